This design comes from an exercise in tuning for small area and a short achievable clock period on the open sky130 flow, not from production work. Where RTL was checked, it was by simulation tests only, not by an equivalence proof against the original. Order is by start time. A run may have started before the one above it ended, and the first run may already hold edits. The series may have gaps, and a smaller design here may also do less where the tests do not look. No functional check of the RTL was part of run 1.

<file path="flow/design.v">
`timescale 1ns/1ps
module CSA_3_2 (
    input a,
    input b,
    input cin,
    output cout,
    output sum
); 
assign sum = a^b^cin;
assign cout = (a&&b)||(cin&&(a||b));
endmodule
`timescale 1ns/1ps
module Booth_Encoder (input[16-1:0] weight,
                      input[16-1:0] feature,
                      output reg [16*2*8-1:0] PP);
    integer i;
    wire[16:0] PP_0;
    assign PP_0 = {weight,1'b0}; 
    reg  signed  [2:0]  PPC[0:16/2-1];
    always @(*) begin
        for(i = 0;i<16/2;i = i+1)begin
            case(PP_0[2*i+:3]) 
                3'd0:PPC[i] <= 3'd0;
                3'd1:PPC[i] <= 3'd1;
                3'd2:PPC[i] <= 3'd1;
                3'd3:PPC[i] <= 3'd2;
                3'd4:PPC[i] <= -3'sd2;
                3'd5:PPC[i] <= -3'sd1;
                3'd6:PPC[i] <= -3'sd1;
                3'd7:PPC[i] <= 3'd0;
            endcase
        end
    end
    always @(*) begin
        for(i = 0;i<16/2;i = i+1)begin
            case(PPC[i]) 
                3'd0:PP[i*16*2+:16*2]   <= 16*2'd0; 
                3'd1:PP[i*16*2+:16*2]   <= {{16{feature[16-1]}},feature}<<2*i; 
                3'd2:PP[i*16*2+:16*2]   <= {{16{feature[16-1]}},feature}<<(2*i+1); 
                -3'sd1:PP[i*16*2+:16*2] <= (~{{16{feature[16-1]}},feature}+1)<<2*i; 
                -3'sd2:PP[i*16*2+:16*2] <= (~{{16{feature[16-1]}},feature}+1)<<(2*i+1); 
                default:PP[i*16*2+:16*2] <= 16*2'd0;
            endcase
        end
    end
endmodule
`timescale 1ns/1ps
module Wallace_PPA_16 (input[16*2*8-1:0] PP,   
                       output[16*2-1:0] cout,
                       output[16*2-1:0] sum);
    reg[16*2-1:0] PP_reg[0:7];
    integer j;
    always @(*) begin
        for(j = 0;j<8;j = j+1)
            PP_reg[j] <= PP[j*16*2+:16*2];
    end
    wire[16*2-1:0] cout_1_1,cout_1_2,cout_2_1,cout_2_2,cout_3_1,cout_4_1;
    wire[16*2-1:0] cout_1_1_r,cout_1_2_r,cout_2_1_r,cout_2_2_r,cout_3_1_r,cout_4_1_r;
    wire[16*2-1:0] sum_1_1,sum_1_2,sum_2_1,sum_2_2,sum_3_1,sum_4_1;
    assign cout_1_1_r = cout_1_1 <<1;
    assign cout_1_2_r = cout_1_2 <<1;
    assign cout_2_1_r = cout_2_1 <<1;
    assign cout_2_2_r = cout_2_2 <<1;
    assign cout_3_1_r = cout_3_1 <<1;
    assign cout_4_1_r = cout_4_1 <<1;
    genvar i;
    generate
    for(i = 0;i<16*2;i= i+1)begin
        CSA_3_2  u_1_1 (
        .a   (PP_reg[0][i]),
        .b   (PP_reg[1][i]),
        .cin (PP_reg[2][i]),
        .cout(cout_1_1[i]),
        .sum (sum_1_1[i])
        );
        CSA_3_2  u_1_2 (
        .a   (PP_reg[3][i]),
        .b   (PP_reg[4][i]),
        .cin (PP_reg[5][i]),
        .cout(cout_1_2[i]),
        .sum (sum_1_2[i])
        );
        CSA_3_2  u_2_1 (
        .a   (cout_1_1_r[i]),
        .b   (sum_1_1[i]),
        .cin (sum_1_2[i]),
        .cout(cout_2_1[i]),
        .sum (sum_2_1[i])
        );
        CSA_3_2  u_2_2 (
        .a   (cout_1_2_r[i]),
        .b   (PP_reg[6][i]),
        .cin (PP_reg[7][i]),
        .cout(cout_2_2[i]),
        .sum (sum_2_2[i])
        );
        CSA_3_2  u_3_1 (
        .a   (sum_2_1[i]),
        .b   (cout_2_1_r[i]),
        .cin (sum_2_2[i]),
        .cout(cout_3_1[i]),
        .sum (sum_3_1[i])
        );
        CSA_3_2  u_4_1 (
        .a   (cout_2_2_r[i]),
        .b   (cout_3_1_r[i]),
        .cin (sum_3_1[i]),
        .cout(cout[i]),
        .sum (sum[i])
        );
    end
    endgenerate
endmodule
`timescale 1ns/1ps
module MAC (input[16-1:0] weight,
            input[16-1:0] feature,
            input[16*2-1:0] psum_in,
            output[16*2-1:0] psum_out);
    wire [16*2*8-1:0]                     PP;
    Booth_Encoder  u_Booth_Encoder (
    .weight (weight),
    .feature(feature),
    .PP     (PP)
    );
    wire [16*2-1:0]                   PPA_cout;
    wire [16*2-1:0]                   PPA_cout_r;
    wire [16*2-1:0]                   PPA_sum ;
    assign PPA_cout_r = PPA_cout << 1;
    Wallace_PPA_16  u_Wallace_PPA_16 (
    .PP  (PP),
    .cout(PPA_cout),
    .sum (PPA_sum)
    );
    wire signed[16*2-1:0]                   adder_cout;
    wire signed[16*2-1:0]                   adder_sum ;
    genvar i;
    generate
        for(i = 0;i<16*2;i= i+1)begin
            CSA_3_2  u_CSA (
                .a   (PPA_cout_r[i]),
                .b   (PPA_sum[i]),
                .cin (psum_in[i]),
                .cout(adder_cout[i]),
                .sum (adder_sum[i])
                );          
        end
    endgenerate
    assign psum_out = (adder_cout << 1) + adder_sum;
endmodule
`timescale 1ns/1ps
module PE (
    input clk,
    input rst_n,
    input[16-1:0] w_in,
    input w_valid,
    input[16-1:0] fm_in,
    input[16*2-1:0] psum_in,
    output[16-1:0] w_out,
    output[16-1:0] fm_out,
    output [16*2-1:0] psum_out
);
reg[16-1:0] w_reg;
always @(posedge clk or negedge rst_n) begin
    if(~rst_n)
        w_reg <= 'd0;
    else if(w_valid)
        w_reg <= w_in;
    else
        w_reg <= w_reg;
end
reg[16-1:0] fm_reg;
reg[16*2-1:0] psum_reg;
always @(posedge clk or negedge rst_n) begin
    if(~rst_n)begin
        fm_reg <= 'd0;
        psum_reg <= 'd0;
    end
    else begin
        fm_reg <= fm_in;
        psum_reg <= psum_in;
    end
end
wire[16*2-1:0] psum_out_MAC;
reg[16*2-1:0] psum_out_reg;
MAC  u_MAC (
    .weight  (w_reg  ),
    .feature (fm_reg ),
    .psum_in (psum_reg ),
    .psum_out(psum_out_MAC)
);
always @(posedge clk or negedge rst_n) begin
    if(~rst_n)begin
        psum_out_reg <= 'd0;
    end
    else begin
        psum_out_reg <= psum_out_MAC;
    end
end
assign psum_out = psum_out_reg;
endmodule
`timescale 1ns/1ps
module conv1d#(
    parameter k = 16'd3 
) (
    input clk,
    input rst_n,
    input w_valid,
    input [k*16-1:0] w_in, 
    input [16-1:0] x,
    input [16-1:0] b, 
    output signed[16*2-1:0] y 
);
wire[16-1:0]                    w_out   ;
wire [16-1:0]                   fm_out  ;
wire [16*2-1:0]                   psum_out[0:k-1];
genvar  i;
generate
    for(i=0;i<k;i=i+1) begin :inst_PE
        if(i==0)
            PE  u_PE (
                .clk     (clk     ),
                .rst_n   (rst_n   ),
                .w_in    (w_in[i*16+:16]    ),
                .w_valid (w_valid ),
                .fm_in   (x ),
                .psum_in ({{16{b[16-1]}},b} ),
                .w_out   (),
                .fm_out  (),
                .psum_out(psum_out[i])
            );
        else begin
            PE  u_PE (
                .clk     (clk     ),
                .rst_n   (rst_n   ),
                .w_in    (w_in[i*16+:16]    ),
                .w_valid (w_valid ),
                .fm_in   (x ),
                .psum_in (psum_out[i-1]),
                .w_out   (),
                .fm_out  (),
                .psum_out(psum_out[i])
            );
        end
    end
endgenerate
assign y=psum_out[k-1];
endmodule
</file>
<file path="flow/run.sh">
#!/bin/bash
# synth_recipe.tcl (not shown) runs the flow's synth.tcl, then flattens the netlist and writes it again
# the make line also repeats each setting of config.mk as NAME=value (left out here)
make -C /OpenROAD-flow-scripts/flow DESIGN_CONFIG=/design/flow/config.mk WORK_HOME=/design/flow/orfs CLKGATE_MAP_FILE= SYNTH_SCRIPT=/design/flow/synth_recipe.tcl finish
</file>
<file path="flow/config.mk">
export PLATFORM = sky130hd
export DESIGN_NAME = conv1d
export DESIGN_NICKNAME = conv1d
export VERILOG_FILES = /design/flow/design.v
export SDC_FILE = /design/flow/constraint.sdc
export NUM_CORES = 4
export LEC_CHECK = 0
export CAP_MARGIN = 20
export CORE_MARGIN = 2
export CORE_UTILIZATION = 40
export SLEW_MARGIN = 20
</file>
<file path="flow/constraint.sdc">
create_clock -name core_clock -period 10.0 [get_ports {clk}]
set_input_delay 2.0000 -clock core_clock [delete_from_list [all_inputs] [get_ports {clk}]]
set_output_delay 2.0000 -clock core_clock [all_outputs]
set_load 0.01 [all_outputs]
</file>
==> flow_summary.yaml, run 1 <==
cts:
  clock-sinks: 240
  cts_tree: "built"
  cts_root_buf: "clkbuf_16"
  cts.reportedPaths.clkPinSlew_ns: 0.06
  cts_setup_buffers: 0
  insertion_delay_ns: 0.64
  cts_hold_buf: 0
  cts.htree.levels: 1
  post_cts_resize_count: 0
  cts_inserted_buffers: 30
  max-clock-path-buffers: 3
timing:
  rsz0062_at_grt: "no"
  whs_ns: 0.333
  clock_skew_ns: 0.0328
  max_freq_mhz: 112
  drv_slew: 0
  min_period_ns: 8.95
  final-setup-viol-count: 0
  slew_headroom: 0.209
  worst_pin_slew_ns: 1.18
  fin_crit_sh: 0.895
  final.setup.tns_ns: 0
  final_hold_viol_count: 0
floorplan:
  boundaryPins: 115
  row_count: 112
  initial_core_util: 0.403
  fp.dieH_um: 310
  coreArea_sq_mm: 0.0932
  die_area_sq_mm: 0.0964
  die_w_um: 310
synth:
  netlist.area_leader.share: 0.249
  synth_cells: 4501
  synth-seq-area-share: 0.160
  async_flop_share: 1.00
  netlist_area_sq_mm: 0.0376
  synth_edf_count: 0
  synth_cell_types: 78
  ys_top_cells_by_area: "fa_1, dfrtp_1, ha_1"
  yosysWarnings: 6
  netlist.top_cell.by_area: "fa_1"
  synth_area_per_cell_sq_um: 8.34
  synth-main-ff-cell: "dfrtp_1"
  synth_seq_cells: 240
worst_setup_path:
  critPathLaunchType: "register"
  timing.rr.end: "inst_PE[0].genblk1.u_PE.psum_out_reg[28]"
  crit_start: "inst_PE[1].genblk1.u_PE.fm_reg[2]"
  worst_ep_required_time_ns: 10.54
  crit_path_max_incr_delay_ns: 0.87
  crit_path_top_delay_cell: "o311ai_1"
  critPathBufInv: 7
  cp-endpoint: "inst_PE[0].genblk1.u_PE.psum_out_reg[28]"
  cp_top_family: "compound AO/OA/AOI/OAI gates"
  cp-end-kind: "register"
  r2r-start: "inst_PE[1].genblk1.u_PE.fm_reg[2]"
  worstSetupPathType: "reg2reg"
  cp.arrival_ns: 9.49
  rrSetupSlack_ns: 1.05
  critical_path_depth: 28
  critPathMaxFanout: 30
  r2r_cells: 28
routing:
  ant_nets: 0
  first_pass_iters: 7
  vias: 34500
  vias_per_cell: 6.07
  route.detailed.drc: 0
  initialDrtViolationCount: 4711
  wl_per_cell_um: 25.3
  wl_um: 144000
cells_and_area:
  stdcell_count: 5682
  most-common-layout-cells: "inv_1, fa_1, o21ai_0, a21oi_1, nand2_1"
  layout_commonest_cell: "inv_1"
  drive_above_1_share: 0.0723
  multi_input_area_sq_mm: 0.0278
  largest_register_ffs: 96
  final.fill_count: 9278
  area_growth_pct: 9.37
  layout.nets: 5178
  seq_area_sq_mm: 0.00601
global_routing:
  antenna_found_initial: 8
  grt_pass1_vias: 34400
  track_usage: 0.300
  grt_pass1_wl_um: 218000
  grt_max_degree: 71
  grt.overflow.total: 0
placement:
  gp_congestion: 1.00
  dp_hpwl_um: 107000
  io_buffer_count: 114
  dp_cells: 5624
min_path:
  hp-class: "reg2reg"
flow_run:
  cap_viol_max_count: 0
status:
  status: "finished clean"
-- worst min-delay path by stage --
stage	from	to	slack, ns	cells past startpoint
after floorplan	inst_PE[0].genblk1.u_PE.psum_out_reg[0]	inst_PE[1].genblk1.u_PE.psum_reg[0]	0.33	0
after global placement	inst_PE[1].genblk1.u_PE.psum_out_reg[19]	inst_PE[2].genblk1.u_PE.psum_reg[19]	0.33	0
after detailed placement	inst_PE[0].genblk1.u_PE.psum_out_reg[1]	inst_PE[1].genblk1.u_PE.psum_reg[1]	0.33	0
after CTS	inst_PE[0].genblk1.u_PE.psum_out_reg[7]	inst_PE[1].genblk1.u_PE.psum_reg[7]	0.34	0
after global routing	inst_PE[0].genblk1.u_PE.psum_out_reg[7]	inst_PE[1].genblk1.u_PE.psum_reg[7]	0.35	0
final	inst_PE[0].genblk1.u_PE.psum_out_reg[7]	inst_PE[1].genblk1.u_PE.psum_reg[7]	0.33	0
-- final cells by class --
class	instances	share of cell area
sequential	240	0.146
timing repair buffer	260	0.0551
inverter	617	0.0564
clock inverter	19	0.00609
clock buffer	37	0.0202
antenna	2	0.000122
multi-input combinational	3253	0.678
tap	1254	0.0382
-- cell usage after synthesis, types with 10 or more instances --
library cell  instances
a31o_2               15
and2_1               37
o311a_1              20
inv_1               612
nor2b_1              43
or2_2                12
a211oi_1             45
a21oi_1             349
mux2_2               55
a31oi_1              26
a221o_1              15
a21o_1               72
and3_1               23
a22o_1               30
a22oi_1             111
dfrtp_1             240
nand3_1              26
clkbuf_1            352
fa_1                468
xor2_1               39
nand2b_1             38
nor3_1               88
a221oi_1            124
a311oi_1             10
o21ai_0             359
nand2_1             344
o31ai_1              19
xnor2_1             122
a222oi_1             45
o22ai_1              23
mux2i_1              17
buf_1                26
o21a_1               24
nor2_1              304
a21boi_0             20
ha_1                225
-- layer usage --
metal  global-route usage  share of wire  vias to the layer above
li1                     -              -                    15100
met1                0.399           0.39                    16700
met2                0.464           0.44                     2166
met3               0.0580           0.11                      526
met4                0.161          0.063                        4
met5                    0        0.00021                        -
-- logic make-up (layout without fill, tap and decap cells) --
kind of cell	count (synthesis)	count (layout)	synth area share
xor+xnor	165	165	0.0399
buf+inv	1008	933	0.102
simple gates	942	942	0.111
fa+ha+maj	693	693	0.324
flops	240	240	0.160
compound gates	1380	1380	0.241
mux	73	73	0.0216
other cells	0	2	0
-- per-stage QoR --
step	util	worst slack [ns]	area (sq um)
2_1_floorplan	-	2.19	37600
5_1_grt	0.441	0.803	41100
3_3_place_gp	0.429	1.31	40000
3_5_place_dp	0.429	1.22	40000
4_1_cts	0.441	1.19	41100
6_report	0.441	1.05	41100
Power of run 1 is not shown: default switching activity piles up to over one toggle a cycle in this logic, so the estimate is an artifact.
## Run 2: large edit since run 1, in outline
flow/design.v: 247 -> 1265 lines; modules unchanged: 0
  CSA_3_2: edited, 10 -> 10 lines
  HA_2_2: new, 9 lines
  conv1d: edited, 46 -> 1244 lines, shown in part
  removed: Booth_Encoder, Wallace_PPA_16, MAC, PE
  code outside the modules changed too, not shown
==> module CSA_3_2 as of run 2 <==
module CSA_3_2 (
    input a,
    input b,
    input cin,
    output cout,
    output sum
);
  assign sum = a ^ b ^ cin;
  assign cout = (a & b) | (cin & (a | b));
endmodule
==> module HA_2_2 as of run 2 <==
module HA_2_2 (
    input a,
    input b,
    output cout,
    output sum
);
  assign sum = a ^ b;
  assign cout = a & b;
endmodule
==> module conv1d, changes in run 2, first 25 of 1285 lines <==
@@ -1,4 +1,2 @@
-module conv1d#(
-    parameter k = 16'd3 
-) (
+module conv1d (
     input clk,
@@ -6,41 +4,1241 @@
     input w_valid,
-    input [k*16-1:0] w_in, 
-    input [16-1:0] x,
-    input [16-1:0] b, 
-    output signed[16*2-1:0] y 
+    input [47:0] w_in,
+    input [15:0] x,
+    input [15:0] b,
+    output [31:0] y
 );
-wire[16-1:0]                    w_out   ;
-wire [16-1:0]                   fm_out  ;
-wire [16*2-1:0]                   psum_out[0:k-1];
-genvar  i;
-generate
-    for(i=0;i<k;i=i+1) begin :inst_PE
-        if(i==0)
-            PE  u_PE (
--- a/flow/config.mk
+++ b/flow/config.mk
@@ -11 +11,3 @@
 export SLEW_MARGIN = 20
+export SYNTH_HIERARCHICAL = 1
+export SYNTH_MINIMUM_KEEP_SIZE = 0
==> flow_summary.yaml, run 2 <==
status:
  status: "finished clean"
placement:
  io_buffer_count: 114
  dp_cells: 3348
  placed_area_sq_mm: 0.0288
  dp_hpwl_um: 54500
  place_ws_ns: 4.14
  gp_congestion: 0.897
timing:
  worst_pin_slew_ns: 1.04
  clock_skew_ns: 0.0123
  worst_slack_ns: 4.10
  final-setup-viol-count: 0
  rsz0062_at_grt: "no"
  max_freq_mhz: 169
  fin_crit_sh: 0.590
  min_period_ns: 5.90
  final_hold_viol_count: 0
  slew_headroom: 0.304
  drv_slew: 0
  final.setup.tns_ns: 0
cells_and_area:
  final.fill_count: 6224
  most-common-layout-cells: "xnor2_1, a22oi_1, fa_1, dfrtp_1, ha_1"
  final_area_sq_mm: 0.0298
  area_growth_pct: 9.49
  layout_commonest_cell: "xnor2_1"
  stdcell_count: 3405
  layout.nets: 3077
  multi_input_area_sq_mm: 0.0200
  drive_above_1_share: 0.0786
  seq_area_sq_mm: 0.00622
cts:
  cts_root_buf: "clkbuf_16"
  cts_inserted_buffers: 30
  post_cts_resize_count: 0
  cts.reportedPaths.clkPinSlew_ns: 0.06
  clock-sinks: 249
  cts_tree: "built"
  insertion_delay_ns: 0.57
  max-clock-path-buffers: 3
  cts_hold_buf: 0
  cts.htree.levels: 1
  cts_setup_buffers: 0
routing:
  first_pass_iters: 6
  vias: 20200
  ant_nets: 0
  vias_per_cell: 5.93
  route.detailed.drc: 0
  initialDrtViolationCount: 1758
  wl_per_cell_um: 22.3
  wl_um: 76000
floorplan:
  boundaryPins: 115
  die_area_sq_mm: 0.0702
  initial_core_util: 0.405
  fp.dieH_um: 265
  coreArea_sq_mm: 0.0673
  row_count: 95
  die_w_um: 265
synth:
  synth_cells: 2592
  synth_common_cells: "xnor2_1, a22oi_1, fa_1"
  yosysMostFrequentCell: "xnor2_1"
  synth_edf_count: 0
  netlist_area_sq_mm: 0.0273
  synth_seq_cells: 249
  async_flop_share: 0.936
  synth-main-ff-cell: "dfrtp_1"
  netlist.area_leader.share: 0.239
  netlist.top_cell.by_area: "fa_1"
  synth_cell_types: 70
  ys_top_cells_by_area: "fa_1, dfrtp_1, xnor2_1"
  synth-seq-area-share: 0.227
  yosysWarnings: 7
  synth_area_per_cell_sq_um: 10.5
worst_setup_path:
  worstSetupPathType: "reg2reg"
  cp.arrival_ns: 6.35
  worst_ep_required_time_ns: 10.44
  critPathLaunchType: "register"
  r2r_cells: 16
  critPathMaxFanout: 31
  cp-end-kind: "register"
global_routing:
  grt_pass1_vias: 21700
  grt_pass1_wl_um: 121000
  track_usage: 0.218
  antenna_found_initial: 2
  grt.overflow.total: 0
  grt_max_degree: 71
min_path:
  hold_depth: 0
  hp-class: "reg2reg"
flow_run:
  cap_viol_max_count: 0
run 2: metal layers:
| layer | track usage | wire length [um] | share of wire |
|---|---|---|---|
| met5 | 0 | 0 | 0 |
| met4 | 0.0861 | 2880 | 0.038 |
| met3 | 0.0341 | 5110 | 0.067 |
| met2 | 0.366 | 36100 | 0.48 |
| met1 | 0.281 | 31900 | 0.42 |
run 2: path summary, 6_finish.rpt:
path	start	slack (ns)	endpoint
max	dtwo[5]	4.10	yr[31]
min	a[1]	0.34	a2[1]
max reg2reg	dtwo[5]	4.10	yr[31]
min reg2reg	a[1]	0.34	a2[1]
max in group asynchronous	rst_n	6.82	a[18]
min in group asynchronous	rst_n	1.35	yr[7]
run 2: layout make-up:
type,instances,share of cell area
antenna,1,0.0000839
clock inverter,11,0.00541
multi-input combinational,2053,0.669
timing repair buffer,148,0.0468
clock buffer,45,0.0304
tap,873,0.0366
inverter,25,0.00314
sequential,249,0.208
run 2: worst max-delay path: stages, from the launching register on:
cell     delay (ns)
dfxtp_1        0.88
buf_4          0.52
a22oi_1        0.18
xnor2_1        0.26
fa_1           0.46
fa_1           0.41
fa_1           0.54
fa_1           0.41
ha_1           0.40
nand3_1        0.16
nor2_1         0.29
nand2_1        0.09
a21oi_1        0.31
o21ai_0        0.29
o21ai_0        0.27
a21oi_1        0.11
xnor2_1        0.14
run 2: logic make-up after synthesis:
logic type	Yosys count	synth area share
compound gates	681	0.175
xor+xnor	526	0.169
fa+ha+maj	487	0.313
buf+inv	290	0.0400
flops	249	0.227
mux	49	0.0202
other cells	1	0.000138
simple gates	309	0.0556
run 2: per-module statistics from Yosys, one instance, submodules excluded:
module | flip-flops and latches | cells inside | cell area (sq um)
CSA_3_2 | 0 | 1 | 20.0
HA_2_2 | 0 | 1 | 12.5
conv1d | 249 | 2206 | 20000
run 2: stage by stage:
step                       util  hold slack [ns]
after global routing      0.444            0.348
after global placement    0.428            0.332
final                     0.444            0.343
after floorplan               -            0.331
after CTS                 0.444            0.344
after detailed placement  0.428            0.335
Power of run 2 is left out for the same reason.
==> inputs of run 3 (changes only) <==
--- a/flow/config.mk
+++ b/flow/config.mk
@@ -10,2 +10,3 @@
 export CORE_UTILIZATION = 40
+export SETUP_SLACK_MARGIN = 5
 export SLEW_MARGIN = 20
==> flow_summary.yaml, run 3 <==
status:
  status: "finished clean"
global_routing:
  grt_busiest_layer: "met2"
  use_met1: 0.304
  grt_pass1_vias: 22200
  track_usage: 0.229
  grt_pass1_wl_um: 128000
  grt.overflow.total: 0
  use_met2: 0.390
  gr-usage-met3: 0.0301
  antenna_found_initial: 2
  grt_max_degree: 127
cells_and_area:
  final_area_sq_mm: 0.0330
  final.fill_count: 5984
  layout_commonest_cell: "xnor2_1"
  fin_util: 0.491
  drive_above_1_share: 0.210
  layout.nets: 3221
  antenna_cells: 0
  most-common-layout-cells: "xnor2_1, a22oi_1, fa_1, dfrtp_1, ha_1"
  area_growth_pct: 21.2
min_path:
  worst_hold_path.endpoint: "b2[1]"
  hold_depth: 0
  hold_start: "bs[1]"
  hp-class: "reg2reg"
worst_setup_path:
  crit_start: "w2[9]"
  crit_path_top_delay_cell: "fa_1"
  worst_ep_required_time_ns: 10.51
  worstSetupPathType: "reg2reg"
  r2r-start: "w2[9]"
  cp_top_family: "adder cells"
  critical_path_depth: 15
  r2r_cells: 15
  cp_common_cell: "fa_1"
  path_cells: "a22oi_2, xnor2_1, fa_1, fa_2, fa_1, fa_1, ha_4, a21o_1, a31oi_4, or3b_4, a32o_2, a311oi_4, a21oi_2, o2111a_1, nor3_2"
  cp.arrival_ns: 5.48
  timing.rr.end: "yr[24]"
  rrSetupSlack_ns: 5.03
  cp-end-kind: "register"
  critPathLaunchType: "register"
  critPathMaxFanout: 4
  critPathBufInv: 0
  crit_path_max_incr_delay_ns: 0.54
flow_run:
  cap_viol_max_count: 0
floorplan:
  coreArea_sq_mm: 0.0673
  fp.dieH_um: 265
  row_count: 95
  die_w_um: 265
  initial_core_util: 0.405
  boundaryPins: 115
  die_area_sq_mm: 0.0702
cts:
  max-clock-path-buffers: 3
  cts_inserted_buffers: 30
  clock-sinks: 249
  cts.htree.levels: 1
  cts.reportedPaths.clkPinSlew_ns: 0.07
  cts_tree: "built"
  insertion_delay_ns: 0.59
  cts_root_buf: "clkbuf_16"
synth:
  synth_area_per_cell_sq_um: 10.5
  synth_cell_types: 70
  yosysWarnings: 7
  synth-seq-area-share: 0.227
  yosysMostFrequentCell: "xnor2_1"
  netlist.area_leader.share: 0.239
  synth_seq_cells: 249
  netlist.top_cell.by_area: "fa_1"
  netlist_area_sq_mm: 0.0273
  synth_cells: 2592
  synth-main-ff-cell: "dfrtp_1"
  synth_edf_count: 0
  synth_common_cells: "xnor2_1, a22oi_1, fa_1"
  ys_top_cells_by_area: "fa_1, dfrtp_1, xnor2_1"
  async_flop_share: 0.936
timing:
  slew_headroom: 0.420
  drv_slew: 0
  min_period_ns: 4.97
  worst_slack_ns: 5.03
  worst_pin_slew_ns: 0.870
  fin_crit_sh: 0.497
  rsz0062_at_grt: "yes"
  final.setup.tns_ns: 0
  final_hold_viol_count: 0
  final-setup-viol-count: 0
  max_freq_mhz: 201
  clock_skew_ns: 0.0186
routing:
  vias: 21500
  vias_per_cell: 6.07
  route.detailed.drc: 0
  wl_um: 90000
  initialDrtViolationCount: 2152
  ant_nets: 0
  first_pass_iters: 6
  wl_per_cell_um: 25.4
placement:
  io_buffer_count: 114
  dp_hpwl_um: 53800
  placed_area_sq_mm: 0.0288
  gp_congestion: 0.895
  place_ws_ns: 4.05
==> run 3: what timing repair did <==
item,CTS,global route
pin swaps,7,69
resized for setup,186,207
buffers inserted,40,82
hold buffers,0,0
gates cloned,5,21
setup endpoints to repair,51,29
==> run 3: kinds of logic after synthesis <==
group / Yosys count / share of synthesized area
compound gates: 681 / 0.175
fa+ha+maj: 487 / 0.313
simple gates: 309 / 0.0556
mux: 49 / 0.0202
other cells: 1 / 0.000138
buf+inv: 290 / 0.0400
flops: 249 / 0.227
xor+xnor: 526 / 0.169
==> run 3: worst max-delay path by stage <==
stage	endpoint
2_1_floorplan	a[28]
3_3_place_gp	a[28]
3_5_place_dp	a[28]
4_1_cts	a[28]
5_1_grt	a[28]
6_report	yr[24]
==> run 3: final cells by class <==
cell class | count | area (sq um) | share of cell area
multi-input combinational | 2053 | 21000 | 0.635
clock inverter | 12 | 119 | 0.00360
sequential | 249 | 6420 | 0.194
tap | 873 | 1090 | 0.0331
timing repair buffer | 292 | 3450 | 0.104
inverter | 25 | 93.8 | 0.00284
clock buffer | 42 | 887 | 0.0268
==> run 3: modules after synthesis, one instance, submodules excluded <==
module   cells  area, sq um
CSA_3_2      1         20.0
HA_2_2       1         12.5
conv1d    2206        20000
==> run 3: through the flow <==
step	hold WS (ns)	cells
finish	0.341	3546
global route	0.347	3546
floorplan	0.331	2592
detailed placement	0.335	3344
global placement	0.332	3344
CTS	0.339	3443
==> run 3: layer usage <==
| metal | share of wire | wire length, um |
|---|---|---|
| met5 | 0 | 0 |
| met4 | 0.044 | 3970 |
| met3 | 0.085 | 7670 |
| met2 | 0.47 | 42400 |
| met1 | 0.40 | 36000 |
Power of run 3 is left out for the same reason.
==> inputs of run 4 (changes only) <==
--- a/flow/design.v
+++ b/flow/design.v
@@ -20,2 +20,9 @@
 endmodule
+module CPA_32 (
+    input [31:0] a,
+    input [31:0] b,
+    output [31:0] s
+);
+  assign s = a + b;
+endmodule
 `timescale 1ns/1ps
@@ -1245,5 +1252,6 @@
   wire [31:0] m2_403 = {m2_401, m2_399, m2_397, m2_395, m2_393, m2_392, m2_389, m2_387, m2_386, m2_384, m2_382, m2_380, m2_378, m2_376, m2_374, m2_372, m2_370, m2_368, m2_366, m2_364, m2_362, m2_360, m2_358, m2_356, m2_354, m2_352, m2_350, m2_348, m2_346, m2_344, m2_342, m2_0};
-  wire [31:0] s0 = m0_376 + m0_377;
-  wire [31:0] s1 = m1_402 + m1_403;
-  wire [31:0] s2 = m2_402 + m2_403;
+  wire [31:0] s0, s1, s2;
+  CPA_32 u_cpa0 (.a(m0_376), .b(m0_377), .s(s0));
+  CPA_32 u_cpa1 (.a(m1_402), .b(m1_403), .s(s1));
+  CPA_32 u_cpa2 (.a(m2_402), .b(m2_403), .s(s2));
   wire [17:0] a2n = a[31:14] + {17'd0, x[15]};
==> flow_summary.yaml, run 4 <==
status:
  status: "finished clean"
worst_setup_path:
  path_cells: "a22oi_1, xnor2_1, fa_1, fa_1, fa_1, fa_1, ha_1, a21oi_1, nor3b_1, a31oi_2, o211ai_2, o21ai_2, a221oi_2, xnor2_1"
  worst_ep_required_time_ns: 10.50
  crit_path_top_delay_cell: "dfrtp_2"
  cp_common_cell: "fa_1"
  critPathMaxFanout: 17
  critPathLaunchType: "register"
  cp-end-kind: "register"
  cp.arrival_ns: 5.43
  worstSetupPathType: "reg2reg"
  crit_path_max_incr_delay_ns: 0.63
  critPathBufInv: 0
  cp_top_family: "adder cells"
routing:
  ant_nets: 0
  vias_per_cell: 6.05
  wl_um: 84900
  first_pass_iters: 8
  route.detailed.drc: 0
  initialDrtViolationCount: 2213
  wl_per_cell_um: 24.7
  vias: 20800
cts:
  cts_tree: "built"
  insertion_delay_ns: 0.59
  cts_inserted_buffers: 30
  max-clock-path-buffers: 3
  cts.htree.levels: 1
  cts_hold_buf: 0
  cts_root_buf: "clkbuf_16"
  clock-sinks: 249
  cts.reportedPaths.clkPinSlew_ns: 0.06
timing:
  final_hold_viol_count: 0
  clock_skew_ns: 0.0236
  fin_crit_sh: 0.493
  worst_pin_slew_ns: 0.884
  final.setup.tns_ns: 0
  rsz0062_at_grt: "yes"
  drv_slew: 0
  slew_headroom: 0.411
  min_period_ns: 4.93
  max_freq_mhz: 203
  final-setup-viol-count: 0
flow_run:
  cap_viol_max_count: 0
cells_and_area:
  layout_commonest_cell: "xnor2_1"
  area_growth_pct: 16.5
  antenna_cells: 0
  drive_above_1_share: 0.163
  layout.nets: 3113
  most-common-layout-cells: "xnor2_1, a22oi_1, fa_1, ha_1, dfrtp_1"
synth:
  yosysWarnings: 7
  synth_area_per_cell_sq_um: 10.7
  synth-seq-area-share: 0.229
  synth_common_cells: "xnor2_1, a22oi_1, fa_1"
  synth_seq_cells: 249
  synth_cells: 2523
  async_flop_share: 0.936
  synth-main-ff-cell: "dfrtp_1"
  synth_cell_types: 59
  netlist.top_cell.by_area: "fa_1"
  netlist_area_sq_mm: 0.0271
  ys_top_cells_by_area: "fa_1, dfrtp_1, xnor2_1"
  yosysMostFrequentCell: "xnor2_1"
  netlist.area_leader.share: 0.240
  synth_edf_count: 0
placement:
  io_buffer_count: 114
  gp_congestion: 0.941
  dp_hpwl_um: 51700
floorplan:
  die_w_um: 264
  coreArea_sq_mm: 0.0672
  boundaryPins: 115
  die_area_sq_mm: 0.0698
  initial_core_util: 0.403
  fp.dieH_um: 264
  row_count: 95
global_routing:
  grt_max_degree: 114
  track_usage: 0.216
  grt_pass1_vias: 21600
  grt.overflow.total: 0
  antenna_found_initial: 0
  grt_pass1_wl_um: 121000
min_path:
  hp-class: "reg2reg"
## run 4: changes by cell type after synthesis, sizes merged, moves of 7 or more
cell    previous run  this run
a21o              47        36
and3              19        11
buf               38        74
clkbuf           227       178
nand2            103        77
nor2              54        34
nor2b             14         7
o21ai             81        91
o21bai            17         9
o31ai              2         9
## run 4: worst register-to-register path: stages, from the launching register on
cell and delay, ns:
dfrtp_2 0.63, a22oi_1 0.18, xnor2_1 0.24, fa_1 0.50, fa_1 0.43, fa_1 0.53
fa_1 0.42, ha_1 0.40, a21oi_1 0.40, nor3b_1 0.30, a31oi_2 0.09, o211ai_2 0.15
o21ai_2 0.15, a221oi_2 0.27, xnor2_1 0.15
## run 4: final timing paths
check	depth (start not counted)	from	slack [ns]	end
setup / recovery	14	w1[5]	5.07	bs[30]
hold / removal	0	bs[12]	0.34	b2[12]
setup reg to reg	14	w1[5]	5.07	bs[30]
hold reg to reg	0	bs[12]	0.34	b2[12]
max in group asynchronous	2	rst_n	7.06	w1[8]
min in group asynchronous	1	rst_n	1.49	yr[9]
## run 4: cell type report
| type | instances | area, sq um |
|---|---|---|
| inverter | 26 | 97.6 |
| fill | 5990 | 35600 |
| clock buffer | 45 | 868 |
| multi-input combinational | 1999 | 20100 |
| timing repair buffer | 236 | 2860 |
| clock inverter | 11 | 91.3 |
| tap | 873 | 1090 |
| sequential | 249 | 6400 |
## run 4: per-module statistics from Yosys, one instance, submodules excluded
module / area, sq um / cells inside / flip-flops and latches / times used
HA_2_2: 12.5 / 1 / 0 / 64
conv1d: 15000 / 1474 / 249 / 1
CPA_32: 1600 / 221 / 0 / 3
CSA_3_2: 20.0 / 1 / 0 / 322
## run 4: cells by family after synthesis
logic type | count (synthesis) | share of synthesized area
buf+inv | 278 | 0.0416
flops | 249 | 0.229
fa+ha+maj | 488 | 0.315
other cells | 1 | 0.000138
xor+xnor | 534 | 0.173
compound gates | 673 | 0.174
simple gates | 252 | 0.0480
mux | 48 | 0.0200
## run 4: metrics by stage
step	utilization	setup WS (ns)	instances	area, sq um	hold slack [ns]
4_1_cts	0.446	4.97	3353	30000	0.346
6_report	0.470	5.07	3439	31500	0.341
5_1_grt	0.470	4.88	3439	31500	0.350
2_1_floorplan	-	5.28	2526	27100	0.331
3_5_place_dp	0.425	4.23	3291	28600	0.335
3_3_place_gp	0.425	4.24	3291	28600	0.332
## run 4: timing repair
item	CTS	global route
pin swaps	2	19
setup buffers	6	60
gates resized for setup	138	124
endpoints found under the setup margin	44	29
gates cloned	0	26
## run 4: layer usage
layer / vias to the layer above / part of all wire / track usage
li1: 8860 / - / -
met1: 10600 / 0.41 / 0.282
met2: 1156 / 0.46 / 0.369
met3: 220 / 0.096 / 0.0325
met4: 0 / 0.033 / 0.0700
met5: - / 0 / 0
Power of run 4 is left out for the same reason.
==> inputs of run 5 (changes only) <==
--- a/flow/design.v
+++ b/flow/design.v
@@ -25,3 +25,196 @@
 );
-  assign s = a + b;
+  wire [31:0] p0 = a ^ b;
+  wire [31:0] g0 = a & b;
+  wire G0 = g0[1] | (p0[1] & g0[0]);
+  wire P0 = p0[1] & p0[0];
+  wire G1 = g0[3] | (p0[3] & g0[2]);
+  wire P1 = p0[3] & p0[2];
+  wire G2 = g0[5] | (p0[5] & g0[4]);
+  wire P2 = p0[5] & p0[4];
+  wire G3 = g0[7] | (p0[7] & g0[6]);
+  wire P3 = p0[7] & p0[6];
+  wire G4 = g0[9] | (p0[9] & g0[8]);
+  wire P4 = p0[9] & p0[8];
+  wire G5 = g0[11] | (p0[11] & g0[10]);
+  wire P5 = p0[11] & p0[10];
+  wire G6 = g0[13] | (p0[13] & g0[12]);
+  wire P6 = p0[13] & p0[12];
+  wire G7 = g0[15] | (p0[15] & g0[14]);
+  wire P7 = p0[15] & p0[14];
+  wire G8 = g0[17] | (p0[17] & g0[16]);
+  wire P8 = p0[17] & p0[16];
+  wire G9 = g0[19] | (p0[19] & g0[18]);
+  wire P9 = p0[19] & p0[18];
+  wire G10 = g0[21] | (p0[21] & g0[20]);
+  wire P10 = p0[21] & p0[20];
+  wire G11 = g0[23] | (p0[23] & g0[22]);
+  wire P11 = p0[23] & p0[22];
+  wire G12 = g0[25] | (p0[25] & g0[24]);
+  wire P12 = p0[25] & p0[24];
+  wire G13 = g0[27] | (p0[27] & g0[26]);
+  wire P13 = p0[27] & p0[26];
+  wire G14 = g0[29] | (p0[29] & g0[28]);
+  wire P14 = p0[29] & p0[28];
+  wire G15 = g0[31] | (p0[31] & g0[30]);
+  wire P15 = p0[31] & p0[30];
+  wire G16 = g0[2] | (p0[2] & G0);
+  wire P16 = p0[2] & P0;
+  wire G17 = G1 | (P1 & G0);
+  wire P17 = P1 & P0;
+  wire G18 = g0[6] | (p0[6] & G2);
+  wire P18 = p0[6] & P2;
+  wire G19 = G3 | (P3 & G2);
+  wire P19 = P3 & P2;
+  wire G20 = g0[10] | (p0[10] & G4);
+  wire P20 = p0[10] & P4;
+  wire G21 = G5 | (P5 & G4);
+  wire P21 = P5 & P4;
+  wire G22 = g0[14] | (p0[14] & G6);
+  wire P22 = p0[14] & P6;
+  wire G23 = G7 | (P7 & G6);
+  wire P23 = P7 & P6;
+  wire G24 = g0[18] | (p0[18] & G8);
+  wire P24 = p0[18] & P8;
+  wire G25 = G9 | (P9 & G8);
+  wire P25 = P9 & P8;
+  wire G26 = g0[22] | (p0[22] & G10);
+  wire P26 = p0[22] & P10;
+  wire G27 = G11 | (P11 & G10);
+  wire P27 = P11 & P10;
+  wire G28 = g0[26] | (p0[26] & G12);
+  wire P28 = p0[26] & P12;
+  wire G29 = G13 | (P13 & G12);
+  wire P29 = P13 & P12;
+  wire G30 = g0[30] | (p0[30] & G14);
+  wire P30 = p0[30] & P14;
+  wire G31 = G15 | (P15 & G14);
+  wire P31 = P15 & P14;
+  wire G32 = g0[4] | (p0[4] & G17);
+  wire P32 = p0[4] & P17;
+  wire G33 = G2 | (P2 & G17);
+  wire P33 = P2 & P17;
+  wire G34 = G18 | (P18 & G17);
+  wire P34 = P18 & P17;
+  wire G35 = G19 | (P19 & G17);
+  wire P35 = P19 & P17;
+  wire G36 = g0[12] | (p0[12] & G21);
+  wire P36 = p0[12] & P21;
+  wire G37 = G6 | (P6 & G21);
+  wire P37 = P6 & P21;
+  wire G38 = G22 | (P22 & G21);
+  wire P38 = P22 & P21;
+  wire G39 = G23 | (P23 & G21);
+  wire P39 = P23 & P21;
+  wire G40 = g0[20] | (p0[20] & G25);
+  wire P40 = p0[20] & P25;
+  wire G41 = G10 | (P10 & G25);
+  wire P41 = P10 & P25;
+  wire G42 = G26 | (P26 & G25);
+  wire P42 = P26 & P25;
+  wire G43 = G27 | (P27 & G25);
+  wire P43 = P27 & P25;
+  wire G44 = g0[28] | (p0[28] & G29);
+  wire P44 = p0[28] & P29;
+  wire G45 = G14 | (P14 & G29);
+  wire P45 = P14 & P29;
+  wire G46 = G30 | (P30 & G29);
+  wire P46 = P30 & P29;
+  wire G47 = G31 | (P31 & G29);
+  wire P47 = P31 & P29;
+  wire G48 = g0[8] | (p0[8] & G35);
+  wire P48 = p0[8] & P35;
+  wire G49 = G4 | (P4 & G35);
+  wire P49 = P4 & P35;
+  wire G50 = G20 | (P20 & G35);
+  wire P50 = P20 & P35;
+  wire G51 = G21 | (P21 & G35);
+  wire P51 = P21 & P35;
+  wire G52 = G36 | (P36 & G35);
+  wire P52 = P36 & P35;
+  wire G53 = G37 | (P37 & G35);
+  wire P53 = P37 & P35;
+  wire G54 = G38 | (P38 & G35);
+  wire P54 = P38 & P35;
+  wire G55 = G39 | (P39 & G35);
+  wire P55 = P39 & P35;
+  wire G56 = g0[24] | (p0[24] & G43);
+  wire P56 = p0[24] & P43;
+  wire G57 = G12 | (P12 & G43);
+  wire P57 = P12 & P43;
+  wire G58 = G28 | (P28 & G43);
+  wire P58 = P28 & P43;
+  wire G59 = G29 | (P29 & G43);
+  wire P59 = P29 & P43;
+  wire G60 = G44 | (P44 & G43);
+  wire P60 = P44 & P43;
+  wire G61 = G45 | (P45 & G43);
+  wire P61 = P45 & P43;
+  wire G62 = G46 | (P46 & G43);
+  wire P62 = P46 & P43;
+  wire G63 = G47 | (P47 & G43);
+  wire P63 = P47 & P43;
+  wire G64 = g0[16] | (p0[16] & G55);
+  wire P64 = p0[16] & P55;
+  wire G65 = G8 | (P8 & G55);
+  wire P65 = P8 & P55;
+  wire G66 = G24 | (P24 & G55);
+  wire P66 = P24 & P55;
+  wire G67 = G25 | (P25 & G55);
+  wire P67 = P25 & P55;
+  wire G68 = G40 | (P40 & G55);
+  wire P68 = P40 & P55;
+  wire G69 = G41 | (P41 & G55);
+  wire P69 = P41 & P55;
+  wire G70 = G42 | (P42 & G55);
+  wire P70 = P42 & P55;
+  wire G71 = G43 | (P43 & G55);
+  wire P71 = P43 & P55;
+  wire G72 = G56 | (P56 & G55);
+  wire P72 = P56 & P55;
+  wire G73 = G57 | (P57 & G55);
+  wire P73 = P57 & P55;
+  wire G74 = G58 | (P58 & G55);
+  wire P74 = P58 & P55;
+  wire G75 = G59 | (P59 & G55);
+  wire P75 = P59 & P55;
+  wire G76 = G60 | (P60 & G55);
+  wire P76 = P60 & P55;
+  wire G77 = G61 | (P61 & G55);
+  wire P77 = P61 & P55;
+  wire G78 = G62 | (P62 & G55);
+  wire P78 = P62 & P55;
+  wire G79 = G63 | (P63 & G55);
+  wire P79 = P63 & P55;
+  assign s[0] = p0[0];
+  assign s[1] = p0[1] ^ g0[0];
+  assign s[2] = p0[2] ^ G0;
+  assign s[3] = p0[3] ^ G16;
+  assign s[4] = p0[4] ^ G17;
+  assign s[5] = p0[5] ^ G32;
+  assign s[6] = p0[6] ^ G33;
+  assign s[7] = p0[7] ^ G34;
+  assign s[8] = p0[8] ^ G35;
+  assign s[9] = p0[9] ^ G48;
+  assign s[10] = p0[10] ^ G49;
+  assign s[11] = p0[11] ^ G50;
+  assign s[12] = p0[12] ^ G51;
+  assign s[13] = p0[13] ^ G52;
+  assign s[14] = p0[14] ^ G53;
+  assign s[15] = p0[15] ^ G54;
+  assign s[16] = p0[16] ^ G55;
+  assign s[17] = p0[17] ^ G64;
+  assign s[18] = p0[18] ^ G65;
+  assign s[19] = p0[19] ^ G66;
+  assign s[20] = p0[20] ^ G67;
+  assign s[21] = p0[21] ^ G68;
+  assign s[22] = p0[22] ^ G69;
+  assign s[23] = p0[23] ^ G70;
+  assign s[24] = p0[24] ^ G71;
+  assign s[25] = p0[25] ^ G72;
+  assign s[26] = p0[26] ^ G73;
+  assign s[27] = p0[27] ^ G74;
+  assign s[28] = p0[28] ^ G75;
+  assign s[29] = p0[29] ^ G76;
+  assign s[30] = p0[30] ^ G77;
+  assign s[31] = p0[31] ^ G78;
 endmodule
==> flow_summary.yaml, run 5 <==
cts:
  cts.htree.levels: 1
  max-clock-path-buffers: 3
  insertion_delay_ns: 0.58
  clock-sinks: 249
  cts_inserted_buffers: 31
  cts_root_buf: "clkbuf_16"
  cts_hold_buf: 0
  cts_tree: "built"
  cts.reportedPaths.clkPinSlew_ns: 0.06
routing:
  route.detailed.drc: 0
  first_pass_iters: 6
  wl_per_cell_um: 23.7
  initialDrtViolationCount: 1980
  wl_um: 80900
  ant_nets: 0
  vias: 20100
  vias_per_cell: 5.90
timing:
  final.setup.tns_ns: 0
  final-setup-viol-count: 0
  worst_pin_slew_ns: 0.902
  drv_slew: 0
  clock_skew_ns: 0.0157
  min_period_ns: 4.94
  fin_crit_sh: 0.494
  final_hold_viol_count: 0
  max_freq_mhz: 202
  rsz0062_at_grt: "yes"
  slew_headroom: 0.399
synth:
  netlist.top_cell.by_area: "fa_1"
  async_flop_share: 0.936
  synth.area.mux_share: 0.0202
  ys_top_cells_by_area: "fa_1, dfrtp_1, xnor2_1"
  synth_compound_gate_area_share: 0.159
  synth_area_per_cell_sq_um: 10.9
  synth-main-ff-cell: "dfrtp_1"
  yosysMostFrequentCell: "xnor2_1"
  synth-seq-area-share: 0.231
  synth_cells: 2466
  synth_cell_types: 57
  netlist_area_sq_mm: 0.0268
  synth_top_family_by_area: "adder cells"
  yosysWarnings: 7
  synth_common_cells: "xnor2_1, a22oi_1, fa_1"
  synthSimpleGateAreaFrac: 0.0523
  synthAdderAreaFrac: 0.327
  synth_seq_cells: 249
  netlist.area_leader.share: 0.252
  synth_edf_count: 0
  synth_xor_xnor_area_share: 0.163
worst_setup_path:
  cp.arrival_ns: 5.41
  worstSetupPathType: "reg2reg"
  cp-end-kind: "register"
  critPathLaunchType: "register"
  worst_ep_required_time_ns: 10.47
  critPathMaxFanout: 14
global_routing:
  track_usage: 0.214
  grt.overflow.total: 0
  grt_max_degree: 116
  grt_pass1_vias: 21300
  antenna_found_initial: 0
  grt_pass1_wl_um: 118000
min_path:
  hp-class: "reg2reg"
cells_and_area:
  layout_commonest_cell: "xnor2_1"
  drive_above_1_share: 0.166
  most-common-layout-cells: "xnor2_1, a22oi_1, fa_1, ha_1, dfrtp_1"
  layout.nets: 3105
  area_growth_pct: 17.2
  fin_util: 0.476
  antenna_cells: 0
status:
  status: "finished clean"
placement:
  io_buffer_count: 114
  gp_congestion: 0.853
  dp_hpwl_um: 47700
floorplan:
  fp.dieH_um: 263
  boundaryPins: 115
  die_w_um: 263
  row_count: 94
  initial_core_util: 0.406
  coreArea_sq_mm: 0.0660
  die_area_sq_mm: 0.0690
flow_run:
  cap_viol_max_count: 0
-- run 5: changes by cell type after synthesis, sizes merged, moves of 18 or more --
cell / change
nor2: +18
nor3: +18
o21ai: -45
inv: +54
a21oi: -39
a21o: -24
xnor2: -21
-- run 5: routing by layer --
| layer | part of all wire | global-route usage |
|---|---|---|
| met5 | 0 | 0 |
| met4 | 0.034 | 0.0628 |
| met3 | 0.080 | 0.0322 |
| met2 | 0.48 | 0.373 |
| met1 | 0.41 | 0.274 |
-- run 5: path summary, 6_finish.rpt --
path | startpoint | end | slack [ns] | cells past startpoint
worst max-delay path | dtwo[7] | yr[30] | 5.06 | 15
worst min-delay path | a[3] | a2[3] | 0.34 | 0
worst max register to register | dtwo[7] | yr[30] | 5.06 | 15
worst min register to register | a[3] | a2[3] | 0.34 | 0
max in group asynchronous | rst_n | w1[11] | 6.29 | 3
min in group asynchronous | rst_n | yr[8] | 1.46 | 1
-- run 5: critical path, cell delays in order, from the launching register on --
cell      delay [ns]
dfxtp_4         0.37
buf_12          0.15
buf_12          0.16
a22oi_1         0.20
xnor2_1         0.14
fa_1            0.54
fa_1            0.44
fa_1            0.49
fa_1            0.57
ha_4            0.23
and3_1          0.21
a221oi_4        0.30
a22oi_2         0.14
a221o_1         0.42
o21a_1          0.22
o31a_1          0.24
-- run 5: layout make-up --
type	instances	area (sq um)
sequential	249	6410
tap	864	1080
multi-input combinational	1903	19600
fill	5875	34600
clock buffer	44	875
clock inverter	13	158
timing repair buffer	260	2970
inverter	80	300
-- run 5: cell families (layout without fill, tap and decap cells) --
group	Yosys count	after routing
AO/OA/AOI/OAI	583	583
adder cells (fa/ha/maj)	497	497
other	1	4
AND/OR/NAND/NOR	273	273
multiplexers	48	48
buffers and inverters	317	397
XOR/XNOR	498	498
flip-flops	249	249
-- run 5: repair_timing --
item,CTS,global route
pin swaps,4,30
setup endpoints to repair,50,35
gates resized for setup,149,100
buffers inserted,29,68
gates cloned,4,17
-- run 5: stage by stage --
step           hold slack, ns  setup slack, ns  cell area [sq um]  instances
2_1_floorplan           0.331             5.10              26800       2469
3_3_place_gp            0.334             4.37              28300       3238
3_5_place_dp            0.335             4.26              28300       3238
4_1_cts                 0.333             5.00              30100       3328
5_1_grt                 0.342             4.93              31400       3413
6_report                0.341             5.06              31400       3413
-- run 5: modules after synthesis (local to each module, per instance) --
module   flops+latches  copies in the design  area [sq um]
HA_2_2               0                    64          12.5
CPA_32               0                     3          1490
CSA_3_2              0                   322          20.0
conv1d             249                     1         15000
Power of run 5 is left out for the same reason.
==> inputs of run 6 (changes only) <==
==> flow/flow/run.sh (new file) <==
#!/bin/bash
# Standard layout, with plain buf_1 cells as the port buffers instead of
# the delay buffers that buffer_ports picks by default.
cp standard.sh standard_sh_copy.log
export BUFFER_PORTS_ARGS="-buffer_cell sky130_fd_sc_hd__buf_1"
bash standard.sh > standard.log 2>&1
==> flow/standard.sh (new file) <==
#!/bin/bash
# synth_recipe.tcl (not shown) runs the flow's synth.tcl, then flattens the netlist and writes it again
# the make line also repeats each setting of config.mk as NAME=value (left out here)
make -C /OpenROAD-flow-scripts/flow DESIGN_CONFIG=/design/flow/config.mk WORK_HOME=/design/flow/orfs CLKGATE_MAP_FILE= SYNTH_SCRIPT=/design/flow/synth_recipe.tcl "${@:-finish}"
removed: flow/run.sh
==> flow_summary.yaml, run 6 <==
placement:
  dp_cells: 3238
  dp_hpwl_um: 46800
  placed_area_sq_mm: 0.0276
  gp_congestion: 0.841
  io_buffer_count: 114
  place_ws_ns: 4.22
cts:
  cts.htree.levels: 1
  cts_inserted_buffers: 31
  insertion_delay_ns: 0.61
  cts_hold_buf: 0
  cts.reportedPaths.clkPinSlew_ns: 0.07
  cts_tree: "built"
  cts_root_buf: "clkbuf_16"
  max-clock-path-buffers: 3
  clock-sinks: 249
worst_setup_path:
  rrSetupSlack_ns: 5.04
  critical_path_depth: 16
  cp-endpoint: "bs[31]"
  timing.rr.end: "bs[31]"
  critPathBufInv: 4
  r2r-start: "dtwo[0]"
  cp-end-kind: "register"
  cp_common_cell: "fa_1"
  cp.arrival_ns: 5.47
  worstSetupPathType: "reg2reg"
  r2r_cells: 16
  path_cells: "bufbuf_16, a22oi_1, xnor2_1, fa_1, fa_1, fa_1, fa_1, ha_1, inv_1, o21bai_1, a221oi_4, buf_4, buf_4, a211oi_2, nor3_1, a211oi_2"
  crit_path_max_incr_delay_ns: 0.54
  cp_top_family: "adder cells"
  crit_path_top_delay_cell: "fa_1"
  worst_ep_required_time_ns: 10.51
  critPathLaunchType: "register"
  critPathMaxFanout: 12
  crit_start: "dtwo[0]"
synth:
  ys_top_cells_by_area: "fa_1, dfrtp_1, xnor2_1"
  async_flop_share: 0.936
  synth_edf_count: 0
  netlist.top_cell.by_area: "fa_1"
  yosysWarnings: 7
  synth_cells: 2466
  synth_seq_cells: 249
  netlist.area_leader.share: 0.252
  synth_area_per_cell_sq_um: 10.9
  netlist_area_sq_mm: 0.0268
  synth_cell_types: 57
  synth-seq-area-share: 0.231
  yosysMostFrequentCell: "xnor2_1"
  synth-main-ff-cell: "dfrtp_1"
  synth_common_cells: "xnor2_1, a22oi_1, fa_1"
routing:
  wl_per_cell_um: 24.2
  ant_nets: 0
  vias: 20600
  first_pass_iters: 8
  vias_per_cell: 5.98
  wl_um: 83300
  initialDrtViolationCount: 2275
  route.detailed.drc: 0
cells_and_area:
  layout_commonest_cell: "xnor2_1"
  drive_above_1_share: 0.189
  antenna_cells: 0
  area_growth_pct: 17.5
  layout.nets: 3134
  final_area_sq_mm: 0.0315
  most-common-layout-cells: "xnor2_1, a22oi_1, fa_1, ha_1, dfrtp_1"
  stdcell_count: 3443
floorplan:
  die_w_um: 263
  coreArea_sq_mm: 0.0660
  boundaryPins: 115
  initial_core_util: 0.406
  fp.dieH_um: 263
  row_count: 94
  die_area_sq_mm: 0.0690
timing:
  rsz0062_at_grt: "yes"
  min_period_ns: 4.96
  clock_skew_ns: 0.0278
  worst_slack_ns: 5.04
  fin_crit_sh: 0.496
  worst_pin_slew_ns: 0.918
  final_hold_viol_count: 0
  final.setup.tns_ns: 0
  slew_headroom: 0.388
  drv_slew: 0
  final-setup-viol-count: 0
  max_freq_mhz: 202
global_routing:
  track_usage: 0.216
  grt_pass1_vias: 21600
  grt.overflow.total: 0
  grt_pass1_wl_um: 120000
  antenna_found_initial: 0
  grt_max_degree: 70
flow_run:
  cap_viol_max_count: 0
status:
  status: "finished clean"
min_path:
  hp-class: "reg2reg"
## run 6: cell counts after synthesis
No cell type changed its count.
## run 6: stage by stage
step | hold WS, ns | utilization
6_report | 0.345 | 0.477
5_1_grt | 0.345 | 0.477
4_1_cts | 0.348 | 0.450
3_5_place_dp | 0.335 | 0.418
3_3_place_gp | 0.331 | 0.418
2_1_floorplan | 0.331 | -
## run 6: Yosys stat by module (local to each module, per instance)
module | copies in the design | cells inside | area [sq um] | flops+latches
HA_2_2 | 64 | 1 | 12.5 | 0
CPA_32 | 3 | 202 | 1490 | 0
conv1d | 1 | 1474 | 15000 | 249
CSA_3_2 | 322 | 1 | 20.0 | 0
## run 6: how the worst min path moves through the flow
stage             end  depth (start not counted)   from
2_1_floorplan   a2[0]                          0   a[0]
3_3_place_gp    b2[4]                          0  bs[4]
3_5_place_dp    a2[5]                          0   a[5]
4_1_cts         b2[4]                          0  bs[4]
5_1_grt         a2[4]                          0   a[4]
6_report       a2[11]                          0  a[11]
## run 6: cell type report
type,instances,area [sq um]
Clock buffer,39,846
Clock inverter,19,273
Fill cell,5874,34500
Inverter,80,300
Multi-Input combinational cell,1903,19800
Sequential cell,249,6430
Tap cell,864,1080
Timing Repair Buffer,289,2750
## run 6: logic make-up (layout without fill, tap and decap cells)
group                    Yosys count  count (layout)  share of synthesized area
other                              1               4                   0.000140
adder cells (fa/ha/maj)          497             497                      0.327
AND/OR/NAND/NOR                  273             273                     0.0523
XOR/XNOR                         498             498                      0.163
AO/OA/AOI/OAI                    583             583                      0.159
buffers and inverters            317             427                     0.0470
multiplexers                      48              48                     0.0202
flip-flops                       249             249                      0.231
## run 6: what timing repair did
item | CTS | global route
gates resized for setup | 151 | 141
pin swaps | 3 | 42
buffers inserted | 24 | 92
gates cloned | 11 | 20
endpoints found under the setup margin | 50 | 41
## run 6: worst register-to-register path: stages (launching register included)
cell and delay, ns:
dfxtp_4 0.37, bufbuf_16 0.31, a22oi_1 0.26, xnor2_1 0.21, fa_1 0.50, fa_1 0.46
fa_1 0.54, fa_1 0.42, ha_1 0.36, inv_1 0.07, o21bai_1 0.24, a221oi_4 0.10
buf_4 0.18, buf_4 0.15, a211oi_2 0.37, nor3_1 0.12, a211oi_2 0.21
## run 6: layer usage
layer	routed length [um]	up-vias	part of all wire	GRT usage
met5	0	-	0	0
met4	3340	0	0.040	0.0707
met3	8260	238	0.099	0.0334
met2	38400	1152	0.46	0.364
met1	33300	10500	0.40	0.285
li1	-	8736	-	-
Power of run 6 is left out for the same reason.
--- run 7: outline of the changes from run 6 ---
flow/design.v: 1466 -> 2303 lines; modules unchanged: 3
  BOOTH_ENC: new, 10 lines
  conv1d: edited, 1245 -> 2072 lines, not shown
==> module BOOTH_ENC as of run 7 <==
module BOOTH_ENC (
    input [2:0] g,
    output neg,
    output one,
    output two
);
  assign neg = g[2];
  assign one = g[1] ^ g[0];
  assign two = (g[2] & ~g[1] & ~g[0]) | (~g[2] & g[1] & g[0]);
endmodule
removed: flow/flow/run.sh
removed: flow/standard.sh
==> flow/run.sh (new file) <==
#!/bin/bash
# synth_recipe.tcl (not shown) runs the flow's synth.tcl, then flattens the netlist and writes it again
# the make line also repeats each setting of config.mk as NAME=value (left out here)
make -C /OpenROAD-flow-scripts/flow DESIGN_CONFIG=/design/flow/config.mk WORK_HOME=/design/flow/orfs CLKGATE_MAP_FILE= SYNTH_SCRIPT=/design/flow/synth_recipe.tcl finish
==> flow_summary.yaml, run 7 <==
synth:
  async_flop_share: 0.962
  synth_common_cells: "xnor2_1, dfrtp_1, a22oi_1"
  synth_area_per_cell_sq_um: 12.0
  netlist_area_sq_mm: 0.0314
  netlist.area_leader.share: 0.306
  synthAdderAreaFrac: 0.279
  synth_cells: 2627
  synth_seq_cells: 426
  yosysWarnings: 7
  synth_top_family_by_area: "adder cells"
  synth.area.mux_share: 0.0191
  synthSimpleGateAreaFrac: 0.0423
  ys_top_cells_by_area: "dfrtp_1, fa_1, xnor2_1"
  synth_cell_types: 56
  synth_xor_xnor_area_share: 0.139
  synth-seq-area-share: 0.338
  netlist.top_cell.by_area: "dfrtp_1"
  synth-main-ff-cell: "dfrtp_1"
  synth_edf_count: 0
  synth_compound_gate_area_share: 0.140
  yosysMostFrequentCell: "xnor2_1"
cells_and_area:
  most-common-layout-cells: "xnor2_1, dfrtp_1, a22oi_1, fa_1, ha_1"
  fin_util: 0.450
  final.fill_count: 7131
  layout_commonest_cell: "xnor2_1"
  multi_input_area_sq_mm: 0.0195
  antenna_cells: 0
  area_growth_pct: 11.2
  seq_area_sq_mm: 0.0106
  layout.nets: 3196
  drive_above_1_share: 0.0944
timing:
  final.setup.tns_ns: 0
  clock_skew_ns: 0.0297
  fin_crit_sh: 0.471
  drv_slew: 0
  whs_ns: 0.380
  worst_pin_slew_ns: 1.05
  final-setup-viol-count: 0
  rsz0062_at_grt: "yes"
  max_freq_mhz: 212
  slew_headroom: 0.299
  final_hold_viol_count: 0
  min_period_ns: 4.71
cts:
  clock-sinks: 426
  cts_inserted_buffers: 51
  cts_hold_buf: 0
  cts.reportedPaths.clkPinSlew_ns: 0.06
  insertion_delay_ns: 0.60
  cts_root_buf: "clkbuf_16"
  cts_tree: "built"
  post_cts_resize_count: 0
  cts.htree.levels: 2
  cts_setup_buffers: 0
  max-clock-path-buffers: 3
global_routing:
  antenna_found_initial: 0
  track_usage: 0.205
  grt.overflow.total: 0
  grt_pass1_wl_um: 132000
  grt_max_degree: 98
  grt_pass1_vias: 23000
worst_setup_path:
  crit_path_top_delay_cell: "fa_1"
  cp.arrival_ns: 5.19
  cp-end-kind: "register"
  critPathMaxFanout: 37
  critPathLaunchType: "register"
  cp_common_cell: "fa_1"
  path_cells: "buf_4, fa_1, fa_1, fa_1, ha_1, nand3_1, a211oi_1, o211ai_1, a21oi_1, nor2_1, o311ai_0"
  worst_ep_required_time_ns: 10.48
  crit_path_max_incr_delay_ns: 0.57
  worstSetupPathType: "reg2reg"
flow_run:
  cap_viol_max_count: 0
routing:
  initialDrtViolationCount: 1695
  wl_per_cell_um: 22.0
  vias: 20700
  route.detailed.drc: 0
  ant_nets: 0
  wl_um: 81300
  vias_per_cell: 5.60
  first_pass_iters: 6
floorplan:
  initial_core_util: 0.405
  die_w_um: 284
  coreArea_sq_mm: 0.0776
  row_count: 102
  fp.dieH_um: 284
  die_area_sq_mm: 0.0807
  boundaryPins: 115
placement:
  gp_congestion: 0.846
  dp_hpwl_um: 55500
  io_buffer_count: 114
min_path:
  hp-class: "reg2reg"
status:
  status: "finished clean"
-- run 7: final cells by class --
type                       instances  area share
clock buffer                      76      0.0433
clock inverter                    19     0.00742
inverter                          80     0.00860
multi-input combinational       1905       0.558
sequential                       426       0.305
tap                             1040      0.0373
timing repair buffer             152      0.0409
-- run 7: modules after synthesis (local to each module, per instance) --
module	flip-flops and latches	cells inside	copies in the design
HA_2_2	0	1	64
conv1d	426	1595	1
CSA_3_2	0	1	322
CPA_32	0	202	3
BOOTH_ENC	0	5	8
-- run 7: stage by stage --
step | setup slack, ns | std cells | area (sq um)
finish | 5.29 | 3698 | 34900
floorplan | 6.31 | 2633 | 31400
global route | 4.99 | 3698 | 34900
CTS | 5.23 | 3698 | 34900
global placement | 5.03 | 3602 | 33100
detailed placement | 5.20 | 3603 | 33100
-- run 7: final timing paths --
check	from	end	depth (start not counted)	slack, ns
hold / removal	a2[31]	bc0_31	0	0.38
hold reg to reg	a2[31]	bc0_31	0	0.38
setup / recovery	dneg[3]	yr[25]	11	5.29
min in group asynchronous	rst_n	yr[7]	1	1.39
setup reg to reg	dneg[3]	yr[25]	11	5.29
max in group asynchronous	rst_n	dneg[4]	3	6.58
-- run 7: per-layer routing --
metal	vias up	wire, um	GRT usage
li1	9043	-	-
met1	10800	34200	0.265
met2	738	40500	0.354
met3	165	4440	0.0295
met4	0	2180	0.0633
met5	-	0	0
-- run 7: cells by family after synthesis --
group	Yosys count
mux	48
buf+inv	302
simple gates	270
xor+xnor	499
other cells	1
compound gates	584
fa+ha+maj	497
flops	426
-- run 7: critical path: cells and delay by family (launching register included) --
family                     cells  cell delay (ns)
AOI/OAI and AO/OA              4             1.71
DFF                            1             0.39
and+or+nand+nor                2             0.25
adders and majority gates      4             1.84
buffers and inverters          1             0.36
Power of run 7 is not shown: the default activity estimate is doubtful for this run.
==> inputs of run 8 (changes only) <==
==> flow/design.v: back to that of run 5 <==
--- a/flow/config.mk
+++ b/flow/config.mk
@@ -9,3 +9,4 @@
 export CORE_MARGIN = 2
-export CORE_UTILIZATION = 40
+export CORE_UTILIZATION = 65
+export PLACE_DENSITY = 0.75
 export SETUP_SLACK_MARGIN = 5
==> flow_summary.yaml, run 8 <==
status:
  status: "finished clean"
routing:
  vias: 21800
  vias_per_cell: 7.00
  route.detailed.drc: 0
  initialDrtViolationCount: 3081
  first_pass_iters: 10
  ant_nets: 0
  wl_um: 86600
  wl_per_cell_um: 27.9
worst_setup_path:
  rrSetupSlack_ns: 4.96
  r2r-start: "done[3]"
  worst_ep_required_time_ns: 10.46
  critPathLaunchType: "register"
  r2r_cells: 14
  timing.rr.end: "bs[30]"
  worstSetupPathType: "reg2reg"
  cp.arrival_ns: 5.51
  cp-end-kind: "register"
  critPathMaxFanout: 13
timing:
  final-setup-viol-count: 0
  fin_crit_sh: 0.504
  final_hold_viol_count: 0
  rsz0062_at_grt: "yes"
  clock_skew_ns: 0.0211
  min_period_ns: 5.04
  drv_slew: 0
  slew_headroom: 0.418
  max_freq_mhz: 198
  final.setup.tns_ns: 0
  worst_pin_slew_ns: 0.869
min_path:
  hold_depth: 0
  hold_start: "a[12]"
  worst_hold_path.endpoint: "a2[12]"
  hp-class: "reg2reg"
synth:
  synth-main-ff-cell: "dfrtp_1"
  netlist.area_leader.share: 0.252
  synth_area_per_cell_sq_um: 10.9
  synth_seq_cells: 249
  synth_common_cells: "xnor2_1, a22oi_1, fa_1"
  async_flop_share: 0.936
  ys_top_cells_by_area: "fa_1, dfrtp_1, xnor2_1"
  netlist_area_sq_mm: 0.0268
  synth_edf_count: 0
  synth-seq-area-share: 0.231
  synth_cells: 2466
  yosysMostFrequentCell: "xnor2_1"
  netlist.top_cell.by_area: "fa_1"
  synth_cell_types: 57
  yosysWarnings: 7
cts:
  cts_inserted_buffers: 29
  cts.reportedPaths.clkPinSlew_ns: 0.07
  cts_tree: "built"
  cts_root_buf: "clkbuf_16"
  insertion_delay_ns: 0.59
  clock-sinks: 249
  cts.htree.levels: 1
  max-clock-path-buffers: 3
flow_run:
  cap_viol_max_count: 0
placement:
  gp_congestion: 0.836
  dp_hpwl_um: 44200
  io_buffer_count: 114
floorplan:
  initial_core_util: 0.657
  die_area_sq_mm: 0.0428
  fp.dieH_um: 207
  boundaryPins: 115
  coreArea_sq_mm: 0.0407
  row_count: 74
  die_w_um: 207
cells_and_area:
  most-common-layout-cells: "xnor2_1, a22oi_1, fa_1, ha_1, dfrtp_1"
  layout.nets: 3132
  layout_commonest_cell: "xnor2_1"
  drive_above_1_share: 0.189
  area_growth_pct: 18.3
  final.fill_count: 2470
  antenna_cells: 0
global_routing:
  track_usage: 0.343
  antenna_found_initial: 0
  grt_pass1_vias: 22100
  grt_max_degree: 101
  grt.overflow.total: 0
  grt_pass1_wl_um: 115000
-- run 8: cell types whose count changed in the layout (fill, tap and decap cells not counted), sizes merged, moves of 8 or more --
| cell | delta |
|---|---|
| nand2 | -9 |
| dfrtp | -186 |
| buf | +97 |
| dfstp | +9 |
| o22ai | -8 |
-- run 8: worst max-delay path by stage --
| stage | from | endpoint |
|---|---|---|
| after floorplan | w2[4] | yr[30] |
| after global placement | dneg[0] | yr[28] |
| after detailed placement | dneg[0] | yr[28] |
| after CTS | w1[9] | bs[31] |
| after global routing | done[3] | bs[31] |
| final | done[3] | bs[30] |
-- run 8: cell families (layout without fill, tap and decap cells) --
family,Yosys count,after routing,share of synthesized area
compound gates,583,583,0.159
xor+xnor,498,498,0.163
fa+ha+maj,497,497,0.327
buf+inv,317,422,0.0470
simple gates,273,273,0.0523
flops,249,249,0.231
mux,48,48,0.0202
other cells,1,4,0.000140
-- run 8: what timing repair did --
action	in CTS	in global routing
hold buffers	0	0
resized for setup	139	158
gates cloned	6	31
setup endpoints to repair	48	37
pin swaps	5	42
buffers inserted	24	87
-- run 8: modules after synthesis, one instance, submodules excluded --
module,cells,cell area [sq um],times used
conv1d,1474,15000,1
CPA_32,202,1490,3
CSA_3_2,1,20.0,322
HA_2_2,1,12.5,64
-- run 8: area by class of cell --
class                      count  area [sq um]  share of cell area
inverter                      80           300             0.00948
tap                          532           666              0.0210
clock inverter                18           225             0.00711
sequential                   249          6420               0.203
timing repair buffer         289          3470               0.110
multi-input combinational   1903         19800               0.625
clock buffer                  35           778              0.0246
-- run 8: stage by stage --
| step | utilization | hold WS, ns | setup WS, ns | instance area, sq um | instances |
|---|---|---|---|---|---|
| 3_3_place_gp | 0.684 | 0.332 | 4.39 | 27800 | 2905 |
| 4_1_cts | 0.728 | 0.344 | 5.01 | 29600 | 2988 |
| 2_1_floorplan | - | 0.331 | 5.10 | 26800 | 2469 |
| 3_5_place_dp | 0.684 | 0.335 | 4.20 | 27800 | 2905 |
| 6_report | 0.777 | 0.342 | 4.96 | 31700 | 3106 |
| 5_1_grt | 0.777 | 0.346 | 4.80 | 31700 | 3106 |
-- run 8: worst max-delay path: stages (launching register included) --
cell and delay (ns):
dfxtp_2 0.44, clkbuf_16 0.24, a22oi_1 0.11, xnor2_1 0.36, fa_1 0.50, fa_1 0.41
fa_1 0.48, fa_1 0.50, ha_2 0.31, a21o_1 0.22, a221oi_4 0.33, a22oi_2 0.17
a221o_1 0.38, o21a_1 0.22, o31a_1 0.24
-- run 8: layer usage --
metal | up-vias | GRT usage | routed length, um
met5 | - | 0.00576 | 56
met2 | 1771 | 0.582 | 38700
li1 | 8757 | - | -
met1 | 10700 | 0.422 | 29700
met3 | 556 | 0.0732 | 12100
met4 | 2 | 0.155 | 6070
Power of run 8 is left out: the tool's default activity adds up to more than one toggle a clock period on the data nets, which glitch-free logic cannot reach.
==> inputs of run 9 (changes only) <==
==> flow/design.v: back to that of run 7 <==
==> flow_summary.yaml, run 9 <==
synth:
  synth.area.mux_share: 0.0191
  synthSimpleGateAreaFrac: 0.0423
  synth-seq-area-share: 0.338
  async_flop_share: 0.962
  synth_common_cells: "xnor2_1, dfrtp_1, a22oi_1"
  netlist_area_sq_mm: 0.0314
  yosysMostFrequentCell: "xnor2_1"
  synth_compound_gate_area_share: 0.140
  synth_seq_cells: 426
  synth_area_per_cell_sq_um: 12.0
  ys_top_cells_by_area: "dfrtp_1, fa_1, xnor2_1"
  synth_top_family_by_area: "adder cells"
  synthAdderAreaFrac: 0.279
  netlist.area_leader.share: 0.306
  synth-main-ff-cell: "dfrtp_1"
  synth_cell_types: 56
  synth_xor_xnor_area_share: 0.139
  synth_edf_count: 0
  netlist.top_cell.by_area: "dfrtp_1"
  yosysWarnings: 7
  synth_cells: 2627
timing:
  drv_slew: 0
  min_period_ns: 4.63
  final_hold_viol_count: 0
  final-setup-viol-count: 0
  worst_pin_slew_ns: 1.08
  slew_headroom: 0.277
  clock_skew_ns: 0.0256
  fin_crit_sh: 0.463
  final.setup.tns_ns: 0
  max_freq_mhz: 216
  rsz0062_at_grt: "no"
cells_and_area:
  layout.nets: 3194
  area_growth_pct: 9.47
  drive_above_1_share: 0.0919
  most-common-layout-cells: "xnor2_1, dfrtp_1, a22oi_1, fa_1, ha_1"
  antenna_cells: 0
  layout_commonest_cell: "xnor2_1"
cts:
  cts_setup_buffers: 0
  cts.htree.levels: 2
  cts_root_buf: "clkbuf_16"
  cts_hold_buf: 0
  cts_tree: "built"
  clock-sinks: 426
  post_cts_resize_count: 0
  cts.reportedPaths.clkPinSlew_ns: 0.06
  max-clock-path-buffers: 3
  cts_inserted_buffers: 48
  insertion_delay_ns: 0.61
worst_setup_path:
  critPathMaxFanout: 37
  worst_ep_required_time_ns: 10.49
  critPathLaunchType: "register"
  cp-end-kind: "register"
  worstSetupPathType: "reg2reg"
  rrSetupSlack_ns: 5.37
  cp.arrival_ns: 5.12
floorplan:
  fp.dieH_um: 224
  initial_core_util: 0.658
  die_w_um: 224
  die_area_sq_mm: 0.0501
  coreArea_sq_mm: 0.0477
  row_count: 80
  boundaryPins: 115
routing:
  route.detailed.drc: 0
  vias_per_cell: 6.46
  vias: 21100
  first_pass_iters: 7
  ant_nets: 0
  wl_um: 76200
  wl_per_cell_um: 23.3
  initialDrtViolationCount: 1814
status:
  status: "finished clean"
min_path:
  hp-class: "reg2reg"
placement:
  io_buffer_count: 114
  dp_hpwl_um: 51000
  gp_congestion: 0.861
global_routing:
  grt_max_degree: 153
  grt_pass1_vias: 23200
  track_usage: 0.315
  antenna_found_initial: 0
  grt_pass1_wl_um: 123000
  grt.overflow.total: 0
flow_run:
  cap_viol_max_count: 0
-- run 9: changes by cell type after synthesis, sizes merged, moves of 2 or more --
cell    before  now
o21ai       46   39
nor2        52   55
clkbuf     163  147
nand3b       7    0
nor3        28   26
o22ai        9   17
dfstp       35   26
nand3       36   33
dfrtp      198  384
nand2       65   74
-- run 9: final cells by class --
type / instances / area, sq um
clock buffers: 71 / 1430
inverters: 80 / 300
multi-input cells: 1905 / 19500
repair buffers: 153 / 1460
clock inverters: 19 / 312
fillers: 3261 / 13400
well taps: 615 / 769
flip-flops and latches: 426 / 10600
-- run 9: logic make-up (layout without fill, tap and decap cells) --
logic type	Yosys count	count (layout)
multiplexers	48	48
flip-flops	426	426
XOR/XNOR	499	499
AO/OA/AOI/OAI	584	584
other	1	7
buffers and inverters	302	323
AND/OR/NAND/NOR	270	270
adder cells (fa/ha/maj)	497	497
-- run 9: modules after synthesis, one instance, submodules excluded --
module	times used	cells inside	cell area [sq um]	flops+latches
HA_2_2	64	1	12.5	0
BOOTH_ENC	8	5	38.8	0
conv1d	1	1595	19400	426
CPA_32	3	202	1490	0
CSA_3_2	322	1	20.0	0
-- run 9: final timing paths --
check	from	to	cells after the start
max	dneg[3]	yr[28]	11
min	a2[31]	bc0_31	0
max reg2reg	dneg[3]	yr[28]	11
min reg2reg	a2[31]	bc0_31	0
max in group asynchronous	rst_n	dneg[7]	2
min in group asynchronous	rst_n	yr[8]	1
-- run 9: through the flow --
step | area, sq um | std cells | setup WS [ns] | util | hold WS (ns)
2_1_floorplan | 31400 | 2633 | 6.31 | - | 0.333
3_3_place_gp | 32600 | 3179 | 5.27 | 0.683 | 0.339
3_5_place_dp | 32600 | 3179 | 5.23 | 0.683 | 0.337
4_1_cts | 34400 | 3269 | 5.40 | 0.720 | 0.355
5_1_grt | 34400 | 3269 | 5.20 | 0.720 | 0.372
6_report | 34400 | 3269 | 5.37 | 0.720 | 0.352
-- run 9: worst max-delay path, cell delays in order, from the launching register on --
cell      delay, ns
dfrtp_2        0.38
buf_4          0.35
fa_1           0.56
fa_1           0.52
fa_1           0.42
ha_1           0.34
a21oi_1        0.15
o22ai_1        0.11
o211ai_1       0.66
a21oi_1        0.32
or4_1          0.54
o2111a_1       0.16
-- run 9: metal layers --
layer  global-route usage  wire, um
met5                    0         0
met4                0.128      2710
met3               0.0430      5330
met2                0.552     38600
met1                0.399     29500
Power of run 9 is not shown: the default activity estimate is doubtful for this run.
## Run 10: large edit since run 9, in outline
flow/design.v: 2303 -> 2375 lines; modules unchanged: 3
  CPA_32: edited, 200 -> 267 lines, not shown
  conv1d: edited, 2072 -> 2077 lines, not shown
==> flow_summary.yaml, run 10 <==
routing:
  ant_nets: 0
  initialDrtViolationCount: 1834
  first_pass_iters: 6
  wl_um: 79900
  wl_per_cell_um: 24.4
  vias_per_cell: 6.62
  vias: 21700
  route.detailed.drc: 0
global_routing:
  grt_pass1_wl_um: 128000
  grt.overflow.total: 0
  antenna_found_initial: 1
  grt_max_degree: 97
  grt_pass1_vias: 23700
  track_usage: 0.326
synth:
  yosysMostFrequentCell: "xnor2_1"
  synth-main-ff-cell: "dfrtp_1"
  async_flop_share: 0.962
  synth_common_cells: "xnor2_1, dfrtp_1, a22oi_1"
  synth_edf_count: 0
  netlist.area_leader.share: 0.304
  synth_area_per_cell_sq_um: 11.9
  synth-seq-area-share: 0.336
  ys_top_cells_by_area: "dfrtp_1, fa_1, xnor2_1"
  synth_cell_types: 64
  synth_cells: 2644
  netlist.top_cell.by_area: "dfrtp_1"
  netlist_area_sq_mm: 0.0316
  yosysWarnings: 7
  synth_seq_cells: 426
floorplan:
  row_count: 80
  die_w_um: 224
  initial_core_util: 0.660
  boundaryPins: 115
  die_area_sq_mm: 0.0503
  coreArea_sq_mm: 0.0478
  fp.dieH_um: 224
cells_and_area:
  layout.nets: 3193
  final_area_sq_mm: 0.0344
  antenna_cells: 0
  layout_commonest_cell: "xnor2_1"
  seq_area_sq_mm: 0.0106
  final.fill_count: 3319
  area_growth_pct: 9.07
  most-common-layout-cells: "xnor2_1, dfrtp_1, a22oi_1, fa_1, ha_1"
  drive_above_1_share: 0.101
  multi_input_area_sq_mm: 0.0198
worst_setup_path:
  cp.arrival_ns: 4.99
  critPathBufInv: 1
  crit_path_top_delay_cell: "buf_4"
  rrSetupSlack_ns: 5.50
  cp-endpoint: "yr[28]"
  worst_ep_required_time_ns: 10.49
  r2r-start: "dneg[2]"
  crit_path_max_incr_delay_ns: 0.59
  cp-end-kind: "register"
  crit_start: "dneg[2]"
  critPathMaxFanout: 37
  path_cells: "buf_4, ha_1, fa_1, fa_1, ha_1, and3_1, a221oi_2, a21oi_2, nor3_2, o21bai_2, or3b_1, a32o_1"
  worstSetupPathType: "reg2reg"
  timing.rr.end: "yr[28]"
  critPathLaunchType: "register"
  r2r_cells: 12
  cp_top_family: "adder cells"
  critical_path_depth: 12
placement:
  gp_congestion: 0.925
  io_buffer_count: 114
  dp_hpwl_um: 53300
  placed_area_sq_mm: 0.0327
cts:
  cts_tree: "built"
  cts_setup_buffers: 0
  max-clock-path-buffers: 3
  cts.reportedPaths.clkPinSlew_ns: 0.06
  insertion_delay_ns: 0.60
  clock-sinks: 426
  cts_inserted_buffers: 49
  post_cts_resize_count: 0
  cts_root_buf: "clkbuf_16"
  cts.htree.levels: 2
  cts_hold_buf: 0
timing:
  slew_headroom: 0.262
  rsz0062_at_grt: "no"
  min_period_ns: 4.50
  drv_slew: 0
  clock_skew_ns: 0.0252
  fin_crit_sh: 0.450
  max_freq_mhz: 222
  final.setup.tns_ns: 0
  final_hold_viol_count: 0
  final-setup-viol-count: 0
  worst_pin_slew_ns: 1.11
min_path:
  hp-class: "reg2reg"
flow_run:
  cap_viol_max_count: 0
status:
  status: "finished clean"
## run 10: cell types whose count changed in the layout (fill, tap and decap cells not counted), moves of 8 or more
cell / delta
and4_1: -8
fa_1: -11
xor2_1: +26
o21ai_0: +30
nor2_1: -21
a21oi_1: +27
o211ai_1: -9
or4_1: -9
nand2_1: +27
nor3_1: -15
inv_1: -66
a21o_1: +27
nand2b_1: -12
## run 10: worst min-delay path by stage
stage	from	end	slack, ns	cells past startpoint
after global placement	a2[31]	bc0_31	0.34	0
after CTS	a2[31]	bc0_31	0.34	0
after detailed placement	a2[31]	bc0_31	0.34	0
final	a2[31]	bc0_31	0.33	0
after global routing	a2[31]	bc0_31	0.35	0
after floorplan	a2[31]	bc0_31	0.33	0
## run 10: Yosys stat by module, one instance, submodules excluded
module,times used,cells,area [sq um],flops+latches
conv1d,1,1558,19100,426
CPA_32,3,219,1620,0
BOOTH_ENC,8,5,38.8,0
CSA_3_2,323,1,20.0,0
HA_2_2,66,1,12.5,0
## run 10: layout make-up
| cell class | instances | area share |
|---|---|---|
| multi-input cells | 1973 | 0.576 |
| flip-flops and latches | 426 | 0.309 |
| repair buffers | 157 | 0.0425 |
| clock buffers | 71 | 0.0424 |
| well taps | 615 | 0.0223 |
| clock inverters | 20 | 0.00636 |
| inverters | 14 | 0.00153 |
## run 10: cell families after synthesis
| kind of cell | synth area share |
|---|---|
| adders and majority gates | 0.271 |
| xor gates and xnor gates | 0.145 |
| AOI/OAI and AO/OA | 0.156 |
| other | 0.000119 |
| and+or+nand+nor | 0.0363 |
| buffers and inverters | 0.0366 |
| muxes | 0.0190 |
| DFF | 0.336 |
## run 10: metal layers
layer  vias up  routed length, um  global-route usage
met1     11100              30400               0.412
met5         -                  0                   0
met3       278               6790              0.0624
met2      1160              39500               0.550
met4         0               3280               0.147
li1       9190                  -                   -
## run 10: metrics by stage
stage,worst slack (ns),hold WS [ns],instances,util
after global routing,5.31,0.347,3276,0.720
after floorplan,6.37,0.333,2650,-
after global placement,5.21,0.337,3185,0.684
after CTS,5.57,0.336,3276,0.719
final,5.50,0.334,3276,0.720
after detailed placement,5.11,0.337,3185,0.684
## run 10: worst reg2reg max path, delay by kind of cell, from the launching register on
kind	cells	cell delay [ns]
AO/OA/AOI/OAI	4	0.97
adder cells (fa/ha/maj)	4	1.54
buffers and inverters	1	0.59
flip-flops	1	0.35
AND/OR/NAND/NOR	3	0.93
Power of run 10 is not shown: the default activity estimate is doubtful for this run.
==> inputs of run 11 (changes only) <==
--- a/flow/config.mk
+++ b/flow/config.mk
@@ -7,3 +7,3 @@
 export LEC_CHECK = 0
-export CAP_MARGIN = 20
+export CAP_MARGIN = 70
 export CORE_MARGIN = 2
@@ -12,3 +12,3 @@
 export SETUP_SLACK_MARGIN = 5
-export SLEW_MARGIN = 20
+export SLEW_MARGIN = 70
 export SYNTH_HIERARCHICAL = 1
==> flow_summary.yaml, run 11 <==
status:
  status: "finished clean"
timing:
  final-setup-viol-count: 0
  drv_slew: 0
  fin_crit_sh: 0.426
  rsz0062_at_grt: "no"
  final_hold_viol_count: 0
  clock_skew_ns: 0.0183
  whs_ns: 0.351
  min_period_ns: 4.26
  final.setup.tns_ns: 0
  max_freq_mhz: 235
cts:
  post_cts_resize_count: 0
  cts.htree.levels: 2
  cts_setup_buffers: 0
  insertion_delay_ns: 0.60
  cts_inserted_buffers: 49
  max-clock-path-buffers: 3
  cts_hold_buf: 0
  cts.reportedPaths.clkPinSlew_ns: 0.06
  cts_tree: "built"
  clock-sinks: 426
  cts_root_buf: "clkbuf_16"
global_routing:
  grt_pass1_vias: 23900
  grt_pass1_wl_um: 129000
  grt.overflow.total: 0
  antenna_found_initial: 0
  grt_max_degree: 45
  track_usage: 0.328
synth:
  synth-main-ff-cell: "dfrtp_1"
  netlist.area_leader.share: 0.304
  async_flop_share: 0.962
  synth_cell_types: 64
  synth_common_cells: "xnor2_1, dfrtp_1, a22oi_1"
  synth_edf_count: 0
  ys_top_cells_by_area: "dfrtp_1, fa_1, xnor2_1"
  netlist_area_sq_mm: 0.0316
  netlist.top_cell.by_area: "dfrtp_1"
  yosysMostFrequentCell: "xnor2_1"
  yosysWarnings: 7
  synth_area_per_cell_sq_um: 11.9
  synth-seq-area-share: 0.336
  synth_seq_cells: 426
  synth_cells: 2644
cells_and_area:
  area_growth_pct: 12.3
  final.fill_count: 3153
  antenna_cells: 0
  most-common-layout-cells: "xnor2_1, a22oi_1, dfrtp_1, fa_1, ha_1"
  layout_commonest_cell: "xnor2_1"
  layout.nets: 3229
  drive_above_1_share: 0.129
worst_setup_path:
  cp-end-kind: "register"
  crit_path_max_incr_delay_ns: 0.46
  cp_common_cell: "fa_1"
  critPathLaunchType: "register"
  path_cells: "buf_8, fa_1, fa_1, fa_1, ha_1, a211o_1, a21oi_1, o22ai_1, nor3_2, o21bai_2, or3b_1, a32o_1"
  critPathMaxFanout: 19
  worst_ep_required_time_ns: 10.48
  cp.arrival_ns: 4.75
  worstSetupPathType: "reg2reg"
  crit_path_top_delay_cell: "fa_1"
floorplan:
  coreArea_sq_mm: 0.0478
  row_count: 80
  boundaryPins: 115
  fp.dieH_um: 224
  initial_core_util: 0.660
  die_w_um: 224
  die_area_sq_mm: 0.0503
routing:
  ant_nets: 0
  route.detailed.drc: 0
  wl_um: 80800
  initialDrtViolationCount: 1762
  first_pass_iters: 6
  vias: 21700
  wl_per_cell_um: 24.4
  vias_per_cell: 6.56
placement:
  gp_congestion: 0.925
  dp_hpwl_um: 55500
  io_buffer_count: 114
min_path:
  hp-class: "reg2reg"
flow_run:
  cap_viol_max_count: 0
[run 11: cell counts after synthesis]
No cell type changed its count.
[run 11: routing by layer]
metal | vias up | part of all wire | global-route usage
li1 | 9246 | - | -
met1 | 11100 | 0.38 | 0.413
met2 | 1191 | 0.50 | 0.563
met3 | 248 | 0.079 | 0.0517
met4 | 0 | 0.037 | 0.152
met5 | - | 0 | 0
[run 11: area by class of cell]
class / instances / area [sq um] / area share
timing repair buffer: 193 / 2230 / 0.0630
clock buffer: 65 / 1390 / 0.0391
tap: 615 / 769 / 0.0217
multi-input combinational: 1973 / 19900 / 0.563
inverter: 14 / 52.6 / 0.00148
sequential: 426 / 10700 / 0.301
clock inverter: 27 / 378 / 0.0107
[run 11: critical path: cells and delay by family (launching register included)]
family / cells / cell delay (ns)
AO/OA/AOI/OAI: 5 / 1.10
adder cells (fa/ha/maj): 4 / 1.69
buffers and inverters: 1 / 0.21
AND/OR/NAND/NOR: 2 / 0.72
flip-flops: 1 / 0.41
[run 11: per-stage QoR]
stage,std cells,util,setup slack [ns],area (sq um)
2_1_floorplan,2650,-,6.37,31600
3_3_place_gp,3185,0.684,5.21,32700
3_5_place_dp,3212,0.700,5.47,33500
4_1_cts,3304,0.736,5.80,35200
5_1_grt,3313,0.741,5.57,35400
6_report,3313,0.741,5.74,35400
[run 11: per-module statistics from Yosys (local to each module, per instance)]
module / cell area (sq um) / copies in the design / cells inside / flops+latches
conv1d: 19100 / 1 / 1558 / 426
CPA_32: 1620 / 3 / 219 / 0
BOOTH_ENC: 38.8 / 8 / 5 / 0
CSA_3_2: 20.0 / 323 / 1 / 0
HA_2_2: 12.5 / 66 / 1 / 0
[run 11: cells by family after synthesis]
logic type / synth area share
compound gates: 0.156
xor+xnor: 0.145
fa+ha+maj: 0.271
flops: 0.336
buf+inv: 0.0366
simple gates: 0.0363
mux: 0.0190
other cells: 0.000119
[run 11: worst paths after layout]
path,from,endpoint,slack [ns],depth (start not counted)
min in group asynchronous,rst_n,yr[7],1.26,1
max reg2reg,dneg[3],yr[28],5.74,12
max,dneg[3],yr[28],5.74,12
min reg2reg,a2[31],bc0_31,0.35,0
min,a2[31],bc0_31,0.35,0
max in group asynchronous,rst_n,ac0_28,7.04,7
Power of run 11 is not shown: the default activity estimate is doubtful for this run.
==> inputs of run 12 (changes only) <==
--- a/flow/config.mk
+++ b/flow/config.mk
@@ -7,3 +7,3 @@
 export LEC_CHECK = 0
-export CAP_MARGIN = 70
+export CAP_MARGIN = 90
 export CORE_MARGIN = 2
@@ -12,3 +12,3 @@
 export SETUP_SLACK_MARGIN = 5
-export SLEW_MARGIN = 70
+export SLEW_MARGIN = 90
 export SYNTH_HIERARCHICAL = 1
==> flow_summary.yaml, run 12 <==
floorplan:
  fp.dieH_um: 224
  row_count: 80
  boundaryPins: 115
  die_w_um: 224
  initial_core_util: 0.660
synth:
  yosysMostFrequentCell: "xnor2_1"
  yosysWarnings: 7
  netlist_area_sq_mm: 0.0316
  synth_seq_cells: 426
  synth-main-ff-cell: "dfrtp_1"
  netlist.top_cell.by_area: "dfrtp_1"
  synth-seq-area-share: 0.336
  ys_top_cells_by_area: "dfrtp_1, fa_1, xnor2_1"
  synth_cells: 2644
  synth_cell_types: 64
  synth_common_cells: "xnor2_1, dfrtp_1, a22oi_1"
  async_flop_share: 0.962
  synth_edf_count: 0
  netlist.area_leader.share: 0.304
  synth_area_per_cell_sq_um: 11.9
placement:
  gp_congestion: 0.925
  io_buffer_count: 114
status:
  status: "aborted with a tool error"
  failing_step: "detailed placement (3_5_place_dp)"
  stop_error: "[ERROR DPL-0038] Utilization greater than 100%, impossible to legalize"
run 12: kinds of logic after synthesis:
| kind of cell | after synthesis | synth area share |
|---|---|---|
| AOI/OAI and AO/OA | 668 | 0.156 |
| xor gates and xnor gates | 522 | 0.145 |
| adders and majority gates | 489 | 0.271 |
| buffers and inverters | 251 | 0.0366 |
| DFF | 426 | 0.336 |
| muxes | 48 | 0.0190 |
| other | 1 | 0.000119 |
| and+or+nand+nor | 239 | 0.0363 |
run 12: per-stage QoR:
| step | instances | hold WS (ns) | setup WS (ns) |
|---|---|---|---|
| global placement | 3185 | 0.337 | 5.21 |
| floorplan | 2650 | 0.333 | 6.37 |
run 12: worst max path at each step:
stage                   depth (start not counted)  slack (ns)      to  startpoint
after global placement                          7        5.21  sc2_15        x[1]
after floorplan                                 7        6.37  sc4_10     w_valid
run 12: per-module statistics from Yosys (local to each module, per instance):
module     area (sq um)  cells inside  flip-flops and latches  times used
BOOTH_ENC          38.8             5                       0           8
CPA_32             1620           219                       0           3
CSA_3_2            20.0             1                       0         323
HA_2_2             12.5             1                       0          66
conv1d            19100          1558                     426           1
==> inputs of run 13 (changes only) <==
==> flow/flow/run.sh (new file) <==
#!/bin/bash
# The standard layout (standard.sh, unchanged), with plain buf_1
# cells as the port buffers instead of the delay buffers that ORFS's
# buffer_ports picks by default.  standard.sh's full output goes to
# standard.log; ORFS writes each step's log under orfs/logs/.
export BUFFER_PORTS_ARGS="-buffer_cell sky130_fd_sc_hd__buf_1"
bash standard.sh > standard.log 2>&1
==> flow/standard.sh (new file) <==
#!/bin/bash
# synth_recipe.tcl (not shown) runs the flow's synth.tcl, then flattens the netlist and writes it again
# the make line also repeats each setting of config.mk as NAME=value (left out here)
make -C /OpenROAD-flow-scripts/flow DESIGN_CONFIG=/design/flow/config.mk WORK_HOME=/design/flow/orfs CLKGATE_MAP_FILE= SYNTH_SCRIPT=/design/flow/synth_recipe.tcl "${@:-finish}"
--- a/flow/config.mk
+++ b/flow/config.mk
@@ -7,3 +7,3 @@
 export LEC_CHECK = 0
-export CAP_MARGIN = 90
+export CAP_MARGIN = 70
 export CORE_MARGIN = 2
@@ -12,3 +12,3 @@
 export SETUP_SLACK_MARGIN = 5
-export SLEW_MARGIN = 90
+export SLEW_MARGIN = 70
 export SYNTH_HIERARCHICAL = 1
removed: flow/run.sh
==> flow_summary.yaml, run 13 <==
min_path:
  worst_hold_path.endpoint: "bc0_31"
  hold_depth: 0
  hp-class: "reg2reg"
  hold_start: "a2[31]"
timing:
  final.setup.tns_ns: 0
  drv_slew: 0
  clock_skew_ns: 0.0282
  fin_crit_sh: 0.418
  rsz0062_at_grt: "no"
  final_hold_viol_count: 0
  max_freq_mhz: 239
  min_period_ns: 4.18
  final-setup-viol-count: 0
synth:
  yosysMostFrequentCell: "xnor2_1"
  synth_seq_cells: 426
  synth_common_cells: "xnor2_1, dfrtp_1, a22oi_1"
  synth-main-ff-cell: "dfrtp_1"
  netlist.area_leader.share: 0.304
  yosysWarnings: 7
  ys_top_cells_by_area: "dfrtp_1, fa_1, xnor2_1"
  netlist_area_sq_mm: 0.0316
  netlist.top_cell.by_area: "dfrtp_1"
  synth_cell_types: 64
  synth-seq-area-share: 0.336
  synth_edf_count: 0
  async_flop_share: 0.962
  synth_cells: 2644
  synth_area_per_cell_sq_um: 11.9
placement:
  gp_congestion: 0.993
  dp_cells: 3200
  dp_hpwl_um: 55100
  placed_area_sq_mm: 0.0327
  io_buffer_count: 114
routing:
  wl_um: 79800
  vias: 21700
  initialDrtViolationCount: 1912
  route.detailed.drc: 0
  ant_nets: 0
  wl_per_cell_um: 24.2
  vias_per_cell: 6.57
  first_pass_iters: 6
cts:
  cts_inserted_buffers: 48
  cts_tree: "built"
  post_cts_resize_count: 0
  cts_root_buf: "clkbuf_16"
  clock-sinks: 426
  cts_setup_buffers: 0
  cts_hold_buf: 0
  cts.reportedPaths.clkPinSlew_ns: 0.06
  max-clock-path-buffers: 3
  cts.htree.levels: 2
  insertion_delay_ns: 0.62
global_routing:
  track_usage: 0.325
  grt.overflow.total: 0
  grt_pass1_vias: 23400
  grt_max_degree: 64
  antenna_found_initial: 0
  grt_pass1_wl_um: 127000
cells_and_area:
  final.fill_count: 3189
  layout.nets: 3214
  area_growth_pct: 9.95
  final_area_sq_mm: 0.0347
  drive_above_1_share: 0.129
  fin_util: 0.725
  stdcell_count: 3297
  antenna_cells: 0
  most-common-layout-cells: "xnor2_1, a22oi_1, dfrtp_1, fa_1, ha_1"
  layout_commonest_cell: "xnor2_1"
floorplan:
  die_w_um: 224
  coreArea_sq_mm: 0.0478
  fp.dieH_um: 224
  initial_core_util: 0.660
  die_area_sq_mm: 0.0503
  row_count: 80
  boundaryPins: 115
worst_setup_path:
  worst_ep_required_time_ns: 10.52
  worstSetupPathType: "reg2reg"
  critPathMaxFanout: 16
  cp.arrival_ns: 4.70
  r2r-start: "dneg[3]"
  r2r_cells: 12
  rrSetupSlack_ns: 5.82
  critPathLaunchType: "register"
  cp-end-kind: "register"
  timing.rr.end: "yr[25]"
flow_run:
  cap_viol_max_count: 0
status:
  status: "finished clean"
[run 13: cell counts after synthesis]
Identical to the previous run, type by type.
[run 13: layout make-up]
cell class                      count  area, sq um  share of cell area
Multi-Input combinational cell   1973        20000               0.577
Sequential cell                   426        10700               0.308
Timing Repair Buffer              179         1420              0.0410
Clock buffer                       63         1350              0.0388
Tap cell                          615          769              0.0222
Clock inverter                     27          400              0.0115
Inverter                           14         52.6             0.00151
[run 13: worst max path at each step]
stage / cells past startpoint / slack (ns) / end / start
2_1_floorplan: 7 / 6.37 / sc4_10 / w_valid
3_3_place_gp: 5 / 5.31 / sc3_19 / x[7]
3_5_place_dp: 12 / 5.76 / yr[28] / dneg[2]
4_1_cts: 12 / 5.71 / yr[28] / dneg[2]
5_1_grt: 12 / 5.62 / yr[25] / dneg[3]
6_report: 12 / 5.82 / yr[25] / dneg[3]
[run 13: per-module statistics from Yosys, one instance, submodules excluded]
| module | flip-flops and latches | times used |
|---|---|---|
| HA_2_2 | 0 | 66 |
| CSA_3_2 | 0 | 323 |
| conv1d | 426 | 1 |
| CPA_32 | 0 | 3 |
| BOOTH_ENC | 0 | 8 |
[run 13: per-stage QoR]
stage               hold WS, ns  setup WS (ns)
finish                    0.356           5.82
detailed placement        0.337           5.76
floorplan                 0.333           6.37
global route              0.360           5.62
CTS                       0.348           5.71
global placement          0.336           5.31
[run 13: worst max-delay path: stages (launching register included)]
cell	delay (ns)
dfrtp_2	0.41
buf_8	0.19
fa_1	0.45
fa_1	0.51
fa_1	0.42
ha_1	0.40
nand2_1	0.10
o32ai_1	0.27
nor2_1	0.15
o311ai_4	0.35
a41oi_2	0.29
o31ai_1	0.36
xor2_1	0.16
[run 13: kinds of logic (layout without fill, tap and decap cells)]
logic type	Yosys count	in the layout	share of synthesized area
XOR/XNOR	522	522	0.145
adder cells (fa/ha/maj)	489	489	0.271
AND/OR/NAND/NOR	239	239	0.0363
AO/OA/AOI/OAI	668	668	0.156
multiplexers	48	48	0.0190
flip-flops	426	426	0.336
buffers and inverters	251	283	0.0366
other	1	7	0.000119
[run 13: metal layers]
metal | GRT usage | part of all wire
met4 | 0.135 | 0.036
met5 | 0 | 0
met2 | 0.562 | 0.50
met3 | 0.0503 | 0.077
met1 | 0.413 | 0.38
Power of run 13 is not shown: the default activity estimate is doubtful for this run.
==> run 14: too many edits to list; what changed since run 13 <==
flow/design.v: 2375 -> 2502 lines; modules unchanged: 4
  conv1d: edited, 2077 -> 2204 lines, not shown
==> flow_summary.yaml, run 14 <==
status:
  status: "finished clean"
cts:
  insertion_delay_ns: 0.60
  cts_inserted_buffers: 48
  cts_root_buf: "clkbuf_16"
  post_cts_resize_count: 0
  cts_setup_buffers: 0
  cts_hold_buf: 0
  cts.reportedPaths.clkPinSlew_ns: 0.07
  max-clock-path-buffers: 3
  cts.htree.levels: 2
  clock-sinks: 420
  cts_tree: "built"
worst_setup_path:
  worstSetupPathType: "reg2reg"
  worst_ep_required_time_ns: 10.45
  cp-end-kind: "register"
  critPathLaunchType: "register"
  cp_common_cell: "ha_1"
  crit_path_max_incr_delay_ns: 0.44
  r2r_cells: 13
  critPathMaxFanout: 4
  path_cells: "ha_1, fa_1, a21o_2, a221oi_2, o2bb2ai_1, o21ai_0, xor2_1, ha_1, ha_1, nand3_1, xnor2_1, ha_1, fa_1"
  crit_path_top_delay_cell: "fa_1"
  cp.arrival_ns: 4.63
flow_run:
  cap_viol_max_count: 0
routing:
  ant_nets: 0
  vias_per_cell: 6.49
  wl_per_cell_um: 24.9
  vias: 20100
  initialDrtViolationCount: 1911
  first_pass_iters: 6
  wl_um: 77100
  route.detailed.drc: 0
floorplan:
  initial_core_util: 0.655
  die_area_sq_mm: 0.0485
  coreArea_sq_mm: 0.0464
  die_w_um: 220
  fp.dieH_um: 220
  boundaryPins: 115
  row_count: 79
timing:
  final_hold_viol_count: 0
  max_freq_mhz: 239
  final.setup.tns_ns: 0
  rsz0062_at_grt: "no"
  final-setup-viol-count: 0
  min_period_ns: 4.18
  fin_crit_sh: 0.418
  clock_skew_ns: 0.0343
  drv_slew: 0
cells_and_area:
  fin_util: 0.723
  final_area_sq_mm: 0.0335
  antenna_cells: 0
  largest_register_ffs: 32
  drive_above_1_share: 0.134
  seq_area_sq_mm: 0.0105
  most-common-layout-cells: "xnor2_1, fa_1, a22oi_1, dfrtp_1, ha_1"
  multi_input_area_sq_mm: 0.0189
  layout.nets: 3020
  final.fill_count: 3102
  area_growth_pct: 10.4
  layout_commonest_cell: "xnor2_1"
synth:
  yosysMostFrequentCell: "xnor2_1"
  synthSimpleGateAreaFrac: 0.0280
  synth-main-ff-cell: "dfrtp_1"
  synth_compound_gate_area_share: 0.141
  synth_cell_types: 61
  synth_common_cells: "xnor2_1, dfrtp_1, fa_1"
  synth_seq_cells: 420
  synthAdderAreaFrac: 0.288
  async_flop_share: 0.962
  synth_edf_count: 0
  synth_cells: 2444
  synth-seq-area-share: 0.344
  netlist_area_sq_mm: 0.0304
  synth_area_per_cell_sq_um: 12.4
  synth_xor_xnor_area_share: 0.142
  synth.area.mux_share: 0.0198
  synth_top_family_by_area: "adder cells"
  yosysWarnings: 7
  netlist.area_leader.share: 0.311
  netlist.top_cell.by_area: "dfrtp_1"
  ys_top_cells_by_area: "dfrtp_1, fa_1, xnor2_1"
global_routing:
  grt_pass1_vias: 22000
  grt.overflow.total: 0
  grt_max_degree: 58
  antenna_found_initial: 0
  grt_pass1_wl_um: 123000
  track_usage: 0.333
placement:
  io_buffer_count: 114
  dp_hpwl_um: 53300
  placed_area_sq_mm: 0.0317
  gp_congestion: 0.891
min_path:
  hp-class: "reg2reg"
  hold_depth: 0
run 14: area by class of cell:
cell class                 instances  share of cell area
tap                              607              0.0226
clock buffer                      71              0.0438
timing repair buffer             184              0.0463
sequential                       420               0.314
multi-input combinational       1787               0.565
clock inverter                    19             0.00709
inverter                           9             0.00101
run 14: worst max-delay path, delay by kind of cell, from the launching register on:
family	cells	cell delay, ns
and+or+nand+nor	1	0.12
adders and majority gates	6	1.92
xor gates and xnor gates	2	0.53
DFF	1	0.37
AOI/OAI and AO/OA	4	1.11
run 14: worst paths after layout:
check / start / slack (ns) / endpoint
min in group asynchronous: rst_n / 1.30 / yr[10]
setup / recovery: bc0_0 / 5.82 / sc2_18
max in group asynchronous: rst_n / 7.30 / a20_26
hold / removal: ac1_15 / 0.34 / a21_15
hold reg to reg: ac1_15 / 0.34 / a21_15
setup reg to reg: bc0_0 / 5.82 / sc2_18
run 14: logic make-up (layout without fill, tap and decap cells):
kind of cell	Yosys count	after routing
AOI/OAI and AO/OA	576	576
xor gates and xnor gates	492	492
adders and majority gates	487	487
DFF	420	420
buffers and inverters	241	283
and+or+nand+nor	179	179
muxes	48	48
other	1	5
run 14: layer usage:
layer / wire, um / track usage / vias to the layer above / part of all wire
met5: 0 / 0 / - / 0
met4: 3090 / 0.156 / 0 / 0.040
met3: 6460 / 0.0535 / 257 / 0.084
met2: 37800 / 0.548 / 1163 / 0.49
met1: 29800 / 0.438 / 10200 / 0.39
li1: - / - / 8463 / -
run 14: per-stage QoR:
stage | setup WS [ns] | cells | hold slack [ns]
finish | 5.82 | 3097 | 0.342
global route | 5.68 | 3097 | 0.348
CTS | 5.85 | 3092 | 0.343
detailed placement | 5.37 | 3002 | 0.335
global placement | 4.97 | 2973 | 0.332
floorplan | 5.88 | 2448 | 0.331
run 14: modules after synthesis (local to each module, per instance):
module / flops+latches / cells inside / times used
BOOTH_ENC: 0 / 5 / 8
CSA_3_2: 0 / 1 / 353
conv1d: 420 / 1547 / 1
CPA_32: 0 / 219 / 2
HA_2_2: 0 / 1 / 66
Power of run 14 is not shown: the default activity estimate is doubtful for this run.
--- run 15: outline of the changes from run 14 ---
flow/design.v: 2502 -> 2610 lines; modules unchanged: 4
  conv1d: edited, 2204 -> 2312 lines, not shown
==> flow_summary.yaml, run 15 <==
synth:
  synth_edf_count: 0
  synth-seq-area-share: 0.362
  async_flop_share: 0.965
  yosysMostFrequentCell: "xnor2_1"
  netlist.top_cell.by_area: "dfrtp_1"
  netlist_area_sq_mm: 0.0312
  synth_area_per_cell_sq_um: 12.6
  ys_top_cells_by_area: "dfrtp_1, fa_1, xnor2_1"
  synth_seq_cells: 454
  netlist.area_leader.share: 0.330
  synth_common_cells: "xnor2_1, dfrtp_1, fa_1"
  yosysWarnings: 7
  synth_cell_types: 64
  synth_cells: 2483
  synth-main-ff-cell: "dfrtp_1"
worst_setup_path:
  cp_common_cell: "fa_1"
  critPathLaunchType: "register"
  critPathMaxFanout: 7
  crit_path_max_incr_delay_ns: 0.57
  crit_path_top_delay_cell: "fa_1"
  crit_start: "sc1_14"
  worst_ep_required_time_ns: 10.51
  cp-end-kind: "register"
  r2r-start: "sc1_14"
  path_cells: "fa_1, fa_1, fa_1, ha_1, nand4_1, nor2_1, nand3_1, nor4_2, a21oi_2, o31ai_1, xor2_1"
  r2r_cells: 11
  timing.rr.end: "yr[27]"
  cp.arrival_ns: 4.87
  rrSetupSlack_ns: 5.63
  worstSetupPathType: "reg2reg"
routing:
  vias_per_cell: 6.48
  first_pass_iters: 5
  route.detailed.drc: 0
  vias: 20400
  ant_nets: 0
  wl_per_cell_um: 24.8
  wl_um: 78200
  initialDrtViolationCount: 1775
floorplan:
  die_w_um: 223
  initial_core_util: 0.656
  coreArea_sq_mm: 0.0476
  boundaryPins: 115
  fp.dieH_um: 223
  die_area_sq_mm: 0.0498
  row_count: 80
global_routing:
  grt_pass1_wl_um: 125000
  track_usage: 0.326
  grt.overflow.total: 0
  grt_pass1_vias: 22300
  antenna_found_initial: 0
  grt_max_degree: 59
timing:
  clock_skew_ns: 0.0331
  min_period_ns: 4.37
  final_hold_viol_count: 0
  drv_slew: 0
  final.setup.tns_ns: 0
  fin_crit_sh: 0.437
  final-setup-viol-count: 0
  max_freq_mhz: 229
  worst_slack_ns: 5.63
  rsz0062_at_grt: "no"
cells_and_area:
  layout.nets: 3063
  most-common-layout-cells: "xnor2_1, dfrtp_1, fa_1, a22oi_1, ha_1"
  area_growth_pct: 10.1
  final.fill_count: 3172
  largest_register_ffs: 32
  antenna_cells: 0
  drive_above_1_share: 0.131
  layout_commonest_cell: "xnor2_1"
min_path:
  hold_depth: 0
  hp-class: "reg2reg"
  hold_start: "ac1_18"
  worst_hold_path.endpoint: "a21_18"
placement:
  dp_hpwl_um: 54100
  gp_congestion: 0.912
  place_ws_ns: 5.71
  io_buffer_count: 114
cts:
  cts_setup_buffers: 0
  cts.htree.levels: 2
  clock-sinks: 454
  cts_inserted_buffers: 50
  cts_root_buf: "clkbuf_16"
  cts.reportedPaths.clkPinSlew_ns: 0.06
  cts_hold_buf: 0
  max-clock-path-buffers: 3
  post_cts_resize_count: 0
  cts_tree: "built"
  insertion_delay_ns: 0.61
status:
  status: "finished clean"
flow_run:
  cap_viol_max_count: 0
run 15: Yosys stat by module, one instance, submodules excluded:
module	area [sq um]	flops+latches	times used	cells inside
CSA_3_2	20.0	0	353	1
HA_2_2	12.5	0	66	1
BOOTH_ENC	38.8	0	8	5
CPA_32	1620	0	2	219
conv1d	19800	454	1	1586
run 15: through the flow:
stage	cells	hold slack (ns)	utilization	cell area, sq um
6_report	3149	0.342	0.722	34400
5_1_grt	3149	0.350	0.722	34400
4_1_cts	3144	0.346	0.719	34300
3_5_place_dp	3051	0.335	0.683	32500
3_3_place_gp	3024	0.331	0.666	31700
2_1_floorplan	2487	0.331	-	31300
run 15: kinds of logic after synthesis:
family / after synthesis / synth area share
other: 1 / 0.000120
flip-flops: 454 / 0.362
XOR/XNOR: 492 / 0.138
AO/OA/AOI/OAI: 576 / 0.137
adder cells (fa/ha/maj): 487 / 0.280
multiplexers: 48 / 0.0192
AND/OR/NAND/NOR: 182 / 0.0279
buffers and inverters: 243 / 0.0360
run 15: worst max-delay path: cells and delay by family (launching register included):
family | cells | cell delay [ns]
compound gates | 2 | 0.50
simple gates | 4 | 1.28
fa+ha+maj | 4 | 1.91
flops | 1 | 0.41
xor+xnor | 1 | 0.17
run 15: area by class of cell:
cell class                 count  area [sq um]  share of cell area
tap                          615           769              0.0224
timing repair buffer         186          1490              0.0433
clock inverter                22           323             0.00938
clock buffer                  71          1420              0.0413
sequential                   454         11400               0.331
inverter                      11          41.3             0.00120
multi-input combinational   1790         19000               0.551
run 15: layer usage:
metal / GRT usage / vias to the layer above / share of wire
met5: 0 / - / 0
met4: 0.136 / 0 / 0.041
met3: 0.0582 / 250 / 0.086
met2: 0.540 / 1138 / 0.49
met1: 0.430 / 10400 / 0.39
li1: - / 8584 / -
run 15: worst max path at each step:
| stage | to | slack (ns) | cells past startpoint |
|---|---|---|---|
| 3_5_place_dp | yr[28] | 5.71 | 12 |
| 2_1_floorplan | sc4_10 | 6.37 | 7 |
| 6_report | yr[27] | 5.63 | 11 |
| 4_1_cts | yr[28] | 5.67 | 12 |
| 3_3_place_gp | sc3_13 | 5.52 | 6 |
| 5_1_grt | yr[27] | 5.53 | 11 |
Power of run 15 is not shown: default switching activity piles up to over one toggle a cycle in this logic, so the estimate is an artifact.
==> inputs of run 16 (changes only) <==
==> flow/design.v: back to that of run 14 <==
--- a/flow/config.mk
+++ b/flow/config.mk
@@ -10,2 +10,3 @@
 export CORE_UTILIZATION = 65
+export CTS_BUF_LIST = sky130_fd_sc_hd__clkbuf_4 sky130_fd_sc_hd__clkbuf_8
 export PLACE_DENSITY = 0.75
==> flow_summary.yaml, run 16 <==
global_routing:
  grt_pass1_wl_um: 122000
  antenna_found_initial: 0
  grt_pass1_vias: 22300
  grt_max_degree: 58
  grt.overflow.total: 0
  track_usage: 0.333
cells_and_area:
  final_area_sq_mm: 0.0336
  antenna_cells: 0
  area_growth_pct: 10.6
  most-common-layout-cells: "xnor2_1, fa_1, a22oi_1, dfrtp_1, ha_1"
  layout_commonest_cell: "xnor2_1"
  layout.nets: 3048
  largest_register_ffs: 32
  drive_above_1_share: 0.153
synth:
  yosysMostFrequentCell: "xnor2_1"
  netlist_area_sq_mm: 0.0304
  async_flop_share: 0.962
  synth_seq_cells: 420
  synth-main-ff-cell: "dfrtp_1"
  synth_common_cells: "xnor2_1, dfrtp_1, fa_1"
  synth_edf_count: 0
  synth-seq-area-share: 0.344
  ys_top_cells_by_area: "dfrtp_1, fa_1, xnor2_1"
  netlist.top_cell.by_area: "dfrtp_1"
  synth_cells: 2444
  yosysWarnings: 7
  synth_area_per_cell_sq_um: 12.4
  synth_cell_types: 61
  netlist.area_leader.share: 0.311
cts:
  cts_inserted_buffers: 73
  cts.htree.levels: 3
  cts_root_buf: "clkbuf_8"
  post_cts_resize_count: 0
  max-clock-path-buffers: 3
  cts_tree: "built"
  cts.reportedPaths.clkPinSlew_ns: 0.06
  cts_hold_buf: 0
  cts_setup_buffers: 0
  insertion_delay_ns: 0.66
  clock-sinks: 420
routing:
  initialDrtViolationCount: 1916
  wl_per_cell_um: 24.6
  ant_nets: 0
  wl_um: 77300
  vias: 20300
  vias_per_cell: 6.47
  route.detailed.drc: 0
  first_pass_iters: 6
placement:
  io_buffer_count: 114
  dp_hpwl_um: 53300
  placed_area_sq_mm: 0.0317
  gp_congestion: 0.891
flow_run:
  cap_viol_max_count: 0
worst_setup_path:
  cp.arrival_ns: 4.68
  rrSetupSlack_ns: 5.83
  worstSetupPathType: "reg2reg"
  critPathLaunchType: "register"
  cp-endpoint: "sc3_16"
  r2r-start: "bc0_0"
  critPathMaxFanout: 4
  cp-end-kind: "register"
  worst_ep_required_time_ns: 10.50
  crit_start: "bc0_0"
  timing.rr.end: "sc3_16"
  r2r_cells: 12
floorplan:
  die_area_sq_mm: 0.0485
  coreArea_sq_mm: 0.0464
  boundaryPins: 115
  fp.dieH_um: 220
  die_w_um: 220
  initial_core_util: 0.655
  row_count: 79
timing:
  final.setup.tns_ns: 0
  max_freq_mhz: 240
  clock_skew_ns: 0.0484
  min_period_ns: 4.17
  final-setup-viol-count: 0
  final_hold_viol_count: 0
  rsz0062_at_grt: "no"
  fin_crit_sh: 0.417
  drv_slew: 0
status:
  status: "finished clean"
min_path:
  hp-class: "reg2reg"
==> run 16: cell families (layout without fill, tap and decap cells) <==
family          after synthesis  count (layout)  synth area share
compound gates              576             576             0.141
xor+xnor                    492             492             0.142
fa+ha+maj                   487             487             0.288
buf+inv                     241             330            0.0367
flops                       420             420             0.344
mux                          48              48            0.0198
other cells                   1               5          0.000123
simple gates                179             179            0.0280
==> run 16: metrics by stage <==
step | instances | worst slack, ns | hold WS [ns] | util
4_1_cts | 3136 | 5.83 | 0.327 | 0.720
3_3_place_gp | 2973 | 4.97 | 0.332 | 0.665
5_1_grt | 3144 | 5.65 | 0.347 | 0.724
2_1_floorplan | 2448 | 5.88 | 0.331 | -
3_5_place_dp | 3002 | 5.37 | 0.335 | 0.683
6_report | 3144 | 5.83 | 0.329 | 0.724
==> run 16: cell type report <==
type,instances,area [sq um]
Timing Repair Buffer,187,1620
Fill cell,3129,12800
Sequential cell,420,10500
Tap cell,607,759
Multi-Input combinational cell,1787,18900
Inverter,9,33.8
Clock inverter,22,262
Clock buffer,112,1430
==> run 16: worst min-delay path by stage <==
stage / from / endpoint / slack (ns) / cells after the start
floorplan: ac0_0 / a20_0 / 0.33 / 0
global placement: ac1_14 / a21_14 / 0.33 / 0
detailed placement: ac0_21 / a20_21 / 0.33 / 0
CTS: ac1_15 / a21_15 / 0.33 / 0
global route: ac1_6 / a21_6 / 0.35 / 0
finish: ac1_15 / a21_15 / 0.33 / 0
==> run 16: worst max-delay path, cell delays in order, from the launching register on <==
cell	delay (ns)
dfrtp_1	0.37
ha_1	0.22
fa_1	0.40
a21o_2	0.25
a221oi_2	0.40
o2bb2ai_1	0.29
o21ai_0	0.19
xor2_1	0.23
ha_1	0.27
ha_1	0.27
xor2_1	0.23
fa_1	0.47
fa_1	0.44
==> run 16: Yosys stat by module (local to each module, per instance) <==
module     flops+latches  cells
BOOTH_ENC              0      5
CSA_3_2                0      1
conv1d               420   1547
HA_2_2                 0      1
CPA_32                 0    219
==> run 16: routing by layer <==
layer | vias to the layer above | share of wire | GRT usage | routed length [um]
li1 | 8527 | - | - | -
met1 | 10300 | 0.39 | 0.434 | 30000
met2 | 1198 | 0.48 | 0.543 | 37100
met3 | 293 | 0.088 | 0.0676 | 6770
met4 | 0 | 0.043 | 0.153 | 3360
met5 | - | 0 | 0 | 0
Power of run 16 is not shown: the default activity estimate is doubtful for this run.
==> inputs of run 17 (changes only) <==
--- a/flow/config.mk
+++ b/flow/config.mk
@@ -9,5 +9,5 @@
 export CORE_MARGIN = 2
-export CORE_UTILIZATION = 65
+export CORE_UTILIZATION = 72
 export CTS_BUF_LIST = sky130_fd_sc_hd__clkbuf_4 sky130_fd_sc_hd__clkbuf_8
-export PLACE_DENSITY = 0.75
+export PLACE_DENSITY = 0.8
 export SETUP_SLACK_MARGIN = 5
==> flow_summary.yaml, run 17 <==
status:
  status: "finished clean"
global_routing:
  grt_pass1_wl_um: 123000
  grt_pass1_vias: 22700
  grt_max_degree: 61
  track_usage: 0.366
  grt.overflow.total: 0
  antenna_found_initial: 0
timing:
  drv_slew: 0
  max_freq_mhz: 238
  worst_slack_ns: 5.79
  rsz0062_at_grt: "no"
  final-setup-viol-count: 0
  min_period_ns: 4.21
  final_hold_viol_count: 0
  clock_skew_ns: 0.0257
  final.setup.tns_ns: 0
  fin_crit_sh: 0.421
floorplan:
  fp.dieH_um: 209
  die_area_sq_mm: 0.0438
  boundaryPins: 115
  coreArea_sq_mm: 0.0418
  row_count: 75
  die_w_um: 209
  initial_core_util: 0.727
placement:
  place_ws_ns: 5.35
  io_buffer_count: 114
  dp_hpwl_um: 53100
  gp_congestion: 0.897
cells_and_area:
  multi_input_area_sq_mm: 0.0189
  area_growth_pct: 9.78
  antenna_cells: 0
  layout.nets: 3043
  seq_area_sq_mm: 0.0105
  largest_register_ffs: 32
  final.fill_count: 2360
  drive_above_1_share: 0.151
  most-common-layout-cells: "xnor2_1, fa_1, a22oi_1, dfrtp_1, ha_1"
  layout_commonest_cell: "xnor2_1"
routing:
  ant_nets: 0
  initialDrtViolationCount: 2097
  wl_per_cell_um: 25.2
  first_pass_iters: 7
  vias_per_cell: 6.73
  vias: 20700
  route.detailed.drc: 0
  wl_um: 77500
cts:
  post_cts_resize_count: 0
  cts.htree.levels: 3
  insertion_delay_ns: 0.67
  cts_root_buf: "clkbuf_8"
  cts_setup_buffers: 0
  cts_tree: "built"
  cts_inserted_buffers: 74
  clock-sinks: 420
  cts.reportedPaths.clkPinSlew_ns: 0.06
  cts_hold_buf: 0
  max-clock-path-buffers: 3
worst_setup_path:
  critPathBufInv: 1
  critPathLaunchType: "register"
  critPathMaxFanout: 4
  crit_path_max_incr_delay_ns: 0.49
  crit_path_top_delay_cell: "fa_1"
  worst_ep_required_time_ns: 10.53
  cp.arrival_ns: 4.74
  worstSetupPathType: "reg2reg"
  cp-end-kind: "register"
  path_cells: "ha_1, fa_1, a21o_2, a221oi_2, clkbuf_2, o2bb2ai_1, o21ai_0, xor2_1, ha_1, ha_1, xor2_1, fa_1, fa_1"
  cp_top_family: "adder cells"
synth:
  synth-main-ff-cell: "dfrtp_1"
  yosysWarnings: 7
  synth_cell_types: 61
  async_flop_share: 0.962
  yosysMostFrequentCell: "xnor2_1"
  synth_cells: 2444
  netlist_area_sq_mm: 0.0304
  synth_edf_count: 0
  synth_area_per_cell_sq_um: 12.4
  ys_top_cells_by_area: "dfrtp_1, fa_1, xnor2_1"
  synth_common_cells: "xnor2_1, dfrtp_1, fa_1"
  synth-seq-area-share: 0.344
  synth_seq_cells: 420
  netlist.area_leader.share: 0.311
  netlist.top_cell.by_area: "dfrtp_1"
min_path:
  hp-class: "reg2reg"
flow_run:
  cap_viol_max_count: 0
==> run 17: cell counts after synthesis <==
Identical to the previous run, type by type.
==> run 17: area by class of cell <==
cell class | count | share of cell area
clock inverters | 28 | 0.0109
repair buffers | 181 | 0.0410
inverters | 9 | 0.00101
multi-input cells | 1787 | 0.568
well taps | 539 | 0.0202
flip-flops and latches | 420 | 0.316
clock buffers | 110 | 0.0430
==> run 17: routing by layer <==
metal / routed length, um / global-route usage / up-vias
met2: 38700 / 0.620 / 1331
met4: 3050 / 0.162 / 0
li1: - / - / 8518
met5: 0 / 0 / -
met1: 28500 / 0.460 / 10500
met3: 7170 / 0.0790 / 287
==> run 17: worst register-to-register path: cells and delay by family, from the launching register on <==
family	cells	cell delay [ns]
flops	1	0.38
compound gates	4	0.94
buf+inv	1	0.21
fa+ha+maj	6	2.07
xor+xnor	2	0.47
==> run 17: final timing paths <==
check | startpoint | to | slack [ns] | cells after the start
max in group asynchronous | rst_n | sc0_30 | 7.48 | 4
worst max-delay path | bc0_0 | sc3_16 | 5.79 | 13
worst max register to register | bc0_0 | sc3_16 | 5.79 | 13
worst min register to register | ac0_25 | a20_25 | 0.34 | 0
worst min-delay path | ac0_25 | a20_25 | 0.34 | 0
min in group asynchronous | rst_n | yr[0] | 1.24 | 1
==> run 17: cells by family after synthesis <==
kind of cell | count (synthesis) | share of synthesized area
multiplexers | 48 | 0.0198
AND/OR/NAND/NOR | 179 | 0.0280
buffers and inverters | 241 | 0.0367
XOR/XNOR | 492 | 0.142
adder cells (fa/ha/maj) | 487 | 0.288
other | 1 | 0.000123
AO/OA/AOI/OAI | 576 | 0.141
flip-flops | 420 | 0.344
==> run 17: per-module statistics from Yosys (local to each module, per instance) <==
module,flops+latches,cell area [sq um],cells inside,copies in the design
BOOTH_ENC,0,38.8,5,8
CPA_32,0,1620,219,2
CSA_3_2,0,20.0,1,353
HA_2_2,0,12.5,1,66
conv1d,420,18900,1547,1
==> run 17: through the flow <==
stage	cell area [sq um]	util	hold slack, ns	std cells
6_report	33300	0.798	0.344	3074
5_1_grt	33300	0.798	0.352	3074
4_1_cts	33200	0.795	0.342	3068
3_5_place_dp	31400	0.752	0.335	2930
3_3_place_gp	30800	0.737	0.332	2910
2_1_floorplan	30400	-	0.331	2448
Power of run 17 is not shown: the default activity estimate is doubtful for this run.
--- run 18: outline of the changes from run 17 ---
flow/design.v: 2502 -> 2772 lines; modules unchanged: 4
  C42_4_2: new, 16 lines, not shown
  C42N_4_2: new, 14 lines
  INC_18: new, 83 lines, not shown
  conv1d: edited, 2204 -> 2361 lines, not shown
==> module C42N_4_2 as of run 18 <==
module C42N_4_2 (
    input x1,
    input x2,
    input x3,
    input x4,
    output sum,
    output carry,
    output cout
);
  wire a = x1 ^ x2;
  assign cout = a ? x3 : x1;
  assign sum = a ^ x3 ^ x4;
  assign carry = (a ^ x3) & x4;
endmodule
--- a/flow/config.mk
+++ b/flow/config.mk
@@ -9,5 +9,4 @@
 export CORE_MARGIN = 2
-export CORE_UTILIZATION = 72
-export CTS_BUF_LIST = sky130_fd_sc_hd__clkbuf_4 sky130_fd_sc_hd__clkbuf_8
-export PLACE_DENSITY = 0.8
+export CORE_UTILIZATION = 65
+export PLACE_DENSITY = 0.75
 export SETUP_SLACK_MARGIN = 5
==> flow_summary.yaml, run 18 <==
status:
  status: "finished clean"
worst_setup_path:
  worst_ep_required_time_ns: 10.52
  cp-end-kind: "register"
  critPathMaxFanout: 16
  worstSetupPathType: "reg2reg"
  critPathLaunchType: "register"
  timing.rr.end: "yr[25]"
  rrSetupSlack_ns: 5.94
  r2r-start: "dneg[3]"
  r2r_cells: 13
  cp.arrival_ns: 4.58
cts:
  post_cts_resize_count: 0
  cts_inserted_buffers: 51
  cts.htree.levels: 2
  cts_tree: "built"
  cts_root_buf: "clkbuf_16"
  insertion_delay_ns: 0.61
  max-clock-path-buffers: 3
  cts.reportedPaths.clkPinSlew_ns: 0.06
  clock-sinks: 469
  cts_hold_buf: 0
  cts_setup_buffers: 0
routing:
  initialDrtViolationCount: 1934
  route.detailed.drc: 0
  first_pass_iters: 6
  wl_um: 76500
  vias: 19800
  wl_per_cell_um: 24.9
  vias_per_cell: 6.44
  ant_nets: 0
placement:
  io_buffer_count: 114
  dp_hpwl_um: 51800
  gp_congestion: 0.875
  placed_area_sq_mm: 0.0322
synth:
  netlist.top_cell.by_area: "dfrtp_1"
  yosysWarnings: 7
  synth_cell_types: 64
  netlist_area_sq_mm: 0.0310
  async_flop_share: 0.966
  yosysMostFrequentCell: "dfrtp_1"
  synth_area_per_cell_sq_um: 12.9
  synth_common_cells: "dfrtp_1, xnor2_1, a22oi_1"
  synth_seq_cells: 469
  synth-main-ff-cell: "dfrtp_1"
  ys_top_cells_by_area: "dfrtp_1, fa_1, xnor2_1"
  synth_edf_count: 0
  synth_cells: 2401
  netlist.area_leader.share: 0.345
  synth-seq-area-share: 0.377
timing:
  final.setup.tns_ns: 0
  clock_skew_ns: 0.0315
  final-setup-viol-count: 0
  fin_crit_sh: 0.406
  final_hold_viol_count: 0
  rsz0062_at_grt: "no"
  min_period_ns: 4.06
  drv_slew: 0
  max_freq_mhz: 246
floorplan:
  die_area_sq_mm: 0.0494
  row_count: 80
  die_w_um: 222
  fp.dieH_um: 222
  coreArea_sq_mm: 0.0474
  initial_core_util: 0.653
  boundaryPins: 115
global_routing:
  grt.overflow.total: 0
  grt_pass1_vias: 21500
  grt_max_degree: 59
  antenna_found_initial: 0
  grt_pass1_wl_um: 121000
  track_usage: 0.318
cells_and_area:
  fin_util: 0.720
  final.fill_count: 3212
  antenna_cells: 0
  layout_commonest_cell: "xnor2_1"
  layout.nets: 2928
  largest_register_ffs: 32
  multi_input_area_sq_mm: 0.0183
  most-common-layout-cells: "xnor2_1, dfrtp_1, a22oi_1, fa_1, buf_1"
  seq_area_sq_mm: 0.0118
  drive_above_1_share: 0.132
  area_growth_pct: 10.2
  final_area_sq_mm: 0.0342
min_path:
  hold_start: "ac1_15"
  hold_depth: 0
  hp-class: "reg2reg"
  worst_hold_path.endpoint: "a21_15"
flow_run:
  cap_viol_max_count: 0
-- run 18: area by class of cell --
cell class	count	area share
sequential	469	0.344
clock inverter	31	0.0119
clock buffer	65	0.0416
multi-input combinational	1702	0.536
tap	615	0.0225
timing repair buffer	185	0.0432
inverter	6	0.000659
-- run 18: worst max-delay path by stage --
stage            start  endpoint  slack [ns]  cells past startpoint
2_1_floorplan  w_valid    sc5_15        5.97                      8
3_3_place_gp     x[13]    sc5_17        5.27                      7
3_5_place_dp   w_valid    sc5_16        5.47                      8
4_1_cts        dneg[3]    yr[29]        5.95                     13
5_1_grt        dneg[3]    yr[29]        5.75                     13
6_report       dneg[3]    yr[25]        5.94                     13
-- run 18: per-stage QoR --
| stage | setup slack (ns) | instances | hold WS, ns |
|---|---|---|---|
| 2_1_floorplan | 5.97 | 2404 | 0.331 |
| 3_3_place_gp | 5.27 | 2949 | 0.332 |
| 3_5_place_dp | 5.47 | 2973 | 0.335 |
| 4_1_cts | 5.95 | 3069 | 0.315 |
| 5_1_grt | 5.75 | 3073 | 0.320 |
| 6_report | 5.94 | 3073 | 0.321 |
-- run 18: cell families (layout without fill, tap and decap cells) --
group	count (synthesis)	count (layout)	share of synthesized area
mux	48	48	0.0193
other cells	1	4	0.000121
xor+xnor	529	529	0.162
simple gates	151	151	0.0210
fa+ha+maj	459	459	0.263
compound gates	511	511	0.123
buf+inv	233	287	0.0347
flops	469	469	0.377
-- run 18: modules after synthesis, one instance, submodules excluded --
module	flip-flops and latches	times used	cells	area, sq um
BOOTH_ENC	0	8	5	38.8
C42N_4_2	0	2	3	46.3
C42_4_2	0	27	7	62.6
CPA_32	0	1	219	1620
CSA_3_2	0	328	1	20.0
HA_2_2	0	66	1	12.5
conv1d	469	1	1553	19900
-- run 18: per-layer routing --
layer / GRT usage / wire, um / up-vias
li1: - / - / 8253
met5: 0 / 0 / -
met1: 0.426 / 30100 / 10200
met4: 0.139 / 2910 / 0
met3: 0.0624 / 6460 / 259
met2: 0.513 / 37000 / 1102
-- run 18: worst max-delay path, stage by stage (launching register included) --
cell	delay, ns
dfrtp_2	0.41
buf_8	0.19
fa_1	0.52
maj3_1	0.42
xor2_1	0.17
xnor2_1	0.13
ha_1	0.38
nand2_1	0.10
o32ai_1	0.26
nor2_1	0.14
o311ai_4	0.37
a41oi_2	0.30
o31ai_1	0.39
xor2_1	0.17
Power of run 18 is not shown: default switching activity piles up to over one toggle a cycle in this logic, so the estimate is an artifact.
==> inputs of run 19 (changes only) <==
--- a/flow/design.v
+++ b/flow/design.v
@@ -1992,69 +1992,131 @@
   wire m3_100, m3_101;
-  CSA_3_2 u_m3_100 (.a(sc0_0), .b(sc1_0), .cin(sc2_0), .cout(m3_101), .sum(m3_100));
+  HA_2_2 u_m3_100 (.a(sc0_0), .b(sc1_0), .cout(m3_101), .sum(m3_100));
   wire m3_102, m3_103;
-  CSA_3_2 u_m3_102 (.a(sc0_1), .b(sc1_1), .cin(sc2_1), .cout(m3_103), .sum(m3_102));
-  wire m3_104, m3_105, m3_106;
-  C42N_4_2 u_m3_104 (.x1(sc2_2), .x2(sc3_2), .x3(sc4_2), .x4(m3_0), .sum(m3_104), .carry(m3_105), .cout(m3_106));
-  wire m3_107, m3_108, m3_109;
-  C42_4_2 u_m3_107 (.x1(sc2_3), .x2(sc3_3), .x3(m3_1), .x4(m3_2), .cin(m3_106), .sum(m3_107), .carry(m3_108), .cout(m3_109));
-  wire m3_110, m3_111, m3_112;
-  C42_4_2 u_m3_110 (.x1(sc5_4), .x2(m3_3), .x3(m3_6), .x4(m3_4), .cin(m3_109), .sum(m3_110), .carry(m3_111), .cout(m3_112));
-  wire m3_113, m3_114, m3_115;
-  C42_4_2 u_m3_113 (.x1(m3_7), .x2(m3_10), .x3(m3_5), .x4(m3_8), .cin(m3_112), .sum(m3_113), .carry(m3_114), .cout(m3_115));
-  wire m3_116, m3_117, m3_118;
-  C42_4_2 u_m3_116 (.x1(m3_11), .x2(m3_9), .x3(m3_12), .x4(m3_14), .cin(m3_115), .sum(m3_116), .carry(m3_117), .cout(m3_118));
-  wire m3_119, m3_120, m3_121;
-  C42_4_2 u_m3_119 (.x1(m3_13), .x2(m3_15), .x3(m3_16), .x4(m3_18), .cin(m3_118), .sum(m3_119), .carry(m3_120), .cout(m3_121));
-  wire m3_122, m3_123, m3_124;
-  C42_4_2 u_m3_122 (.x1(m3_17), .x2(m3_19), .x3(m3_20), .x4(m3_22), .cin(m3_121), .sum(m3_122), .carry(m3_123), .cout(m3_124));
-  wire m3_125, m3_126, m3_127;
-  C42_4_2 u_m3_125 (.x1(m3_21), .x2(m3_23), .x3(m3_24), .x4(m3_26), .cin(m3_124), .sum(m3_125), .carry(m3_126), .cout(m3_127));
-  wire m3_128, m3_129, m3_130;
-  C42_4_2 u_m3_128 (.x1(m3_25), .x2(m3_27), .x3(m3_28), .x4(m3_30), .cin(m3_127), .sum(m3_128), .carry(m3_129), .cout(m3_130));
-  wire m3_131, m3_132, m3_133;
-  C42_4_2 u_m3_131 (.x1(m3_29), .x2(m3_31), .x3(m3_32), .x4(m3_34), .cin(m3_130), .sum(m3_131), .carry(m3_132), .cout(m3_133));
-  wire m3_134, m3_135, m3_136;
-  C42_4_2 u_m3_134 (.x1(m3_33), .x2(m3_35), .x3(m3_36), .x4(m3_38), .cin(m3_133), .sum(m3_134), .carry(m3_135), .cout(m3_136));
-  wire m3_137, m3_138, m3_139;
-  C42_4_2 u_m3_137 (.x1(m3_37), .x2(m3_39), .x3(m3_40), .x4(m3_42), .cin(m3_136), .sum(m3_137), .carry(m3_138), .cout(m3_139));
-  wire m3_140, m3_141, m3_142;
-  C42_4_2 u_m3_140 (.x1(m3_41), .x2(m3_43), .x3(m3_44), .x4(m3_46), .cin(m3_139), .sum(m3_140), .carry(m3_141), .cout(m3_142));
-  wire m3_143, m3_144, m3_145;
-  C42_4_2 u_m3_143 (.x1(m3_45), .x2(m3_47), .x3(m3_48), .x4(m3_50), .cin(m3_142), .sum(m3_143), .carry(m3_144), .cout(m3_145));
-  wire m3_146, m3_147, m3_148;
-  C42_4_2 u_m3_146 (.x1(m3_49), .x2(m3_51), .x3(m3_52), .x4(m3_54), .cin(m3_145), .sum(m3_146), .carry(m3_147), .cout(m3_148));
-  wire m3_149, m3_150, m3_151;
-  C42_4_2 u_m3_149 (.x1(m3_53), .x2(m3_55), .x3(m3_56), .x4(m3_58), .cin(m3_148), .sum(m3_149), .carry(m3_150), .cout(m3_151));
-  wire m3_152, m3_153, m3_154;
-  C42_4_2 u_m3_152 (.x1(m3_57), .x2(m3_59), .x3(m3_60), .x4(m3_62), .cin(m3_151), .sum(m3_152), .carry(m3_153), .cout(m3_154));
-  wire m3_155, m3_156, m3_157;
-  C42_4_2 u_m3_155 (.x1(m3_61), .x2(m3_63), .x3(m3_64), .x4(m3_66), .cin(m3_154), .sum(m3_155), .carry(m3_156), .cout(m3_157));
-  wire m3_158, m3_159, m3_160;
-  C42_4_2 u_m3_158 (.x1(m3_65), .x2(m3_67), .x3(m3_68), .x4(m3_70), .cin(m3_157), .sum(m3_158), .carry(m3_159), .cout(m3_160));
-  wire m3_161, m3_162, m3_163;
-  C42_4_2 u_m3_161 (.x1(m3_69), .x2(m3_71), .x3(m3_72), .x4(m3_74), .cin(m3_160), .sum(m3_161), .carry(m3_162), .cout(m3_163));
-  wire m3_164, m3_165, m3_166;
-  C42_4_2 u_m3_164 (.x1(m3_73), .x2(m3_75), .x3(m3_76), .x4(m3_78), .cin(m3_163), .sum(m3_164), .carry(m3_165), .cout(m3_166));
-  wire m3_167, m3_168, m3_169;
-  C42_4_2 u_m3_167 (.x1(m3_77), .x2(m3_79), .x3(m3_80), .x4(m3_82), .cin(m3_166), .sum(m3_167), .carry(m3_168), .cout(m3_169));
-  wire m3_170, m3_171, m3_172;
-  C42_4_2 u_m3_170 (.x1(m3_81), .x2(m3_83), .x3(m3_84), .x4(m3_86), .cin(m3_169), .sum(m3_170), .carry(m3_171), .cout(m3_172));
-  wire m3_173, m3_174, m3_175;
-  C42_4_2 u_m3_173 (.x1(m3_85), .x2(m3_87), .x3(m3_88), .x4(m3_90), .cin(m3_172), .sum(m3_173), .carry(m3_174), .cout(m3_175));
-  wire m3_176, m3_177, m3_178;
-  C42_4_2 u_m3_176 (.x1(m3_94), .x2(m3_89), .x3(m3_91), .x4(m3_92), .cin(m3_175), .sum(m3_176), .carry(m3_177), .cout(m3_178));
-  wire m3_179, m3_180, m3_181;
-  C42_4_2 u_m3_179 (.x1(sc3_27), .x2(m3_95), .x3(m3_93), .x4(m3_96), .cin(m3_178), .sum(m3_179), .carry(m3_180), .cout(m3_181));
-  wire m3_182, m3_183, m3_184;
-  C42_4_2 u_m3_182 (.x1(sc2_28), .x2(sc3_28), .x3(m3_98), .x4(m3_97), .cin(m3_181), .sum(m3_182), .carry(m3_183), .cout(m3_184));
-  wire m3_185, m3_186, m3_187;
-  C42_4_2 u_m3_185 (.x1(sc0_29), .x2(sc1_29), .x3(sc2_29), .x4(m3_99), .cin(m3_184), .sum(m3_185), .carry(m3_186), .cout(m3_187));
-  wire m3_188, m3_189, m3_190;
-  C42N_4_2 u_m3_188 (.x1(sc0_30), .x2(sc1_30), .x3(sc2_30), .x4(m3_187), .sum(m3_188), .carry(m3_189), .cout(m3_190));
-  wire m3_191, m3_192;
-  HA_2_2 u_m3_191 (.a(sc0_31), .b(m3_190), .cout(m3_192), .sum(m3_191));
-  wire [31:0] m3_193 = {m3_189, m3_186, m3_183, m3_180, m3_177, m3_174, m3_171, m3_168, m3_165, m3_162, m3_159, m3_156, m3_153, m3_150, m3_147, m3_144, m3_141, m3_138, m3_135, m3_132, m3_129, m3_126, m3_123, m3_120, m3_117, m3_114, m3_111, m3_108, m3_105, m3_103, m3_101, m3_100};
-  wire [31:0] m3_194 = {m3_191, m3_188, m3_185, m3_182, m3_179, m3_176, m3_173, m3_170, m3_167, m3_164, m3_161, m3_158, m3_155, m3_152, m3_149, m3_146, m3_143, m3_140, m3_137, m3_134, m3_131, m3_128, m3_125, m3_122, m3_119, m3_116, m3_113, m3_110, m3_107, m3_104, m3_102, sc3_0};
+  HA_2_2 u_m3_102 (.a(sc0_1), .b(sc1_1), .cout(m3_103), .sum(m3_102));
+  wire m3_104, m3_105;
+  CSA_3_2 u_m3_104 (.a(sc2_2), .b(sc3_2), .cin(sc4_2), .cout(m3_105), .sum(m3_104));
+  wire m3_106, m3_107;
+  CSA_3_2 u_m3_106 (.a(sc2_3), .b(sc3_3), .cin(m3_1), .cout(m3_107), .sum(m3_106));
+  wire m3_108, m3_109;
+  CSA_3_2 u_m3_108 (.a(sc5_4), .b(m3_3), .cin(m3_6), .cout(m3_109), .sum(m3_108));
+  wire m3_110, m3_111;
+  CSA_3_2 u_m3_110 (.a(m3_7), .b(m3_10), .cin(m3_5), .cout(m3_111), .sum(m3_110));
+  wire m3_112, m3_113;
+  CSA_3_2 u_m3_112 (.a(m3_11), .b(m3_9), .cin(m3_12), .cout(m3_113), .sum(m3_112));
+  wire m3_114, m3_115;
+  CSA_3_2 u_m3_114 (.a(m3_13), .b(m3_15), .cin(m3_16), .cout(m3_115), .sum(m3_114));
+  wire m3_116, m3_117;
+  CSA_3_2 u_m3_116 (.a(m3_17), .b(m3_19), .cin(m3_20), .cout(m3_117), .sum(m3_116));
+  wire m3_118, m3_119;
+  CSA_3_2 u_m3_118 (.a(m3_21), .b(m3_23), .cin(m3_24), .cout(m3_119), .sum(m3_118));
+  wire m3_120, m3_121;
+  CSA_3_2 u_m3_120 (.a(m3_25), .b(m3_27), .cin(m3_28), .cout(m3_121), .sum(m3_120));
+  wire m3_122, m3_123;
+  CSA_3_2 u_m3_122 (.a(m3_29), .b(m3_31), .cin(m3_32), .cout(m3_123), .sum(m3_122));
+  wire m3_124, m3_125;
+  CSA_3_2 u_m3_124 (.a(m3_33), .b(m3_35), .cin(m3_36), .cout(m3_125), .sum(m3_124));
+  wire m3_126, m3_127;
+  CSA_3_2 u_m3_126 (.a(m3_37), .b(m3_39), .cin(m3_40), .cout(m3_127), .sum(m3_126));
+  wire m3_128, m3_129;
+  CSA_3_2 u_m3_128 (.a(m3_41), .b(m3_43), .cin(m3_44), .cout(m3_129), .sum(m3_128));
+  wire m3_130, m3_131;
+  CSA_3_2 u_m3_130 (.a(m3_45), .b(m3_47), .cin(m3_48), .cout(m3_131), .sum(m3_130));
+  wire m3_132, m3_133;
+  CSA_3_2 u_m3_132 (.a(m3_49), .b(m3_51), .cin(m3_52), .cout(m3_133), .sum(m3_132));
+  wire m3_134, m3_135;
+  CSA_3_2 u_m3_134 (.a(m3_53), .b(m3_55), .cin(m3_56), .cout(m3_135), .sum(m3_134));
+  wire m3_136, m3_137;
+  CSA_3_2 u_m3_136 (.a(m3_57), .b(m3_59), .cin(m3_60), .cout(m3_137), .sum(m3_136));
+  wire m3_138, m3_139;
+  CSA_3_2 u_m3_138 (.a(m3_61), .b(m3_63), .cin(m3_64), .cout(m3_139), .sum(m3_138));
+  wire m3_140, m3_141;
+  CSA_3_2 u_m3_140 (.a(m3_65), .b(m3_67), .cin(m3_68), .cout(m3_141), .sum(m3_140));
+  wire m3_142, m3_143;
+  CSA_3_2 u_m3_142 (.a(m3_69), .b(m3_71), .cin(m3_72), .cout(m3_143), .sum(m3_142));
+  wire m3_144, m3_145;
+  CSA_3_2 u_m3_144 (.a(m3_73), .b(m3_75), .cin(m3_76), .cout(m3_145), .sum(m3_144));
+  wire m3_146, m3_147;
+  CSA_3_2 u_m3_146 (.a(m3_77), .b(m3_79), .cin(m3_80), .cout(m3_147), .sum(m3_146));
+  wire m3_148, m3_149;
+  CSA_3_2 u_m3_148 (.a(m3_81), .b(m3_83), .cin(m3_84), .cout(m3_149), .sum(m3_148));
+  wire m3_150, m3_151;
+  CSA_3_2 u_m3_150 (.a(m3_85), .b(m3_87), .cin(m3_88), .cout(m3_151), .sum(m3_150));
+  wire m3_152, m3_153;
+  CSA_3_2 u_m3_152 (.a(m3_94), .b(m3_89), .cin(m3_91), .cout(m3_153), .sum(m3_152));
+  wire m3_154, m3_155;
+  CSA_3_2 u_m3_154 (.a(sc3_27), .b(m3_95), .cin(m3_93), .cout(m3_155), .sum(m3_154));
+  wire m3_156, m3_157;
+  CSA_3_2 u_m3_156 (.a(sc2_28), .b(sc3_28), .cin(m3_98), .cout(m3_157), .sum(m3_156));
+  wire m3_158, m3_159;
+  CSA_3_2 u_m3_158 (.a(sc0_29), .b(sc1_29), .cin(sc2_29), .cout(m3_159), .sum(m3_158));
+  wire m3_160, m3_161;
+  HA_2_2 u_m3_160 (.a(sc0_30), .b(sc1_30), .cout(m3_161), .sum(m3_160));
+  wire m3_162, m3_163;
+  HA_2_2 u_m3_162 (.a(sc2_0), .b(sc3_0), .cout(m3_163), .sum(m3_162));
+  wire m3_164, m3_165;
+  CSA_3_2 u_m3_164 (.a(sc2_1), .b(m3_101), .cin(m3_102), .cout(m3_165), .sum(m3_164));
+  wire m3_166, m3_167;
+  CSA_3_2 u_m3_166 (.a(m3_103), .b(m3_0), .cin(m3_104), .cout(m3_167), .sum(m3_166));
+  wire m3_168, m3_169;
+  CSA_3_2 u_m3_168 (.a(m3_2), .b(m3_105), .cin(m3_106), .cout(m3_169), .sum(m3_168));
+  wire m3_170, m3_171;
+  CSA_3_2 u_m3_170 (.a(m3_4), .b(m3_107), .cin(m3_108), .cout(m3_171), .sum(m3_170));
+  wire m3_172, m3_173;
+  CSA_3_2 u_m3_172 (.a(m3_8), .b(m3_109), .cin(m3_110), .cout(m3_173), .sum(m3_172));
+  wire m3_174, m3_175;
+  CSA_3_2 u_m3_174 (.a(m3_14), .b(m3_111), .cin(m3_112), .cout(m3_175), .sum(m3_174));
+  wire m3_176, m3_177;
+  CSA_3_2 u_m3_176 (.a(m3_18), .b(m3_113), .cin(m3_114), .cout(m3_177), .sum(m3_176));
+  wire m3_178, m3_179;
+  CSA_3_2 u_m3_178 (.a(m3_22), .b(m3_115), .cin(m3_116), .cout(m3_179), .sum(m3_178));
+  wire m3_180, m3_181;
+  CSA_3_2 u_m3_180 (.a(m3_26), .b(m3_117), .cin(m3_118), .cout(m3_181), .sum(m3_180));
+  wire m3_182, m3_183;
+  CSA_3_2 u_m3_182 (.a(m3_30), .b(m3_119), .cin(m3_120), .cout(m3_183), .sum(m3_182));
+  wire m3_184, m3_185;
+  CSA_3_2 u_m3_184 (.a(m3_34), .b(m3_121), .cin(m3_122), .cout(m3_185), .sum(m3_184));
+  wire m3_186, m3_187;
+  CSA_3_2 u_m3_186 (.a(m3_38), .b(m3_123), .cin(m3_124), .cout(m3_187), .sum(m3_186));
+  wire m3_188, m3_189;
+  CSA_3_2 u_m3_188 (.a(m3_42), .b(m3_125), .cin(m3_126), .cout(m3_189), .sum(m3_188));
+  wire m3_190, m3_191;
+  CSA_3_2 u_m3_190 (.a(m3_46), .b(m3_127), .cin(m3_128), .cout(m3_191), .sum(m3_190));
+  wire m3_192, m3_193;
+  CSA_3_2 u_m3_192 (.a(m3_50), .b(m3_129), .cin(m3_130), .cout(m3_193), .sum(m3_192));
+  wire m3_194, m3_195;
+  CSA_3_2 u_m3_194 (.a(m3_54), .b(m3_131), .cin(m3_132), .cout(m3_195), .sum(m3_194));
+  wire m3_196, m3_197;
+  CSA_3_2 u_m3_196 (.a(m3_58), .b(m3_133), .cin(m3_134), .cout(m3_197), .sum(m3_196));
+  wire m3_198, m3_199;
+  CSA_3_2 u_m3_198 (.a(m3_62), .b(m3_135), .cin(m3_136), .cout(m3_199), .sum(m3_198));
+  wire m3_200, m3_201;
+  CSA_3_2 u_m3_200 (.a(m3_66), .b(m3_137), .cin(m3_138), .cout(m3_201), .sum(m3_200));
+  wire m3_202, m3_203;
+  CSA_3_2 u_m3_202 (.a(m3_70), .b(m3_139), .cin(m3_140), .cout(m3_203), .sum(m3_202));
+  wire m3_204, m3_205;
+  CSA_3_2 u_m3_204 (.a(m3_74), .b(m3_141), .cin(m3_142), .cout(m3_205), .sum(m3_204));
+  wire m3_206, m3_207;
+  CSA_3_2 u_m3_206 (.a(m3_78), .b(m3_143), .cin(m3_144), .cout(m3_207), .sum(m3_206));
+  wire m3_208, m3_209;
+  CSA_3_2 u_m3_208 (.a(m3_82), .b(m3_145), .cin(m3_146), .cout(m3_209), .sum(m3_208));
+  wire m3_210, m3_211;
+  CSA_3_2 u_m3_210 (.a(m3_86), .b(m3_147), .cin(m3_148), .cout(m3_211), .sum(m3_210));
+  wire m3_212, m3_213;
+  CSA_3_2 u_m3_212 (.a(m3_90), .b(m3_149), .cin(m3_150), .cout(m3_213), .sum(m3_212));
+  wire m3_214, m3_215;
+  CSA_3_2 u_m3_214 (.a(m3_92), .b(m3_151), .cin(m3_152), .cout(m3_215), .sum(m3_214));
+  wire m3_216, m3_217;
+  CSA_3_2 u_m3_216 (.a(m3_96), .b(m3_153), .cin(m3_154), .cout(m3_217), .sum(m3_216));
+  wire m3_218, m3_219;
+  CSA_3_2 u_m3_218 (.a(m3_97), .b(m3_156), .cin(m3_155), .cout(m3_219), .sum(m3_218));
+  wire m3_220, m3_221;
+  CSA_3_2 u_m3_220 (.a(m3_99), .b(m3_158), .cin(m3_157), .cout(m3_221), .sum(m3_220));
+  wire m3_222, m3_223;
+  CSA_3_2 u_m3_222 (.a(sc2_30), .b(m3_160), .cin(m3_159), .cout(m3_223), .sum(m3_222));
+  wire m3_224, m3_225;
+  HA_2_2 u_m3_224 (.a(sc0_31), .b(m3_161), .cout(m3_225), .sum(m3_224));
+  wire [31:0] m3_226 = {m3_224, m3_222, m3_220, m3_217, m3_215, m3_214, m3_211, m3_209, m3_207, m3_205, m3_203, m3_201, m3_199, m3_197, m3_195, m3_193, m3_191, m3_189, m3_187, m3_185, m3_183, m3_181, m3_179, m3_177, m3_175, m3_173, m3_171, m3_169, m3_167, m3_165, m3_163, m3_100};
+  wire [31:0] m3_227 = {m3_223, m3_221, m3_219, m3_218, m3_216, m3_213, m3_212, m3_210, m3_208, m3_206, m3_204, m3_202, m3_200, m3_198, m3_196, m3_194, m3_192, m3_190, m3_188, m3_186, m3_184, m3_182, m3_180, m3_178, m3_176, m3_174, m3_172, m3_170, m3_168, m3_166, m3_164, m3_162};
   wire [31:0] y_s;
-  CPA_32 u_cpa_y (.a(m3_193), .b(m3_194), .s(y_s));
+  CPA_32 u_cpa_y (.a(m3_226), .b(m3_227), .s(y_s));
   always @(posedge clk or negedge rst_n) begin
==> flow_summary.yaml, run 19 <==
global_routing:
  antenna_found_initial: 0
  track_usage: 0.321
  use_met2: 0.509
  grt_pass1_wl_um: 117000
  gr-usage-met3: 0.0570
  use_met1: 0.441
  grt_max_degree: 67
  grt.overflow.total: 0
  grt_busiest_layer: "met2"
  grt_pass1_vias: 20800
cts:
  insertion_delay_ns: 0.60
  cts_tree: "built"
  clock-sinks: 469
  cts_setup_buffers: 0
  max-clock-path-buffers: 3
  cts.reportedPaths.clkPinSlew_ns: 0.06
  cts_root_buf: "clkbuf_16"
  post_cts_resize_count: 0
  cts_inserted_buffers: 51
  cts.htree.levels: 2
  cts_hold_buf: 0
timing:
  final-setup-viol-count: 0
  min_period_ns: 4.27
  rsz0062_at_grt: "no"
  max_freq_mhz: 234
  fin_crit_sh: 0.427
  drv_slew: 0
  final_hold_viol_count: 0
  clock_skew_ns: 0.0250
  final.setup.tns_ns: 0
floorplan:
  die_w_um: 220
  initial_core_util: 0.655
  fp.dieH_um: 220
  die_area_sq_mm: 0.0485
  boundaryPins: 115
  coreArea_sq_mm: 0.0464
  row_count: 79
routing:
  initialDrtViolationCount: 1944
  wl_per_cell_um: 25.5
  wl_um: 74600
  vias: 19000
  first_pass_iters: 6
  vias_per_cell: 6.51
  route.detailed.drc: 0
  ant_nets: 0
cells_and_area:
  final.fill_count: 3028
  seq_area_sq_mm: 0.0118
  layout.nets: 2848
  antenna_cells: 0
  largest_register_ffs: 32
  multi_input_area_sq_mm: 0.0177
  most-common-layout-cells: "xnor2_1, dfrtp_1, fa_1, a22oi_1, buf_1"
  area_growth_pct: 9.83
  final_area_sq_mm: 0.0334
  layout_commonest_cell: "xnor2_1"
  drive_above_1_share: 0.135
flow_run:
  cap_viol_max_count: 0
worst_setup_path:
  path_cells: "fa_1, fa_1, fa_1, ha_1, a211o_1, a21oi_1, o22ai_1, nor3_2, o21bai_2, or3b_1, a32o_1"
  r2r_cells: 11
  cp.arrival_ns: 4.76
  cp-end-kind: "register"
  worstSetupPathType: "reg2reg"
  crit_path_top_delay_cell: "fa_1"
  critPathLaunchType: "register"
  critPathMaxFanout: 6
  worst_ep_required_time_ns: 10.49
  cp_common_cell: "fa_1"
  crit_path_max_incr_delay_ns: 0.58
placement:
  placed_area_sq_mm: 0.0315
  dp_hpwl_um: 49600
  io_buffer_count: 114
  gp_congestion: 0.930
synth:
  synth_cell_types: 61
  synth_common_cells: "dfrtp_1, xnor2_1, fa_1"
  synth.area.mux_share: 0.0196
  synth_edf_count: 0
  ys_top_cells_by_area: "dfrtp_1, fa_1, xnor2_1"
  synth-main-ff-cell: "dfrtp_1"
  synth_compound_gate_area_share: 0.121
  netlist.area_leader.share: 0.352
  synthAdderAreaFrac: 0.296
  synth-seq-area-share: 0.385
  synth_top_family_by_area: "adder cells"
  async_flop_share: 0.966
  synth_xor_xnor_area_share: 0.129
  netlist.top_cell.by_area: "dfrtp_1"
  yosysWarnings: 7
  yosysMostFrequentCell: "dfrtp_1"
  synth_area_per_cell_sq_um: 13.4
  netlist_area_sq_mm: 0.0304
  synth_cells: 2266
  synth_seq_cells: 469
  synthSimpleGateAreaFrac: 0.0147
status:
  status: "finished clean"
min_path:
  hold_depth: 0
  hp-class: "reg2reg"
[run 19: critical path: cells and delay by family, from the launching register on]
kind | cells | cell delay [ns]
flops | 1 | 0.40
compound gates | 5 | 1.19
simple gates | 2 | 0.68
fa+ha+maj | 4 | 1.88
[run 19: area by class of cell]
type	count	share of cell area
clock inverter	24	0.00904
inverter	6	0.000675
sequential	469	0.352
timing repair buffer	182	0.0418
tap	607	0.0228
clock buffer	70	0.0428
multi-input combinational	1567	0.531
[run 19: worst paths after layout]
check,startpoint,endpoint,slack (ns)
min reg2reg,bc1_30,sc1_30,0.34
max,sc0_8,yr[28],5.73
max in group asynchronous,rst_n,w0[5],7.38
max reg2reg,sc0_8,yr[28],5.73
min in group asynchronous,rst_n,sc2_26,1.30
min,bc1_30,sc1_30,0.34
[run 19: per-module statistics from Yosys, one instance, submodules excluded]
| module | area, sq um | cells inside |
|---|---|---|
| BOOTH_ENC | 38.8 | 5 |
| CPA_32 | 1620 | 219 |
| CSA_3_2 | 20.0 | 1 |
| HA_2_2 | 12.5 | 1 |
| conv1d | 19900 | 1553 |
[run 19: cell families (layout without fill, tap and decap cells)]
| logic type | after synthesis | in the layout |
|---|---|---|
| other | 1 | 4 |
| adder cells (fa/ha/maj) | 488 | 488 |
| multiplexers | 48 | 48 |
| AO/OA/AOI/OAI | 484 | 484 |
| AND/OR/NAND/NOR | 97 | 97 |
| flip-flops | 469 | 469 |
| XOR/XNOR | 446 | 446 |
| buffers and inverters | 233 | 282 |
[run 19: routing by layer]
layer / vias up / share of wire
met2: 1082 / 0.49
met4: 0 / 0.034
met3: 223 / 0.083
met1: 10000 / 0.40
li1: 7732 / -
met5: - / 0
[run 19: stage by stage]
stage | setup WS (ns) | hold slack [ns] | instances | util
5_1_grt | 5.64 | 0.342 | 2925 | 0.720
3_3_place_gp | 5.37 | 0.332 | 2808 | 0.667
2_1_floorplan | 5.97 | 0.331 | 2269 | -
4_1_cts | 5.70 | 0.337 | 2918 | 0.716
6_report | 5.73 | 0.337 | 2925 | 0.720
3_5_place_dp | 5.67 | 0.335 | 2824 | 0.679
Power of run 19 is left out for the same reason.
==> run 20: too many edits to list; what changed since run 19 <==
flow/design.v: 2834 -> 2781 lines; modules unchanged: 7
  conv1d: edited, 2423 -> 2370 lines, not shown
==> flow_summary.yaml, run 20 <==
cells_and_area:
  final.fill_count: 3248
  seq_area_sq_mm: 0.0119
  layout.nets: 2975
  multi_input_area_sq_mm: 0.0187
  drive_above_1_share: 0.132
  most-common-layout-cells: "xnor2_1, dfrtp_1, a22oi_1, fa_1, buf_1"
  layout_commonest_cell: "xnor2_1"
  antenna_cells: 0
  largest_register_ffs: 32
  area_growth_pct: 8.64
timing:
  worst_slack_ns: 5.91
  min_period_ns: 4.09
  rsz0062_at_grt: "no"
  drv_slew: 0
  whs_ns: 0.336
  fin_crit_sh: 0.409
  final_hold_viol_count: 0
  clock_skew_ns: 0.0252
  final-setup-viol-count: 0
  max_freq_mhz: 245
  final.setup.tns_ns: 0
worst_setup_path:
  crit_path_top_delay_cell: "fa_1"
  cp.arrival_ns: 4.56
  critPathLaunchType: "primary input"
  timing.rr.end: "yr[28]"
  r2r_cells: 12
  critPathBufInv: 3
  cp_top_family: "buffers and inverters"
  crit_path_max_incr_delay_ns: 0.46
  worst_ep_required_time_ns: 10.47
  cp-end-kind: "register"
  path_cells: "clkbuf_8, buf_8, mux2i_1, clkinv_2, xnor2_1, ha_1, fa_1"
  r2r-start: "sc0_8"
  critPathMaxFanout: 33
  worstSetupPathType: "in2reg"
  rrSetupSlack_ns: 5.95
cts:
  cts_root_buf: "clkbuf_16"
  post_cts_resize_count: 0
  max-clock-path-buffers: 3
  cts.htree.levels: 2
  cts_inserted_buffers: 51
  insertion_delay_ns: 0.60
  cts_hold_buf: 0
  cts.reportedPaths.clkPinSlew_ns: 0.06
  clock-sinks: 477
  cts_tree: "built"
  cts_setup_buffers: 0
routing:
  route.detailed.drc: 0
  route.met3.wl_um: 6320
  wl_um: 79000
  top_layer: "met5"
  met1_length_um: 30800
  vias: 20000
  ant_nets: 0
  wl_per_cell_um: 25.3
  wl_met2_um: 38900
  first_pass_iters: 6
  initialDrtViolationCount: 1822
  vias_per_cell: 6.42
floorplan:
  initial_core_util: 0.662
  die_area_sq_mm: 0.0506
  die_w_um: 225
  row_count: 80
  coreArea_sq_mm: 0.0479
  boundaryPins: 115
  fp.dieH_um: 225
synth:
  synth_edf_count: 0
  ys_top_cells_by_area: "dfrtp_1, fa_1, xnor2_1"
  synth_common_cells: "dfrtp_1, xnor2_1, a22oi_1"
  synth_seq_cells: 477
  async_flop_share: 0.966
  netlist.top_cell.by_area: "dfrtp_1"
  synth_cell_types: 71
  synth-main-ff-cell: "dfrtp_1"
  netlist.area_leader.share: 0.343
  synth_cells: 2464
  synth_area_per_cell_sq_um: 12.9
  yosysWarnings: 7
  synth-seq-area-share: 0.375
  yosysMostFrequentCell: "dfrtp_1"
  netlist_area_sq_mm: 0.0317
flow_run:
  cap_viol_max_count: 0
placement:
  io_buffer_count: 114
  place_ws_ns: 5.38
  gp_congestion: 0.879
  dp_hpwl_um: 53000
status:
  status: "finished clean"
min_path:
  hold_depth: 0
  hp-class: "reg2reg"
  hold_start: "bc0_0"
  worst_hold_path.endpoint: "sc0_0"
global_routing:
  track_usage: 0.323
  antenna_found_initial: 1
  grt_max_degree: 59
  grt_pass1_vias: 21700
  grt_pass1_wl_um: 124000
  grt.overflow.total: 0
==> run 20: worst max path at each step <==
stage | start | endpoint | cells after the start
floorplan | w_valid | sc5_15 | 8
global placement | w_valid | sc5_16 | 7
detailed placement | w_valid | sc5_15 | 7
CTS | sc0_8 | yr[28] | 12
global route | w2neg[3] | yr[29] | 12
finish | w_valid | sc5_15 | 7
==> run 20: modules after synthesis, one instance, submodules excluded <==
module     copies in the design  flops+latches  area (sq um)
conv1d                        1            477         20300
CSA_3_2                     328              0          20.0
BOOTH_ENC                    16              0          38.8
C42_4_2                      27              0          62.6
C42N_4_2                      2              0          46.3
HA_2_2                       66              0          12.5
CPA_32                        1              0          1620
==> run 20: per-stage QoR <==
stage	utilization	instance area, sq um	cells
final	0.719	34500	3119
after global routing	0.719	34500	3119
after CTS	0.716	34400	3114
after detailed placement	0.680	32600	3019
after global placement	0.671	32200	3010
after floorplan	-	31800	2470
==> run 20: logic make-up (layout without fill, tap and decap cells) <==
group,after synthesis,in the layout,share of synthesized area
XOR/XNOR,537,537,0.161
multiplexers,56,56,0.0234
AO/OA/AOI/OAI,519,519,0.123
adder cells (fa/ha/maj),459,459,0.256
flip-flops,477,477,0.375
AND/OR/NAND/NOR,167,167,0.0230
other,1,7,0.000118
buffers and inverters,248,282,0.0386
==> run 20: layer usage <==
layer | GRT usage | vias up
met5 | 0 | -
met4 | 0.124 | 2
met3 | 0.0608 | 238
met2 | 0.536 | 1042
met1 | 0.426 | 10300
li1 | - | 8404
==> run 20: cell type report <==
cell class / instances / share of cell area
Multi-Input combinational cell: 1745 / 0.542
Sequential cell: 477 / 0.346
Clock buffer: 75 / 0.0440
Timing Repair Buffer: 173 / 0.0362
Tap cell: 615 / 0.0223
Clock inverter: 20 / 0.00697
Inverter: 14 / 0.00236
Power of run 20 is left out for the same reason.
==> inputs of run 21 (changes only) <==
==> flow/design.v: back to that of run 18 <==
--- a/flow/config.mk
+++ b/flow/config.mk
@@ -7,8 +7,8 @@
 export LEC_CHECK = 0
-export CAP_MARGIN = 70
+export CAP_MARGIN = 80
 export CORE_MARGIN = 2
-export CORE_UTILIZATION = 65
-export PLACE_DENSITY = 0.75
+export CORE_UTILIZATION = 60
+export PLACE_DENSITY = 0.7
 export SETUP_SLACK_MARGIN = 5
-export SLEW_MARGIN = 70
+export SLEW_MARGIN = 80
 export SYNTH_HIERARCHICAL = 1
==> flow_summary.yaml, run 21 <==
timing:
  clock_skew_ns: 0.0172
  fin_crit_sh: 0.425
  final.setup.tns_ns: 0
  final_hold_viol_count: 0
  min_period_ns: 4.25
  whs_ns: 0.342
  rsz0062_at_grt: "no"
  final-setup-viol-count: 0
  drv_slew: 0
  max_freq_mhz: 235
worst_setup_path:
  crit_path_max_incr_delay_ns: 0.47
  crit_path_top_delay_cell: "fa_1"
  critical_path_depth: 15
  r2r_cells: 15
  path_cells: "buf_8, buf_16, fa_1, maj3_1, xor2_1, xnor2_1, ha_1, nand2_1, a2111oi_4, nor2_2, o311ai_4, buf_1, a41oi_4, o31ai_1, xor2_1"
  critPathMaxFanout: 14
  cp-end-kind: "register"
  critPathLaunchType: "register"
  cp.arrival_ns: 4.77
  critPathBufInv: 3
  cp_top_family: "adder cells"
  cp_common_cell: "xor2_1"
  rrSetupSlack_ns: 5.75
  worstSetupPathType: "reg2reg"
  worst_ep_required_time_ns: 10.51
synth:
  netlist.area_leader.share: 0.345
  ys_top_cells_by_area: "dfrtp_1, fa_1, xnor2_1"
  synth-seq-area-share: 0.377
  synth_area_per_cell_sq_um: 12.9
  async_flop_share: 0.966
  netlist.top_cell.by_area: "dfrtp_1"
  synth_seq_cells: 469
  netlist_area_sq_mm: 0.0310
  synth_cells: 2401
  synth_cell_types: 64
  synth-main-ff-cell: "dfrtp_1"
  synth_common_cells: "dfrtp_1, xnor2_1, a22oi_1"
  synth_edf_count: 0
  yosysWarnings: 7
  yosysMostFrequentCell: "dfrtp_1"
cells_and_area:
  drive_above_1_share: 0.153
  largest_register_ffs: 32
  multi_input_area_sq_mm: 0.0186
  final.fill_count: 3583
  most-common-layout-cells: "xnor2_1, dfrtp_1, a22oi_1, fa_1, buf_1"
  antenna_cells: 0
  area_growth_pct: 13.7
  layout.nets: 2970
  final_area_sq_mm: 0.0352
  layout_commonest_cell: "xnor2_1"
  seq_area_sq_mm: 0.0118
floorplan:
  coreArea_sq_mm: 0.0512
  die_w_um: 231
  die_area_sq_mm: 0.0535
  fp.dieH_um: 231
  row_count: 83
  boundaryPins: 115
  initial_core_util: 0.605
placement:
  dp_hpwl_um: 53300
  placed_area_sq_mm: 0.0331
  io_buffer_count: 114
  gp_congestion: 0.880
routing:
  ant_nets: 0
  first_pass_iters: 6
  initialDrtViolationCount: 1803
  vias_per_cell: 6.23
  route.detailed.drc: 0
  vias: 19800
  wl_per_cell_um: 24.4
  wl_um: 77700
global_routing:
  track_usage: 0.299
  grt_pass1_wl_um: 123000
  grt.overflow.total: 0
  antenna_found_initial: 0
  grt_pass1_vias: 21300
  grt_max_degree: 47
cts:
  cts.reportedPaths.clkPinSlew_ns: 0.06
  cts_inserted_buffers: 51
  cts_root_buf: "clkbuf_16"
  cts_setup_buffers: 0
  max-clock-path-buffers: 3
  clock-sinks: 469
  post_cts_resize_count: 0
  insertion_delay_ns: 0.59
  cts_tree: "built"
  cts.htree.levels: 2
  cts_hold_buf: 0
min_path:
  hp-class: "reg2reg"
  hold_depth: 0
flow_run:
  cap_viol_max_count: 0
status:
  status: "finished clean"
## run 21: cell count changes after synthesis, sizes merged
| cell | before | now |
|---|---|---|
| nand2 | 88 | 80 |
| dfrtp | 435 | 427 |
| mux2i | 8 | 0 |
| clkbuf | 139 | 150 |
| xnor2 | 434 | 426 |
| nand2b | 16 | 8 |
| o22ai | 17 | 9 |
| buf | 95 | 77 |
| inv | 14 | 6 |
## run 21: logic make-up after synthesis
kind of cell	Yosys count	share of synthesized area
AO/OA/AOI/OAI	511	0.123
flip-flops	469	0.377
XOR/XNOR	529	0.162
buffers and inverters	233	0.0347
adder cells (fa/ha/maj)	459	0.263
multiplexers	48	0.0193
AND/OR/NAND/NOR	151	0.0210
other	1	0.000121
## run 21: modules after synthesis, one instance, submodules excluded
module	flops+latches	cells
BOOTH_ENC	0	5
C42N_4_2	0	3
C42_4_2	0	7
CPA_32	0	219
CSA_3_2	0	1
HA_2_2	0	1
conv1d	469	1553
## run 21: layout make-up
cell class,instances,area share
multi-input cells,1702,0.527
flip-flops and latches,469,0.335
repair buffers,227,0.0610
clock buffers,63,0.0392
well taps,680,0.0242
clock inverters,31,0.0124
inverters,6,0.000639
## run 21: worst paths after layout
| path | from | to |
|---|---|---|
| worst max-delay path | dneg[2] | yr[29] |
| worst min register to register | ac1_20 | a21_20 |
| worst min-delay path | ac1_20 | a21_20 |
| min in group asynchronous | rst_n | yr[9] |
| worst max register to register | dneg[2] | yr[29] |
| max in group asynchronous | rst_n | a20_24 |
## run 21: layer usage
metal / up-vias / global-route usage / wire (um)
li1: 8298 / - / -
met3: 237 / 0.0525 / 6050
met5: - / 0.00276 / 0
met1: 10200 / 0.412 / 31800
met4: 0 / 0.0982 / 2590
met2: 1010 / 0.487 / 37300
## run 21: worst register-to-register path: cells and delay by family (launching register included)
kind | cells | cell delay [ns]
xor gates and xnor gates | 3 | 0.46
adders and majority gates | 3 | 1.31
AOI/OAI and AO/OA | 4 | 1.17
and+or+nand+nor | 2 | 0.28
buffers and inverters | 3 | 0.55
DFF | 1 | 0.42
## run 21: through the flow
step | instances | util | setup WS (ns)
after CTS | 3162 | 0.681 | 5.75
after global placement | 3014 | 0.617 | 5.20
after floorplan | 2404 | - | 5.97
after global routing | 3178 | 0.688 | 5.57
final | 3178 | 0.688 | 5.75
after detailed placement | 3068 | 0.646 | 5.60
Power of run 21 is left out for the same reason.
==> inputs of run 22 (changes only) <==
--- a/flow/design.v
+++ b/flow/design.v
@@ -68,228 +68,161 @@
   wire G0 = g0[1] | (p0[1] & g0[0]);
-  wire G1 = g0[2] | (p0[2] & g0[1]);
-  wire P1 = p0[2] & p0[1];
-  wire G2 = g0[3] | (p0[3] & g0[2]);
-  wire P2 = p0[3] & p0[2];
-  wire G3 = g0[4] | (p0[4] & g0[3]);
-  wire P3 = p0[4] & p0[3];
-  wire G4 = g0[5] | (p0[5] & g0[4]);
-  wire P4 = p0[5] & p0[4];
-  wire G5 = g0[6] | (p0[6] & g0[5]);
-  wire P5 = p0[6] & p0[5];
-  wire G6 = g0[7] | (p0[7] & g0[6]);
-  wire P6 = p0[7] & p0[6];
-  wire G7 = g0[8] | (p0[8] & g0[7]);
-  wire P7 = p0[8] & p0[7];
-  wire G8 = g0[9] | (p0[9] & g0[8]);
-  wire P8 = p0[9] & p0[8];
-  wire G9 = g0[10] | (p0[10] & g0[9]);
-  wire P9 = p0[10] & p0[9];
-  wire G10 = g0[11] | (p0[11] & g0[10]);
-  wire P10 = p0[11] & p0[10];
-  wire G11 = g0[12] | (p0[12] & g0[11]);
-  wire P11 = p0[12] & p0[11];
-  wire G12 = g0[13] | (p0[13] & g0[12]);
-  wire P12 = p0[13] & p0[12];
-  wire G13 = g0[14] | (p0[14] & g0[13]);
-  wire P13 = p0[14] & p0[13];
-  wire G14 = g0[15] | (p0[15] & g0[14]);
-  wire P14 = p0[15] & p0[14];
-  wire G15 = g0[16] | (p0[16] & g0[15]);
-  wire P15 = p0[16] & p0[15];
-  wire G16 = g0[17] | (p0[17] & g0[16]);
-  wire P16 = p0[17] & p0[16];
-  wire G17 = g0[18] | (p0[18] & g0[17]);
-  wire P17 = p0[18] & p0[17];
-  wire G18 = g0[19] | (p0[19] & g0[18]);
-  wire P18 = p0[19] & p0[18];
-  wire G19 = g0[20] | (p0[20] & g0[19]);
-  wire P19 = p0[20] & p0[19];
-  wire G20 = g0[21] | (p0[21] & g0[20]);
-  wire P20 = p0[21] & p0[20];
-  wire G21 = g0[22] | (p0[22] & g0[21]);
-  wire P21 = p0[22] & p0[21];
-  wire G22 = g0[23] | (p0[23] & g0[22]);
-  wire P22 = p0[23] & p0[22];
-  wire G23 = g0[24] | (p0[24] & g0[23]);
-  wire P23 = p0[24] & p0[23];
-  wire G24 = g0[25] | (p0[25] & g0[24]);
-  wire P24 = p0[25] & p0[24];
-  wire G25 = g0[26] | (p0[26] & g0[25]);
-  wire P25 = p0[26] & p0[25];
-  wire G26 = g0[27] | (p0[27] & g0[26]);
-  wire P26 = p0[27] & p0[26];
-  wire G27 = g0[28] | (p0[28] & g0[27]);
-  wire P27 = p0[28] & p0[27];
-  wire G28 = g0[29] | (p0[29] & g0[28]);
-  wire P28 = p0[29] & p0[28];
-  wire G29 = g0[30] | (p0[30] & g0[29]);
-  wire P29 = p0[30] & p0[29];
-  wire G30 = g0[31] | (p0[31] & g0[30]);
-  wire P30 = p0[31] & p0[30];
-  wire G31 = G1 | (P1 & g0[0]);
-  wire G32 = G2 | (P2 & G0);
-  wire G33 = G3 | (P3 & G1);
-  wire P33 = P3 & P1;
-  wire G34 = G4 | (P4 & G2);
-  wire P34 = P4 & P2;
-  wire G35 = G5 | (P5 & G3);
-  wire P35 = P5 & P3;
-  wire G36 = G6 | (P6 & G4);
-  wire P36 = P6 & P4;
-  wire G37 = G7 | (P7 & G5);
-  wire P37 = P7 & P5;
-  wire G38 = G8 | (P8 & G6);
-  wire P38 = P8 & P6;
-  wire G39 = G9 | (P9 & G7);
-  wire P39 = P9 & P7;
-  wire G40 = G10 | (P10 & G8);
-  wire P40 = P10 & P8;
-  wire G41 = G11 | (P11 & G9);
-  wire P41 = P11 & P9;
-  wire G42 = G12 | (P12 & G10);
-  wire P42 = P12 & P10;
-  wire G43 = G13 | (P13 & G11);
-  wire P43 = P13 & P11;
-  wire G44 = G14 | (P14 & G12);
-  wire P44 = P14 & P12;
-  wire G45 = G15 | (P15 & G13);
-  wire P45 = P15 & P13;
-  wire G46 = G16 | (P16 & G14);
-  wire P46 = P16 & P14;
-  wire G47 = G17 | (P17 & G15);
-  wire P47 = P17 & P15;
-  wire G48 = G18 | (P18 & G16);
-  wire P48 = P18 & P16;
-  wire G49 = G19 | (P19 & G17);
-  wire P49 = P19 & P17;
-  wire G50 = G20 | (P20 & G18);
-  wire P50 = P20 & P18;
-  wire G51 = G21 | (P21 & G19);
-  wire P51 = P21 & P19;
-  wire G52 = G22 | (P22 & G20);
-  wire P52 = P22 & P20;
-  wire G53 = G23 | (P23 & G21);
-  wire P53 = P23 & P21;
-  wire G54 = G24 | (P24 & G22);
-  wire P54 = P24 & P22;
-  wire G55 = G25 | (P25 & G23);
-  wire P55 = P25 & P23;
-  wire G56 = G26 | (P26 & G24);
-  wire P56 = P26 & P24;
-  wire G57 = G27 | (P27 & G25);
-  wire P57 = P27 & P25;
-  wire G58 = G28 | (P28 & G26);
-  wire P58 = P28 & P26;
-  wire G59 = G29 | (P29 & G27);
-  wire P59 = P29 & P27;
-  wire G60 = G30 | (P30 & G28);
-  wire P60 = P30 & P28;
-  wire G61 = G33 | (P33 & g0[0]);
-  wire G62 = G34 | (P34 & G0);
-  wire G63 = G35 | (P35 & G31);
-  wire G64 = G36 | (P36 & G32);
-  wire G65 = G37 | (P37 & G33);
-  wire P65 = P37 & P33;
-  wire G66 = G38 | (P38 & G34);
-  wire P66 = P38 & P34;
-  wire G67 = G39 | (P39 & G35);
-  wire P67 = P39 & P35;
-  wire G68 = G40 | (P40 & G36);
-  wire P68 = P40 & P36;
-  wire G69 = G41 | (P41 & G37);
-  wire P69 = P41 & P37;
-  wire G70 = G42 | (P42 & G38);
-  wire P70 = P42 & P38;
-  wire G71 = G43 | (P43 & G39);
-  wire P71 = P43 & P39;
-  wire G72 = G44 | (P44 & G40);
-  wire P72 = P44 & P40;
-  wire G73 = G45 | (P45 & G41);
-  wire P73 = P45 & P41;
-  wire G74 = G46 | (P46 & G42);
-  wire P74 = P46 & P42;
-  wire G75 = G47 | (P47 & G43);
-  wire P75 = P47 & P43;
-  wire G76 = G48 | (P48 & G44);
-  wire P76 = P48 & P44;
-  wire G77 = G49 | (P49 & G45);
-  wire P77 = P49 & P45;
-  wire G78 = G50 | (P50 & G46);
-  wire P78 = P50 & P46;
-  wire G79 = G51 | (P51 & G47);
-  wire P79 = P51 & P47;
-  wire G80 = G52 | (P52 & G48);
-  wire P80 = P52 & P48;
-  wire G81 = G53 | (P53 & G49);
-  wire P81 = P53 & P49;
-  wire G82 = G54 | (P54 & G50);
-  wire P82 = P54 & P50;
-  wire G83 = G55 | (P55 & G51);
-  wire P83 = P55 & P51;
-  wire G84 = G56 | (P56 & G52);
-  wire P84 = P56 & P52;
-  wire G85 = G57 | (P57 & G53);
-  wire P85 = P57 & P53;
-  wire G86 = G58 | (P58 & G54);
-  wire P86 = P58 & P54;
-  wire G87 = G59 | (P59 & G55);
-  wire P87 = P59 & P55;
-  wire G88 = G60 | (P60 & G56);
-  wire P88 = P60 & P56;
-  wire G89 = G65 | (P65 & g0[0]);
-  wire G90 = G66 | (P66 & G0);
-  wire G91 = G67 | (P67 & G31);
-  wire G92 = G68 | (P68 & G32);
-  wire G93 = G69 | (P69 & G61);
-  wire G94 = G70 | (P70 & G62);
-  wire G95 = G71 | (P71 & G63);
-  wire G96 = G72 | (P72 & G64);
-  wire G97 = G73 | (P73 & G65);
-  wire P97 = P73 & P65;
-  wire G98 = G74 | (P74 & G66);
-  wire P98 = P74 & P66;
-  wire G99 = G75 | (P75 & G67);
-  wire P99 = P75 & P67;
-  wire G100 = G76 | (P76 & G68);
-  wire P100 = P76 & P68;
-  wire G101 = G77 | (P77 & G69);
-  wire P101 = P77 & P69;
-  wire G102 = G78 | (P78 & G70);
-  wire P102 = P78 & P70;
-  wire G103 = G79 | (P79 & G71);
-  wire P103 = P79 & P71;
-  wire G104 = G80 | (P80 & G72);
-  wire P104 = P80 & P72;
-  wire G105 = G81 | (P81 & G73);
-  wire P105 = P81 & P73;
-  wire G106 = G82 | (P82 & G74);
-  wire P106 = P82 & P74;
-  wire G107 = G83 | (P83 & G75);
-  wire P107 = P83 & P75;
-  wire G108 = G84 | (P84 & G76);
-  wire P108 = P84 & P76;
-  wire G109 = G85 | (P85 & G77);
-  wire P109 = P85 & P77;
-  wire G110 = G86 | (P86 & G78);
-  wire P110 = P86 & P78;
-  wire G111 = G87 | (P87 & G79);
-  wire P111 = P87 & P79;
-  wire G112 = G88 | (P88 & G80);
-  wire P112 = P88 & P80;
-  wire G113 = G97 | (P97 & g0[0]);
-  wire G114 = G98 | (P98 & G0);
-  wire G115 = G99 | (P99 & G31);
-  wire G116 = G100 | (P100 & G32);
-  wire G117 = G101 | (P101 & G61);
-  wire G118 = G102 | (P102 & G62);
-  wire G119 = G103 | (P103 & G63);
-  wire G120 = G104 | (P104 & G64);
-  wire G121 = G105 | (P105 & G89);
-  wire G122 = G106 | (P106 & G90);
-  wire G123 = G107 | (P107 & G91);
-  wire G124 = G108 | (P108 & G92);
-  wire G125 = G109 | (P109 & G93);
-  wire G126 = G110 | (P110 & G94);
-  wire G127 = G111 | (P111 & G95);
-  wire G128 = G112 | (P112 & G96);
+  wire P0 = p0[1] & p0[0];
+  wire G1 = g0[3] | (p0[3] & g0[2]);
+  wire P1 = p0[3] & p0[2];
+  wire G2 = g0[5] | (p0[5] & g0[4]);
+  wire P2 = p0[5] & p0[4];
+  wire G3 = g0[7] | (p0[7] & g0[6]);
+  wire P3 = p0[7] & p0[6];
+  wire G4 = g0[9] | (p0[9] & g0[8]);
+  wire P4 = p0[9] & p0[8];
+  wire G5 = g0[11] | (p0[11] & g0[10]);
+  wire P5 = p0[11] & p0[10];
+  wire G6 = g0[13] | (p0[13] & g0[12]);
+  wire P6 = p0[13] & p0[12];
+  wire G7 = g0[15] | (p0[15] & g0[14]);
+  wire P7 = p0[15] & p0[14];
+  wire G8 = g0[17] | (p0[17] & g0[16]);
+  wire P8 = p0[17] & p0[16];
+  wire G9 = g0[19] | (p0[19] & g0[18]);
+  wire P9 = p0[19] & p0[18];
+  wire G10 = g0[21] | (p0[21] & g0[20]);
+  wire P10 = p0[21] & p0[20];
+  wire G11 = g0[23] | (p0[23] & g0[22]);
+  wire P11 = p0[23] & p0[22];
+  wire G12 = g0[25] | (p0[25] & g0[24]);
+  wire P12 = p0[25] & p0[24];
+  wire G13 = g0[27] | (p0[27] & g0[26]);
+  wire P13 = p0[27] & p0[26];
+  wire G14 = g0[29] | (p0[29] & g0[28]);
+  wire P14 = p0[29] & p0[28];
+  wire G15 = g0[31] | (p0[31] & g0[30]);
+  wire P15 = p0[31] & p0[30];
+  wire G16 = g0[2] | (p0[2] & G0);
+  wire P16 = p0[2] & P0;
+  wire G17 = G1 | (P1 & G0);
+  wire P17 = P1 & P0;
+  wire G18 = g0[6] | (p0[6] & G2);
+  wire P18 = p0[6] & P2;
+  wire G19 = G3 | (P3 & G2);
+  wire P19 = P3 & P2;
+  wire G20 = g0[10] | (p0[10] & G4);
+  wire P20 = p0[10] & P4;
+  wire G21 = G5 | (P5 & G4);
+  wire P21 = P5 & P4;
+  wire G22 = g0[14] | (p0[14] & G6);
+  wire P22 = p0[14] & P6;
+  wire G23 = G7 | (P7 & G6);
+  wire P23 = P7 & P6;
+  wire G24 = g0[18] | (p0[18] & G8);
+  wire P24 = p0[18] & P8;
+  wire G25 = G9 | (P9 & G8);
+  wire P25 = P9 & P8;
+  wire G26 = g0[22] | (p0[22] & G10);
+  wire P26 = p0[22] & P10;
+  wire G27 = G11 | (P11 & G10);
+  wire P27 = P11 & P10;
+  wire G28 = g0[26] | (p0[26] & G12);
+  wire P28 = p0[26] & P12;
+  wire G29 = G13 | (P13 & G12);
+  wire P29 = P13 & P12;
+  wire G30 = g0[30] | (p0[30] & G14);
+  wire P30 = p0[30] & P14;
+  wire G31 = G15 | (P15 & G14);
+  wire P31 = P15 & P14;
+  wire G32 = g0[4] | (p0[4] & G17);
+  wire P32 = p0[4] & P17;
+  wire G33 = G2 | (P2 & G17);
+  wire P33 = P2 & P17;
+  wire G34 = G18 | (P18 & G17);
+  wire P34 = P18 & P17;
+  wire G35 = G19 | (P19 & G17);
+  wire P35 = P19 & P17;
+  wire G36 = g0[12] | (p0[12] & G21);
+  wire P36 = p0[12] & P21;
+  wire G37 = G6 | (P6 & G21);
+  wire P37 = P6 & P21;
+  wire G38 = G22 | (P22 & G21);
+  wire P38 = P22 & P21;
+  wire G39 = G23 | (P23 & G21);
+  wire P39 = P23 & P21;
+  wire G40 = g0[20] | (p0[20] & G25);
+  wire P40 = p0[20] & P25;
+  wire G41 = G10 | (P10 & G25);
+  wire P41 = P10 & P25;
+  wire G42 = G26 | (P26 & G25);
+  wire P42 = P26 & P25;
+  wire G43 = G27 | (P27 & G25);
+  wire P43 = P27 & P25;
+  wire G44 = g0[28] | (p0[28] & G29);
+  wire P44 = p0[28] & P29;
+  wire G45 = G14 | (P14 & G29);
+  wire P45 = P14 & P29;
+  wire G46 = G30 | (P30 & G29);
+  wire P46 = P30 & P29;
+  wire G47 = G31 | (P31 & G29);
+  wire P47 = P31 & P29;
+  wire G48 = g0[8] | (p0[8] & G35);
+  wire P48 = p0[8] & P35;
+  wire G49 = G4 | (P4 & G35);
+  wire P49 = P4 & P35;
+  wire G50 = G20 | (P20 & G35);
+  wire P50 = P20 & P35;
+  wire G51 = G21 | (P21 & G35);
+  wire P51 = P21 & P35;
+  wire G52 = G36 | (P36 & G35);
+  wire P52 = P36 & P35;
+  wire G53 = G37 | (P37 & G35);
+  wire P53 = P37 & P35;
+  wire G54 = G38 | (P38 & G35);
+  wire P54 = P38 & P35;
+  wire G55 = G39 | (P39 & G35);
+  wire P55 = P39 & P35;
+  wire G56 = g0[24] | (p0[24] & G43);
+  wire P56 = p0[24] & P43;
+  wire G57 = G12 | (P12 & G43);
+  wire P57 = P12 & P43;
+  wire G58 = G28 | (P28 & G43);
+  wire P58 = P28 & P43;
+  wire G59 = G29 | (P29 & G43);
+  wire P59 = P29 & P43;
+  wire G60 = G44 | (P44 & G43);
+  wire P60 = P44 & P43;
+  wire G61 = G45 | (P45 & G43);
+  wire P61 = P45 & P43;
+  wire G62 = G46 | (P46 & G43);
+  wire P62 = P46 & P43;
+  wire G63 = G47 | (P47 & G43);
+  wire P63 = P47 & P43;
+  wire G64 = g0[16] | (p0[16] & G55);
+  wire P64 = p0[16] & P55;
+  wire G65 = G8 | (P8 & G55);
+  wire P65 = P8 & P55;
+  wire G66 = G24 | (P24 & G55);
+  wire P66 = P24 & P55;
+  wire G67 = G25 | (P25 & G55);
+  wire P67 = P25 & P55;
+  wire G68 = G40 | (P40 & G55);
+  wire P68 = P40 & P55;
+  wire G69 = G41 | (P41 & G55);
+  wire P69 = P41 & P55;
+  wire G70 = G42 | (P42 & G55);
+  wire P70 = P42 & P55;
+  wire G71 = G43 | (P43 & G55);
+  wire P71 = P43 & P55;
+  wire G72 = G56 | (P56 & G55);
+  wire P72 = P56 & P55;
+  wire G73 = G57 | (P57 & G55);
+  wire P73 = P57 & P55;
+  wire G74 = G58 | (P58 & G55);
+  wire P74 = P58 & P55;
+  wire G75 = G59 | (P59 & G55);
+  wire P75 = P59 & P55;
+  wire G76 = G60 | (P60 & G55);
+  wire P76 = P60 & P55;
+  wire G77 = G61 | (P61 & G55);
+  wire P77 = P61 & P55;
+  wire G78 = G62 | (P62 & G55);
+  wire P78 = P62 & P55;
+  wire G79 = G63 | (P63 & G55);
+  wire P79 = P63 & P55;
   assign s[0] = p0[0];
@@ -297,31 +230,31 @@
   assign s[2] = p0[2] ^ G0;
-  assign s[3] = p0[3] ^ G31;
-  assign s[4] = p0[4] ^ G32;
-  assign s[5] = p0[5] ^ G61;
-  assign s[6] = p0[6] ^ G62;
-  assign s[7] = p0[7] ^ G63;
-  assign s[8] = p0[8] ^ G64;
-  assign s[9] = p0[9] ^ G89;
-  assign s[10] = p0[10] ^ G90;
-  assign s[11] = p0[11] ^ G91;
-  assign s[12] = p0[12] ^ G92;
-  assign s[13] = p0[13] ^ G93;
-  assign s[14] = p0[14] ^ G94;
-  assign s[15] = p0[15] ^ G95;
-  assign s[16] = p0[16] ^ G96;
-  assign s[17] = p0[17] ^ G113;
-  assign s[18] = p0[18] ^ G114;
-  assign s[19] = p0[19] ^ G115;
-  assign s[20] = p0[20] ^ G116;
-  assign s[21] = p0[21] ^ G117;
-  assign s[22] = p0[22] ^ G118;
-  assign s[23] = p0[23] ^ G119;
-  assign s[24] = p0[24] ^ G120;
-  assign s[25] = p0[25] ^ G121;
-  assign s[26] = p0[26] ^ G122;
-  assign s[27] = p0[27] ^ G123;
-  assign s[28] = p0[28] ^ G124;
-  assign s[29] = p0[29] ^ G125;
-  assign s[30] = p0[30] ^ G126;
-  assign s[31] = p0[31] ^ G127;
+  assign s[3] = p0[3] ^ G16;
+  assign s[4] = p0[4] ^ G17;
+  assign s[5] = p0[5] ^ G32;
+  assign s[6] = p0[6] ^ G33;
+  assign s[7] = p0[7] ^ G34;
+  assign s[8] = p0[8] ^ G35;
+  assign s[9] = p0[9] ^ G48;
+  assign s[10] = p0[10] ^ G49;
+  assign s[11] = p0[11] ^ G50;
+  assign s[12] = p0[12] ^ G51;
+  assign s[13] = p0[13] ^ G52;
+  assign s[14] = p0[14] ^ G53;
+  assign s[15] = p0[15] ^ G54;
+  assign s[16] = p0[16] ^ G55;
+  assign s[17] = p0[17] ^ G64;
+  assign s[18] = p0[18] ^ G65;
+  assign s[19] = p0[19] ^ G66;
+  assign s[20] = p0[20] ^ G67;
+  assign s[21] = p0[21] ^ G68;
+  assign s[22] = p0[22] ^ G69;
+  assign s[23] = p0[23] ^ G70;
+  assign s[24] = p0[24] ^ G71;
+  assign s[25] = p0[25] ^ G72;
+  assign s[26] = p0[26] ^ G73;
+  assign s[27] = p0[27] ^ G74;
+  assign s[28] = p0[28] ^ G75;
+  assign s[29] = p0[29] ^ G76;
+  assign s[30] = p0[30] ^ G77;
+  assign s[31] = p0[31] ^ G78;
 endmodule
--- a/flow/config.mk
+++ b/flow/config.mk
@@ -7,8 +7,8 @@
 export LEC_CHECK = 0
-export CAP_MARGIN = 80
+export CAP_MARGIN = 70
 export CORE_MARGIN = 2
-export CORE_UTILIZATION = 60
-export PLACE_DENSITY = 0.7
+export CORE_UTILIZATION = 65
+export PLACE_DENSITY = 0.75
 export SETUP_SLACK_MARGIN = 5
-export SLEW_MARGIN = 80
+export SLEW_MARGIN = 70
 export SYNTH_HIERARCHICAL = 1
==> flow_summary.yaml, run 22 <==
status:
  status: "finished clean"
worst_setup_path:
  worst_ep_required_time_ns: 10.48
  timing.rr.end: "yr[28]"
  crit_path_max_incr_delay_ns: 0.53
  cp.arrival_ns: 4.62
  cp-end-kind: "register"
  worstSetupPathType: "reg2reg"
  crit_path_top_delay_cell: "fa_1"
  critPathMaxFanout: 7
  r2r_cells: 14
  r2r-start: "dneg[3]"
  path_cells: "fa_1, maj3_1, xor2_1, xnor2_1, ha_1, nand3_1, o22ai_1, o211ai_1, buf_1, buf_1, buf_1, a21oi_2, or4_1, o2111a_1"
  critPathLaunchType: "register"
  cp_common_cell: "buf_1"
  rrSetupSlack_ns: 5.86
min_path:
  hold_start: "bc1_26"
  hp-class: "reg2reg"
  worst_hold_path.endpoint: "sc1_26"
  hold_depth: 0
routing:
  route.detailed.drc: 0
  vias: 19400
  first_pass_iters: 6
  wl_um: 74000
  wl_per_cell_um: 24.3
  initialDrtViolationCount: 1989
  ant_nets: 0
  vias_per_cell: 6.37
synth:
  yosysMostFrequentCell: "dfrtp_1"
  ys_top_cells_by_area: "dfrtp_1, fa_1, xnor2_1"
  synth-main-ff-cell: "dfrtp_1"
  netlist.area_leader.share: 0.346
  synth_common_cells: "dfrtp_1, xnor2_1, a22oi_1"
  netlist.top_cell.by_area: "dfrtp_1"
  synth_cells: 2384
  async_flop_share: 0.966
  netlist_area_sq_mm: 0.0309
  synth_area_per_cell_sq_um: 12.9
  synth-seq-area-share: 0.379
  synth_edf_count: 0
  synth_seq_cells: 469
  yosysWarnings: 7
  synth_cell_types: 57
cells_and_area:
  layout_commonest_cell: "xnor2_1"
  largest_register_ffs: 32
  stdcell_count: 3046
  area_growth_pct: 9.77
  antenna_cells: 0
  drive_above_1_share: 0.126
  layout.nets: 2913
  most-common-layout-cells: "xnor2_1, dfrtp_1, a22oi_1, fa_1, buf_1"
floorplan:
  coreArea_sq_mm: 0.0468
  boundaryPins: 115
  row_count: 79
  die_w_um: 222
  die_area_sq_mm: 0.0492
  fp.dieH_um: 222
  initial_core_util: 0.660
global_routing:
  antenna_found_initial: 0
  grt.overflow.total: 0
  grt_pass1_vias: 21200
  grt_max_degree: 61
  grt_pass1_wl_um: 118000
  track_usage: 0.309
cts:
  cts_root_buf: "clkbuf_16"
  cts.htree.levels: 2
  cts.reportedPaths.clkPinSlew_ns: 0.06
  cts_setup_buffers: 0
  cts_inserted_buffers: 50
  post_cts_resize_count: 0
  clock-sinks: 469
  cts_hold_buf: 0
  max-clock-path-buffers: 3
  cts_tree: "built"
  insertion_delay_ns: 0.60
timing:
  final_hold_viol_count: 0
  max_freq_mhz: 241
  final.setup.tns_ns: 0
  fin_crit_sh: 0.414
  clock_skew_ns: 0.0233
  min_period_ns: 4.14
  worst_slack_ns: 5.86
  rsz0062_at_grt: "no"
  final-setup-viol-count: 0
  drv_slew: 0
placement:
  io_buffer_count: 114
  dp_cells: 2949
  gp_congestion: 0.882
  dp_hpwl_um: 49300
  place_ws_ns: 5.45
flow_run:
  cap_viol_max_count: 0
run 22: changes by cell type after synthesis, sizes merged, moves of 5 or more:
cell	before	now
a21oi	30	19
o21ai	67	56
inv	6	28
a21o	14	4
nor2	37	42
nand2	80	70
xor2	74	63
run 22: area by class of cell:
| cell class | instances | area (sq um) |
|---|---|---|
| repair buffers | 180 | 1310 |
| multi-input cells | 1668 | 18100 |
| fillers | 3069 | 12900 |
| inverters | 28 | 105 |
| clock buffers | 65 | 1420 |
| flip-flops and latches | 469 | 11800 |
| clock inverters | 29 | 407 |
| well taps | 607 | 759 |
run 22: worst max-delay path, delay by kind of cell, from the launching register on:
family / cells / cell delay (ns)
compound gates: 4 / 0.63
simple gates: 2 / 0.62
flops: 1 / 0.45
buf+inv: 3 / 0.73
xor+xnor: 2 / 0.31
fa+ha+maj: 3 / 1.28
run 22: per-stage QoR:
step / hold slack (ns) / utilization / area, sq um
finish: 0.342 / 0.725 / 33900
global route: 0.352 / 0.725 / 33900
CTS: 0.346 / 0.722 / 33800
detailed placement: 0.335 / 0.683 / 31900
global placement: 0.331 / 0.672 / 31400
floorplan: 0.331 / - / 30900
run 22: cell families after synthesis:
kind of cell,share of synthesized area
xor gates and xnor gates,0.159
AOI/OAI and AO/OA,0.117
DFF,0.379
adders and majority gates,0.266
buffers and inverters,0.0369
and+or+nand+nor,0.0221
muxes,0.0193
other,0.000122
run 22: how the worst max path moves through the flow:
stage	to	from
after floorplan	sc5_15	w_valid
after global placement	sc5_17	w_valid
after detailed placement	sc5_16	w_valid
after CTS	yr[28]	dneg[3]
after global routing	yr[25]	dneg[3]
final	yr[28]	dneg[3]
run 22: modules after synthesis, one instance, submodules excluded:
| module | area [sq um] | cells inside | copies in the design | flops+latches |
|---|---|---|---|---|
| HA_2_2 | 12.5 | 1 | 66 | 0 |
| BOOTH_ENC | 38.8 | 5 | 8 | 0 |
| C42N_4_2 | 46.3 | 3 | 2 | 0 |
| conv1d | 19900 | 1553 | 1 | 469 |
| CPA_32 | 1490 | 202 | 1 | 0 |
| CSA_3_2 | 20.0 | 1 | 328 | 0 |
| C42_4_2 | 62.6 | 7 | 27 | 0 |
run 22: routing by layer:
metal,share of wire,up-vias,GRT usage
met3,0.078,246,0.0576
met2,0.48,1009,0.502
met5,0,-,0
li1,-,8147,-
met1,0.40,10000,0.419
met4,0.035,0,0.122
Power of run 22 is not shown: the default activity estimate is doubtful for this run.
==> inputs of run 23 (changes only) <==
==> flow/design.v: back to that of run 18 <==
--- a/flow/config.mk
+++ b/flow/config.mk
@@ -7,3 +7,3 @@
 export LEC_CHECK = 0
-export CAP_MARGIN = 70
+export CAP_MARGIN = 75
 export CORE_MARGIN = 2
@@ -12,3 +12,3 @@
 export SETUP_SLACK_MARGIN = 5
-export SLEW_MARGIN = 70
+export SLEW_MARGIN = 75
 export SYNTH_HIERARCHICAL = 1
==> flow_summary.yaml, run 23 <==
timing:
  clock_skew_ns: 0.0270
  fin_crit_sh: 0.405
  final-setup-viol-count: 0
  drv_slew: 0
  min_period_ns: 4.05
  rsz0062_at_grt: "no"
  final.setup.tns_ns: 0
  final_hold_viol_count: 0
  max_freq_mhz: 247
placement:
  dp_hpwl_um: 52800
  io_buffer_count: 114
  placed_area_sq_mm: 0.0325
  gp_congestion: 0.875
cells_and_area:
  most-common-layout-cells: "xnor2_1, dfrtp_1, a22oi_1, fa_1, buf_1"
  drive_above_1_share: 0.136
  layout_commonest_cell: "xnor2_1"
  antenna_cells: 0
  largest_register_ffs: 32
  layout.nets: 2942
  area_growth_pct: 10.8
  final_area_sq_mm: 0.0343
worst_setup_path:
  path_cells: "buf_8, fa_1, maj3_1, nor2_1, o21ai_0, ha_1, a211o_1, a21oi_1, o22ai_2, nor3_2, o21bai_2, or3b_1, a32o_1"
  cp_top_family: "adder cells"
  cp.arrival_ns: 4.52
  worst_ep_required_time_ns: 10.47
  critPathBufInv: 1
  critPathLaunchType: "register"
  r2r_cells: 13
  crit_path_max_incr_delay_ns: 0.48
  worstSetupPathType: "reg2reg"
  critical_path_depth: 13
  crit_path_top_delay_cell: "fa_1"
  cp-end-kind: "register"
  critPathMaxFanout: 16
cts:
  insertion_delay_ns: 0.60
  cts_tree: "built"
  cts.reportedPaths.clkPinSlew_ns: 0.06
  cts_inserted_buffers: 51
  cts_setup_buffers: 0
  cts.htree.levels: 2
  max-clock-path-buffers: 3
  cts_hold_buf: 0
  cts_root_buf: "clkbuf_16"
  post_cts_resize_count: 0
  clock-sinks: 469
synth:
  netlist.area_leader.share: 0.345
  async_flop_share: 0.966
  yosysWarnings: 7
  synth_cell_types: 64
  synth_area_per_cell_sq_um: 12.9
  synth_edf_count: 0
  netlist.top_cell.by_area: "dfrtp_1"
  netlist_area_sq_mm: 0.0310
  ys_top_cells_by_area: "dfrtp_1, fa_1, xnor2_1"
  synth-seq-area-share: 0.377
  yosysMostFrequentCell: "dfrtp_1"
  synth_common_cells: "dfrtp_1, xnor2_1, a22oi_1"
  synth-main-ff-cell: "dfrtp_1"
  synth_seq_cells: 469
  synth_cells: 2401
min_path:
  hp-class: "reg2reg"
  hold_depth: 0
floorplan:
  die_area_sq_mm: 0.0494
  die_w_um: 222
  coreArea_sq_mm: 0.0474
  fp.dieH_um: 222
  row_count: 80
  initial_core_util: 0.653
  boundaryPins: 115
global_routing:
  grt_pass1_vias: 21600
  grt_pass1_wl_um: 122000
  grt_busiest_layer: "met2"
  grt_max_degree: 58
  antenna_found_initial: 0
  use_met2: 0.518
  gr-usage-met3: 0.0614
  use_met1: 0.430
  track_usage: 0.320
  grt.overflow.total: 0
routing:
  first_pass_iters: 6
  route.detailed.drc: 0
  vias_per_cell: 6.43
  ant_nets: 0
  wl_um: 76800
  initialDrtViolationCount: 1834
  wl_per_cell_um: 24.9
  vias: 19800
flow_run:
  cap_viol_max_count: 0
status:
  status: "finished clean"
-- run 23: cell types whose count changed after synthesis, moves of 9 or more --
cell,previous run,this run
nand2_1,70,80
o21ai_0,56,66
a21oi_1,19,28
xor2_1,63,74
a21o_1,4,13
inv_1,28,6
-- run 23: metal layers --
layer	share of wire	wire length, um
met5	0	0
met4	0.039	2970
met3	0.085	6550
met2	0.48	37000
met1	0.39	30300
-- run 23: per-module statistics from Yosys (local to each module, per instance) --
module,flops+latches,copies in the design
HA_2_2,0,66
BOOTH_ENC,0,8
C42N_4_2,0,2
C42_4_2,0,27
CSA_3_2,0,328
CPA_32,0,1
conv1d,469,1
-- run 23: cell type report --
type	count	area [sq um]
Fill cell	3164	13100
Multi-Input combinational cell	1702	18400
Clock buffer	68	1370
Inverter	6	22.5
Sequential cell	469	11800
Clock inverter	26	313
Tap cell	615	769
Timing Repair Buffer	199	1650
-- run 23: cells by family after synthesis --
group / count (synthesis) / synth area share
AO/OA/AOI/OAI: 511 / 0.123
XOR/XNOR: 529 / 0.162
adder cells (fa/ha/maj): 459 / 0.263
buffers and inverters: 233 / 0.0347
flip-flops: 469 / 0.377
multiplexers: 48 / 0.0193
other: 1 / 0.000121
AND/OR/NAND/NOR: 151 / 0.0210
-- run 23: final timing paths --
check	from	end	slack [ns]
worst max register to register	dneg[3]	yr[28]	5.95
max in group asynchronous	rst_n	ac0_28	7.17
min in group asynchronous	rst_n	yr[11]	1.23
worst min register to register	ac1_13	a21_13	0.34
worst max-delay path	dneg[3]	yr[28]	5.95
worst min-delay path	ac1_13	a21_13	0.34
-- run 23: per-stage QoR --
step | hold WS [ns] | util | setup WS, ns | instances
2_1_floorplan | 0.331 | - | 5.97 | 2404
3_3_place_gp | 0.332 | 0.664 | 5.27 | 2949
3_5_place_dp | 0.335 | 0.686 | 5.42 | 2988
4_1_cts | 0.333 | 0.721 | 5.96 | 3082
5_1_grt | 0.343 | 0.724 | 5.76 | 3085
6_report | 0.338 | 0.724 | 5.95 | 3085
-- run 23: worst register-to-register path, delay by kind of cell, from the launching register on --
kind | cells | cell delay [ns]
buf+inv | 1 | 0.19
compound gates | 6 | 1.21
simple gates | 3 | 0.79
flops | 1 | 0.42
fa+ha+maj | 3 | 1.34
Power of run 23 is left out: the tool's default activity adds up to more than one toggle a clock period on the data nets, which glitch-free logic cannot reach.
==> inputs of run 24 (changes only) <==
--- a/flow/design.v
+++ b/flow/design.v
@@ -1782,3 +1782,3 @@
   wire m2_136, m2_137;
-  HA_2_2 u_m2_136 (.a(bc0_12), .b(bc1_12), .cout(m2_137), .sum(m2_136));
+  HA_2_2 u_m2_136 (.a(nneg[6]), .b(bc0_12), .cout(m2_137), .sum(m2_136));
   wire m2_138, m2_139;
@@ -1802,3 +1802,3 @@
   wire m2_156, m2_157;
-  HA_2_2 u_m2_156 (.a(bc0_6), .b(bc1_6), .cout(m2_157), .sum(m2_156));
+  HA_2_2 u_m2_156 (.a(nneg[3]), .b(bc0_6), .cout(m2_157), .sum(m2_156));
   wire m2_158, m2_159;
@@ -1806,3 +1806,3 @@
   wire m2_160, m2_161;
-  CSA_3_2 u_m2_160 (.a(bc0_8), .b(bc1_8), .cin(nneg[4]), .cout(m2_161), .sum(m2_160));
+  CSA_3_2 u_m2_160 (.a(nneg[4]), .b(bc0_8), .cin(bc1_8), .cout(m2_161), .sum(m2_160));
   wire m2_162, m2_163;
@@ -1814,3 +1814,3 @@
   wire m2_168, m2_169;
-  CSA_3_2 u_m2_168 (.a(bc0_10), .b(bc1_10), .cin(nneg[5]), .cout(m2_169), .sum(m2_168));
+  CSA_3_2 u_m2_168 (.a(nneg[5]), .b(bc0_10), .cin(bc1_10), .cout(m2_169), .sum(m2_168));
   wire m2_170, m2_171;
@@ -1826,3 +1826,3 @@
   wire m2_180, m2_181;
-  CSA_3_2 u_m2_180 (.a(m2_136), .b(nneg[6]), .cin(m2_102), .cout(m2_181), .sum(m2_180));
+  CSA_3_2 u_m2_180 (.a(bc1_12), .b(m2_136), .cin(m2_102), .cout(m2_181), .sum(m2_180));
   wire m2_182, m2_183;
@@ -2600,5 +2600,5 @@
       bc0_31 <= m1_467;
-      sc0_0 <= bc0_0;
-      sc1_0 <= bc1_0;
-      sc2_0 <= nneg[0];
+      sc0_0 <= nneg[0];
+      sc1_0 <= bc0_0;
+      sc2_0 <= bc1_0;
       sc3_0 <= m2_0;
@@ -2607,5 +2607,5 @@
       sc2_1 <= m2_1;
-      sc0_2 <= bc0_2;
-      sc1_2 <= bc1_2;
-      sc2_2 <= nneg[1];
+      sc0_2 <= nneg[1];
+      sc1_2 <= bc0_2;
+      sc2_2 <= bc1_2;
       sc3_2 <= m2_17;
@@ -2616,5 +2616,5 @@
       sc3_3 <= m2_3;
-      sc0_4 <= bc0_4;
-      sc1_4 <= bc1_4;
-      sc2_4 <= nneg[2];
+      sc0_4 <= nneg[2];
+      sc1_4 <= bc0_4;
+      sc2_4 <= bc1_4;
       sc3_4 <= m2_19;
@@ -2627,4 +2627,4 @@
       sc4_5 <= m2_5;
-      sc0_6 <= m2_156;
-      sc1_6 <= nneg[3];
+      sc0_6 <= bc1_6;
+      sc1_6 <= m2_156;
       sc2_6 <= m2_21;
--- a/flow/config.mk
+++ b/flow/config.mk
@@ -7,3 +7,3 @@
 export LEC_CHECK = 0
-export CAP_MARGIN = 75
+export CAP_MARGIN = 70
 export CORE_MARGIN = 2
@@ -12,3 +12,3 @@
 export SETUP_SLACK_MARGIN = 5
-export SLEW_MARGIN = 75
+export SLEW_MARGIN = 70
 export SYNTH_HIERARCHICAL = 1
==> flow_summary.yaml, run 24 <==
status:
  status: "finished clean"
synth:
  synth_cell_types: 64
  netlist.area_leader.share: 0.345
  synth_common_cells: "dfrtp_1, xnor2_1, a22oi_1"
  yosysMostFrequentCell: "dfrtp_1"
  netlist.top_cell.by_area: "dfrtp_1"
  synth-main-ff-cell: "dfrtp_1"
  synth_edf_count: 0
  synth-seq-area-share: 0.378
  synth_area_per_cell_sq_um: 12.9
  netlist_area_sq_mm: 0.0310
  yosysWarnings: 7
  async_flop_share: 0.966
  ys_top_cells_by_area: "dfrtp_1, fa_1, xnor2_1"
  synth_cells: 2402
  synth_seq_cells: 470
cells_and_area:
  drive_above_1_share: 0.131
  seq_area_sq_mm: 0.0118
  layout.nets: 2927
  final.fill_count: 3202
  area_growth_pct: 9.94
  layout_commonest_cell: "xnor2_1"
  largest_register_ffs: 32
  multi_input_area_sq_mm: 0.0183
  antenna_cells: 0
  most-common-layout-cells: "xnor2_1, dfrtp_1, a22oi_1, fa_1, buf_1"
routing:
  vias_per_cell: 6.41
  first_pass_iters: 6
  initialDrtViolationCount: 2274
  wl_per_cell_um: 24.8
  wl_um: 76200
  route.detailed.drc: 0
  ant_nets: 0
  vias: 19700
cts:
  post_cts_resize_count: 0
  cts_setup_buffers: 0
  insertion_delay_ns: 0.61
  cts_root_buf: "clkbuf_16"
  cts_tree: "built"
  cts_inserted_buffers: 51
  cts.htree.levels: 2
  clock-sinks: 470
  cts_hold_buf: 0
  max-clock-path-buffers: 3
  cts.reportedPaths.clkPinSlew_ns: 0.06
worst_setup_path:
  critPathMaxFanout: 17
  critPathLaunchType: "register"
  path_cells: "buf_8, fa_1, maj3_1, xor2_1, xnor2_1, ha_1, nand2_1, a2111oi_2, nor2_1, o311ai_4, a41oi_2, o31ai_1, xor2_1"
  critPathBufInv: 1
  cp.arrival_ns: 4.67
  worst_ep_required_time_ns: 10.54
  cp-end-kind: "register"
  crit_path_max_incr_delay_ns: 0.53
  crit_path_top_delay_cell: "fa_1"
  cp_top_family: "compound AO/OA/AOI/OAI gates"
  cp_common_cell: "xor2_1"
  worstSetupPathType: "reg2reg"
timing:
  min_period_ns: 4.13
  fin_crit_sh: 0.413
  rsz0062_at_grt: "no"
  final.setup.tns_ns: 0
  final-setup-viol-count: 0
  max_freq_mhz: 242
  final_hold_viol_count: 0
  drv_slew: 0
  clock_skew_ns: 0.0238
global_routing:
  grt_pass1_vias: 21500
  track_usage: 0.318
  antenna_found_initial: 0
  grt_max_degree: 60
  grt.overflow.total: 0
  grt_pass1_wl_um: 121000
floorplan:
  row_count: 80
  boundaryPins: 115
  fp.dieH_um: 222
  die_w_um: 222
  die_area_sq_mm: 0.0495
  initial_core_util: 0.654
  coreArea_sq_mm: 0.0474
placement:
  io_buffer_count: 114
  gp_congestion: 0.857
  dp_hpwl_um: 51300
flow_run:
  cap_viol_max_count: 0
min_path:
  hp-class: "reg2reg"
run 24: logic make-up after synthesis:
family	count (synthesis)	synth area share
AOI/OAI and AO/OA	511	0.122
DFF	470	0.378
and+or+nand+nor	151	0.0209
buffers and inverters	233	0.0347
xor gates and xnor gates	529	0.162
adders and majority gates	459	0.262
muxes	48	0.0192
other	1	0.000121
run 24: final timing paths:
path | depth (start not counted) | endpoint | from | slack (ns)
max | 13 | yr[29] | dneg[2] | 5.87
min | 0 | sc1_25 | bc1_25 | 0.33
max reg2reg | 13 | yr[29] | dneg[2] | 5.87
min reg2reg | 0 | sc1_25 | bc1_25 | 0.33
max in group asynchronous | 6 | br[16] | rst_n | 7.03
min in group asynchronous | 1 | yr[9] | rst_n | 1.31
run 24: final cells by class:
class,count,area share
Multi-Input combinational cell,1702,0.537
Sequential cell,470,0.346
Clock buffer,69,0.0427
Timing Repair Buffer,183,0.0413
Tap cell,615,0.0226
Clock inverter,27,0.00969
Inverter,6,0.000661
run 24: layer usage:
layer / wire length, um / GRT usage
met5: 0 / 0
met4: 2920 / 0.133
met3: 6790 / 0.0575
met2: 36200 / 0.511
met1: 30300 / 0.434
run 24: per-module statistics from Yosys (local to each module, per instance):
module | area, sq um | times used
CPA_32 | 1620 | 1
BOOTH_ENC | 38.8 | 8
conv1d | 19900 | 1
C42_4_2 | 62.6 | 27
HA_2_2 | 12.5 | 66
CSA_3_2 | 20.0 | 328
C42N_4_2 | 46.3 | 2
run 24: per-stage QoR:
stage | util | instances | setup WS (ns) | hold slack (ns) | instance area, sq um
global route | 0.719 | 3072 | 5.70 | 0.342 | 34100
floorplan | - | 2405 | 5.97 | 0.331 | 31000
detailed placement | 0.678 | 2971 | 5.46 | 0.335 | 32200
CTS | 0.715 | 3067 | 5.81 | 0.329 | 33900
global placement | 0.664 | 2948 | 5.26 | 0.332 | 31500
finish | 0.719 | 3072 | 5.87 | 0.330 | 34100
Power of run 24 is left out for the same reason.
==> inputs of run 25 (changes only) <==
--- a/flow/design.v
+++ b/flow/design.v
@@ -68,228 +68,161 @@
   wire G0 = g0[1] | (p0[1] & g0[0]);
-  wire G1 = g0[2] | (p0[2] & g0[1]);
-  wire P1 = p0[2] & p0[1];
-  wire G2 = g0[3] | (p0[3] & g0[2]);
-  wire P2 = p0[3] & p0[2];
-  wire G3 = g0[4] | (p0[4] & g0[3]);
-  wire P3 = p0[4] & p0[3];
-  wire G4 = g0[5] | (p0[5] & g0[4]);
-  wire P4 = p0[5] & p0[4];
-  wire G5 = g0[6] | (p0[6] & g0[5]);
-  wire P5 = p0[6] & p0[5];
-  wire G6 = g0[7] | (p0[7] & g0[6]);
-  wire P6 = p0[7] & p0[6];
-  wire G7 = g0[8] | (p0[8] & g0[7]);
-  wire P7 = p0[8] & p0[7];
-  wire G8 = g0[9] | (p0[9] & g0[8]);
-  wire P8 = p0[9] & p0[8];
-  wire G9 = g0[10] | (p0[10] & g0[9]);
-  wire P9 = p0[10] & p0[9];
-  wire G10 = g0[11] | (p0[11] & g0[10]);
-  wire P10 = p0[11] & p0[10];
-  wire G11 = g0[12] | (p0[12] & g0[11]);
-  wire P11 = p0[12] & p0[11];
-  wire G12 = g0[13] | (p0[13] & g0[12]);
-  wire P12 = p0[13] & p0[12];
-  wire G13 = g0[14] | (p0[14] & g0[13]);
-  wire P13 = p0[14] & p0[13];
-  wire G14 = g0[15] | (p0[15] & g0[14]);
-  wire P14 = p0[15] & p0[14];
-  wire G15 = g0[16] | (p0[16] & g0[15]);
-  wire P15 = p0[16] & p0[15];
-  wire G16 = g0[17] | (p0[17] & g0[16]);
-  wire P16 = p0[17] & p0[16];
-  wire G17 = g0[18] | (p0[18] & g0[17]);
-  wire P17 = p0[18] & p0[17];
-  wire G18 = g0[19] | (p0[19] & g0[18]);
-  wire P18 = p0[19] & p0[18];
-  wire G19 = g0[20] | (p0[20] & g0[19]);
-  wire P19 = p0[20] & p0[19];
-  wire G20 = g0[21] | (p0[21] & g0[20]);
-  wire P20 = p0[21] & p0[20];
-  wire G21 = g0[22] | (p0[22] & g0[21]);
-  wire P21 = p0[22] & p0[21];
-  wire G22 = g0[23] | (p0[23] & g0[22]);
-  wire P22 = p0[23] & p0[22];
-  wire G23 = g0[24] | (p0[24] & g0[23]);
-  wire P23 = p0[24] & p0[23];
-  wire G24 = g0[25] | (p0[25] & g0[24]);
-  wire P24 = p0[25] & p0[24];
-  wire G25 = g0[26] | (p0[26] & g0[25]);
-  wire P25 = p0[26] & p0[25];
-  wire G26 = g0[27] | (p0[27] & g0[26]);
-  wire P26 = p0[27] & p0[26];
-  wire G27 = g0[28] | (p0[28] & g0[27]);
-  wire P27 = p0[28] & p0[27];
-  wire G28 = g0[29] | (p0[29] & g0[28]);
-  wire P28 = p0[29] & p0[28];
-  wire G29 = g0[30] | (p0[30] & g0[29]);
-  wire P29 = p0[30] & p0[29];
-  wire G30 = g0[31] | (p0[31] & g0[30]);
-  wire P30 = p0[31] & p0[30];
-  wire G31 = G1 | (P1 & g0[0]);
-  wire G32 = G2 | (P2 & G0);
-  wire G33 = G3 | (P3 & G1);
-  wire P33 = P3 & P1;
-  wire G34 = G4 | (P4 & G2);
-  wire P34 = P4 & P2;
-  wire G35 = G5 | (P5 & G3);
-  wire P35 = P5 & P3;
-  wire G36 = G6 | (P6 & G4);
-  wire P36 = P6 & P4;
-  wire G37 = G7 | (P7 & G5);
-  wire P37 = P7 & P5;
-  wire G38 = G8 | (P8 & G6);
-  wire P38 = P8 & P6;
-  wire G39 = G9 | (P9 & G7);
-  wire P39 = P9 & P7;
-  wire G40 = G10 | (P10 & G8);
-  wire P40 = P10 & P8;
-  wire G41 = G11 | (P11 & G9);
-  wire P41 = P11 & P9;
-  wire G42 = G12 | (P12 & G10);
-  wire P42 = P12 & P10;
-  wire G43 = G13 | (P13 & G11);
-  wire P43 = P13 & P11;
-  wire G44 = G14 | (P14 & G12);
-  wire P44 = P14 & P12;
-  wire G45 = G15 | (P15 & G13);
-  wire P45 = P15 & P13;
-  wire G46 = G16 | (P16 & G14);
-  wire P46 = P16 & P14;
-  wire G47 = G17 | (P17 & G15);
-  wire P47 = P17 & P15;
-  wire G48 = G18 | (P18 & G16);
-  wire P48 = P18 & P16;
-  wire G49 = G19 | (P19 & G17);
-  wire P49 = P19 & P17;
-  wire G50 = G20 | (P20 & G18);
-  wire P50 = P20 & P18;
-  wire G51 = G21 | (P21 & G19);
-  wire P51 = P21 & P19;
-  wire G52 = G22 | (P22 & G20);
-  wire P52 = P22 & P20;
-  wire G53 = G23 | (P23 & G21);
-  wire P53 = P23 & P21;
-  wire G54 = G24 | (P24 & G22);
-  wire P54 = P24 & P22;
-  wire G55 = G25 | (P25 & G23);
-  wire P55 = P25 & P23;
-  wire G56 = G26 | (P26 & G24);
-  wire P56 = P26 & P24;
-  wire G57 = G27 | (P27 & G25);
-  wire P57 = P27 & P25;
-  wire G58 = G28 | (P28 & G26);
-  wire P58 = P28 & P26;
-  wire G59 = G29 | (P29 & G27);
-  wire P59 = P29 & P27;
-  wire G60 = G30 | (P30 & G28);
-  wire P60 = P30 & P28;
-  wire G61 = G33 | (P33 & g0[0]);
-  wire G62 = G34 | (P34 & G0);
-  wire G63 = G35 | (P35 & G31);
-  wire G64 = G36 | (P36 & G32);
-  wire G65 = G37 | (P37 & G33);
-  wire P65 = P37 & P33;
-  wire G66 = G38 | (P38 & G34);
-  wire P66 = P38 & P34;
-  wire G67 = G39 | (P39 & G35);
-  wire P67 = P39 & P35;
-  wire G68 = G40 | (P40 & G36);
-  wire P68 = P40 & P36;
-  wire G69 = G41 | (P41 & G37);
-  wire P69 = P41 & P37;
-  wire G70 = G42 | (P42 & G38);
-  wire P70 = P42 & P38;
-  wire G71 = G43 | (P43 & G39);
-  wire P71 = P43 & P39;
-  wire G72 = G44 | (P44 & G40);
-  wire P72 = P44 & P40;
-  wire G73 = G45 | (P45 & G41);
-  wire P73 = P45 & P41;
-  wire G74 = G46 | (P46 & G42);
-  wire P74 = P46 & P42;
-  wire G75 = G47 | (P47 & G43);
-  wire P75 = P47 & P43;
-  wire G76 = G48 | (P48 & G44);
-  wire P76 = P48 & P44;
-  wire G77 = G49 | (P49 & G45);
-  wire P77 = P49 & P45;
-  wire G78 = G50 | (P50 & G46);
-  wire P78 = P50 & P46;
-  wire G79 = G51 | (P51 & G47);
-  wire P79 = P51 & P47;
-  wire G80 = G52 | (P52 & G48);
-  wire P80 = P52 & P48;
-  wire G81 = G53 | (P53 & G49);
-  wire P81 = P53 & P49;
-  wire G82 = G54 | (P54 & G50);
-  wire P82 = P54 & P50;
-  wire G83 = G55 | (P55 & G51);
-  wire P83 = P55 & P51;
-  wire G84 = G56 | (P56 & G52);
-  wire P84 = P56 & P52;
-  wire G85 = G57 | (P57 & G53);
-  wire P85 = P57 & P53;
-  wire G86 = G58 | (P58 & G54);
-  wire P86 = P58 & P54;
-  wire G87 = G59 | (P59 & G55);
-  wire P87 = P59 & P55;
-  wire G88 = G60 | (P60 & G56);
-  wire P88 = P60 & P56;
-  wire G89 = G65 | (P65 & g0[0]);
-  wire G90 = G66 | (P66 & G0);
-  wire G91 = G67 | (P67 & G31);
-  wire G92 = G68 | (P68 & G32);
-  wire G93 = G69 | (P69 & G61);
-  wire G94 = G70 | (P70 & G62);
-  wire G95 = G71 | (P71 & G63);
-  wire G96 = G72 | (P72 & G64);
-  wire G97 = G73 | (P73 & G65);
-  wire P97 = P73 & P65;
-  wire G98 = G74 | (P74 & G66);
-  wire P98 = P74 & P66;
-  wire G99 = G75 | (P75 & G67);
-  wire P99 = P75 & P67;
-  wire G100 = G76 | (P76 & G68);
-  wire P100 = P76 & P68;
-  wire G101 = G77 | (P77 & G69);
-  wire P101 = P77 & P69;
-  wire G102 = G78 | (P78 & G70);
-  wire P102 = P78 & P70;
-  wire G103 = G79 | (P79 & G71);
-  wire P103 = P79 & P71;
-  wire G104 = G80 | (P80 & G72);
-  wire P104 = P80 & P72;
-  wire G105 = G81 | (P81 & G73);
-  wire P105 = P81 & P73;
-  wire G106 = G82 | (P82 & G74);
-  wire P106 = P82 & P74;
-  wire G107 = G83 | (P83 & G75);
-  wire P107 = P83 & P75;
-  wire G108 = G84 | (P84 & G76);
-  wire P108 = P84 & P76;
-  wire G109 = G85 | (P85 & G77);
-  wire P109 = P85 & P77;
-  wire G110 = G86 | (P86 & G78);
-  wire P110 = P86 & P78;
-  wire G111 = G87 | (P87 & G79);
-  wire P111 = P87 & P79;
-  wire G112 = G88 | (P88 & G80);
-  wire P112 = P88 & P80;
-  wire G113 = G97 | (P97 & g0[0]);
-  wire G114 = G98 | (P98 & G0);
-  wire G115 = G99 | (P99 & G31);
-  wire G116 = G100 | (P100 & G32);
-  wire G117 = G101 | (P101 & G61);
-  wire G118 = G102 | (P102 & G62);
-  wire G119 = G103 | (P103 & G63);
-  wire G120 = G104 | (P104 & G64);
-  wire G121 = G105 | (P105 & G89);
-  wire G122 = G106 | (P106 & G90);
-  wire G123 = G107 | (P107 & G91);
-  wire G124 = G108 | (P108 & G92);
-  wire G125 = G109 | (P109 & G93);
-  wire G126 = G110 | (P110 & G94);
-  wire G127 = G111 | (P111 & G95);
-  wire G128 = G112 | (P112 & G96);
+  wire P0 = p0[1] & p0[0];
+  wire G1 = g0[3] | (p0[3] & g0[2]);
+  wire P1 = p0[3] & p0[2];
+  wire G2 = g0[5] | (p0[5] & g0[4]);
+  wire P2 = p0[5] & p0[4];
+  wire G3 = g0[7] | (p0[7] & g0[6]);
+  wire P3 = p0[7] & p0[6];
+  wire G4 = g0[9] | (p0[9] & g0[8]);
+  wire P4 = p0[9] & p0[8];
+  wire G5 = g0[11] | (p0[11] & g0[10]);
+  wire P5 = p0[11] & p0[10];
+  wire G6 = g0[13] | (p0[13] & g0[12]);
+  wire P6 = p0[13] & p0[12];
+  wire G7 = g0[15] | (p0[15] & g0[14]);
+  wire P7 = p0[15] & p0[14];
+  wire G8 = g0[17] | (p0[17] & g0[16]);
+  wire P8 = p0[17] & p0[16];
+  wire G9 = g0[19] | (p0[19] & g0[18]);
+  wire P9 = p0[19] & p0[18];
+  wire G10 = g0[21] | (p0[21] & g0[20]);
+  wire P10 = p0[21] & p0[20];
+  wire G11 = g0[23] | (p0[23] & g0[22]);
+  wire P11 = p0[23] & p0[22];
+  wire G12 = g0[25] | (p0[25] & g0[24]);
+  wire P12 = p0[25] & p0[24];
+  wire G13 = g0[27] | (p0[27] & g0[26]);
+  wire P13 = p0[27] & p0[26];
+  wire G14 = g0[29] | (p0[29] & g0[28]);
+  wire P14 = p0[29] & p0[28];
+  wire G15 = g0[31] | (p0[31] & g0[30]);
+  wire P15 = p0[31] & p0[30];
+  wire G16 = g0[2] | (p0[2] & G0);
+  wire P16 = p0[2] & P0;
+  wire G17 = G1 | (P1 & G0);
+  wire P17 = P1 & P0;
+  wire G18 = g0[6] | (p0[6] & G2);
+  wire P18 = p0[6] & P2;
+  wire G19 = G3 | (P3 & G2);
+  wire P19 = P3 & P2;
+  wire G20 = g0[10] | (p0[10] & G4);
+  wire P20 = p0[10] & P4;
+  wire G21 = G5 | (P5 & G4);
+  wire P21 = P5 & P4;
+  wire G22 = g0[14] | (p0[14] & G6);
+  wire P22 = p0[14] & P6;
+  wire G23 = G7 | (P7 & G6);
+  wire P23 = P7 & P6;
+  wire G24 = g0[18] | (p0[18] & G8);
+  wire P24 = p0[18] & P8;
+  wire G25 = G9 | (P9 & G8);
+  wire P25 = P9 & P8;
+  wire G26 = g0[22] | (p0[22] & G10);
+  wire P26 = p0[22] & P10;
+  wire G27 = G11 | (P11 & G10);
+  wire P27 = P11 & P10;
+  wire G28 = g0[26] | (p0[26] & G12);
+  wire P28 = p0[26] & P12;
+  wire G29 = G13 | (P13 & G12);
+  wire P29 = P13 & P12;
+  wire G30 = g0[30] | (p0[30] & G14);
+  wire P30 = p0[30] & P14;
+  wire G31 = G15 | (P15 & G14);
+  wire P31 = P15 & P14;
+  wire G32 = g0[4] | (p0[4] & G17);
+  wire P32 = p0[4] & P17;
+  wire G33 = G2 | (P2 & G17);
+  wire P33 = P2 & P17;
+  wire G34 = G18 | (P18 & G17);
+  wire P34 = P18 & P17;
+  wire G35 = G19 | (P19 & G17);
+  wire P35 = P19 & P17;
+  wire G36 = g0[12] | (p0[12] & G21);
+  wire P36 = p0[12] & P21;
+  wire G37 = G6 | (P6 & G21);
+  wire P37 = P6 & P21;
+  wire G38 = G22 | (P22 & G21);
+  wire P38 = P22 & P21;
+  wire G39 = G23 | (P23 & G21);
+  wire P39 = P23 & P21;
+  wire G40 = g0[20] | (p0[20] & G25);
+  wire P40 = p0[20] & P25;
+  wire G41 = G10 | (P10 & G25);
+  wire P41 = P10 & P25;
+  wire G42 = G26 | (P26 & G25);
+  wire P42 = P26 & P25;
+  wire G43 = G27 | (P27 & G25);
+  wire P43 = P27 & P25;
+  wire G44 = g0[28] | (p0[28] & G29);
+  wire P44 = p0[28] & P29;
+  wire G45 = G14 | (P14 & G29);
+  wire P45 = P14 & P29;
+  wire G46 = G30 | (P30 & G29);
+  wire P46 = P30 & P29;
+  wire G47 = G31 | (P31 & G29);
+  wire P47 = P31 & P29;
+  wire G48 = g0[8] | (p0[8] & G35);
+  wire P48 = p0[8] & P35;
+  wire G49 = G4 | (P4 & G35);
+  wire P49 = P4 & P35;
+  wire G50 = G20 | (P20 & G35);
+  wire P50 = P20 & P35;
+  wire G51 = G21 | (P21 & G35);
+  wire P51 = P21 & P35;
+  wire G52 = G36 | (P36 & G35);
+  wire P52 = P36 & P35;
+  wire G53 = G37 | (P37 & G35);
+  wire P53 = P37 & P35;
+  wire G54 = G38 | (P38 & G35);
+  wire P54 = P38 & P35;
+  wire G55 = G39 | (P39 & G35);
+  wire P55 = P39 & P35;
+  wire G56 = g0[24] | (p0[24] & G43);
+  wire P56 = p0[24] & P43;
+  wire G57 = G12 | (P12 & G43);
+  wire P57 = P12 & P43;
+  wire G58 = G28 | (P28 & G43);
+  wire P58 = P28 & P43;
+  wire G59 = G29 | (P29 & G43);
+  wire P59 = P29 & P43;
+  wire G60 = G44 | (P44 & G43);
+  wire P60 = P44 & P43;
+  wire G61 = G45 | (P45 & G43);
+  wire P61 = P45 & P43;
+  wire G62 = G46 | (P46 & G43);
+  wire P62 = P46 & P43;
+  wire G63 = G47 | (P47 & G43);
+  wire P63 = P47 & P43;
+  wire G64 = g0[16] | (p0[16] & G55);
+  wire P64 = p0[16] & P55;
+  wire G65 = G8 | (P8 & G55);
+  wire P65 = P8 & P55;
+  wire G66 = G24 | (P24 & G55);
+  wire P66 = P24 & P55;
+  wire G67 = G25 | (P25 & G55);
+  wire P67 = P25 & P55;
+  wire G68 = G40 | (P40 & G55);
+  wire P68 = P40 & P55;
+  wire G69 = G41 | (P41 & G55);
+  wire P69 = P41 & P55;
+  wire G70 = G42 | (P42 & G55);
+  wire P70 = P42 & P55;
+  wire G71 = G43 | (P43 & G55);
+  wire P71 = P43 & P55;
+  wire G72 = G56 | (P56 & G55);
+  wire P72 = P56 & P55;
+  wire G73 = G57 | (P57 & G55);
+  wire P73 = P57 & P55;
+  wire G74 = G58 | (P58 & G55);
+  wire P74 = P58 & P55;
+  wire G75 = G59 | (P59 & G55);
+  wire P75 = P59 & P55;
+  wire G76 = G60 | (P60 & G55);
+  wire P76 = P60 & P55;
+  wire G77 = G61 | (P61 & G55);
+  wire P77 = P61 & P55;
+  wire G78 = G62 | (P62 & G55);
+  wire P78 = P62 & P55;
+  wire G79 = G63 | (P63 & G55);
+  wire P79 = P63 & P55;
   assign s[0] = p0[0];
@@ -297,31 +230,31 @@
   assign s[2] = p0[2] ^ G0;
-  assign s[3] = p0[3] ^ G31;
-  assign s[4] = p0[4] ^ G32;
-  assign s[5] = p0[5] ^ G61;
-  assign s[6] = p0[6] ^ G62;
-  assign s[7] = p0[7] ^ G63;
-  assign s[8] = p0[8] ^ G64;
-  assign s[9] = p0[9] ^ G89;
-  assign s[10] = p0[10] ^ G90;
-  assign s[11] = p0[11] ^ G91;
-  assign s[12] = p0[12] ^ G92;
-  assign s[13] = p0[13] ^ G93;
-  assign s[14] = p0[14] ^ G94;
-  assign s[15] = p0[15] ^ G95;
-  assign s[16] = p0[16] ^ G96;
-  assign s[17] = p0[17] ^ G113;
-  assign s[18] = p0[18] ^ G114;
-  assign s[19] = p0[19] ^ G115;
-  assign s[20] = p0[20] ^ G116;
-  assign s[21] = p0[21] ^ G117;
-  assign s[22] = p0[22] ^ G118;
-  assign s[23] = p0[23] ^ G119;
-  assign s[24] = p0[24] ^ G120;
-  assign s[25] = p0[25] ^ G121;
-  assign s[26] = p0[26] ^ G122;
-  assign s[27] = p0[27] ^ G123;
-  assign s[28] = p0[28] ^ G124;
-  assign s[29] = p0[29] ^ G125;
-  assign s[30] = p0[30] ^ G126;
-  assign s[31] = p0[31] ^ G127;
+  assign s[3] = p0[3] ^ G16;
+  assign s[4] = p0[4] ^ G17;
+  assign s[5] = p0[5] ^ G32;
+  assign s[6] = p0[6] ^ G33;
+  assign s[7] = p0[7] ^ G34;
+  assign s[8] = p0[8] ^ G35;
+  assign s[9] = p0[9] ^ G48;
+  assign s[10] = p0[10] ^ G49;
+  assign s[11] = p0[11] ^ G50;
+  assign s[12] = p0[12] ^ G51;
+  assign s[13] = p0[13] ^ G52;
+  assign s[14] = p0[14] ^ G53;
+  assign s[15] = p0[15] ^ G54;
+  assign s[16] = p0[16] ^ G55;
+  assign s[17] = p0[17] ^ G64;
+  assign s[18] = p0[18] ^ G65;
+  assign s[19] = p0[19] ^ G66;
+  assign s[20] = p0[20] ^ G67;
+  assign s[21] = p0[21] ^ G68;
+  assign s[22] = p0[22] ^ G69;
+  assign s[23] = p0[23] ^ G70;
+  assign s[24] = p0[24] ^ G71;
+  assign s[25] = p0[25] ^ G72;
+  assign s[26] = p0[26] ^ G73;
+  assign s[27] = p0[27] ^ G74;
+  assign s[28] = p0[28] ^ G75;
+  assign s[29] = p0[29] ^ G76;
+  assign s[30] = p0[30] ^ G77;
+  assign s[31] = p0[31] ^ G78;
 endmodule
--- a/flow/config.mk
+++ b/flow/config.mk
@@ -7,3 +7,3 @@
 export LEC_CHECK = 0
-export CAP_MARGIN = 70
+export CAP_MARGIN = 75
 export CORE_MARGIN = 2
@@ -12,3 +12,3 @@
 export SETUP_SLACK_MARGIN = 5
-export SLEW_MARGIN = 70
+export SLEW_MARGIN = 75
 export SYNTH_HIERARCHICAL = 1
==> flow_summary.yaml, run 25 <==
worst_setup_path:
  cp_common_cell: "buf_1"
  worst_ep_required_time_ns: 10.52
  critPathLaunchType: "register"
  cp.arrival_ns: 4.50
  critPathMaxFanout: 5
  path_cells: "fa_1, maj3_1, xor2_1, xnor2_1, ha_1, nand3_1, a211oi_2, o211ai_1, buf_2, buf_1, buf_1, buf_1, a211oi_4, buf_2, nor3_1, a211oi_2"
  r2r-start: "sc0_6"
  timing.rr.end: "yr[31]"
  crit_path_top_delay_cell: "fa_1"
  crit_path_max_incr_delay_ns: 0.53
  cp-end-kind: "register"
  rrSetupSlack_ns: 6.02
  worstSetupPathType: "reg2reg"
  r2r_cells: 16
synth:
  synth_area_per_cell_sq_um: 13.0
  synth-seq-area-share: 0.379
  netlist.top_cell.by_area: "dfrtp_1"
  synth_seq_cells: 470
  yosysMostFrequentCell: "dfrtp_1"
  synth_edf_count: 0
  async_flop_share: 0.966
  netlist_area_sq_mm: 0.0309
  ys_top_cells_by_area: "dfrtp_1, fa_1, xnor2_1"
  yosysWarnings: 7
  synth-main-ff-cell: "dfrtp_1"
  netlist.area_leader.share: 0.347
  synth_cells: 2385
  synth_common_cells: "dfrtp_1, xnor2_1, a22oi_1"
  synth_cell_types: 57
min_path:
  worst_hold_path.endpoint: "sc2_2"
  hold_start: "bc1_2"
  hp-class: "reg2reg"
  hold_depth: 0
global_routing:
  grt_pass1_vias: 21700
  grt.overflow.total: 0
  grt_max_degree: 53
  antenna_found_initial: 1
  track_usage: 0.317
  grt_pass1_wl_um: 121000
timing:
  fin_crit_sh: 0.398
  final_hold_viol_count: 0
  rsz0062_at_grt: "no"
  clock_skew_ns: 0.0321
  max_freq_mhz: 252
  drv_slew: 0
  final-setup-viol-count: 0
  final.setup.tns_ns: 0
  min_period_ns: 3.98
cts:
  clock-sinks: 470
  post_cts_resize_count: 0
  cts_hold_buf: 0
  max-clock-path-buffers: 3
  cts.reportedPaths.clkPinSlew_ns: 0.06
  insertion_delay_ns: 0.61
  cts_inserted_buffers: 51
  cts.htree.levels: 2
  cts_tree: "built"
  cts_root_buf: "clkbuf_16"
  cts_setup_buffers: 0
routing:
  initialDrtViolationCount: 2295
  wl_per_cell_um: 24.5
  vias_per_cell: 6.40
  ant_nets: 0
  route.detailed.drc: 0
  first_pass_iters: 6
  vias: 19700
  wl_um: 75400
cells_and_area:
  layout.nets: 2940
  layout_commonest_cell: "xnor2_1"
  largest_register_ffs: 32
  drive_above_1_share: 0.139
  area_growth_pct: 11.4
  antenna_cells: 0
  most-common-layout-cells: "xnor2_1, dfrtp_1, a22oi_1, fa_1, buf_1"
placement:
  io_buffer_count: 114
  gp_congestion: 0.877
  dp_hpwl_um: 51800
floorplan:
  initial_core_util: 0.661
  coreArea_sq_mm: 0.0468
  die_w_um: 222
  boundaryPins: 115
  row_count: 79
  fp.dieH_um: 222
  die_area_sq_mm: 0.0493
status:
  status: "finished clean"
flow_run:
  cap_viol_max_count: 0
## run 25: cell count changes in the layout (fill, tap and decap cells not counted), moves of 9 or more
cell,before,now
nand2_1,80,70
o21ai_0,66,53
a21o_1,13,4
inv_1,6,28
dfrtp_2,34,8
xor2_1,72,61
dfrtp_4,4,30
buf_2,1,16
## run 25: metrics by stage
stage | cell area, sq um | cells | util | worst slack (ns) | hold WS, ns
2_1_floorplan | 30900 | 2388 | - | 5.97 | 0.331
3_3_place_gp | 31400 | 2927 | 0.672 | 5.28 | 0.332
3_5_place_dp | 32500 | 2977 | 0.696 | 5.62 | 0.335
4_1_cts | 34400 | 3071 | 0.735 | 6.06 | 0.333
5_1_grt | 34400 | 3072 | 0.736 | 5.79 | 0.335
6_report | 34400 | 3072 | 0.736 | 6.02 | 0.330
## run 25: critical path: cells and delay by family, from the launching register on
kind | cells | cell delay (ns)
adder cells (fa/ha/maj) | 3 | 1.28
AO/OA/AOI/OAI | 4 | 0.88
buffers and inverters | 5 | 0.78
flip-flops | 1 | 0.43
XOR/XNOR | 2 | 0.30
AND/OR/NAND/NOR | 2 | 0.22
## run 25: cell families after synthesis
logic type	synth area share
AO/OA/AOI/OAI	0.117
XOR/XNOR	0.159
adder cells (fa/ha/maj)	0.266
buffers and inverters	0.0368
flip-flops	0.379
multiplexers	0.0193
other	0.000121
AND/OR/NAND/NOR	0.0220
## run 25: worst max path at each step
stage | start | end | slack [ns]
finish | sc0_6 | yr[31] | 6.02
global route | sc0_6 | yr[31] | 5.79
CTS | sc0_6 | yr[31] | 6.06
detailed placement | x[15] | sc5_15 | 5.62
global placement | x[11] | sc5_17 | 5.28
floorplan | w_valid | sc5_15 | 5.97
## run 25: per-module statistics from Yosys (local to each module, per instance)
| module | flops+latches | times used | area, sq um |
|---|---|---|---|
| CSA_3_2 | 0 | 328 | 20.0 |
| HA_2_2 | 0 | 66 | 12.5 |
| CPA_32 | 0 | 1 | 1490 |
| C42_4_2 | 0 | 27 | 62.6 |
| conv1d | 470 | 1 | 19900 |
| C42N_4_2 | 0 | 2 | 46.3 |
| BOOTH_ENC | 0 | 8 | 38.8 |
## run 25: per-layer routing
layer	global-route usage	share of wire	wire [um]
met1	0.430	0.39	29500
met2	0.511	0.48	35900
met3	0.0620	0.094	7120
met4	0.123	0.038	2840
met5	0	0.00020	15
## run 25: final cells by class
| type | instances | area [sq um] |
|---|---|---|
| flip-flops and latches | 470 | 11900 |
| repair buffers | 205 | 1690 |
| clock inverters | 31 | 415 |
| fillers | 2980 | 12300 |
| clock buffers | 63 | 1410 |
| multi-input cells | 1668 | 18200 |
| well taps | 607 | 759 |
| inverters | 28 | 105 |
Power of run 25 is not shown: the default activity estimate is doubtful for this run.
==> inputs of run 26 (changes only) <==
--- a/flow/design.v
+++ b/flow/design.v
@@ -67,162 +67,162 @@
   wire [31:0] g0 = a & b;
-  wire G0 = g0[1] | (p0[1] & g0[0]);
-  wire P0 = p0[1] & p0[0];
-  wire G1 = g0[3] | (p0[3] & g0[2]);
-  wire P1 = p0[3] & p0[2];
-  wire G2 = g0[5] | (p0[5] & g0[4]);
-  wire P2 = p0[5] & p0[4];
-  wire G3 = g0[7] | (p0[7] & g0[6]);
-  wire P3 = p0[7] & p0[6];
-  wire G4 = g0[9] | (p0[9] & g0[8]);
-  wire P4 = p0[9] & p0[8];
-  wire G5 = g0[11] | (p0[11] & g0[10]);
-  wire P5 = p0[11] & p0[10];
-  wire G6 = g0[13] | (p0[13] & g0[12]);
-  wire P6 = p0[13] & p0[12];
-  wire G7 = g0[15] | (p0[15] & g0[14]);
-  wire P7 = p0[15] & p0[14];
-  wire G8 = g0[17] | (p0[17] & g0[16]);
-  wire P8 = p0[17] & p0[16];
-  wire G9 = g0[19] | (p0[19] & g0[18]);
-  wire P9 = p0[19] & p0[18];
-  wire G10 = g0[21] | (p0[21] & g0[20]);
-  wire P10 = p0[21] & p0[20];
-  wire G11 = g0[23] | (p0[23] & g0[22]);
-  wire P11 = p0[23] & p0[22];
-  wire G12 = g0[25] | (p0[25] & g0[24]);
-  wire P12 = p0[25] & p0[24];
-  wire G13 = g0[27] | (p0[27] & g0[26]);
-  wire P13 = p0[27] & p0[26];
-  wire G14 = g0[29] | (p0[29] & g0[28]);
-  wire P14 = p0[29] & p0[28];
-  wire G15 = g0[31] | (p0[31] & g0[30]);
-  wire P15 = p0[31] & p0[30];
-  wire G16 = g0[2] | (p0[2] & G0);
-  wire P16 = p0[2] & P0;
-  wire G17 = G1 | (P1 & G0);
-  wire P17 = P1 & P0;
-  wire G18 = g0[6] | (p0[6] & G2);
-  wire P18 = p0[6] & P2;
-  wire G19 = G3 | (P3 & G2);
-  wire P19 = P3 & P2;
-  wire G20 = g0[10] | (p0[10] & G4);
-  wire P20 = p0[10] & P4;
-  wire G21 = G5 | (P5 & G4);
-  wire P21 = P5 & P4;
-  wire G22 = g0[14] | (p0[14] & G6);
-  wire P22 = p0[14] & P6;
-  wire G23 = G7 | (P7 & G6);
-  wire P23 = P7 & P6;
-  wire G24 = g0[18] | (p0[18] & G8);
-  wire P24 = p0[18] & P8;
-  wire G25 = G9 | (P9 & G8);
-  wire P25 = P9 & P8;
-  wire G26 = g0[22] | (p0[22] & G10);
-  wire P26 = p0[22] & P10;
-  wire G27 = G11 | (P11 & G10);
-  wire P27 = P11 & P10;
-  wire G28 = g0[26] | (p0[26] & G12);
-  wire P28 = p0[26] & P12;
-  wire G29 = G13 | (P13 & G12);
-  wire P29 = P13 & P12;
-  wire G30 = g0[30] | (p0[30] & G14);
-  wire P30 = p0[30] & P14;
-  wire G31 = G15 | (P15 & G14);
-  wire P31 = P15 & P14;
-  wire G32 = g0[4] | (p0[4] & G17);
-  wire P32 = p0[4] & P17;
-  wire G33 = G2 | (P2 & G17);
-  wire P33 = P2 & P17;
-  wire G34 = G18 | (P18 & G17);
-  wire P34 = P18 & P17;
-  wire G35 = G19 | (P19 & G17);
-  wire P35 = P19 & P17;
-  wire G36 = g0[12] | (p0[12] & G21);
-  wire P36 = p0[12] & P21;
-  wire G37 = G6 | (P6 & G21);
-  wire P37 = P6 & P21;
-  wire G38 = G22 | (P22 & G21);
-  wire P38 = P22 & P21;
-  wire G39 = G23 | (P23 & G21);
-  wire P39 = P23 & P21;
-  wire G40 = g0[20] | (p0[20] & G25);
-  wire P40 = p0[20] & P25;
-  wire G41 = G10 | (P10 & G25);
-  wire P41 = P10 & P25;
-  wire G42 = G26 | (P26 & G25);
-  wire P42 = P26 & P25;
-  wire G43 = G27 | (P27 & G25);
-  wire P43 = P27 & P25;
-  wire G44 = g0[28] | (p0[28] & G29);
-  wire P44 = p0[28] & P29;
-  wire G45 = G14 | (P14 & G29);
-  wire P45 = P14 & P29;
-  wire G46 = G30 | (P30 & G29);
-  wire P46 = P30 & P29;
-  wire G47 = G31 | (P31 & G29);
-  wire P47 = P31 & P29;
-  wire G48 = g0[8] | (p0[8] & G35);
-  wire P48 = p0[8] & P35;
-  wire G49 = G4 | (P4 & G35);
-  wire P49 = P4 & P35;
-  wire G50 = G20 | (P20 & G35);
-  wire P50 = P20 & P35;
-  wire G51 = G21 | (P21 & G35);
-  wire P51 = P21 & P35;
-  wire G52 = G36 | (P36 & G35);
-  wire P52 = P36 & P35;
-  wire G53 = G37 | (P37 & G35);
-  wire P53 = P37 & P35;
-  wire G54 = G38 | (P38 & G35);
-  wire P54 = P38 & P35;
-  wire G55 = G39 | (P39 & G35);
-  wire P55 = P39 & P35;
-  wire G56 = g0[24] | (p0[24] & G43);
-  wire P56 = p0[24] & P43;
-  wire G57 = G12 | (P12 & G43);
-  wire P57 = P12 & P43;
-  wire G58 = G28 | (P28 & G43);
-  wire P58 = P28 & P43;
-  wire G59 = G29 | (P29 & G43);
-  wire P59 = P29 & P43;
-  wire G60 = G44 | (P44 & G43);
-  wire P60 = P44 & P43;
-  wire G61 = G45 | (P45 & G43);
-  wire P61 = P45 & P43;
-  wire G62 = G46 | (P46 & G43);
-  wire P62 = P46 & P43;
-  wire G63 = G47 | (P47 & G43);
-  wire P63 = P47 & P43;
-  wire G64 = g0[16] | (p0[16] & G55);
-  wire P64 = p0[16] & P55;
-  wire G65 = G8 | (P8 & G55);
-  wire P65 = P8 & P55;
-  wire G66 = G24 | (P24 & G55);
-  wire P66 = P24 & P55;
-  wire G67 = G25 | (P25 & G55);
-  wire P67 = P25 & P55;
-  wire G68 = G40 | (P40 & G55);
-  wire P68 = P40 & P55;
-  wire G69 = G41 | (P41 & G55);
-  wire P69 = P41 & P55;
-  wire G70 = G42 | (P42 & G55);
-  wire P70 = P42 & P55;
-  wire G71 = G43 | (P43 & G55);
-  wire P71 = P43 & P55;
-  wire G72 = G56 | (P56 & G55);
-  wire P72 = P56 & P55;
-  wire G73 = G57 | (P57 & G55);
-  wire P73 = P57 & P55;
-  wire G74 = G58 | (P58 & G55);
-  wire P74 = P58 & P55;
-  wire G75 = G59 | (P59 & G55);
-  wire P75 = P59 & P55;
-  wire G76 = G60 | (P60 & G55);
-  wire P76 = P60 & P55;
-  wire G77 = G61 | (P61 & G55);
-  wire P77 = P61 & P55;
-  wire G78 = G62 | (P62 & G55);
-  wire P78 = P62 & P55;
-  wire G79 = G63 | (P63 & G55);
-  wire P79 = P63 & P55;
+  wire G0;
+  GO_1 u_go0 (.gh(g0[1]), .ph(p0[1]), .gl(g0[0]), .g(G0));
+  wire G1, P1;
+  GP_1 u_gp1 (.gh(g0[3]), .ph(p0[3]), .gl(g0[2]), .pl(p0[2]), .g(G1), .p(P1));
+  wire G2, P2;
+  GP_1 u_gp2 (.gh(g0[5]), .ph(p0[5]), .gl(g0[4]), .pl(p0[4]), .g(G2), .p(P2));
+  wire G3, P3;
+  GP_1 u_gp3 (.gh(g0[7]), .ph(p0[7]), .gl(g0[6]), .pl(p0[6]), .g(G3), .p(P3));
+  wire G4, P4;
+  GP_1 u_gp4 (.gh(g0[9]), .ph(p0[9]), .gl(g0[8]), .pl(p0[8]), .g(G4), .p(P4));
+  wire G5, P5;
+  GP_1 u_gp5 (.gh(g0[11]), .ph(p0[11]), .gl(g0[10]), .pl(p0[10]), .g(G5), .p(P5));
+  wire G6, P6;
+  GP_1 u_gp6 (.gh(g0[13]), .ph(p0[13]), .gl(g0[12]), .pl(p0[12]), .g(G6), .p(P6));
+  wire G7, P7;
+  GP_1 u_gp7 (.gh(g0[15]), .ph(p0[15]), .gl(g0[14]), .pl(p0[14]), .g(G7), .p(P7));
+  wire G8, P8;
+  GP_1 u_gp8 (.gh(g0[17]), .ph(p0[17]), .gl(g0[16]), .pl(p0[16]), .g(G8), .p(P8));
+  wire G9, P9;
+  GP_1 u_gp9 (.gh(g0[19]), .ph(p0[19]), .gl(g0[18]), .pl(p0[18]), .g(G9), .p(P9));
+  wire G10, P10;
+  GP_1 u_gp10 (.gh(g0[21]), .ph(p0[21]), .gl(g0[20]), .pl(p0[20]), .g(G10), .p(P10));
+  wire G11, P11;
+  GP_1 u_gp11 (.gh(g0[23]), .ph(p0[23]), .gl(g0[22]), .pl(p0[22]), .g(G11), .p(P11));
+  wire G12, P12;
+  GP_1 u_gp12 (.gh(g0[25]), .ph(p0[25]), .gl(g0[24]), .pl(p0[24]), .g(G12), .p(P12));
+  wire G13, P13;
+  GP_1 u_gp13 (.gh(g0[27]), .ph(p0[27]), .gl(g0[26]), .pl(p0[26]), .g(G13), .p(P13));
+  wire G14, P14;
+  GP_1 u_gp14 (.gh(g0[29]), .ph(p0[29]), .gl(g0[28]), .pl(p0[28]), .g(G14), .p(P14));
+  wire G15, P15;
+  GP_1 u_gp15 (.gh(g0[31]), .ph(p0[31]), .gl(g0[30]), .pl(p0[30]), .g(G15), .p(P15));
+  wire G16;
+  GO_1 u_go16 (.gh(g0[2]), .ph(p0[2]), .gl(G0), .g(G16));
+  wire G17;
+  GO_1 u_go17 (.gh(G1), .ph(P1), .gl(G0), .g(G17));
+  wire G18, P18;
+  GP_1 u_gp18 (.gh(g0[6]), .ph(p0[6]), .gl(G2), .pl(P2), .g(G18), .p(P18));
+  wire G19, P19;
+  GP_1 u_gp19 (.gh(G3), .ph(P3), .gl(G2), .pl(P2), .g(G19), .p(P19));
+  wire G20, P20;
+  GP_1 u_gp20 (.gh(g0[10]), .ph(p0[10]), .gl(G4), .pl(P4), .g(G20), .p(P20));
+  wire G21, P21;
+  GP_1 u_gp21 (.gh(G5), .ph(P5), .gl(G4), .pl(P4), .g(G21), .p(P21));
+  wire G22, P22;
+  GP_1 u_gp22 (.gh(g0[14]), .ph(p0[14]), .gl(G6), .pl(P6), .g(G22), .p(P22));
+  wire G23, P23;
+  GP_1 u_gp23 (.gh(G7), .ph(P7), .gl(G6), .pl(P6), .g(G23), .p(P23));
+  wire G24, P24;
+  GP_1 u_gp24 (.gh(g0[18]), .ph(p0[18]), .gl(G8), .pl(P8), .g(G24), .p(P24));
+  wire G25, P25;
+  GP_1 u_gp25 (.gh(G9), .ph(P9), .gl(G8), .pl(P8), .g(G25), .p(P25));
+  wire G26, P26;
+  GP_1 u_gp26 (.gh(g0[22]), .ph(p0[22]), .gl(G10), .pl(P10), .g(G26), .p(P26));
+  wire G27, P27;
+  GP_1 u_gp27 (.gh(G11), .ph(P11), .gl(G10), .pl(P10), .g(G27), .p(P27));
+  wire G28, P28;
+  GP_1 u_gp28 (.gh(g0[26]), .ph(p0[26]), .gl(G12), .pl(P12), .g(G28), .p(P28));
+  wire G29, P29;
+  GP_1 u_gp29 (.gh(G13), .ph(P13), .gl(G12), .pl(P12), .g(G29), .p(P29));
+  wire G30, P30;
+  GP_1 u_gp30 (.gh(g0[30]), .ph(p0[30]), .gl(G14), .pl(P14), .g(G30), .p(P30));
+  wire G31, P31;
+  GP_1 u_gp31 (.gh(G15), .ph(P15), .gl(G14), .pl(P14), .g(G31), .p(P31));
+  wire G32;
+  GO_1 u_go32 (.gh(g0[4]), .ph(p0[4]), .gl(G17), .g(G32));
+  wire G33;
+  GO_1 u_go33 (.gh(G2), .ph(P2), .gl(G17), .g(G33));
+  wire G34;
+  GO_1 u_go34 (.gh(G18), .ph(P18), .gl(G17), .g(G34));
+  wire G35;
+  GO_1 u_go35 (.gh(G19), .ph(P19), .gl(G17), .g(G35));
+  wire G36, P36;
+  GP_1 u_gp36 (.gh(g0[12]), .ph(p0[12]), .gl(G21), .pl(P21), .g(G36), .p(P36));
+  wire G37, P37;
+  GP_1 u_gp37 (.gh(G6), .ph(P6), .gl(G21), .pl(P21), .g(G37), .p(P37));
+  wire G38, P38;
+  GP_1 u_gp38 (.gh(G22), .ph(P22), .gl(G21), .pl(P21), .g(G38), .p(P38));
+  wire G39, P39;
+  GP_1 u_gp39 (.gh(G23), .ph(P23), .gl(G21), .pl(P21), .g(G39), .p(P39));
+  wire G40, P40;
+  GP_1 u_gp40 (.gh(g0[20]), .ph(p0[20]), .gl(G25), .pl(P25), .g(G40), .p(P40));
+  wire G41, P41;
+  GP_1 u_gp41 (.gh(G10), .ph(P10), .gl(G25), .pl(P25), .g(G41), .p(P41));
+  wire G42, P42;
+  GP_1 u_gp42 (.gh(G26), .ph(P26), .gl(G25), .pl(P25), .g(G42), .p(P42));
+  wire G43, P43;
+  GP_1 u_gp43 (.gh(G27), .ph(P27), .gl(G25), .pl(P25), .g(G43), .p(P43));
+  wire G44, P44;
+  GP_1 u_gp44 (.gh(g0[28]), .ph(p0[28]), .gl(G29), .pl(P29), .g(G44), .p(P44));
+  wire G45, P45;
+  GP_1 u_gp45 (.gh(G14), .ph(P14), .gl(G29), .pl(P29), .g(G45), .p(P45));
+  wire G46, P46;
+  GP_1 u_gp46 (.gh(G30), .ph(P30), .gl(G29), .pl(P29), .g(G46), .p(P46));
+  wire G47, P47;
+  GP_1 u_gp47 (.gh(G31), .ph(P31), .gl(G29), .pl(P29), .g(G47), .p(P47));
+  wire G48;
+  GO_1 u_go48 (.gh(g0[8]), .ph(p0[8]), .gl(G35), .g(G48));
+  wire G49;
+  GO_1 u_go49 (.gh(G4), .ph(P4), .gl(G35), .g(G49));
+  wire G50;
+  GO_1 u_go50 (.gh(G20), .ph(P20), .gl(G35), .g(G50));
+  wire G51;
+  GO_1 u_go51 (.gh(G21), .ph(P21), .gl(G35), .g(G51));
+  wire G52;
+  GO_1 u_go52 (.gh(G36), .ph(P36), .gl(G35), .g(G52));
+  wire G53;
+  GO_1 u_go53 (.gh(G37), .ph(P37), .gl(G35), .g(G53));
+  wire G54;
+  GO_1 u_go54 (.gh(G38), .ph(P38), .gl(G35), .g(G54));
+  wire G55;
+  GO_1 u_go55 (.gh(G39), .ph(P39), .gl(G35), .g(G55));
+  wire G56, P56;
+  GP_1 u_gp56 (.gh(g0[24]), .ph(p0[24]), .gl(G43), .pl(P43), .g(G56), .p(P56));
+  wire G57, P57;
+  GP_1 u_gp57 (.gh(G12), .ph(P12), .gl(G43), .pl(P43), .g(G57), .p(P57));
+  wire G58, P58;
+  GP_1 u_gp58 (.gh(G28), .ph(P28), .gl(G43), .pl(P43), .g(G58), .p(P58));
+  wire G59, P59;
+  GP_1 u_gp59 (.gh(G29), .ph(P29), .gl(G43), .pl(P43), .g(G59), .p(P59));
+  wire G60, P60;
+  GP_1 u_gp60 (.gh(G44), .ph(P44), .gl(G43), .pl(P43), .g(G60), .p(P60));
+  wire G61, P61;
+  GP_1 u_gp61 (.gh(G45), .ph(P45), .gl(G43), .pl(P43), .g(G61), .p(P61));
+  wire G62, P62;
+  GP_1 u_gp62 (.gh(G46), .ph(P46), .gl(G43), .pl(P43), .g(G62), .p(P62));
+  wire G63, P63;
+  GP_1 u_gp63 (.gh(G47), .ph(P47), .gl(G43), .pl(P43), .g(G63), .p(P63));
+  wire G64;
+  GO_1 u_go64 (.gh(g0[16]), .ph(p0[16]), .gl(G55), .g(G64));
+  wire G65;
+  GO_1 u_go65 (.gh(G8), .ph(P8), .gl(G55), .g(G65));
+  wire G66;
+  GO_1 u_go66 (.gh(G24), .ph(P24), .gl(G55), .g(G66));
+  wire G67;
+  GO_1 u_go67 (.gh(G25), .ph(P25), .gl(G55), .g(G67));
+  wire G68;
+  GO_1 u_go68 (.gh(G40), .ph(P40), .gl(G55), .g(G68));
+  wire G69;
+  GO_1 u_go69 (.gh(G41), .ph(P41), .gl(G55), .g(G69));
+  wire G70;
+  GO_1 u_go70 (.gh(G42), .ph(P42), .gl(G55), .g(G70));
+  wire G71;
+  GO_1 u_go71 (.gh(G43), .ph(P43), .gl(G55), .g(G71));
+  wire G72;
+  GO_1 u_go72 (.gh(G56), .ph(P56), .gl(G55), .g(G72));
+  wire G73;
+  GO_1 u_go73 (.gh(G57), .ph(P57), .gl(G55), .g(G73));
+  wire G74;
+  GO_1 u_go74 (.gh(G58), .ph(P58), .gl(G55), .g(G74));
+  wire G75;
+  GO_1 u_go75 (.gh(G59), .ph(P59), .gl(G55), .g(G75));
+  wire G76;
+  GO_1 u_go76 (.gh(G60), .ph(P60), .gl(G55), .g(G76));
+  wire G77;
+  GO_1 u_go77 (.gh(G61), .ph(P61), .gl(G55), .g(G77));
+  wire G78;
+  GO_1 u_go78 (.gh(G62), .ph(P62), .gl(G55), .g(G78));
+  wire G79;
+  GO_1 u_go79 (.gh(G63), .ph(P63), .gl(G55), .g(G79));
   assign s[0] = p0[0];
@@ -260,2 +260,9 @@
 endmodule
+module GP_1 (input gh, input ph, input gl, input pl, output g, output p);
+  assign g = gh | (ph & gl);
+  assign p = ph & pl;
+endmodule
+module GO_1 (input gh, input ph, input gl, output g);
+  assign g = gh | (ph & gl);
+endmodule
 module INC_18 (
==> flow_summary.yaml, run 26 <==
synth:
  netlist.area_leader.share: 0.346
  synth_cells: 2366
  synth-seq-area-share: 0.379
  netlist_area_sq_mm: 0.0309
  synth-main-ff-cell: "dfrtp_1"
  synth_seq_cells: 470
  synth_edf_count: 0
  ys_top_cells_by_area: "dfrtp_1, fa_1, xnor2_1"
  synth_cell_types: 29
  netlist.top_cell.by_area: "dfrtp_1"
  synth_area_per_cell_sq_um: 13.1
  async_flop_share: 0.966
  yosysWarnings: 7
  synth_common_cells: "dfrtp_1, xnor2_1, a22oi_1"
  yosysMostFrequentCell: "dfrtp_1"
min_path:
  hold_depth: 0
  worst_hold_path.endpoint: "sc1_25"
  hold_start: "bc1_25"
  hp-class: "reg2reg"
timing:
  final-setup-viol-count: 0
  final.setup.tns_ns: 0
  clock_skew_ns: 0.0235
  max_freq_mhz: 259
  drv_slew: 0
  fin_crit_sh: 0.386
  rsz0062_at_grt: "no"
  final_hold_viol_count: 0
  min_period_ns: 3.86
placement:
  gp_congestion: 0.895
  dp_hpwl_um: 50100
  io_buffer_count: 114
  dp_cells: 2945
worst_setup_path:
  crit_start: "w_valid"
  cp.arrival_ns: 4.31
  critPathLaunchType: "primary input"
  r2r-start: "dneg[2]"
  timing.rr.end: "yr[31]"
  cp-end-kind: "register"
  worstSetupPathType: "in2reg"
  crit_path_max_incr_delay_ns: 0.47
  r2r_cells: 12
  path_cells: "buf_2, buf_8, buf_12, mux2_4, a22oi_1, xnor2_1, fa_1, fa_1"
  critPathMaxFanout: 23
  rrSetupSlack_ns: 6.37
  worst_ep_required_time_ns: 10.45
  cp_common_cell: "fa_1"
  crit_path_top_delay_cell: "fa_1"
routing:
  met1_length_um: 28900
  wl_per_cell_um: 24.0
  route.detailed.drc: 0
  wl_met2_um: 35500
  top_layer: "met4"
  first_pass_iters: 6
  wl_um: 73100
  vias: 19300
  route.met3.wl_um: 6610
  vias_per_cell: 6.35
  initialDrtViolationCount: 1852
  ant_nets: 0
cts:
  cts_inserted_buffers: 50
  cts.htree.levels: 2
  cts.reportedPaths.clkPinSlew_ns: 0.06
  cts_tree: "built"
  insertion_delay_ns: 0.59
  cts_hold_buf: 0
  max-clock-path-buffers: 3
  post_cts_resize_count: 0
  cts_setup_buffers: 0
  clock-sinks: 470
  cts_root_buf: "clkbuf_16"
floorplan:
  coreArea_sq_mm: 0.0468
  initial_core_util: 0.661
  boundaryPins: 115
  die_w_um: 222
  fp.dieH_um: 222
  row_count: 79
  die_area_sq_mm: 0.0493
global_routing:
  track_usage: 0.310
  grt.overflow.total: 0
  grt_pass1_vias: 21500
  grt_pass1_wl_um: 119000
  grt_max_degree: 49
  antenna_found_initial: 0
status:
  status: "finished clean"
flow_run:
  cap_viol_max_count: 0
cells_and_area:
  area_growth_pct: 10.3
  stdcell_count: 3042
  layout_commonest_cell: "xnor2_1"
  drive_above_1_share: 0.128
  antenna_cells: 0
  final.fill_count: 3048
  layout.nets: 2905
  most-common-layout-cells: "xnor2_1, dfrtp_1, a22oi_1, fa_1, buf_1"
  largest_register_ffs: 32
==> run 26: changes by cell type after synthesis, moves of 11 or more <==
cell,change
a21oi_1,-19
xnor2_1,-13
nor2_1,-15
xor2_1,+26
inv_1,-25
and2_1,+43
nand2_1,-11
a21o_1,+71
==> run 26: how the worst max path moves through the flow <==
stage,endpoint,slack (ns),cells after the start
5_1_grt,sc5_17,6.06,8
3_5_place_dp,sc5_17,5.56,8
3_3_place_gp,sc5_17,5.31,7
2_1_floorplan,sc5_15,5.97,8
6_report,sc5_17,6.14,8
4_1_cts,sc5_17,6.15,8
==> run 26: critical path: cells and delay by family <==
family	cells	cell delay, ns
xor+xnor	1	0.17
fa+ha+maj	2	0.92
buf+inv	3	0.53
mux	1	0.42
compound gates	1	0.25
==> run 26: through the flow <==
| step | worst slack, ns | hold WS, ns | area, sq um | utilization |
|---|---|---|---|---|
| 2_1_floorplan | 5.97 | 0.331 | 30900 | - |
| 3_3_place_gp | 5.31 | 0.332 | 31500 | 0.673 |
| 3_5_place_dp | 5.56 | 0.335 | 32300 | 0.691 |
| 4_1_cts | 6.15 | 0.327 | 34000 | 0.728 |
| 5_1_grt | 6.06 | 0.335 | 34100 | 0.729 |
| 6_report | 6.14 | 0.333 | 34100 | 0.729 |
==> run 26: Yosys stat by module (local to each module, per instance) <==
module,cell area [sq um],flops+latches,cells
BOOTH_ENC,38.8,0,5
C42N_4_2,46.3,0,3
C42_4_2,62.6,0,7
CPA_32,682,0,63
CSA_3_2,20.0,0,1
GO_1,7.51,0,1
GP_1,13.8,0,2
HA_2_2,12.5,0,1
conv1d,19900,470,1554
==> run 26: cells by family after synthesis <==
family                     synth area share
AOI/OAI and AO/OA                     0.120
other                              0.000121
adders and majority gates             0.263
buffers and inverters                0.0340
DFF                                   0.379
and+or+nand+nor                      0.0212
muxes                                0.0193
xor gates and xnor gates              0.164
==> run 26: layout make-up <==
class                   instances  area, sq um  area share
repair buffers                195         1550      0.0455
flip-flops and latches        470        11800       0.347
inverters                       3         11.3    0.000330
clock inverters                19          223     0.00653
clock buffers                  75         1480      0.0433
well taps                     607          759      0.0223
multi-input cells            1673        18200       0.535
==> run 26: routing by layer <==
| metal | global-route usage | vias up |
|---|---|---|
| met4 | 0.109 | 0 |
| li1 | - | 8075 |
| met1 | 0.417 | 10100 |
| met3 | 0.0692 | 192 |
| met5 | 0 | - |
| met2 | 0.502 | 988 |
Power of run 26 is not shown: the default activity estimate is doubtful for this run.
==> run 27: too many edits to list; what changed since run 26 <==
flow/design.v: 2712 -> 2651 lines; modules unchanged: 9
  conv1d: edited, 2361 -> 2300 lines, not shown
==> flow_summary.yaml, run 27 <==
cells_and_area:
  most-common-layout-cells: "xnor2_1, dfrtp_1, a22oi_1, fa_1, ha_1"
  final.fill_count: 3173
  multi_input_area_sq_mm: 0.0191
  layout_commonest_cell: "xnor2_1"
  antenna_cells: 0
  fin_util: 0.726
  largest_register_ffs: 32
  seq_area_sq_mm: 0.0115
  layout.nets: 2988
  area_growth_pct: 10.3
  drive_above_1_share: 0.126
timing:
  min_period_ns: 3.87
  rsz0062_at_grt: "no"
  fin_crit_sh: 0.387
  max_freq_mhz: 258
  final_hold_viol_count: 0
  final-setup-viol-count: 0
  drv_slew: 0
  clock_skew_ns: 0.0224
  final.setup.tns_ns: 0
worst_setup_path:
  worst_ep_required_time_ns: 10.48
  rrSetupSlack_ns: 6.49
  critPathLaunchType: "primary input"
  timing.rr.end: "bc1_18"
  r2r-start: "dneg[6]"
  critPathMaxFanout: 22
  cp.arrival_ns: 4.35
  cp-end-kind: "register"
  r2r_cells: 8
  worstSetupPathType: "in2reg"
min_path:
  hold_depth: 0
  worst_hold_path.endpoint: "a20_2"
  hold_start: "ac0_2"
  hp-class: "reg2reg"
floorplan:
  fp.dieH_um: 224
  coreArea_sq_mm: 0.0476
  row_count: 80
  boundaryPins: 115
  die_w_um: 224
  initial_core_util: 0.658
  die_area_sq_mm: 0.0500
synth:
  netlist.area_leader.share: 0.330
  netlist_area_sq_mm: 0.0313
  synth_seq_cells: 455
  synth_area_per_cell_sq_um: 12.6
  synth-seq-area-share: 0.362
  synth_common_cells: "xnor2_1, dfrtp_1, a22oi_1"
  ys_top_cells_by_area: "dfrtp_1, fa_1, xnor2_1"
  netlist.top_cell.by_area: "dfrtp_1"
  yosysMostFrequentCell: "xnor2_1"
  yosysWarnings: 7
  synth-main-ff-cell: "dfrtp_1"
  async_flop_share: 0.965
  synth_cell_types: 29
  synth_cells: 2482
  synth_edf_count: 0
global_routing:
  use_met2: 0.498
  grt.overflow.total: 0
  antenna_found_initial: 0
  track_usage: 0.309
  gr-usage-met3: 0.0483
  grt_max_degree: 51
  grt_pass1_vias: 21400
  grt_busiest_layer: "met2"
  grt_pass1_wl_um: 119000
  use_met1: 0.430
cts:
  cts.htree.levels: 2
  cts_inserted_buffers: 50
  post_cts_resize_count: 0
  insertion_delay_ns: 0.60
  cts_hold_buf: 0
  cts_setup_buffers: 0
  clock-sinks: 455
  cts_root_buf: "clkbuf_16"
  max-clock-path-buffers: 3
  cts.reportedPaths.clkPinSlew_ns: 0.06
  cts_tree: "built"
routing:
  vias: 19800
  wl_per_cell_um: 23.5
  ant_nets: 0
  vias_per_cell: 6.28
  wl_um: 74300
  route.detailed.drc: 0
  initialDrtViolationCount: 1764
  first_pass_iters: 6
placement:
  io_buffer_count: 114
  gp_congestion: 0.875
  dp_hpwl_um: 51500
flow_run:
  cap_viol_max_count: 0
status:
  status: "finished clean"
## run 27: area by class of cell
class                           instances  share of cell area
Multi-Input combinational cell       1804               0.552
Sequential cell                       455               0.332
Timing Repair Buffer                  188              0.0432
Clock buffer                           65              0.0410
Tap cell                              615              0.0223
Clock inverter                         29             0.00977
Inverter                                3            0.000326
## run 27: kinds of logic after synthesis
logic type      after synthesis  synth area share
other cells                   1          0.000120
simple gates                181            0.0259
compound gates              515             0.122
xor+xnor                    598             0.192
mux                          48            0.0190
buf+inv                     226            0.0335
flops                       455             0.362
fa+ha+maj                   458             0.246
## run 27: metrics by stage
step                      hold slack, ns  instance area (sq um)  instances  setup WS (ns)
after floorplan                    0.331                  31400       2485           6.04
after global placement             0.333                  31900       3030           5.11
after detailed placement           0.335                  32700       3064           5.54
after CTS                          0.346                  34500       3158           6.19
after global routing               0.351                  34600       3159           6.04
final                              0.345                  34600       3159           6.13
## run 27: metal layers
metal / part of all wire / routed length (um)
met1: 0.41 / 30700
met5: 0 / 0
met2: 0.48 / 35700
met3: 0.078 / 5790
met4: 0.029 / 2190
## run 27: worst max-delay path by stage
stage	end	start	slack [ns]	cells after the start
after global placement	sc2_16	x[13]	5.11	7
after CTS	sc3_18	x[15]	6.19	10
final	sc3_18	x[15]	6.13	10
after global routing	sc1_11	x[1]	6.04	11
after detailed placement	sc3_18	x[15]	5.54	10
after floorplan	sc1_11	x[0]	6.04	8
## run 27: critical path: stages
cell and delay (ns):
buf_1 0.08, buf_6 0.29, nand2b_1 0.15, o22ai_4 0.26, buf_4 0.21, buf_2 0.19
a22oi_1 0.10, xnor2_1 0.22, xor3_1 0.49, ha_1 0.31
## run 27: Yosys stat by module (local to each module, per instance)
module / times used / cells / flip-flops and latches / area [sq um]
BOOTH_ENC: 8 / 5 / 0 / 38.8
C42N_4_2: 7 / 3 / 0 / 46.3
C42_4_2: 48 / 7 / 0 / 62.6
CPA_32: 1 / 63 / 0 / 682
CSA_3_2: 281 / 1 / 0 / 20.0
GO_1: 30 / 1 / 0 / 7.51
GP_1: 45 / 2 / 0 / 13.8
HA_2_2: 82 / 1 / 0 / 12.5
conv1d: 1 / 1539 / 455 / 19500
Power of run 27 is not shown: the default activity estimate is doubtful for this run.
==> inputs of run 28 (changes only) <==
==> flow/design.v: back to that of run 26 <==
--- a/flow/config.mk
+++ b/flow/config.mk
@@ -10,2 +10,4 @@
 export CORE_UTILIZATION = 65
+export CTS_CLUSTER_DIAMETER = 100
+export CTS_CLUSTER_SIZE = 30
 export PLACE_DENSITY = 0.75
==> flow_summary.yaml, run 28 <==
status:
  status: "finished clean"
worst_setup_path:
  path_cells: "buf_2, buf_8, buf_12, mux2_4, a22oi_1, xnor2_1, fa_1, fa_1"
  critical_path_depth: 8
  crit_path_top_delay_cell: "fa_1"
  cp.arrival_ns: 4.31
  cp_common_cell: "fa_1"
  crit_path_max_incr_delay_ns: 0.46
  cp_top_family: "adder cells"
  critPathLaunchType: "primary input"
  cp-end-kind: "register"
  r2r_cells: 12
  worstSetupPathType: "in2reg"
  critPathBufInv: 3
  critPathMaxFanout: 23
  worst_ep_required_time_ns: 10.46
synth:
  synth_seq_cells: 470
  yosysWarnings: 7
  synth_cells: 2366
  ys_top_cells_by_area: "dfrtp_1, fa_1, xnor2_1"
  synth_common_cells: "dfrtp_1, xnor2_1, a22oi_1"
  netlist.top_cell.by_area: "dfrtp_1"
  netlist.area_leader.share: 0.346
  synth_edf_count: 0
  synth_area_per_cell_sq_um: 13.1
  synth-main-ff-cell: "dfrtp_1"
  netlist_area_sq_mm: 0.0309
  synth_cell_types: 29
  async_flop_share: 0.966
  yosysMostFrequentCell: "dfrtp_1"
  synth-seq-area-share: 0.379
placement:
  dp_hpwl_um: 50100
  place_ws_ns: 5.56
  io_buffer_count: 114
  gp_congestion: 0.895
min_path:
  hp-class: "reg2reg"
  hold_depth: 0
routing:
  wl_per_cell_um: 23.8
  first_pass_iters: 6
  vias_per_cell: 6.34
  initialDrtViolationCount: 1743
  route.detailed.drc: 0
  wl_um: 71000
  vias: 18900
  ant_nets: 0
global_routing:
  grt_pass1_vias: 21000
  grt_max_degree: 49
  antenna_found_initial: 0
  grt.overflow.total: 0
  grt_pass1_wl_um: 116000
  track_usage: 0.301
cts:
  cts_root_buf: "clkbuf_16"
  clock-sinks: 470
  cts.htree.levels: 1
  insertion_delay_ns: 0.57
  cts_setup_buffers: 0
  post_cts_resize_count: 0
  cts_hold_buf: 0
  max-clock-path-buffers: 3
  cts_inserted_buffers: 20
  cts.reportedPaths.clkPinSlew_ns: 0.12
  cts_tree: "built"
floorplan:
  initial_core_util: 0.661
  boundaryPins: 115
  row_count: 79
  die_w_um: 222
  die_area_sq_mm: 0.0493
  fp.dieH_um: 222
  coreArea_sq_mm: 0.0468
timing:
  rsz0062_at_grt: "no"
  final_hold_viol_count: 0
  final.setup.tns_ns: 0
  max_freq_mhz: 259
  min_period_ns: 3.86
  drv_slew: 0
  final-setup-viol-count: 0
  clock_skew_ns: 0.0221
  fin_crit_sh: 0.386
  worst_slack_ns: 6.14
cells_and_area:
  layout.nets: 2873
  multi_input_area_sq_mm: 0.0182
  area_growth_pct: 6.74
  layout_commonest_cell: "xnor2_1"
  final.fill_count: 3199
  most-common-layout-cells: "xnor2_1, dfrtp_1, a22oi_1, fa_1, buf_1"
  antenna_cells: 0
  drive_above_1_share: 0.107
  fin_util: 0.706
  largest_register_ffs: 32
  seq_area_sq_mm: 0.0118
flow_run:
  cap_viol_max_count: 0
-- run 28: cell types whose count changed after synthesis, sizes merged, moves of 21 or more --
cell,previous run,this run
ha,122,101
xor2,110,89
nor2,48,27
fa,281,328
xnor3,48,27
o21ai,72,51
xnor2,432,411
nand2,80,59
maj3,55,29
-- run 28: worst paths after layout --
check / from / to / slack, ns
max in group asynchronous: rst_n / ac0_24 / 7.40
worst max register to register: dneg[2] / yr[31] / 6.35
min in group asynchronous: rst_n / yr[13] / 1.29
worst min-delay path: ac0_5 / a20_5 / 0.35
worst max-delay path: w_valid / sc5_17 / 6.14
worst min register to register: ac0_5 / a20_5 / 0.35
-- run 28: cells by family after synthesis --
group                      synth area share
AOI/OAI and AO/OA                     0.120
adders and majority gates             0.263
and+or+nand+nor                      0.0212
other                              0.000121
muxes                                0.0193
DFF                                   0.379
buffers and inverters                0.0340
xor gates and xnor gates              0.164
-- run 28: through the flow --
step	hold slack, ns	instance area (sq um)	cells
after floorplan	0.331	30900	2369
after global placement	0.332	31500	2914
after detailed placement	0.335	32300	2945
after CTS	0.341	32900	2981
after global routing	0.345	33000	2982
final	0.346	33000	2982
-- run 28: per-module statistics from Yosys (local to each module, per instance), a selection --
module | area, sq um | cells inside | flip-flops and latches | times used
conv1d | 19900 | 1554 | 470 | 1
C42_4_2 | 62.6 | 7 | 0 | 27
C42N_4_2 | 46.3 | 3 | 0 | 2
BOOTH_ENC | 38.8 | 5 | 0 | 8
HA_2_2 | 12.5 | 1 | 0 | 66
GO_1 | 7.51 | 1 | 0 | 30
-- run 28: final cells by class --
class / instances / share of cell area
tap: 607 / 0.0230
inverter: 3 / 0.000341
clock buffer: 31 / 0.0171
timing repair buffer: 193 / 0.0466
multi-input combinational: 1673 / 0.553
clock inverter: 5 / 0.00167
sequential: 470 / 0.359
-- run 28: routing by layer --
layer / wire, um / track usage
met1: 28900 / 0.419
met2: 34600 / 0.493
met3: 5850 / 0.0525
met4: 1620 / 0.0839
met5: 0 / 0
Power of run 28 is not shown: the default activity estimate is doubtful for this run.
==> inputs of run 29 (changes only) <==
--- a/flow/config.mk
+++ b/flow/config.mk
@@ -10,3 +10,3 @@
 export CORE_UTILIZATION = 65
-export CTS_CLUSTER_DIAMETER = 100
+export CTS_CLUSTER_DIAMETER = 60
 export CTS_CLUSTER_SIZE = 30
==> flow_summary.yaml, run 29 <==
status:
  status: "finished clean"
timing:
  min_period_ns: 3.85
  final-setup-viol-count: 0
  rsz0062_at_grt: "no"
  fin_crit_sh: 0.385
  clock_skew_ns: 0.0339
  max_freq_mhz: 260
  final.setup.tns_ns: 0
  final_hold_viol_count: 0
  drv_slew: 0
synth:
  ys_top_cells_by_area: "dfrtp_1, fa_1, xnor2_1"
  synth_edf_count: 0
  async_flop_share: 0.966
  netlist.area_leader.share: 0.346
  synth_area_per_cell_sq_um: 13.1
  netlist_area_sq_mm: 0.0309
  synth_cells: 2366
  synth-seq-area-share: 0.379
  synth-main-ff-cell: "dfrtp_1"
  yosysMostFrequentCell: "dfrtp_1"
  synth_seq_cells: 470
  synth_cell_types: 29
  yosysWarnings: 7
  netlist.top_cell.by_area: "dfrtp_1"
  synth_common_cells: "dfrtp_1, xnor2_1, a22oi_1"
routing:
  initialDrtViolationCount: 1899
  route.detailed.drc: 0
  wl_um: 71600
  ant_nets: 0
  first_pass_iters: 6
  vias: 19100
  vias_per_cell: 6.33
  wl_per_cell_um: 23.7
cells_and_area:
  multi_input_area_sq_mm: 0.0182
  layout_commonest_cell: "xnor2_1"
  layout.nets: 2891
  most-common-layout-cells: "xnor2_1, dfrtp_1, a22oi_1, fa_1, buf_1"
  seq_area_sq_mm: 0.0118
  antenna_cells: 0
  final.fill_count: 3082
  drive_above_1_share: 0.124
  largest_register_ffs: 32
  area_growth_pct: 9.36
worst_setup_path:
  cp-end-kind: "register"
  critPathLaunchType: "primary input"
  cp.arrival_ns: 4.30
  worst_ep_required_time_ns: 10.45
  critPathMaxFanout: 23
  worstSetupPathType: "in2reg"
placement:
  gp_congestion: 0.895
  dp_hpwl_um: 50100
  io_buffer_count: 114
cts:
  cts.htree.levels: 2
  cts_setup_buffers: 0
  cts_tree: "built"
  cts.reportedPaths.clkPinSlew_ns: 0.09
  cts_root_buf: "clkbuf_16"
  insertion_delay_ns: 0.60
  cts_inserted_buffers: 38
  post_cts_resize_count: 0
  max-clock-path-buffers: 3
  cts_hold_buf: 0
  clock-sinks: 470
floorplan:
  die_area_sq_mm: 0.0493
  row_count: 79
  die_w_um: 222
  initial_core_util: 0.661
  fp.dieH_um: 222
  coreArea_sq_mm: 0.0468
  boundaryPins: 115
flow_run:
  cap_viol_max_count: 0
global_routing:
  track_usage: 0.304
  grt_max_degree: 49
  grt.overflow.total: 0
  grt_pass1_vias: 21100
  grt_pass1_wl_um: 117000
  antenna_found_initial: 0
min_path:
  hp-class: "reg2reg"
## run 29: cell counts after synthesis
No cell type changed its count.
## run 29: final timing paths
path	from	endpoint	slack, ns	cells past startpoint
max reg2reg	dneg[2]	yr[31]	6.36	12
min	bc0_26	sc0_26	0.33	0
max	w_valid	sc5_17	6.15	8
min in group asynchronous	rst_n	yr[17]	1.29	1
max in group asynchronous	rst_n	ac0_28	7.41	5
min reg2reg	bc0_26	sc0_26	0.33	0
## run 29: area by class of cell
type | count | area share
multi-input cells | 1673 | 0.540
flip-flops and latches | 470 | 0.350
repair buffers | 193 | 0.0455
clock buffers | 42 | 0.0301
well taps | 607 | 0.0225
clock inverters | 28 | 0.0121
inverters | 3 | 0.000333
## run 29: worst max-delay path, stage by stage
cell	delay, ns
buf_2	0.09
buf_8	0.19
buf_12	0.24
mux2_4	0.42
a22oi_1	0.25
xnor2_1	0.17
fa_1	0.46
fa_1	0.45
## run 29: cells by family after synthesis
group           count (synthesis)  synth area share
mux                            48            0.0193
compound gates                494             0.120
flops                         470             0.379
other cells                     1          0.000121
fa+ha+maj                     458             0.263
simple gates                  139            0.0212
buf+inv                       226            0.0340
xor+xnor                      530             0.164
## run 29: metal layers
metal / GRT usage / part of all wire / vias to the layer above / wire length (um)
li1: - / - / 8047 / -
met1: 0.416 / 0.40 / 9927 / 28900
met2: 0.493 / 0.48 / 929 / 34700
met3: 0.0637 / 0.085 / 175 / 6100
met4: 0.0944 / 0.026 / 0 / 1880
met5: 0 / 0 / - / 0
## run 29: through the flow
step | instances | instance area [sq um] | hold WS (ns) | setup slack (ns) | utilization
after CTS | 3015 | 33700 | 0.329 | 6.17 | 0.722
final | 3016 | 33800 | 0.330 | 6.15 | 0.723
after global routing | 3016 | 33800 | 0.340 | 6.06 | 0.723
after global placement | 2914 | 31500 | 0.332 | 5.31 | 0.673
after floorplan | 2369 | 30900 | 0.331 | 5.97 | -
after detailed placement | 2945 | 32300 | 0.335 | 5.56 | 0.691
## run 29: Yosys stat by module (local to each module, per instance)
module | cells | area [sq um] | flops+latches | copies in the design
C42_4_2 | 7 | 62.6 | 0 | 27
C42N_4_2 | 3 | 46.3 | 0 | 2
GP_1 | 2 | 13.8 | 0 | 45
GO_1 | 1 | 7.51 | 0 | 30
CPA_32 | 63 | 682 | 0 | 1
HA_2_2 | 1 | 12.5 | 0 | 66
CSA_3_2 | 1 | 20.0 | 0 | 328
conv1d | 1554 | 19900 | 470 | 1
BOOTH_ENC | 5 | 38.8 | 0 | 8
Power of run 29 is not shown: the default activity estimate is doubtful for this run.
==> inputs of run 30 (changes only) <==
--- a/flow/design.v
+++ b/flow/design.v
@@ -1932,69 +1932,131 @@
   wire m3_100, m3_101;
-  CSA_3_2 u_m3_100 (.a(sc0_0), .b(sc1_0), .cin(sc2_0), .cout(m3_101), .sum(m3_100));
+  HA_2_2 u_m3_100 (.a(sc0_0), .b(sc1_0), .cout(m3_101), .sum(m3_100));
   wire m3_102, m3_103;
-  CSA_3_2 u_m3_102 (.a(sc0_1), .b(sc1_1), .cin(sc2_1), .cout(m3_103), .sum(m3_102));
-  wire m3_104, m3_105, m3_106;
-  C42N_4_2 u_m3_104 (.x1(sc2_2), .x2(sc3_2), .x3(sc4_2), .x4(m3_0), .sum(m3_104), .carry(m3_105), .cout(m3_106));
-  wire m3_107, m3_108, m3_109;
-  C42_4_2 u_m3_107 (.x1(sc2_3), .x2(sc3_3), .x3(m3_1), .x4(m3_2), .cin(m3_106), .sum(m3_107), .carry(m3_108), .cout(m3_109));
-  wire m3_110, m3_111, m3_112;
-  C42_4_2 u_m3_110 (.x1(sc5_4), .x2(m3_3), .x3(m3_6), .x4(m3_4), .cin(m3_109), .sum(m3_110), .carry(m3_111), .cout(m3_112));
-  wire m3_113, m3_114, m3_115;
-  C42_4_2 u_m3_113 (.x1(m3_7), .x2(m3_10), .x3(m3_5), .x4(m3_8), .cin(m3_112), .sum(m3_113), .carry(m3_114), .cout(m3_115));
-  wire m3_116, m3_117, m3_118;
-  C42_4_2 u_m3_116 (.x1(m3_11), .x2(m3_9), .x3(m3_12), .x4(m3_14), .cin(m3_115), .sum(m3_116), .carry(m3_117), .cout(m3_118));
-  wire m3_119, m3_120, m3_121;
-  C42_4_2 u_m3_119 (.x1(m3_13), .x2(m3_15), .x3(m3_16), .x4(m3_18), .cin(m3_118), .sum(m3_119), .carry(m3_120), .cout(m3_121));
-  wire m3_122, m3_123, m3_124;
-  C42_4_2 u_m3_122 (.x1(m3_17), .x2(m3_19), .x3(m3_20), .x4(m3_22), .cin(m3_121), .sum(m3_122), .carry(m3_123), .cout(m3_124));
-  wire m3_125, m3_126, m3_127;
-  C42_4_2 u_m3_125 (.x1(m3_21), .x2(m3_23), .x3(m3_24), .x4(m3_26), .cin(m3_124), .sum(m3_125), .carry(m3_126), .cout(m3_127));
-  wire m3_128, m3_129, m3_130;
-  C42_4_2 u_m3_128 (.x1(m3_25), .x2(m3_27), .x3(m3_28), .x4(m3_30), .cin(m3_127), .sum(m3_128), .carry(m3_129), .cout(m3_130));
-  wire m3_131, m3_132, m3_133;
-  C42_4_2 u_m3_131 (.x1(m3_29), .x2(m3_31), .x3(m3_32), .x4(m3_34), .cin(m3_130), .sum(m3_131), .carry(m3_132), .cout(m3_133));
-  wire m3_134, m3_135, m3_136;
-  C42_4_2 u_m3_134 (.x1(m3_33), .x2(m3_35), .x3(m3_36), .x4(m3_38), .cin(m3_133), .sum(m3_134), .carry(m3_135), .cout(m3_136));
-  wire m3_137, m3_138, m3_139;
-  C42_4_2 u_m3_137 (.x1(m3_37), .x2(m3_39), .x3(m3_40), .x4(m3_42), .cin(m3_136), .sum(m3_137), .carry(m3_138), .cout(m3_139));
-  wire m3_140, m3_141, m3_142;
-  C42_4_2 u_m3_140 (.x1(m3_41), .x2(m3_43), .x3(m3_44), .x4(m3_46), .cin(m3_139), .sum(m3_140), .carry(m3_141), .cout(m3_142));
-  wire m3_143, m3_144, m3_145;
-  C42_4_2 u_m3_143 (.x1(m3_45), .x2(m3_47), .x3(m3_48), .x4(m3_50), .cin(m3_142), .sum(m3_143), .carry(m3_144), .cout(m3_145));
-  wire m3_146, m3_147, m3_148;
-  C42_4_2 u_m3_146 (.x1(m3_49), .x2(m3_51), .x3(m3_52), .x4(m3_54), .cin(m3_145), .sum(m3_146), .carry(m3_147), .cout(m3_148));
-  wire m3_149, m3_150, m3_151;
-  C42_4_2 u_m3_149 (.x1(m3_53), .x2(m3_55), .x3(m3_56), .x4(m3_58), .cin(m3_148), .sum(m3_149), .carry(m3_150), .cout(m3_151));
-  wire m3_152, m3_153, m3_154;
-  C42_4_2 u_m3_152 (.x1(m3_57), .x2(m3_59), .x3(m3_60), .x4(m3_62), .cin(m3_151), .sum(m3_152), .carry(m3_153), .cout(m3_154));
-  wire m3_155, m3_156, m3_157;
-  C42_4_2 u_m3_155 (.x1(m3_61), .x2(m3_63), .x3(m3_64), .x4(m3_66), .cin(m3_154), .sum(m3_155), .carry(m3_156), .cout(m3_157));
-  wire m3_158, m3_159, m3_160;
-  C42_4_2 u_m3_158 (.x1(m3_65), .x2(m3_67), .x3(m3_68), .x4(m3_70), .cin(m3_157), .sum(m3_158), .carry(m3_159), .cout(m3_160));
-  wire m3_161, m3_162, m3_163;
-  C42_4_2 u_m3_161 (.x1(m3_69), .x2(m3_71), .x3(m3_72), .x4(m3_74), .cin(m3_160), .sum(m3_161), .carry(m3_162), .cout(m3_163));
-  wire m3_164, m3_165, m3_166;
-  C42_4_2 u_m3_164 (.x1(m3_73), .x2(m3_75), .x3(m3_76), .x4(m3_78), .cin(m3_163), .sum(m3_164), .carry(m3_165), .cout(m3_166));
-  wire m3_167, m3_168, m3_169;
-  C42_4_2 u_m3_167 (.x1(m3_77), .x2(m3_79), .x3(m3_80), .x4(m3_82), .cin(m3_166), .sum(m3_167), .carry(m3_168), .cout(m3_169));
-  wire m3_170, m3_171, m3_172;
-  C42_4_2 u_m3_170 (.x1(m3_81), .x2(m3_83), .x3(m3_84), .x4(m3_86), .cin(m3_169), .sum(m3_170), .carry(m3_171), .cout(m3_172));
-  wire m3_173, m3_174, m3_175;
-  C42_4_2 u_m3_173 (.x1(m3_85), .x2(m3_87), .x3(m3_88), .x4(m3_90), .cin(m3_172), .sum(m3_173), .carry(m3_174), .cout(m3_175));
-  wire m3_176, m3_177, m3_178;
-  C42_4_2 u_m3_176 (.x1(m3_94), .x2(m3_89), .x3(m3_91), .x4(m3_92), .cin(m3_175), .sum(m3_176), .carry(m3_177), .cout(m3_178));
-  wire m3_179, m3_180, m3_181;
-  C42_4_2 u_m3_179 (.x1(sc3_27), .x2(m3_95), .x3(m3_93), .x4(m3_96), .cin(m3_178), .sum(m3_179), .carry(m3_180), .cout(m3_181));
-  wire m3_182, m3_183, m3_184;
-  C42_4_2 u_m3_182 (.x1(sc2_28), .x2(sc3_28), .x3(m3_98), .x4(m3_97), .cin(m3_181), .sum(m3_182), .carry(m3_183), .cout(m3_184));
-  wire m3_185, m3_186, m3_187;
-  C42_4_2 u_m3_185 (.x1(sc0_29), .x2(sc1_29), .x3(sc2_29), .x4(m3_99), .cin(m3_184), .sum(m3_185), .carry(m3_186), .cout(m3_187));
-  wire m3_188, m3_189, m3_190;
-  C42N_4_2 u_m3_188 (.x1(sc0_30), .x2(sc1_30), .x3(sc2_30), .x4(m3_187), .sum(m3_188), .carry(m3_189), .cout(m3_190));
-  wire m3_191, m3_192;
-  HA_2_2 u_m3_191 (.a(sc0_31), .b(m3_190), .cout(m3_192), .sum(m3_191));
-  wire [31:0] m3_193 = {m3_189, m3_186, m3_183, m3_180, m3_177, m3_174, m3_171, m3_168, m3_165, m3_162, m3_159, m3_156, m3_153, m3_150, m3_147, m3_144, m3_141, m3_138, m3_135, m3_132, m3_129, m3_126, m3_123, m3_120, m3_117, m3_114, m3_111, m3_108, m3_105, m3_103, m3_101, m3_100};
-  wire [31:0] m3_194 = {m3_191, m3_188, m3_185, m3_182, m3_179, m3_176, m3_173, m3_170, m3_167, m3_164, m3_161, m3_158, m3_155, m3_152, m3_149, m3_146, m3_143, m3_140, m3_137, m3_134, m3_131, m3_128, m3_125, m3_122, m3_119, m3_116, m3_113, m3_110, m3_107, m3_104, m3_102, sc3_0};
+  HA_2_2 u_m3_102 (.a(sc0_1), .b(sc1_1), .cout(m3_103), .sum(m3_102));
+  wire m3_104, m3_105;
+  CSA_3_2 u_m3_104 (.a(sc2_2), .b(sc3_2), .cin(sc4_2), .cout(m3_105), .sum(m3_104));
+  wire m3_106, m3_107;
+  CSA_3_2 u_m3_106 (.a(sc2_3), .b(sc3_3), .cin(m3_1), .cout(m3_107), .sum(m3_106));
+  wire m3_108, m3_109;
+  CSA_3_2 u_m3_108 (.a(sc5_4), .b(m3_3), .cin(m3_6), .cout(m3_109), .sum(m3_108));
+  wire m3_110, m3_111;
+  CSA_3_2 u_m3_110 (.a(m3_7), .b(m3_10), .cin(m3_5), .cout(m3_111), .sum(m3_110));
+  wire m3_112, m3_113;
+  CSA_3_2 u_m3_112 (.a(m3_11), .b(m3_9), .cin(m3_12), .cout(m3_113), .sum(m3_112));
+  wire m3_114, m3_115;
+  CSA_3_2 u_m3_114 (.a(m3_13), .b(m3_15), .cin(m3_16), .cout(m3_115), .sum(m3_114));
+  wire m3_116, m3_117;
+  CSA_3_2 u_m3_116 (.a(m3_17), .b(m3_19), .cin(m3_20), .cout(m3_117), .sum(m3_116));
+  wire m3_118, m3_119;
+  CSA_3_2 u_m3_118 (.a(m3_21), .b(m3_23), .cin(m3_24), .cout(m3_119), .sum(m3_118));
+  wire m3_120, m3_121;
+  CSA_3_2 u_m3_120 (.a(m3_25), .b(m3_27), .cin(m3_28), .cout(m3_121), .sum(m3_120));
+  wire m3_122, m3_123;
+  CSA_3_2 u_m3_122 (.a(m3_29), .b(m3_31), .cin(m3_32), .cout(m3_123), .sum(m3_122));
+  wire m3_124, m3_125;
+  CSA_3_2 u_m3_124 (.a(m3_33), .b(m3_35), .cin(m3_36), .cout(m3_125), .sum(m3_124));
+  wire m3_126, m3_127;
+  CSA_3_2 u_m3_126 (.a(m3_37), .b(m3_39), .cin(m3_40), .cout(m3_127), .sum(m3_126));
+  wire m3_128, m3_129;
+  CSA_3_2 u_m3_128 (.a(m3_41), .b(m3_43), .cin(m3_44), .cout(m3_129), .sum(m3_128));
+  wire m3_130, m3_131;
+  CSA_3_2 u_m3_130 (.a(m3_45), .b(m3_47), .cin(m3_48), .cout(m3_131), .sum(m3_130));
+  wire m3_132, m3_133;
+  CSA_3_2 u_m3_132 (.a(m3_49), .b(m3_51), .cin(m3_52), .cout(m3_133), .sum(m3_132));
+  wire m3_134, m3_135;
+  CSA_3_2 u_m3_134 (.a(m3_53), .b(m3_55), .cin(m3_56), .cout(m3_135), .sum(m3_134));
+  wire m3_136, m3_137;
+  CSA_3_2 u_m3_136 (.a(m3_57), .b(m3_59), .cin(m3_60), .cout(m3_137), .sum(m3_136));
+  wire m3_138, m3_139;
+  CSA_3_2 u_m3_138 (.a(m3_61), .b(m3_63), .cin(m3_64), .cout(m3_139), .sum(m3_138));
+  wire m3_140, m3_141;
+  CSA_3_2 u_m3_140 (.a(m3_65), .b(m3_67), .cin(m3_68), .cout(m3_141), .sum(m3_140));
+  wire m3_142, m3_143;
+  CSA_3_2 u_m3_142 (.a(m3_69), .b(m3_71), .cin(m3_72), .cout(m3_143), .sum(m3_142));
+  wire m3_144, m3_145;
+  CSA_3_2 u_m3_144 (.a(m3_73), .b(m3_75), .cin(m3_76), .cout(m3_145), .sum(m3_144));
+  wire m3_146, m3_147;
+  CSA_3_2 u_m3_146 (.a(m3_77), .b(m3_79), .cin(m3_80), .cout(m3_147), .sum(m3_146));
+  wire m3_148, m3_149;
+  CSA_3_2 u_m3_148 (.a(m3_81), .b(m3_83), .cin(m3_84), .cout(m3_149), .sum(m3_148));
+  wire m3_150, m3_151;
+  CSA_3_2 u_m3_150 (.a(m3_85), .b(m3_87), .cin(m3_88), .cout(m3_151), .sum(m3_150));
+  wire m3_152, m3_153;
+  CSA_3_2 u_m3_152 (.a(m3_94), .b(m3_89), .cin(m3_91), .cout(m3_153), .sum(m3_152));
+  wire m3_154, m3_155;
+  CSA_3_2 u_m3_154 (.a(sc3_27), .b(m3_95), .cin(m3_93), .cout(m3_155), .sum(m3_154));
+  wire m3_156, m3_157;
+  CSA_3_2 u_m3_156 (.a(sc2_28), .b(sc3_28), .cin(m3_98), .cout(m3_157), .sum(m3_156));
+  wire m3_158, m3_159;
+  CSA_3_2 u_m3_158 (.a(sc0_29), .b(sc1_29), .cin(sc2_29), .cout(m3_159), .sum(m3_158));
+  wire m3_160, m3_161;
+  HA_2_2 u_m3_160 (.a(sc0_30), .b(sc1_30), .cout(m3_161), .sum(m3_160));
+  wire m3_162, m3_163;
+  HA_2_2 u_m3_162 (.a(sc2_0), .b(sc3_0), .cout(m3_163), .sum(m3_162));
+  wire m3_164, m3_165;
+  CSA_3_2 u_m3_164 (.a(sc2_1), .b(m3_101), .cin(m3_102), .cout(m3_165), .sum(m3_164));
+  wire m3_166, m3_167;
+  CSA_3_2 u_m3_166 (.a(m3_103), .b(m3_0), .cin(m3_104), .cout(m3_167), .sum(m3_166));
+  wire m3_168, m3_169;
+  CSA_3_2 u_m3_168 (.a(m3_2), .b(m3_105), .cin(m3_106), .cout(m3_169), .sum(m3_168));
+  wire m3_170, m3_171;
+  CSA_3_2 u_m3_170 (.a(m3_4), .b(m3_107), .cin(m3_108), .cout(m3_171), .sum(m3_170));
+  wire m3_172, m3_173;
+  CSA_3_2 u_m3_172 (.a(m3_8), .b(m3_109), .cin(m3_110), .cout(m3_173), .sum(m3_172));
+  wire m3_174, m3_175;
+  CSA_3_2 u_m3_174 (.a(m3_14), .b(m3_111), .cin(m3_112), .cout(m3_175), .sum(m3_174));
+  wire m3_176, m3_177;
+  CSA_3_2 u_m3_176 (.a(m3_18), .b(m3_113), .cin(m3_114), .cout(m3_177), .sum(m3_176));
+  wire m3_178, m3_179;
+  CSA_3_2 u_m3_178 (.a(m3_22), .b(m3_115), .cin(m3_116), .cout(m3_179), .sum(m3_178));
+  wire m3_180, m3_181;
+  CSA_3_2 u_m3_180 (.a(m3_26), .b(m3_117), .cin(m3_118), .cout(m3_181), .sum(m3_180));
+  wire m3_182, m3_183;
+  CSA_3_2 u_m3_182 (.a(m3_30), .b(m3_119), .cin(m3_120), .cout(m3_183), .sum(m3_182));
+  wire m3_184, m3_185;
+  CSA_3_2 u_m3_184 (.a(m3_34), .b(m3_121), .cin(m3_122), .cout(m3_185), .sum(m3_184));
+  wire m3_186, m3_187;
+  CSA_3_2 u_m3_186 (.a(m3_38), .b(m3_123), .cin(m3_124), .cout(m3_187), .sum(m3_186));
+  wire m3_188, m3_189;
+  CSA_3_2 u_m3_188 (.a(m3_42), .b(m3_125), .cin(m3_126), .cout(m3_189), .sum(m3_188));
+  wire m3_190, m3_191;
+  CSA_3_2 u_m3_190 (.a(m3_46), .b(m3_127), .cin(m3_128), .cout(m3_191), .sum(m3_190));
+  wire m3_192, m3_193;
+  CSA_3_2 u_m3_192 (.a(m3_50), .b(m3_129), .cin(m3_130), .cout(m3_193), .sum(m3_192));
+  wire m3_194, m3_195;
+  CSA_3_2 u_m3_194 (.a(m3_54), .b(m3_131), .cin(m3_132), .cout(m3_195), .sum(m3_194));
+  wire m3_196, m3_197;
+  CSA_3_2 u_m3_196 (.a(m3_58), .b(m3_133), .cin(m3_134), .cout(m3_197), .sum(m3_196));
+  wire m3_198, m3_199;
+  CSA_3_2 u_m3_198 (.a(m3_62), .b(m3_135), .cin(m3_136), .cout(m3_199), .sum(m3_198));
+  wire m3_200, m3_201;
+  CSA_3_2 u_m3_200 (.a(m3_66), .b(m3_137), .cin(m3_138), .cout(m3_201), .sum(m3_200));
+  wire m3_202, m3_203;
+  CSA_3_2 u_m3_202 (.a(m3_70), .b(m3_139), .cin(m3_140), .cout(m3_203), .sum(m3_202));
+  wire m3_204, m3_205;
+  CSA_3_2 u_m3_204 (.a(m3_74), .b(m3_141), .cin(m3_142), .cout(m3_205), .sum(m3_204));
+  wire m3_206, m3_207;
+  CSA_3_2 u_m3_206 (.a(m3_78), .b(m3_143), .cin(m3_144), .cout(m3_207), .sum(m3_206));
+  wire m3_208, m3_209;
+  CSA_3_2 u_m3_208 (.a(m3_82), .b(m3_145), .cin(m3_146), .cout(m3_209), .sum(m3_208));
+  wire m3_210, m3_211;
+  CSA_3_2 u_m3_210 (.a(m3_86), .b(m3_147), .cin(m3_148), .cout(m3_211), .sum(m3_210));
+  wire m3_212, m3_213;
+  CSA_3_2 u_m3_212 (.a(m3_90), .b(m3_149), .cin(m3_150), .cout(m3_213), .sum(m3_212));
+  wire m3_214, m3_215;
+  CSA_3_2 u_m3_214 (.a(m3_92), .b(m3_151), .cin(m3_152), .cout(m3_215), .sum(m3_214));
+  wire m3_216, m3_217;
+  CSA_3_2 u_m3_216 (.a(m3_96), .b(m3_153), .cin(m3_154), .cout(m3_217), .sum(m3_216));
+  wire m3_218, m3_219;
+  CSA_3_2 u_m3_218 (.a(m3_97), .b(m3_156), .cin(m3_155), .cout(m3_219), .sum(m3_218));
+  wire m3_220, m3_221;
+  CSA_3_2 u_m3_220 (.a(m3_99), .b(m3_158), .cin(m3_157), .cout(m3_221), .sum(m3_220));
+  wire m3_222, m3_223;
+  CSA_3_2 u_m3_222 (.a(sc2_30), .b(m3_160), .cin(m3_159), .cout(m3_223), .sum(m3_222));
+  wire m3_224, m3_225;
+  HA_2_2 u_m3_224 (.a(sc0_31), .b(m3_161), .cout(m3_225), .sum(m3_224));
+  wire [31:0] m3_226 = {m3_224, m3_222, m3_220, m3_217, m3_215, m3_214, m3_211, m3_209, m3_207, m3_205, m3_203, m3_201, m3_199, m3_197, m3_195, m3_193, m3_191, m3_189, m3_187, m3_185, m3_183, m3_181, m3_179, m3_177, m3_175, m3_173, m3_171, m3_169, m3_167, m3_165, m3_163, m3_100};
+  wire [31:0] m3_227 = {m3_223, m3_221, m3_219, m3_218, m3_216, m3_213, m3_212, m3_210, m3_208, m3_206, m3_204, m3_202, m3_200, m3_198, m3_196, m3_194, m3_192, m3_190, m3_188, m3_186, m3_184, m3_182, m3_180, m3_178, m3_176, m3_174, m3_172, m3_170, m3_168, m3_166, m3_164, m3_162};
   wire [31:0] y_s;
-  CPA_32 u_cpa_y (.a(m3_193), .b(m3_194), .s(y_s));
+  CPA_32 u_cpa_y (.a(m3_226), .b(m3_227), .s(y_s));
   always @(posedge clk or negedge rst_n) begin
--- a/flow/config.mk
+++ b/flow/config.mk
@@ -10,3 +10,3 @@
 export CORE_UTILIZATION = 65
-export CTS_CLUSTER_DIAMETER = 60
+export CTS_CLUSTER_DIAMETER = 100
 export CTS_CLUSTER_SIZE = 30
==> flow_summary.yaml, run 30 <==
cells_and_area:
  layout_commonest_cell: "dfrtp_1"
  largest_register_ffs: 32
  final.fill_count: 3148
  stdcell_count: 2839
  seq_area_sq_mm: 0.0118
  most-common-layout-cells: "dfrtp_1, xnor2_1, fa_1, a22oi_1, buf_1"
  area_growth_pct: 6.51
  multi_input_area_sq_mm: 0.0176
  drive_above_1_share: 0.111
  antenna_cells: 0
  layout.nets: 2790
routing:
  wl_per_cell_um: 24.4
  wl_um: 69400
  first_pass_iters: 7
  route.detailed.drc: 0
  initialDrtViolationCount: 1901
  ant_nets: 0
  vias_per_cell: 6.39
  vias: 18100
synth:
  netlist.top_cell.by_area: "dfrtp_1"
  synth_cells: 2231
  netlist_area_sq_mm: 0.0303
  synth.area.mux_share: 0.0197
  netlist.area_leader.share: 0.353
  yosysWarnings: 7
  synth_seq_cells: 470
  ys_top_cells_by_area: "dfrtp_1, fa_1, xnor2_1"
  synth_top_family_by_area: "adder cells"
  synth_area_per_cell_sq_um: 13.6
  synth_xor_xnor_area_share: 0.130
  async_flop_share: 0.966
  synth_cell_types: 26
  synthSimpleGateAreaFrac: 0.0149
  synthAdderAreaFrac: 0.296
  synth_edf_count: 0
  yosysMostFrequentCell: "dfrtp_1"
  synth-seq-area-share: 0.386
  synth_compound_gate_area_share: 0.118
  synth-main-ff-cell: "dfrtp_1"
  synth_common_cells: "dfrtp_1, fa_1, xnor2_1"
status:
  status: "finished clean"
worst_setup_path:
  crit_path_max_incr_delay_ns: 0.46
  cp_top_family: "adder cells"
  critPathLaunchType: "primary input"
  cp-end-kind: "register"
  critPathBufInv: 3
  critPathMaxFanout: 20
  crit_path_top_delay_cell: "fa_1"
  worst_ep_required_time_ns: 10.44
  cp.arrival_ns: 4.23
  worstSetupPathType: "in2reg"
  path_cells: "buf_2, buf_8, buf_12, mux2_4, a22oi_1, xnor2_1, fa_1, fa_1"
  cp_common_cell: "fa_1"
timing:
  final.setup.tns_ns: 0
  fin_crit_sh: 0.380
  rsz0062_at_grt: "no"
  final_hold_viol_count: 0
  final-setup-viol-count: 0
  drv_slew: 0
  clock_skew_ns: 0.0165
  max_freq_mhz: 263
  min_period_ns: 3.80
cts:
  cts_root_buf: "clkbuf_16"
  max-clock-path-buffers: 3
  clock-sinks: 470
  cts.htree.levels: 1
  cts_setup_buffers: 0
  cts.reportedPaths.clkPinSlew_ns: 0.12
  post_cts_resize_count: 0
  cts_inserted_buffers: 19
  cts_hold_buf: 0
  insertion_delay_ns: 0.55
  cts_tree: "built"
floorplan:
  die_w_um: 220
  initial_core_util: 0.655
  die_area_sq_mm: 0.0484
  row_count: 79
  fp.dieH_um: 220
  coreArea_sq_mm: 0.0463
  boundaryPins: 115
placement:
  io_buffer_count: 114
  dp_hpwl_um: 48500
  dp_cells: 2805
  gp_congestion: 0.887
flow_run:
  cap_viol_max_count: 0
min_path:
  hp-class: "reg2reg"
global_routing:
  grt_max_degree: 51
  grt_pass1_wl_um: 110000
  track_usage: 0.298
  grt_pass1_vias: 20000
  grt.overflow.total: 0
  antenna_found_initial: 0
## run 30: cell count changes in the layout (fill, tap and decap cells not counted), moves of 19 or more
cell	previous run	this run
clkbuf_16	39	20
xnor2_1	411	384
xor2_1	87	60
o21ai_0	51	24
maj3_1	29	0
nand2_1	59	32
nor2_1	27	0
fa_1	328	384
xnor3_1	27	0
## run 30: cell type report
| type | count | share of cell area |
|---|---|---|
| Multi-Input combinational cell | 1538 | 0.546 |
| Inverter | 3 | 0.000349 |
| Sequential cell | 470 | 0.367 |
| Clock inverter | 1 | 0.000271 |
| Clock buffer | 32 | 0.0165 |
| Tap cell | 607 | 0.0235 |
| Timing Repair Buffer | 188 | 0.0460 |
## run 30: cell families after synthesis
| kind of cell | Yosys count |
|---|---|
| AND/OR/NAND/NOR | 85 |
| AO/OA/AOI/OAI | 467 |
| flip-flops | 470 |
| buffers and inverters | 226 |
| XOR/XNOR | 447 |
| adder cells (fa/ha/maj) | 487 |
| other | 1 |
| multiplexers | 48 |
## run 30: per-module statistics from Yosys (local to each module, per instance)
module | cells inside | times used | flops+latches | cell area, sq um
HA_2_2 | 1 | 70 | 0 | 12.5
BOOTH_ENC | 5 | 8 | 0 | 38.8
conv1d | 1554 | 1 | 470 | 19900
GP_1 | 2 | 45 | 0 | 13.8
CPA_32 | 63 | 1 | 0 | 682
GO_1 | 1 | 30 | 0 | 7.51
CSA_3_2 | 1 | 384 | 0 | 20.0
## run 30: metal layers
metal  vias up  routed length, um  GRT usage
li1       7472                  -          -
met1      9496              28000      0.415
met2       974              33500      0.483
met3       198               6040     0.0502
met4         0               1840     0.0984
met5         -                  0          0
## run 30: worst register-to-register path, cell delays in order (launching register included)
cell,delay (ns)
dfrtp_2,0.47
fa_1,0.50
fa_1,0.52
fa_1,0.43
ha_1,0.34
a21o_1,0.20
a21o_1,0.18
a21o_2,0.27
a21o_4,0.31
a21o_1,0.24
xor3_1,0.20
## run 30: final timing paths
| check | cells past startpoint | to | from | slack (ns) |
|---|---|---|---|---|
| max reg2reg | 10 | yr[31] | dneg[2] | 6.22 |
| min reg2reg | 0 | a21_14 | ac1_14 | 0.35 |
| min | 0 | a21_14 | ac1_14 | 0.35 |
| max | 8 | sc5_15 | w_valid | 6.20 |
| max in group asynchronous | 5 | a20_17 | rst_n | 7.30 |
| min in group asynchronous | 1 | w2[14] | rst_n | 1.33 |
## run 30: stage by stage
stage / worst slack [ns] / hold slack [ns] / utilization / instance area, sq um
global placement: 5.32 / 0.332 / 0.667 / 30800
floorplan: 5.97 / 0.331 / - / 30300
detailed placement: 5.65 / 0.335 / 0.685 / 31700
global route: 6.15 / 0.356 / 0.698 / 32300
finish: 6.20 / 0.352 / 0.698 / 32300
CTS: 6.09 / 0.350 / 0.697 / 32200
Power of run 30 is not shown: the default activity estimate is doubtful for this run.
==> inputs of run 31 (changes only) <==
--- a/flow/config.mk
+++ b/flow/config.mk
@@ -10,3 +10,3 @@
 export CORE_UTILIZATION = 65
-export CTS_CLUSTER_DIAMETER = 100
+export CTS_CLUSTER_DIAMETER = 80
 export CTS_CLUSTER_SIZE = 30
==> flow_summary.yaml, run 31 <==
synth:
  synth_compound_gate_area_share: 0.118
  synth-seq-area-share: 0.386
  netlist.area_leader.share: 0.353
  synth_xor_xnor_area_share: 0.130
  synth.area.mux_share: 0.0197
  synthSimpleGateAreaFrac: 0.0149
  netlist_area_sq_mm: 0.0303
  synth_cells: 2231
  ys_top_cells_by_area: "dfrtp_1, fa_1, xnor2_1"
  netlist.top_cell.by_area: "dfrtp_1"
  synth_edf_count: 0
  synth-main-ff-cell: "dfrtp_1"
  yosysWarnings: 7
  synth_common_cells: "dfrtp_1, fa_1, xnor2_1"
  synth_seq_cells: 470
  async_flop_share: 0.966
  synth_cell_types: 26
  synth_area_per_cell_sq_um: 13.6
  synthAdderAreaFrac: 0.296
  synth_top_family_by_area: "adder cells"
  yosysMostFrequentCell: "dfrtp_1"
timing:
  max_freq_mhz: 265
  min_period_ns: 3.77
  fin_crit_sh: 0.377
  drv_slew: 0
  final_hold_viol_count: 0
  rsz0062_at_grt: "no"
  final.setup.tns_ns: 0
  clock_skew_ns: 0.0339
  final-setup-viol-count: 0
cells_and_area:
  layout.nets: 2798
  layout_commonest_cell: "dfrtp_1"
  area_growth_pct: 7.97
  final.fill_count: 3113
  most-common-layout-cells: "dfrtp_1, xnor2_1, fa_1, a22oi_1, buf_1"
  largest_register_ffs: 32
  drive_above_1_share: 0.122
  multi_input_area_sq_mm: 0.0176
  antenna_cells: 0
  seq_area_sq_mm: 0.0118
flow_run:
  cap_viol_max_count: 0
worst_setup_path:
  worst_ep_required_time_ns: 10.49
  timing.rr.end: "yr[31]"
  r2r_cells: 10
  cp-end-kind: "register"
  cp-endpoint: "yr[31]"
  r2r-start: "dneg[2]"
  cp.arrival_ns: 4.26
  critPathLaunchType: "register"
  rrSetupSlack_ns: 6.23
  worstSetupPathType: "reg2reg"
  critPathMaxFanout: 16
  crit_start: "dneg[2]"
global_routing:
  antenna_found_initial: 0
  grt.overflow.total: 0
  track_usage: 0.300
  grt_pass1_vias: 20200
  grt_pass1_wl_um: 111000
  grt_max_degree: 51
floorplan:
  row_count: 79
  die_w_um: 220
  coreArea_sq_mm: 0.0463
  fp.dieH_um: 220
  die_area_sq_mm: 0.0484
  boundaryPins: 115
  initial_core_util: 0.655
cts:
  cts.htree.levels: 1
  cts_inserted_buffers: 27
  post_cts_resize_count: 0
  cts_root_buf: "clkbuf_16"
  cts_setup_buffers: 0
  clock-sinks: 470
  cts_tree: "built"
  insertion_delay_ns: 0.61
  max-clock-path-buffers: 3
  cts_hold_buf: 0
  cts.reportedPaths.clkPinSlew_ns: 0.11
routing:
  ant_nets: 0
  first_pass_iters: 8
  wl_um: 70000
  vias_per_cell: 6.36
  initialDrtViolationCount: 1858
  route.detailed.drc: 0
  wl_per_cell_um: 24.5
  vias: 18200
placement:
  dp_hpwl_um: 48500
  io_buffer_count: 114
  gp_congestion: 0.887
min_path:
  hp-class: "reg2reg"
status:
  status: "finished clean"
[run 31: cell count changes in the layout (fill, tap and decap cells not counted), sizes merged]
cell,before,now
clkinv,1,6
inv,3,15
clkbuf,38,36
clkinvlp,0,1
bufinv,0,1
[run 31: cells by family (layout without fill, tap and decap cells)]
family | after synthesis | count (layout)
AOI/OAI and AO/OA | 467 | 467
other | 1 | 4
adders and majority gates | 487 | 487
and+or+nand+nor | 85 | 85
buffers and inverters | 226 | 241
muxes | 48 | 48
DFF | 470 | 470
xor gates and xnor gates | 447 | 447
[run 31: per-layer routing]
layer / global-route usage / routed length [um]
met2: 0.485 / 33800
met5: 0 / 0
met1: 0.417 / 28000
met3: 0.0538 / 6100
met4: 0.102 / 2020
[run 31: area by class of cell]
type | instances | share of cell area
clock inverters | 20 | 0.00918
clock buffers | 30 | 0.0210
repair buffers | 188 | 0.0454
well taps | 607 | 0.0232
flip-flops and latches | 470 | 0.362
inverters | 3 | 0.000344
multi-input cells | 1538 | 0.539
[run 31: through the flow]
step | setup slack [ns] | cells | cell area [sq um] | hold WS, ns | util
floorplan | 5.97 | 2234 | 30300 | 0.331 | -
CTS | 6.09 | 2855 | 32700 | 0.332 | 0.707
detailed placement | 5.65 | 2805 | 31700 | 0.335 | 0.685
finish | 6.23 | 2856 | 32700 | 0.336 | 0.707
global route | 6.15 | 2856 | 32700 | 0.332 | 0.707
global placement | 5.32 | 2774 | 30800 | 0.332 | 0.667
[run 31: worst min path at each step]
stage | from | to | slack [ns] | depth (start not counted)
floorplan | ac0_0 | a20_0 | 0.33 | 0
global placement | ac1_18 | a21_18 | 0.33 | 0
detailed placement | ac0_0 | a20_0 | 0.33 | 0
CTS | ac0_22 | a20_22 | 0.33 | 0
global route | ac0_22 | a20_22 | 0.33 | 0
finish | ac0_22 | a20_22 | 0.34 | 0
[run 31: worst max-delay path, stage by stage, from the launching register on]
cell and delay (ns):
dfrtp_2 0.48, fa_1 0.50, fa_1 0.52, fa_1 0.43, ha_1 0.33, a21o_1 0.20
a21o_1 0.18, a21o_2 0.27, a21o_4 0.31, a21o_1 0.22, xor3_1 0.20
[run 31: modules after synthesis, one instance, submodules excluded]
module     cell area, sq um  flip-flops and latches
BOOTH_ENC              38.8                       0
CSA_3_2                20.0                       0
GP_1                   13.8                       0
conv1d                19900                     470
CPA_32                  682                       0
HA_2_2                 12.5                       0
GO_1                   7.51                       0
Power of run 31 is not shown: the default activity estimate is doubtful for this run.
==> inputs of run 32 (changes only) <==
--- a/flow/config.mk
+++ b/flow/config.mk
@@ -7,6 +7,6 @@
 export LEC_CHECK = 0
-export CAP_MARGIN = 75
+export CAP_MARGIN = 65
 export CORE_MARGIN = 2
 export CORE_UTILIZATION = 65
-export CTS_CLUSTER_DIAMETER = 80
+export CTS_CLUSTER_DIAMETER = 100
 export CTS_CLUSTER_SIZE = 30
@@ -14,3 +14,3 @@
 export SETUP_SLACK_MARGIN = 5
-export SLEW_MARGIN = 75
+export SLEW_MARGIN = 65
 export SYNTH_HIERARCHICAL = 1
==> flow_summary.yaml, run 32 <==
status:
  status: "finished clean"
worst_setup_path:
  rrSetupSlack_ns: 6.04
  r2r_cells: 11
  path_cells: "buf_8, ha_1, fa_1, fa_1, ha_1, and2_1, a21o_1, a21o_1, a21o_2, a21o_1, xor3_1"
  critical_path_depth: 11
  r2r-start: "dneg[1]"
  cp_top_family: "adder cells"
  cp.arrival_ns: 4.38
  cp_common_cell: "a21o_1"
  cp-end-kind: "register"
  timing.rr.end: "yr[31]"
  worst_ep_required_time_ns: 10.42
  crit_path_top_delay_cell: "fa_1"
  critPathMaxFanout: 37
  critPathLaunchType: "register"
  worstSetupPathType: "reg2reg"
  crit_path_max_incr_delay_ns: 0.44
  critPathBufInv: 1
timing:
  final_hold_viol_count: 0
  final-setup-viol-count: 0
  min_period_ns: 3.96
  drv_slew: 0
  final.setup.tns_ns: 0
  slew_headroom: 0.653
  worst_pin_slew_ns: 0.520
  max_freq_mhz: 253
  fin_crit_sh: 0.396
  clock_skew_ns: 0.0181
  rsz0062_at_grt: "no"
cts:
  clock-sinks: 470
  cts_hold_buf: 0
  cts.htree.levels: 1
  cts_tree: "built"
  cts_root_buf: "clkbuf_16"
  cts_inserted_buffers: 19
  max-clock-path-buffers: 3
  cts_setup_buffers: 0
  post_cts_resize_count: 0
  insertion_delay_ns: 0.55
  cts.reportedPaths.clkPinSlew_ns: 0.11
global_routing:
  grt_pass1_vias: 20000
  grt_max_degree: 68
  grt.overflow.total: 0
  grt_pass1_wl_um: 110000
  antenna_found_initial: 0
  track_usage: 0.299
synth:
  synth_edf_count: 0
  synth_cell_types: 26
  ys_top_cells_by_area: "dfrtp_1, fa_1, xnor2_1"
  netlist_area_sq_mm: 0.0303
  yosysWarnings: 7
  netlist.top_cell.by_area: "dfrtp_1"
  synth_seq_cells: 470
  synth_cells: 2231
  async_flop_share: 0.966
  netlist.area_leader.share: 0.353
  synth_area_per_cell_sq_um: 13.6
  synth-main-ff-cell: "dfrtp_1"
  yosysMostFrequentCell: "dfrtp_1"
  synth-seq-area-share: 0.386
  synth_common_cells: "dfrtp_1, fa_1, xnor2_1"
cells_and_area:
  final.fill_count: 3206
  layout_commonest_cell: "dfrtp_1"
  fin_util: 0.689
  most-common-layout-cells: "dfrtp_1, xnor2_1, fa_1, a22oi_1, buf_1"
  largest_register_ffs: 32
  drive_above_1_share: 0.105
  area_growth_pct: 5.19
  antenna_cells: 0
  layout.nets: 2775
routing:
  ant_nets: 0
  wl_per_cell_um: 24.6
  wl_um: 69400
  vias: 18000
  initialDrtViolationCount: 1704
  first_pass_iters: 8
  vias_per_cell: 6.39
  route.detailed.drc: 0
floorplan:
  initial_core_util: 0.655
  die_w_um: 220
  coreArea_sq_mm: 0.0463
  boundaryPins: 115
  die_area_sq_mm: 0.0484
  row_count: 79
  fp.dieH_um: 220
placement:
  dp_hpwl_um: 47000
  gp_congestion: 0.887
  io_buffer_count: 114
min_path:
  hp-class: "reg2reg"
  hold_depth: 0
  worst_hold_path.endpoint: "a21_23"
  hold_start: "ac1_23"
flow_run:
  cap_viol_max_count: 0
==> run 32: per-module statistics from Yosys, one instance, submodules excluded <==
module     cells inside  flops+latches
conv1d             1554            470
CPA_32               63              0
BOOTH_ENC             5              0
CSA_3_2               1              0
GP_1                  2              0
HA_2_2                1              0
GO_1                  1              0
==> run 32: per-stage QoR <==
step | instances | worst slack [ns] | area, sq um | hold slack (ns)
2_1_floorplan | 2234 | 5.97 | 30300 | 0.331
3_5_place_dp | 2786 | 5.55 | 31200 | 0.335
3_3_place_gp | 2774 | 5.32 | 30800 | 0.332
4_1_cts | 2819 | 6.04 | 31800 | 0.351
6_report | 2824 | 6.04 | 31900 | 0.348
5_1_grt | 2824 | 5.83 | 31900 | 0.347
==> run 32: worst max-delay path by stage <==
| stage | startpoint | end | slack [ns] |
|---|---|---|---|
| after floorplan | w_valid | sc5_15 | 5.97 |
| after global placement | w_valid | sc5_16 | 5.32 |
| after detailed placement | w_valid | sc5_16 | 5.55 |
| final | dneg[1] | yr[31] | 6.04 |
| after global routing | dneg[1] | yr[31] | 5.83 |
| after CTS | dneg[1] | yr[31] | 6.04 |
==> run 32: layout make-up <==
type	count	area, sq um	area share
Tap cell	607	759	0.0238
Timing Repair Buffer	173	1170	0.0368
Inverter	3	11.3	0.000353
Clock inverter	1	8.76	0.000275
Clock buffer	32	544	0.0171
Sequential cell	470	11800	0.369
Multi-Input combinational cell	1538	17600	0.553
==> run 32: kinds of logic after synthesis <==
logic type | share of synthesized area
compound gates | 0.118
xor+xnor | 0.130
fa+ha+maj | 0.296
buf+inv | 0.0347
flops | 0.386
mux | 0.0197
other cells | 0.000124
simple gates | 0.0149
==> run 32: worst register-to-register path: cells and delay by family, from the launching register on <==
kind	cells	cell delay, ns
XOR/XNOR	1	0.23
flip-flops	1	0.38
AO/OA/AOI/OAI	4	1.25
buffers and inverters	1	0.36
adder cells (fa/ha/maj)	4	1.48
AND/OR/NAND/NOR	1	0.14
==> run 32: routing by layer <==
layer,vias up,wire (um),track usage
met3,182,5670,0.0468
met5,-,0,0
met1,9489,28200,0.417
li1,7435,-,-
met2,933,33800,0.485
met4,0,1810,0.104
Power of run 32 is not shown: the default activity estimate is doubtful for this run.
==> inputs of run 33 (changes only) <==
--- a/flow/config.mk
+++ b/flow/config.mk
@@ -7,10 +7,10 @@
 export LEC_CHECK = 0
-export CAP_MARGIN = 65
+export CAP_MARGIN = 75
 export CORE_MARGIN = 2
-export CORE_UTILIZATION = 65
+export CORE_UTILIZATION = 70
 export CTS_CLUSTER_DIAMETER = 100
 export CTS_CLUSTER_SIZE = 30
-export PLACE_DENSITY = 0.75
+export PLACE_DENSITY = 0.8
 export SETUP_SLACK_MARGIN = 5
-export SLEW_MARGIN = 65
+export SLEW_MARGIN = 75
 export SYNTH_HIERARCHICAL = 1
==> flow_summary.yaml, run 33 <==
status:
  status: "finished clean"
synth:
  synth_area_per_cell_sq_um: 13.6
  netlist_area_sq_mm: 0.0303
  synth-seq-area-share: 0.386
  synth_cells: 2231
  synth-main-ff-cell: "dfrtp_1"
  yosysWarnings: 7
  synth_seq_cells: 470
  async_flop_share: 0.966
  netlist.area_leader.share: 0.353
  ys_top_cells_by_area: "dfrtp_1, fa_1, xnor2_1"
  synth_cell_types: 26
  yosysMostFrequentCell: "dfrtp_1"
  synth_common_cells: "dfrtp_1, fa_1, xnor2_1"
  netlist.top_cell.by_area: "dfrtp_1"
  synth_edf_count: 0
timing:
  max_freq_mhz: 262
  fin_crit_sh: 0.381
  final-setup-viol-count: 0
  final.setup.tns_ns: 0
  whs_ns: 0.350
  worst_slack_ns: 6.19
  drv_slew: 0
  min_period_ns: 3.81
  clock_skew_ns: 0.0223
  rsz0062_at_grt: "no"
  final_hold_viol_count: 0
cells_and_area:
  largest_register_ffs: 32
  layout_commonest_cell: "dfrtp_1"
  final.fill_count: 2604
  most-common-layout-cells: "dfrtp_1, xnor2_1, fa_1, a22oi_1, buf_1"
  antenna_cells: 0
  stdcell_count: 2824
  layout.nets: 2797
  area_growth_pct: 6.84
  drive_above_1_share: 0.115
global_routing:
  grt.overflow.total: 0
  grt_pass1_vias: 20100
  antenna_found_initial: 0
  track_usage: 0.328
  grt_max_degree: 48
  grt_pass1_wl_um: 112000
floorplan:
  fp.dieH_um: 212
  coreArea_sq_mm: 0.0429
  die_area_sq_mm: 0.0450
  die_w_um: 212
  boundaryPins: 115
  initial_core_util: 0.707
  row_count: 76
worst_setup_path:
  crit_path_max_incr_delay_ns: 0.48
  worstSetupPathType: "in2reg"
  crit_start: "w_valid"
  cp-end-kind: "register"
  path_cells: "buf_2, buf_8, buf_12, mux2_4, a22oi_1, xnor2_1, fa_1, fa_1"
  timing.rr.end: "yr[31]"
  critPathLaunchType: "primary input"
  cp.arrival_ns: 4.25
  worst_ep_required_time_ns: 10.44
  crit_path_top_delay_cell: "fa_1"
  rrSetupSlack_ns: 6.26
  cp-endpoint: "sc5_17"
  r2r_cells: 10
  r2r-start: "dneg[2]"
  critPathMaxFanout: 18
  cp_common_cell: "fa_1"
cts:
  clock-sinks: 470
  cts_tree: "built"
  post_cts_resize_count: 0
  cts_root_buf: "clkbuf_16"
  cts_inserted_buffers: 19
  cts.reportedPaths.clkPinSlew_ns: 0.12
  cts.htree.levels: 1
  cts_hold_buf: 0
  cts_setup_buffers: 0
  max-clock-path-buffers: 3
  insertion_delay_ns: 0.56
min_path:
  hold_start: "ac1_21"
  hp-class: "reg2reg"
routing:
  vias: 18400
  wl_um: 70400
  initialDrtViolationCount: 1849
  route.detailed.drc: 0
  ant_nets: 0
  first_pass_iters: 6
  vias_per_cell: 6.51
  wl_per_cell_um: 24.9
placement:
  dp_cells: 2790
  io_buffer_count: 114
  dp_hpwl_um: 49200
  place_ws_ns: 5.64
  gp_congestion: 0.884
flow_run:
  cap_viol_max_count: 0
-- run 33: per-stage QoR --
step	area (sq um)	util
2_1_floorplan	30300	-
3_3_place_gp	30800	0.718
3_5_place_dp	31800	0.741
4_1_cts	32400	0.754
5_1_grt	32400	0.755
6_report	32400	0.755
-- run 33: final cells by class --
cell class,instances,area (sq um),area share
Clock buffer,31,531,0.0164
Inverter,3,11.3,0.000348
Sequential cell,470,11800,0.366
Tap cell,585,732,0.0226
Multi-Input combinational cell,1538,17700,0.545
Timing Repair Buffer,195,1570,0.0486
Clock inverter,2,35.0,0.00108
-- run 33: how the worst min path moves through the flow --
| stage | endpoint | slack [ns] | cells after the start |
|---|---|---|---|
| final | a21_21 | 0.35 | 0 |
| after detailed placement | a20_19 | 0.33 | 0 |
| after CTS | a21_25 | 0.36 | 0 |
| after floorplan | a20_0 | 0.33 | 0 |
| after global placement | a21_14 | 0.33 | 0 |
| after global routing | a21_21 | 0.36 | 0 |
-- run 33: worst max-delay path: cells and delay by family --
kind	cells	cell delay (ns)
adders and majority gates	2	0.94
AOI/OAI and AO/OA	1	0.24
muxes	1	0.43
xor gates and xnor gates	1	0.16
buffers and inverters	3	0.43
-- run 33: Yosys stat by module, one instance, submodules excluded --
module,cell area [sq um],copies in the design,cells
BOOTH_ENC,38.8,8,5
CPA_32,682,1,63
CSA_3_2,20.0,384,1
GO_1,7.51,30,1
GP_1,13.8,45,2
HA_2_2,12.5,70,1
conv1d,19900,1,1554
-- run 33: logic make-up after synthesis --
family                     Yosys count  synth area share
adders and majority gates          487             0.296
DFF                                470             0.386
other                                1          0.000124
buffers and inverters              226            0.0347
muxes                               48            0.0197
AOI/OAI and AO/OA                  467             0.118
and+or+nand+nor                     85            0.0149
xor gates and xnor gates           447             0.130
-- run 33: per-layer routing --
| metal | track usage | up-vias | part of all wire | wire [um] |
|---|---|---|---|---|
| met5 | 0 | - | 0 | 0 |
| met4 | 0.109 | 0 | 0.033 | 2340 |
| met3 | 0.0513 | 215 | 0.090 | 6350 |
| met2 | 0.530 | 1095 | 0.49 | 34200 |
| met1 | 0.463 | 9579 | 0.39 | 27500 |
| li1 | - | 7484 | - | - |
Power of run 33 is not shown: the default activity estimate is doubtful for this run.
==> inputs of run 34 (changes only) <==
--- a/flow/config.mk
+++ b/flow/config.mk
@@ -7,10 +7,10 @@
 export LEC_CHECK = 0
-export CAP_MARGIN = 75
+export CAP_MARGIN = 80
 export CORE_MARGIN = 2
-export CORE_UTILIZATION = 70
+export CORE_UTILIZATION = 65
 export CTS_CLUSTER_DIAMETER = 100
 export CTS_CLUSTER_SIZE = 30
-export PLACE_DENSITY = 0.8
+export PLACE_DENSITY = 0.75
 export SETUP_SLACK_MARGIN = 5
-export SLEW_MARGIN = 75
+export SLEW_MARGIN = 80
 export SYNTH_HIERARCHICAL = 1
==> flow_summary.yaml, run 34 <==
worst_setup_path:
  critPathLaunchType: "primary input"
  r2r_cells: 10
  cp_common_cell: "buf_2"
  crit_path_top_delay_cell: "fa_1"
  path_cells: "buf_1, buf_8, buf_12, nand2b_1, o22ai_4, buf_2, buf_2, a22oi_1, clkdlybuf4s50_1, xnor2_2, fa_1"
  worstSetupPathType: "in2reg"
  worst_ep_required_time_ns: 10.50
  timing.rr.end: "yr[31]"
  cp.arrival_ns: 4.48
  rrSetupSlack_ns: 6.24
  cp-end-kind: "register"
  r2r-start: "dneg[2]"
  crit_path_max_incr_delay_ns: 0.53
  critPathMaxFanout: 19
routing:
  vias: 18500
  route.detailed.drc: 0
  initialDrtViolationCount: 2123
  wl_per_cell_um: 25.0
  ant_nets: 0
  vias_per_cell: 6.45
  wl_um: 71800
  first_pass_iters: 6
placement:
  io_buffer_count: 114
  gp_congestion: 0.887
  dp_hpwl_um: 50100
  placed_area_sq_mm: 0.0322
  dp_cells: 2823
synth:
  synth_seq_cells: 470
  synth_cells: 2231
  synth_edf_count: 0
  synth-main-ff-cell: "dfrtp_1"
  synth_area_per_cell_sq_um: 13.6
  netlist_area_sq_mm: 0.0303
  synth_common_cells: "dfrtp_1, fa_1, xnor2_1"
  yosysMostFrequentCell: "dfrtp_1"
  ys_top_cells_by_area: "dfrtp_1, fa_1, xnor2_1"
  yosysWarnings: 7
  netlist.top_cell.by_area: "dfrtp_1"
  synth_cell_types: 26
  netlist.area_leader.share: 0.353
  async_flop_share: 0.966
  synth-seq-area-share: 0.386
cts:
  cts_setup_buffers: 0
  cts_root_buf: "clkbuf_16"
  max-clock-path-buffers: 3
  clock-sinks: 470
  cts_tree: "built"
  cts.reportedPaths.clkPinSlew_ns: 0.12
  post_cts_resize_count: 0
  cts.htree.levels: 1
  cts_hold_buf: 0
  insertion_delay_ns: 0.56
  cts_inserted_buffers: 19
timing:
  final.setup.tns_ns: 0
  final-setup-viol-count: 0
  final_hold_viol_count: 0
  rsz0062_at_grt: "no"
  drv_slew: 0
  clock_skew_ns: 0.0176
  min_period_ns: 3.98
  fin_crit_sh: 0.398
  max_freq_mhz: 251
cells_and_area:
  layout.nets: 2823
  largest_register_ffs: 32
  fin_util: 0.715
  layout_commonest_cell: "dfrtp_1"
  most-common-layout-cells: "dfrtp_1, fa_1, xnor2_1, a22oi_1, buf_1"
  area_growth_pct: 9.11
  drive_above_1_share: 0.125
  stdcell_count: 2873
  final_area_sq_mm: 0.0331
min_path:
  hold_start: "ac1_20"
  worst_hold_path.endpoint: "a21_20"
  hp-class: "reg2reg"
  hold_depth: 0
global_routing:
  grt_pass1_wl_um: 113000
  grt_max_degree: 50
  grt_pass1_vias: 20500
  track_usage: 0.308
  antenna_found_initial: 1
  grt.overflow.total: 0
floorplan:
  fp.dieH_um: 220
  row_count: 79
  boundaryPins: 115
  coreArea_sq_mm: 0.0463
  die_area_sq_mm: 0.0484
  initial_core_util: 0.655
  die_w_um: 220
status:
  status: "finished clean"
flow_run:
  cap_viol_max_count: 0
## run 34: cell counts after synthesis
Identical to the previous run, type by type.
## run 34: cell type report
type,instances,area (sq um)
Multi-Input combinational cell,1538,17700
Fill cell,3028,13200
Sequential cell,470,11800
Timing Repair Buffer,221,2160
Tap cell,607,759
Clock buffer,31,531
Clock inverter,2,60.1
Inverter,3,11.3
Antenna cell,1,2.50
## run 34: worst max-delay path, delay by kind of cell
kind	cells	cell delay [ns]
AND/OR/NAND/NOR	1	0.11
adder cells (fa/ha/maj)	1	0.53
AO/OA/AOI/OAI	2	0.29
XOR/XNOR	1	0.16
buffers and inverters	6	1.35
## run 34: cells by family (layout without fill, tap and decap cells)
logic type | Yosys count | in the layout | synth area share
simple gates | 85 | 85 | 0.0149
flops | 470 | 470 | 0.386
compound gates | 467 | 467 | 0.118
fa+ha+maj | 487 | 487 | 0.296
mux | 48 | 48 | 0.0197
other cells | 1 | 5 | 0.000124
xor+xnor | 447 | 447 | 0.130
buf+inv | 226 | 257 | 0.0347
## run 34: metrics by stage
step | hold WS [ns] | setup slack (ns)
floorplan | 0.331 | 5.97
global placement | 0.332 | 5.32
detailed placement | 0.335 | 5.63
CTS | 0.357 | 6.21
global route | 0.362 | 5.96
finish | 0.352 | 6.02
## run 34: metal layers
layer  track usage  share of wire  up-vias
met5             0              0        -
met4         0.111          0.029        0
li1              -              -     7532
met1         0.427           0.39     9726
met3        0.0475          0.088      216
met2         0.500           0.49     1043
## run 34: worst max path at each step
| stage | from | end | slack, ns | cells past startpoint |
|---|---|---|---|---|
| floorplan | w_valid | sc5_15 | 5.97 | 8 |
| global placement | w_valid | sc5_16 | 5.32 | 7 |
| detailed placement | w_valid | sc5_17 | 5.63 | 8 |
| CTS | w_valid | sc5_17 | 6.21 | 8 |
| global route | x[15] | sc1_17 | 5.96 | 11 |
| finish | x[15] | sc1_17 | 6.02 | 11 |
## run 34: modules after synthesis (local to each module, per instance)
module / flops+latches / copies in the design
HA_2_2: 0 / 70
BOOTH_ENC: 0 / 8
conv1d: 470 / 1
CPA_32: 0 / 1
CSA_3_2: 0 / 384
GO_1: 0 / 30
GP_1: 0 / 45
Power of run 34 is not shown: the default activity estimate is doubtful for this run.
==> inputs of run 35 (changes only) <==
--- a/flow/config.mk
+++ b/flow/config.mk
@@ -7,3 +7,3 @@
 export LEC_CHECK = 0
-export CAP_MARGIN = 80
+export CAP_MARGIN = 85
 export CORE_MARGIN = 2
@@ -14,3 +14,3 @@
 export SETUP_SLACK_MARGIN = 5
-export SLEW_MARGIN = 80
+export SLEW_MARGIN = 85
 export SYNTH_HIERARCHICAL = 1
==> flow_summary.yaml, run 35 <==
worst_setup_path:
  r2r_cells: 8
  cp-end-kind: "register"
  worstSetupPathType: "in2reg"
  timing.rr.end: "bc1_18"
  cp_common_cell: "buf_2"
  rrSetupSlack_ns: 5.97
  critPathLaunchType: "primary input"
  r2r-start: "w1[4]"
  worst_ep_required_time_ns: 10.52
  cp-endpoint: "sc4_14"
  path_cells: "buf_1, buf_8, buf_16, nand2_1, o22ai_4, buf_2, buf_2, clkdlybuf4s18_2, a22oi_1, clkdlybuf4s50_1, xnor2_2, fa_1"
  crit_path_max_incr_delay_ns: 0.54
  crit_path_top_delay_cell: "fa_1"
  cp.arrival_ns: 4.89
  crit_start: "x[1]"
  critPathMaxFanout: 13
routing:
  initialDrtViolationCount: 2107
  vias_per_cell: 6.52
  wl_um: 79600
  wl_per_cell_um: 26.8
  ant_nets: 0
  first_pass_iters: 6
  route.detailed.drc: 0
  vias: 19400
synth:
  ys_top_cells_by_area: "dfrtp_1, fa_1, xnor2_1"
  synth_common_cells: "dfrtp_1, fa_1, xnor2_1"
  synth_cell_types: 26
  yosysMostFrequentCell: "dfrtp_1"
  synth-main-ff-cell: "dfrtp_1"
  netlist.top_cell.by_area: "dfrtp_1"
  synth-seq-area-share: 0.386
  synth_edf_count: 0
  synth_area_per_cell_sq_um: 13.6
  async_flop_share: 0.966
  synth_seq_cells: 470
  netlist.area_leader.share: 0.353
  synth_cells: 2231
  netlist_area_sq_mm: 0.0303
  yosysWarnings: 7
cts:
  insertion_delay_ns: 0.57
  cts.reportedPaths.clkPinSlew_ns: 0.12
  clock-sinks: 470
  cts_setup_buffers: 0
  post_cts_resize_count: 0
  cts_tree: "built"
  cts_hold_buf: 0
  cts_inserted_buffers: 19
  cts_root_buf: "clkbuf_16"
  max-clock-path-buffers: 3
  cts.htree.levels: 1
floorplan:
  fp.dieH_um: 220
  boundaryPins: 115
  row_count: 79
  die_area_sq_mm: 0.0484
  coreArea_sq_mm: 0.0463
  initial_core_util: 0.655
  die_w_um: 220
flow_run:
  cap_viol_max_count: 0
global_routing:
  grt_busiest_layer: "met2"
  antenna_found_initial: 0
  grt_pass1_vias: 21000
  grt.overflow.total: 0
  track_usage: 0.317
  use_met2: 0.523
  grt_pass1_wl_um: 116000
  grt_max_degree: 32
  gr-usage-met3: 0.0520
  use_met1: 0.433
cells_and_area:
  area_growth_pct: 19.9
  antenna_cells: 0
  most-common-layout-cells: "dfrtp_1, fa_1, xnor2_1, a22oi_1, xnor2_2"
  fin_util: 0.786
  largest_register_ffs: 32
  layout_commonest_cell: "dfrtp_1"
  layout.nets: 2925
  drive_above_1_share: 0.284
  final.fill_count: 2453
timing:
  rsz0062_at_grt: "no"
  final.setup.tns_ns: 0
  min_period_ns: 4.37
  final-setup-viol-count: 0
  clock_skew_ns: 0.0297
  fin_crit_sh: 0.437
  max_freq_mhz: 229
  drv_slew: 0
  final_hold_viol_count: 0
placement:
  dp_hpwl_um: 55800
  io_buffer_count: 114
  gp_congestion: 0.887
status:
  status: "finished clean"
min_path:
  hp-class: "reg2reg"
==> run 35: cell counts after synthesis <==
Identical to the previous run, type by type.
==> run 35: area by class of cell <==
type	count	area (sq um)	share of cell area
flip-flops and latches	470	11800	0.326
inverters	3	11.3	0.000310
well taps	607	759	0.0209
clock buffers	32	534	0.0147
repair buffers	323	3400	0.0934
multi-input cells	1538	19800	0.545
clock inverters	1	8.76	0.000241
==> run 35: cells by family after synthesis <==
logic type,after synthesis,share of synthesized area
buffers and inverters,226,0.0347
adders and majority gates,487,0.296
AOI/OAI and AO/OA,467,0.118
DFF,470,0.386
other,1,0.000124
muxes,48,0.0197
xor gates and xnor gates,447,0.130
and+or+nand+nor,85,0.0149
==> run 35: how the worst min path moves through the flow <==
stage                start     end  cells after the start
finish              ac1_22  a21_22                      0
global route        ac1_22  a21_22                      0
CTS                 ac1_24  a21_24                      0
detailed placement   ac0_0   a20_0                      0
global placement    ac1_18  a21_18                      0
floorplan            ac0_0   a20_0                      0
==> run 35: worst max-delay path, delay by kind of cell <==
family	cells	cell delay [ns]
compound gates	2	0.30
buf+inv	7	1.76
xor+xnor	1	0.16
fa+ha+maj	1	0.54
simple gates	1	0.11
==> run 35: metrics by stage <==
step                instances  instance area, sq um  setup slack [ns]  hold slack, ns
floorplan                2234                 30300              5.97           0.331
global placement         2774                 30800              5.32           0.332
detailed placement       2922                 33900              5.17           0.335
CTS                      2955                 34400              5.75           0.352
global route             2974                 36400              5.55           0.350
finish                   2974                 36400              5.63           0.341
==> run 35: layer usage <==
metal	routed length, um	share of wire
met2	39900	0.50
met4	2820	0.035
met3	6880	0.086
met5	0	0
met1	30000	0.38
==> run 35: Yosys stat by module (local to each module, per instance) <==
module | flip-flops and latches | cells | cell area [sq um]
BOOTH_ENC | 0 | 5 | 38.8
CPA_32 | 0 | 63 | 682
CSA_3_2 | 0 | 1 | 20.0
GO_1 | 0 | 1 | 7.51
GP_1 | 0 | 2 | 13.8
HA_2_2 | 0 | 1 | 12.5
conv1d | 470 | 1554 | 19900
Power of run 35 is not shown: the default activity estimate is doubtful for this run.
==> inputs of run 36 (changes only) <==
--- a/flow/design.v
+++ b/flow/design.v
@@ -1722,3 +1722,3 @@
   wire m2_136, m2_137;
-  HA_2_2 u_m2_136 (.a(nneg[6]), .b(bc0_12), .cout(m2_137), .sum(m2_136));
+  HA_2_2 u_m2_136 (.a(bc0_12), .b(bc1_12), .cout(m2_137), .sum(m2_136));
   wire m2_138, m2_139;
@@ -1742,3 +1742,3 @@
   wire m2_156, m2_157;
-  HA_2_2 u_m2_156 (.a(nneg[3]), .b(bc0_6), .cout(m2_157), .sum(m2_156));
+  HA_2_2 u_m2_156 (.a(bc0_6), .b(bc1_6), .cout(m2_157), .sum(m2_156));
   wire m2_158, m2_159;
@@ -1746,3 +1746,3 @@
   wire m2_160, m2_161;
-  CSA_3_2 u_m2_160 (.a(nneg[4]), .b(bc0_8), .cin(bc1_8), .cout(m2_161), .sum(m2_160));
+  CSA_3_2 u_m2_160 (.a(bc0_8), .b(bc1_8), .cin(nneg[4]), .cout(m2_161), .sum(m2_160));
   wire m2_162, m2_163;
@@ -1754,3 +1754,3 @@
   wire m2_168, m2_169;
-  CSA_3_2 u_m2_168 (.a(nneg[5]), .b(bc0_10), .cin(bc1_10), .cout(m2_169), .sum(m2_168));
+  CSA_3_2 u_m2_168 (.a(bc0_10), .b(bc1_10), .cin(nneg[5]), .cout(m2_169), .sum(m2_168));
   wire m2_170, m2_171;
@@ -1766,3 +1766,3 @@
   wire m2_180, m2_181;
-  CSA_3_2 u_m2_180 (.a(bc1_12), .b(m2_136), .cin(m2_102), .cout(m2_181), .sum(m2_180));
+  CSA_3_2 u_m2_180 (.a(m2_136), .b(nneg[6]), .cin(m2_102), .cout(m2_181), .sum(m2_180));
   wire m2_182, m2_183;
@@ -2602,5 +2602,5 @@
       bc0_31 <= m1_467;
-      sc0_0 <= nneg[0];
-      sc1_0 <= bc0_0;
-      sc2_0 <= bc1_0;
+      sc0_0 <= bc0_0;
+      sc1_0 <= bc1_0;
+      sc2_0 <= nneg[0];
       sc3_0 <= m2_0;
@@ -2609,5 +2609,5 @@
       sc2_1 <= m2_1;
-      sc0_2 <= nneg[1];
-      sc1_2 <= bc0_2;
-      sc2_2 <= bc1_2;
+      sc0_2 <= bc0_2;
+      sc1_2 <= bc1_2;
+      sc2_2 <= nneg[1];
       sc3_2 <= m2_17;
@@ -2618,5 +2618,5 @@
       sc3_3 <= m2_3;
-      sc0_4 <= nneg[2];
-      sc1_4 <= bc0_4;
-      sc2_4 <= bc1_4;
+      sc0_4 <= bc0_4;
+      sc1_4 <= bc1_4;
+      sc2_4 <= nneg[2];
       sc3_4 <= m2_19;
@@ -2629,4 +2629,4 @@
       sc4_5 <= m2_5;
-      sc0_6 <= bc1_6;
-      sc1_6 <= m2_156;
+      sc0_6 <= m2_156;
+      sc1_6 <= nneg[3];
       sc2_6 <= m2_21;
--- a/flow/config.mk
+++ b/flow/config.mk
@@ -7,3 +7,3 @@
 export LEC_CHECK = 0
-export CAP_MARGIN = 85
+export CAP_MARGIN = 75
 export CORE_MARGIN = 2
@@ -14,3 +14,3 @@
 export SETUP_SLACK_MARGIN = 5
-export SLEW_MARGIN = 85
+export SLEW_MARGIN = 75
 export SYNTH_HIERARCHICAL = 1
==> flow_summary.yaml, run 36 <==
status:
  status: "finished clean"
cts:
  cts_setup_buffers: 0
  cts_root_buf: "clkbuf_16"
  cts_tree: "built"
  cts.reportedPaths.clkPinSlew_ns: 0.11
  max-clock-path-buffers: 3
  clock-sinks: 469
  cts_hold_buf: 0
  cts.htree.levels: 1
  insertion_delay_ns: 0.56
  post_cts_resize_count: 0
  cts_inserted_buffers: 20
worst_setup_path:
  worst_ep_required_time_ns: 10.43
  crit_path_max_incr_delay_ns: 0.52
  path_cells: "buf_8, fa_1, fa_1, fa_1, ha_1, a21o_1, a21o_1, a21o_2, a21o_4, a21o_1, xor3_1"
  cp-end-kind: "register"
  critPathMaxFanout: 20
  rrSetupSlack_ns: 6.16
  critPathLaunchType: "register"
  crit_path_top_delay_cell: "fa_1"
  worstSetupPathType: "reg2reg"
  cp.arrival_ns: 4.28
routing:
  first_pass_iters: 7
  wl_um: 71200
  wl_per_cell_um: 25.0
  vias_per_cell: 6.37
  ant_nets: 0
  initialDrtViolationCount: 1952
  route.detailed.drc: 0
  vias: 18100
floorplan:
  die_w_um: 220
  die_area_sq_mm: 0.0483
  row_count: 79
  coreArea_sq_mm: 0.0463
  boundaryPins: 115
  fp.dieH_um: 220
  initial_core_util: 0.655
synth:
  synth_common_cells: "dfrtp_1, fa_1, xnor2_1"
  synth-main-ff-cell: "dfrtp_1"
  netlist.top_cell.by_area: "dfrtp_1"
  netlist.area_leader.share: 0.353
  synth_seq_cells: 469
  yosysMostFrequentCell: "dfrtp_1"
  yosysWarnings: 7
  netlist_area_sq_mm: 0.0303
  synth_area_per_cell_sq_um: 13.6
  synth-seq-area-share: 0.386
  synth_cell_types: 26
  synth_cells: 2230
  synth_edf_count: 0
  ys_top_cells_by_area: "dfrtp_1, fa_1, xnor2_1"
  async_flop_share: 0.966
timing:
  max_freq_mhz: 260
  whs_ns: 0.344
  fin_crit_sh: 0.384
  rsz0062_at_grt: "no"
  worst_slack_ns: 6.16
  final-setup-viol-count: 0
  drv_slew: 0
  min_period_ns: 3.84
  clock_skew_ns: 0.0227
  final_hold_viol_count: 0
  final.setup.tns_ns: 0
cells_and_area:
  drive_above_1_share: 0.117
  layout.nets: 2795
  seq_area_sq_mm: 0.0118
  most-common-layout-cells: "dfrtp_1, xnor2_1, fa_1, a22oi_1, buf_1"
  area_growth_pct: 7.09
  multi_input_area_sq_mm: 0.0176
  final_area_sq_mm: 0.0324
  largest_register_ffs: 32
  layout_commonest_cell: "dfrtp_1"
  final.fill_count: 3091
  antenna_cells: 0
global_routing:
  grt_pass1_vias: 19800
  antenna_found_initial: 0
  grt_pass1_wl_um: 113000
  track_usage: 0.308
  grt_max_degree: 50
  grt.overflow.total: 0
placement:
  place_ws_ns: 5.63
  gp_congestion: 0.872
  io_buffer_count: 114
  placed_area_sq_mm: 0.0318
  dp_hpwl_um: 49100
min_path:
  hp-class: "reg2reg"
flow_run:
  cap_viol_max_count: 0
## run 36: path summary, 6_finish.rpt
path	endpoint	from	cells after the start
max	yr[31]	dneg[2]	11
min	a21_22	ac1_22	0
max reg2reg	yr[31]	dneg[2]	11
min reg2reg	a21_22	ac1_22	0
max in group asynchronous	a20_17	rst_n	6
min in group asynchronous	yr[25]	rst_n	1
## run 36: cells by family (layout without fill, tap and decap cells)
| kind of cell | count (synthesis) | after routing | share of synthesized area |
|---|---|---|---|
| muxes | 48 | 48 | 0.0197 |
| adders and majority gates | 487 | 487 | 0.296 |
| DFF | 469 | 469 | 0.386 |
| other | 1 | 4 | 0.000124 |
| xor gates and xnor gates | 447 | 447 | 0.130 |
| buffers and inverters | 226 | 232 | 0.0347 |
| AOI/OAI and AO/OA | 467 | 467 | 0.118 |
| and+or+nand+nor | 85 | 85 | 0.0149 |
## run 36: layout make-up
| class | count | share of cell area |
|---|---|---|
| inverter | 3 | 0.000347 |
| clock buffer | 31 | 0.0174 |
| timing repair buffer | 193 | 0.0492 |
| sequential | 469 | 0.365 |
| clock inverter | 5 | 0.00150 |
| tap | 607 | 0.0234 |
| multi-input combinational | 1538 | 0.544 |
## run 36: metal layers
layer	share of wire	wire length (um)	vias up	track usage
met4	0.029	2030	0	0.101
met2	0.48	34300	953	0.493
met5	0	0	-	0
li1	-	-	7469	-
met3	0.081	5740	188	0.0468
met1	0.41	29100	9508	0.438
## run 36: critical path, delay by kind of cell (launching register included)
| family | cells | cell delay, ns |
|---|---|---|
| XOR/XNOR | 1 | 0.18 |
| adder cells (fa/ha/maj) | 4 | 1.71 |
| buffers and inverters | 1 | 0.19 |
| flip-flops | 1 | 0.42 |
| AO/OA/AOI/OAI | 5 | 1.18 |
## run 36: Yosys stat by module, one instance, submodules excluded
| module | times used | flip-flops and latches | area, sq um | cells inside |
|---|---|---|---|---|
| GO_1 | 30 | 0 | 7.51 | 1 |
| CSA_3_2 | 384 | 0 | 20.0 | 1 |
| conv1d | 1 | 469 | 19900 | 1553 |
| GP_1 | 45 | 0 | 13.8 | 2 |
| HA_2_2 | 70 | 0 | 12.5 | 1 |
| CPA_32 | 1 | 0 | 682 | 63 |
| BOOTH_ENC | 8 | 0 | 38.8 | 5 |
## run 36: per-stage QoR
stage / std cells / util
floorplan: 2233 / -
global placement: 2773 / 0.666
detailed placement: 2809 / 0.687
CTS: 2845 / 0.700
global route: 2846 / 0.701
finish: 2846 / 0.701
Power of run 36 is not shown: the default activity estimate is doubtful for this run.
==> inputs of run 37 (changes only) <==
--- a/flow/design.v
+++ b/flow/design.v
@@ -70,159 +70,257 @@
   wire G1, P1;
-  GP_1 u_gp1 (.gh(g0[3]), .ph(p0[3]), .gl(g0[2]), .pl(p0[2]), .g(G1), .p(P1));
+  GP_1 u_gp1 (.gh(g0[2]), .ph(p0[2]), .gl(g0[1]), .pl(p0[1]), .g(G1), .p(P1));
   wire G2, P2;
-  GP_1 u_gp2 (.gh(g0[5]), .ph(p0[5]), .gl(g0[4]), .pl(p0[4]), .g(G2), .p(P2));
+  GP_1 u_gp2 (.gh(g0[3]), .ph(p0[3]), .gl(g0[2]), .pl(p0[2]), .g(G2), .p(P2));
   wire G3, P3;
-  GP_1 u_gp3 (.gh(g0[7]), .ph(p0[7]), .gl(g0[6]), .pl(p0[6]), .g(G3), .p(P3));
+  GP_1 u_gp3 (.gh(g0[4]), .ph(p0[4]), .gl(g0[3]), .pl(p0[3]), .g(G3), .p(P3));
   wire G4, P4;
-  GP_1 u_gp4 (.gh(g0[9]), .ph(p0[9]), .gl(g0[8]), .pl(p0[8]), .g(G4), .p(P4));
+  GP_1 u_gp4 (.gh(g0[5]), .ph(p0[5]), .gl(g0[4]), .pl(p0[4]), .g(G4), .p(P4));
   wire G5, P5;
-  GP_1 u_gp5 (.gh(g0[11]), .ph(p0[11]), .gl(g0[10]), .pl(p0[10]), .g(G5), .p(P5));
+  GP_1 u_gp5 (.gh(g0[6]), .ph(p0[6]), .gl(g0[5]), .pl(p0[5]), .g(G5), .p(P5));
   wire G6, P6;
-  GP_1 u_gp6 (.gh(g0[13]), .ph(p0[13]), .gl(g0[12]), .pl(p0[12]), .g(G6), .p(P6));
+  GP_1 u_gp6 (.gh(g0[7]), .ph(p0[7]), .gl(g0[6]), .pl(p0[6]), .g(G6), .p(P6));
   wire G7, P7;
-  GP_1 u_gp7 (.gh(g0[15]), .ph(p0[15]), .gl(g0[14]), .pl(p0[14]), .g(G7), .p(P7));
+  GP_1 u_gp7 (.gh(g0[8]), .ph(p0[8]), .gl(g0[7]), .pl(p0[7]), .g(G7), .p(P7));
   wire G8, P8;
-  GP_1 u_gp8 (.gh(g0[17]), .ph(p0[17]), .gl(g0[16]), .pl(p0[16]), .g(G8), .p(P8));
+  GP_1 u_gp8 (.gh(g0[9]), .ph(p0[9]), .gl(g0[8]), .pl(p0[8]), .g(G8), .p(P8));
   wire G9, P9;
-  GP_1 u_gp9 (.gh(g0[19]), .ph(p0[19]), .gl(g0[18]), .pl(p0[18]), .g(G9), .p(P9));
+  GP_1 u_gp9 (.gh(g0[10]), .ph(p0[10]), .gl(g0[9]), .pl(p0[9]), .g(G9), .p(P9));
   wire G10, P10;
-  GP_1 u_gp10 (.gh(g0[21]), .ph(p0[21]), .gl(g0[20]), .pl(p0[20]), .g(G10), .p(P10));
+  GP_1 u_gp10 (.gh(g0[11]), .ph(p0[11]), .gl(g0[10]), .pl(p0[10]), .g(G10), .p(P10));
   wire G11, P11;
-  GP_1 u_gp11 (.gh(g0[23]), .ph(p0[23]), .gl(g0[22]), .pl(p0[22]), .g(G11), .p(P11));
+  GP_1 u_gp11 (.gh(g0[12]), .ph(p0[12]), .gl(g0[11]), .pl(p0[11]), .g(G11), .p(P11));
   wire G12, P12;
-  GP_1 u_gp12 (.gh(g0[25]), .ph(p0[25]), .gl(g0[24]), .pl(p0[24]), .g(G12), .p(P12));
+  GP_1 u_gp12 (.gh(g0[13]), .ph(p0[13]), .gl(g0[12]), .pl(p0[12]), .g(G12), .p(P12));
   wire G13, P13;
-  GP_1 u_gp13 (.gh(g0[27]), .ph(p0[27]), .gl(g0[26]), .pl(p0[26]), .g(G13), .p(P13));
+  GP_1 u_gp13 (.gh(g0[14]), .ph(p0[14]), .gl(g0[13]), .pl(p0[13]), .g(G13), .p(P13));
   wire G14, P14;
-  GP_1 u_gp14 (.gh(g0[29]), .ph(p0[29]), .gl(g0[28]), .pl(p0[28]), .g(G14), .p(P14));
+  GP_1 u_gp14 (.gh(g0[15]), .ph(p0[15]), .gl(g0[14]), .pl(p0[14]), .g(G14), .p(P14));
   wire G15, P15;
-  GP_1 u_gp15 (.gh(g0[31]), .ph(p0[31]), .gl(g0[30]), .pl(p0[30]), .g(G15), .p(P15));
-  wire G16;
-  GO_1 u_go16 (.gh(g0[2]), .ph(p0[2]), .gl(G0), .g(G16));
-  wire G17;
-  GO_1 u_go17 (.gh(G1), .ph(P1), .gl(G0), .g(G17));
+  GP_1 u_gp15 (.gh(g0[16]), .ph(p0[16]), .gl(g0[15]), .pl(p0[15]), .g(G15), .p(P15));
+  wire G16, P16;
+  GP_1 u_gp16 (.gh(g0[17]), .ph(p0[17]), .gl(g0[16]), .pl(p0[16]), .g(G16), .p(P16));
+  wire G17, P17;
+  GP_1 u_gp17 (.gh(g0[18]), .ph(p0[18]), .gl(g0[17]), .pl(p0[17]), .g(G17), .p(P17));
   wire G18, P18;
-  GP_1 u_gp18 (.gh(g0[6]), .ph(p0[6]), .gl(G2), .pl(P2), .g(G18), .p(P18));
+  GP_1 u_gp18 (.gh(g0[19]), .ph(p0[19]), .gl(g0[18]), .pl(p0[18]), .g(G18), .p(P18));
   wire G19, P19;
-  GP_1 u_gp19 (.gh(G3), .ph(P3), .gl(G2), .pl(P2), .g(G19), .p(P19));
+  GP_1 u_gp19 (.gh(g0[20]), .ph(p0[20]), .gl(g0[19]), .pl(p0[19]), .g(G19), .p(P19));
   wire G20, P20;
-  GP_1 u_gp20 (.gh(g0[10]), .ph(p0[10]), .gl(G4), .pl(P4), .g(G20), .p(P20));
+  GP_1 u_gp20 (.gh(g0[21]), .ph(p0[21]), .gl(g0[20]), .pl(p0[20]), .g(G20), .p(P20));
   wire G21, P21;
-  GP_1 u_gp21 (.gh(G5), .ph(P5), .gl(G4), .pl(P4), .g(G21), .p(P21));
+  GP_1 u_gp21 (.gh(g0[22]), .ph(p0[22]), .gl(g0[21]), .pl(p0[21]), .g(G21), .p(P21));
   wire G22, P22;
-  GP_1 u_gp22 (.gh(g0[14]), .ph(p0[14]), .gl(G6), .pl(P6), .g(G22), .p(P22));
+  GP_1 u_gp22 (.gh(g0[23]), .ph(p0[23]), .gl(g0[22]), .pl(p0[22]), .g(G22), .p(P22));
   wire G23, P23;
-  GP_1 u_gp23 (.gh(G7), .ph(P7), .gl(G6), .pl(P6), .g(G23), .p(P23));
+  GP_1 u_gp23 (.gh(g0[24]), .ph(p0[24]), .gl(g0[23]), .pl(p0[23]), .g(G23), .p(P23));
   wire G24, P24;
-  GP_1 u_gp24 (.gh(g0[18]), .ph(p0[18]), .gl(G8), .pl(P8), .g(G24), .p(P24));
+  GP_1 u_gp24 (.gh(g0[25]), .ph(p0[25]), .gl(g0[24]), .pl(p0[24]), .g(G24), .p(P24));
   wire G25, P25;
-  GP_1 u_gp25 (.gh(G9), .ph(P9), .gl(G8), .pl(P8), .g(G25), .p(P25));
+  GP_1 u_gp25 (.gh(g0[26]), .ph(p0[26]), .gl(g0[25]), .pl(p0[25]), .g(G25), .p(P25));
   wire G26, P26;
-  GP_1 u_gp26 (.gh(g0[22]), .ph(p0[22]), .gl(G10), .pl(P10), .g(G26), .p(P26));
+  GP_1 u_gp26 (.gh(g0[27]), .ph(p0[27]), .gl(g0[26]), .pl(p0[26]), .g(G26), .p(P26));
   wire G27, P27;
-  GP_1 u_gp27 (.gh(G11), .ph(P11), .gl(G10), .pl(P10), .g(G27), .p(P27));
+  GP_1 u_gp27 (.gh(g0[28]), .ph(p0[28]), .gl(g0[27]), .pl(p0[27]), .g(G27), .p(P27));
   wire G28, P28;
-  GP_1 u_gp28 (.gh(g0[26]), .ph(p0[26]), .gl(G12), .pl(P12), .g(G28), .p(P28));
+  GP_1 u_gp28 (.gh(g0[29]), .ph(p0[29]), .gl(g0[28]), .pl(p0[28]), .g(G28), .p(P28));
   wire G29, P29;
-  GP_1 u_gp29 (.gh(G13), .ph(P13), .gl(G12), .pl(P12), .g(G29), .p(P29));
+  GP_1 u_gp29 (.gh(g0[30]), .ph(p0[30]), .gl(g0[29]), .pl(p0[29]), .g(G29), .p(P29));
   wire G30, P30;
-  GP_1 u_gp30 (.gh(g0[30]), .ph(p0[30]), .gl(G14), .pl(P14), .g(G30), .p(P30));
-  wire G31, P31;
-  GP_1 u_gp31 (.gh(G15), .ph(P15), .gl(G14), .pl(P14), .g(G31), .p(P31));
+  GP_1 u_gp30 (.gh(g0[31]), .ph(p0[31]), .gl(g0[30]), .pl(p0[30]), .g(G30), .p(P30));
+  wire G31;
+  GO_1 u_go31 (.gh(G1), .ph(P1), .gl(g0[0]), .g(G31));
   wire G32;
-  GO_1 u_go32 (.gh(g0[4]), .ph(p0[4]), .gl(G17), .g(G32));
-  wire G33;
-  GO_1 u_go33 (.gh(G2), .ph(P2), .gl(G17), .g(G33));
-  wire G34;
-  GO_1 u_go34 (.gh(G18), .ph(P18), .gl(G17), .g(G34));
-  wire G35;
-  GO_1 u_go35 (.gh(G19), .ph(P19), .gl(G17), .g(G35));
+  GO_1 u_go32 (.gh(G2), .ph(P2), .gl(G0), .g(G32));
+  wire G33, P33;
+  GP_1 u_gp33 (.gh(G3), .ph(P3), .gl(G1), .pl(P1), .g(G33), .p(P33));
+  wire G34, P34;
+  GP_1 u_gp34 (.gh(G4), .ph(P4), .gl(G2), .pl(P2), .g(G34), .p(P34));
+  wire G35, P35;
+  GP_1 u_gp35 (.gh(G5), .ph(P5), .gl(G3), .pl(P3), .g(G35), .p(P35));
   wire G36, P36;
-  GP_1 u_gp36 (.gh(g0[12]), .ph(p0[12]), .gl(G21), .pl(P21), .g(G36), .p(P36));
+  GP_1 u_gp36 (.gh(G6), .ph(P6), .gl(G4), .pl(P4), .g(G36), .p(P36));
   wire G37, P37;
-  GP_1 u_gp37 (.gh(G6), .ph(P6), .gl(G21), .pl(P21), .g(G37), .p(P37));
+  GP_1 u_gp37 (.gh(G7), .ph(P7), .gl(G5), .pl(P5), .g(G37), .p(P37));
   wire G38, P38;
-  GP_1 u_gp38 (.gh(G22), .ph(P22), .gl(G21), .pl(P21), .g(G38), .p(P38));
+  GP_1 u_gp38 (.gh(G8), .ph(P8), .gl(G6), .pl(P6), .g(G38), .p(P38));
   wire G39, P39;
-  GP_1 u_gp39 (.gh(G23), .ph(P23), .gl(G21), .pl(P21), .g(G39), .p(P39));
+  GP_1 u_gp39 (.gh(G9), .ph(P9), .gl(G7), .pl(P7), .g(G39), .p(P39));
   wire G40, P40;
-  GP_1 u_gp40 (.gh(g0[20]), .ph(p0[20]), .gl(G25), .pl(P25), .g(G40), .p(P40));
+  GP_1 u_gp40 (.gh(G10), .ph(P10), .gl(G8), .pl(P8), .g(G40), .p(P40));
   wire G41, P41;
-  GP_1 u_gp41 (.gh(G10), .ph(P10), .gl(G25), .pl(P25), .g(G41), .p(P41));
+  GP_1 u_gp41 (.gh(G11), .ph(P11), .gl(G9), .pl(P9), .g(G41), .p(P41));
   wire G42, P42;
-  GP_1 u_gp42 (.gh(G26), .ph(P26), .gl(G25), .pl(P25), .g(G42), .p(P42));
+  GP_1 u_gp42 (.gh(G12), .ph(P12), .gl(G10), .pl(P10), .g(G42), .p(P42));
   wire G43, P43;
-  GP_1 u_gp43 (.gh(G27), .ph(P27), .gl(G25), .pl(P25), .g(G43), .p(P43));
+  GP_1 u_gp43 (.gh(G13), .ph(P13), .gl(G11), .pl(P11), .g(G43), .p(P43));
   wire G44, P44;
-  GP_1 u_gp44 (.gh(g0[28]), .ph(p0[28]), .gl(G29), .pl(P29), .g(G44), .p(P44));
+  GP_1 u_gp44 (.gh(G14), .ph(P14), .gl(G12), .pl(P12), .g(G44), .p(P44));
   wire G45, P45;
-  GP_1 u_gp45 (.gh(G14), .ph(P14), .gl(G29), .pl(P29), .g(G45), .p(P45));
+  GP_1 u_gp45 (.gh(G15), .ph(P15), .gl(G13), .pl(P13), .g(G45), .p(P45));
   wire G46, P46;
-  GP_1 u_gp46 (.gh(G30), .ph(P30), .gl(G29), .pl(P29), .g(G46), .p(P46));
+  GP_1 u_gp46 (.gh(G16), .ph(P16), .gl(G14), .pl(P14), .g(G46), .p(P46));
   wire G47, P47;
-  GP_1 u_gp47 (.gh(G31), .ph(P31), .gl(G29), .pl(P29), .g(G47), .p(P47));
-  wire G48;
-  GO_1 u_go48 (.gh(g0[8]), .ph(p0[8]), .gl(G35), .g(G48));
-  wire G49;
-  GO_1 u_go49 (.gh(G4), .ph(P4), .gl(G35), .g(G49));
-  wire G50;
-  GO_1 u_go50 (.gh(G20), .ph(P20), .gl(G35), .g(G50));
-  wire G51;
-  GO_1 u_go51 (.gh(G21), .ph(P21), .gl(G35), .g(G51));
-  wire G52;
-  GO_1 u_go52 (.gh(G36), .ph(P36), .gl(G35), .g(G52));
-  wire G53;
-  GO_1 u_go53 (.gh(G37), .ph(P37), .gl(G35), .g(G53));
-  wire G54;
-  GO_1 u_go54 (.gh(G38), .ph(P38), .gl(G35), .g(G54));
-  wire G55;
-  GO_1 u_go55 (.gh(G39), .ph(P39), .gl(G35), .g(G55));
+  GP_1 u_gp47 (.gh(G17), .ph(P17), .gl(G15), .pl(P15), .g(G47), .p(P47));
+  wire G48, P48;
+  GP_1 u_gp48 (.gh(G18), .ph(P18), .gl(G16), .pl(P16), .g(G48), .p(P48));
+  wire G49, P49;
+  GP_1 u_gp49 (.gh(G19), .ph(P19), .gl(G17), .pl(P17), .g(G49), .p(P49));
+  wire G50, P50;
+  GP_1 u_gp50 (.gh(G20), .ph(P20), .gl(G18), .pl(P18), .g(G50), .p(P50));
+  wire G51, P51;
+  GP_1 u_gp51 (.gh(G21), .ph(P21), .gl(G19), .pl(P19), .g(G51), .p(P51));
+  wire G52, P52;
+  GP_1 u_gp52 (.gh(G22), .ph(P22), .gl(G20), .pl(P20), .g(G52), .p(P52));
+  wire G53, P53;
+  GP_1 u_gp53 (.gh(G23), .ph(P23), .gl(G21), .pl(P21), .g(G53), .p(P53));
+  wire G54, P54;
+  GP_1 u_gp54 (.gh(G24), .ph(P24), .gl(G22), .pl(P22), .g(G54), .p(P54));
+  wire G55, P55;
+  GP_1 u_gp55 (.gh(G25), .ph(P25), .gl(G23), .pl(P23), .g(G55), .p(P55));
   wire G56, P56;
-  GP_1 u_gp56 (.gh(g0[24]), .ph(p0[24]), .gl(G43), .pl(P43), .g(G56), .p(P56));
+  GP_1 u_gp56 (.gh(G26), .ph(P26), .gl(G24), .pl(P24), .g(G56), .p(P56));
   wire G57, P57;
-  GP_1 u_gp57 (.gh(G12), .ph(P12), .gl(G43), .pl(P43), .g(G57), .p(P57));
+  GP_1 u_gp57 (.gh(G27), .ph(P27), .gl(G25), .pl(P25), .g(G57), .p(P57));
   wire G58, P58;
-  GP_1 u_gp58 (.gh(G28), .ph(P28), .gl(G43), .pl(P43), .g(G58), .p(P58));
+  GP_1 u_gp58 (.gh(G28), .ph(P28), .gl(G26), .pl(P26), .g(G58), .p(P58));
   wire G59, P59;
-  GP_1 u_gp59 (.gh(G29), .ph(P29), .gl(G43), .pl(P43), .g(G59), .p(P59));
+  GP_1 u_gp59 (.gh(G29), .ph(P29), .gl(G27), .pl(P27), .g(G59), .p(P59));
   wire G60, P60;
-  GP_1 u_gp60 (.gh(G44), .ph(P44), .gl(G43), .pl(P43), .g(G60), .p(P60));
-  wire G61, P61;
-  GP_1 u_gp61 (.gh(G45), .ph(P45), .gl(G43), .pl(P43), .g(G61), .p(P61));
-  wire G62, P62;
-  GP_1 u_gp62 (.gh(G46), .ph(P46), .gl(G43), .pl(P43), .g(G62), .p(P62));
-  wire G63, P63;
-  GP_1 u_gp63 (.gh(G47), .ph(P47), .gl(G43), .pl(P43), .g(G63), .p(P63));
+  GP_1 u_gp60 (.gh(G30), .ph(P30), .gl(G28), .pl(P28), .g(G60), .p(P60));
+  wire G61;
+  GO_1 u_go61 (.gh(G33), .ph(P33), .gl(g0[0]), .g(G61));
+  wire G62;
+  GO_1 u_go62 (.gh(G34), .ph(P34), .gl(G0), .g(G62));
+  wire G63;
+  GO_1 u_go63 (.gh(G35), .ph(P35), .gl(G31), .g(G63));
   wire G64;
-  GO_1 u_go64 (.gh(g0[16]), .ph(p0[16]), .gl(G55), .g(G64));
-  wire G65;
-  GO_1 u_go65 (.gh(G8), .ph(P8), .gl(G55), .g(G65));
-  wire G66;
-  GO_1 u_go66 (.gh(G24), .ph(P24), .gl(G55), .g(G66));
-  wire G67;
-  GO_1 u_go67 (.gh(G25), .ph(P25), .gl(G55), .g(G67));
-  wire G68;
-  GO_1 u_go68 (.gh(G40), .ph(P40), .gl(G55), .g(G68));
-  wire G69;
-  GO_1 u_go69 (.gh(G41), .ph(P41), .gl(G55), .g(G69));
-  wire G70;
-  GO_1 u_go70 (.gh(G42), .ph(P42), .gl(G55), .g(G70));
-  wire G71;
-  GO_1 u_go71 (.gh(G43), .ph(P43), .gl(G55), .g(G71));
-  wire G72;
-  GO_1 u_go72 (.gh(G56), .ph(P56), .gl(G55), .g(G72));
-  wire G73;
-  GO_1 u_go73 (.gh(G57), .ph(P57), .gl(G55), .g(G73));
-  wire G74;
-  GO_1 u_go74 (.gh(G58), .ph(P58), .gl(G55), .g(G74));
-  wire G75;
-  GO_1 u_go75 (.gh(G59), .ph(P59), .gl(G55), .g(G75));
-  wire G76;
-  GO_1 u_go76 (.gh(G60), .ph(P60), .gl(G55), .g(G76));
-  wire G77;
-  GO_1 u_go77 (.gh(G61), .ph(P61), .gl(G55), .g(G77));
-  wire G78;
-  GO_1 u_go78 (.gh(G62), .ph(P62), .gl(G55), .g(G78));
-  wire G79;
-  GO_1 u_go79 (.gh(G63), .ph(P63), .gl(G55), .g(G79));
+  GO_1 u_go64 (.gh(G36), .ph(P36), .gl(G32), .g(G64));
+  wire G65, P65;
+  GP_1 u_gp65 (.gh(G37), .ph(P37), .gl(G33), .pl(P33), .g(G65), .p(P65));
+  wire G66, P66;
+  GP_1 u_gp66 (.gh(G38), .ph(P38), .gl(G34), .pl(P34), .g(G66), .p(P66));
+  wire G67, P67;
+  GP_1 u_gp67 (.gh(G39), .ph(P39), .gl(G35), .pl(P35), .g(G67), .p(P67));
+  wire G68, P68;
+  GP_1 u_gp68 (.gh(G40), .ph(P40), .gl(G36), .pl(P36), .g(G68), .p(P68));
+  wire G69, P69;
+  GP_1 u_gp69 (.gh(G41), .ph(P41), .gl(G37), .pl(P37), .g(G69), .p(P69));
+  wire G70, P70;
+  GP_1 u_gp70 (.gh(G42), .ph(P42), .gl(G38), .pl(P38), .g(G70), .p(P70));
+  wire G71, P71;
+  GP_1 u_gp71 (.gh(G43), .ph(P43), .gl(G39), .pl(P39), .g(G71), .p(P71));
+  wire G72, P72;
+  GP_1 u_gp72 (.gh(G44), .ph(P44), .gl(G40), .pl(P40), .g(G72), .p(P72));
+  wire G73, P73;
+  GP_1 u_gp73 (.gh(G45), .ph(P45), .gl(G41), .pl(P41), .g(G73), .p(P73));
+  wire G74, P74;
+  GP_1 u_gp74 (.gh(G46), .ph(P46), .gl(G42), .pl(P42), .g(G74), .p(P74));
+  wire G75, P75;
+  GP_1 u_gp75 (.gh(G47), .ph(P47), .gl(G43), .pl(P43), .g(G75), .p(P75));
+  wire G76, P76;
+  GP_1 u_gp76 (.gh(G48), .ph(P48), .gl(G44), .pl(P44), .g(G76), .p(P76));
+  wire G77, P77;
+  GP_1 u_gp77 (.gh(G49), .ph(P49), .gl(G45), .pl(P45), .g(G77), .p(P77));
+  wire G78, P78;
+  GP_1 u_gp78 (.gh(G50), .ph(P50), .gl(G46), .pl(P46), .g(G78), .p(P78));
+  wire G79, P79;
+  GP_1 u_gp79 (.gh(G51), .ph(P51), .gl(G47), .pl(P47), .g(G79), .p(P79));
+  wire G80, P80;
+  GP_1 u_gp80 (.gh(G52), .ph(P52), .gl(G48), .pl(P48), .g(G80), .p(P80));
+  wire G81, P81;
+  GP_1 u_gp81 (.gh(G53), .ph(P53), .gl(G49), .pl(P49), .g(G81), .p(P81));
+  wire G82, P82;
+  GP_1 u_gp82 (.gh(G54), .ph(P54), .gl(G50), .pl(P50), .g(G82), .p(P82));
+  wire G83, P83;
+  GP_1 u_gp83 (.gh(G55), .ph(P55), .gl(G51), .pl(P51), .g(G83), .p(P83));
+  wire G84, P84;
+  GP_1 u_gp84 (.gh(G56), .ph(P56), .gl(G52), .pl(P52), .g(G84), .p(P84));
+  wire G85, P85;
+  GP_1 u_gp85 (.gh(G57), .ph(P57), .gl(G53), .pl(P53), .g(G85), .p(P85));
+  wire G86, P86;
+  GP_1 u_gp86 (.gh(G58), .ph(P58), .gl(G54), .pl(P54), .g(G86), .p(P86));
+  wire G87, P87;
+  GP_1 u_gp87 (.gh(G59), .ph(P59), .gl(G55), .pl(P55), .g(G87), .p(P87));
+  wire G88, P88;
+  GP_1 u_gp88 (.gh(G60), .ph(P60), .gl(G56), .pl(P56), .g(G88), .p(P88));
+  wire G89;
+  GO_1 u_go89 (.gh(G65), .ph(P65), .gl(g0[0]), .g(G89));
+  wire G90;
+  GO_1 u_go90 (.gh(G66), .ph(P66), .gl(G0), .g(G90));
+  wire G91;
+  GO_1 u_go91 (.gh(G67), .ph(P67), .gl(G31), .g(G91));
+  wire G92;
+  GO_1 u_go92 (.gh(G68), .ph(P68), .gl(G32), .g(G92));
+  wire G93;
+  GO_1 u_go93 (.gh(G69), .ph(P69), .gl(G61), .g(G93));
+  wire G94;
+  GO_1 u_go94 (.gh(G70), .ph(P70), .gl(G62), .g(G94));
+  wire G95;
+  GO_1 u_go95 (.gh(G71), .ph(P71), .gl(G63), .g(G95));
+  wire G96;
+  GO_1 u_go96 (.gh(G72), .ph(P72), .gl(G64), .g(G96));
+  wire G97, P97;
+  GP_1 u_gp97 (.gh(G73), .ph(P73), .gl(G65), .pl(P65), .g(G97), .p(P97));
+  wire G98, P98;
+  GP_1 u_gp98 (.gh(G74), .ph(P74), .gl(G66), .pl(P66), .g(G98), .p(P98));
+  wire G99, P99;
+  GP_1 u_gp99 (.gh(G75), .ph(P75), .gl(G67), .pl(P67), .g(G99), .p(P99));
+  wire G100, P100;
+  GP_1 u_gp100 (.gh(G76), .ph(P76), .gl(G68), .pl(P68), .g(G100), .p(P100));
+  wire G101, P101;
+  GP_1 u_gp101 (.gh(G77), .ph(P77), .gl(G69), .pl(P69), .g(G101), .p(P101));
+  wire G102, P102;
+  GP_1 u_gp102 (.gh(G78), .ph(P78), .gl(G70), .pl(P70), .g(G102), .p(P102));
+  wire G103, P103;
+  GP_1 u_gp103 (.gh(G79), .ph(P79), .gl(G71), .pl(P71), .g(G103), .p(P103));
+  wire G104, P104;
+  GP_1 u_gp104 (.gh(G80), .ph(P80), .gl(G72), .pl(P72), .g(G104), .p(P104));
+  wire G105, P105;
+  GP_1 u_gp105 (.gh(G81), .ph(P81), .gl(G73), .pl(P73), .g(G105), .p(P105));
+  wire G106, P106;
+  GP_1 u_gp106 (.gh(G82), .ph(P82), .gl(G74), .pl(P74), .g(G106), .p(P106));
+  wire G107, P107;
+  GP_1 u_gp107 (.gh(G83), .ph(P83), .gl(G75), .pl(P75), .g(G107), .p(P107));
+  wire G108, P108;
+  GP_1 u_gp108 (.gh(G84), .ph(P84), .gl(G76), .pl(P76), .g(G108), .p(P108));
+  wire G109, P109;
+  GP_1 u_gp109 (.gh(G85), .ph(P85), .gl(G77), .pl(P77), .g(G109), .p(P109));
+  wire G110, P110;
+  GP_1 u_gp110 (.gh(G86), .ph(P86), .gl(G78), .pl(P78), .g(G110), .p(P110));
+  wire G111, P111;
+  GP_1 u_gp111 (.gh(G87), .ph(P87), .gl(G79), .pl(P79), .g(G111), .p(P111));
+  wire G112, P112;
+  GP_1 u_gp112 (.gh(G88), .ph(P88), .gl(G80), .pl(P80), .g(G112), .p(P112));
+  wire G113;
+  GO_1 u_go113 (.gh(G97), .ph(P97), .gl(g0[0]), .g(G113));
+  wire G114;
+  GO_1 u_go114 (.gh(G98), .ph(P98), .gl(G0), .g(G114));
+  wire G115;
+  GO_1 u_go115 (.gh(G99), .ph(P99), .gl(G31), .g(G115));
+  wire G116;
+  GO_1 u_go116 (.gh(G100), .ph(P100), .gl(G32), .g(G116));
+  wire G117;
+  GO_1 u_go117 (.gh(G101), .ph(P101), .gl(G61), .g(G117));
+  wire G118;
+  GO_1 u_go118 (.gh(G102), .ph(P102), .gl(G62), .g(G118));
+  wire G119;
+  GO_1 u_go119 (.gh(G103), .ph(P103), .gl(G63), .g(G119));
+  wire G120;
+  GO_1 u_go120 (.gh(G104), .ph(P104), .gl(G64), .g(G120));
+  wire G121;
+  GO_1 u_go121 (.gh(G105), .ph(P105), .gl(G89), .g(G121));
+  wire G122;
+  GO_1 u_go122 (.gh(G106), .ph(P106), .gl(G90), .g(G122));
+  wire G123;
+  GO_1 u_go123 (.gh(G107), .ph(P107), .gl(G91), .g(G123));
+  wire G124;
+  GO_1 u_go124 (.gh(G108), .ph(P108), .gl(G92), .g(G124));
+  wire G125;
+  GO_1 u_go125 (.gh(G109), .ph(P109), .gl(G93), .g(G125));
+  wire G126;
+  GO_1 u_go126 (.gh(G110), .ph(P110), .gl(G94), .g(G126));
+  wire G127;
+  GO_1 u_go127 (.gh(G111), .ph(P111), .gl(G95), .g(G127));
+  wire G128;
+  GO_1 u_go128 (.gh(G112), .ph(P112), .gl(G96), .g(G128));
   assign s[0] = p0[0];
@@ -230,31 +328,31 @@
   assign s[2] = p0[2] ^ G0;
-  assign s[3] = p0[3] ^ G16;
-  assign s[4] = p0[4] ^ G17;
-  assign s[5] = p0[5] ^ G32;
-  assign s[6] = p0[6] ^ G33;
-  assign s[7] = p0[7] ^ G34;
-  assign s[8] = p0[8] ^ G35;
-  assign s[9] = p0[9] ^ G48;
-  assign s[10] = p0[10] ^ G49;
-  assign s[11] = p0[11] ^ G50;
-  assign s[12] = p0[12] ^ G51;
-  assign s[13] = p0[13] ^ G52;
-  assign s[14] = p0[14] ^ G53;
-  assign s[15] = p0[15] ^ G54;
-  assign s[16] = p0[16] ^ G55;
-  assign s[17] = p0[17] ^ G64;
-  assign s[18] = p0[18] ^ G65;
-  assign s[19] = p0[19] ^ G66;
-  assign s[20] = p0[20] ^ G67;
-  assign s[21] = p0[21] ^ G68;
-  assign s[22] = p0[22] ^ G69;
-  assign s[23] = p0[23] ^ G70;
-  assign s[24] = p0[24] ^ G71;
-  assign s[25] = p0[25] ^ G72;
-  assign s[26] = p0[26] ^ G73;
-  assign s[27] = p0[27] ^ G74;
-  assign s[28] = p0[28] ^ G75;
-  assign s[29] = p0[29] ^ G76;
-  assign s[30] = p0[30] ^ G77;
-  assign s[31] = p0[31] ^ G78;
+  assign s[3] = p0[3] ^ G31;
+  assign s[4] = p0[4] ^ G32;
+  assign s[5] = p0[5] ^ G61;
+  assign s[6] = p0[6] ^ G62;
+  assign s[7] = p0[7] ^ G63;
+  assign s[8] = p0[8] ^ G64;
+  assign s[9] = p0[9] ^ G89;
+  assign s[10] = p0[10] ^ G90;
+  assign s[11] = p0[11] ^ G91;
+  assign s[12] = p0[12] ^ G92;
+  assign s[13] = p0[13] ^ G93;
+  assign s[14] = p0[14] ^ G94;
+  assign s[15] = p0[15] ^ G95;
+  assign s[16] = p0[16] ^ G96;
+  assign s[17] = p0[17] ^ G113;
+  assign s[18] = p0[18] ^ G114;
+  assign s[19] = p0[19] ^ G115;
+  assign s[20] = p0[20] ^ G116;
+  assign s[21] = p0[21] ^ G117;
+  assign s[22] = p0[22] ^ G118;
+  assign s[23] = p0[23] ^ G119;
+  assign s[24] = p0[24] ^ G120;
+  assign s[25] = p0[25] ^ G121;
+  assign s[26] = p0[26] ^ G122;
+  assign s[27] = p0[27] ^ G123;
+  assign s[28] = p0[28] ^ G124;
+  assign s[29] = p0[29] ^ G125;
+  assign s[30] = p0[30] ^ G126;
+  assign s[31] = p0[31] ^ G127;
 endmodule
@@ -1722,3 +1820,3 @@
   wire m2_136, m2_137;
-  HA_2_2 u_m2_136 (.a(bc0_12), .b(bc1_12), .cout(m2_137), .sum(m2_136));
+  HA_2_2 u_m2_136 (.a(nneg[6]), .b(bc0_12), .cout(m2_137), .sum(m2_136));
   wire m2_138, m2_139;
@@ -1742,3 +1840,3 @@
   wire m2_156, m2_157;
-  HA_2_2 u_m2_156 (.a(bc0_6), .b(bc1_6), .cout(m2_157), .sum(m2_156));
+  HA_2_2 u_m2_156 (.a(nneg[3]), .b(bc0_6), .cout(m2_157), .sum(m2_156));
   wire m2_158, m2_159;
@@ -1746,3 +1844,3 @@
   wire m2_160, m2_161;
-  CSA_3_2 u_m2_160 (.a(bc0_8), .b(bc1_8), .cin(nneg[4]), .cout(m2_161), .sum(m2_160));
+  CSA_3_2 u_m2_160 (.a(nneg[4]), .b(bc0_8), .cin(bc1_8), .cout(m2_161), .sum(m2_160));
   wire m2_162, m2_163;
@@ -1754,3 +1852,3 @@
   wire m2_168, m2_169;
-  CSA_3_2 u_m2_168 (.a(bc0_10), .b(bc1_10), .cin(nneg[5]), .cout(m2_169), .sum(m2_168));
+  CSA_3_2 u_m2_168 (.a(nneg[5]), .b(bc0_10), .cin(bc1_10), .cout(m2_169), .sum(m2_168));
   wire m2_170, m2_171;
@@ -1766,3 +1864,3 @@
   wire m2_180, m2_181;
-  CSA_3_2 u_m2_180 (.a(m2_136), .b(nneg[6]), .cin(m2_102), .cout(m2_181), .sum(m2_180));
+  CSA_3_2 u_m2_180 (.a(bc1_12), .b(m2_136), .cin(m2_102), .cout(m2_181), .sum(m2_180));
   wire m2_182, m2_183;
@@ -2602,5 +2700,5 @@
       bc0_31 <= m1_467;
-      sc0_0 <= bc0_0;
-      sc1_0 <= bc1_0;
-      sc2_0 <= nneg[0];
+      sc0_0 <= nneg[0];
+      sc1_0 <= bc0_0;
+      sc2_0 <= bc1_0;
       sc3_0 <= m2_0;
@@ -2609,5 +2707,5 @@
       sc2_1 <= m2_1;
-      sc0_2 <= bc0_2;
-      sc1_2 <= bc1_2;
-      sc2_2 <= nneg[1];
+      sc0_2 <= nneg[1];
+      sc1_2 <= bc0_2;
+      sc2_2 <= bc1_2;
       sc3_2 <= m2_17;
@@ -2618,5 +2716,5 @@
       sc3_3 <= m2_3;
-      sc0_4 <= bc0_4;
-      sc1_4 <= bc1_4;
-      sc2_4 <= nneg[2];
+      sc0_4 <= nneg[2];
+      sc1_4 <= bc0_4;
+      sc2_4 <= bc1_4;
       sc3_4 <= m2_19;
@@ -2629,4 +2727,4 @@
       sc4_5 <= m2_5;
-      sc0_6 <= m2_156;
-      sc1_6 <= nneg[3];
+      sc0_6 <= bc1_6;
+      sc1_6 <= m2_156;
       sc2_6 <= m2_21;
==> flow_summary.yaml, run 37 <==
timing:
  final_hold_viol_count: 0
  max_freq_mhz: 258
  min_period_ns: 3.87
  final-setup-viol-count: 0
  fin_crit_sh: 0.387
  clock_skew_ns: 0.0286
  worst_slack_ns: 6.13
  final.setup.tns_ns: 0
  drv_slew: 0
  rsz0062_at_grt: "no"
cts:
  cts_root_buf: "clkbuf_16"
  cts_inserted_buffers: 20
  post_cts_resize_count: 0
  max-clock-path-buffers: 3
  insertion_delay_ns: 0.57
  cts.reportedPaths.clkPinSlew_ns: 0.12
  cts_hold_buf: 0
  cts.htree.levels: 1
  cts_setup_buffers: 0
  cts_tree: "built"
  clock-sinks: 470
global_routing:
  grt_max_degree: 48
  antenna_found_initial: 0
  grt.overflow.total: 0
  grt_pass1_vias: 21400
  track_usage: 0.317
  grt_pass1_wl_um: 121000
synth:
  synth_common_cells: "dfrtp_1, fa_1, xnor2_1"
  synth_edf_count: 0
  netlist.top_cell.by_area: "dfrtp_1"
  yosysMostFrequentCell: "dfrtp_1"
  netlist_area_sq_mm: 0.0310
  async_flop_share: 0.966
  yosysWarnings: 7
  ys_top_cells_by_area: "dfrtp_1, fa_1, xnor2_1"
  synth-seq-area-share: 0.378
  synth_area_per_cell_sq_um: 13.3
  synth-main-ff-cell: "dfrtp_1"
  synth_cells: 2329
  netlist.area_leader.share: 0.346
  synth_cell_types: 26
  synth_seq_cells: 470
routing:
  vias: 19100
  wl_um: 75700
  wl_per_cell_um: 25.7
  vias_per_cell: 6.46
  route.detailed.drc: 0
  ant_nets: 0
  initialDrtViolationCount: 1822
  first_pass_iters: 6
worst_setup_path:
  cp-end-kind: "register"
  crit_path_max_incr_delay_ns: 0.55
  worstSetupPathType: "in2reg"
  cp_common_cell: "buf_2"
  critPathLaunchType: "primary input"
  critPathMaxFanout: 22
  crit_path_top_delay_cell: "fa_1"
  path_cells: "clkbuf_2, buf_6, nand2b_1, o22ai_4, buf_2, buf_2, a22oi_1, xnor2_1, ha_1, fa_1"
  cp.arrival_ns: 4.38
  worst_ep_required_time_ns: 10.51
cells_and_area:
  largest_register_ffs: 32
  area_growth_pct: 6.88
  drive_above_1_share: 0.109
  fin_util: 0.699
  most-common-layout-cells: "dfrtp_1, xnor2_1, fa_1, a22oi_1, a21o_1"
  seq_area_sq_mm: 0.0118
  layout_commonest_cell: "dfrtp_1"
  final.fill_count: 3232
  layout.nets: 2894
  antenna_cells: 0
  multi_input_area_sq_mm: 0.0183
floorplan:
  initial_core_util: 0.654
  boundaryPins: 115
  die_area_sq_mm: 0.0494
  coreArea_sq_mm: 0.0473
  fp.dieH_um: 222
  row_count: 80
  die_w_um: 222
placement:
  io_buffer_count: 114
  gp_congestion: 0.911
  dp_hpwl_um: 54100
  place_ws_ns: 5.55
flow_run:
  cap_viol_max_count: 0
status:
  status: "finished clean"
min_path:
  hp-class: "reg2reg"
==> run 37: changes by cell type after synthesis, sizes merged <==
cell   previous run  this run
dfrtp           427       428
and2             45        94
a21o             75       124
==> run 37: metrics by stage <==
stage / instances / hold WS [ns] / area, sq um
2_1_floorplan: 2332 / 0.331 / 31000
3_3_place_gp: 2880 / 0.332 / 31500
3_5_place_dp: 2917 / 0.335 / 32500
4_1_cts: 2952 / 0.344 / 33100
5_1_grt: 2952 / 0.336 / 33100
6_report: 2952 / 0.343 / 33100
==> run 37: kinds of logic (layout without fill, tap and decap cells) <==
group | Yosys count | after routing | share of synthesized area
AO/OA/AOI/OAI | 516 | 516 | 0.128
AND/OR/NAND/NOR | 134 | 134 | 0.0245
other | 1 | 4 | 0.000121
buffers and inverters | 226 | 231 | 0.0339
adder cells (fa/ha/maj) | 487 | 487 | 0.290
multiplexers | 48 | 48 | 0.0193
XOR/XNOR | 447 | 447 | 0.127
flip-flops | 470 | 470 | 0.378
==> run 37: worst max-delay path, delay by kind of cell <==
| kind | cells | cell delay, ns |
|---|---|---|
| compound gates | 2 | 0.29 |
| buf+inv | 4 | 0.90 |
| fa+ha+maj | 2 | 0.89 |
| simple gates | 1 | 0.15 |
| xor+xnor | 1 | 0.15 |
==> run 37: metal layers <==
metal | part of all wire | up-vias | global-route usage
li1 | - | 7840 | -
met1 | 0.39 | 9979 | 0.419
met2 | 0.50 | 1026 | 0.530
met3 | 0.075 | 238 | 0.0473
met4 | 0.041 | 0 | 0.139
met5 | 0 | - | 0
==> run 37: modules after synthesis, one instance, submodules excluded <==
module	cells	flops+latches	copies in the design
HA_2_2	1	0	70
GP_1	2	0	94
BOOTH_ENC	5	0	8
GO_1	1	0	30
conv1d	1554	470	1
CPA_32	63	0	1
CSA_3_2	1	0	384
==> run 37: cell type report <==
type	instances	share of cell area
Inverter	3	0.000340
Tap cell	615	0.0232
Sequential cell	470	0.358
Clock buffer	32	0.0171
Timing Repair Buffer	193	0.0469
Multi-Input combinational cell	1636	0.552
Clock inverter	3	0.00230
==> run 37: final timing paths <==
kind,start,end,slack (ns),cells past startpoint
max,x[15],sc5_16,6.13,10
max reg2reg,dneg[2],yr[31],6.16,11
min reg2reg,ac1_21,a21_21,0.34,0
min,ac1_21,a21_21,0.34,0
max in group asynchronous,rst_n,a20_17,7.16,7
min in group asynchronous,rst_n,w2[10],1.38,2
Power of run 37 is not shown: default switching activity piles up to over one toggle a cycle in this logic, so the estimate is an artifact.
==> inputs of run 38 (changes only) <==
==> flow/design.v: back to that of run 30 <==
--- a/flow/config.mk
+++ b/flow/config.mk
@@ -9,6 +9,6 @@
 export CORE_MARGIN = 2
-export CORE_UTILIZATION = 65
+export CORE_UTILIZATION = 60
 export CTS_CLUSTER_DIAMETER = 100
 export CTS_CLUSTER_SIZE = 30
-export PLACE_DENSITY = 0.75
+export PLACE_DENSITY = 0.7
 export SETUP_SLACK_MARGIN = 5
==> flow_summary.yaml, run 38 <==
cts:
  cts_setup_buffers: 0
  cts.htree.levels: 1
  insertion_delay_ns: 0.60
  cts_root_buf: "clkbuf_16"
  clock-sinks: 470
  max-clock-path-buffers: 3
  cts_tree: "built"
  cts_hold_buf: 0
  post_cts_resize_count: 0
  cts.reportedPaths.clkPinSlew_ns: 0.12
  cts_inserted_buffers: 21
worst_setup_path:
  rrSetupSlack_ns: 6.17
  cp-endpoint: "yr[31]"
  path_cells: "buf_8, fa_1, fa_1, fa_1, ha_1, a21o_1, a21o_1, a21o_2, a21o_4, a21o_1, xor3_1"
  critPathBufInv: 1
  timing.rr.end: "yr[31]"
  worst_ep_required_time_ns: 10.48
  r2r_cells: 11
  worstSetupPathType: "reg2reg"
  crit_path_top_delay_cell: "fa_1"
  r2r-start: "dneg[2]"
  cp.arrival_ns: 4.31
  cp_top_family: "adder cells"
  critPathMaxFanout: 16
  critPathLaunchType: "register"
  crit_start: "dneg[2]"
  cp-end-kind: "register"
  crit_path_max_incr_delay_ns: 0.55
  critical_path_depth: 11
synth:
  yosysWarnings: 7
  async_flop_share: 0.966
  synth_cells: 2231
  netlist.top_cell.by_area: "dfrtp_1"
  synth_compound_gate_area_share: 0.118
  synth_common_cells: "dfrtp_1, fa_1, xnor2_1"
  synth_cell_types: 26
  netlist_area_sq_mm: 0.0303
  synth_top_family_by_area: "adder cells"
  synth-main-ff-cell: "dfrtp_1"
  synthSimpleGateAreaFrac: 0.0149
  ys_top_cells_by_area: "dfrtp_1, fa_1, xnor2_1"
  netlist.area_leader.share: 0.353
  synthAdderAreaFrac: 0.296
  synth_edf_count: 0
  synth.area.mux_share: 0.0197
  yosysMostFrequentCell: "dfrtp_1"
  synth_xor_xnor_area_share: 0.130
  synth_seq_cells: 470
  synth-seq-area-share: 0.386
  synth_area_per_cell_sq_um: 13.6
routing:
  ant_nets: 0
  vias_per_cell: 6.21
  vias: 18100
  first_pass_iters: 6
  wl_um: 71400
  wl_per_cell_um: 24.5
  route.detailed.drc: 0
  initialDrtViolationCount: 1849
floorplan:
  boundaryPins: 115
  die_area_sq_mm: 0.0523
  die_w_um: 229
  row_count: 82
  fp.dieH_um: 229
  initial_core_util: 0.607
  coreArea_sq_mm: 0.0500
status:
  status: "finished clean"
global_routing:
  track_usage: 0.283
  antenna_found_initial: 0
  grt.overflow.total: 0
  grt_max_degree: 50
  grt_pass1_wl_um: 115000
  grt_pass1_vias: 20000
cells_and_area:
  area_growth_pct: 7.32
  drive_above_1_share: 0.115
  layout.nets: 2794
  most-common-layout-cells: "dfrtp_1, xnor2_1, fa_1, a22oi_1, buf_1"
  final.fill_count: 3691
  multi_input_area_sq_mm: 0.0176
  layout_commonest_cell: "dfrtp_1"
  final_area_sq_mm: 0.0325
  antenna_cells: 0
  largest_register_ffs: 32
  seq_area_sq_mm: 0.0118
placement:
  gp_congestion: 0.887
  dp_hpwl_um: 49500
  placed_area_sq_mm: 0.0318
  io_buffer_count: 114
  place_ws_ns: 5.61
timing:
  final.setup.tns_ns: 0
  final_hold_viol_count: 0
  drv_slew: 0
  max_freq_mhz: 261
  clock_skew_ns: 0.0518
  min_period_ns: 3.83
  rsz0062_at_grt: "no"
  final-setup-viol-count: 0
  whs_ns: 0.329
  worst_slack_ns: 6.17
  fin_crit_sh: 0.383
min_path:
  hp-class: "reg2reg"
flow_run:
  cap_viol_max_count: 0
[run 38: cell type report]
cell class / count / share of cell area
clock inverter: 7 / 0.00304
sequential: 470 / 0.364
timing repair buffer: 190 / 0.0477
multi-input combinational: 1538 / 0.542
clock buffer: 31 / 0.0173
tap: 672 / 0.0258
inverter: 3 / 0.000346
[run 38: metrics by stage]
stage,instances,utilization
5_1_grt,2911,0.651
4_1_cts,2911,0.650
6_report,2911,0.651
2_1_floorplan,2234,-
3_3_place_gp,2841,0.619
3_5_place_dp,2873,0.637
[run 38: cell families after synthesis]
kind of cell               Yosys count
other                                1
DFF                                470
muxes                               48
and+or+nand+nor                     85
AOI/OAI and AO/OA                  467
xor gates and xnor gates           447
adders and majority gates          487
buffers and inverters              226
[run 38: Yosys stat by module, one instance, submodules excluded]
module     cell area (sq um)  times used
BOOTH_ENC               38.8           8
CPA_32                   682           1
CSA_3_2                 20.0         384
GO_1                    7.51          30
GP_1                    13.8          45
HA_2_2                  12.5          70
conv1d                 19900           1
[run 38: routing by layer]
metal | track usage | wire length [um] | share of wire | up-vias
met5 | 0 | 0 | 0 | -
met2 | 0.455 | 34600 | 0.48 | 875
met3 | 0.0449 | 5610 | 0.079 | 175
li1 | - | - | - | 7468
met4 | 0.0862 | 1890 | 0.026 | 0
met1 | 0.401 | 29300 | 0.41 | 9562
[run 38: how the worst min path moves through the flow]
stage | start | to | slack (ns) | cells past startpoint
4_1_cts | ac1_20 | a21_20 | 0.33 | 0
6_report | ac1_20 | a21_20 | 0.33 | 0
5_1_grt | ac1_29 | a21_29 | 0.34 | 0
3_5_place_dp | ac0_8 | a20_8 | 0.33 | 0
2_1_floorplan | ac0_0 | a20_0 | 0.33 | 0
3_3_place_gp | ac1_18 | a21_18 | 0.33 | 0
Power of run 38 is not shown: the default activity estimate is doubtful for this run.
==> inputs of run 39 (changes only) <==
--- a/flow/config.mk
+++ b/flow/config.mk
@@ -7,8 +7,8 @@
 export LEC_CHECK = 0
-export CAP_MARGIN = 75
+export CAP_MARGIN = 60
 export CORE_MARGIN = 2
-export CORE_UTILIZATION = 60
+export CORE_UTILIZATION = 65
 export CTS_CLUSTER_DIAMETER = 100
 export CTS_CLUSTER_SIZE = 30
-export PLACE_DENSITY = 0.7
+export PLACE_DENSITY = 0.75
 export SETUP_SLACK_MARGIN = 5
==> flow_summary.yaml, run 39 <==
routing:
  wl_per_cell_um: 24.5
  route.detailed.drc: 0
  first_pass_iters: 7
  initialDrtViolationCount: 1830
  ant_nets: 0
  wl_um: 69600
  vias: 18200
  vias_per_cell: 6.42
timing:
  min_period_ns: 3.82
  rsz0062_at_grt: "no"
  fin_crit_sh: 0.382
  final.setup.tns_ns: 0
  final-setup-viol-count: 0
  final_hold_viol_count: 0
  worst_slack_ns: 6.18
  clock_skew_ns: 0.0166
  max_freq_mhz: 262
  drv_slew: 0
worst_setup_path:
  worst_ep_required_time_ns: 10.43
  r2r_cells: 10
  timing.rr.end: "yr[31]"
  r2r-start: "dneg[2]"
  crit_start: "w_valid"
  critPathMaxFanout: 20
  cp_common_cell: "fa_1"
  crit_path_max_incr_delay_ns: 0.46
  worstSetupPathType: "in2reg"
  cp-endpoint: "sc5_17"
  cp.arrival_ns: 4.25
  critPathLaunchType: "primary input"
  rrSetupSlack_ns: 6.20
  path_cells: "buf_2, buf_8, buf_12, mux2_4, a22oi_1, xnor2_1, fa_1, fa_1"
  cp-end-kind: "register"
  crit_path_top_delay_cell: "fa_1"
cells_and_area:
  antenna_cells: 0
  largest_register_ffs: 32
  layout.nets: 2790
  layout_commonest_cell: "dfrtp_1"
  drive_above_1_share: 0.112
  most-common-layout-cells: "dfrtp_1, xnor2_1, fa_1, a22oi_1, buf_1"
  area_growth_pct: 6.50
  final.fill_count: 3147
  fin_util: 0.698
  final_area_sq_mm: 0.0323
  seq_area_sq_mm: 0.0118
  multi_input_area_sq_mm: 0.0176
synth:
  netlist_area_sq_mm: 0.0303
  netlist.area_leader.share: 0.353
  synth-seq-area-share: 0.386
  synth_cell_types: 26
  synth_common_cells: "dfrtp_1, fa_1, xnor2_1"
  yosysMostFrequentCell: "dfrtp_1"
  synth_area_per_cell_sq_um: 13.6
  ys_top_cells_by_area: "dfrtp_1, fa_1, xnor2_1"
  async_flop_share: 0.966
  netlist.top_cell.by_area: "dfrtp_1"
  yosysWarnings: 7
  synth-main-ff-cell: "dfrtp_1"
  synth_edf_count: 0
  synth_seq_cells: 470
  synth_cells: 2231
min_path:
  hp-class: "reg2reg"
cts:
  insertion_delay_ns: 0.56
  clock-sinks: 470
  max-clock-path-buffers: 3
  cts_setup_buffers: 0
  cts_inserted_buffers: 19
  cts.htree.levels: 1
  cts_root_buf: "clkbuf_16"
  cts_tree: "built"
  post_cts_resize_count: 0
  cts.reportedPaths.clkPinSlew_ns: 0.12
  cts_hold_buf: 0
global_routing:
  grt_busiest_layer: "met2"
  grt_pass1_vias: 20000
  grt_max_degree: 51
  track_usage: 0.300
  antenna_found_initial: 0
  gr-usage-met3: 0.0541
  use_met1: 0.419
  use_met2: 0.483
  grt_pass1_wl_um: 111000
  grt.overflow.total: 0
placement:
  place_ws_ns: 5.65
  placed_area_sq_mm: 0.0317
  gp_congestion: 0.887
  io_buffer_count: 114
  dp_hpwl_um: 48500
flow_run:
  cap_viol_max_count: 0
floorplan:
  boundaryPins: 115
  initial_core_util: 0.655
  fp.dieH_um: 220
  coreArea_sq_mm: 0.0463
  row_count: 79
  die_area_sq_mm: 0.0484
  die_w_um: 220
status:
  status: "finished clean"
run 39: Yosys stat by module, one instance, submodules excluded:
module | flip-flops and latches | cells | copies in the design
conv1d | 470 | 1554 | 1
GP_1 | 0 | 2 | 45
HA_2_2 | 0 | 1 | 70
CPA_32 | 0 | 63 | 1
CSA_3_2 | 0 | 1 | 384
BOOTH_ENC | 0 | 5 | 8
GO_1 | 0 | 1 | 30
run 39: final cells by class:
type                            count  share of cell area
Clock buffer                       31              0.0164
Tap cell                          607              0.0235
Sequential cell                   470               0.367
Timing Repair Buffer              188              0.0461
Clock inverter                      2            0.000349
Inverter                            3            0.000349
Multi-Input combinational cell   1538               0.546
run 39: worst min-delay path by stage:
| stage | startpoint | end | cells after the start |
|---|---|---|---|
| 3_3_place_gp | ac1_18 | a21_18 | 0 |
| 6_report | ac1_23 | a21_23 | 0 |
| 4_1_cts | ac0_20 | a20_20 | 0 |
| 2_1_floorplan | ac0_0 | a20_0 | 0 |
| 5_1_grt | ac0_20 | a20_20 | 0 |
| 3_5_place_dp | ac0_0 | a20_0 | 0 |
run 39: layer usage:
metal / vias to the layer above / wire length, um
met5: - / 0
met4: 0 / 1970
met3: 200 / 6040
met2: 999 / 33800
met1: 9573 / 27800
li1: 7450 / -
run 39: logic make-up after synthesis:
group | after synthesis | share of synthesized area
flip-flops | 470 | 0.386
AND/OR/NAND/NOR | 85 | 0.0149
XOR/XNOR | 447 | 0.130
multiplexers | 48 | 0.0197
adder cells (fa/ha/maj) | 487 | 0.296
buffers and inverters | 226 | 0.0347
AO/OA/AOI/OAI | 467 | 0.118
other | 1 | 0.000124
run 39: per-stage QoR:
step | hold WS (ns) | cells
floorplan | 0.331 | 2234
global placement | 0.332 | 2774
detailed placement | 0.335 | 2805
CTS | 0.358 | 2838
global route | 0.358 | 2839
finish | 0.354 | 2839
run 39: critical path: cells and delay by family:
| kind | cells | cell delay, ns |
|---|---|---|
| muxes | 1 | 0.43 |
| AOI/OAI and AO/OA | 1 | 0.27 |
| buffers and inverters | 3 | 0.42 |
| adders and majority gates | 2 | 0.91 |
| xor gates and xnor gates | 1 | 0.17 |
Power of run 39 is not shown: the default activity estimate is doubtful for this run.

[re-timing with driven ports]
No port has a modelled driver above. Below, the same layouts with a new extraction and two added sets of constraints.
Step 1 sets driving cells, clkbuf_16 on the clock port and buf_2 on the other inputs (assumed; they add their load-dependent delay and slew).
Step 2 moves the port delays by t, midway between the first and last clock arrival at a register: inputs arrive t later, outputs are due t later. That takes back most of the time a late clock gives input paths.
Slacks: ideal ports / drivers / drivers and shift; pairs: ideal ports / drivers.
run	t (ns)	setup WS [ns]	worst setup path after step 2
run 1	0.698	1.049 / 1.049 / 1.049	register to register
run 2	0.631	4.099 / 4.099 / 4.099	register to register
run 3	0.647	5.032 / 5.032 / 5.032	register to register
run 4	0.639	5.069 / 5.069 / 5.069	register to register
run 5	0.637	5.056 / 5.056 / 5.056	register to register
run 6	0.651	5.040 / 5.040 / 5.040	register to register
run 7	0.651	5.289 / 5.289 / 5.144	input to register
run 8	0.637	4.955 / 4.955 / 4.955	register to register
run 9	0.657	5.370 / 5.370 / 5.178	input to register
run 10	0.651	5.504 / 5.504 / 5.031	input to register
run 11	0.653	5.737 / 5.737 / 5.434	input to register
run 13	0.657	5.819 / 5.819 / 5.819	register to register
run 14	0.647	5.819 / 5.819 / 5.348	input to register
run 15	0.648	5.631 / 5.631 / 5.631	register to register
run 16	0.699	5.827 / 5.827 / 5.332	input to register
run 17	0.716	5.792 / 5.792 / 5.334	input to register
run 18	0.655	5.942 / 5.942 / 5.485	input to register
run 19	0.649	5.729 / 5.729 / 5.621	input to register
run 20	0.649	5.912 / 5.933 / 5.284	input to register
run 21	0.644	5.748 / 5.748 / 5.554	input to register
run 22	0.649	5.856 / 5.856 / 5.466	input to register
run 23	0.651	5.951 / 5.951 / 5.422	input to register
run 24	0.657	5.871 / 5.871 / 5.484	input to register
run 25	0.653	6.025 / 6.025 / 5.562	input to register
run 26	0.639	6.136 / 6.154 / 5.515	input to register
run 27	0.654	6.129 / 6.165 / 5.511	input to register
run 28	0.625	6.141 / 6.166 / 5.541	input to register
run 29	0.639	6.154 / 6.170 / 5.531	input to register
run 30	0.601	6.204 / 6.221 / 5.639	input to register
run 31	0.647	6.229 / 6.229 / 5.630	input to register
run 32	0.597	6.040 / 6.040 / 5.501	input to register
run 33	0.607	6.190 / 6.227 / 5.621	input to register
run 34	0.611	6.019 / 6.053 / 5.442	input to register
run 35	0.615	5.631 / 5.664 / 5.049	input to register
run 36	0.614	6.156 / 6.156 / 5.644	input to register
run 37	0.615	6.127 / 6.160 / 5.546	input to register
run 38	0.631	6.171 / 6.171 / 5.631	input to register
run 39	0.605	6.176 / 6.198 / 5.609	input to register
After both steps setup and hold are still met in every run listed. The setup slack of run 20, which loses most, moves by +0.021 ns with the drivers and by -0.628 ns with both steps.
